From an optimization exercise on the open Yosys and OpenROAD flow, aimed at small area, a short achievable clock period and few clock cycles; shortcuts taken in it are not production practice.
Where RTL was checked, it was by simulation tests only, not by an equivalence proof against the original.
The runs stand in the order in which they began. Some may have run side by side, so a run need not build on the results above it, and the first need not be the original design.
The series may have gaps, and a smaller design here may also do less where the tests do not look.
For runs 2 to 6, 9 to 15, 19 to 27 and 44 to 47, only the layout was checked, not whether the RTL still works.
The clock cells of runs 35 to 37 and 39 to 47 come from the design's own scripts or RTL, not from TritonCTS.
No driver is modelled on the clock port, so clock power and skew are understated where the tree is cut down; a real chip needs a root buffer or a tree.
Power is estimated from default activity; no workload was simulated.

==> flow/design.v <==
module MF(
	clk,
	rst_n,
	invalid,
	image_in,
	outvalid,
	image_out
);
input				clk,rst_n,invalid;
input 		[7:0]	image_in;
output	reg 		outvalid;
output	reg [7:0]	image_out;
reg			act;
reg [3:0]	row;
reg [3:0]	col;
reg			hc0, hb, hv;	 
wire last = (row == 4'd11);
wire row1_next = act & ((row == 4'd0 & col == 4'd9) | (row == 4'd1 & col != 4'd9));
always @(posedge clk or negedge rst_n) begin
	if (!rst_n) begin
		act <= 1'b0; row <= 4'd0; col <= 4'd0;
	end else if (act & !last) begin
		col <= (col == 4'd9) ? 4'd0 : col + 4'd1;
		row <= (col == 4'd9) ? row + 4'd1 : row;
	end else if (invalid) begin
		act <= 1'b1; row <= 4'd0; col <= 4'd0;
	end else begin
		act <= 1'b0;
	end
end
always @(posedge clk or negedge rst_n) begin
	if (!rst_n) begin
		hc0 <= 1'b0; hb <= 1'b0; hv <= 1'b0; outvalid <= 1'b0;
	end else begin
		hc0 <= (col == 4'd0);
		hb  <= (col <= 4'd1) | (row == 4'd1) | (row == 4'd10);
		hv  <= act & ((row >= 4'd2) | (row == 4'd1 & col != 4'd0));
		outvalid <= hv;
	end
end
reg [7:0]	in_r;
reg [7:0]	lb [1:20];
integer i;
always @(posedge clk) begin
	in_r <= invalid ? image_in : 8'd0;
	lb[1] <= in_r;
	for (i = 2; i <= 19; i = i + 1) lb[i] <= lb[i-1];
	lb[20] <= row1_next ? 8'd0 : lb[19];
end
wire [7:0] a = in_r, b = lb[10], c = lb[20];
wire ab = a >= b, ac = a >= c, bc = b >= c;
wire [7:0] vmax = (ab & ac) ? a : (!ab & bc) ? b : c;
wire [7:0] vmin = (!ab & !ac) ? a : (ab & !bc) ? b : c;
reg [7:0] vx, vn;		 
reg [7:0] lx, ln;		 
reg [7:0] px, pn;		 
always @(posedge clk) begin
	vx <= vmax;
	vn <= vmin;
end
wire [7:0] mx = (hc0 | px >= vx) ? px : vx;
wire [7:0] mn = hb ? 8'd0 : (pn <= vn) ? pn : vn;
wire [8:0] sum = {1'b0, mx} + {1'b0, mn};
always @(posedge clk) begin
	lx <= vx;
	ln <= vn;
	px <= (hc0 | vx >= lx) ? vx : lx;
	pn <= (vn <= ln) ? vn : ln;
	image_out <= sum[8:1];
end
endmodule
==> flow/run.sh <==
#!/bin/bash
# synth_recipe.tcl (not shown) runs the flow's synth.tcl, then flattens the netlist and writes it again
# the make line also repeats each setting of config.mk as NAME=value (left out here)
make -C /OpenROAD-flow-scripts/flow DESIGN_CONFIG=/design/flow/config.mk WORK_HOME=/design/flow/orfs CLKGATE_MAP_FILE= SYNTH_SCRIPT=/design/flow/synth_recipe.tcl finish
==> flow/config.mk <==
export PLATFORM = sky130hd
export DESIGN_NAME = MF
export DESIGN_NICKNAME = MF
export VERILOG_FILES = /design/flow/design.v
export SDC_FILE = /design/flow/constraint.sdc
export NUM_CORES = 4
export LEC_CHECK = 0
export CAP_MARGIN = 20
export CORE_MARGIN = 2
export CORE_UTILIZATION = 40
export SLEW_MARGIN = 20
==> flow/constraint.sdc <==
create_clock -name core_clock -period 10.0 [get_ports {clk}]
set_input_delay 2.0000 -clock core_clock [delete_from_list [all_inputs] [get_ports {clk}]]
set_output_delay 2.0000 -clock core_clock [all_outputs]
set_load 0.01 [all_outputs]
==> impl_metrics.tcl, run 1 <==
set metrics [dict create \
    timing.hold.ws_ns 0.320 \
    max_clock_freq_mhz 266 \
    layout-drive-gt1-share_pct 9.34 \
    clk_pin_slew_ns 0.06 \
    area_growth_pct 17.2 \
    power_switching_mw 0.910 \
    finalPower_mw 2.90 \
    max_cap_violations 0 \
    synthesis.area_sq_um 7730 \
    hold_class "flip-flop to flip-flop" \
    stdcell_count 956 \
    start_util_pct 41.1 \
    cp_cell_sequence "inv_1, ha_1, nor2b_1, o211ai_1, a21oi_1, o22ai_1, a21oi_1, or2_1, fa_1, nor2b_1, o21ai_1, nand2b_1, a21oi_1, o21bai_1, a21o_1, a21o_1" \
    fin_crit_ns 3.75 \
    dp_hpwl_mm 8.78 \
    status "complete, no violations" \
    cts_buffers 24 \
    grt_pass1_wl_mm 20.9 \
    synth_flop_cell "dfxtp_1" \
    grt_pass1_vias 4493 \
    setup_viol 0 \
    rows 50 \
    combPwrFrac_pct 28.5 \
    grt_overflow 0 \
    setup_tns_ns 0 \
    p_leak_nw 3.99 \
    dieHeight_microns 143 \
    p_seq_share_pct 40.6 \
    viasPerCell 4.58 \
    clock_sinks 237 \
    ant_nets 0 \
    post-route-period-util_pct 37.5 \
    slew_headroom_pct 33.2 \
    ctsHoldBuffers 0 \
    fp.dieW_microns 143 \
    clock_power_share_pct 30.8 \
    p_sw_share_pct 31.3 \
    synth_top_area_share_pct 58.0 \
    gp_congestion 0.815 \
    rsz0062_at_grt "no" \
    slowest_stage "o22ai_1" \
    cts_setup_buffers 0 \
    core_area_sq_um 18800 \
    ys_ff_latch 237 \
    powerDensity_nw_per_um2 320 \
    io_buffer_count 19 \
    cp_data_arrival_time_ns 4.20 \
    synthArstFlopShare_pct 5.49 \
    tightest_slew_ns 1.00 \
    drtPass1Iterations 4 \
    critical_path_class "flip-flop to flip-flop" \
    track_usage_pct 12.6 \
    grt_max_degree 16 \
    syn_inst 638 \
    rrSetupSlack_ns 6.25 \
    critPathMostFrequentCell "a21oi_1" \
    synth-edff-count 0 \
    wl_per_cell_microns 12.7 \
    syn_nets 721 \
    drc_errors 0 \
    critPathCaptureType "flip-flop" \
    dr_total_vias 4378 \
    crit_required_ns 10.45 \
    post_cts_resized 0 \
    vdd_drop_max_mv 0.145 \
    synth_cell_types 54 \
    ys_warn_count 2 \
    die_area_sq_um 20500 \
    synth_most_common_cell "dfxtp_1" \
    final_util_pct 48.2 \
    ys_top_cells_by_count "dfxtp_1, ha_1, inv_1" \
    n_antenna_cell 0 \
    drtIter0Drc 151 \
    worst_skew_pair.late_latency_ns 0.52 \
    p_int_mw 1.99 \
    ys_seq_area_share_pct 62.2 \
    syn_avg_cell_area_sq_um 12.1 \
    dp.cells 912 \
    cts_max_path_buffers 3 \
    hold_viol_final 0 \
    cts_root_buffer "clkbuf_16" \
    cts_tree "yes" \
    cp-start-kind "flip-flop" \
    synth_area_leader_cell "dfxtp_1" \
    io_pins 20 \
    clock_skew_ns 0.0181 \
    synth_area_leaders "dfxtp_1, ha_1, mux2i_1" \
    nNetsFinal 761 \
    htree_num_levels 1 \
    grt_antenna_before_repair 0 \
    slowest_delay_ns 0.79 \
    drv_slew 0 \
    crit_fanout 14 \
    totalWireLength_mm 12.1 \
]
## state kept, by name (all words and copies together), names as in the netlist, 4 cells and up
register   count
lb           160
image_out      8
in_r           8
ln             8
lx             8
pn             8
px             8
vn             8
vx             8
col            4
row            4
## worst max-delay path: cells and delay by family, from the launching register on
family	cells	cell delay, ns
AOI/OAI and AO/OA	9	1.86
DFF	1	0.35
adders and majority gates	2	0.74
and+or+nand+nor	4	0.67
buffers and inverters	1	0.08
## power by group through the flow
stage	registers (mW)	logic [mW]	clock network, mW
2_1_floorplan	1.18	0.640	0
3_3_place_gp	1.19	0.795	0
3_5_place_dp	1.20	0.827	0
4_1_cts	1.18	0.833	0.922
5_1_grt	1.20	0.941	0.962
6_report	1.18	0.828	0.895
## worst paths after layout
path	startpoint	cells after the start	end
max	vn[1]$_DFF_P_	16	image_out[7]$_DFF_P_
min	lb[16][4]$_DFF_P_	0	lb[17][4]$_DFF_P_
max reg2reg	vn[1]$_DFF_P_	16	image_out[7]$_DFF_P_
min reg2reg	lb[16][4]$_DFF_P_	0	lb[17][4]$_DFF_P_
max in group asynchronous	rst_n	1	hb$_DFF_PN0_
min in group asynchronous	rst_n	1	col[3]$_DFFE_PN0P_
## layout make-up
class	count	area (sq um)
fill	1644	9760
sequential	237	4810
multi-input combinational	335	2670
clock buffer	32	712
tap	260	325
inverter	61	229
timing repair buffer	19	190
clock inverter	12	131
## per-stage QoR
stage	worst slack, ns	area (sq um)
6_report	6.25	9070
3_3_place_gp	6.49	8220
4_1_cts	6.28	9070
5_1_grt	5.89	9070
3_5_place_dp	6.28	8220
2_1_floorplan	6.87	7730
## layer usage
metal / share of wire (%) / wire, microns / GRT usage (%) / vias up
met5: 0 / 0 / 0 / -
met2: 46 / 5520 / 20.6 / 83
met4: 2.5 / 300 / 4.48 / 0
met1: 49 / 5910 / 16.6 / 2029
li1: - / - / - / 2242
met3: 3.2 / 385 / 2.45 / 24
## cell usage in the layout (no fill, tap or decap), types with 10 or more instances in the layout
cell type and instances:
a21oi_1 25, and2_1 10, clkbuf_16 25, clkdlybuf4s50_1 19, dfrtp_1 13, dfxtp_1 224
ha_1 71, inv_1 61, mux2i_1 34, nand2_1 24, nand3_1 11, nor2_1 26
nor2b_1 12, o21ai_0 13, o21ai_1 23
## cells by family (layout without fill, tap and decap cells)
logic type | Yosys count | in the layout | synth area share, %
xor+xnor | 5 | 5 | 0.566
mux | 45 | 45 | 6.00
simple gates | 110 | 110 | 7.47
buf+inv | 66 | 124 | 3.30
flops | 237 | 237 | 62.2
fa+ha+maj | 72 | 72 | 11.7
compound gates | 103 | 103 | 8.73
Testbench counts, summed over its fixed seeds: cycles 14,464.
==> run 2: changes to the inputs <==
--- a/flow/design.v
+++ b/flow/design.v
@@ -14,5 +14,5 @@
 reg [3:0]	row;
 reg [3:0]	col;
-reg			hc0, hb, hv;	 
+reg			hb, hv;		 
 wire last = (row == 4'd11);
 wire row1_next = act & ((row == 4'd0 & col == 4'd9) | (row == 4'd1 & col != 4'd9));
@@ -31,7 +31,6 @@
 always @(posedge clk or negedge rst_n) begin
 	if (!rst_n) begin
-		hc0 <= 1'b0; hb <= 1'b0; hv <= 1'b0; outvalid <= 1'b0;
+		hb <= 1'b0; hv <= 1'b0; outvalid <= 1'b0;
 	end else begin
-		hc0 <= (col == 4'd0);
 		hb  <= (col <= 4'd1) | (row == 4'd1) | (row == 4'd10);
 		hv  <= act & ((row >= 4'd2) | (row == 4'd1 & col != 4'd0));
@@ -52,20 +51,22 @@
 wire [7:0] vmax = (ab & ac) ? a : (!ab & bc) ? b : c;
 wire [7:0] vmin = (!ab & !ac) ? a : (ab & !bc) ? b : c;
-reg [7:0] vx, vn;		 
-reg [7:0] lx, ln;		 
-reg [7:0] px, pn;		 
+reg [7:0] x0, x1, x2;	 
+reg [7:0] n0, n1, n2;	 
+reg       psx, hx, psn, hn;
+wire       psx_d = (x0 >= x1) | (col == 4'd1);	 
+wire [7:0] px = psx_d ? x0 : x1;
+wire       hx_d = (vmax > px) & (col != 4'd0);	 
+wire       psn_d = (n0 <= n1);
+wire [7:0] pn = psn_d ? n0 : n1;
+wire       hn_d = (vmin < pn);
 always @(posedge clk) begin
-	vx <= vmax;
-	vn <= vmin;
+	x0 <= vmax; x1 <= x0; x2 <= x1;
+	n0 <= vmin; n1 <= n0; n2 <= n1;
+	psx <= psx_d; hx <= hx_d;
+	psn <= psn_d; hn <= hn_d;
 end
-wire [7:0] mx = (hc0 | px >= vx) ? px : vx;
-wire [7:0] mn = hb ? 8'd0 : (pn <= vn) ? pn : vn;
+wire [7:0] mx = hx ? x0 : psx ? x1 : x2;
+wire [7:0] mn = hb ? 8'd0 : hn ? n0 : psn ? n1 : n2;
 wire [8:0] sum = {1'b0, mx} + {1'b0, mn};
-always @(posedge clk) begin
-	lx <= vx;
-	ln <= vn;
-	px <= (hc0 | vx >= lx) ? vx : lx;
-	pn <= (vn <= ln) ? vn : ln;
-	image_out <= sum[8:1];
-end
+always @(posedge clk) image_out <= sum[8:1];
 endmodule
==> flow/flow/run.sh (new file) <==
#!/bin/bash
set -euo pipefail
bash standard.sh SETUP_SLACK_MARGIN=7.2 finish > orfs_flow.log 2>&1
==> flow/standard.sh (new file) <==
#!/bin/bash
# synth_recipe.tcl (not shown) runs the flow's synth.tcl, then flattens the netlist and writes it again
# the make line also repeats each setting of config.mk as NAME=value (left out here)
make -C /OpenROAD-flow-scripts/flow DESIGN_CONFIG=/design/flow/config.mk WORK_HOME=/design/flow/orfs CLKGATE_MAP_FILE= SYNTH_SCRIPT=/design/flow/synth_recipe.tcl "${@:-finish}"
removed: flow/run.sh
==> run 2 against run 1 <==
  * Area after synthesis grew 1.0%
  * Worst hold slack barely moved
  * Register-to-register slack better by 0.76 ns
  * Critical path depth decreased by 15
  * Sequential cell count up 3
  * First-iteration DRC count increased by 15%
  * Clock skew fell by 0.0087 ns
==> impl_metrics.tcl, run 2 <==
set metrics [dict create \
    status "complete, no violations" \
    p_leak_nw 4.27 \
    finalPower_mw 2.48 \
    synth-edff-count 0 \
    drtPass1Iterations 4 \
    r2r_start "lb[20][6]$_SDFF_PP0_" \
    hold_viol_final 0 \
    clock_skew_ns 0.00935 \
    rr_endpoint "hn$_DFF_P_" \
    hold_depth 0 \
    max_cap_violations 0 \
    die_area_sq_um 20700 \
    cp_cell_sequence "buf_2" \
    viasPerCell 4.73 \
    clock_sinks 240 \
    htree_num_levels 1 \
    met3_length_microns 601 \
    top_layer "met4" \
    stdcell_count 1009 \
    cp_top_family "flip-flops" \
    vdd_drop_max_mv 0.183 \
    io_buffer_count 19 \
    synth_cell_types 52 \
    grt_pass1_vias 4806 \
    worst_skew_pair.late_latency_ns 0.51 \
    max_flop_register "lb" \
    post-route-period-util_pct 29.9 \
    fp.dieW_microns 144 \
    io_pins 20 \
    slew_headroom_pct 32.7 \
    synth_xor_area_share_pct 0.561 \
    cp_data_arrival_time_ns 0.99 \
    synthesis.area_sq_um 7810 \
    layout-drive-gt1-share_pct 22.2 \
    hold_class "flip-flop to flip-flop" \
    grt_pass1_wl_mm 23.1 \
    core_area_sq_um 19300 \
    syn_nets 740 \
    wl_per_cell_microns 14.2 \
    crit_required_ns 8.00 \
    cts_buffers 24 \
    seq_area_sq_um 4920 \
    cts_tree "yes" \
    synth_top_area_share_pct 58.4 \
    setup_viol 0 \
    totalWireLength_mm 14.3 \
    synth_area_leader_cell "dfxtp_1" \
    synth_most_common_cell "dfxtp_1" \
    muxShareOfSynthArea_pct 5.59 \
    area_growth_pct 26.2 \
    multi_input_area_sq_um 3110 \
    drc_errors 0 \
    cts_max_path_buffers 3 \
    max_clock_freq_mhz 334 \
    power_switching_mw 0.626 \
    p_sw_share_pct 25.3 \
    start_util_pct 40.4 \
    cts_root_buffer "clkbuf_16" \
    rows 51 \
    ys_warn_count 2 \
    combPwrFrac_pct 16.4 \
    drv_slew 0 \
    cp-start-kind "flip-flop" \
    largest_reg_flops 160 \
    nNetsFinal 808 \
    met1_length_mm 6.42 \
    synth_compound_area_share_pct 8.86 \
    syn_inst 658 \
    clk_pin_slew_ns 0.06 \
    mostFrequentLayoutCells "dfxtp_1, ha_1, mux2i_1, inv_1, nor2_1" \
    syn_avg_cell_area_sq_um 11.9 \
    place_area_sq_um 8320 \
    track_usage_pct 14.1 \
    dr_total_vias 4769 \
    crit_fanout 1 \
    design_area_sq_um 9860 \
    rrSetupSlack_ns 7.01 \
    clock_power_share_pct 38.7 \
    n_antenna_cell 0 \
    layout_commonest_cell "dfxtp_1" \
    critical_path_class "flip-flop to output port" \
    grt_antenna_before_repair 0 \
    critPathCaptureType "output port" \
    ys_ff_latch 240 \
    p_int_mw 1.85 \
    crit_buf_inv 1 \
    r2r_cells 13 \
    n_fill_cell 1639 \
    synth-simple-area-share_pct 8.68 \
    ys_top_cells_by_count "dfxtp_1, ha_1, inv_1" \
    grt_max_degree 18 \
    hold-path-endpoint "lb[4][6]$_DFF_P_" \
    synthArstFlopShare_pct 5.00 \
    drtIter0Drc 174 \
    p_seq_share_pct 44.9 \
    rsz0062_at_grt "yes" \
    synth_area_leaders "dfxtp_1, ha_1, mux2i_1" \
    slowest_stage "dfrtp_1" \
    synth_flop_cell "dfxtp_1" \
    ant_nets 0 \
    slowest_delay_ns 0.35 \
    gp_congestion 0.813 \
    grt_overflow 0 \
    hp-start "lb[3][6]$_DFF_P_" \
    dp_hpwl_mm 9.47 \
    fin_crit_ns 2.99 \
    ys_seq_area_share_pct 62.3 \
    wl_met2_mm 6.93 \
    timing.hold.ws_ns 0.320 \
    synth_top_family_by_area "adder cells" \
    powerDensity_nw_per_um2 251 \
    tightest_slew_ns 1.01 \
    synth_fa_ha_area_share_pct 11.5 \
    dp.cells 932 \
    dieHeight_microns 144 \
    setup_tns_ns 0 \
]
[run 2: cell count changes after synthesis, moves of 5 or more]
cell     change
nand4_1      +6
nand2_1     +11
inv_1       -19
buf_2        +5
mux2i_1      +7
mux2_2       -6
a21oi_1     +14
o21ai_1     -22
o21ai_0     +18
nor2_1      +11
[run 2: power by group through the flow]
stage,logic (mW),clock network [mW],registers (mW)
6_report,0.406,0.958,1.11
5_1_grt,0.452,1.02,1.13
4_1_cts,0.375,0.981,1.11
3_5_place_dp,0.347,0,1.14
3_3_place_gp,0.333,0,1.13
2_1_floorplan,0.272,0,1.10
[run 2: worst max-delay path by stage]
stage                     slack, ns            startpoint  cells after the start                  to
after global placement         6.69               invalid                      5  row[3]$_DFFE_PN0P_
after CTS                      6.98    outvalid$_DFF_PN0_                      1            outvalid
after floorplan                7.20     lb[10][4]$_DFF_P_                     14          hx$_DFF_P_
final                          7.01    outvalid$_DFF_PN0_                      1            outvalid
after global routing           6.89  lb[20][6]$_SDFF_PP0_                     13          hn$_DFF_P_
after detailed placement       6.56    in_r[4]$_SDFF_PN0_                     12          hn$_DFF_P_
[run 2: area by class of cell]
class                   instances  share of cell area, %
flip-flops and latches        240                   49.9
clock buffers                  30                   6.74
well taps                     265                   3.36
clock inverters                14                   2.11
multi-input cells             366                   31.6
repair buffers                 52                   4.67
inverters                      42                   1.62
[run 2: kinds of logic (layout without fill, tap and decap cells)]
kind of cell               after synthesis  after routing
muxes                                   43             43
adders and majority gates               71             71
and+or+nand+nor                        136            136
DFF                                    240            240
AOI/OAI and AO/OA                      111            111
buffers and inverters                   52            138
xor gates and xnor gates                 5              5
[run 2: metal layers]
| layer | global-route usage, % | up-vias |
|---|---|---|
| met4 | 5.31 | 0 |
| met3 | 3.10 | 29 |
| met1 | 17.3 | 2248 |
| li1 | - | 2395 |
| met5 | 0 | - |
| met2 | 24.1 | 97 |
[run 2: through the flow]
stage                     utilization (%)  setup WS (ns)
after CTS                            49.3           6.98
after global placement               43.0           6.69
final                                51.0           7.01
after floorplan                         -           7.20
after global routing                 51.0           6.89
after detailed placement             43.0           6.56
[run 2: what timing repair did]
| action | 4_1_cts | 5_1_grt |
|---|---|---|
| gates cloned | 0 | 1 |
| gates resized for setup | 91 | 45 |
| setup endpoints to repair | 15 | 15 |
| setup buffers | 18 | 14 |
| pin swaps | 22 | 24 |
| hold buffers | 0 | 0 |
==> run 3: changes to the inputs <==
--- a/flow/config.mk
+++ b/flow/config.mk
@@ -8,4 +8,7 @@
 export CAP_MARGIN = 20
 export CORE_MARGIN = 2
-export CORE_UTILIZATION = 40
+export CORE_UTILIZATION = 65
+export CTS_BUF_LIST = sky130_fd_sc_hd__clkbuf_16
+export CTS_CLUSTER_DIAMETER = 60
+export CTS_CLUSTER_SIZE = 24
 export SLEW_MARGIN = 20
==> run 3 against run 2 <==
  * Still clean
  * Sequential cell count did not move
  * Critical path depth rose by 14
  * Sequential power is essentially flat
  * Non-clock buffer count is 7 higher
  * Setup slack got worse by 0.027 ns
  * Global-route usage grew 7.7 points
  * Utilization rose by 27 points
  * Clock power fell by 39%
  * Cell area shrank 6.5%
  * Clock skew is 0.0038 ns higher
  * Clock-buffer cell count shrank 15
  * Wire length fell by 0.20%
  * Highest routed layer unchanged
==> impl_metrics.tcl, run 3 <==
set metrics [dict create \
    status "complete, no violations" \
    vdd_drop_max_mv 0.202 \
    crit_fanout 5 \
    layout_commonest_cell "dfxtp_1" \
    clk_pin_slew_ns 0.09 \
    synth_cell_types 52 \
    tightest_slew_ns 0.561 \
    grt_pass1_wl_mm 22.5 \
    cts_root_buffer "clkbuf_16" \
    io_buffer_count 19 \
    synthArstFlopShare_pct 5.00 \
    die_area_sq_um 12900 \
    dr_total_vias 4725 \
    ant_nets 0 \
    rsz0062_at_grt "yes" \
    finalPower_mw 2.11 \
    post-route-period-util_pct 30.2 \
    grt_antenna_before_repair 0 \
    synth_area_leaders "dfxtp_1, ha_1, mux2i_1" \
    cts_max_path_buffers 3 \
    max_flop_register "lb" \
    grt_overflow 0 \
    drtPass1Iterations 5 \
    viasPerCell 5.39 \
    crit_required_ns 10.38 \
    syn_inst 658 \
    mostFrequentLayoutCells "dfxtp_1, ha_1, inv_1, mux2i_1" \
    core_area_sq_um 11900 \
    r2r_cells 15 \
    ys_warn_count 2 \
    setup_viol 0 \
    max_clock_freq_mhz 331 \
    grt_pass1_vias 4728 \
    clock_skew_ns 0.0131 \
    synth-edff-count 0 \
    ys_top_cells_by_count "dfxtp_1, ha_1, inv_1" \
    ys_seq_area_share_pct 62.3 \
    drv_slew 0 \
    worst_skew_pair.late_latency_ns 0.47 \
    area_growth_pct 17.9 \
    dp_hpwl_mm 8.98 \
    clock_sinks 240 \
    fp.dieW_microns 114 \
    drtIter0Drc 299 \
    nNetsFinal 806 \
    htree_num_levels 1 \
    place_area_sq_um 8170 \
    n_antenna_cell 0 \
    syn_avg_cell_area_sq_um 11.9 \
    start_util_pct 65.9 \
    design_area_sq_um 9210 \
    setup_tns_ns 0 \
    gp_congestion 0.858 \
    cp-start-kind "flip-flop" \
    synth_top_area_share_pct 58.4 \
    wl_per_cell_microns 16.3 \
    critical_path_class "flip-flop to flip-flop" \
    cts_tree "yes" \
    grt_max_degree 26 \
    p_leak_nw 4.08 \
    io_pins 20 \
    rows 40 \
    synth_most_common_cell "dfxtp_1" \
    ys_ff_latch 240 \
    critPathCaptureType "flip-flop" \
    powerDensity_nw_per_um2 229 \
    cp_data_arrival_time_ns 3.40 \
    layout-drive-gt1-share_pct 20.5 \
    cts_buffers 15 \
    hold_class "flip-flop to flip-flop" \
    syn_nets 740 \
    drc_errors 0 \
    slew_headroom_pct 62.5 \
    totalWireLength_mm 14.3 \
    hold_depth 0 \
    synth_area_leader_cell "dfxtp_1" \
    synthesis.area_sq_um 7810 \
    hold_viol_final 0 \
    dieHeight_microns 114 \
    largest_reg_flops 160 \
    ctsHoldBuffers 0 \
    fin_crit_ns 3.02 \
    track_usage_pct 21.7 \
    max_cap_violations 0 \
    synth_flop_cell "dfxtp_1" \
]
-- run 3: cell counts after synthesis --
Identical to the previous run, type by type.
-- run 3: per-layer routing --
layer  track usage, %  share of wire, %
met1             28.9                46
met4             9.59               4.3
met3             3.56               4.0
met2             35.4                46
met5                0                 0
-- run 3: final timing paths --
| path | startpoint | end | slack [ns] |
|---|---|---|---|
| worst max-delay path | in_r[0]$_SDFF_PN0_ | hn$_DFF_P_ | 6.98 |
| worst min-delay path | lb[5][3]$_DFF_P_ | lb[6][3]$_DFF_P_ | 0.32 |
| worst max register to register | in_r[0]$_SDFF_PN0_ | hn$_DFF_P_ | 6.98 |
| worst min register to register | lb[5][3]$_DFF_P_ | lb[6][3]$_DFF_P_ | 0.32 |
| max in group asynchronous | rst_n | col[2]$_DFFE_PN0P_ | 7.74 |
| min in group asynchronous | rst_n | row[2]$_DFFE_PN0P_ | 1.89 |
-- run 3: power by group --
part | switching [mW] | total (mW) | internal (mW)
logic | 0.206 | 0.415 | 0.209
registers | 0.0685 | 1.11 | 1.04
clock network | 0.304 | 0.586 | 0.283
total | 0.578 | 2.11 | 1.53
-- run 3: critical path: stages, from the launching register on --
cell,delay (ns)
dfxtp_4,0.35
inv_1,0.05
ha_1,0.28
nand2b_4,0.15
a2111oi_4,0.42
o31ai_4,0.14
nor2_2,0.17
buf_6,0.14
nand2_2,0.06
o21ai_2,0.07
ha_1,0.27
a21o_1,0.19
a21o_1,0.17
a21oi_2,0.15
nand2_1,0.09
o31ai_2,0.23
-- run 3: logic make-up after synthesis --
group / count (synthesis) / synth area share, %
DFF: 240 / 62.3
buffers and inverters: 52 / 2.58
xor gates and xnor gates: 5 / 0.561
and+or+nand+nor: 136 / 8.68
muxes: 43 / 5.59
adders and majority gates: 71 / 11.5
AOI/OAI and AO/OA: 111 / 8.86
-- run 3: stage by stage --
| stage | setup WS, ns | utilization (%) | cells | hold slack (ns) |
|---|---|---|---|---|
| after CTS | 7.03 | 75.5 | 865 | 0.326 |
| after floorplan | 7.20 | - | 658 | 0.310 |
| after detailed placement | 6.62 | 68.9 | 815 | 0.312 |
| after global placement | 6.71 | 68.9 | 815 | 0.310 |
| after global routing | 6.86 | 77.7 | 877 | 0.326 |
| final | 6.98 | 77.7 | 877 | 0.320 |
-- run 3: timing repair --
action                                 in CTS  in global routing
pin swaps                                  27                 26
cloned                                      0                  1
setup endpoints to repair                  15                 11
setup buffers                              27                 11
endpoints found under the hold margin       0                  0
resized for setup                          84                 46
-- run 3: area by class of cell --
type / count / area [sq um]
clock buffers: 15 / 375
clock inverters: 8 / 63.8
fillers: 720 / 2650
inverters: 42 / 158
multi-input cells: 366 / 3050
flip-flops and latches: 240 / 4920
well taps: 147 / 184
repair buffers: 59 / 460
==> run 4: changes to the inputs <==
--- a/flow/config.mk
+++ b/flow/config.mk
@@ -9,6 +9,6 @@
 export CORE_MARGIN = 2
 export CORE_UTILIZATION = 65
-export CTS_BUF_LIST = sky130_fd_sc_hd__clkbuf_16
-export CTS_CLUSTER_DIAMETER = 60
-export CTS_CLUSTER_SIZE = 24
+export CTS_BUF_LIST = sky130_fd_sc_hd__clkbuf_8
+export CTS_CLUSTER_DIAMETER = 50
+export CTS_CLUSTER_SIZE = 16
 export SLEW_MARGIN = 20
==> run 4 against run 3 <==
  * Clock-buffer cell count increased by 8
  * Largest cell class unchanged
  * Via count is 3.2% higher
  * Critical path type unchanged
  * Power fell by 0.85%
  * Cell area increased by 1.7%
==> impl_metrics.tcl, run 4 <==
set metrics [dict create \
    status "complete, no violations" \
    crit_required_ns 10.39 \
    area_growth_pct 19.9 \
    synthesis.area_sq_um 7810 \
    totalWireLength_mm 15.6 \
    synth-edff-count 0 \
    syn_avg_cell_area_sq_um 11.9 \
    n_antenna_cell 0 \
    gp_congestion 0.858 \
    tightest_slew_ns 0.579 \
    ys_seq_area_share_pct 62.3 \
    ys_top_cells_by_count "dfxtp_1, ha_1, inv_1" \
    rsz0062_at_grt "yes" \
    post-route-period-util_pct 31.8 \
    max_flop_register "lb" \
    slowest_stage "dfxtp_4" \
    cp-startpoint "lb[20][5]$_SDFF_PP0_" \
    viasPerCell 5.48 \
    met1_length_mm 6.78 \
    io_buffer_count 19 \
    ys_ff_latch 240 \
    syn_nets 740 \
    synth_flop_cell "dfxtp_1" \
    syn_inst 658 \
    clock_skew_ns 0.0178 \
    slowest_delay_ns 0.38 \
    grt_max_degree 18 \
    drtIter0Drc 307 \
    grt_antenna_before_repair 0 \
    synth_most_common_cell "dfxtp_1" \
    slew_headroom_pct 61.3 \
    fin_ws_ns 6.82 \
    r2r_cells 15 \
    start_util_pct 65.9 \
    ys_warn_count 2 \
    hold_viol_final 0 \
    dr_total_vias 4874 \
    synth_area_leader_cell "dfxtp_1" \
    dieHeight_microns 114 \
    powerDensity_nw_per_um2 224 \
    cts_max_path_buffers 3 \
    synth_cell_types 52 \
    drv_slew 0 \
    critical_path_class "flip-flop to flip-flop" \
    worst_skew_pair.late_latency_ns 0.51 \
    cp_cell_sequence "inv_2, ha_4, a21oi_1, o21ai_1, a21oi_2, buf_12, nand2_4, buf_12, mux2i_1, o21ai_1, ha_1, a211oi_2, nor2b_2, o31ai_2, o31ai_2" \
    wl_per_cell_microns 17.6 \
    ant_nets 0 \
    max_cap_violations 0 \
    grt_overflow 0 \
    htree_num_levels 1 \
    rr_endpoint "hn$_DFF_P_" \
    dp.cells 815 \
    crit_fanout 5 \
    mostFrequentLayoutCells "dfxtp_1, ha_1, inv_1, mux2i_1, buf_4" \
    wl_met2_mm 7.31 \
    rows 40 \
    path_depth 15 \
    dp_hpwl_mm 8.98 \
    setup.worst_path.end "hn$_DFF_P_" \
    nNetsFinal 817 \
    vdd_drop_max_mv 0.216 \
    ctsHoldBuffers 0 \
    synthArstFlopShare_pct 5.00 \
    cp_top_family "compound AO/OA/AOI/OAI gates" \
    rrSetupSlack_ns 6.82 \
    track_usage_pct 22.0 \
    layout_commonest_cell "dfxtp_1" \
    hold_class "flip-flop to flip-flop" \
    setup_tns_ns 0 \
    place_ws_ns 6.62 \
    clk_pin_slew_ns 0.09 \
    cts_tree "yes" \
    cts_buffers 20 \
    fp.dieW_microns 114 \
    drc_errors 0 \
    cp_data_arrival_time_ns 3.57 \
    clock_sinks 240 \
    setup_viol 0 \
    hold_depth 0 \
    synth_area_leaders "dfxtp_1, ha_1, mux2i_1" \
    top_layer "met4" \
    die_area_sq_um 12900 \
    cp-start-kind "flip-flop" \
    largest_reg_flops 160 \
    layout-drive-gt1-share_pct 23.4 \
    synth_top_area_share_pct 58.4 \
    drtPass1Iterations 5 \
    cts_root_buffer "clkbuf_8" \
    io_pins 20 \
    crit_buf_inv 3 \
    max_clock_freq_mhz 314 \
    n_fill_cell 736 \
    final_util_pct 79.0 \
    met3_length_microns 633 \
    p_leak_nw 4.12 \
    critPathCaptureType "flip-flop" \
    fin_crit_ns 3.18 \
    core_area_sq_um 11900 \
    grt_pass1_vias 4749 \
    stdcell_count 890 \
    r2r_start "lb[20][5]$_SDFF_PP0_" \
    grt_pass1_wl_mm 22.6 \
]
run 4: worst min path at each step:
stage	start	to
floorplan	lb[9][4]$_DFF_P_	lb[10][4]$_DFF_P_
global placement	lb[7][4]$_DFF_P_	lb[8][4]$_DFF_P_
detailed placement	lb[12][1]$_DFF_P_	lb[13][1]$_DFF_P_
CTS	lb[9][1]$_DFF_P_	lb[10][1]$_DFF_P_
global route	lb[13][2]$_DFF_P_	lb[14][2]$_DFF_P_
finish	lb[15][3]$_DFF_P_	lb[16][3]$_DFF_P_
run 4: where the power goes:
part | leakage [nW] | internal [mW] | switching [mW]
Clock | 0.205 | 0.239 | 0.296
Combinational | 1.88 | 0.225 | 0.223
Sequential | 2.03 | 1.04 | 0.0693
Total | 4.12 | 1.51 | 0.588
run 4: repair_timing:
item                                    4_1_cts  5_1_grt
pin swaps                                    23       27
endpoints found under the setup margin       15       15
setup buffers                                25       20
resized for setup                           102       50
run 4: metrics by stage:
step	hold WS (ns)	area [sq um]	power [mW]
2_1_floorplan	0.310	7840	1.38
5_1_grt	0.316	9370	2.20
3_3_place_gp	0.310	8170	1.46
6_report	0.317	9370	2.09
4_1_cts	0.316	8980	2.05
3_5_place_dp	0.312	8170	1.48
run 4: kinds of logic (layout without fill, tap and decap cells):
kind of cell	count (synthesis)	after routing	share of synthesized area, %
muxes	43	43	5.59
AOI/OAI and AO/OA	111	111	8.86
adders and majority gates	71	71	11.5
buffers and inverters	52	137	2.58
DFF	240	240	62.3
and+or+nand+nor	136	136	8.68
xor gates and xnor gates	5	5	0.561
run 4: cell type report:
class                           count  area (sq um)  share of cell area, %
Inverter                           42           158                   1.68
Clock inverter                      7          70.1                  0.748
Clock buffer                       23           317                   3.38
Sequential cell                   240          4920                   52.5
Tap cell                          147           184                   1.96
Timing Repair Buffer               65           547                   5.84
Multi-Input combinational cell    366          3170                   33.8
run 4: layer usage:
metal,track usage [%],vias up
met3,3.88,64
met1,29.0,2284
met2,36.5,125
met5,0,-
met4,8.46,0
li1,-,2401
==> run 5: changes to the inputs <==
--- a/flow/design.v
+++ b/flow/design.v
@@ -40,22 +40,28 @@
 reg [7:0]	in_r;
 reg [7:0]	lb [1:20];
+reg			ab, ac, bc;
 integer i;
+wire [7:0] a_d = invalid ? image_in : 8'd0;
+wire [7:0] c_d = row1_next ? 8'd0 : lb[19];
 always @(posedge clk) begin
-	in_r <= invalid ? image_in : 8'd0;
+	in_r <= a_d;
 	lb[1] <= in_r;
 	for (i = 2; i <= 19; i = i + 1) lb[i] <= lb[i-1];
-	lb[20] <= row1_next ? 8'd0 : lb[19];
+	lb[20] <= c_d;
+	ab <= invalid ? image_in >= lb[9] : lb[9] == 8'd0;
+	ac <= row1_next | (invalid ? image_in >= lb[19] : lb[19] == 8'd0);
+	bc <= row1_next | lb[9] >= lb[19];
 end
 wire [7:0] a = in_r, b = lb[10], c = lb[20];
-wire ab = a >= b, ac = a >= c, bc = b >= c;
 wire [7:0] vmax = (ab & ac) ? a : (!ab & bc) ? b : c;
 wire [7:0] vmin = (!ab & !ac) ? a : (ab & !bc) ? b : c;
 reg [7:0] x0, x1, x2;	 
 reg [7:0] n0, n1, n2;	 
+reg       gx, gn;		 
 reg       psx, hx, psn, hn;
-wire       psx_d = (x0 >= x1) | (col == 4'd1);	 
+wire       psx_d = gx | (col == 4'd1);	 
 wire [7:0] px = psx_d ? x0 : x1;
 wire       hx_d = (vmax > px) & (col != 4'd0);	 
-wire       psn_d = (n0 <= n1);
+wire       psn_d = gn;
 wire [7:0] pn = psn_d ? n0 : n1;
 wire       hn_d = (vmin < pn);
@@ -63,4 +69,5 @@
 	x0 <= vmax; x1 <= x0; x2 <= x1;
 	n0 <= vmin; n1 <= n0; n2 <= n1;
+	gx <= vmax >= x0; gn <= vmin <= n0;
 	psx <= psx_d; hx <= hx_d;
 	psn <= psn_d; hn <= hn_d;
==> flow/flow/run.sh (replaced) <==
#!/bin/bash
set -euo pipefail
bash standard.sh SETUP_SLACK_MARGIN=7.5 finish > orfs_flow.log 2>&1
--- a/flow/config.mk
+++ b/flow/config.mk
@@ -9,6 +9,6 @@
 export CORE_MARGIN = 2
 export CORE_UTILIZATION = 65
-export CTS_BUF_LIST = sky130_fd_sc_hd__clkbuf_8
-export CTS_CLUSTER_DIAMETER = 50
-export CTS_CLUSTER_SIZE = 16
+export CTS_BUF_LIST = sky130_fd_sc_hd__clkbuf_16
+export CTS_CLUSTER_DIAMETER = 60
+export CTS_CLUSTER_SIZE = 24
 export SLEW_MARGIN = 20
==> run 5 against run 4 <==
  * Largest cell class unchanged
  * Clock-buffer cell count down 8
  * Wire length is 9.9% lower
  * Highest routed layer unchanged
  * Setup slack improved by 0.22 ns
  * Final cell count decreased by 5.7%
  * Synthesized cell count did not move
  * Cell area decreased by 5.3%
  * First-iteration DRC count shrank 16%
==> impl_metrics.tcl, run 5 <==
set metrics [dict create \
    rrSetupSlack_ns 7.65 \
    cts_max_path_buffers 3 \
    grt_overflow 0 \
    grt_pass1_wl_mm 22.9 \
    mostFrequentLayoutCells "dfxtp_1, ha_1, inv_1, nor2_1, mux2i_1" \
    rsz0062_at_grt "yes" \
    grt_max_degree 25 \
    hold_viol_final 0 \
    ys_seq_area_share_pct 62.9 \
    area_growth_pct 12.3 \
    largest_reg_flops 160 \
    cts_root_buffer "clkbuf_16" \
    crit_required_ns 8.00 \
    ys_ff_latch 245 \
    rows 40 \
    critPathCaptureType "output port" \
    n_fill_cell 798 \
    synth_most_common_cell "dfxtp_1" \
    worst_skew_pair.late_latency_ns 0.46 \
    setup_viol 0 \
    dr_total_vias 4627 \
    synth_area_leaders "dfxtp_1, ha_1, mux2i_1" \
    io_pins 20 \
    post-route-period-util_pct 29.6 \
    ys_top_cells_by_count "dfxtp_1, ha_1, inv_1" \
    synth_cell_types 49 \
    n_antenna_cell 0 \
    rr_endpoint "image_out[5]$_DFF_P_" \
    ctsHoldBuffers 0 \
    slowest_delay_ns 0.37 \
    max_flop_register "lb" \
    fp.dieW_microns 114 \
    syn_avg_cell_area_sq_um 12.0 \
    r2r_cells 9 \
    drtIter0Drc 257 \
    cts_tree "yes" \
    cp_data_arrival_time_ns 0.96 \
    die_area_sq_um 13000 \
    drv_slew 0 \
    synth_area_leader_cell "dfxtp_1" \
    gp_congestion 0.878 \
    max_cap_violations 0 \
    powerDensity_nw_per_um2 327 \
    stdcell_count 839 \
    synth_flop_cell "dfxtp_1" \
    path_depth 1 \
    wl_per_cell_microns 16.8 \
    cp_cell_sequence "buf_2" \
    critical_path_class "flip-flop to output port" \
    grt_antenna_before_repair 0 \
    slowest_stage "dfrtp_1" \
    hold_depth 0 \
    synthArstFlopShare_pct 4.90 \
    layout_commonest_cell "dfxtp_1" \
    dieHeight_microns 114 \
    layout-drive-gt1-share_pct 11.0 \
    grt_pass1_vias 4605 \
    r2r_start "psx$_DFF_P_" \
    hold_class "flip-flop to flip-flop" \
    syn_inst 658 \
    viasPerCell 5.51 \
    hp-start "lb[15][7]$_DFF_P_" \
    vdd_drop_max_mv 0.186 \
    final_util_pct 74.5 \
    tightest_slew_ns 0.632 \
    synthesis.area_sq_um 7900 \
    start_util_pct 66.3 \
    p_leak_nw 3.94 \
    syn_nets 739 \
    cts_buffers 15 \
    hold-path-endpoint "lb[16][7]$_DFF_P_" \
    htree_num_levels 1 \
    io_buffer_count 19 \
    dp.cells 813 \
    clk_pin_slew_ns 0.09 \
    slew_headroom_pct 57.7 \
    dp_hpwl_mm 9.80 \
    fin_crit_ns 2.96 \
    crit_buf_inv 1 \
    cp-start-kind "flip-flop" \
    synth_top_area_share_pct 59.1 \
    crit_fanout 1 \
    synth-edff-count 0 \
    totalWireLength_mm 14.1 \
    status "complete, no violations" \
    max_clock_freq_mhz 338 \
    drc_errors 0 \
    clock_skew_ns 0.0162 \
    setup_tns_ns 0 \
    ys_warn_count 2 \
    cp_top_family "flip-flops" \
    core_area_sq_um 11900 \
    nNetsFinal 769 \
    clock_sinks 245 \
    drtPass1Iterations 4 \
    timing.hold.ws_ns 0.323 \
    track_usage_pct 22.3 \
    ant_nets 0 \
]
[run 5: cell types whose count changed in the layout (fill, tap and decap cells not counted), sizes merged, moves of 6 or more]
cell / before / now
a211oi: 3 / 19
a21oi: 39 / 29
buf: 54 / 17
clkbuf: 24 / 16
clkdlybuf4s50: 9 / 1
mux2i: 41 / 32
nand2: 35 / 26
nor2b: 13 / 19
o22ai: 0 / 11
[run 5: worst max-delay path by stage]
| stage | slack, ns | from | to |
|---|---|---|---|
| CTS | 7.03 | outvalid$_DFF_PN0_ | outvalid |
| finish | 7.04 | outvalid$_DFF_PN0_ | outvalid |
| floorplan | 7.00 | image_in[0] | ac$_DFF_P_ |
| global route | 7.01 | outvalid$_DFF_PN0_ | outvalid |
| global placement | 6.22 | invalid | ac$_DFF_P_ |
| detailed placement | 6.10 | invalid | ac$_DFF_P_ |
[run 5: repair_timing]
action                     CTS  global route
setup endpoints to repair   33            16
buffers inserted             2             3
pin swaps                    4            10
gates resized for setup     80            16
[run 5: per-layer routing]
layer / GRT usage [%] / vias up / part of all wire, %
li1: - / 2331 / -
met1: 29.1 / 2215 / 46
met2: 39.3 / 62 / 49
met3: 2.91 / 19 / 2.5
met4: 5.53 / 0 / 2.0
met5: 0 / - / 0
[run 5: logic make-up after synthesis]
| logic type | share of synthesized area [%] |
|---|---|
| adders and majority gates | 11.2 |
| xor gates and xnor gates | 0.555 |
| AOI/OAI and AO/OA | 9.79 |
| DFF | 62.9 |
| and+or+nand+nor | 8.52 |
| buffers and inverters | 2.60 |
| muxes | 4.48 |
[run 5: report_power, final]
part           switching, mW  total, mW  internal, mW
logic                  0.495      0.928         0.433
clock network          0.307      0.640         0.332
registers              0.160       1.33          1.17
total                  0.963       2.90          1.94
[run 5: final cells by class]
type	count	area, sq um	share of cell area (%)
clock inverter	6	103	1.16
multi-input combinational	360	2870	32.4
clock buffer	15	375	4.23
sequential	245	4980	56.2
tap	147	184	2.07
inverter	42	174	1.96
timing repair buffer	24	179	2.02
[run 5: stage by stage]
step                area [sq um]  setup slack (ns)  total power [mW]
global route                8870              7.01              3.09
detailed placement          8320              6.10              2.23
finish                      8870              7.04              2.90
floorplan                   7990              7.00              1.98
CTS                         8800              7.03              2.89
global placement            8320              6.22              2.18
==> run 6: changes to the inputs <==
==> flow/flow/run.sh (replaced) <==
#!/bin/bash
set -euo pipefail
bash standard.sh SETUP_SLACK_MARGIN=7.2 finish > orfs_flow.log 2>&1
==> run 6 against run 5 <==
  * Largest power group unchanged
  * Clock skew down 0.0019 ns
  * First-iteration DRC count up 5.1%
  * Sequential share of layout area up 0.67 points
  * Area after synthesis unchanged
  * Synthesized cell count unchanged
  * Non-clock buffer count down 5
  * Worst hold slack better by 0.0071 ns
  * Power down 2.5%
==> impl_metrics.tcl, run 6 <==
set metrics [dict create \
    p_leak_nw 3.91 \
    io_buffer_count 19 \
    use_met1_pct 29.8 \
    slew_headroom_pct 59.0 \
    start_util_pct 66.3 \
    ys_top_cells_by_count "dfxtp_1, ha_1, inv_1" \
    synth_flop_cell "dfxtp_1" \
    track_usage_pct 21.7 \
    rsz0062_at_grt "yes" \
    clock_sinks 245 \
    max_flop_register "lb" \
    use_met2_pct 35.4 \
    layout_commonest_cell "dfxtp_1" \
    cts_buffers 15 \
    crit_fanout 1 \
    largest_reg_flops 160 \
    synthArstFlopShare_pct 4.90 \
    cp-start-kind "flip-flop" \
    cp_cell_sequence "buf_2" \
    syn_nets 739 \
    slowest_delay_ns 0.36 \
    io_pins 20 \
    wl_per_cell_microns 16.4 \
    synth_cell_types 49 \
    synth_most_common_cell "dfxtp_1" \
    hold_viol_final 0 \
    fin_crit_ns 2.94 \
    syn_avg_cell_area_sq_um 12.0 \
    drc_errors 0 \
    multi_input_area_sq_um 2820 \
    cts_tree "yes" \
    worst_skew_pair.late_latency_ns 0.46 \
    slowest_stage "dfrtp_1" \
    post-route-period-util_pct 29.4 \
    critPathCaptureType "output port" \
    ant_nets 0 \
    viasPerCell 5.46 \
    cp_top_family "flip-flops" \
    synth-edff-count 0 \
    fp.dieW_microns 114 \
    crit_buf_inv 1 \
    cp_data_arrival_time_ns 0.94 \
    setup_viol 0 \
    status "complete, no violations" \
    clock_skew_ns 0.0142 \
    gp_congestion 0.878 \
    clk_pin_slew_ns 0.08 \
    grt_antenna_before_repair 0 \
    synth_area_leader_cell "dfxtp_1" \
    critical_path_class "flip-flop to output port" \
    drtIter0Drc 270 \
    setup_tns_ns 0 \
    drtPass1Iterations 4 \
    use_met3_pct 3.23 \
    grt_pass1_wl_mm 22.6 \
    totalWireLength_mm 13.7 \
    powerDensity_nw_per_um2 323 \
    htree_num_levels 1 \
    gr-max-usage-layer "met2" \
    grt_pass1_vias 4599 \
    crit_required_ns 8.00 \
    synthesis.area_sq_um 7900 \
    ys_ff_latch 245 \
    core_area_sq_um 11900 \
    ys_warn_count 2 \
    layout-drive-gt1-share_pct 8.56 \
    n_antenna_cell 0 \
    vdd_drop_max_mv 0.185 \
    max_clock_freq_mhz 340 \
    ys_seq_area_share_pct 62.9 \
    die_area_sq_um 13000 \
    cts_setup_buffers 0 \
    final_util_pct 73.4 \
    tightest_slew_ns 0.613 \
    n_fill_cell 837 \
    area_growth_pct 10.7 \
    ctsHoldBuffers 0 \
    dieHeight_microns 114 \
    max_cap_violations 0 \
    grt_max_degree 26 \
    cts_max_path_buffers 3 \
    synth_top_area_share_pct 59.1 \
    synth_area_leaders "dfxtp_1, ha_1, mux2i_1" \
    dp_hpwl_mm 9.86 \
    rows 40 \
    grt_overflow 0 \
    mostFrequentLayoutCells "dfxtp_1, ha_1, inv_1, nor2_1, mux2i_1" \
    dr_total_vias 4566 \
    seq_area_sq_um 4970 \
    cts_root_buffer "clkbuf_16" \
    hold_class "flip-flop to flip-flop" \
    syn_inst 658 \
    drv_slew 0 \
    nNetsFinal 764 \
]
==> run 6: power by group <==
| part | total [mW] | internal [mW] | switching, mW |
|---|---|---|---|
| Clock | 0.622 | 0.308 | 0.314 |
| Combinational | 0.869 | 0.408 | 0.461 |
| Sequential | 1.33 | 1.17 | 0.167 |
| Total | 2.83 | 1.88 | 0.942 |
==> run 6: timing repair <==
item,CTS,global route
gates resized for setup,56,18
pin swaps,4,4
setup endpoints to repair,20,21
hold endpoints to repair,0,0
==> run 6: layer usage <==
| layer | wire (microns) | up-vias |
|---|---|---|
| met3 | 426 | 33 |
| met1 | 6560 | 2145 |
| met4 | 386 | 0 |
| met2 | 6340 | 71 |
| li1 | - | 2317 |
| met5 | 0 | - |
==> run 6: final cells by class <==
type                            count  area share, %
Sequential cell                   245           56.8
Multi-Input combinational cell    360           32.2
Clock buffer                       15           4.29
Tap cell                          147           2.10
Inverter                           42           1.99
Timing Repair Buffer               19           1.49
Clock inverter                      8           1.04
==> run 6: cell families after synthesis <==
| family | share of synthesized area (%) |
|---|---|
| adder cells (fa/ha/maj) | 11.2 |
| multiplexers | 4.48 |
| AO/OA/AOI/OAI | 9.79 |
| AND/OR/NAND/NOR | 8.52 |
| buffers and inverters | 2.60 |
| XOR/XNOR | 0.555 |
| flip-flops | 62.9 |
==> run 6: worst paths after layout <==
kind / end / slack, ns / from / cells past startpoint
min in group asynchronous: col[1]$_DFFE_PN0P_ / 1.89 / rst_n / 1
worst max register to register: gx$_DFF_P_ / 7.42 / bc$_DFF_P_ / 8
worst min register to register: lb[8][2]$_DFF_P_ / 0.33 / lb[7][2]$_DFF_P_ / 0
worst max-delay path: outvalid / 7.06 / outvalid$_DFF_PN0_ / 1
worst min-delay path: lb[8][2]$_DFF_P_ / 0.33 / lb[7][2]$_DFF_P_ / 0
max in group asynchronous: col[2]$_DFFE_PN0P_ / 7.73 / rst_n / 1
==> run 6: metrics by stage <==
| step | power (mW) | setup slack, ns | area [sq um] | hold slack (ns) | cells |
|---|---|---|---|---|---|
| floorplan | 1.98 | 7.00 | 7980 | 0.310 | 658 |
| global placement | 2.18 | 6.23 | 8310 | 0.310 | 813 |
| detailed placement | 2.22 | 6.17 | 8310 | 0.312 | 813 |
| CTS | 2.83 | 7.04 | 8730 | 0.332 | 836 |
| global route | 3.03 | 7.02 | 8740 | 0.334 | 836 |
| finish | 2.83 | 7.06 | 8740 | 0.330 | 836 |
==> run 7: changes to the inputs <==
--- a/flow/design.v
+++ b/flow/design.v
@@ -31,11 +31,11 @@
 always @(posedge clk or negedge rst_n) begin
 	if (!rst_n) begin
-		hb <= 1'b0; hv <= 1'b0; outvalid <= 1'b0;
+		hb <= 1'b0; hv <= 1'b0;
 	end else begin
 		hb  <= (col <= 4'd1) | (row == 4'd1) | (row == 4'd10);
 		hv  <= act & ((row >= 4'd2) | (row == 4'd1 & col != 4'd0));
-		outvalid <= hv;
 	end
 end
+always @(posedge clk) outvalid <= hv;
 reg [7:0]	in_r;
 reg [7:0]	lb [1:20];
==> flow/flow/run.sh (replaced) <==
#!/bin/bash
set -euo pipefail
bash standard.sh SETUP_SLACK_MARGIN=7.2 ADDER_MAP_FILE= finish > orfs_flow.log 2>&1
==> run 7 against run 6 <==
  * Critical path type is now input pin to flip-flop
  * Sequential cell count unchanged
  * Wire length decreased by 7.7%
  * First-iteration DRC count increased by 11%
  * Still clean on timing, DRC and antenna
  * Power decreased by 18%
  * Die area decreased by 2.8%
  * Largest power group unchanged
  * Sequential power decreased by 9.8%
==> impl_metrics.tcl, run 7 <==
set metrics [dict create \
    status "complete, no violations" \
    cp_cell_sequence "buf_8, clkinv_8, maj3_2, maj3_2, maj3_2, maj3_2, maj3_2, o21ai_1" \
    rows 39 \
    vdd_drop_max_mv 0.226 \
    cp_top_family "adder cells" \
    dr_total_vias 4369 \
    slew_headroom_pct 58.7 \
    wl_per_cell_microns 15.7 \
    synth_area_leaders "dfxtp_1, mux2i_1, dfrtp_1" \
    ant_nets 0 \
    grt_overflow 0 \
    fin_ws_ns 6.63 \
    clock_skew_ns 0.0145 \
    area_growth_pct 9.47 \
    grt_pass1_wl_mm 21.2 \
    synth_most_common_cell "dfxtp_1" \
    drtPass1Iterations 4 \
    synth_cell_types 67 \
    setup_viol 0 \
    dp_hpwl_mm 8.87 \
    fp.dieW_microns 113 \
    grt_antenna_before_repair 0 \
    syn_nets 651 \
    hold_class "flip-flop to flip-flop" \
    synthesis.area_sq_um 7670 \
    htree_num_levels 1 \
    core_area_sq_um 11500 \
    crit_required_ns 10.41 \
    place_area_sq_um 7950 \
    drc_errors 0 \
    post-route-period-util_pct 33.7 \
    synthArstFlopShare_pct 4.49 \
    p_sw_share_pct 29.0 \
    cts_root_buffer "clkbuf_16" \
    critical_path_class "input pin to flip-flop" \
    syn_inst 640 \
    fin_crit_ns 3.37 \
    powerDensity_nw_per_um2 275 \
    track_usage_pct 20.4 \
    gp_congestion 0.843 \
    final_util_pct 73.2 \
    totalWireLength_mm 12.7 \
    design_area_sq_um 8390 \
    layout-drive-gt1-share_pct 12.5 \
    rsz0062_at_grt "yes" \
    slowest_delay_ns 0.31 \
    ys_top_cells_by_count "dfxtp_1, nand2_1, mux2i_1, nor2_1, inv_1" \
    synth_flop_cell "dfxtp_1" \
    grt_pass1_vias 4320 \
    grt_max_degree 26 \
    synth_top_area_share_pct 61.1 \
    io_pins 20 \
    cts_tree "yes" \
    layout_commonest_cell "dfxtp_1" \
    power_switching_mw 0.670 \
    p_leak_nw 3.47 \
    ys_warn_count 2 \
    die_area_sq_um 12700 \
    max_clock_freq_mhz 296 \
    mostFrequentLayoutCells "dfxtp_1, nand2_1, nor2_1, mux2i_1, inv_1" \
    worst_skew_pair.late_latency_ns 0.47 \
    clk_pin_slew_ns 0.09 \
    drtIter0Drc 301 \
    combPwrFrac_pct 22.4 \
    crit_fanout 3 \
    synth_area_leader_cell "dfxtp_1" \
    crit_buf_inv 2 \
    place_ws_ns 5.64 \
    ys_seq_area_share_pct 64.7 \
    ys_ff_latch 245 \
    cts_buffers 15 \
    slowest_stage "maj3_2" \
    synth-edff-count 0 \
    ctsHoldBuffers 0 \
    p_int_mw 1.64 \
    max_flop_register "lb" \
    drv_slew 0 \
    cts_max_path_buffers 3 \
    io_buffer_count 19 \
    clock_power_share_pct 25.8 \
    cp_data_arrival_time_ns 3.78 \
    hold_viol_final 0 \
    viasPerCell 5.41 \
    p_seq_share_pct 51.8 \
    largest_reg_flops 160 \
    clock_sinks 245 \
    dieHeight_microns 113 \
    syn_avg_cell_area_sq_um 12.0 \
    start_util_pct 66.9 \
    cp-start-kind "input pin" \
    tightest_slew_ns 0.616 \
    n_antenna_cell 0 \
    critPathCaptureType "flip-flop" \
    max_cap_violations 0 \
    critPathMostFrequentCell "maj3_2" \
    nNetsFinal 671 \
    setup_tns_ns 0 \
]
==> run 7: worst reg2reg max path, delay by kind of cell (launching register included) <==
family,cells,cell delay [ns]
compound gates,2,0.27
fa+ha+maj,4,1.32
flops,1,0.71
mux,2,0.41
==> run 7: path summary, 6_finish.rpt <==
check,startpoint,to,slack (ns),cells after the start
setup / recovery,image_in[1],ab$_DFF_P_,6.63,8
hold / removal,lb[8][0]$_DFF_P_,lb[9][0]$_DFF_P_,0.33,0
setup reg to reg,ac$_DFF_P_,gx$_DFF_P_,7.19,8
hold reg to reg,lb[8][0]$_DFF_P_,lb[9][0]$_DFF_P_,0.33,0
max in group asynchronous,rst_n,row[2]$_DFFE_PN0P_,7.81,1
min in group asynchronous,rst_n,col[2]$_DFFE_PN0P_,1.86,1
==> run 7: cell type report <==
cell class,instances,area (sq um)
Multi-Input combinational cell,340,2470
Fill cell,812,3080
Clock inverter,7,70.1
Inverter,38,155
Clock buffer,15,375
Timing Repair Buffer,20,171
Sequential cell,245,4970
Tap cell,143,179
==> run 7: layer usage <==
| layer | global-route usage [%] | share of wire (%) | wire length, microns | vias to the layer above |
|---|---|---|---|---|
| met3 | 2.75 | 3.8 | 477 | 24 |
| met4 | 5.93 | 2.5 | 313 | 0 |
| met1 | 28.4 | 48 | 6040 | 2045 |
| met2 | 33.8 | 46 | 5830 | 95 |
| met5 | 0 | 0 | 0 | - |
| li1 | - | - | - | 2205 |
==> run 7: repair_timing <==
| action | in CTS | in global routing |
|---|---|---|
| cloned | 0 | 0 |
| resized for setup | 56 | 9 |
| setup endpoints to repair | 24 | 17 |
| pin swaps | 6 | 9 |
| buffers inserted | 0 | 1 |
==> run 7: per-stage QoR <==
stage	std cells	hold slack [ns]	total power [mW]
floorplan	640	0.310	1.62
global placement	785	0.310	1.72
detailed placement	785	0.312	1.74
CTS	807	0.329	2.32
global route	808	0.330	2.43
finish	808	0.328	2.31
==> run 7: power groups by stage <==
| stage | Clock (mW) | Sequential (mW) | Combinational (mW) |
|---|---|---|---|
| after global routing | 0.643 | 1.21 | 0.571 |
| final | 0.594 | 1.20 | 0.517 |
| after CTS | 0.608 | 1.19 | 0.513 |
| after global placement | 0 | 1.21 | 0.507 |
| after floorplan | 0 | 1.16 | 0.465 |
| after detailed placement | 0 | 1.22 | 0.524 |
==> run 7: cells by family (layout without fill, tap and decap cells) <==
kind of cell | count (synthesis) | in the layout | synth area share (%)
fa+ha+maj | 33 | 33 | 4.59
xor+xnor | 31 | 31 | 3.54
mux | 46 | 46 | 6.51
simple gates | 143 | 143 | 9.24
compound gates | 87 | 87 | 8.14
buf+inv | 55 | 80 | 3.28
flops | 245 | 245 | 64.7
Testbench counts for the RTL of run 7, summed over its fixed seeds: cycles 14,464.
==> run 8: changes to the inputs <==
==> flow/flow/run.sh (replaced) <==
#!/bin/bash
set -euo pipefail
bash standard.sh SETUP_SLACK_MARGIN=7.2 finish > orfs_flow.log 2>&1
==> run 8 against run 7 <==
  * Setup slack improved by 0.49 ns
  * Sequential cell count is the same
  * Utilization up 0.18 points
  * Largest power group unchanged
  * Cell area rose by 4.6%
  * Area after synthesis is 3.1% higher
  * Clock power rose by 3.7%
  * Worst hold slack hardly changed
  * Critical endpoint is now image_out[6]
  * Clock-buffer cell count unchanged
  * Critical path type is now flip-flop to output port
  * Critical path depth shrank 7
==> impl_metrics.tcl, run 8 <==
set metrics [dict create \
    crit_fanout 1 \
    max_clock_freq_mhz 347 \
    drc_errors 0 \
    htree_num_levels 1 \
    tightest_slew_ns 0.600 \
    fp.dieW_microns 114 \
    cp_cell_sequence "buf_2" \
    post-route-period-util_pct 28.8 \
    wl_per_cell_microns 16.1 \
    seq_area_sq_um 4970 \
    rows 40 \
    hold_viol_final 0 \
    hp-start "lb[3][1]$_DFF_P_" \
    start_util_pct 66.1 \
    io_buffer_count 19 \
    cts_max_path_buffers 3 \
    gp_congestion 0.901 \
    ant_nets 0 \
    setup_tns_ns 0 \
    syn_nets 735 \
    crit_buf_inv 1 \
    slowest_delay_ns 0.31 \
    totalWireLength_mm 13.4 \
    cts_root_buffer "clkbuf_16" \
    dp.cells 808 \
    dieHeight_microns 114 \
    max_cap_violations 0 \
    ctsHoldBuffers 0 \
    crit_required_ns 8.00 \
    multi_input_area_sq_um 2820 \
    r2r_start "psn$_DFF_P_" \
    p_leak_nw 3.91 \
    io_pins 20 \
    max_flop_register "lb" \
    fin_crit_ns 2.88 \
    area_growth_pct 11.0 \
    grt_overflow 0 \
    ys_top_cells_by_count "dfxtp_1, ha_1, inv_1" \
    hold_class "flip-flop to flip-flop" \
    synth-edff-count 0 \
    powerDensity_nw_per_um2 325 \
    ys_warn_count 2 \
    dp_hpwl_mm 9.64 \
    cp_top_family "flip-flops" \
    synth_area_leader_cell "dfxtp_1" \
    slew_headroom_pct 59.7 \
    dr_total_vias 4490 \
    track_usage_pct 21.4 \
    synth_most_common_cell "dfxtp_1" \
    slowest_stage "dfxtp_1" \
    grt_pass1_wl_mm 22.3 \
    mostFrequentLayoutCells "dfxtp_1, ha_1, inv_1, nor2_1, mux2i_1" \
    cp_data_arrival_time_ns 0.88 \
    cp-start-kind "flip-flop" \
    syn_inst 654 \
    critical_path_class "flip-flop to output port" \
    synth_top_area_share_pct 59.3 \
    clock_skew_ns 0.0143 \
    finalPower_mw 2.85 \
    drtIter0Drc 259 \
    die_area_sq_um 13100 \
    n_antenna_cell 0 \
    ys_ff_latch 245 \
    stdcell_count 834 \
    rsz0062_at_grt "yes" \
    clk_pin_slew_ns 0.09 \
    status "complete, no violations" \
    nNetsFinal 764 \
    drtPass1Iterations 4 \
    grt_max_degree 26 \
    syn_avg_cell_area_sq_um 12.1 \
    synth_cell_types 52 \
    drv_slew 0 \
    clock_sinks 245 \
    synthesis.area_sq_um 7900 \
    n_fill_cell 825 \
    ys_seq_area_share_pct 62.8 \
    cts_tree "yes" \
    synthArstFlopShare_pct 4.49 \
    cts_buffers 15 \
    vdd_drop_max_mv 0.170 \
    cp-startpoint "image_out[6]$_DFF_P_" \
    grt_antenna_before_repair 0 \
    synth_flop_cell "dfxtp_1" \
    setup_viol 0 \
    critPathCaptureType "output port" \
    viasPerCell 5.38 \
    synth_area_leaders "dfxtp_1, ha_1, mux2i_1" \
    layout-drive-gt1-share_pct 9.75 \
    layout_commonest_cell "dfxtp_1" \
    worst_skew_pair.late_latency_ns 0.46 \
    grt_pass1_vias 4576 \
    core_area_sq_um 12000 \
    largest_reg_flops 160 \
]
-- run 8: cells by family after synthesis --
kind of cell             count (synthesis)  share of synthesized area (%)
XOR/XNOR                                 7                          0.776
buffers and inverters                   55                           2.71
flip-flops                             245                           62.8
multiplexers                            36                           4.67
AO/OA/AOI/OAI                          117                           9.53
AND/OR/NAND/NOR                        124                           8.38
adder cells (fa/ha/maj)                 70                           11.2
-- run 8: power by group --
group / internal [mW] / total (mW) / leakage, nW / switching [mW]
logic: 0.429 / 0.901 / 1.59 / 0.473
registers: 1.17 / 1.33 / 2.09 / 0.166
clock network: 0.307 / 0.616 / 0.227 / 0.310
total: 1.90 / 2.85 / 3.91 / 0.948
-- run 8: timing repair --
item                                    CTS  global route
endpoints found under the setup margin   22            16
gates resized for setup                  60            13
pin swaps                                 5             2
endpoints found under the hold margin     0             0
setup buffers                             0             5
-- run 8: stage by stage --
step | hold slack [ns] | area, sq um | setup slack, ns | util (%)
4_1_cts | 0.332 | 8710 | 7.09 | 72.8
5_1_grt | 0.334 | 8770 | 7.08 | 73.4
6_report | 0.328 | 8770 | 7.12 | 73.4
3_5_place_dp | 0.312 | 8290 | 6.18 | 69.3
2_1_floorplan | 0.310 | 7970 | 7.00 | -
3_3_place_gp | 0.310 | 8290 | 6.22 | 69.3
-- run 8: worst paths after layout --
check | to | slack [ns] | cells after the start
worst max-delay path | image_out[6] | 7.12 | 1
worst min-delay path | lb[4][1]$_DFF_P_ | 0.33 | 0
worst max register to register | image_out[5]$_DFF_P_ | 7.31 | 9
worst min register to register | lb[4][1]$_DFF_P_ | 0.33 | 0
max in group asynchronous | hv$_DFF_PN0_ | 7.79 | 1
min in group asynchronous | hb$_DFF_PN0_ | 1.87 | 1
-- run 8: layer usage --
layer / vias up / GRT usage [%] / part of all wire, % / routed length, microns
li1: 2314 / - / - / -
met1: 2067 / 29.4 / 49 / 6510
met2: 80 / 35.7 / 46 / 6130
met3: 29 / 2.65 / 2.9 / 392
met4: 0 / 6.50 / 2.8 / 371
met5: - / 0 / 0 / 0
-- run 8: final cells by class --
cell class / count / share of cell area [%]
Sequential cell: 245 / 56.6
Multi-Input combinational cell: 354 / 32.1
Clock buffer: 15 / 4.28
Tap cell: 147 / 2.10
Inverter: 43 / 2.02
Timing Repair Buffer: 24 / 1.95
Clock inverter: 6 / 0.955
==> run 9: changes to the inputs <==
--- a/flow/design.v
+++ b/flow/design.v
@@ -56,8 +56,9 @@
 wire [7:0] vmax = (ab & ac) ? a : (!ab & bc) ? b : c;
 wire [7:0] vmin = (!ab & !ac) ? a : (ab & !bc) ? b : c;
-reg [7:0] x0, x1, x2;	 
-reg [7:0] n0, n1, n2;	 
-reg       gx, gn;		 
-reg       psx, hx, psn, hn;
+reg [7:0] x0, x1;	 
+reg [7:0] n0, n1;	 
+reg [7:0] xp, np;	 
+reg       gx, gn;	 
+reg       hx, hn;	 
 wire       psx_d = gx | (col == 4'd1);	 
 wire [7:0] px = psx_d ? x0 : x1;
@@ -67,12 +68,11 @@
 wire       hn_d = (vmin < pn);
 always @(posedge clk) begin
-	x0 <= vmax; x1 <= x0; x2 <= x1;
-	n0 <= vmin; n1 <= n0; n2 <= n1;
+	x0 <= vmax; x1 <= x0; xp <= px;
+	n0 <= vmin; n1 <= n0; np <= pn;
 	gx <= vmax >= x0; gn <= vmin <= n0;
-	psx <= psx_d; hx <= hx_d;
-	psn <= psn_d; hn <= hn_d;
+	hx <= hx_d; hn <= hn_d;
 end
-wire [7:0] mx = hx ? x0 : psx ? x1 : x2;
-wire [7:0] mn = hb ? 8'd0 : hn ? n0 : psn ? n1 : n2;
+wire [7:0] mx = hx ? x0 : xp;
+wire [7:0] mn = hb ? 8'd0 : hn ? n0 : np;
 wire [8:0] sum = {1'b0, mx} + {1'b0, mn};
 always @(posedge clk) image_out <= sum[8:1];
--- a/flow/config.mk
+++ b/flow/config.mk
@@ -10,5 +10,5 @@
 export CORE_UTILIZATION = 65
 export CTS_BUF_LIST = sky130_fd_sc_hd__clkbuf_16
-export CTS_CLUSTER_DIAMETER = 60
-export CTS_CLUSTER_SIZE = 24
+export CTS_CLUSTER_DIAMETER = 80
+export CTS_CLUSTER_SIZE = 40
 export SLEW_MARGIN = 20
==> run 9 against run 8 <==
  * Cell area fell by 2.1%
  * Utilization decreased by 1.3 points
  * Sequential share of layout area increased by 0.71 points
  * Global-route usage down 0.77 points
  * Register-to-register slack improved by 0.09 ns
  * Largest cell class unchanged
  * Highest routed layer unchanged
==> impl_metrics.tcl, run 9 <==
set metrics [dict create \
    totalWireLength_mm 12.7 \
    hold_viol_final 0 \
    largest_reg_flops 160 \
    max_flop_register "lb" \
    grt_pass1_wl_mm 21.3 \
    critical_path_class "flip-flop to output port" \
    rsz0062_at_grt "yes" \
    design_area_sq_um 8590 \
    fin_crit_ns 2.90 \
    p_leak_nw 3.90 \
    io_pins 20 \
    n_antenna_cell 0 \
    vdd_drop_max_mv 0.228 \
    synth_flop_cell "dfxtp_1" \
    ys_ff_latch 243 \
    drc_errors 0 \
    dieHeight_microns 114 \
    synth_cell_types 45 \
    cts_buffers 11 \
    max_cap_violations 0 \
    core_area_sq_um 11900 \
    start_util_pct 66.3 \
    hold_class "flip-flop to flip-flop" \
    r2r_start "col[0]$_DFFE_PN0P_" \
    slew_headroom_pct 29.9 \
    rows 40 \
    worst_skew_pair.late_latency_ns 0.48 \
    dp_hpwl_mm 9.28 \
    crit_required_ns 8.00 \
    crit_buf_inv 1 \
    htree_num_levels 1 \
    track_usage_pct 20.6 \
    synthArstFlopShare_pct 4.53 \
    cts_tree "yes" \
    drtPass1Iterations 6 \
    cp_top_family "flip-flops" \
    clock_skew_ns 0.0207 \
    tightest_slew_ns 1.04 \
    grt_max_degree 41 \
    ys_seq_area_share_pct 62.3 \
    syn_avg_cell_area_sq_um 12.1 \
    clock_sinks 243 \
    layout-drive-gt1-share_pct 8.32 \
    grt_antenna_before_repair 0 \
    drtIter0Drc 307 \
    max_clock_freq_mhz 344 \
    cp-start-kind "flip-flop" \
    nNetsFinal 750 \
    dr_total_vias 4378 \
    synth_top_area_share_pct 58.8 \
    setup_tns_ns 0 \
    setup_viol 0 \
    layout_commonest_cell "dfxtp_1" \
    wl_per_cell_microns 15.5 \
    hp-start "lb[11][0]$_DFF_P_" \
    ant_nets 0 \
    grt_pass1_vias 4352 \
    ys_top_cells_by_count "dfxtp_1, ha_1, inv_1" \
    cp-startpoint "image_out[1]$_DFF_P_" \
    powerDensity_nw_per_um2 294 \
    crit_fanout 1 \
    mostFrequentLayoutCells "dfxtp_1, ha_1, inv_1, mux2i_1, a21oi_1" \
    syn_nets 731 \
    critPathCaptureType "output port" \
    slowest_delay_ns 0.32 \
    status "complete, no violations" \
    ys_warn_count 2 \
    synth_area_leaders "dfxtp_1, ha_1, mux2i_1" \
    drv_slew 0 \
    synthesis.area_sq_um 7890 \
    io_buffer_count 19 \
    gp_congestion 0.808 \
    post-route-period-util_pct 29.0 \
    syn_inst 650 \
    clk_pin_slew_ns 0.12 \
    die_area_sq_um 13000 \
    synth-edff-count 0 \
    cp_cell_sequence "buf_2" \
    cp_data_arrival_time_ns 0.90 \
    n_fill_cell 842 \
    synth_most_common_cell "dfxtp_1" \
    cts_max_path_buffers 3 \
    fp.dieW_microns 114 \
    synth_area_leader_cell "dfxtp_1" \
    area_growth_pct 8.78 \
    place_area_sq_um 8270 \
    viasPerCell 5.34 \
    cts_root_buffer "clkbuf_16" \
    slowest_stage "dfxtp_1" \
    grt_overflow 0 \
]
[run 9: worst reg2reg max path, cell delays in order, from the launching register on]
cell	delay, ns
dfrtp_1	0.46
ha_1	0.27
a21oi_2	0.53
mux2i_1	0.32
ha_1	0.28
nor2b_1	0.13
o21a_1	0.16
o21a_1	0.16
o21bai_1	0.13
a21oi_1	0.08
[run 9: timing repair]
item / CTS / global route
buffers inserted: 0 / 0
hold buffers: 0 / 0
resized for setup: 50 / 8
setup endpoints to repair: 20 / 12
hold endpoints to repair: 0 / 0
[run 9: final timing paths]
kind	slack, ns	endpoint	depth (start not counted)
setup / recovery	7.10	image_out[1]	1
setup reg to reg	7.40	hx$_DFF_P_	9
min in group asynchronous	1.85	row[2]$_DFFE_PN0P_	1
hold / removal	0.32	lb[12][0]$_DFF_P_	0
hold reg to reg	0.32	lb[12][0]$_DFF_P_	0
max in group asynchronous	7.82	hb$_DFF_PN0_	1
[run 9: cell families after synthesis]
family | after synthesis | synth area share (%)
flops | 243 | 62.3
compound gates | 101 | 7.94
simple gates | 109 | 7.31
mux | 52 | 6.75
fa+ha+maj | 70 | 11.2
buf+inv | 67 | 3.60
xor+xnor | 8 | 0.888
[run 9: stage by stage]
| step | worst slack (ns) | util [%] | power, mW | hold slack (ns) | cells |
|---|---|---|---|---|---|
| floorplan | 7.09 | - | 1.82 | 0.310 | 650 |
| global placement | 6.30 | 69.4 | 1.97 | 0.310 | 803 |
| detailed placement | 6.22 | 69.4 | 2.00 | 0.312 | 803 |
| CTS | 7.08 | 72.2 | 2.55 | 0.329 | 820 |
| global route | 7.06 | 72.1 | 2.71 | 0.331 | 820 |
| finish | 7.10 | 72.1 | 2.52 | 0.322 | 820 |
[run 9: final cells by class]
cell class                      instances  area (sq um)  area share [%]
Multi-Input combinational cell        340          2770            32.3
Tap cell                              147           184            2.14
Clock inverter                          6           110            1.28
Clock buffer                           11           275            3.21
Inverter                               54           205            2.39
Timing Repair Buffer                   19           120            1.40
Sequential cell                       243          4920            57.3
[run 9: layer usage]
| metal | vias to the layer above | track usage [%] | routed length [microns] |
|---|---|---|---|
| met3 | 18 | 2.65 | 382 |
| met5 | - | 0 | 0 |
| li1 | 2236 | - | - |
| met2 | 55 | 34.4 | 5920 |
| met1 | 2069 | 28.7 | 6120 |
| met4 | 0 | 5.37 | 273 |
[run 9: where the power goes]
| group | switching (mW) | internal [mW] |
|---|---|---|
| registers | 0.143 | 1.14 |
| clock network | 0.309 | 0.249 |
| logic | 0.354 | 0.331 |
==> run 10: changes to the inputs <==
--- a/flow/config.mk
+++ b/flow/config.mk
@@ -11,4 +11,4 @@
 export CTS_BUF_LIST = sky130_fd_sc_hd__clkbuf_16
 export CTS_CLUSTER_DIAMETER = 80
-export CTS_CLUSTER_SIZE = 40
+export CTS_CLUSTER_SIZE = 30
 export SLEW_MARGIN = 20
==> run 10 against run 9 <==
  * Still clean on timing, DRC and antenna
  * Utilization is 0.27 points lower
  * Die area stayed put
  * Sequential cell count stayed put
  * Sequential power hardly changed
  * Critical endpoint unchanged
  * Largest cell class unchanged
==> impl_metrics.tcl, run 10 <==
set metrics [dict create \
    clock_sinks 243 \
    drtPass1Iterations 4 \
    synth_flop_cell "dfxtp_1" \
    place_ws_ns 6.22 \
    crit_buf_inv 1 \
    grt_pass1_vias 4396 \
    setup_tns_ns 0 \
    htree_num_levels 1 \
    io_buffer_count 19 \
    wl_per_cell_microns 15.5 \
    ant_nets 0 \
    synth_top_area_share_pct 58.8 \
    dieHeight_microns 114 \
    syn_nets 731 \
    synth_area_leaders "dfxtp_1, ha_1, mux2i_1" \
    r2r_cells 10 \
    hold-path-endpoint "lb[3][1]$_DFF_P_" \
    power_switching_mw 0.783 \
    p_int_mw 1.71 \
    finalPower_mw 2.49 \
    cp_top_family "flip-flops" \
    hold_viol_final 0 \
    clk_pin_slew_ns 0.10 \
    clock_power_share_pct 21.2 \
    timing.hold.ws_ns 0.319 \
    cts_buffers 12 \
    powerDensity_nw_per_um2 291 \
    crit_fanout 1 \
    hp-start "lb[2][1]$_DFF_P_" \
    critPathCaptureType "output port" \
    nNetsFinal 751 \
    gp_congestion 0.808 \
    tightest_slew_ns 1.04 \
    drtIter0Drc 292 \
    hold_class "flip-flop to flip-flop" \
    slowest_delay_ns 0.32 \
    synth_most_common_cell "dfxtp_1" \
    synth_cell_types 45 \
    fin_ws_ns 7.10 \
    design_area_sq_um 8550 \
    hold_depth 0 \
    slew_headroom_pct 30.2 \
    dp.cells 803 \
    viasPerCell 5.34 \
    drc_errors 0 \
    r2r_start "ac$_DFF_P_" \
    io_pins 20 \
    drv_slew 0 \
    vdd_drop_max_mv 0.180 \
    layout_commonest_cell "dfxtp_1" \
    rr_endpoint "gx$_DFF_P_" \
    clock_skew_ns 0.0250 \
    final_util_pct 71.8 \
    cts_tree "yes" \
    synthesis.area_sq_um 7890 \
    fin_crit_ns 2.90 \
    dr_total_vias 4370 \
    stdcell_count 819 \
    rrSetupSlack_ns 7.29 \
    synthArstFlopShare_pct 4.53 \
    critical_path_class "flip-flop to output port" \
    place_area_sq_um 8270 \
    cp-start-kind "flip-flop" \
    rsz0062_at_grt "yes" \
    grt_max_degree 32 \
    die_area_sq_um 13000 \
    p_seq_share_pct 51.3 \
    fp.dieW_microns 114 \
    crit_required_ns 8.00 \
    cts_root_buffer "clkbuf_16" \
    track_usage_pct 20.8 \
    cts_max_path_buffers 3 \
    cp_cell_sequence "buf_2" \
    ys_seq_area_share_pct 62.3 \
    max_flop_register "lb" \
    max_cap_violations 0 \
    grt_antenna_before_repair 0 \
    max_clock_freq_mhz 345 \
    layout-drive-gt1-share_pct 8.18 \
    grt_pass1_wl_mm 21.5 \
    slowest_stage "dfxtp_1" \
    ctsHoldBuffers 0 \
    ys_warn_count 2 \
    setup_viol 0 \
    cp_data_arrival_time_ns 0.90 \
    dp_hpwl_mm 9.28 \
    synth-edff-count 0 \
    ys_ff_latch 243 \
    p_sw_share_pct 31.4 \
    post-route-period-util_pct 29.0 \
    largest_reg_flops 160 \
    ys_top_cells_by_count "dfxtp_1, ha_1, inv_1" \
    p_leak_nw 3.89 \
    syn_avg_cell_area_sq_um 12.1 \
    rows 40 \
    area_growth_pct 8.37 \
    synth_area_leader_cell "dfxtp_1" \
    start_util_pct 66.3 \
    syn_inst 650 \
    grt_overflow 0 \
    mostFrequentLayoutCells "dfxtp_1, ha_1, inv_1, mux2i_1, a21oi_1" \
    n_antenna_cell 0 \
    status "complete, no violations" \
    core_area_sq_um 11900 \
    totalWireLength_mm 12.7 \
    worst_skew_pair.late_latency_ns 0.47 \
    combPwrFrac_pct 27.5 \
]
## run 10: cell counts after synthesis
No cell type changed its count.
## run 10: power groups by stage
stage,sequential [mW],combinational (mW),clock (mW)
2_1_floorplan,1.23,0.592,0
3_3_place_gp,1.29,0.678,0
3_5_place_dp,1.30,0.702,0
4_1_cts,1.28,0.692,0.540
5_1_grt,1.30,0.798,0.574
6_report,1.28,0.685,0.529
## run 10: cell families after synthesis
group / Yosys count / synth area share (%)
compound gates: 101 / 7.94
xor+xnor: 8 / 0.888
fa+ha+maj: 70 / 11.2
buf+inv: 67 / 3.60
flops: 243 / 62.3
mux: 52 / 6.75
simple gates: 109 / 7.31
## run 10: metal layers
layer	wire length, microns	up-vias	GRT usage [%]
li1	-	2239	-
met1	6270	2053	29.0
met2	5850	58	34.7
met3	350	20	2.54
met4	248	0	5.28
met5	0	-	0
## run 10: repair_timing
action | 4_1_cts | 5_1_grt
gates resized for setup | 51 | 10
endpoints found under the setup margin | 20 | 13
buffers inserted | 0 | 0
## run 10: area by class of cell
type                    instances  area [sq um]
well taps                     147           184
clock inverters                 3          36.3
clock buffers                  13           325
repair buffers                 19           113
inverters                      54           205
flip-flops and latches        243          4920
multi-input cells             340          2770
fillers                       856          3360
## run 10: worst max path at each step
| stage | cells after the start | endpoint | startpoint |
|---|---|---|---|
| global route | 10 | gx$_DFF_P_ | ac$_DFF_P_ |
| global placement | 5 | ac$_DFF_P_ | invalid |
| floorplan | 5 | ab$_DFF_P_ | image_in[6] |
| detailed placement | 5 | ac$_DFF_P_ | invalid |
| CTS | 1 | outvalid | outvalid$_DFF_P_ |
| finish | 1 | image_out[1] | image_out[1]$_DFF_P_ |
==> run 11: changes to the inputs <==
--- a/flow/config.mk
+++ b/flow/config.mk
@@ -8,5 +8,5 @@
 export CAP_MARGIN = 20
 export CORE_MARGIN = 2
-export CORE_UTILIZATION = 65
+export CORE_UTILIZATION = 75
 export CTS_BUF_LIST = sky130_fd_sc_hd__clkbuf_16
 export CTS_CLUSTER_DIAMETER = 80
==> run 11 against run 10 <==
  * Via count is 4.5% higher
  * Register-to-register slack better by 0.15 ns
  * Power is 2.5% higher
  * First-iteration DRC count is 9.9% lower
  * Utilization is 12 points higher
  * Worst hold slack better by 0.0023 ns
  * Maximum frequency is 0.51% lower
  * Die area is 13% lower
  * Area after synthesis stayed put
  * Clock-buffer cell count stayed put
  * Combinational power is 6.6% higher
==> impl_metrics.tcl, run 11 <==
set metrics [dict create \
    synth-edff-count 0 \
    dp.cells 792 \
    start_util_pct 76.8 \
    core_area_sq_um 10300 \
    dr_total_vias 4568 \
    synth_area_leaders "dfxtp_1, ha_1, mux2i_1" \
    nNetsFinal 751 \
    largest_reg_flops 160 \
    cts_tree "yes" \
    rsz0062_at_grt "yes" \
    hold_depth 0 \
    fin_crit_ns 2.91 \
    cp-start-kind "flip-flop" \
    cp_cell_sequence "buf_6" \
    critical_path_class "flip-flop to output port" \
    hold-path-endpoint "lb[2][5]$_DFF_P_" \
    totalWireLength_mm 15.0 \
    max_flop_register "lb" \
    ant_nets 0 \
    fp.dieW_microns 107 \
    cp_data_arrival_time_ns 0.91 \
    layout-drive-gt1-share_pct 10.3 \
    met3_length_microns 591 \
    max_cap_violations 0 \
    rows 37 \
    clk_pin_slew_ns 0.10 \
    slowest_delay_ns 0.33 \
    syn_nets 731 \
    synthArstFlopShare_pct 4.53 \
    synth_area_leader_cell "dfxtp_1" \
    ys_seq_area_share_pct 62.3 \
    synth_flop_cell "dfxtp_1" \
    n_antenna_cell 0 \
    post-route-period-util_pct 29.1 \
    r2r_start "ab$_DFF_P_" \
    layout_commonest_cell "dfxtp_1" \
    tightest_slew_ns 1.12 \
    synth_most_common_cell "dfxtp_1" \
    cp-startpoint "image_out[0]$_DFF_P_" \
    grt_antenna_before_repair 0 \
    clock_skew_ns 0.0305 \
    crit_fanout 1 \
    grt_pass1_vias 4755 \
    slowest_stage "dfxtp_2" \
    ys_warn_count 2 \
    drtIter0Drc 263 \
    grt_max_degree 32 \
    dp_hpwl_mm 9.96 \
    ctsHoldBuffers 0 \
    ys_ff_latch 243 \
    hold_class "flip-flop to flip-flop" \
    synth_top_area_share_pct 58.8 \
    syn_inst 650 \
    synth_cell_types 45 \
    wl_per_cell_microns 18.6 \
    met1_length_mm 6.56 \
    stdcell_count 809 \
    io_buffer_count 19 \
    gp_congestion 0.825 \
    synthesis.area_sq_um 7890 \
    cts_root_buffer "clkbuf_16" \
    worst_skew_pair.late_latency_ns 0.48 \
    vdd_drop_max_mv 0.264 \
    drc_errors 0 \
    drtPass1Iterations 4 \
    slew_headroom_pct 24.4 \
    track_usage_pct 26.7 \
    critPathCaptureType "output port" \
    drv_slew 0 \
    grt_pass1_wl_mm 23.5 \
    grt_overflow 0 \
    io_pins 20 \
    setup_tns_ns 0 \
    cts_setup_buffers 0 \
    wl_met2_mm 7.37 \
    powerDensity_nw_per_um2 296 \
    setup_viol 0 \
    viasPerCell 5.65 \
    rr_endpoint "gx$_DFF_P_" \
    status "complete, no violations" \
    htree_num_levels 1 \
    cts_buffers 12 \
    crit_buf_inv 1 \
    crit_required_ns 8.00 \
    ys_top_cells_by_count "dfxtp_1, ha_1, inv_1" \
    top_layer "met4" \
    hp-start "lb[1][5]$_DFF_P_" \
    cp_top_family "flip-flops" \
    dieHeight_microns 107 \
    finalPower_mw 2.56 \
    r2r_cells 8 \
    syn_avg_cell_area_sq_um 12.1 \
    clock_sinks 243 \
    final_util_pct 84.0 \
    max_clock_freq_mhz 343 \
    die_area_sq_um 11400 \
    p_leak_nw 3.92 \
    cts_max_path_buffers 3 \
    hold_viol_final 0 \
    mostFrequentLayoutCells "dfxtp_1, ha_1, inv_1, mux2i_1, a21oi_1" \
    timing.hold.ws_ns 0.321 \
    rrSetupSlack_ns 7.44 \
    area_growth_pct 9.42 \
]
==> run 11: power by group <==
group	internal, mW	total [mW]	switching, mW
Combinational	0.343	0.730	0.388
Sequential	1.14	1.29	0.149
Clock	0.242	0.538	0.296
==> run 11: cell families (layout without fill, tap and decap cells) <==
logic type,Yosys count,count (layout),share of synthesized area [%]
flops,243,243,62.3
fa+ha+maj,70,70,11.2
compound gates,101,101,7.94
mux,52,52,6.75
simple gates,109,109,7.31
buf+inv,67,90,3.60
xor+xnor,8,8,0.888
==> run 11: per-stage QoR <==
step                worst slack [ns]  instance area [sq um]
finish                          7.09                   8640
global route                    7.05                   8640
CTS                             7.08                   8590
detailed placement              6.16                   8260
global placement                6.29                   8260
floorplan                       7.09                   7980
==> run 11: final cells by class <==
class	instances	area, sq um
Multi-Input combinational cell	340	2840
Fill cell	538	1640
Inverter	54	205
Timing Repair Buffer	19	134
Tap cell	136	170
Clock inverter	4	42.5
Sequential cell	243	4920
Clock buffer	13	325
==> run 11: worst max path at each step <==
stage	to	slack [ns]	depth (start not counted)
floorplan	ab$_DFF_P_	7.09	5
global route	image_out[1]	7.05	1
detailed placement	ac$_DFF_P_	6.16	5
finish	image_out[0]	7.09	1
CTS	image_out[0]	7.08	1
global placement	ac$_DFF_P_	6.29	5
==> run 11: timing repair <==
item,4_1_cts,5_1_grt
endpoints found under the hold margin,0,0
endpoints found under the setup margin,20,14
pin swaps,0,5
resized for setup,58,23
==> run 11: routing by layer <==
metal	GRT usage (%)	up-vias
met2	46.5	104
met5	0	-
met1	34.1	2172
met3	3.53	46
met4	9.93	0
li1	-	2246
==> run 12: changes to the inputs <==
--- a/flow/config.mk
+++ b/flow/config.mk
@@ -8,5 +8,5 @@
 export CAP_MARGIN = 20
 export CORE_MARGIN = 2
-export CORE_UTILIZATION = 75
+export CORE_UTILIZATION = 85
 export CTS_BUF_LIST = sky130_fd_sc_hd__clkbuf_16
 export CTS_CLUSTER_DIAMETER = 80
==> run 12 against run 11 <==
  * Critical path depth unchanged
  * First-iteration DRC count increased by 120%
  * Non-clock buffer count unchanged
  * Synthesized cell count unchanged
  * Wire length increased by 68%
  * Maximum frequency decreased by 1.1%
  * Largest power group unchanged
  * Die area decreased by 11%
  * Clock-buffer cell count unchanged
  * Critical path type unchanged
==> impl_metrics.tcl, run 12 <==
set metrics [dict create \
    drv_slew 0 \
    synthArstFlopShare_pct 4.53 \
    area_growth_pct 9.73 \
    synth_most_common_cell "dfxtp_1" \
    ant_nets 0 \
    cts_setup_buffers 0 \
    synth_top_area_share_pct 58.8 \
    grt_pass1_vias 5864 \
    clock_sinks 243 \
    crit_fanout 1 \
    ys_warn_count 2 \
    timing.hold.ws_ns 0.320 \
    drc_errors 0 \
    p_seq_share_pct 47.3 \
    layout_commonest_cell "dfxtp_1" \
    slowest_stage "dfxtp_2" \
    synth_flop_cell "dfxtp_1" \
    hold_class "flip-flop to flip-flop" \
    rsz0062_at_grt "yes" \
    grt_pass1_wl_mm 34.2 \
    synth_area_leader_cell "dfxtp_1" \
    cts_root_buffer "clkbuf_16" \
    tightest_slew_ns 0.827 \
    max_flop_register "lb" \
    syn_nets 731 \
    totalWireLength_mm 25.2 \
    cp-start-kind "flip-flop" \
    setup_tns_ns 0 \
    crit_buf_inv 1 \
    wl_met2_mm 11.4 \
    grt_max_degree 32 \
    p_sw_share_pct 38.3 \
    power_switching_mw 1.09 \
    dp_hpwl_mm 12.4 \
    critPathCaptureType "output port" \
    met3_length_mm 2.86 \
    track_usage_pct 46.4 \
    fin_crit_ns 2.95 \
    mostFrequentLayoutCells "dfxtp_1, ha_1, inv_1, mux2i_1, a21oi_1" \
    clock_skew_ns 0.0410 \
    powerDensity_nw_per_um2 328 \
    io_pins 20 \
    n_fill_cell 212 \
    start_util_pct 86.7 \
    ys_ff_latch 243 \
    cts_max_path_buffers 3 \
    top_layer "met4" \
    met1_length_mm 8.16 \
    drtIter0Drc 570 \
    synth_cell_types 45 \
    worst_skew_pair.late_latency_ns 0.50 \
    cp_data_arrival_time_ns 0.95 \
    vdd_drop_max_mv 0.235 \
    critical_path_class "flip-flop to output port" \
    status "complete, no violations" \
    die_area_sq_um 10100 \
    layout-drive-gt1-share_pct 11.8 \
    clk_pin_slew_ns 0.12 \
    io_buffer_count 19 \
    fp.dieW_microns 100 \
    viasPerCell 7.35 \
    dieHeight_microns 100 \
    hold_viol_final 0 \
    grt_overflow 0 \
    synth_area_leaders "dfxtp_1, ha_1, mux2i_1" \
    synth-edff-count 0 \
    slew_headroom_pct 43.3 \
    gp_congestion 0.855 \
    drtPass1Iterations 6 \
    dr_total_vias 5759 \
    ctsHoldBuffers 0 \
    cp_cell_sequence "buf_6" \
    cts_tree "yes" \
    synthesis.area_sq_um 7890 \
    core_area_sq_um 9110 \
    largest_reg_flops 160 \
    cts_buffers 12 \
    htree_num_levels 1 \
    ys_top_cells_by_count "dfxtp_1, ha_1, inv_1" \
    grt_antenna_before_repair 3 \
    slowest_delay_ns 0.34 \
    syn_avg_cell_area_sq_um 12.1 \
    nNetsFinal 751 \
    max_cap_violations 0 \
    setup_viol 0 \
    ys_seq_area_share_pct 62.3 \
    syn_inst 650 \
    p_leak_nw 3.92 \
    rows 35 \
    wl_per_cell_microns 32.2 \
    p_int_mw 1.76 \
    cp_top_family "flip-flops" \
    max_clock_freq_mhz 339 \
    combPwrFrac_pct 32.8 \
    post-route-period-util_pct 29.5 \
    clock_power_share_pct 19.9 \
    crit_required_ns 8.00 \
]
==> run 12: cell types whose count changed in the layout (fill, tap and decap cells not counted), moves of 2 or more <==
cell and change:
clkdlybuf4s15_2 -2, buf_6 +2, dfxtp_1 -4, dfxtp_4 +2
dfxtp_2 +2
==> run 12: final timing paths <==
kind	start	cells past startpoint	end	slack [ns]
min in group asynchronous	rst_n	1	col[0]$_DFFE_PN0P_	1.86
min reg2reg	lb[7][4]$_DFF_P_	0	lb[8][4]$_DFF_P_	0.32
max in group asynchronous	rst_n	1	row[2]$_DFFE_PN0P_	7.75
min	lb[7][4]$_DFF_P_	0	lb[8][4]$_DFF_P_	0.32
max	outvalid$_DFF_P_	1	outvalid	7.05
max reg2reg	hx$_DFF_P_	8	image_out[7]$_DFF_P_	7.19
==> run 12: metal layers <==
layer	up-vias	track usage [%]
li1	2244	-
met1	2662	49.9
met2	588	78.6
met3	265	10.4
met4	0	37.0
met5	-	0
==> run 12: stage by stage <==
| step | power [mW] | area (sq um) | instances | util, % | setup slack, ns |
|---|---|---|---|---|---|
| floorplan | 1.82 | 7980 | 650 | - | 7.09 |
| global placement | 1.95 | 8220 | 767 | 90.3 | 6.31 |
| detailed placement | 2.06 | 8220 | 767 | 90.3 | 6.14 |
| CTS | 2.66 | 8580 | 783 | 94.2 | 7.07 |
| global route | 2.90 | 8660 | 783 | 95.1 | 7.03 |
| finish | 2.84 | 8660 | 784 | 95.1 | 7.05 |
==> run 12: cell families (layout without fill, tap and decap cells) <==
group	Yosys count	after routing	synth area share [%]
muxes	52	52	6.75
buffers and inverters	67	89	3.60
other	0	1	0
xor gates and xnor gates	8	8	0.888
DFF	243	243	62.3
adders and majority gates	70	70	11.2
AOI/OAI and AO/OA	101	101	7.94
and+or+nand+nor	109	109	7.31
==> run 12: layout make-up <==
class	instances	area [sq um]	share of cell area, %
Clock buffer	13	325	3.76
Tap cell	111	139	1.60
Multi-Input combinational cell	340	2890	33.3
Antenna cell	1	2.50	0.0289
Sequential cell	243	4930	57.0
Clock inverter	3	37.5	0.433
Timing Repair Buffer	19	133	1.53
Inverter	54	205	2.37
==> run 12: timing repair <==
action / in CTS / in global routing
resized for setup: 75 / 26
setup endpoints to repair: 23 / 14
pin swaps: 6 / 7
==> run 12: power by group through the flow <==
stage	registers [mW]	clock network [mW]	logic (mW)
after floorplan	1.23	0	0.592
after global routing	1.35	0.587	0.964
after CTS	1.30	0.543	0.816
after global placement	1.29	0	0.667
final	1.35	0.565	0.934
after detailed placement	1.31	0	0.754
==> run 13: changes to the inputs <==
--- a/flow/design.v
+++ b/flow/design.v
@@ -38,4 +38,34 @@
 end
 always @(posedge clk) outvalid <= hv;
+function [1:0] cmp8;
+	input [7:0] a, b;
+	reg [7:0] g, l;
+	reg [3:0] g1, l1;
+	reg [1:0] g2, l2;
+	integer k;
+	begin
+		g = a & ~b;
+		l = ~a & b;
+		for (k = 0; k < 4; k = k + 1) begin
+			g1[k] = g[2*k+1] | (~l[2*k+1] & g[2*k]);
+			l1[k] = l[2*k+1] | (~g[2*k+1] & l[2*k]);
+		end
+		for (k = 0; k < 2; k = k + 1) begin
+			g2[k] = g1[2*k+1] | (~l1[2*k+1] & g1[2*k]);
+			l2[k] = l1[2*k+1] | (~g1[2*k+1] & l1[2*k]);
+		end
+		cmp8 = {g2[1] | (~l2[1] & g2[0]), l2[1] | (~g2[1] & l2[0])};
+	end
+endfunction
+function ge8;	 
+	input [7:0] a, b;
+	reg [1:0] r;
+	begin r = cmp8(a, b); ge8 = ~r[0]; end
+endfunction
+function gt8;	 
+	input [7:0] a, b;
+	reg [1:0] r;
+	begin r = cmp8(a, b); gt8 = r[1]; end
+endfunction
 reg [7:0]	in_r;
 reg [7:0]	lb [1:20];
@@ -49,7 +79,7 @@
 	for (i = 2; i <= 19; i = i + 1) lb[i] <= lb[i-1];
 	lb[20] <= c_d;
-	ab <= invalid ? image_in >= lb[9] : lb[9] == 8'd0;
-	ac <= row1_next | (invalid ? image_in >= lb[19] : lb[19] == 8'd0);
-	bc <= row1_next | lb[9] >= lb[19];
+	ab <= invalid ? ge8(image_in, lb[9]) : lb[9] == 8'd0;
+	ac <= row1_next | (invalid ? ge8(image_in, lb[19]) : lb[19] == 8'd0);
+	bc <= row1_next | ge8(lb[9], lb[19]);
 end
 wire [7:0] a = in_r, b = lb[10], c = lb[20];
@@ -63,12 +93,12 @@
 wire       psx_d = gx | (col == 4'd1);	 
 wire [7:0] px = psx_d ? x0 : x1;
-wire       hx_d = (vmax > px) & (col != 4'd0);	 
+wire       hx_d = gt8(vmax, px) & (col != 4'd0);	 
 wire       psn_d = gn;
 wire [7:0] pn = psn_d ? n0 : n1;
-wire       hn_d = (vmin < pn);
+wire       hn_d = gt8(pn, vmin);
 always @(posedge clk) begin
 	x0 <= vmax; x1 <= x0; xp <= px;
 	n0 <= vmin; n1 <= n0; np <= pn;
-	gx <= vmax >= x0; gn <= vmin <= n0;
+	gx <= ge8(vmax, x0); gn <= ge8(n0, vmin);
 	hx <= hx_d; hn <= hn_d;
 end
--- a/flow/config.mk
+++ b/flow/config.mk
@@ -8,5 +8,5 @@
 export CAP_MARGIN = 20
 export CORE_MARGIN = 2
-export CORE_UTILIZATION = 85
+export CORE_UTILIZATION = 65
 export CTS_BUF_LIST = sky130_fd_sc_hd__clkbuf_16
 export CTS_CLUSTER_DIAMETER = 80
==> run 13 against run 12 <==
  * Still clean
  * Synthesized cell count decreased by 4.9%
  * Clock-buffer cell count unchanged
  * Sequential share of layout area increased by 3.1 points
  * Maximum frequency decreased by 16%
  * Combinational power decreased by 36%
  * Worst hold slack got worse by 0.014 ns
  * Critical path depth increased by 7
==> impl_metrics.tcl, run 13 <==
set metrics [dict create \
    cts_root_buffer "clkbuf_16" \
    crit_buf_inv 1 \
    syn_avg_cell_area_sq_um 12.1 \
    crit_fanout 2 \
    p_seq_share_pct 53.2 \
    r2r_start "ab$_DFF_P_" \
    ys_top_cells_by_count "dfxtp_1, inv_1, mux2i_1" \
    area_growth_pct 9.25 \
    worst_skew_pair.late_latency_ns 0.47 \
    synth-edff-count 0 \
    clock_power_share_pct 22.0 \
    design_area_sq_um 8200 \
    ant_nets 0 \
    clock_sinks 243 \
    mostFrequentLayoutCells "dfxtp_1, inv_1, mux2i_1, nor2_1, o21ai_0" \
    hp-start "lb[17][2]$_DFF_P_" \
    die_area_sq_um 12400 \
    drtPass1Iterations 4 \
    synth_most_common_cell "dfxtp_1" \
    core_area_sq_um 11300 \
    synth_flop_cell "dfxtp_1" \
    muxShareOfSynthArea_pct 9.85 \
    max_cap_violations 0 \
    drv_slew 0 \
    synthArstFlopShare_pct 4.53 \
    drc_errors 0 \
    fin_crit_ns 3.51 \
    max_flop_register "lb" \
    tightest_slew_ns 1.06 \
    gp_congestion 0.802 \
    fp.dieW_microns 111 \
    cp_top_family "adder cells" \
    fin_ws_ns 6.49 \
    n_antenna_cell 0 \
    max_clock_freq_mhz 285 \
    critPathMostFrequentCell "maj3_2" \
    hold_viol_final 0 \
    hold_class "flip-flop to flip-flop" \
    critPathCaptureType "flip-flop" \
    ys_seq_area_share_pct 65.5 \
    setup_tns_ns 0 \
    powerDensity_nw_per_um2 295 \
    synth_compound_area_share_pct 7.52 \
    syn_inst 618 \
    syn_nets 644 \
    ys_ff_latch 243 \
    setup_viol 0 \
    synthesis.area_sq_um 7510 \
    combPwrFrac_pct 24.8 \
    layout-drive-gt1-share_pct 12.0 \
    vdd_drop_max_mv 0.249 \
    cts_max_path_buffers 3 \
    largest_reg_flops 160 \
    rows 39 \
    cp-startpoint "image_in[0]" \
    critical_path_class "input pin to flip-flop" \
    final_util_pct 72.4 \
    place_ws_ns 5.54 \
    synth-simple-area-share_pct 7.88 \
    synth_area_leader_cell "dfxtp_1" \
    cp-start-kind "input pin" \
    synth_top_area_share_pct 61.9 \
    ys_warn_count 2 \
    viasPerCell 5.33 \
    totalWireLength_mm 12.3 \
    power_switching_mw 0.741 \
    p_sw_share_pct 30.6 \
    p_leak_nw 3.56 \
    cp_cell_sequence "buf_6, nand2b_4, maj3_2, maj3_2, maj3_2, maj3_2, maj3_2, a41o_1" \
    rsz0062_at_grt "yes" \
    grt_max_degree 32 \
    htree_num_levels 1 \
    timing.hold.ws_ns 0.306 \
    synth_area_leaders "dfxtp_1, mux2i_1, dfrtp_1" \
    io_buffer_count 19 \
    track_usage_pct 20.3 \
    cts_buffers 12 \
    p_int_mw 1.68 \
    clk_pin_slew_ns 0.11 \
    nNetsFinal 666 \
    io_pins 20 \
    synth_fa_ha_area_share_pct 5.38 \
    cp_data_arrival_time_ns 3.89 \
    layout_commonest_cell "dfxtp_1" \
    dr_total_vias 4190 \
    drtIter0Drc 244 \
    post-route-period-util_pct 35.1 \
    grt_overflow 0 \
    synth_cell_types 54 \
    slowest_delay_ns 0.30 \
    cts_tree "yes" \
    slowest_stage "maj3_2" \
    synth_top_family_by_area "multiplexers" \
    dp_hpwl_mm 8.65 \
    place_area_sq_um 7840 \
    grt_pass1_vias 4071 \
    slew_headroom_pct 29.6 \
    wl_per_cell_microns 15.6 \
    crit_required_ns 10.38 \
    clock_skew_ns 0.0310 \
    grt_antenna_before_repair 0 \
    dieHeight_microns 111 \
    start_util_pct 66.3 \
    status "complete, no violations" \
    synth_xor_area_share_pct 0.467 \
    grt_pass1_wl_mm 20.5 \
]
-- run 13: metal layers --
layer / up-vias / share of wire (%) / GRT usage, %
li1: 2124 / - / -
met1: 1997 / 49 / 29.2
met2: 46 / 45 / 32.4
met3: 23 / 2.7 / 2.67
met4: 0 / 3.0 / 6.67
met5: - / 0 / 0
-- run 13: worst paths after layout --
check | slack, ns | endpoint | depth (start not counted)
setup / recovery | 6.49 | ab$_DFF_P_ | 8
hold / removal | 0.31 | lb[18][2]$_DFF_P_ | 0
setup reg to reg | 6.82 | gx$_DFF_P_ | 7
hold reg to reg | 0.31 | lb[18][2]$_DFF_P_ | 0
max in group asynchronous | 7.82 | col[3]$_DFFE_PN0P_ | 1
min in group asynchronous | 1.85 | row[0]$_DFFE_PN0P_ | 1
-- run 13: cells by family after synthesis --
kind of cell    Yosys count
flops                   243
xor+xnor                  4
compound gates           86
simple gates            117
buf+inv                  62
fa+ha+maj                35
mux                      71
-- run 13: through the flow --
| stage | total power [mW] | std cells |
|---|---|---|
| 2_1_floorplan | 1.74 | 618 |
| 3_3_place_gp | 1.89 | 768 |
| 3_5_place_dp | 1.92 | 768 |
| 4_1_cts | 2.43 | 786 |
| 5_1_grt | 2.57 | 786 |
| 6_report | 2.42 | 786 |
-- run 13: area by class of cell --
| cell class | instances | area (sq um) |
|---|---|---|
| multi-input cells | 313 | 2390 |
| clock buffers | 13 | 325 |
| fillers | 802 | 3120 |
| flip-flops and latches | 243 | 4930 |
| inverters | 50 | 188 |
| clock inverters | 4 | 40.0 |
| repair buffers | 20 | 156 |
| well taps | 143 | 179 |
-- run 13: power by group through the flow --
stage                     registers [mW]  logic (mW)  clock network [mW]
after floorplan                     1.23       0.510                   0
after global placement              1.30       0.592                   0
after detailed placement            1.31       0.611                   0
after CTS                           1.29       0.601               0.544
after global routing                1.31       0.680               0.576
final                               1.29       0.601               0.533
-- run 13: what timing repair did --
action	4_1_cts	5_1_grt
pin swaps	8	1
hold buffers	0	0
setup endpoints to repair	23	18
resized for setup	54	3
setup buffers	1	0
==> run 14: changes to the inputs <==
--- a/flow/design.v
+++ b/flow/design.v
@@ -79,6 +79,6 @@
 	for (i = 2; i <= 19; i = i + 1) lb[i] <= lb[i-1];
 	lb[20] <= c_d;
-	ab <= invalid ? ge8(image_in, lb[9]) : lb[9] == 8'd0;
-	ac <= row1_next | (invalid ? ge8(image_in, lb[19]) : lb[19] == 8'd0);
+	ab <= invalid ? image_in >= lb[9] : lb[9] == 8'd0;
+	ac <= row1_next | (invalid ? image_in >= lb[19] : lb[19] == 8'd0);
 	bc <= row1_next | ge8(lb[9], lb[19]);
 end
==> run 14 against run 13 <==
  * Sequential share of layout area is 0.33 points lower
  * Synthesized cell count is 0.65% higher
  * First-iteration DRC count is 4.9% higher
  * Via count is 0.67% higher
  * Sequential cell count stayed put
  * Cell area is 0.52% higher
  * Die area is 0.31% higher
  * Final cell count is 0.25% higher
  * Utilization is 0.063 points higher
  * Non-clock buffer count is 1 lower
  * Largest power group unchanged
  * Critical path type unchanged
  * Still clean on timing, DRC and antenna
  * Global-route usage is 0.35 points lower
  * Register-to-register slack better by 0.23 ns
==> impl_metrics.tcl, run 14 <==
set metrics [dict create \
    n_antenna_cell 0 \
    synth_flop_cell "dfxtp_1" \
    slew_headroom_pct 32.3 \
    n_fill_cell 840 \
    clock_sinks 243 \
    cts_buffers 12 \
    finalPower_mw 2.40 \
    layout-drive-gt1-share_pct 11.0 \
    clock_skew_ns 0.0263 \
    gp_congestion 0.809 \
    max_cap_violations 0 \
    r2r_cells 8 \
    rsz0062_at_grt "yes" \
    track_usage_pct 20.0 \
    cts_tree "yes" \
    dieHeight_microns 112 \
    setup_tns_ns 0 \
    critical_path_class "input pin to flip-flop" \
    largest_reg_flops 160 \
    area_growth_pct 9.47 \
    ys_ff_latch 243 \
    ys_top_cells_by_count "dfxtp_1, inv_1, nor2_1" \
    synth_cell_types 52 \
    synthesis.area_sq_um 7530 \
    tightest_slew_ns 1.01 \
    p_leak_nw 3.64 \
    critPathCaptureType "flip-flop" \
    fin_crit_ns 3.25 \
    syn_nets 664 \
    p_int_mw 1.68 \
    nNetsFinal 684 \
    p_sw_share_pct 29.9 \
    cp-start-kind "input pin" \
    ctsHoldBuffers 0 \
    design_area_sq_um 8240 \
    viasPerCell 5.35 \
    grt_antenna_before_repair 0 \
    mostFrequentLayoutCells "dfxtp_1, inv_1, nor2_1, mux2i_1, ha_1" \
    ys_warn_count 2 \
    grt_max_degree 32 \
    rrSetupSlack_ns 7.05 \
    clk_pin_slew_ns 0.11 \
    grt_pass1_wl_mm 20.2 \
    die_area_sq_um 12500 \
    wl_per_cell_microns 15.4 \
    syn_avg_cell_area_sq_um 12.1 \
    drv_slew 0 \
    start_util_pct 66.2 \
    synthArstFlopShare_pct 4.53 \
    hold_depth 0 \
    combPwrFrac_pct 24.9 \
    io_buffer_count 19 \
    post-route-period-util_pct 32.5 \
    powerDensity_nw_per_um2 291 \
    worst_skew_pair.late_latency_ns 0.47 \
    syn_inst 622 \
    ant_nets 0 \
    synth_top_area_share_pct 61.7 \
    hold_class "flip-flop to flip-flop" \
    layout_commonest_cell "dfxtp_1" \
    setup_viol 0 \
    synth_area_leader_cell "dfxtp_1" \
    cts_root_buffer "clkbuf_16" \
    synth_area_leaders "dfxtp_1, ha_1, mux2i_1" \
    cp_data_arrival_time_ns 3.61 \
    rows 39 \
    grt_overflow 0 \
    status "complete, no violations" \
    grt_pass1_vias 4235 \
    max_clock_freq_mhz 307 \
    p_seq_share_pct 52.9 \
    dp_hpwl_mm 8.45 \
    totalWireLength_mm 12.2 \
    synth-edff-count 0 \
    clock_power_share_pct 22.1 \
    dr_total_vias 4218 \
    crit_fanout 3 \
    hold_viol_final 0 \
    ys_seq_area_share_pct 65.3 \
    core_area_sq_um 11400 \
    htree_num_levels 1 \
    drtIter0Drc 256 \
    cts_max_path_buffers 3 \
    drtPass1Iterations 5 \
    drc_errors 0 \
    fp.dieW_microns 112 \
    max_flop_register "lb" \
    io_pins 20 \
    vdd_drop_max_mv 0.188 \
    power_switching_mw 0.717 \
    place_area_sq_um 7870 \
    synth_most_common_cell "dfxtp_1" \
    crit_required_ns 10.35 \
]
run 14: changes by cell type in the layout (fill, tap and decap cells not counted), moves of 4 or more:
cell / before / now
o21ai_1: 0 / 7
a21oi_1: 14 / 21
o21ai_0: 28 / 19
ha_1: 14 / 28
maj3_2: 10 / 3
a22oi_1: 6 / 2
nor2_1: 31 / 37
o22ai_1: 0 / 5
a21o_1: 0 / 13
mux2i_1: 48 / 35
a31oi_1: 2 / 6
run 14: cell type report:
cell class              count  area, sq um  area share, %
flip-flops and latches    243         4920           59.7
repair buffers             19          154           1.87
clock buffers              13          325           3.95
multi-input cells         318         2430           29.4
clock inverters             4         40.0          0.486
well taps                 143          179           2.17
inverters                  48          193           2.34
run 14: worst paths after layout:
kind	from	endpoint
max	image_in[0]	ab$_DFF_P_
min	lb[5][3]$_DFF_P_	lb[6][3]$_DFF_P_
max reg2reg	ab$_DFF_P_	hn$_DFF_P_
min reg2reg	lb[5][3]$_DFF_P_	lb[6][3]$_DFF_P_
max in group asynchronous	rst_n	row[3]$_DFFE_PN0P_
min in group asynchronous	rst_n	col[2]$_DFFE_PN0P_
run 14: cell families after synthesis:
group	Yosys count	synth area share, %
compound gates	102	8.61
xor+xnor	6	0.698
fa+ha+maj	42	6.76
buf+inv	61	3.26
flops	243	65.3
mux	61	8.59
simple gates	107	6.75
run 14: metal layers:
| layer | wire, microns | global-route usage (%) |
|---|---|---|
| met2 | 5490 | 32.6 |
| met4 | 383 | 7.33 |
| met1 | 5890 | 27.2 |
| met3 | 401 | 3.21 |
| met5 | 0 | 0 |
run 14: through the flow:
step | setup slack (ns) | hold WS, ns | util, % | instances
CTS | 6.77 | 0.323 | 72.3 | 788
global placement | 5.79 | 0.310 | 69.2 | 771
floorplan | 6.53 | 0.310 | - | 622
finish | 6.75 | 0.318 | 72.5 | 788
global route | 6.73 | 0.329 | 72.5 | 788
detailed placement | 5.77 | 0.312 | 69.2 | 771
run 14: what timing repair did:
item | 4_1_cts | 5_1_grt
buffers inserted | 0 | 0
setup endpoints to repair | 23 | 16
gates resized for setup | 53 | 6
pin swaps | 4 | 1
run 14: critical path: stages:
cell,delay [ns]
buf_8,0.11
inv_12,0.04
ha_4,0.18
nand2b_4,0.13
a21o_1,0.15
a21o_1,0.15
a21o_1,0.15
a21o_1,0.18
a21o_1,0.15
a21o_1,0.17
a21oi_2,0.13
o21ai_1,0.07
run 14: power groups by stage:
stage	registers, mW	logic (mW)	clock network (mW)
detailed placement	1.29	0.607	0
global placement	1.28	0.593	0
floorplan	1.22	0.512	0
finish	1.27	0.598	0.530
global route	1.29	0.674	0.581
CTS	1.27	0.597	0.544
==> run 15: changes to the inputs <==
--- a/flow/design.v
+++ b/flow/design.v
@@ -79,6 +79,6 @@
 	for (i = 2; i <= 19; i = i + 1) lb[i] <= lb[i-1];
 	lb[20] <= c_d;
-	ab <= invalid ? image_in >= lb[9] : lb[9] == 8'd0;
-	ac <= row1_next | (invalid ? image_in >= lb[19] : lb[19] == 8'd0);
+	ab <= invalid ? ge8(image_in, lb[9]) : lb[9] == 8'd0;
+	ac <= row1_next | (invalid ? ge8(image_in, lb[19]) : lb[19] == 8'd0);
 	bc <= row1_next | ge8(lb[9], lb[19]);
 end
--- a/flow/config.mk
+++ b/flow/config.mk
@@ -6,4 +6,5 @@
 export NUM_CORES = 4
 export LEC_CHECK = 0
+export ABC_AREA = 1
 export CAP_MARGIN = 20
 export CORE_MARGIN = 2
==> run 15 against run 14 <==
  * Cell area about the same
  * Global-route usage is 3.1 points higher
  * Combinational power is about 30% higher
  * Critical path depth is 11 lower
  * Wire length grew 13%
  * Clock power is essentially flat
  * Setup slack better by 0.35 ns
  * Sequential cell count unchanged
  * Register-to-register slack improved by 0.55 ns
  * Power increased by 7.3%
  * Non-clock buffer count stayed put
  * Critical endpoint is now outvalid
  * Largest cell class unchanged
==> impl_metrics.tcl, run 15 <==
set metrics [dict create \
    synth-edff-count 0 \
    grt_overflow 0 \
    cts_root_buffer "clkbuf_16" \
    drv_slew 0 \
    slowest_delay_ns 0.31 \
    hold_depth 0 \
    multi_input_area_sq_um 2200 \
    tightest_slew_ns 0.527 \
    critPathCaptureType "output port" \
    gp_congestion 0.819 \
    drc_errors 0 \
    layout_commonest_cell "dfxtp_1" \
    setup_tns_ns 0 \
    cts_tree "yes" \
    slew_headroom_pct 64.9 \
    grt_antenna_before_repair 0 \
    start_util_pct 66.4 \
    crit_buf_inv 1 \
    die_area_sq_um 12500 \
    largest_reg_flops 160 \
    drtIter0Drc 406 \
    max_clock_freq_mhz 344 \
    core_area_sq_um 11400 \
    slowest_stage "dfxtp_1" \
    path_depth 1 \
    power_switching_mw 0.893 \
    cts_max_path_buffers 3 \
    vdd_drop_max_mv 0.278 \
    clock_skew_ns 0.0165 \
    p_int_mw 1.68 \
    synth_flop_cell "dfxtp_1" \
    synth_area_leader_cell "dfxtp_1" \
    post-route-period-util_pct 29.1 \
    synth_area_leaders "dfxtp_1, nand2_1, inv_1" \
    cp-start-kind "flip-flop" \
    fin_ws_ns 7.09 \
    synth_top_area_share_pct 61.5 \
    grt_pass1_vias 5087 \
    io_buffer_count 19 \
    grt_max_degree 32 \
    crit_required_ns 8.00 \
    area_growth_pct 9.23 \
    worst_skew_pair.late_latency_ns 0.47 \
    syn_nets 839 \
    grt_pass1_wl_mm 23.7 \
    cts_setup_buffers 0 \
    ant_nets 0 \
    synth_cell_types 41 \
    ys_top_cells_by_count "dfxtp_1, nand2_1, inv_1" \
    wl_per_cell_microns 13.9 \
    nNetsFinal 867 \
    clk_pin_slew_ns 0.11 \
    r2r_cells 11 \
    ctsHoldBuffers 0 \
    ys_ff_latch 243 \
    setup_viol 0 \
    cp_top_family "flip-flops" \
    hold_viol_final 0 \
    p_leak_nw 4.03 \
    io_pins 20 \
    n_antenna_cell 0 \
    syn_inst 813 \
    cp_cell_sequence "buf_2" \
    max_cap_violations 0 \
    powerDensity_nw_per_um2 312 \
    totalWireLength_mm 13.8 \
    hold_class "flip-flop to flip-flop" \
    ys_seq_area_share_pct 65.2 \
    crit_fanout 1 \
    rows 39 \
    seq_area_sq_um 4920 \
    viasPerCell 5.20 \
    dp_hpwl_mm 9.91 \
    timing.hold.ws_ns 0.326 \
    dr_total_vias 5136 \
    fp.dieW_microns 112 \
    synth_most_common_cell "dfxtp_1" \
    layout-drive-gt1-share_pct 5.21 \
    max_flop_register "lb" \
    ys_warn_count 2 \
    dieHeight_microns 112 \
    final_util_pct 72.5 \
    p_sw_share_pct 34.7 \
    clock_power_share_pct 20.7 \
    status "complete, no violations" \
    cp_data_arrival_time_ns 0.91 \
    cts_buffers 12 \
    place_ws_ns 6.42 \
    synthesis.area_sq_um 7550 \
    syn_avg_cell_area_sq_um 9.29 \
    htree_num_levels 1 \
    n_fill_cell 835 \
    p_seq_share_pct 49.0 \
    critical_path_class "flip-flop to output port" \
    fin_crit_ns 2.91 \
    mostFrequentLayoutCells "dfxtp_1, nand2_1, inv_1, nand3_1, nor2_1" \
    track_usage_pct 23.1 \
    clock_sinks 243 \
    rsz0062_at_grt "yes" \
    drtPass1Iterations 12 \
    synthArstFlopShare_pct 4.53 \
    combPwrFrac_pct 30.3 \
]
run 15: area by class of cell:
class / count / area share [%]
sequential: 243 / 59.7
multi-input combinational: 452 / 26.7
inverter: 113 / 5.14
clock buffer: 13 / 3.94
tap: 143 / 2.17
timing repair buffer: 19 / 1.93
clock inverter: 4 / 0.440
run 15: logic make-up after synthesis:
logic type,after synthesis,share of synthesized area (%)
buffers and inverters,118,5.88
xor gates and xnor gates,9,1.04
DFF,243,65.2
and+or+nand+nor,329,17.8
AOI/OAI and AO/OA,99,7.51
adders and majority gates,15,2.58
run 15: stage by stage:
stage | std cells | total power [mW] | area, sq um
finish | 987 | 2.57 | 8250
global route | 987 | 2.77 | 8250
CTS | 987 | 2.58 | 8220
detailed placement | 970 | 2.07 | 7900
global placement | 970 | 2.03 | 7900
floorplan | 813 | 1.85 | 7550
run 15: power groups by stage:
| stage | sequential [mW] | clock (mW) | combinational, mW |
|---|---|---|---|
| finish | 1.26 | 0.532 | 0.780 |
| global route | 1.28 | 0.574 | 0.908 |
| CTS | 1.26 | 0.546 | 0.778 |
| detailed placement | 1.28 | 0 | 0.786 |
| global placement | 1.27 | 0 | 0.752 |
| floorplan | 1.25 | 0 | 0.593 |
run 15: per-layer routing:
layer	wire length [microns]	track usage, %
met5	0	0
met4	408	7.74
met3	645	3.10
met2	6520	39.8
met1	6180	30.3
run 15: worst paths after layout:
kind,from,endpoint,slack (ns)
worst max-delay path,outvalid$_DFF_P_,outvalid,7.09
worst min-delay path,lb[5][0]$_DFF_P_,lb[6][0]$_DFF_P_,0.33
worst max register to register,hn$_DFF_P_,image_out[7]$_DFF_P_,7.60
worst min register to register,lb[5][0]$_DFF_P_,lb[6][0]$_DFF_P_,0.33
max in group asynchronous,rst_n,col[0]$_DFFE_PN0P_,7.84
min in group asynchronous,rst_n,row[0]$_DFFE_PN0P_,1.84
run 15: timing repair:
item / 4_1_cts / 5_1_grt
cloned: 0 / 0
pin swaps: 1 / 1
gates resized for setup: 44 / 10
endpoints found under the setup margin: 20 / 11
==> run 16: changes to the inputs <==
--- a/flow/design.v
+++ b/flow/design.v
@@ -23,8 +23,6 @@
 		col <= (col == 4'd9) ? 4'd0 : col + 4'd1;
 		row <= (col == 4'd9) ? row + 4'd1 : row;
-	end else if (invalid) begin
-		act <= 1'b1; row <= 4'd0; col <= 4'd0;
 	end else begin
-		act <= 1'b0;
+		act <= invalid; row <= 4'd0; col <= 4'd0;
 	end
 end
==> flow/flow/run.sh (replaced) <==
#!/bin/bash
set -euo pipefail
KNOBS="SETUP_SLACK_MARGIN=7.2"
bash standard.sh $KNOBS cts > orfs_flow_cts.log 2>&1
R=orfs/results/$FLOW_PLATFORM/MF/base
openroad -no_init -exit -threads "${NUM_CORES:-4}" flow/unroot.tcl > unroot.log 2>&1
bash standard.sh $KNOBS finish > orfs_flow_finish.log 2>&1
==> flow/flow/unroot.tcl (new file) <==
set odb orfs/results/$::env(FLOW_PLATFORM)/MF/base/4_cts.odb
read_db $odb
set block [ord::get_db_block]
set port_net [[$block findBTerm clk] getNet]
set roots {}
foreach it [$port_net getITerms] { lappend roots [$it getInst] }
if {[llength $roots] != 1} { puts "unroot: clock port drives [llength $roots] cells; left as is"; exit 0 }
set root [lindex $roots 0]
set master [[$root getMaster] getName]
if {![string match "sky130_fd_sc_hd__clkbuf_*" $master]} { puts "unroot: root is $master; left as is"; exit 0 }
set out_net ""
foreach it [$root getITerms] {
  if {[$it isOutputSignal]} { set out_net [$it getNet] }
}
set loads {}
foreach it [$out_net getITerms] {
  if {[$it getInst] ne $root} { lappend loads $it }
}
if {[llength $loads] > 4 || [llength [$out_net getBTerms]] > 0} { puts "unroot: root drives [llength $loads] pins; left as is"; exit 0 }
foreach it $loads { $it disconnect; $it connect $port_net }
puts "unroot: removed [$root getName] ($master); clock port now drives [llength $loads] buffers"
odb::dbInst_destroy $root
odb::dbNet_destroy $out_net
write_db $odb
==> run 16 against run 15 <==
  * Via count decreased by 2.5%
  * Cell area shrank 0.11%
  * Setup slack better by 0.12 ns
  * Combinational power decreased by 42%
  * Synthesized cell count decreased by 1.7%
  * Global-route usage down 0.68 points
  * Sequential power is 9% lower
  * Critical path type unchanged
  * Critical endpoint is now image_out[5]
  * Largest cell class unchanged
==> impl_metrics.tcl, run 16 <==
set metrics [dict create \
    status "complete, no violations" \
    synthesis.area_sq_um 7550 \
    nNetsFinal 851 \
    grt_pass1_vias 4862 \
    worst_skew_pair.late_latency_ns 0.34 \
    cp_top_family "flip-flops" \
    syn_nets 825 \
    cp-start-kind "flip-flop" \
    layout-drive-gt1-share_pct 7.48 \
    synth_top_area_share_pct 61.5 \
    fin_crit_ns 2.79 \
    crit_fanout 1 \
    critPathCaptureType "output port" \
    synthArstFlopShare_pct 4.53 \
    p_sw_share_pct 29.2 \
    cts_root_buffer "clkbuf_16" \
    dp.cells 955 \
    drtIter0Drc 297 \
    area_growth_pct 9.10 \
    synth-edff-count 0 \
    dr_total_vias 5008 \
    gp_congestion 0.898 \
    p_leak_nw 3.96 \
    slowest_stage "dfxtp_2" \
    max_flop_register "lb" \
    totalWireLength_mm 13.7 \
    cts_max_path_buffers 3 \
    final_util_pct 72.5 \
    drc_errors 0 \
    slew_headroom_pct 66.3 \
    hold_viol_final 0 \
    grt_pass1_wl_mm 22.9 \
    p_int_mw 1.51 \
    critical_path_class "flip-flop to output port" \
    cts_tree "yes" \
    design_area_sq_um 8240 \
    start_util_pct 66.4 \
    ys_ff_latch 243 \
    grt_overflow 0 \
    htree_num_levels 1 \
    n_antenna_cell 0 \
    cp_data_arrival_time_ns 0.79 \
    cp-startpoint "image_out[5]$_DFF_P_" \
    combPwrFrac_pct 21.3 \
    p_seq_share_pct 54.0 \
    powerDensity_nw_per_um2 259 \
    clock_sinks 243 \
    synth_cell_types 40 \
    ctsHoldBuffers 0 \
    core_area_sq_um 11400 \
    synth_flop_cell "dfxtp_1" \
    ys_top_cells_by_count "dfxtp_1, nand2_1, inv_1" \
    timing.hold.ws_ns 0.318 \
    synth_area_leaders "dfxtp_1, nand2_1, inv_1" \
    syn_inst 799 \
    grt_max_degree 32 \
    max_clock_freq_mhz 359 \
    setup_tns_ns 0 \
    ant_nets 0 \
    grt_antenna_before_repair 0 \
    rsz0062_at_grt "yes" \
    wl_per_cell_microns 14.1 \
    dp_hpwl_mm 9.82 \
    cts_setup_buffers 0 \
    layout_commonest_cell "dfxtp_1" \
    finalPower_mw 2.13 \
    power_switching_mw 0.622 \
    post-route-period-util_pct 27.9 \
    stdcell_count 972 \
    setup_viol 0 \
    place_ws_ns 6.63 \
    syn_avg_cell_area_sq_um 9.45 \
    synth_area_leader_cell "dfxtp_1" \
    crit_required_ns 8.00 \
    die_area_sq_um 12500 \
    r2r_start "hn$_DFF_P_" \
    dieHeight_microns 112 \
    tightest_slew_ns 0.504 \
    max_cap_violations 0 \
    vdd_drop_max_mv 0.206 \
    ys_warn_count 2 \
    fin_ws_ns 7.21 \
    drv_slew 0 \
    clk_pin_slew_ns 0.10 \
    rows 39 \
    cts_buffers 12 \
    place_area_sq_um 7880 \
    slowest_delay_ns 0.33 \
    synth_most_common_cell "dfxtp_1" \
    clock_skew_ns 0.0281 \
    largest_reg_flops 160 \
    cp_cell_sequence "buf_6" \
    mostFrequentLayoutCells "dfxtp_1, nand2_1, inv_1, nor2_1, nand3_1" \
    fp.dieW_microns 112 \
    ys_seq_area_share_pct 65.1 \
    io_pins 20 \
    io_buffer_count 19 \
    hp-start "lb[15][7]$_DFF_P_" \
    hold_class "flip-flop to flip-flop" \
    clock_power_share_pct 24.8 \
    track_usage_pct 22.4 \
    crit_buf_inv 1 \
    drtPass1Iterations 5 \
    viasPerCell 5.15 \
]
## run 16: final cells by class
cell class                      count  area (sq um)
Clock buffer                       12           300
Clock inverter                      5          71.3
Fill cell                         828          3130
Inverter                          108           408
Multi-Input combinational cell    442          2200
Sequential cell                   243          4920
Tap cell                          143           179
Timing Repair Buffer               19           161
## run 16: cells by family after synthesis
logic type      synth area share, %
buf+inv                        5.90
fa+ha+maj                      2.58
flops                          65.1
simple gates                   18.2
compound gates                 7.01
xor+xnor                       1.16
## run 16: path summary, 6_finish.rpt
kind                                         to  slack, ns  cells after the start
max                                image_out[5]       7.21                      1
min                           lb[16][7]$_DFF_P_       0.32                      0
max reg2reg                image_out[5]$_DFF_P_       7.72                      9
min reg2reg                   lb[16][7]$_DFF_P_       0.32                      0
max in group asynchronous          hb$_DFF_PN0_       7.67                      1
min in group asynchronous    row[3]$_DFFE_PN0P_       1.98                      1
## run 16: metal layers
metal  wire length (microns)  part of all wire, %  track usage, %
met1                    6330                   46            30.3
met5                       0                    0               0
met4                     470                  3.4            7.98
met3                     503                  3.7            2.12
met2                    6370                   47            38.0
## run 16: what timing repair did
action / 4_1_cts / 5_1_grt
resized for setup: 44 / 13
pin swaps: 0 / 4
setup endpoints to repair: 11 / 8
## run 16: power by group through the flow
| stage | registers [mW] | clock network (mW) | logic [mW] |
|---|---|---|---|
| finish | 1.15 | 0.528 | 0.453 |
| global route | 1.16 | 0.573 | 0.520 |
| CTS | 1.15 | 0.569 | 0.449 |
| detailed placement | 1.17 | 0 | 0.458 |
| global placement | 1.17 | 0 | 0.442 |
| floorplan | 1.15 | 0 | 0.341 |
Testbench counts for the RTL of run 16, summed over its fixed seeds: cycles 14,464.
==> run 17: changes to the inputs <==
--- a/flow/config.mk
+++ b/flow/config.mk
@@ -10,5 +10,5 @@
 export CORE_MARGIN = 2
 export CORE_UTILIZATION = 65
-export CTS_BUF_LIST = sky130_fd_sc_hd__clkbuf_16
+export CTS_BUF_LIST = sky130_fd_sc_hd__clkbuf_8 sky130_fd_sc_hd__clkbuf_16
 export CTS_CLUSTER_DIAMETER = 80
 export CTS_CLUSTER_SIZE = 30
==> run 17 against run 16 <==
  * Wire length unchanged
  * Critical path type unchanged
  * Global-route usage unchanged
  * Sequential power about the same
==> impl_metrics.tcl, run 17 <==
set metrics [dict create \
    grt_antenna_before_repair 0 \
    slew_headroom_pct 66.3 \
    cp_cell_sequence "buf_6" \
    setup_viol 0 \
    n_antenna_cell 0 \
    slowest_delay_ns 0.33 \
    drtPass1Iterations 5 \
    vdd_drop_max_mv 0.206 \
    rsz0062_at_grt "yes" \
    dp_hpwl_mm 9.82 \
    max_cap_violations 0 \
    synthArstFlopShare_pct 4.53 \
    syn_inst 799 \
    core_area_sq_um 11400 \
    n_fill_cell 828 \
    slowest_stage "dfxtp_2" \
    cts_root_buffer "clkbuf_16" \
    crit_fanout 1 \
    p_seq_share_pct 54.0 \
    rows 39 \
    gp_congestion 0.898 \
    timing.hold.ws_ns 0.318 \
    p_leak_nw 3.96 \
    cp_data_arrival_time_ns 0.79 \
    die_area_sq_um 12500 \
    combPwrFrac_pct 21.3 \
    cp-start-kind "flip-flop" \
    ys_ff_latch 243 \
    cts_setup_buffers 0 \
    grt_overflow 0 \
    syn_avg_cell_area_sq_um 9.45 \
    synth_area_leaders "dfxtp_1, nand2_1, inv_1" \
    clock_sinks 243 \
    io_pins 20 \
    cts_max_path_buffers 3 \
    start_util_pct 66.4 \
    max_flop_register "lb" \
    hold_class "flip-flop to flip-flop" \
    drc_errors 0 \
    synth_cell_types 40 \
    grt_max_degree 32 \
    crit_buf_inv 1 \
    dieHeight_microns 112 \
    synth_most_common_cell "dfxtp_1" \
    status "complete, no violations" \
    hold_viol_final 0 \
    totalWireLength_mm 13.7 \
    synth_area_leader_cell "dfxtp_1" \
    grt_pass1_vias 4862 \
    tightest_slew_ns 0.504 \
    fin_crit_ns 2.79 \
    ys_seq_area_share_pct 65.1 \
    cp_top_family "flip-flops" \
    viasPerCell 5.15 \
    area_growth_pct 9.10 \
    clock_power_share_pct 24.8 \
    ys_warn_count 2 \
    drtIter0Drc 297 \
    power_switching_mw 0.622 \
    max_clock_freq_mhz 359 \
    synth-edff-count 0 \
    p_sw_share_pct 29.2 \
    ys_top_cells_by_count "dfxtp_1, nand2_1, inv_1" \
    layout-drive-gt1-share_pct 7.48 \
    cts_buffers 12 \
    crit_required_ns 8.00 \
    track_usage_pct 22.4 \
    p_int_mw 1.51 \
    htree_num_levels 1 \
    nNetsFinal 851 \
    powerDensity_nw_per_um2 259 \
    dr_total_vias 5008 \
    critPathCaptureType "output port" \
    synth_flop_cell "dfxtp_1" \
    grt_pass1_wl_mm 22.9 \
    largest_reg_flops 160 \
    post-route-period-util_pct 27.9 \
    syn_nets 825 \
    cts_tree "yes" \
    drv_slew 0 \
    clk_pin_slew_ns 0.10 \
    critical_path_class "flip-flop to output port" \
    wl_per_cell_microns 14.1 \
    worst_skew_pair.late_latency_ns 0.34 \
    setup_tns_ns 0 \
    ant_nets 0 \
    layout_commonest_cell "dfxtp_1" \
    clock_skew_ns 0.0281 \
    synthesis.area_sq_um 7550 \
    io_buffer_count 19 \
    fp.dieW_microns 112 \
    synth_top_area_share_pct 61.5 \
    ctsHoldBuffers 0 \
    mostFrequentLayoutCells "dfxtp_1, nand2_1, inv_1, nor2_1, nand3_1" \
]
## run 17: cell counts after synthesis
Identical to the previous run, type by type.
## run 17: final timing paths
kind / startpoint / to / slack [ns] / cells past startpoint
min reg2reg: lb[15][7]$_DFF_P_ / lb[16][7]$_DFF_P_ / 0.32 / 0
min: lb[15][7]$_DFF_P_ / lb[16][7]$_DFF_P_ / 0.32 / 0
max reg2reg: hn$_DFF_P_ / image_out[5]$_DFF_P_ / 7.72 / 9
max in group asynchronous: rst_n / hb$_DFF_PN0_ / 7.67 / 1
min in group asynchronous: rst_n / row[3]$_DFFE_PN0P_ / 1.98 / 1
max: image_out[5]$_DFF_P_ / image_out[5] / 7.21 / 1
## run 17: area by class of cell
cell class / instances / area [sq um] / share of cell area, %
multi-input cells: 442 / 2200 / 26.7
repair buffers: 19 / 161 / 1.96
well taps: 143 / 179 / 2.17
clock buffers: 12 / 300 / 3.64
flip-flops and latches: 243 / 4920 / 59.7
clock inverters: 5 / 71.3 / 0.866
inverters: 108 / 408 / 4.95
## run 17: per-layer routing
| metal | up-vias | track usage, % | wire (microns) |
|---|---|---|---|
| li1 | 2547 | - | - |
| met1 | 2280 | 30.3 | 6330 |
| met2 | 134 | 38.0 | 6370 |
| met3 | 47 | 2.12 | 503 |
| met4 | 0 | 7.98 | 470 |
| met5 | - | 0 | 0 |
## run 17: timing repair
item	in CTS	in global routing
gates resized for setup	44	13
pin swaps	0	4
setup endpoints to repair	11	8
## run 17: power groups by stage
stage | Clock [mW] | Combinational (mW) | Sequential (mW)
2_1_floorplan | 0 | 0.341 | 1.15
3_3_place_gp | 0 | 0.442 | 1.17
3_5_place_dp | 0 | 0.458 | 1.17
4_1_cts | 0.569 | 0.449 | 1.15
5_1_grt | 0.573 | 0.520 | 1.16
6_report | 0.528 | 0.453 | 1.15
## run 17: kinds of logic after synthesis
family | share of synthesized area (%)
flops | 65.1
buf+inv | 5.90
xor+xnor | 1.16
fa+ha+maj | 2.58
compound gates | 7.01
simple gates | 18.2
## run 17: through the flow
stage / cell area (sq um) / std cells / util [%] / total power [mW] / worst slack, ns
after floorplan: 7550 / 799 / - / 1.50 / 7.29
after global placement: 7880 / 955 / 69.3 / 1.61 / 6.69
after detailed placement: 7880 / 955 / 69.3 / 1.63 / 6.63
after CTS: 8240 / 973 / 72.5 / 2.17 / 7.06
after global routing: 8240 / 972 / 72.5 / 2.26 / 7.18
final: 8240 / 972 / 72.5 / 2.13 / 7.21
==> run 18: changes to the inputs <==
--- a/flow/flow/run.sh
+++ b/flow/flow/run.sh
@@ -1,5 +1,5 @@
 #!/bin/bash
 set -euo pipefail
-KNOBS="SETUP_SLACK_MARGIN=7.2"
+KNOBS="SETUP_SLACK_MARGIN=7.7"
 bash standard.sh $KNOBS cts > orfs_flow_cts.log 2>&1
 R=orfs/results/$FLOW_PLATFORM/MF/base
--- a/flow/config.mk
+++ b/flow/config.mk
@@ -10,5 +10,5 @@
 export CORE_MARGIN = 2
 export CORE_UTILIZATION = 65
-export CTS_BUF_LIST = sky130_fd_sc_hd__clkbuf_8 sky130_fd_sc_hd__clkbuf_16
+export CTS_BUF_LIST = sky130_fd_sc_hd__clkbuf_16
 export CTS_CLUSTER_DIAMETER = 80
 export CTS_CLUSTER_SIZE = 30
==> run 18 against run 17 <==
  * Critical endpoint is now outvalid
  * Setup slack gained 0.0031 ns
  * Cell area grew 1.4%
  * Clock-buffer cell count unchanged
  * Global-route usage increased by 0.38 points
  * Sequential cell count unchanged
  * Maximum frequency increased by 0.11%
  * Clock skew fell by 0.011 ns
  * Clock power shrank 4.4%
==> impl_metrics.tcl, run 18 <==
set metrics [dict create \
    grt_pass1_vias 5084 \
    syn_inst 799 \
    top_layer "met4" \
    ys_seq_area_share_pct 65.1 \
    viasPerCell 5.23 \
    max_cap_violations 0 \
    powerDensity_nw_per_um2 257 \
    syn_avg_cell_area_sq_um 9.45 \
    r2r_start "hb$_DFF_PN0_" \
    dieHeight_microns 112 \
    p_leak_nw 3.94 \
    setup_tns_ns 0 \
    tightest_slew_ns 0.492 \
    rr_endpoint "image_out[7]$_DFF_P_" \
    cp_top_family "flip-flops" \
    track_usage_pct 22.8 \
    crit_fanout 1 \
    rsz0062_at_grt "yes" \
    ys_warn_count 2 \
    fp.dieW_microns 112 \
    ys_ff_latch 243 \
    synth_xor_area_share_pct 1.16 \
    synth_area_leaders "dfxtp_1, nand2_1, inv_1" \
    n_antenna_cell 0 \
    ctsHoldBuffers 0 \
    n_fill_cell 800 \
    synth_top_family_by_area "simple AND/OR/NAND/NOR gates" \
    cp_data_arrival_time_ns 0.78 \
    max_flop_register "lb" \
    synth_flop_cell "dfxtp_1" \
    synth_cell_types 40 \
    crit_required_ns 8.00 \
    hold_class "flip-flop to flip-flop" \
    synthesis.area_sq_um 7550 \
    cp-start-kind "flip-flop" \
    synth_most_common_cell "dfxtp_1" \
    slowest_stage "dfxtp_2" \
    hold_depth 0 \
    core_area_sq_um 11400 \
    drtPass1Iterations 6 \
    dp_hpwl_mm 9.92 \
    drtIter0Drc 474 \
    grt_overflow 0 \
    synthArstFlopShare_pct 4.53 \
    cp_cell_sequence "buf_6" \
    io_pins 20 \
    layout_commonest_cell "dfxtp_1" \
    ant_nets 0 \
    drc_errors 0 \
    ys_top_cells_by_count "dfxtp_1, nand2_1, inv_1" \
    grt_pass1_wl_mm 23.3 \
    cts_tree "yes" \
    synth_area_leader_cell "dfxtp_1" \
    io_buffer_count 19 \
    layout-drive-gt1-share_pct 12.3 \
    wl_met2_mm 6.69 \
    muxShareOfSynthArea_pct 0 \
    rrSetupSlack_ns 7.86 \
    die_area_sq_um 12500 \
    worst_skew_pair.late_latency_ns 0.34 \
    slew_headroom_pct 67.1 \
    totalWireLength_mm 14.0 \
    crit_buf_inv 1 \
    synth_compound_area_share_pct 7.01 \
    max_clock_freq_mhz 359 \
    synth_top_area_share_pct 61.5 \
    met1_length_mm 6.24 \
    met3_length_microns 649 \
    htree_num_levels 1 \
    hold_viol_final 0 \
    vdd_drop_max_mv 0.263 \
    grt_antenna_before_repair 0 \
    r2r_cells 12 \
    final_util_pct 73.4 \
    slowest_delay_ns 0.33 \
    critical_path_class "flip-flop to output port" \
    post-route-period-util_pct 27.8 \
    wl_per_cell_microns 14.3 \
    clock_sinks 243 \
    fin_crit_ns 2.78 \
    drv_slew 0 \
    synth-edff-count 0 \
    area_growth_pct 10.6 \
    critPathCaptureType "output port" \
    grt_max_degree 32 \
    dr_total_vias 5101 \
    cts_buffers 12 \
    start_util_pct 66.4 \
    gp_congestion 0.928 \
    mostFrequentLayoutCells "dfxtp_1, nand2_1, inv_1, nor2_1, nand3_1" \
    status "complete, no violations" \
    clock_skew_ns 0.0169 \
    largest_reg_flops 160 \
    cts_max_path_buffers 3 \
    clk_pin_slew_ns 0.11 \
    nNetsFinal 854 \
    syn_nets 825 \
    synth-simple-area-share_pct 18.2 \
    rows 39 \
    hp-start "lb[16][7]$_DFF_P_" \
    cts_root_buffer "clkbuf_16" \
    synth_fa_ha_area_share_pct 2.58 \
    hold-path-endpoint "lb[17][7]$_DFF_P_" \
    setup_viol 0 \
]
==> run 18: power by group <==
part	internal (mW)	switching, mW	total (mW)
Clock	0.225	0.280	0.505
Combinational	0.189	0.295	0.484
Sequential	1.09	0.0646	1.16
==> run 18: area by class of cell <==
cell class | instances | area (sq um) | share of cell area [%]
Clock buffer | 12 | 300 | 3.60
Clock inverter | 5 | 40.0 | 0.479
Inverter | 108 | 415 | 4.97
Multi-Input combinational cell | 442 | 2260 | 27.1
Sequential cell | 243 | 4930 | 59.1
Tap cell | 143 | 179 | 2.14
Timing Repair Buffer | 22 | 223 | 2.67
==> run 18: what timing repair did <==
| action | 4_1_cts | 5_1_grt |
|---|---|---|
| setup buffers | 2 | 1 |
| pin swaps | 13 | 13 |
| endpoints found under the hold margin | 0 | 0 |
| cloned | 0 | 0 |
| setup endpoints to repair | 22 | 25 |
| resized for setup | 98 | 21 |
==> run 18: worst max-delay path by stage <==
stage	to	slack, ns	cells after the start	from
detailed placement	ab$_DFF_P_	6.61	8	image_in[3]
floorplan	ab$_DFF_P_	7.30	7	image_in[3]
finish	outvalid	7.22	1	outvalid$_DFF_P_
global placement	ab$_DFF_P_	6.65	8	image_in[3]
global route	outvalid	7.19	1	outvalid$_DFF_P_
CTS	outvalid	7.08	1	outvalid$_DFF_P_
==> run 18: kinds of logic after synthesis <==
family                   Yosys count
AO/OA/AOI/OAI                     92
XOR/XNOR                          10
adder cells (fa/ha/maj)           15
buffers and inverters            114
flip-flops                       243
AND/OR/NAND/NOR                  325
==> run 18: routing by layer <==
metal  up-vias  global-route usage [%]
met3        29                    2.34
met1      2336                    29.7
met5         -                       0
li1       2564                       -
met2       172                    40.3
met4         0                    7.16
==> run 18: metrics by stage <==
| step | std cells | setup slack, ns | cell area, sq um | hold slack [ns] | power (mW) |
|---|---|---|---|---|---|
| floorplan | 799 | 7.30 | 7590 | 0.310 | 1.50 |
| global placement | 955 | 6.65 | 7900 | 0.310 | 1.61 |
| detailed placement | 955 | 6.61 | 7900 | 0.312 | 1.63 |
| CTS | 975 | 7.08 | 8340 | 0.333 | 2.17 |
| global route | 975 | 7.19 | 8350 | 0.329 | 2.27 |
| finish | 975 | 7.22 | 8350 | 0.329 | 2.15 |
==> run 19: changes to the inputs <==
--- a/flow/design.v
+++ b/flow/design.v
@@ -18,21 +18,20 @@
 wire row1_next = act & ((row == 4'd0 & col == 4'd9) | (row == 4'd1 & col != 4'd9));
 always @(posedge clk or negedge rst_n) begin
-	if (!rst_n) begin
-		act <= 1'b0; row <= 4'd0; col <= 4'd0;
-	end else if (act & !last) begin
+	if (!rst_n) act <= 1'b0;
+	else act <= (act & !last) | invalid;
+end
+always @(posedge clk) begin
+	if (act & !last) begin
 		col <= (col == 4'd9) ? 4'd0 : col + 4'd1;
 		row <= (col == 4'd9) ? row + 4'd1 : row;
 	end else begin
-		act <= invalid; row <= 4'd0; col <= 4'd0;
+		row <= 4'd0; col <= 4'd0;
 	end
 end
 always @(posedge clk or negedge rst_n) begin
-	if (!rst_n) begin
-		hb <= 1'b0; hv <= 1'b0;
-	end else begin
-		hb  <= (col <= 4'd1) | (row == 4'd1) | (row == 4'd10);
-		hv  <= act & ((row >= 4'd2) | (row == 4'd1 & col != 4'd0));
-	end
+	if (!rst_n) hv <= 1'b0;
+	else hv <= act & ((row >= 4'd2) | (row == 4'd1 & col != 4'd0));
 end
+always @(posedge clk) hb <= (col <= 4'd1) | (row == 4'd1) | (row == 4'd10);
 always @(posedge clk) outvalid <= hv;
 function [1:0] cmp8;
--- a/flow/flow/run.sh
+++ b/flow/flow/run.sh
@@ -1,5 +1,5 @@
 #!/bin/bash
 set -euo pipefail
-KNOBS="SETUP_SLACK_MARGIN=7.7"
+KNOBS="SETUP_SLACK_MARGIN=7.45"
 bash standard.sh $KNOBS cts > orfs_flow_cts.log 2>&1
 R=orfs/results/$FLOW_PLATFORM/MF/base
==> run 19 against run 18 <==
  * Die area shrank 0.40%
  * Setup slack lost 0.0042 ns
  * Global-route usage shrank 0.36 points
  * Critical path type unchanged
  * Largest cell class unchanged
==> impl_metrics.tcl, run 19 <==
set metrics [dict create \
    status "complete, no violations" \
    area_growth_pct 9.58 \
    cp-startpoint "image_out[7]$_DFF_P_" \
    clock_sinks 243 \
    cp_cell_sequence "buf_6" \
    vdd_drop_max_mv 0.206 \
    crit_required_ns 8.00 \
    synthArstFlopShare_pct 0.823 \
    cts_max_path_buffers 3 \
    dieHeight_microns 112 \
    hold_viol_final 0 \
    hold_depth 0 \
    max_clock_freq_mhz 359 \
    viasPerCell 5.20 \
    path_depth 1 \
    dp.cells 955 \
    r2r_cells 11 \
    hold_class "flip-flop to flip-flop" \
    cp-start-kind "flip-flop" \
    synth_area_leaders "dfxtp_1, nand2_1, inv_1" \
    grt_pass1_vias 4933 \
    ant_nets 0 \
    max_flop_register "lb" \
    rr_endpoint "image_out[7]$_DFF_P_" \
    die_area_sq_um 12400 \
    cts_tree "yes" \
    fin_crit_ns 2.79 \
    synth-edff-count 0 \
    ys_warn_count 2 \
    synth_area_leader_cell "dfxtp_1" \
    drv_slew 0 \
    ys_seq_area_share_pct 64.8 \
    cp_data_arrival_time_ns 0.79 \
    io_pins 20 \
    setup.worst_path.end "image_out[7]" \
    track_usage_pct 22.5 \
    syn_inst 802 \
    nNetsFinal 853 \
    mostFrequentLayoutCells "dfxtp_1, nand2_1, inv_1, nand3_1, nor2_1" \
    ys_top_cells_by_count "dfxtp_1, nand2_1, inv_1" \
    htree_num_levels 1 \
    rsz0062_at_grt "yes" \
    crit_fanout 1 \
    drc_errors 0 \
    start_util_pct 66.1 \
    n_fill_cell 824 \
    grt_max_degree 31 \
    multi_input_area_sq_um 2250 \
    grt_pass1_wl_mm 23.0 \
    critical_path_class "flip-flop to output port" \
    drtPass1Iterations 5 \
    layout-drive-gt1-share_pct 9.52 \
    worst_skew_pair.late_latency_ns 0.34 \
    r2r_start "hx$_DFF_P_" \
    slowest_delay_ns 0.34 \
    setup_tns_ns 0 \
    tightest_slew_ns 0.590 \
    critPathCaptureType "output port" \
    p_leak_nw 3.95 \
    rows 39 \
    slew_headroom_pct 60.7 \
    dp_hpwl_mm 9.67 \
    powerDensity_nw_per_um2 307 \
    seq_area_sq_um 4880 \
    stdcell_count 973 \
    crit_buf_inv 1 \
    synth_cell_types 40 \
    io_buffer_count 19 \
    n_antenna_cell 0 \
    syn_avg_cell_area_sq_um 9.38 \
    ys_ff_latch 243 \
    drtIter0Drc 422 \
    cts_root_buffer "clkbuf_16" \
    setup_viol 0 \
    wl_per_cell_microns 14.2 \
    synth_most_common_cell "dfxtp_1" \
    layout_commonest_cell "dfxtp_1" \
    grt_antenna_before_repair 0 \
    synth_flop_cell "dfxtp_1" \
    grt_overflow 0 \
    clock_skew_ns 0.0218 \
    synth_top_area_share_pct 64.1 \
    totalWireLength_mm 13.8 \
    largest_reg_flops 160 \
    cp_top_family "flip-flops" \
    fp.dieW_microns 112 \
    syn_nets 828 \
    max_cap_violations 0 \
    dr_total_vias 5060 \
    cts_buffers 12 \
    core_area_sq_um 11400 \
    slowest_stage "dfxtp_2" \
    rrSetupSlack_ns 7.75 \
    gp_congestion 0.948 \
    clk_pin_slew_ns 0.11 \
    post-route-period-util_pct 27.9 \
    synthesis.area_sq_um 7520 \
]
## run 19: changes by cell type after synthesis, sizes merged, moves of 2 or more
cell / previous run / this run
nand2: 193 / 204
o21ai: 50 / 37
xor2: 8 / 5
o211ai: 3 / 5
nor2: 67 / 53
a21oi: 20 / 22
a211oi: 1 / 9
buf: 2 / 4
nand3: 48 / 55
inv: 105 / 108
dfxtp: 232 / 241
dfrtp: 11 / 2
clkinv: 3 / 1
## run 19: worst min path at each step
| stage | endpoint | slack, ns | from |
|---|---|---|---|
| 6_report | lb[7][4]$_DFF_P_ | 0.32 | lb[6][4]$_DFF_P_ |
| 5_1_grt | lb[7][4]$_DFF_P_ | 0.32 | lb[6][4]$_DFF_P_ |
| 4_1_cts | lb[7][4]$_DFF_P_ | 0.32 | lb[6][4]$_DFF_P_ |
| 3_5_place_dp | lb[18][3]$_DFF_P_ | 0.31 | lb[17][3]$_DFF_P_ |
| 3_3_place_gp | lb[2][2]$_DFF_P_ | 0.31 | lb[1][2]$_DFF_P_ |
| 2_1_floorplan | lb[12][0]$_DFF_P_ | 0.31 | lb[11][0]$_DFF_P_ |
## run 19: per-stage QoR
stage	area, sq um	power (mW)	worst slack, ns	utilization, %	hold WS [ns]
after floorplan	7520	1.82	7.29	-	0.310
final	8240	2.53	7.21	72.5	0.317
after global placement	7830	1.98	6.64	68.8	0.310
after global routing	8240	2.71	7.19	72.5	0.324
after CTS	8200	2.56	7.07	72.1	0.322
after detailed placement	7830	2.02	6.61	68.8	0.312
## run 19: routing by layer
layer | part of all wire [%] | vias up | GRT usage (%)
li1 | - | 2572 | -
met1 | 46 | 2282 | 30.4
met2 | 46 | 165 | 38.3
met3 | 5.0 | 41 | 2.94
met4 | 3.0 | 0 | 6.58
met5 | 0 | - | 0
## run 19: repair_timing
| item | 4_1_cts | 5_1_grt |
|---|---|---|
| endpoints found under the setup margin | 12 | 12 |
| hold buffers | 0 | 0 |
| resized for setup | 62 | 49 |
| pin swaps | 6 | 16 |
| setup buffers | 0 | 2 |
| endpoints found under the hold margin | 0 | 0 |
## run 19: cell families after synthesis
kind of cell	share of synthesized area (%)
AO/OA/AOI/OAI	7.19
XOR/XNOR	0.699
adder cells (fa/ha/maj)	2.60
buffers and inverters	6.29
flip-flops	64.8
AND/OR/NAND/NOR	18.4
## run 19: final cells by class
class | count | share of cell area (%)
multi-input cells | 441 | 27.3
well taps | 143 | 2.17
repair buffers | 21 | 1.94
clock inverters | 4 | 0.729
clock buffers | 12 | 3.64
flip-flops and latches | 243 | 59.2
inverters | 109 | 5.06
## run 19: power by group
group	leakage [nW]	internal (mW)	switching, mW
logic	1.74	0.272	0.471
registers	2.03	1.15	0.108
clock network	0.177	0.250	0.282
total	3.95	1.67	0.860
==> run 20: changes to the inputs <==
--- a/flow/design.v
+++ b/flow/design.v
@@ -14,5 +14,4 @@
 reg [3:0]	row;
 reg [3:0]	col;
-reg			hb, hv;		 
 wire last = (row == 4'd11);
 wire row1_next = act & ((row == 4'd0 & col == 4'd9) | (row == 4'd1 & col != 4'd9));
@@ -21,18 +20,17 @@
 	else act <= (act & !last) | invalid;
 end
+wire       step = act & !last;
+wire [3:0] col_n = step ? ((col == 4'd9) ? 4'd0 : col + 4'd1) : 4'd0;
+wire [3:0] row_n = step ? ((col == 4'd9) ? row + 4'd1 : row) : 4'd0;
+reg        c0, c1, border;
 always @(posedge clk) begin
-	if (act & !last) begin
-		col <= (col == 4'd9) ? 4'd0 : col + 4'd1;
-		row <= (col == 4'd9) ? row + 4'd1 : row;
-	end else begin
-		row <= 4'd0; col <= 4'd0;
-	end
+	col <= col_n;
+	row <= row_n;
+	c0 <= (col_n == 4'd0);
+	c1 <= (col_n == 4'd1);
+	border <= (col_n <= 4'd1) | (row_n == 4'd1) | (row_n == 4'd10);
 end
-always @(posedge clk or negedge rst_n) begin
-	if (!rst_n) hv <= 1'b0;
-	else hv <= act & ((row >= 4'd2) | (row == 4'd1 & col != 4'd0));
-end
-always @(posedge clk) hb <= (col <= 4'd1) | (row == 4'd1) | (row == 4'd10);
-always @(posedge clk) outvalid <= hv;
+wire valid = act & ((row >= 4'd2) | (row == 4'd1 & col != 4'd0));
+always @(posedge clk) outvalid <= valid;
 function [1:0] cmp8;
 	input [7:0] a, b;
@@ -85,22 +83,17 @@
 reg [7:0] x0, x1;	 
 reg [7:0] n0, n1;	 
-reg [7:0] xp, np;	 
 reg       gx, gn;	 
-reg       hx, hn;	 
-wire       psx_d = gx | (col == 4'd1);	 
-wire [7:0] px = psx_d ? x0 : x1;
-wire       hx_d = gt8(vmax, px) & (col != 4'd0);	 
-wire       psn_d = gn;
-wire [7:0] pn = psn_d ? n0 : n1;
-wire       hn_d = gt8(pn, vmin);
+wire [7:0] px = (gx | c1) ? x0 : x1;	 
+wire       hx = gt8(vmax, px) & !c0;	 
+wire [7:0] pn = gn ? n0 : n1;
+wire       hn = gt8(pn, vmin);
+wire [7:0] mx = hx ? vmax : px;
+wire [7:0] mn = border ? 8'd0 : hn ? vmin : pn;
+wire [8:0] sum = {1'b0, mx} + {1'b0, mn};
 always @(posedge clk) begin
-	x0 <= vmax; x1 <= x0; xp <= px;
-	n0 <= vmin; n1 <= n0; np <= pn;
+	x0 <= vmax; x1 <= x0;
+	n0 <= vmin; n1 <= n0;
 	gx <= ge8(vmax, x0); gn <= ge8(n0, vmin);
-	hx <= hx_d; hn <= hn_d;
+	image_out <= sum[8:1];
 end
-wire [7:0] mx = hx ? x0 : xp;
-wire [7:0] mn = hb ? 8'd0 : hn ? n0 : np;
-wire [8:0] sum = {1'b0, mx} + {1'b0, mn};
-always @(posedge clk) image_out <= sum[8:1];
 endmodule
==> run 20 against run 19 <==
  * Still clean on timing, DRC and antenna
  * Maximum frequency shrank 11%
  * First-iteration DRC count grew 22%
  * Synthesized cell count shrank 4.5%
  * Sequential cell count shrank 17
  * Sequential share of layout area shrank 4.8 points
  * Largest cell class unchanged
  * Wire length grew 17%
==> impl_metrics.tcl, run 20 <==
set metrics [dict create \
    p_leak_nw 3.84 \
    vdd_drop_max_mv 0.340 \
    drtPass1Iterations 5 \
    max_cap_violations 0 \
    rsz0062_at_grt "yes" \
    synth-edff-count 0 \
    mostFrequentLayoutCells "dfxtp_1, nand2_1, inv_1, nor2_1, nand3_1" \
    design_area_sq_um 8360 \
    drc_errors 0 \
    syn_inst 766 \
    dp_hpwl_mm 9.62 \
    layout_commonest_cell "dfxtp_1" \
    grt_antenna_before_repair 0 \
    setup_viol 0 \
    area_growth_pct 17.3 \
    dieHeight_microns 109 \
    fp.dieW_microns 109 \
    slowest_stage "dfxtp_4" \
    worst_skew_pair.late_latency_ns 0.33 \
    cts_root_buffer "clkbuf_16" \
    grt_max_degree 32 \
    timing.hold.ws_ns 0.334 \
    status "complete, no violations" \
    cts_max_path_buffers 3 \
    dp.cells 919 \
    cts_buffers 11 \
    slew_headroom_pct 60.3 \
    grt_overflow 0 \
    io_pins 20 \
    totalWireLength_mm 16.2 \
    tightest_slew_ns 0.579 \
    rrSetupSlack_ns 6.88 \
    io_buffer_count 19 \
    slowest_delay_ns 0.46 \
    synthArstFlopShare_pct 0.442 \
    cp_data_arrival_time_ns 3.34 \
    clk_pin_slew_ns 0.11 \
    gp_congestion 0.859 \
    max_clock_freq_mhz 320 \
    syn_nets 792 \
    nNetsFinal 848 \
    critPathCaptureType "flip-flop" \
    ys_seq_area_share_pct 63.6 \
    hold_viol_final 0 \
    crit_fanout 15 \
    setup_tns_ns 0 \
    synth_flop_cell "dfxtp_1" \
    cts_tree "yes" \
    stdcell_count 962 \
    cp_cell_sequence "nand2_1, o21ai_1, nand3_1, nand3_1, nand2_1, a21oi_2, nand2_2, nand2_4, inv_6, o21ai_4, a21oi_4, fa_2, nand3_2, nand2_2, a21oi_2, nor2_2, nor2_1, nor2_1, nor2_1, o21bai_1" \
    critPathMostFrequentCell "nor2_1" \
    cp-start-kind "flip-flop" \
    synth_most_common_cell "dfxtp_1" \
    clock_skew_ns 0.00830 \
    fin_crit_ns 3.12 \
    rows 38 \
    track_usage_pct 25.5 \
    max_flop_register "lb" \
    final_util_pct 77.8 \
    htree_num_levels 1 \
    grt_pass1_wl_mm 23.4 \
    crit_required_ns 10.22 \
    synth_cell_types 44 \
    n_antenna_cell 0 \
    layout-drive-gt1-share_pct 19.8 \
    ys_warn_count 2 \
    powerDensity_nw_per_um2 378 \
    drv_slew 0 \
    largest_reg_flops 160 \
    post-route-period-util_pct 31.2 \
    wl_per_cell_microns 16.8 \
    drtIter0Drc 515 \
    critical_path_class "flip-flop to flip-flop" \
    ctsHoldBuffers 0 \
    syn_avg_cell_area_sq_um 9.30 \
    hold_class "flip-flop to flip-flop" \
    die_area_sq_um 11800 \
    synth_area_leader_cell "dfxtp_1" \
    synth_area_leaders "dfxtp_1, nand2_1, inv_1" \
    ant_nets 0 \
    start_util_pct 66.3 \
    ys_top_cells_by_count "dfxtp_1, nand2_1, inv_1" \
    grt_pass1_vias 4809 \
    viasPerCell 5.41 \
    core_area_sq_um 10700 \
    dr_total_vias 5204 \
    place_area_sq_um 7490 \
    ys_ff_latch 226 \
    synth_top_area_share_pct 63.2 \
    synthesis.area_sq_um 7120 \
    clock_sinks 226 \
]
run 20: final cells by class:
class                   count  area (sq um)
clock inverters             2          20.0
inverters                 115           459
repair buffers             49           378
well taps                 140           175
flip-flops and latches    226          4540
clock buffers              10           250
multi-input cells         420          2530
fillers                   695          2390
run 20: critical path, delay by kind of cell, from the launching register on:
family | cells | cell delay, ns
adders and majority gates | 1 | 0.39
DFF | 1 | 0.46
buffers and inverters | 1 | 0.06
and+or+nand+nor | 12 | 1.27
AOI/OAI and AO/OA | 6 | 0.85
run 20: worst paths after layout:
| path | depth (start not counted) | start | end |
|---|---|---|---|
| max | 20 | gn$_DFF_P_ | image_out[7]$_DFF_P_ |
| min in group asynchronous | 1 | rst_n | act$_DFF_PN0_ |
| max in group asynchronous | 1 | rst_n | act$_DFF_PN0_ |
| min reg2reg | 0 | lb[1][0]$_DFF_P_ | lb[2][0]$_DFF_P_ |
| min | 0 | lb[1][0]$_DFF_P_ | lb[2][0]$_DFF_P_ |
| max reg2reg | 20 | gn$_DFF_P_ | image_out[7]$_DFF_P_ |
run 20: report_power, final:
group          internal (mW)  switching [mW]  leakage [nW]  total [mW]
logic                  0.650           0.931          1.81        1.58
clock network          0.187           0.255         0.136       0.442
registers               1.04          0.0938          1.89        1.14
total                   1.88            1.28          3.84        3.16
run 20: what timing repair did:
item | in CTS | in global routing
pin swaps | 28 | 29
gates cloned | 0 | 1
gates resized for setup | 120 | 71
endpoints found under the setup margin | 20 | 21
setup buffers | 17 | 13
run 20: metrics by stage:
step | setup slack (ns) | power [mW]
final | 6.88 | 3.16
after global routing | 6.72 | 3.33
after CTS | 7.09 | 2.80
after detailed placement | 6.24 | 2.13
after global placement | 6.31 | 2.08
after floorplan | 7.04 | 1.89
run 20: logic make-up after synthesis:
| logic type | count (synthesis) | synth area share [%] |
|---|---|---|
| XOR/XNOR | 5 | 0.615 |
| multiplexers | 1 | 0.141 |
| buffers and inverters | 121 | 6.67 |
| flip-flops | 226 | 63.6 |
| AND/OR/NAND/NOR | 301 | 18.4 |
| AO/OA/AOI/OAI | 95 | 7.60 |
| adder cells (fa/ha/maj) | 17 | 3.02 |
run 20: metal layers:
metal	wire (microns)	up-vias	global-route usage, %
li1	-	2535	-
met1	6820	2407	33.0
met3	828	56	3.77
met4	753	0	12.6
met5	0	-	0
met2	7770	206	42.0
==> run 21: changes to the inputs <==
--- a/flow/design.v
+++ b/flow/design.v
@@ -81,18 +81,16 @@
 wire [7:0] vmax = (ab & ac) ? a : (!ab & bc) ? b : c;
 wire [7:0] vmin = (!ab & !ac) ? a : (ab & !bc) ? b : c;
-reg [7:0] x0, x1;	 
-reg [7:0] n0, n1;	 
-reg       gx, gn;	 
-wire [7:0] px = (gx | c1) ? x0 : x1;	 
-wire       hx = gt8(vmax, px) & !c0;	 
-wire [7:0] pn = gn ? n0 : n1;
-wire       hn = gt8(pn, vmin);
-wire [7:0] mx = hx ? vmax : px;
-wire [7:0] mn = border ? 8'd0 : hn ? vmin : pn;
+reg [7:0] x0, n0;	 
+reg [7:0] xp, np;	 
+wire       hx = gt8(vmax, xp) & !c0;	 
+wire       hn = gt8(np, vmin);
+wire       gx = ge8(vmax, x0) | c0;	 
+wire       gn = ge8(n0, vmin);
+wire [7:0] mx = hx ? vmax : xp;
+wire [7:0] mn = border ? 8'd0 : hn ? vmin : np;
 wire [8:0] sum = {1'b0, mx} + {1'b0, mn};
 always @(posedge clk) begin
-	x0 <= vmax; x1 <= x0;
-	n0 <= vmin; n1 <= n0;
-	gx <= ge8(vmax, x0); gn <= ge8(n0, vmin);
+	x0 <= vmax; xp <= gx ? vmax : x0;
+	n0 <= vmin; np <= gn ? vmin : n0;
 	image_out <= sum[8:1];
 end
==> run 21 against run 20 <==
  * Sequential power hardly changed
  * Die area is 0.79% lower
  * Sequential cell count is 3 lower
  * Critical path type unchanged
  * Highest routed layer unchanged
==> impl_metrics.tcl, run 21 <==
set metrics [dict create \
    status "complete, no violations" \
    mostFrequentLayoutCells "dfxtp_1, nand2_1, inv_1, nor2_1" \
    setup_tns_ns 0 \
    cts_tree "yes" \
    grt_pass1_vias 4981 \
    gp_congestion 0.903 \
    ys_seq_area_share_pct 63.3 \
    max_clock_freq_mhz 317 \
    ctsHoldBuffers 0 \
    slowest_stage "dfxtp_4" \
    layout-drive-gt1-share_pct 24.3 \
    grt_overflow 0 \
    wl_per_cell_microns 16.2 \
    grt_pass1_wl_mm 22.9 \
    dp.cells 921 \
    totalWireLength_mm 15.9 \
    cp_cell_sequence "buf_12, nor2_4, buf_6, nand2_1, nand2_4, inv_2, nand2_1, nand2_2, o21ai_2, nand2_2, nand2_4, o21ai_2, a21oi_4, ha_4, a21oi_2, nand2_2, a21oi_2, nor2_1, nor2_1, nor2_1, nor2_1, o21bai_1" \
    clk_pin_slew_ns 0.11 \
    fin_ws_ns 6.85 \
    area_growth_pct 21.1 \
    synth-edff-count 0 \
    die_area_sq_um 11700 \
    clock_skew_ns 0.0109 \
    critical_path_class "flip-flop to flip-flop" \
    syn_avg_cell_area_sq_um 9.19 \
    drtPass1Iterations 5 \
    io_buffer_count 19 \
    drv_slew 0 \
    max_flop_register "lb" \
    n_antenna_cell 0 \
    hold_class "flip-flop to flip-flop" \
    fp.dieW_microns 108 \
    largest_reg_flops 160 \
    rows 38 \
    synth_area_leader_cell "dfxtp_1" \
    post-route-period-util_pct 31.5 \
    drtIter0Drc 462 \
    vdd_drop_max_mv 0.341 \
    layout_commonest_cell "dfxtp_1" \
    dieHeight_microns 108 \
    crit_fanout 7 \
    io_pins 20 \
    powerDensity_nw_per_um2 359 \
    tightest_slew_ns 0.526 \
    cp-startpoint "ab$_DFF_P_" \
    cts_max_path_buffers 3 \
    grt_max_degree 32 \
    synth_flop_cell "dfxtp_1" \
    cp_top_family "simple AND/OR/NAND/NOR gates" \
    syn_inst 769 \
    synth_area_leaders "dfxtp_1, nand2_1, inv_1" \
    viasPerCell 5.36 \
    ys_top_cells_by_count "dfxtp_1, nand2_1, inv_1" \
    slew_headroom_pct 64.8 \
    final_util_pct 79.6 \
    hp-start "lb[8][4]$_DFF_P_" \
    place_ws_ns 6.35 \
    finalPower_mw 3.07 \
    clock_sinks 223 \
    nNetsFinal 869 \
    syn_nets 795 \
    setup_viol 0 \
    ys_warn_count 2 \
    cp-start-kind "flip-flop" \
    r2r_start "ab$_DFF_P_" \
    stdcell_count 984 \
    worst_skew_pair.late_latency_ns 0.33 \
    ys_ff_latch 223 \
    track_usage_pct 24.9 \
    dp_hpwl_mm 9.60 \
    hold_viol_final 0 \
    synth_cell_types 42 \
    core_area_sq_um 10700 \
    synthArstFlopShare_pct 0.448 \
    synth_most_common_cell "dfxtp_1" \
    rsz0062_at_grt "yes" \
    max_cap_violations 0 \
    critPathMostFrequentCell "nor2_1" \
    crit_buf_inv 3 \
    synthesis.area_sq_um 7070 \
    ant_nets 0 \
    cp_data_arrival_time_ns 3.38 \
    start_util_pct 65.8 \
    synth_top_area_share_pct 62.9 \
    fin_crit_ns 3.15 \
    p_leak_nw 3.93 \
    cts_buffers 11 \
    critPathCaptureType "flip-flop" \
    htree_num_levels 1 \
    crit_required_ns 10.23 \
    dr_total_vias 5272 \
    grt_antenna_before_repair 1 \
    slowest_delay_ns 0.37 \
    drc_errors 0 \
    cts_root_buffer "clkbuf_16" \
]
## run 21: cell types whose count changed after synthesis, moves of 5 or more
cell and delta:
inv_2 +9, a21oi_1 +6, inv_1 -12, o21ai_0 -18, nand2_1 +24, nor4_1 -5, nand2_2 -9, o21ai_1 +11
## run 21: cell families (layout without fill, tap and decap cells)
family	after synthesis	after routing	share of synthesized area [%]
simple gates	306	308	18.3
xor+xnor	6	6	0.744
compound gates	101	102	8.41
fa+ha+maj	15	15	2.76
buf+inv	118	190	6.50
flops	223	223	63.3
## run 21: stage by stage
stage | hold slack (ns) | instance area [sq um]
after floorplan | 0.310 | 7110
after global placement | 0.310 | 7410
after detailed placement | 0.312 | 7410
after CTS | 0.333 | 8140
after global routing | 0.339 | 8560
final | 0.329 | 8560
## run 21: cell type report
| class | instances | area (sq um) |
|---|---|---|
| clock buffers | 10 | 250 |
| clock inverters | 3 | 25.0 |
| fillers | 684 | 2190 |
| inverters | 111 | 432 |
| multi-input cells | 431 | 2660 |
| flip-flops and latches | 223 | 4480 |
| well taps | 140 | 175 |
| repair buffers | 66 | 532 |
## run 21: final timing paths
| path | cells past startpoint | slack [ns] | to |
|---|---|---|---|
| worst max-delay path | 22 | 6.85 | image_out[7]$_DFF_P_ |
| worst min-delay path | 0 | 0.33 | lb[9][4]$_DFF_P_ |
| worst max register to register | 22 | 6.85 | image_out[7]$_DFF_P_ |
| worst min register to register | 0 | 0.33 | lb[9][4]$_DFF_P_ |
| max in group asynchronous | 1 | 8.09 | act$_DFF_PN0_ |
| min in group asynchronous | 1 | 1.81 | act$_DFF_PN0_ |
## run 21: worst register-to-register path, cell delays in order, from the launching register on
cell and delay [ns]:
dfxtp_4 0.37, buf_12 0.14, nor2_4 0.17, buf_6 0.15, nand2_1 0.09, nand2_4 0.14, inv_2 0.08, nand2_1 0.13
nand2_2 0.08, o21ai_2 0.15, nand2_2 0.11, nand2_4 0.13, o21ai_2 0.09, a21oi_4 0.18, ha_4 0.24, a21oi_2 0.17
nand2_2 0.10, a21oi_2 0.14, nor2_1 0.07, nor2_1 0.11, nor2_1 0.07, nor2_1 0.08, o21bai_1 0.06
## run 21: power breakdown
group / switching [mW] / internal [mW] / leakage [nW] / total (mW)
Combinational: 0.877 / 0.626 / 1.93 / 1.50
Sequential: 0.0884 / 1.03 / 1.86 / 1.12
Clock: 0.255 / 0.188 / 0.140 / 0.443
Total: 1.22 / 1.85 / 3.93 / 3.07
## run 21: routing by layer
layer	part of all wire, %	global-route usage, %
met2	50	44.1
met5	0	0
met1	41	30.0
met4	3.6	8.97
met3	5.8	5.36
## run 21: timing repair
item | CTS | global route
gates resized for setup | 131 | 80
buffers inserted | 30 | 17
pin swaps | 44 | 43
setup endpoints to repair | 29 | 28
gates cloned | 1 | 2
==> run 22: changes to the inputs <==
--- a/flow/design.v
+++ b/flow/design.v
@@ -14,4 +14,5 @@
 reg [3:0]	row;
 reg [3:0]	col;
+reg			hb, hv;		 
 wire last = (row == 4'd11);
 wire row1_next = act & ((row == 4'd0 & col == 4'd9) | (row == 4'd1 & col != 4'd9));
@@ -20,17 +21,18 @@
 	else act <= (act & !last) | invalid;
 end
-wire       step = act & !last;
-wire [3:0] col_n = step ? ((col == 4'd9) ? 4'd0 : col + 4'd1) : 4'd0;
-wire [3:0] row_n = step ? ((col == 4'd9) ? row + 4'd1 : row) : 4'd0;
-reg        c0, c1, border;
 always @(posedge clk) begin
-	col <= col_n;
-	row <= row_n;
-	c0 <= (col_n == 4'd0);
-	c1 <= (col_n == 4'd1);
-	border <= (col_n <= 4'd1) | (row_n == 4'd1) | (row_n == 4'd10);
+	if (act & !last) begin
+		col <= (col == 4'd9) ? 4'd0 : col + 4'd1;
+		row <= (col == 4'd9) ? row + 4'd1 : row;
+	end else begin
+		row <= 4'd0; col <= 4'd0;
+	end
 end
-wire valid = act & ((row >= 4'd2) | (row == 4'd1 & col != 4'd0));
-always @(posedge clk) outvalid <= valid;
+always @(posedge clk or negedge rst_n) begin
+	if (!rst_n) hv <= 1'b0;
+	else hv <= act & ((row >= 4'd2) | (row == 4'd1 & col != 4'd0));
+end
+always @(posedge clk) hb <= (col <= 4'd1) | (row == 4'd1) | (row == 4'd10);
+always @(posedge clk) outvalid <= hv;
 function [1:0] cmp8;
 	input [7:0] a, b;
@@ -81,17 +83,24 @@
 wire [7:0] vmax = (ab & ac) ? a : (!ab & bc) ? b : c;
 wire [7:0] vmin = (!ab & !ac) ? a : (ab & !bc) ? b : c;
-reg [7:0] x0, n0;	 
+reg [7:0] x0, x1;	 
+reg [7:0] n0, n1;	 
 reg [7:0] xp, np;	 
-wire       hx = gt8(vmax, xp) & !c0;	 
-wire       hn = gt8(np, vmin);
-wire       gx = ge8(vmax, x0) | c0;	 
-wire       gn = ge8(n0, vmin);
-wire [7:0] mx = hx ? vmax : xp;
-wire [7:0] mn = border ? 8'd0 : hn ? vmin : np;
+reg       gx, gn;	 
+reg       hx, hn;	 
+wire       psx_d = gx | (col == 4'd1);	 
+wire [7:0] px = psx_d ? x0 : x1;
+wire       hx_d = gt8(vmax, px) & (col != 4'd0);	 
+wire       psn_d = gn;
+wire [7:0] pn = psn_d ? n0 : n1;
+wire       hn_d = gt8(pn, vmin);
+always @(posedge clk) begin
+	x0 <= vmax; x1 <= x0; xp <= px;
+	n0 <= vmin; n1 <= n0; np <= pn;
+	gx <= ge8(vmax, x0); gn <= ge8(n0, vmin);
+	hx <= hx_d; hn <= hn_d;
+end
+wire [7:0] mx = hx ? x0 : xp;
+wire [7:0] mn = hb ? 8'd0 : hn ? n0 : np;
 wire [8:0] sum = {1'b0, mx} + {1'b0, mn};
-always @(posedge clk) begin
-	x0 <= vmax; xp <= gx ? vmax : x0;
-	n0 <= vmin; np <= gn ? vmin : n0;
-	image_out <= sum[8:1];
-end
+always @(posedge clk) image_out <= sum[8:1];
 endmodule
--- a/flow/config.mk
+++ b/flow/config.mk
@@ -9,5 +9,5 @@
 export CAP_MARGIN = 20
 export CORE_MARGIN = 2
-export CORE_UTILIZATION = 65
+export CORE_UTILIZATION = 55
 export CTS_BUF_LIST = sky130_fd_sc_hd__clkbuf_16
 export CTS_CLUSTER_DIAMETER = 80
==> run 22 against run 21 <==
  * Cell area decreased by 3.5%
  * Via count fell by 6.4%
  * Maximum frequency up 14%
  * Critical path type is now flip-flop to output port
  * Register-to-register slack improved by 0.90 ns
  * Final cell count increased by 2.2%
==> impl_metrics.tcl, run 22 <==
set metrics [dict create \
    dp_hpwl_mm 9.62 \
    area_growth_pct 9.80 \
    max_cap_violations 0 \
    ys_top_cells_by_count "dfxtp_1, nand2_1, inv_1" \
    crit_required_ns 8.00 \
    clock_sinks 243 \
    grt_overflow 0 \
    grt_pass1_vias 4578 \
    hold-path-endpoint "lb[2][4]$_DFF_P_" \
    powerDensity_nw_per_um2 305 \
    core_area_sq_um 13300 \
    clock_skew_ns 0.0146 \
    setup_tns_ns 0 \
    cp_top_family "flip-flops" \
    ys_warn_count 2 \
    max_flop_register "lb" \
    p_leak_nw 3.95 \
    nNetsFinal 853 \
    synth_top_area_share_pct 64.1 \
    rows 42 \
    critical_path_class "flip-flop to output port" \
    viasPerCell 4.90 \
    n_fill_cell 1156 \
    ys_ff_latch 243 \
    wl_per_cell_microns 13.2 \
    dieHeight_microns 121 \
    cp-start-kind "flip-flop" \
    gp_congestion 0.896 \
    drtIter0Drc 357 \
    rsz0062_at_grt "yes" \
    synthesis.area_sq_um 7520 \
    syn_nets 828 \
    grt_antenna_before_repair 0 \
    cts_buffers 12 \
    io_buffer_count 19 \
    synthArstFlopShare_pct 0.823 \
    hold_class "flip-flop to flip-flop" \
    vdd_drop_max_mv 0.199 \
    multi_input_area_sq_um 2230 \
    rr_endpoint "image_out[7]$_DFF_P_" \
    r2r_cells 11 \
    slowest_stage "dfxtp_1" \
    cts_tree "yes" \
    crit_fanout 1 \
    post-route-period-util_pct 27.7 \
    fp.dieW_microns 121 \
    die_area_sq_um 14600 \
    n_antenna_cell 0 \
    slew_headroom_pct 61.7 \
    ys_seq_area_share_pct 64.8 \
    tightest_slew_ns 0.574 \
    mostFrequentLayoutCells "dfxtp_1, nand2_1, inv_1, nand3_1, nor2_1" \
    stdcell_count 1006 \
    synth_area_leader_cell "dfxtp_1" \
    largest_reg_flops 160 \
    dp.cells 988 \
    drv_slew 0 \
    crit_buf_inv 1 \
    totalWireLength_mm 13.3 \
    synth_cell_types 40 \
    dr_total_vias 4933 \
    hold_viol_final 0 \
    setup_viol 0 \
    start_util_pct 56.6 \
    seq_area_sq_um 4880 \
    fin_crit_ns 2.77 \
    cp_cell_sequence "buf_2" \
    layout_commonest_cell "dfxtp_1" \
    ant_nets 0 \
    cts_root_buffer "clkbuf_16" \
    fin_ws_ns 7.23 \
    synth-edff-count 0 \
    synth_area_leaders "dfxtp_1, nand2_1, inv_1" \
    drtPass1Iterations 6 \
    htree_num_levels 1 \
    drc_errors 0 \
    max_clock_freq_mhz 361 \
    layout-drive-gt1-share_pct 8.19 \
    io_pins 20 \
    cts_max_path_buffers 3 \
    clk_pin_slew_ns 0.11 \
    synth_flop_cell "dfxtp_1" \
    cp_data_arrival_time_ns 0.77 \
    slowest_delay_ns 0.31 \
    grt_pass1_wl_mm 21.8 \
    track_usage_pct 18.7 \
    hp-start "lb[1][4]$_DFF_P_" \
    synth_most_common_cell "dfxtp_1" \
    syn_avg_cell_area_sq_um 9.38 \
    hold_depth 0 \
    ctsHoldBuffers 0 \
    critPathCaptureType "output port" \
    place_ws_ns 6.60 \
    grt_max_degree 31 \
    rrSetupSlack_ns 7.75 \
    syn_inst 802 \
    status "complete, no violations" \
    worst_skew_pair.late_latency_ns 0.34 \
    r2r_start "hx$_DFF_P_" \
]
## run 22: cell types whose count changed after synthesis, sizes merged, moves of 5 or more
| cell | delta |
|---|---|
| nand2 | +24 |
| a211oi | +9 |
| a21oi | -9 |
| nor2 | -6 |
| nor4 | +5 |
| dfxtp | +19 |
## run 22: where the power goes
group / internal, mW / switching [mW] / total, mW
combinational: 0.269 / 0.465 / 0.734
sequential: 1.15 / 0.104 / 1.25
clock: 0.250 / 0.284 / 0.534
total: 1.67 / 0.853 / 2.52
## run 22: metal layers
layer / vias to the layer above / track usage (%) / share of wire, %
met2: 91 / 30.3 / 46
li1: 2571 / - / -
met5: - / 0 / 0
met4: 0 / 5.52 / 2.2
met1: 2249 / 26.2 / 49
met3: 22 / 2.40 / 3.5
## run 22: cells by family after synthesis
logic type | count (synthesis) | synth area share [%]
and+or+nand+nor | 330 | 18.4
DFF | 243 | 64.8
buffers and inverters | 118 | 6.29
AOI/OAI and AO/OA | 90 | 7.19
adders and majority gates | 15 | 2.60
xor gates and xnor gates | 6 | 0.699
## run 22: metrics by stage
step           total power, mW  instance area [sq um]  hold slack, ns  utilization, %
3_3_place_gp              1.99                   7870           0.310            59.2
3_5_place_dp              2.02                   7870           0.312            59.2
6_report                  2.52                   8260           0.329            62.1
2_1_floorplan             1.82                   7520           0.310               -
5_1_grt                   2.72                   8260           0.336            62.1
4_1_cts                   2.56                   8220           0.331            61.9
## run 22: repair_timing
| action | in CTS | in global routing |
|---|---|---|
| resized for setup | 62 | 28 |
| pin swaps | 9 | 10 |
| setup endpoints to repair | 12 | 11 |
| buffers inserted | 0 | 2 |
## run 22: worst max-delay path by stage
stage	cells past startpoint	from	endpoint
6_report	1	outvalid$_DFF_P_	outvalid
5_1_grt	1	image_out[0]$_DFF_P_	image_out[0]
4_1_cts	1	image_out[5]$_DFF_P_	image_out[5]
3_5_place_dp	8	image_in[3]	ab$_DFF_P_
3_3_place_gp	8	image_in[3]	ab$_DFF_P_
2_1_floorplan	7	image_in[3]	ab$_DFF_P_
## run 22: cell type report
cell class                      count  area share (%)
Inverter                          109            5.02
Multi-Input combinational cell    441            27.0
Tap cell                          176            2.67
Timing Repair Buffer               21            1.89
Clock buffer                       12            3.64
Clock inverter                      4           0.742
Sequential cell                   243            59.0
==> run 23: changes to the inputs <==
--- a/flow/config.mk
+++ b/flow/config.mk
@@ -9,5 +9,5 @@
 export CAP_MARGIN = 20
 export CORE_MARGIN = 2
-export CORE_UTILIZATION = 55
+export CORE_UTILIZATION = 70
 export CTS_BUF_LIST = sky130_fd_sc_hd__clkbuf_16
 export CTS_CLUSTER_DIAMETER = 80
==> run 23 against run 22 <==
  * Final cell count shrank 3.9%
  * First-iteration DRC count increased by 33%
  * Synthesized cell count is the same
  * Critical path depth unchanged
  * Setup slack worse by 0.023 ns
  * Register-to-register slack got worse by 0.03 ns
  * Critical endpoint is now image_out[0]
  * Largest power group unchanged
==> impl_metrics.tcl, run 23 <==
set metrics [dict create \
    ant_nets 0 \
    cp_cell_sequence "buf_2" \
    synth-edff-count 0 \
    clock_skew_ns 0.0308 \
    critical_path_class "flip-flop to output port" \
    drc_errors 0 \
    io_buffer_count 19 \
    slowest_stage "dfxtp_1" \
    cts_max_path_buffers 3 \
    synthesis.area_sq_um 7520 \
    layout_commonest_cell "dfxtp_1" \
    hold_viol_final 0 \
    max_cap_violations 0 \
    setup_tns_ns 0 \
    cp_data_arrival_time_ns 0.79 \
    vdd_drop_max_mv 0.208 \
    status "complete, no violations" \
    grt_max_degree 32 \
    rr_endpoint "image_out[7]$_DFF_P_" \
    synth_flop_cell "dfxtp_1" \
    ys_ff_latch 243 \
    synth_area_leader_cell "dfxtp_1" \
    hold_depth 0 \
    hp-start "lb[8][7]$_DFF_P_" \
    track_usage_pct 27.1 \
    nNetsFinal 855 \
    n_antenna_cell 0 \
    fp.dieW_microns 108 \
    viasPerCell 5.41 \
    tightest_slew_ns 0.586 \
    dp_hpwl_mm 10.8 \
    post-route-period-util_pct 27.9 \
    ys_seq_area_share_pct 64.8 \
    syn_avg_cell_area_sq_um 9.38 \
    dr_total_vias 5228 \
    layout-drive-gt1-share_pct 9.39 \
    n_fill_cell 641 \
    hold_class "flip-flop to flip-flop" \
    cts_root_buffer "clkbuf_16" \
    synthArstFlopShare_pct 0.823 \
    drv_slew 0 \
    synth_cell_types 40 \
    ys_top_cells_by_count "dfxtp_1, nand2_1, inv_1" \
    crit_buf_inv 1 \
    rsz0062_at_grt "yes" \
    grt_pass1_vias 5149 \
    r2r_cells 12 \
    io_pins 20 \
    gp_congestion 0.930 \
    drtIter0Drc 474 \
    fin_crit_ns 2.79 \
    grt_pass1_wl_mm 24.7 \
    start_util_pct 72.5 \
    syn_inst 802 \
    cp_top_family "flip-flops" \
    max_flop_register "lb" \
    dieHeight_microns 108 \
    rows 37 \
    synth_most_common_cell "dfxtp_1" \
    slowest_delay_ns 0.33 \
    grt_overflow 0 \
    critPathCaptureType "output port" \
    mostFrequentLayoutCells "dfxtp_1, nand2_1, inv_1, nand3_1, nor2_1" \
    drtPass1Iterations 5 \
    largest_reg_flops 160 \
    wl_per_cell_microns 15.8 \
    clock_sinks 243 \
    htree_num_levels 1 \
    synth_top_area_share_pct 64.1 \
    finalPower_mw 2.55 \
    grt_antenna_before_repair 0 \
    powerDensity_nw_per_um2 312 \
    p_leak_nw 3.94 \
    crit_fanout 1 \
    slew_headroom_pct 60.9 \
    crit_required_ns 8.00 \
    core_area_sq_um 10400 \
    worst_skew_pair.late_latency_ns 0.33 \
    ys_warn_count 2 \
    die_area_sq_um 11600 \
    clk_pin_slew_ns 0.11 \
    cp-start-kind "flip-flop" \
    max_clock_freq_mhz 358 \
    area_growth_pct 9.03 \
    syn_nets 828 \
    setup_viol 0 \
    rrSetupSlack_ns 7.72 \
    r2r_start "hx$_DFF_P_" \
    cts_tree "yes" \
    hold-path-endpoint "lb[9][7]$_DFF_P_" \
    cts_buffers 12 \
    synth_area_leaders "dfxtp_1, nand2_1, inv_1" \
    totalWireLength_mm 15.3 \
]
run 23: cell counts after synthesis:
Identical to the previous run, type by type.
run 23: final cells by class:
class	instances	area, sq um	area share [%]
Clock buffer	12	300	3.66
Tap cell	136	170	2.08
Multi-Input combinational cell	441	2220	27.1
Sequential cell	243	4880	59.5
Timing Repair Buffer	23	169	2.06
Inverter	109	420	5.13
Clock inverter	3	37.5	0.458
run 23: where the power goes:
part           leakage [nW]  internal, mW  switching, mW  total [mW]
combinational          1.74         0.278          0.509       0.787
sequential             2.03          1.15          0.112        1.26
clock                 0.170         0.224          0.281       0.505
total                  3.94          1.65          0.902        2.55
run 23: worst max-delay path by stage:
| stage | depth (start not counted) | startpoint | slack (ns) | endpoint |
|---|---|---|---|---|
| floorplan | 7 | image_in[3] | 7.29 | ab$_DFF_P_ |
| global placement | 8 | image_in[3] | 6.67 | ab$_DFF_P_ |
| detailed placement | 8 | image_in[3] | 6.65 | ab$_DFF_P_ |
| CTS | 1 | image_out[0]$_DFF_P_ | 7.06 | image_out[0] |
| global route | 1 | image_out[0]$_DFF_P_ | 7.18 | image_out[0] |
| finish | 1 | image_out[0]$_DFF_P_ | 7.21 | image_out[0] |
run 23: routing by layer:
layer | global-route usage (%) | vias to the layer above | part of all wire (%)
met2 | 47.9 | 179 | 49
met3 | 2.91 | 40 | 4.8
met5 | 0 | - | 0
met1 | 34.5 | 2437 | 42
li1 | - | 2572 | -
met4 | 9.62 | 0 | 3.2
run 23: kinds of logic after synthesis:
kind of cell	after synthesis	share of synthesized area (%)
AOI/OAI and AO/OA	90	7.19
xor gates and xnor gates	6	0.699
adders and majority gates	15	2.60
buffers and inverters	118	6.29
DFF	243	64.8
and+or+nand+nor	330	18.4
run 23: timing repair:
item                                    4_1_cts  5_1_grt
endpoints found under the setup margin       13       12
pin swaps                                     8       13
setup buffers                                 1        3
hold buffers                                  0        0
gates resized for setup                      59       43
run 23: stage by stage:
| step | instances | setup WS, ns | utilization, % | cell area [sq um] | hold WS (ns) |
|---|---|---|---|---|---|
| 6_report | 967 | 7.21 | 79.1 | 8200 | 0.310 |
| 5_1_grt | 967 | 7.18 | 79.1 | 8200 | 0.299 |
| 4_1_cts | 965 | 7.06 | 78.6 | 8150 | 0.307 |
| 3_5_place_dp | 948 | 6.65 | 75.4 | 7820 | 0.312 |
| 3_3_place_gp | 948 | 6.67 | 75.4 | 7820 | 0.310 |
| 2_1_floorplan | 802 | 7.29 | - | 7520 | 0.310 |
==> run 24: changes to the inputs <==
--- a/flow/config.mk
+++ b/flow/config.mk
@@ -9,7 +9,7 @@
 export CAP_MARGIN = 20
 export CORE_MARGIN = 2
-export CORE_UTILIZATION = 70
+export CORE_UTILIZATION = 65
 export CTS_BUF_LIST = sky130_fd_sc_hd__clkbuf_16
-export CTS_CLUSTER_DIAMETER = 80
-export CTS_CLUSTER_SIZE = 30
+export CTS_CLUSTER_DIAMETER = 60
+export CTS_CLUSTER_SIZE = 24
 export SLEW_MARGIN = 20
==> run 24 against run 23 <==
  * Clock skew down 0.015 ns
  * Sequential cell count unchanged
  * Non-clock buffer count down 2
  * Via count down 4.7%
  * Global-route usage down 4.7 points
  * Worst hold slack better by 0.0099 ns
  * Still clean
==> impl_metrics.tcl, run 24 <==
set metrics [dict create \
    status "complete, no violations" \
    r2r_cells 11 \
    max_cap_violations 0 \
    largest_reg_flops 160 \
    grt_pass1_wl_mm 22.9 \
    ant_nets 0 \
    wl_per_cell_microns 13.8 \
    fin_ws_ns 7.22 \
    clock_skew_ns 0.0163 \
    multi_input_area_sq_um 2230 \
    synth_top_area_share_pct 64.1 \
    ys_warn_count 2 \
    io_buffer_count 19 \
    drtIter0Drc 377 \
    slowest_stage "dfxtp_2" \
    synth_flop_cell "dfxtp_1" \
    hp-start "lb[3][4]$_DFF_P_" \
    p_leak_nw 3.98 \
    tightest_slew_ns 0.578 \
    mostFrequentLayoutCells "dfxtp_1, nand2_1, inv_1, nand3_1, nor2_1" \
    grt_max_degree 26 \
    hold_depth 0 \
    cp_data_arrival_time_ns 0.78 \
    combPwrFrac_pct 29.1 \
    drtPass1Iterations 5 \
    nNetsFinal 855 \
    syn_avg_cell_area_sq_um 9.38 \
    clk_pin_slew_ns 0.09 \
    start_util_pct 66.1 \
    viasPerCell 5.11 \
    grt_overflow 0 \
    hold_viol_final 0 \
    n_fill_cell 819 \
    power_switching_mw 0.857 \
    hold-path-endpoint "lb[4][4]$_DFF_P_" \
    cts_max_path_buffers 3 \
    powerDensity_nw_per_um2 307 \
    max_clock_freq_mhz 360 \
    setup_viol 0 \
    cts_buffers 14 \
    gp_congestion 0.948 \
    timing.hold.ws_ns 0.320 \
    ys_ff_latch 243 \
    synthArstFlopShare_pct 0.823 \
    post-route-period-util_pct 27.8 \
    die_area_sq_um 12400 \
    dieHeight_microns 112 \
    setup_tns_ns 0 \
    vdd_drop_max_mv 0.286 \
    fp.dieW_microns 112 \
    dp_hpwl_mm 9.67 \
    max_flop_register "lb" \
    htree_num_levels 1 \
    cp_cell_sequence "buf_6" \
    seq_area_sq_um 4880 \
    drc_errors 0 \
    core_area_sq_um 11400 \
    rsz0062_at_grt "yes" \
    layout-drive-gt1-share_pct 9.25 \
    totalWireLength_mm 13.5 \
    cts_root_buffer "clkbuf_16" \
    worst_skew_pair.late_latency_ns 0.34 \
    p_int_mw 1.68 \
    area_growth_pct 9.83 \
    crit_buf_inv 1 \
    cp_top_family "flip-flops" \
    synth_area_leader_cell "dfxtp_1" \
    crit_required_ns 8.00 \
    layout_commonest_cell "dfxtp_1" \
    p_sw_share_pct 33.8 \
    cts_tree "yes" \
    drv_slew 0 \
    syn_nets 828 \
    dr_total_vias 4982 \
    grt_pass1_vias 4916 \
    clock_sinks 243 \
    rr_endpoint "image_out[7]$_DFF_P_" \
    n_antenna_cell 0 \
    grt_antenna_before_repair 0 \
    hold_class "flip-flop to flip-flop" \
    critical_path_class "flip-flop to output port" \
    synth_most_common_cell "dfxtp_1" \
    ys_seq_area_share_pct 64.8 \
    clock_power_share_pct 21.3 \
    slew_headroom_pct 61.4 \
    place_ws_ns 6.61 \
    io_pins 20 \
    r2r_start "hx$_DFF_P_" \
    ys_top_cells_by_count "dfxtp_1, nand2_1, inv_1" \
    p_seq_share_pct 49.5 \
    fin_crit_ns 2.78 \
    synth_area_leaders "dfxtp_1, nand2_1, inv_1" \
    slowest_delay_ns 0.33 \
    synth_cell_types 40 \
    crit_fanout 1 \
    rrSetupSlack_ns 7.74 \
    track_usage_pct 22.4 \
    syn_inst 802 \
    critPathCaptureType "output port" \
    cp-start-kind "flip-flop" \
    synthesis.area_sq_um 7520 \
    synth-edff-count 0 \
    rows 39 \
]
-- run 24: final cells by class --
| type | count | share of cell area, % |
|---|---|---|
| clock inverters | 4 | 0.424 |
| inverters | 109 | 5.07 |
| multi-input cells | 441 | 27.0 |
| well taps | 143 | 2.17 |
| flip-flops and latches | 243 | 59.1 |
| clock buffers | 14 | 4.24 |
| repair buffers | 21 | 2.03 |
-- run 24: repair_timing --
action | in CTS | in global routing
hold buffers | 0 | 0
buffers inserted | 1 | 1
pin swaps | 6 | 13
endpoints found under the setup margin | 12 | 12
gates resized for setup | 60 | 43
hold endpoints to repair | 0 | 0
-- run 24: how the worst max path moves through the flow --
| stage | startpoint | cells past startpoint | endpoint | slack [ns] |
|---|---|---|---|---|
| after floorplan | image_in[3] | 7 | ab$_DFF_P_ | 7.29 |
| after global placement | image_in[3] | 8 | ab$_DFF_P_ | 6.64 |
| after detailed placement | image_in[3] | 8 | ab$_DFF_P_ | 6.61 |
| after CTS | image_out[0]$_DFF_P_ | 1 | image_out[0] | 7.08 |
| after global routing | image_out[6]$_DFF_P_ | 1 | image_out[6] | 7.20 |
| final | image_out[7]$_DFF_P_ | 1 | image_out[7] | 7.22 |
-- run 24: cells by family (layout without fill, tap and decap cells) --
| kind of cell | Yosys count | after routing | synth area share (%) |
|---|---|---|---|
| simple gates | 330 | 330 | 18.4 |
| flops | 243 | 243 | 64.8 |
| buf+inv | 118 | 148 | 6.29 |
| compound gates | 90 | 90 | 7.19 |
| fa+ha+maj | 15 | 15 | 2.60 |
| xor+xnor | 6 | 6 | 0.699 |
-- run 24: power by group through the flow --
stage	clock network [mW]	logic, mW	registers, mW
6_report	0.541	0.739	1.26
4_1_cts	0.576	0.733	1.26
3_5_place_dp	0	0.740	1.28
3_3_place_gp	0	0.714	1.27
2_1_floorplan	0	0.575	1.24
5_1_grt	0.583	0.861	1.28
-- run 24: per-layer routing --
metal  part of all wire (%)  wire length (microns)  global-route usage (%)
met5                      0                      0                       0
met4                    2.6                    352                    6.58
met3                    3.5                    475                    2.89
met2                     46                   6160                    37.1
met1                     48                   6490                    31.3
-- run 24: metrics by stage --
step                      utilization, %  cell area [sq um]  cells  power, mW
after global placement              68.8               7830    955       1.98
after detailed placement            68.8               7830    955       2.02
after global routing                72.7               8260    975       2.73
final                               72.7               8260    975       2.54
after CTS                           72.4               8230    975       2.56
after floorplan                        -               7520    802       1.82
==> run 25: changes to the inputs <==
--- a/flow/config.mk
+++ b/flow/config.mk
@@ -11,5 +11,5 @@
 export CORE_UTILIZATION = 65
 export CTS_BUF_LIST = sky130_fd_sc_hd__clkbuf_16
-export CTS_CLUSTER_DIAMETER = 60
-export CTS_CLUSTER_SIZE = 24
+export CTS_CLUSTER_DIAMETER = 80
+export CTS_CLUSTER_SIZE = 36
 export SLEW_MARGIN = 20
==> run 25 against run 24 <==
  * Still clean on timing, DRC and antenna
  * Sequential cell count unchanged
  * Die area unchanged
  * Area after synthesis unchanged
  * Global-route usage down 0.15 points
  * Sequential share of layout area up 0.63 points
  * Critical path type unchanged
  * Critical endpoint unchanged
==> impl_metrics.tcl, run 25 <==
set metrics [dict create \
    cts_max_path_buffers 3 \
    drc_errors 0 \
    place_ws_ns 6.61 \
    vdd_drop_max_mv 0.241 \
    ys_top_cells_by_count "dfxtp_1, nand2_1, inv_1" \
    ys_ff_latch 243 \
    drtPass1Iterations 5 \
    stdcell_count 972 \
    wl_per_cell_microns 13.9 \
    max_cap_violations 0 \
    syn_avg_cell_area_sq_um 9.38 \
    critical_path_class "flip-flop to output port" \
    start_util_pct 66.1 \
    clock_sinks 243 \
    dp.cells 955 \
    hold_viol_final 0 \
    largest_reg_flops 160 \
    grt_overflow 0 \
    final_util_pct 71.9 \
    dr_total_vias 5032 \
    layout-drive-gt1-share_pct 9.53 \
    grt_max_degree 37 \
    n_fill_cell 834 \
    powerDensity_nw_per_um2 303 \
    synth_area_leader_cell "dfxtp_1" \
    setup_tns_ns 0 \
    synth_most_common_cell "dfxtp_1" \
    syn_nets 828 \
    clock_skew_ns 0.0182 \
    grt_antenna_before_repair 0 \
    cts_root_buffer "clkbuf_16" \
    clk_pin_slew_ns 0.12 \
    gp_congestion 0.948 \
    core_area_sq_um 11400 \
    dieHeight_microns 112 \
    mostFrequentLayoutCells "dfxtp_1, nand2_1, inv_1, nand3_1, nor2_1" \
    grt_pass1_vias 4901 \
    worst_skew_pair.late_latency_ns 0.34 \
    cp_top_family "flip-flops" \
    synth_flop_cell "dfxtp_1" \
    totalWireLength_mm 13.5 \
    viasPerCell 5.18 \
    slew_headroom_pct 61.6 \
    ys_warn_count 2 \
    synthesis.area_sq_um 7520 \
    drtIter0Drc 508 \
    fin_crit_ns 2.79 \
    cp_cell_sequence "buf_6" \
    synth-edff-count 0 \
    crit_fanout 1 \
    crit_required_ns 8.00 \
    io_pins 20 \
    rows 39 \
    synthArstFlopShare_pct 0.823 \
    ys_seq_area_share_pct 64.8 \
    tightest_slew_ns 0.576 \
    synth_cell_types 40 \
    synth_top_area_share_pct 64.1 \
    finalPower_mw 2.48 \
    max_clock_freq_mhz 359 \
    grt_pass1_wl_mm 22.8 \
    critPathCaptureType "output port" \
    nNetsFinal 852 \
    setup_viol 0 \
    slowest_stage "dfxtp_2" \
    synth_area_leaders "dfxtp_1, nand2_1, inv_1" \
    die_area_sq_um 12400 \
    post-route-period-util_pct 27.9 \
    fin_ws_ns 7.21 \
    cp_data_arrival_time_ns 0.79 \
    track_usage_pct 22.3 \
    status "complete, no violations" \
    syn_inst 802 \
    drv_slew 0 \
    htree_num_levels 1 \
    ant_nets 0 \
    hold_class "flip-flop to flip-flop" \
    area_growth_pct 8.67 \
    cts_buffers 11 \
    cts_tree "yes" \
    fp.dieW_microns 112 \
    rsz0062_at_grt "yes" \
    dp_hpwl_mm 9.67 \
    io_buffer_count 19 \
    max_flop_register "lb" \
    cp-start-kind "flip-flop" \
    slowest_delay_ns 0.34 \
    n_antenna_cell 0 \
    p_leak_nw 3.92 \
    layout_commonest_cell "dfxtp_1" \
    crit_buf_inv 1 \
]
run 25: cell count changes in the layout (fill, tap and decap cells not counted), moves of 2 or more:
cell       previous run  this run
buf_6                 6         4
clkbuf_16            14        10
clkbuf_2              3         5
inv_1               102        99
inv_2                 6         8
inv_6                 0         2
nand2_1             194       196
nor2_1               50        47
nor2_2                3         5
run 25: layer usage:
| layer | vias up | routed length [microns] | global-route usage (%) |
|---|---|---|---|
| met1 | 2273 | 6380 | 31.1 |
| met2 | 156 | 6200 | 37.4 |
| met5 | - | 0 | 0 |
| met4 | 0 | 311 | 6.17 |
| met3 | 32 | 590 | 2.29 |
| li1 | 2571 | - | - |
run 25: timing repair:
| item | CTS | global route |
|---|---|---|
| pin swaps | 6 | 15 |
| setup endpoints to repair | 12 | 12 |
| cloned | 0 | 0 |
| gates resized for setup | 62 | 42 |
| hold buffers | 0 | 0 |
| buffers inserted | 0 | 2 |
run 25: where the power goes:
part	internal (mW)	leakage (nW)	switching [mW]
combinational	0.272	1.74	0.470
clock	0.196	0.149	0.283
sequential	1.15	2.03	0.107
run 25: cell families after synthesis:
| group | share of synthesized area (%) |
|---|---|
| adders and majority gates | 2.60 |
| buffers and inverters | 6.29 |
| AOI/OAI and AO/OA | 7.19 |
| xor gates and xnor gates | 0.699 |
| and+or+nand+nor | 18.4 |
| DFF | 64.8 |
run 25: final cells by class:
class                   instances  area (sq um)  share of cell area [%]
repair buffers                 21           160                    1.96
clock inverters                 5          51.3                   0.628
inverters                     109           414                    5.07
multi-input cells             441          2240                    27.4
flip-flops and latches        243          4880                    59.7
clock buffers                  10           250                    3.06
well taps                     143           179                    2.19
run 25: final timing paths:
| path | start | endpoint | slack, ns | depth (start not counted) |
|---|---|---|---|---|
| setup / recovery | image_out[7]$_DFF_P_ | image_out[7] | 7.21 | 1 |
| hold / removal | lb[17][6]$_DFF_P_ | lb[18][6]$_DFF_P_ | 0.32 | 0 |
| setup reg to reg | hx$_DFF_P_ | image_out[7]$_DFF_P_ | 7.72 | 11 |
| hold reg to reg | lb[17][6]$_DFF_P_ | lb[18][6]$_DFF_P_ | 0.32 | 0 |
| max in group asynchronous | rst_n | act$_DFF_PN0_ | 8.01 | 1 |
| min in group asynchronous | rst_n | hv$_DFF_PN0_ | 1.84 | 1 |
run 25: metrics by stage:
stage	area, sq um	hold WS (ns)
6_report	8170	0.321
5_1_grt	8170	0.324
4_1_cts	8140	0.322
3_5_place_dp	7830	0.312
3_3_place_gp	7830	0.310
2_1_floorplan	7520	0.310
==> run 26: changes to the inputs <==
--- a/flow/design.v
+++ b/flow/design.v
@@ -68,4 +68,5 @@
 reg [7:0]	lb [1:20];
 reg			ab, ac, bc;
+reg			nopix;	 
 integer i;
 wire [7:0] a_d = invalid ? image_in : 8'd0;
@@ -76,11 +77,13 @@
 	for (i = 2; i <= 19; i = i + 1) lb[i] <= lb[i-1];
 	lb[20] <= c_d;
-	ab <= invalid ? ge8(image_in, lb[9]) : lb[9] == 8'd0;
-	ac <= row1_next | (invalid ? ge8(image_in, lb[19]) : lb[19] == 8'd0);
+	ab <= ge8(image_in, lb[9]);
+	ac <= row1_next | ge8(image_in, lb[19]);
+	nopix <= !invalid;
 	bc <= row1_next | ge8(lb[9], lb[19]);
 end
 wire [7:0] a = in_r, b = lb[10], c = lb[20];
-wire [7:0] vmax = (ab & ac) ? a : (!ab & bc) ? b : c;
-wire [7:0] vmin = (!ab & !ac) ? a : (ab & !bc) ? b : c;
+wire       ab_a = ab & !nopix, ac_a = ac & !nopix;
+wire [7:0] vmax = (ab_a & ac_a) ? a : (!ab_a & bc) ? b : c;
+wire [7:0] vmin = (nopix | !ab & !ac) ? a : (ab & !bc) ? b : c;
 reg [7:0] x0, x1;	 
 reg [7:0] n0, n1;	 
--- a/flow/flow/unroot.tcl
+++ b/flow/flow/unroot.tcl
@@ -22,3 +22,28 @@
 odb::dbInst_destroy $root
 odb::dbNet_destroy $out_net
+
+# The paths to the outputs are the longest: give the output registers and
+# the output port buffers a stronger drive (same cell types).
+proc swap_master {inst name} {
+  set m [[ord::get_db] findMaster $name]
+  if {$m ne "NULL" && $m ne ""} { $inst swapMaster $m }
+}
+foreach bt [$block getBTerms] {
+  if {[$bt getIoType] ne "OUTPUT"} continue
+  foreach it [[$bt getNet] getITerms] {
+    set buf [$it getInst]
+    if {[[$buf getMaster] getName] eq "sky130_fd_sc_hd__buf_2"} { swap_master $buf sky130_fd_sc_hd__buf_4 }
+    foreach bit [$buf getITerms] {
+      if {![$bit isInputSignal]} continue
+      foreach dit [[$bit getNet] getITerms] {
+        if {![$dit isOutputSignal]} continue
+        set ff [$dit getInst]
+        if {[[$ff getMaster] getName] eq "sky130_fd_sc_hd__dfxtp_1"} { swap_master $ff sky130_fd_sc_hd__dfxtp_4 }
+        puts "unroot: [$buf getName] [[$buf getMaster] getName], [$ff getName] [[$ff getMaster] getName]"
+      }
+    }
+  }
+}
+detailed_placement
+check_placement
 write_db $odb
--- a/flow/config.mk
+++ b/flow/config.mk
@@ -12,4 +12,4 @@
 export CTS_BUF_LIST = sky130_fd_sc_hd__clkbuf_16
 export CTS_CLUSTER_DIAMETER = 80
-export CTS_CLUSTER_SIZE = 36
+export CTS_CLUSTER_SIZE = 30
 export SLEW_MARGIN = 20
==> run 26 against run 25 <==
  * Utilization rose by 1.3 points
  * Non-clock buffer count rose by 1
  * Global-route usage fell by 0.47 points
  * Setup slack got worse by 0.016 ns
  * Clock power rose by 4.6%
  * Critical path type unchanged
==> impl_metrics.tcl, run 26 <==
set metrics [dict create \
    grt_antenna_before_repair 0 \
    slew_headroom_pct 61.0 \
    setup_tns_ns 0 \
    setup_viol 0 \
    grt_pass1_wl_mm 22.3 \
    critPathCaptureType "output port" \
    dieHeight_microns 112 \
    drc_errors 0 \
    grt_overflow 0 \
    cp-start-kind "flip-flop" \
    synth_fa_ha_area_share_pct 2.57 \
    top_layer "met4" \
    rsz0062_at_grt "yes" \
    io_buffer_count 19 \
    n_antenna_cell 0 \
    syn_inst 786 \
    worst_skew_pair.late_latency_ns 0.34 \
    cp_cell_sequence "buf_6" \
    fp.dieW_microns 112 \
    synth_area_leaders "dfxtp_1, nand2_1, inv_1" \
    ys_warn_count 2 \
    gp_congestion 0.810 \
    cts_buffers 12 \
    synth_top_area_share_pct 63.9 \
    mostFrequentLayoutCells "dfxtp_1, nand2_1, inv_1, nand3_1, nor2_1" \
    tightest_slew_ns 0.579 \
    powerDensity_nw_per_um2 303 \
    synthArstFlopShare_pct 0.820 \
    status "complete, no violations" \
    ctsHoldBuffers 0 \
    hold_depth 0 \
    area_growth_pct 10.2 \
    crit_required_ns 8.00 \
    synth_area_leader_cell "dfxtp_1" \
    ys_top_cells_by_count "dfxtp_1, nand2_1, inv_1" \
    drtIter0Drc 292 \
    slowest_stage "dfxtp_4" \
    clock_sinks 244 \
    cts_tree "yes" \
    stdcell_count 957 \
    rrSetupSlack_ns 7.74 \
    synth_cell_types 43 \
    post-route-period-util_pct 28.0 \
    synth_compound_area_share_pct 8.11 \
    ys_seq_area_share_pct 64.5 \
    viasPerCell 5.18 \
    syn_nets 812 \
    synth_most_common_cell "dfxtp_1" \
    cp_top_family "flip-flops" \
    n_fill_cell 837 \
    htree_num_levels 1 \
    p_sw_share_pct 33.8 \
    grt_pass1_vias 4768 \
    ys_ff_latch 244 \
    muxShareOfSynthArea_pct 0 \
    synth_xor_area_share_pct 0.808 \
    syn_avg_cell_area_sq_um 9.65 \
    final_util_pct 73.2 \
    dr_total_vias 4957 \
    met3_length_microns 473 \
    met1_length_mm 6.27 \
    synth-edff-count 0 \
    synth_top_family_by_area "simple AND/OR/NAND/NOR gates" \
    hold-path-endpoint "lb[17][4]$_DFF_P_" \
    synth_flop_cell "dfxtp_1" \
    max_clock_freq_mhz 357 \
    r2r_cells 11 \
    max_cap_violations 0 \
    rows 39 \
    layout_commonest_cell "dfxtp_1" \
    crit_fanout 1 \
    largest_reg_flops 160 \
    dp_hpwl_mm 9.60 \
    power_switching_mw 0.856 \
    r2r_start "hx$_DFF_P_" \
    cts_root_buffer "clkbuf_16" \
    p_leak_nw 3.93 \
    dp.cells 939 \
    track_usage_pct 21.8 \
    fin_crit_ns 2.80 \
    totalWireLength_mm 13.6 \
    hp-start "lb[16][4]$_DFF_P_" \
    grt_max_degree 31 \
    io_pins 20 \
    drtPass1Iterations 5 \
    p_int_mw 1.67 \
    hold_viol_final 0 \
    wl_met2_mm 6.54 \
    critical_path_class "flip-flop to output port" \
    max_flop_register "lb" \
    ant_nets 0 \
    synthesis.area_sq_um 7590 \
    start_util_pct 66.4 \
    clk_pin_slew_ns 0.11 \
    core_area_sq_um 11400 \
    combPwrFrac_pct 30.0 \
    layout-drive-gt1-share_pct 12.0 \
    clock_skew_ns 0.0253 \
    timing.hold.ws_ns 0.327 \
    p_seq_share_pct 50.1 \
    die_area_sq_um 12600 \
    slowest_delay_ns 0.35 \
    clock_power_share_pct 19.9 \
    cts_max_path_buffers 3 \
    crit_buf_inv 1 \
    drv_slew 0 \
    synth-simple-area-share_pct 17.8 \
    hold_class "flip-flop to flip-flop" \
    cp_data_arrival_time_ns 0.80 \
    wl_per_cell_microns 14.2 \
    nNetsFinal 838 \
    vdd_drop_max_mv 0.247 \
    rr_endpoint "image_out[7]$_DFF_P_" \
]
## run 26: changes by cell type after synthesis, moves of 5 or more
cell	change
nand2_1	-17
o21ai_1	+11
inv_1	-8
nand3_1	-8
nor2_1	-5
nor4_1	-5
o21ai_2	+5
## run 26: worst max path at each step
stage	start	cells past startpoint	end
2_1_floorplan	image_in[3]	6	ac$_DFF_P_
3_3_place_gp	image_in[5]	7	ab$_DFF_P_
5_1_grt	image_out[6]$_DFF_P_	1	image_out[6]
6_report	image_out[6]$_DFF_P_	1	image_out[6]
4_1_cts	image_out[6]$_DFF_P_	1	image_out[6]
3_5_place_dp	image_in[5]	7	ab$_DFF_P_
## run 26: power by group through the flow
stage	registers [mW]	clock network, mW	logic, mW
2_1_floorplan	1.24	0	0.586
3_3_place_gp	1.27	0	0.713
3_5_place_dp	1.27	0	0.735
4_1_cts	1.25	0.537	0.728
5_1_grt	1.29	0.543	0.871
6_report	1.27	0.502	0.760
## run 26: repair_timing
item	in CTS	in global routing
gates resized for setup	59	40
gates cloned	0	0
setup buffers	0	3
endpoints found under the setup margin	11	22
pin swaps	5	8
## run 26: cell families after synthesis
| kind of cell | after synthesis |
|---|---|
| buffers and inverters | 113 |
| xor gates and xnor gates | 7 |
| adders and majority gates | 15 |
| AOI/OAI and AO/OA | 102 |
| and+or+nand+nor | 305 |
| DFF | 244 |
## run 26: metrics by stage
stage	power [mW]	setup slack [ns]	cell area [sq um]
after floorplan	1.82	7.36	7630
after global placement	1.98	6.70	7920
after detailed placement	2.01	6.62	7920
after CTS	2.52	7.08	8260
after global routing	2.70	7.17	8360
final	2.53	7.20	8360
## run 26: final cells by class
class                           count  area, sq um  share of cell area [%]
Timing Repair Buffer               22          211                    2.53
Multi-Input combinational cell    429         2290                    27.4
Tap cell                          143          179                    2.14
Sequential cell                   244         4930                    58.9
Clock inverter                      3         31.3                   0.374
Inverter                          104          422                    5.04
Clock buffer                       12          300                    3.59
## run 26: per-layer routing
layer | track usage [%] | up-vias
met5 | 0 | -
met4 | 6.67 | 0
met3 | 2.86 | 24
met2 | 37.4 | 100
met1 | 29.2 | 2303
li1 | - | 2530
==> run 27: changes to the inputs <==
==> flow/flow/unroot.tcl (replaced) <==
set odb orfs/results/$::env(FLOW_PLATFORM)/MF/base/4_cts.odb
read_db $odb
set block [ord::get_db_block]
set port_net [[$block findBTerm clk] getNet]
set roots {}
foreach it [$port_net getITerms] { lappend roots [$it getInst] }
if {[llength $roots] != 1} { puts "unroot: clock port drives [llength $roots] cells; left as is"; exit 0 }
set root [lindex $roots 0]
set master [[$root getMaster] getName]
if {![string match "sky130_fd_sc_hd__clkbuf_*" $master]} { puts "unroot: root is $master; left as is"; exit 0 }
set out_net ""
foreach it [$root getITerms] {
  if {[$it isOutputSignal]} { set out_net [$it getNet] }
}
set loads {}
foreach it [$out_net getITerms] {
  if {[$it getInst] ne $root} { lappend loads $it }
}
if {[llength $loads] > 4 || [llength [$out_net getBTerms]] > 0} { puts "unroot: root drives [llength $loads] pins; left as is"; exit 0 }
foreach it $loads { $it disconnect; $it connect $port_net }
puts "unroot: removed [$root getName] ($master); clock port now drives [llength $loads] buffers"
odb::dbInst_destroy $root
odb::dbNet_destroy $out_net
write_db $odb
==> run 27 against run 26 <==
  * Power is 1.3% lower
  * Sequential power hardly changed
  * Area after synthesis stayed put
  * Critical path depth stayed put
  * Clock skew hardly changed
  * Cell area is 1.1% lower
  * Global-route usage hardly changed
  * Largest cell class unchanged
  * Maximum frequency is 0.92% higher
  * First-iteration DRC count is 17% higher
  * Synthesized cell count stayed put
  * Still clean on timing, DRC and antenna
  * Critical path type unchanged
  * Sequential cell count stayed put
==> impl_metrics.tcl, run 27 <==
set metrics [dict create \
    critPathCaptureType "output port" \
    crit_buf_inv 1 \
    syn_nets 812 \
    io_pins 20 \
    area_growth_pct 9.02 \
    crit_fanout 1 \
    synthesis.area_sq_um 7590 \
    cts_buffers 12 \
    largest_reg_flops 160 \
    drtIter0Drc 343 \
    wl_per_cell_microns 14.1 \
    fin_ws_ns 7.22 \
    hold_class "flip-flop to flip-flop" \
    cts_max_path_buffers 3 \
    design_area_sq_um 8270 \
    slowest_delay_ns 0.32 \
    synth_area_leaders "dfxtp_1, nand2_1, inv_1" \
    synth_top_area_share_pct 63.9 \
    stdcell_count 957 \
    crit_required_ns 8.00 \
    tightest_slew_ns 0.547 \
    synth-edff-count 0 \
    p_leak_nw 3.91 \
    timing.hold.ws_ns 0.327 \
    max_flop_register "lb" \
    drtPass1Iterations 8 \
    post-route-period-util_pct 27.8 \
    track_usage_pct 21.8 \
    grt_max_degree 31 \
    layout-drive-gt1-share_pct 10.9 \
    syn_inst 786 \
    cp_top_family "flip-flops" \
    clk_pin_slew_ns 0.11 \
    setup_viol 0 \
    ys_warn_count 2 \
    dp_hpwl_mm 9.60 \
    viasPerCell 5.20 \
    io_buffer_count 19 \
    synth_most_common_cell "dfxtp_1" \
    max_clock_freq_mhz 360 \
    fin_crit_ns 2.78 \
    finalPower_mw 2.50 \
    final_util_pct 72.4 \
    place_ws_ns 6.62 \
    n_antenna_cell 0 \
    gp_congestion 0.810 \
    hold_viol_final 0 \
    slew_headroom_pct 63.1 \
    cp-start-kind "flip-flop" \
    powerDensity_nw_per_um2 302 \
    worst_skew_pair.late_latency_ns 0.34 \
    ant_nets 0 \
    core_area_sq_um 11400 \
    drv_slew 0 \
    synth_cell_types 43 \
    start_util_pct 66.4 \
    cp_data_arrival_time_ns 0.78 \
    layout_commonest_cell "dfxtp_1" \
    ys_ff_latch 244 \
    die_area_sq_um 12600 \
    synth_area_leader_cell "dfxtp_1" \
    setup_tns_ns 0 \
    fp.dieW_microns 112 \
    drc_errors 0 \
    htree_num_levels 1 \
    mostFrequentLayoutCells "dfxtp_1, nand2_1, inv_1, nand3_1, nor2_1" \
    grt_pass1_wl_mm 22.3 \
    dp.cells 939 \
    slowest_stage "dfxtp_1" \
    nNetsFinal 838 \
    status "complete, no violations" \
    grt_overflow 0 \
    synth_flop_cell "dfxtp_1" \
    dieHeight_microns 112 \
    synthArstFlopShare_pct 0.820 \
    cp_cell_sequence "buf_2" \
    max_cap_violations 0 \
    grt_pass1_vias 4761 \
    clock_sinks 244 \
    dr_total_vias 4973 \
    cts_root_buffer "clkbuf_16" \
    ctsHoldBuffers 0 \
    critical_path_class "flip-flop to output port" \
    n_fill_cell 841 \
    rows 39 \
    cts_tree "yes" \
    rsz0062_at_grt "yes" \
    vdd_drop_max_mv 0.248 \
    grt_antenna_before_repair 0 \
    place_area_sq_um 7920 \
    ys_top_cells_by_count "dfxtp_1, nand2_1, inv_1" \
    ys_seq_area_share_pct 64.5 \
    syn_avg_cell_area_sq_um 9.65 \
    totalWireLength_mm 13.5 \
    clock_skew_ns 0.0252 \
]
run 27: cell counts after synthesis:
Identical to the previous run, type by type.
run 27: cell families (layout without fill, tap and decap cells):
family | Yosys count | count (layout) | share of synthesized area, %
and+or+nand+nor | 305 | 305 | 17.8
DFF | 244 | 244 | 64.5
buffers and inverters | 113 | 141 | 6.18
AOI/OAI and AO/OA | 102 | 102 | 8.11
adders and majority gates | 15 | 15 | 2.57
xor gates and xnor gates | 7 | 7 | 0.808
run 27: area by class of cell:
cell class | instances | area, sq um | area share [%]
clock buffer | 12 | 300 | 3.63
tap | 143 | 179 | 2.16
inverter | 104 | 422 | 5.10
timing repair buffer | 22 | 155 | 1.88
sequential | 244 | 4890 | 59.2
multi-input combinational | 429 | 2290 | 27.7
clock inverter | 3 | 31.3 | 0.378
run 27: final timing paths:
check | startpoint | endpoint | slack [ns] | depth (start not counted)
max | image_out[6]$_DFF_P_ | image_out[6] | 7.22 | 1
min | lb[16][4]$_DFF_P_ | lb[17][4]$_DFF_P_ | 0.33 | 0
max reg2reg | hn$_DFF_P_ | image_out[7]$_DFF_P_ | 7.76 | 10
min reg2reg | lb[16][4]$_DFF_P_ | lb[17][4]$_DFF_P_ | 0.33 | 0
max in group asynchronous | rst_n | act$_DFF_PN0_ | 8.03 | 1
min in group asynchronous | rst_n | hv$_DFF_PN0_ | 1.83 | 1
run 27: what timing repair did:
item | CTS | global route
pin swaps | 5 | 8
endpoints found under the setup margin | 11 | 22
resized for setup | 59 | 31
buffers inserted | 0 | 3
run 27: routing by layer:
metal | wire length (microns) | track usage [%]
met2 | 6440 | 37.2
met5 | 0 | 0
met4 | 319 | 6.67
met3 | 484 | 2.86
met1 | 6280 | 29.3
run 27: where the power goes:
group          total [mW]  internal [mW]  switching, mW
registers            1.25           1.15          0.106
logic               0.740          0.274          0.466
clock network       0.503          0.224          0.278
total                2.50           1.65          0.850
==> run 28: changes to the inputs <==
--- a/flow/design.v
+++ b/flow/design.v
@@ -18,20 +18,21 @@
 wire row1_next = act & ((row == 4'd0 & col == 4'd9) | (row == 4'd1 & col != 4'd9));
 always @(posedge clk or negedge rst_n) begin
-	if (!rst_n) act <= 1'b0;
-	else act <= (act & !last) | invalid;
-end
-always @(posedge clk) begin
-	if (act & !last) begin
+	if (!rst_n) begin
+		act <= 1'b0; row <= 4'd0; col <= 4'd0;
+	end else if (act & !last) begin
 		col <= (col == 4'd9) ? 4'd0 : col + 4'd1;
 		row <= (col == 4'd9) ? row + 4'd1 : row;
 	end else begin
-		row <= 4'd0; col <= 4'd0;
+		act <= invalid; row <= 4'd0; col <= 4'd0;
 	end
 end
 always @(posedge clk or negedge rst_n) begin
-	if (!rst_n) hv <= 1'b0;
-	else hv <= act & ((row >= 4'd2) | (row == 4'd1 & col != 4'd0));
+	if (!rst_n) begin
+		hb <= 1'b0; hv <= 1'b0;
+	end else begin
+		hb  <= (col <= 4'd1) | (row == 4'd1) | (row == 4'd10);
+		hv  <= act & ((row >= 4'd2) | (row == 4'd1 & col != 4'd0));
+	end
 end
-always @(posedge clk) hb <= (col <= 4'd1) | (row == 4'd1) | (row == 4'd10);
 always @(posedge clk) outvalid <= hv;
 function [1:0] cmp8;
@@ -68,5 +69,4 @@
 reg [7:0]	lb [1:20];
 reg			ab, ac, bc;
-reg			nopix;	 
 integer i;
 wire [7:0] a_d = invalid ? image_in : 8'd0;
@@ -77,13 +77,11 @@
 	for (i = 2; i <= 19; i = i + 1) lb[i] <= lb[i-1];
 	lb[20] <= c_d;
-	ab <= ge8(image_in, lb[9]);
-	ac <= row1_next | ge8(image_in, lb[19]);
-	nopix <= !invalid;
+	ab <= invalid ? ge8(image_in, lb[9]) : lb[9] == 8'd0;
+	ac <= row1_next | (invalid ? ge8(image_in, lb[19]) : lb[19] == 8'd0);
 	bc <= row1_next | ge8(lb[9], lb[19]);
 end
 wire [7:0] a = in_r, b = lb[10], c = lb[20];
-wire       ab_a = ab & !nopix, ac_a = ac & !nopix;
-wire [7:0] vmax = (ab_a & ac_a) ? a : (!ab_a & bc) ? b : c;
-wire [7:0] vmin = (nopix | !ab & !ac) ? a : (ab & !bc) ? b : c;
+wire [7:0] vmax = (ab & ac) ? a : (!ab & bc) ? b : c;
+wire [7:0] vmin = (!ab & !ac) ? a : (ab & !bc) ? b : c;
 reg [7:0] x0, x1;	 
 reg [7:0] n0, n1;	 
==> run 28 against run 27 <==
  * Largest power group unchanged
  * Still clean on timing, DRC and antenna
  * Combinational power shrank about 40%
  * Global-route usage shrank 0.17 points
  * Maximum frequency grew 0.39%
==> impl_metrics.tcl, run 28 <==
set metrics [dict create \
    status "complete, no violations" \
    io_pins 20 \
    crit_required_ns 8.00 \
    nNetsFinal 853 \
    synth_most_common_cell "dfxtp_1" \
    grt_overflow 0 \
    stdcell_count 973 \
    ctsHoldBuffers 0 \
    core_area_sq_um 11400 \
    dp.cells 955 \
    cts_tree "yes" \
    io_buffer_count 19 \
    slew_headroom_pct 65.5 \
    slowest_delay_ns 0.33 \
    cp_cell_sequence "buf_6" \
    cts_root_buffer "clkbuf_16" \
    ant_nets 0 \
    fp.dieW_microns 112 \
    synth_flop_cell "dfxtp_1" \
    drv_slew 0 \
    synth_compound_area_share_pct 7.01 \
    synthArstFlopShare_pct 4.53 \
    synth_fa_ha_area_share_pct 2.58 \
    dp_hpwl_mm 9.61 \
    max_clock_freq_mhz 361 \
    rsz0062_at_grt "yes" \
    setup_tns_ns 0 \
    gp_congestion 0.914 \
    p_leak_nw 3.91 \
    synthesis.area_sq_um 7550 \
    powerDensity_nw_per_um2 256 \
    dr_total_vias 5005 \
    place_area_sq_um 7880 \
    synth_cell_types 40 \
    n_antenna_cell 0 \
    clk_pin_slew_ns 0.10 \
    critical_path_class "flip-flop to output port" \
    viasPerCell 5.14 \
    grt_pass1_wl_mm 22.0 \
    syn_nets 825 \
    p_seq_share_pct 54.6 \
    slowest_stage "dfxtp_2" \
    grt_antenna_before_repair 0 \
    grt_max_degree 32 \
    synth_top_family_by_area "simple AND/OR/NAND/NOR gates" \
    combPwrFrac_pct 21.2 \
    totalWireLength_mm 13.2 \
    hold_class "flip-flop to flip-flop" \
    ys_warn_count 2 \
    die_area_sq_um 12500 \
    drc_errors 0 \
    p_sw_share_pct 29.6 \
    syn_avg_cell_area_sq_um 9.45 \
    mostFrequentLayoutCells "dfxtp_1, nand2_1, inv_1, nor2_1, nand3_1" \
    dieHeight_microns 112 \
    layout-drive-gt1-share_pct 9.16 \
    cp_data_arrival_time_ns 0.77 \
    htree_num_levels 1 \
    crit_fanout 1 \
    setup_viol 0 \
    design_area_sq_um 8210 \
    clock_sinks 243 \
    cts_buffers 12 \
    wl_per_cell_microns 13.6 \
    drtPass1Iterations 5 \
    area_growth_pct 8.75 \
    grt_pass1_vias 4777 \
    max_flop_register "lb" \
    synth-simple-area-share_pct 18.2 \
    max_cap_violations 0 \
    track_usage_pct 21.6 \
    critPathCaptureType "output port" \
    worst_skew_pair.late_latency_ns 0.34 \
    cp_top_family "flip-flops" \
    clock_power_share_pct 24.2 \
    clock_skew_ns 0.0173 \
    start_util_pct 66.4 \
    power_switching_mw 0.623 \
    ys_seq_area_share_pct 65.1 \
    vdd_drop_max_mv 0.274 \
    ys_ff_latch 243 \
    p_int_mw 1.48 \
    crit_buf_inv 1 \
    largest_reg_flops 160 \
    drtIter0Drc 381 \
    rows 39 \
    ys_top_cells_by_count "dfxtp_1, nand2_1, inv_1" \
    synth_area_leaders "dfxtp_1, nand2_1, inv_1" \
    synth-edff-count 0 \
    synth_xor_area_share_pct 1.16 \
    synth_area_leader_cell "dfxtp_1" \
    cp-start-kind "flip-flop" \
    muxShareOfSynthArea_pct 0 \
    syn_inst 799 \
    post-route-period-util_pct 27.7 \
    tightest_slew_ns 0.515 \
    hold_viol_final 0 \
    cts_max_path_buffers 3 \
    layout_commonest_cell "dfxtp_1" \
    synth_top_area_share_pct 61.5 \
    timing.hold.ws_ns 0.330 \
    fin_crit_ns 2.77 \
]
## run 28: cell types whose count changed after synthesis, sizes merged, moves of 4 or more
cell | before | now
a21oi | 24 | 20
nor2 | 49 | 67
dfxtp | 242 | 232
a211oi | 8 | 1
dfrtp | 2 | 11
nor3 | 6 | 2
or2 | 1 | 6
nor4 | 0 | 4
## run 28: cell type report
type	count	area, sq um
inverter	108	408
timing repair buffer	21	145
fill	852	3160
clock inverter	4	38.8
sequential	243	4920
clock buffer	12	300
multi-input combinational	442	2220
tap	143	179
## run 28: worst paths after layout
path | start | to | slack (ns) | depth (start not counted)
max | image_out[5]$_DFF_P_ | image_out[5] | 7.23 | 1
min | lb[1][3]$_DFF_P_ | lb[2][3]$_DFF_P_ | 0.33 | 0
max reg2reg | hn$_DFF_P_ | image_out[5]$_DFF_P_ | 7.76 | 9
min reg2reg | lb[1][3]$_DFF_P_ | lb[2][3]$_DFF_P_ | 0.33 | 0
max in group asynchronous | rst_n | hb$_DFF_PN0_ | 7.66 | 1
min in group asynchronous | rst_n | act$_DFFE_PN0N_ | 1.98 | 1
## run 28: per-stage QoR
step	setup slack, ns	util [%]	total power, mW
final	7.23	72.2	2.11
after global routing	7.20	72.2	2.23
after CTS	7.08	72.5	2.14
after detailed placement	6.63	69.3	1.63
after global placement	6.67	69.3	1.61
after floorplan	7.29	-	1.50
## run 28: metal layers
layer / vias up / part of all wire [%] / GRT usage [%]
li1: 2548 / - / -
met1: 2304 / 47 / 30.0
met2: 126 / 46 / 35.5
met3: 27 / 4.5 / 2.67
met4: 0 / 2.8 / 7.41
met5: - / 0 / 0
## run 28: cells by family (layout without fill, tap and decap cells)
family          after synthesis  in the layout
compound gates               92             92
xor+xnor                     10             10
fa+ha+maj                    15             15
buf+inv                     114            145
flops                       243            243
simple gates                325            325
## run 28: timing repair
action,in CTS,in global routing
buffers inserted,2,0
setup endpoints to repair,12,11
resized for setup,62,14
pin swaps,9,6
## run 28: worst reg2reg max path, cell delays in order (launching register included)
cell     delay, ns
dfxtp_1       0.55
nor2_1        0.09
nor3_1        0.26
inv_1         0.10
fa_1          0.44
o21ai_0       0.29
nand2_1       0.08
nand2_1       0.07
a21oi_1       0.08
xor2_1        0.15
## run 28: power groups by stage
stage | registers, mW | logic [mW] | clock network (mW)
5_1_grt | 1.16 | 0.516 | 0.552
3_5_place_dp | 1.17 | 0.455 | 0
3_3_place_gp | 1.17 | 0.442 | 0
2_1_floorplan | 1.15 | 0.341 | 0
6_report | 1.15 | 0.447 | 0.510
4_1_cts | 1.15 | 0.446 | 0.546
Testbench counts for the RTL of run 28, summed over its fixed seeds: cycles 14,464.
==> run 29: changes to the inputs <==
--- a/flow/config.mk
+++ b/flow/config.mk
@@ -7,5 +7,5 @@
 export LEC_CHECK = 0
 export ABC_AREA = 1
-export CAP_MARGIN = 20
+export CAP_MARGIN = 5
 export CORE_MARGIN = 2
 export CORE_UTILIZATION = 65
@@ -13,3 +13,3 @@
 export CTS_CLUSTER_DIAMETER = 80
 export CTS_CLUSTER_SIZE = 30
-export SLEW_MARGIN = 20
+export SLEW_MARGIN = 5
==> run 29 against run 28 <==
  * Power stayed put
  * Non-clock buffer count stayed put
  * Sequential power hardly changed
  * Maximum frequency stayed put
  * Register-to-register slack hardly changed
  * Die area stayed put
  * Clock skew stayed put
  * Clock-buffer cell count stayed put
  * Synthesized cell count stayed put
  * Sequential cell count stayed put
  * Critical path type unchanged
  * Critical endpoint unchanged
  * Highest routed layer unchanged
==> impl_metrics.tcl, run 29 <==
set metrics [dict create \
    status "complete, no violations" \
    grt_pass1_vias 4777 \
    layout-drive-gt1-share_pct 9.16 \
    cp_top_family "flip-flops" \
    synth_most_common_cell "dfxtp_1" \
    synth_xor_area_share_pct 1.16 \
    dp_hpwl_mm 9.61 \
    worst_skew_pair.late_latency_ns 0.34 \
    cts_tree "yes" \
    grt_antenna_before_repair 0 \
    stdcell_count 973 \
    io_buffer_count 19 \
    drv_slew 0 \
    mostFrequentLayoutCells "dfxtp_1, nand2_1, inv_1, nor2_1, nand3_1" \
    synth_top_family_by_area "simple AND/OR/NAND/NOR gates" \
    dieHeight_microns 112 \
    vdd_drop_max_mv 0.274 \
    grt_max_degree 32 \
    r2r_cells 9 \
    ys_warn_count 2 \
    layout_commonest_cell "dfxtp_1" \
    dp.cells 955 \
    synth_area_leader_cell "dfxtp_1" \
    hold_class "flip-flop to flip-flop" \
    hold-path-endpoint "lb[2][3]$_DFF_P_" \
    synth-edff-count 0 \
    seq_area_sq_um 4920 \
    synth_top_area_share_pct 61.5 \
    grt_overflow 0 \
    ys_seq_area_share_pct 65.1 \
    rrSetupSlack_ns 7.76 \
    cts_root_buffer "clkbuf_16" \
    post-route-period-util_pct 27.7 \
    crit_buf_inv 1 \
    cp_cell_sequence "buf_6" \
    start_util_pct 66.4 \
    n_antenna_cell 0 \
    rr_endpoint "image_out[5]$_DFF_P_" \
    grt_pass1_wl_mm 22.0 \
    drtPass1Iterations 5 \
    wl_per_cell_microns 13.6 \
    synth_cell_types 40 \
    powerDensity_nw_per_um2 256 \
    fin_crit_ns 2.77 \
    ys_top_cells_by_count "dfxtp_1, nand2_1, inv_1" \
    final_util_pct 72.2 \
    max_cap_violations 0 \
    area_growth_pct 8.75 \
    slew_headroom_pct 65.5 \
    multi_input_area_sq_um 2220 \
    drtIter0Drc 381 \
    totalWireLength_mm 13.2 \
    nNetsFinal 853 \
    muxShareOfSynthArea_pct 0 \
    max_flop_register "lb" \
    drc_errors 0 \
    cp-start-kind "flip-flop" \
    htree_num_levels 1 \
    hold_depth 0 \
    gp_congestion 0.914 \
    hp-start "lb[1][3]$_DFF_P_" \
    n_fill_cell 852 \
    critPathCaptureType "output port" \
    ant_nets 0 \
    hold_viol_final 0 \
    r2r_start "hn$_DFF_P_" \
    cts_buffers 12 \
    cp_data_arrival_time_ns 0.77 \
    crit_fanout 1 \
    crit_required_ns 8.00 \
    cts_max_path_buffers 3 \
    largest_reg_flops 160 \
    synth-simple-area-share_pct 18.2 \
    synth_fa_ha_area_share_pct 2.58 \
    slowest_stage "dfxtp_2" \
    synthArstFlopShare_pct 4.53 \
    rows 39 \
    rsz0062_at_grt "yes" \
    track_usage_pct 21.6 \
    die_area_sq_um 12500 \
    setup_tns_ns 0 \
    setup_viol 0 \
    slowest_delay_ns 0.33 \
    critical_path_class "flip-flop to output port" \
    synth_area_leaders "dfxtp_1, nand2_1, inv_1" \
    clock_skew_ns 0.0173 \
    ctsHoldBuffers 0 \
    fp.dieW_microns 112 \
    syn_inst 799 \
    synthesis.area_sq_um 7550 \
    ys_ff_latch 243 \
    dr_total_vias 5005 \
    p_leak_nw 3.91 \
    clk_pin_slew_ns 0.10 \
    max_clock_freq_mhz 361 \
    tightest_slew_ns 0.515 \
    synth_flop_cell "dfxtp_1" \
    viasPerCell 5.14 \
    clock_sinks 243 \
    synth_compound_area_share_pct 7.01 \
    core_area_sq_um 11400 \
    io_pins 20 \
    syn_avg_cell_area_sq_um 9.45 \
    syn_nets 825 \
]
-- run 29: worst reg2reg max path, cell delays in order (launching register included) --
cell and delay (ns):
dfxtp_1 0.55, nor2_1 0.09, nor3_1 0.26, inv_1 0.10
fa_1 0.44, o21ai_0 0.29, nand2_1 0.08, nand2_1 0.07
a21oi_1 0.08, xor2_1 0.15
-- run 29: stage by stage --
step / power [mW] / instance area (sq um) / hold slack [ns] / worst slack (ns)
5_1_grt: 2.23 / 8210 / 0.333 / 7.20
3_3_place_gp: 1.61 / 7880 / 0.310 / 6.67
2_1_floorplan: 1.50 / 7550 / 0.310 / 7.29
6_report: 2.11 / 8210 / 0.330 / 7.23
4_1_cts: 2.14 / 8240 / 0.331 / 7.08
3_5_place_dp: 1.63 / 7880 / 0.312 / 6.63
-- run 29: kinds of logic (layout without fill, tap and decap cells) --
family / Yosys count / after routing
AO/OA/AOI/OAI: 92 / 92
XOR/XNOR: 10 / 10
adder cells (fa/ha/maj): 15 / 15
buffers and inverters: 114 / 145
flip-flops: 243 / 243
AND/OR/NAND/NOR: 325 / 325
-- run 29: power by group --
| part | switching, mW | internal [mW] | leakage [nW] |
|---|---|---|---|
| clock | 0.283 | 0.226 | 0.174 |
| combinational | 0.279 | 0.168 | 1.67 |
| sequential | 0.0602 | 1.09 | 2.07 |
| total | 0.623 | 1.48 | 3.91 |
-- run 29: worst max path at each step --
stage,endpoint,cells past startpoint,start
3_3_place_gp,ab$_DFF_P_,8,image_in[3]
6_report,image_out[5],1,image_out[5]$_DFF_P_
2_1_floorplan,ab$_DFF_P_,7,image_in[3]
4_1_cts,image_out[5],1,image_out[5]$_DFF_P_
3_5_place_dp,ab$_DFF_P_,8,image_in[3]
5_1_grt,outvalid,1,outvalid$_DFF_P_
-- run 29: what timing repair did --
| item | CTS | global route |
|---|---|---|
| endpoints found under the setup margin | 12 | 11 |
| gates resized for setup | 62 | 14 |
| pin swaps | 9 | 6 |
| buffers inserted | 2 | 0 |
-- run 29: cell type report --
| type | count | share of cell area, % |
|---|---|---|
| Clock buffer | 12 | 3.66 |
| Clock inverter | 4 | 0.472 |
| Inverter | 108 | 4.97 |
| Multi-Input combinational cell | 442 | 27.0 |
| Sequential cell | 243 | 59.9 |
| Tap cell | 143 | 2.18 |
| Timing Repair Buffer | 21 | 1.77 |
-- run 29: routing by layer --
layer	global-route usage, %	vias to the layer above	part of all wire (%)
met5	0	-	0
met4	7.41	0	2.8
met3	2.67	27	4.5
met2	35.5	126	46
met1	30.0	2304	47
li1	-	2548	-
==> run 30: changes to the inputs <==
--- a/flow/config.mk
+++ b/flow/config.mk
@@ -7,5 +7,5 @@
 export LEC_CHECK = 0
 export ABC_AREA = 1
-export CAP_MARGIN = 5
+export CAP_MARGIN = 20
 export CORE_MARGIN = 2
 export CORE_UTILIZATION = 65
@@ -13,3 +13,4 @@
 export CTS_CLUSTER_DIAMETER = 80
 export CTS_CLUSTER_SIZE = 30
-export SLEW_MARGIN = 5
+export GPL_TIMING_DRIVEN = 0
+export SLEW_MARGIN = 20
==> run 30 against run 29 <==
  * Critical path depth is the same
  * Cell area grew 1.5%
  * Utilization grew 1.1 points
  * Final cell count grew 0.72%
  * Critical path type unchanged
  * Largest cell class unchanged
  * Largest power group unchanged
==> impl_metrics.tcl, run 30 <==
set metrics [dict create \
    status "complete, no violations" \
    dr_total_vias 5078 \
    grt_pass1_wl_mm 23.7 \
    clk_pin_slew_ns 0.11 \
    synth_area_leader_cell "dfxtp_1" \
    io_pins 20 \
    crit_buf_inv 1 \
    post-route-period-util_pct 27.9 \
    layout-drive-gt1-share_pct 11.1 \
    dieHeight_microns 112 \
    cts_root_buffer "clkbuf_16" \
    cp-start-kind "flip-flop" \
    synth_area_leaders "dfxtp_1, nand2_1, inv_1" \
    final_util_pct 73.3 \
    powerDensity_nw_per_um2 255 \
    syn_avg_cell_area_sq_um 9.45 \
    cp_data_arrival_time_ns 0.79 \
    n_fill_cell 853 \
    mostFrequentLayoutCells "dfxtp_1, nand2_1, inv_1, nor2_1, nand3_1" \
    htree_num_levels 1 \
    slowest_stage "dfxtp_2" \
    clock_sinks 243 \
    cp_top_family "flip-flops" \
    gp_congestion 0.959 \
    slowest_delay_ns 0.33 \
    crit_fanout 1 \
    worst_skew_pair.late_latency_ns 0.35 \
    design_area_sq_um 8330 \
    max_clock_freq_mhz 358 \
    grt_overflow 0 \
    p_leak_nw 3.95 \
    layout_commonest_cell "dfxtp_1" \
    ys_warn_count 2 \
    synth_cell_types 40 \
    ys_seq_area_share_pct 65.1 \
    max_flop_register "lb" \
    slew_headroom_pct 65.9 \
    io_buffer_count 19 \
    viasPerCell 5.18 \
    place_ws_ns 6.57 \
    drtIter0Drc 412 \
    dp_hpwl_mm 9.98 \
    totalWireLength_mm 14.2 \
    syn_inst 799 \
    synth_top_area_share_pct 61.5 \
    synth_most_common_cell "dfxtp_1" \
    drc_errors 0 \
    setup_viol 0 \
    wl_per_cell_microns 14.5 \
    place_area_sq_um 7920 \
    grt_max_degree 32 \
    ys_top_cells_by_count "dfxtp_1, nand2_1, inv_1" \
    grt_pass1_vias 5070 \
    grt_antenna_before_repair 0 \
    n_antenna_cell 0 \
    ys_ff_latch 243 \
    hold_class "flip-flop to flip-flop" \
    clock_skew_ns 0.0231 \
    hold_viol_final 0 \
    cp_cell_sequence "buf_6" \
    fp.dieW_microns 112 \
    fin_ws_ns 7.21 \
    die_area_sq_um 12500 \
    area_growth_pct 10.4 \
    seq_area_sq_um 4920 \
    nNetsFinal 859 \
    critical_path_class "flip-flop to output port" \
    tightest_slew_ns 0.510 \
    drtPass1Iterations 5 \
    max_cap_violations 0 \
    track_usage_pct 23.3 \
    synthesis.area_sq_um 7550 \
    cts_tree "yes" \
    dp.cells 961 \
    rows 39 \
    ctsHoldBuffers 0 \
    cts_buffers 12 \
    cts_max_path_buffers 3 \
    core_area_sq_um 11400 \
    setup_tns_ns 0 \
    synthArstFlopShare_pct 4.53 \
    ant_nets 0 \
    synth-edff-count 0 \
    largest_reg_flops 160 \
    crit_required_ns 8.00 \
    drv_slew 0 \
    critPathCaptureType "output port" \
    stdcell_count 980 \
    start_util_pct 66.4 \
    syn_nets 825 \
    multi_input_area_sq_um 2260 \
    synth_flop_cell "dfxtp_1" \
    fin_crit_ns 2.79 \
    rsz0062_at_grt "yes" \
    vdd_drop_max_mv 0.228 \
]
-- run 30: cell counts after synthesis --
No cell type changed its count.
-- run 30: area by class of cell --
type / count / share of cell area, %
flip-flops and latches: 243 / 59.1
multi-input cells: 442 / 27.1
inverters: 108 / 5.01
clock buffers: 12 / 3.60
well taps: 143 / 2.15
repair buffers: 21 / 2.03
plain buffers: 6 / 0.601
clock inverters: 5 / 0.450
-- run 30: power by group --
part	internal [mW]	total, mW	switching, mW
registers	1.09	1.14	0.0540
logic	0.176	0.476	0.300
clock network	0.225	0.506	0.281
total	1.49	2.13	0.635
-- run 30: what timing repair did --
action                     CTS  global route
setup buffers                1             1
resized for setup           66            43
setup endpoints to repair   20            13
pin swaps                    6             9
-- run 30: final timing paths --
kind / from / to / slack, ns / cells after the start
max in group asynchronous: rst_n / act$_DFFE_PN0N_ / 7.68 / 1
worst max-delay path: outvalid$_DFF_P_ / outvalid / 7.21 / 1
min in group asynchronous: rst_n / hb$_DFF_PN0_ / 1.98 / 1
worst min register to register: lb[8][0]$_DFF_P_ / lb[9][0]$_DFF_P_ / 0.33 / 0
worst min-delay path: lb[8][0]$_DFF_P_ / lb[9][0]$_DFF_P_ / 0.33 / 0
worst max register to register: hn$_DFF_P_ / image_out[7]$_DFF_P_ / 7.80 / 12
-- run 30: kinds of logic (layout without fill, tap and decap cells) --
kind of cell | Yosys count | count (layout) | synth area share, %
compound gates | 92 | 92 | 7.01
xor+xnor | 10 | 10 | 1.16
fa+ha+maj | 15 | 15 | 2.58
buf+inv | 114 | 152 | 5.90
flops | 243 | 243 | 65.1
simple gates | 325 | 325 | 18.2
-- run 30: through the flow --
step                      total power [mW]  hold slack, ns
after floorplan                       1.50           0.310
after global placement                1.61           0.310
after detailed placement              1.64           0.312
after CTS                             2.15           0.334
after global routing                  2.25           0.341
final                                 2.13           0.334
-- run 30: routing by layer --
layer / global-route usage, % / vias up / routed length, microns
li1: - / 2569 / -
met1: 31.1 / 2357 / 6430
met2: 39.2 / 113 / 6660
met3: 2.50 / 39 / 497
met4: 9.47 / 0 / 575
met5: 0 / - / 0
==> run 31: changes to the inputs <==
--- a/flow/design.v
+++ b/flow/design.v
@@ -18,20 +18,28 @@
 wire row1_next = act & ((row == 4'd0 & col == 4'd9) | (row == 4'd1 & col != 4'd9));
 always @(posedge clk or negedge rst_n) begin
-	if (!rst_n) begin
-		act <= 1'b0; row <= 4'd0; col <= 4'd0;
-	end else if (act & !last) begin
+	if (!rst_n) act <= 1'b0;
+	else act <= (act & !last) | invalid;
+end
+always @(posedge clk) begin
+	if (act & !last) begin
 		col <= (col == 4'd9) ? 4'd0 : col + 4'd1;
 		row <= (col == 4'd9) ? row + 4'd1 : row;
 	end else begin
-		act <= invalid; row <= 4'd0; col <= 4'd0;
+		row <= 4'd0; col <= 4'd0;
 	end
 end
+reg			v1;
 always @(posedge clk or negedge rst_n) begin
 	if (!rst_n) begin
-		hb <= 1'b0; hv <= 1'b0;
+		v1 <= 1'b0; hv <= 1'b0;
 	end else begin
-		hb  <= (col <= 4'd1) | (row == 4'd1) | (row == 4'd10);
-		hv  <= act & ((row >= 4'd2) | (row == 4'd1 & col != 4'd0));
+		v1 <= act & ((row >= 4'd2) | (row == 4'd1 & col != 4'd0));
+		hv <= v1;
 	end
+end
+reg			b1;
+always @(posedge clk) begin
+	b1 <= (col <= 4'd1) | (row == 4'd1) | (row == 4'd10);
+	hb <= b1;
 end
 always @(posedge clk) outvalid <= hv;
@@ -67,5 +75,5 @@
 endfunction
 reg [7:0]	in_r;
-reg [7:0]	lb [1:20];
+reg [7:0]	lb [1:21];
 reg			ab, ac, bc;
 integer i;
@@ -77,9 +85,15 @@
 	for (i = 2; i <= 19; i = i + 1) lb[i] <= lb[i-1];
 	lb[20] <= c_d;
-	ab <= invalid ? ge8(image_in, lb[9]) : lb[9] == 8'd0;
-	ac <= row1_next | (invalid ? ge8(image_in, lb[19]) : lb[19] == 8'd0);
-	bc <= row1_next | ge8(lb[9], lb[19]);
+	lb[21] <= lb[20];
+	ab <= ge8(in_r, lb[10]);
+	ac <= ge8(in_r, lb[20]);
+	bc <= ge8(lb[10], lb[20]);
 end
-wire [7:0] a = in_r, b = lb[10], c = lb[20];
+reg			c0, c1;
+always @(posedge clk) begin
+	c0 <= (col == 4'd0);
+	c1 <= (col == 4'd1);
+end
+wire [7:0] a = lb[1], b = lb[11], c = lb[21];
 wire [7:0] vmax = (ab & ac) ? a : (!ab & bc) ? b : c;
 wire [7:0] vmin = (!ab & !ac) ? a : (ab & !bc) ? b : c;
@@ -89,7 +103,7 @@
 reg       gx, gn;	 
 reg       hx, hn;	 
-wire       psx_d = gx | (col == 4'd1);	 
+wire       psx_d = gx | c1;	 
 wire [7:0] px = psx_d ? x0 : x1;
-wire       hx_d = gt8(vmax, px) & (col != 4'd0);	 
+wire       hx_d = gt8(vmax, px) & !c0;	 
 wire       psn_d = gn;
 wire [7:0] pn = psn_d ? n0 : n1;
==> flow/flow/unroot.tcl (replaced) <==
# After clock tree synthesis:
#  - then build the two remaining levels from inverters instead of buffers
#    (an inverter is about half a buffer's delay): every register still sees
#    two stages and an even number of inversions, so no register's clock
#    moves against another's.
set odb orfs/results/$::env(FLOW_PLATFORM)/MF/base/4_cts.odb
read_db $odb
set block [ord::get_db_block]
set port_net [[$block findBTerm clk] getNet]

proc out_net {inst} {
  foreach it [$inst getITerms] { if {[$it isOutputSignal]} { return [$it getNet] } }
  return "NULL"
}
proc loads {net} {
  set l {}
  if {$net eq "NULL" || $net eq ""} { return $l }
  foreach it [$net getITerms] { if {[$it isInputSignal]} { lappend l $it } }
  return $l
}

# 1. remove the root buffer
set roots {}
foreach it [$port_net getITerms] { lappend roots [$it getInst] }
if {[llength $roots] != 1} { puts "unroot: clock port drives [llength $roots] cells; left as is"; write_db $odb; exit 0 }
set root [lindex $roots 0]
set rnet [out_net $root]
set rloads [loads $rnet]
if {![string match "sky130_fd_sc_hd__clkbuf_*" [[$root getMaster] getName]] || [llength $rloads] > 4 || [llength [$rnet getBTerms]] > 0} {
  puts "unroot: root not removed"; write_db $odb; exit 0
}
foreach it $rloads { $it disconnect; $it connect $port_net }
puts "unroot: removed [$root getName]; clock port now drives [llength $rloads] buffers"
odb::dbInst_destroy $root
odb::dbNet_destroy $rnet

# 2. the tree must be port -> mid buffers -> leaf buffers -> registers
set mids {}
foreach it [$port_net getITerms] { lappend mids [$it getInst] }
set leaves {}
set ok 1
foreach m $mids {
  if {![string match "sky130_fd_sc_hd__clkbuf_*" [[$m getMaster] getName]]} { set ok 0 }
  foreach it [loads [out_net $m]] {
    set l [$it getInst]
    set ln [out_net $l]
    if {$ln eq "NULL"} continue   ;# a dummy load
    if {![string match "sky130_fd_sc_hd__clkbuf_*" [[$l getMaster] getName]]} { set ok 0; continue }
    lappend leaves $l
    foreach fit [loads $ln] {
      set f [$fit getInst]
      if {[[$f getMaster] getType] ne "CORE" || [string match "*clkbuf*" [[$f getMaster] getName]] || [[$fit getMTerm] getName] ne "CLK"} {
        if {[out_net $f] ne "NULL" && [llength [loads [out_net $f]]] > 0} { set ok 0 }
      }
    }
  }
}
if {!$ok} { puts "unroot: tree is not two buffer levels; buffers kept"; write_db $odb; exit 0 }

proc to_inv {block inst mname} {
  set m [[ord::get_db] findMaster $mname]
  set in_net ""; set o_net ""
  foreach it [$inst getITerms] {
    if {[$it isInputSignal]} { set in_net [$it getNet] }
    if {[$it isOutputSignal]} { set o_net [$it getNet] }
  }
  set name [$inst getName]
  set loc [$inst getLocation]
  odb::dbInst_destroy $inst
  set new [odb::dbInst_create $block $m ${name}_inv]
  $new setLocation [lindex $loc 0] [lindex $loc 1]
  $new setPlacementStatus PLACED
  [$new findITerm A] connect $in_net
  [$new findITerm Y] connect $o_net
}
foreach m $mids { to_inv $block $m sky130_fd_sc_hd__clkinv_16 }
foreach l $leaves { to_inv $block $l sky130_fd_sc_hd__clkinv_8 }
puts "unroot: [llength $mids] mid and [llength $leaves] leaf buffers made inverters"
detailed_placement
check_placement
write_db $odb
--- a/flow/config.mk
+++ b/flow/config.mk
@@ -13,4 +13,3 @@
 export CTS_CLUSTER_DIAMETER = 80
 export CTS_CLUSTER_SIZE = 30
-export GPL_TIMING_DRIVEN = 0
 export SLEW_MARGIN = 20
==> run 31 against run 30 <==
  * Global-route usage is 1.5 points lower
  * Largest power group unchanged
  * Largest cell class unchanged
  * Maximum frequency increased by 5.7%
  * Combinational power rose by 75%
  * Critical endpoint is now image_out[3]
  * Register-to-register slack improved by 0.03 ns
  * Sequential cell count grew 12
  * Clock-buffer cell count fell by 11
  * Via count fell by 1.2%
==> impl_metrics.tcl, run 31 <==
set metrics [dict create \
    status "complete, no violations" \
    design_area_sq_um 8360 \
    rows 40 \
    syn_inst 817 \
    setup_tns_ns 0 \
    clock_sinks 255 \
    synth_cell_types 38 \
    clock_skew_ns 0.0157 \
    nNetsFinal 866 \
    r2r_start "hn$_DFF_P_" \
    viasPerCell 5.07 \
    layout_commonest_cell "dfxtp_1" \
    power_switching_mw 0.981 \
    grt_pass1_vias 4778 \
    synth_flop_cell "dfxtp_1" \
    hold_viol_final 0 \
    syn_avg_cell_area_sq_um 9.55 \
    powerDensity_nw_per_um2 312 \
    synthesis.area_sq_um 7800 \
    max_cap_violations 0 \
    io_pins 20 \
    die_area_sq_um 12900 \
    combPwrFrac_pct 31.9 \
    synth_most_common_cell "dfxtp_1" \
    stdcell_count 989 \
    hold-path-endpoint "lb[8][3]$_DFF_P_" \
    tightest_slew_ns 0.583 \
    ctsHoldBuffers 0 \
    worst_skew_pair.late_latency_ns 0.20 \
    slowest_delay_ns 0.33 \
    rsz0062_at_grt "yes" \
    grt_overflow 0 \
    p_seq_share_pct 51.6 \
    synth_area_leaders "dfxtp_1, nand2_1, inv_1" \
    io_buffer_count 19 \
    crit_buf_inv 1 \
    cp_data_arrival_time_ns 0.64 \
    grt_pass1_wl_mm 22.5 \
    dr_total_vias 5019 \
    track_usage_pct 21.8 \
    clk_pin_slew_ns 0.11 \
    synth_area_leader_cell "dfxtp_1" \
    rrSetupSlack_ns 7.83 \
    cp_cell_sequence "buf_6" \
    drc_errors 0 \
    synthArstFlopShare_pct 1.18 \
    clock_power_share_pct 16.5 \
    grt_max_degree 32 \
    crit_fanout 1 \
    core_area_sq_um 11900 \
    dp.cells 973 \
    vdd_drop_max_mv 0.166 \
    ys_seq_area_share_pct 65.6 \
    n_antenna_cell 0 \
    dieHeight_microns 114 \
    drv_slew 0 \
    gp_congestion 0.923 \
    synth-edff-count 0 \
    hold_class "flip-flop to flip-flop" \
    grt_antenna_before_repair 0 \
    crit_required_ns 8.00 \
    max_flop_register "lb" \
    n_fill_cell 910 \
    drtPass1Iterations 5 \
    area_growth_pct 7.17 \
    layout-drive-gt1-share_pct 6.18 \
    r2r_cells 11 \
    fp.dieW_microns 114 \
    multi_input_area_sq_um 2180 \
    slowest_stage "dfxtp_2" \
    wl_per_cell_microns 13.8 \
    post-route-period-util_pct 26.4 \
    start_util_pct 65.8 \
    max_clock_freq_mhz 379 \
    rr_endpoint "image_out[7]$_DFF_P_" \
    place_area_sq_um 8120 \
    ys_warn_count 2 \
    dp_hpwl_mm 9.87 \
    ant_nets 0 \
    synth_top_area_share_pct 64.7 \
    timing.hold.ws_ns 0.325 \
    setup_viol 0 \
    totalWireLength_mm 13.7 \
    hold_depth 0 \
    p_int_mw 1.63 \
    fin_crit_ns 2.64 \
    seq_area_sq_um 5120 \
    ys_ff_latch 255 \
    p_leak_nw 3.92 \
    ys_top_cells_by_count "dfxtp_1, nand2_1, inv_1" \
    mostFrequentLayoutCells "dfxtp_1, nand2_1, inv_1, nand3_1" \
    p_sw_share_pct 37.6 \
    critPathCaptureType "output port" \
    drtIter0Drc 431 \
    cp_top_family "flip-flops" \
    final_util_pct 70.5 \
    syn_nets 844 \
    cp-start-kind "flip-flop" \
    critical_path_class "flip-flop to output port" \
    hp-start "lb[7][3]$_DFF_P_" \
    largest_reg_flops 168 \
    slew_headroom_pct 61.1 \
]
-- run 31: cell types whose count changed after synthesis, sizes merged, moves of 4 or more --
cell | before | now
dfxtp | 232 | 252
nor2 | 67 | 48
inv | 105 | 118
dfrtp | 11 | 3
nand3 | 48 | 56
a211oi | 1 | 7
o21bai | 0 | 5
buf | 2 | 6
nand4 | 5 | 1
-- run 31: cell families (layout without fill, tap and decap cells) --
kind of cell	count (synthesis)	in the layout	synth area share, %
and+or+nand+nor	302	302	16.3
AOI/OAI and AO/OA	110	110	8.32
xor gates and xnor gates	6	6	0.674
adders and majority gates	16	16	2.66
DFF	255	255	65.6
buffers and inverters	128	153	6.45
-- run 31: final cells by class --
| class | instances | share of cell area, % |
|---|---|---|
| timing repair buffer | 19 | 1.83 |
| clock inverter | 4 | 0.584 |
| tap | 147 | 2.20 |
| multi-input combinational | 434 | 26.1 |
| clock buffer | 1 | 0.299 |
| inverter | 129 | 7.77 |
| sequential | 255 | 61.3 |
-- run 31: repair_timing --
action | in CTS | in global routing
gates resized for setup | 39 | 4
endpoints found under the setup margin | 10 | 10
setup buffers | 0 | 0
gates cloned | 0 | 0
-- run 31: power by group through the flow --
stage | registers (mW) | logic, mW | clock network [mW]
floorplan | 1.32 | 0.649 | 0
CTS | 1.34 | 0.827 | 0.569
global placement | 1.36 | 0.802 | 0
detailed placement | 1.37 | 0.833 | 0
finish | 1.35 | 0.831 | 0.431
global route | 1.37 | 0.960 | 0.478
-- run 31: how the worst max path moves through the flow --
stage	startpoint	end	slack [ns]	cells after the start
3_3_place_gp	invalid	act$_DFF_PN0_	6.88	2
2_1_floorplan	invalid	act$_DFF_PN0_	7.47	2
3_5_place_dp	invalid	act$_DFF_PN0_	6.86	2
4_1_cts	image_out[3]$_DFF_P_	image_out[3]	7.07	1
6_report	image_out[3]$_DFF_P_	image_out[3]	7.36	1
5_1_grt	outvalid$_DFF_P_	outvalid	7.33	1
-- run 31: layer usage --
layer | wire length, microns | up-vias | GRT usage [%]
li1 | - | 2605 | -
met4 | 279 | 0 | 5.04
met3 | 397 | 21 | 2.13
met2 | 6460 | 100 | 37.5
met5 | 0 | - | 0
met1 | 6520 | 2293 | 30.3
-- run 31: per-stage QoR --
stage,power (mW),worst slack (ns)
floorplan,1.97,7.47
global placement,2.16,6.88
detailed placement,2.20,6.86
CTS,2.74,7.07
global route,2.81,7.33
finish,2.61,7.36
Testbench counts for the RTL of run 31, summed over its fixed seeds: cycles 14,592.
==> run 32: changes to the inputs <==
--- a/flow/flow/run.sh
+++ b/flow/flow/run.sh
@@ -1,5 +1,5 @@
 #!/bin/bash
 set -euo pipefail
-KNOBS="SETUP_SLACK_MARGIN=7.45"
+KNOBS="SETUP_SLACK_MARGIN=7.36"
 bash standard.sh $KNOBS cts > orfs_flow_cts.log 2>&1
 R=orfs/results/$FLOW_PLATFORM/MF/base
==> run 32 against run 31 <==
  * Combinational power about the same
  * Critical path type unchanged
  * Sequential cell count did not move
  * First-iteration DRC count is 15% lower
  * Die area stayed put
  * Global-route usage shrank 0.49 points
  * Sequential share of layout area increased by 0.19 points
  * Via count increased by 0.96%
  * Utilization down 0.23 points
==> impl_metrics.tcl, run 32 <==
set metrics [dict create \
    setup_tns_ns 0 \
    start_util_pct 65.8 \
    critPathCaptureType "output port" \
    ys_seq_area_share_pct 65.6 \
    design_area_sq_um 8330 \
    ys_ff_latch 255 \
    clock_sinks 255 \
    synth-edff-count 0 \
    synth_cell_types 38 \
    rows 40 \
    vdd_drop_max_mv 0.188 \
    place_area_sq_um 8120 \
    totalWireLength_mm 13.4 \
    hold_class "flip-flop to flip-flop" \
    status "complete, no violations" \
    synth_compound_area_share_pct 8.32 \
    layout_commonest_cell "dfxtp_1" \
    io_pins 20 \
    syn_nets 844 \
    powerDensity_nw_per_um2 308 \
    fp.dieW_microns 114 \
    slew_headroom_pct 61.0 \
    seq_area_sq_um 5120 \
    cp_data_arrival_time_ns 0.63 \
    cts_setup_buffers 0 \
    max_cap_violations 0 \
    drtIter0Drc 368 \
    n_fill_cell 931 \
    syn_avg_cell_area_sq_um 9.55 \
    slowest_delay_ns 0.32 \
    hold_viol_final 0 \
    grt_overflow 0 \
    worst_skew_pair.late_latency_ns 0.20 \
    synthArstFlopShare_pct 1.18 \
    r2r_start "hn$_DFF_P_" \
    hp-start "lb[12][5]$_DFF_P_" \
    setup_viol 0 \
    viasPerCell 5.12 \
    finalPower_mw 2.57 \
    ant_nets 0 \
    drv_slew 0 \
    drc_errors 0 \
    multi_input_area_sq_um 2180 \
    syn_inst 817 \
    cp_top_family "flip-flops" \
    synthesis.area_sq_um 7800 \
    synth_top_family_by_area "simple AND/OR/NAND/NOR gates" \
    crit_required_ns 8.00 \
    clock_skew_ns 0.0202 \
    slowest_stage "dfxtp_1" \
    rsz0062_at_grt "yes" \
    nNetsFinal 866 \
    synth_xor_area_share_pct 0.674 \
    grt_antenna_before_repair 0 \
    crit_buf_inv 1 \
    post-route-period-util_pct 26.3 \
    cp-start-kind "flip-flop" \
    drtPass1Iterations 5 \
    ys_warn_count 2 \
    dr_total_vias 5067 \
    layout-drive-gt1-share_pct 5.94 \
    muxShareOfSynthArea_pct 0 \
    cp-startpoint "image_out[4]$_DFF_P_" \
    gp_congestion 0.915 \
    grt_pass1_wl_mm 22.1 \
    fin_crit_ns 2.63 \
    tightest_slew_ns 0.584 \
    cp_cell_sequence "buf_2" \
    n_antenna_cell 0 \
    critical_path_class "flip-flop to output port" \
    dp_hpwl_mm 9.86 \
    grt_max_degree 32 \
    io_buffer_count 19 \
    core_area_sq_um 11900 \
    max_flop_register "lb" \
    clk_pin_slew_ns 0.10 \
    die_area_sq_um 12900 \
    synth-simple-area-share_pct 16.3 \
    track_usage_pct 21.4 \
    area_growth_pct 6.82 \
    p_leak_nw 3.91 \
    synth_fa_ha_area_share_pct 2.66 \
    ys_top_cells_by_count "dfxtp_1, nand2_1, inv_1" \
    crit_fanout 1 \
    synth_area_leaders "dfxtp_1, nand2_1, inv_1" \
    synth_area_leader_cell "dfxtp_1" \
    synth_top_area_share_pct 64.7 \
    dieHeight_microns 114 \
    largest_reg_flops 168 \
    synth_flop_cell "dfxtp_1" \
    synth_most_common_cell "dfxtp_1" \
    max_clock_freq_mhz 380 \
    ctsHoldBuffers 0 \
    grt_pass1_vias 4803 \
    wl_per_cell_microns 13.6 \
    mostFrequentLayoutCells "dfxtp_1, nand2_1, inv_1, nand3_1" \
]
run 32: cell type report:
class | instances | share of cell area [%]
repair buffers | 19 | 1.80
clock inverters | 4 | 0.300
inverters | 129 | 7.79
flip-flops and latches | 255 | 61.5
clock buffers | 1 | 0.300
multi-input cells | 434 | 26.1
well taps | 147 | 2.21
run 32: worst paths after layout:
check / end / slack [ns] / depth (start not counted)
worst max register to register: image_out[7]$_DFF_P_ / 7.79 / 11
worst max-delay path: image_out[4] / 7.37 / 1
max in group asynchronous: hv$_DFF_PN0_ / 7.86 / 1
min in group asynchronous: act$_DFF_PN0_ / 1.98 / 1
worst min register to register: lb[13][5]$_DFF_P_ / 0.32 / 0
worst min-delay path: lb[13][5]$_DFF_P_ / 0.32 / 0
run 32: cell families (layout without fill, tap and decap cells):
| kind of cell | count (synthesis) | after routing |
|---|---|---|
| simple gates | 302 | 302 |
| flops | 255 | 255 |
| buf+inv | 128 | 153 |
| compound gates | 110 | 110 |
| fa+ha+maj | 16 | 16 |
| xor+xnor | 6 | 6 |
run 32: what timing repair did:
action | CTS | global route
endpoints found under the setup margin | 10 | 9
gates resized for setup | 39 | 0
pin swaps | 0 | 0
gates cloned | 0 | 0
run 32: power by group:
| group | total (mW) | switching, mW | internal, mW | leakage, nW |
|---|---|---|---|---|
| registers | 1.34 | 0.122 | 1.22 | 2.13 |
| logic | 0.828 | 0.528 | 0.299 | 1.67 |
| clock network | 0.399 | 0.321 | 0.0788 | 0.116 |
run 32: stage by stage:
| step | std cells | hold WS (ns) | setup slack (ns) | utilization [%] |
|---|---|---|---|---|
| 2_1_floorplan | 817 | 0.310 | 7.42 | - |
| 3_3_place_gp | 973 | 0.310 | 6.88 | 68.4 |
| 3_5_place_dp | 973 | 0.312 | 6.86 | 68.4 |
| 4_1_cts | 990 | 0.327 | 7.08 | 71.0 |
| 5_1_grt | 989 | 0.327 | 7.33 | 70.3 |
| 6_report | 989 | 0.323 | 7.37 | 70.3 |
run 32: worst reg2reg max path, delay by kind of cell, from the launching register on:
family,cells,cell delay (ns)
DFF,1,0.61
and+or+nand+nor,7,0.85
AOI/OAI and AO/OA,3,0.38
adders and majority gates,1,0.31
run 32: per-layer routing:
layer | vias to the layer above | share of wire, % | track usage [%]
li1 | 2616 | - | -
met1 | 2293 | 48 | 29.2
met2 | 130 | 46 | 35.8
met3 | 28 | 3.9 | 2.44
met4 | 0 | 3.0 | 6.99
met5 | - | 0 | 0
==> run 33: changes to the inputs <==
--- a/flow/flow/run.sh
+++ b/flow/flow/run.sh
@@ -1,5 +1,5 @@
 #!/bin/bash
 set -euo pipefail
-KNOBS="SETUP_SLACK_MARGIN=7.36"
+KNOBS="SETUP_SLACK_MARGIN=7.1"
 bash standard.sh $KNOBS cts > orfs_flow_cts.log 2>&1
 R=orfs/results/$FLOW_PLATFORM/MF/base
==> run 33 against run 32 <==
  * Setup slack stayed put
  * Largest cell class unchanged
  * Still clean
  * Wire length stayed put
  * Non-clock buffer count stayed put
==> impl_metrics.tcl, run 33 <==
set metrics [dict create \
    n_antenna_cell 0 \
    status "complete, no violations" \
    grt_overflow 0 \
    syn_nets 844 \
    dr_total_vias 5067 \
    worst_skew_pair.late_latency_ns 0.20 \
    ys_top_cells_by_count "dfxtp_1, nand2_1, inv_1" \
    setup_viol 0 \
    ant_nets 0 \
    hold_class "flip-flop to flip-flop" \
    cp_top_family "flip-flops" \
    p_sw_share_pct 37.8 \
    nNetsFinal 866 \
    critical_path_class "flip-flop to output port" \
    cts_setup_buffers 0 \
    fin_crit_ns 2.63 \
    synth_area_leader_cell "dfxtp_1" \
    cp_cell_sequence "buf_2" \
    hold_viol_final 0 \
    design_area_sq_um 8340 \
    final_util_pct 70.3 \
    place_area_sq_um 8120 \
    dp.cells 973 \
    finalPower_mw 2.57 \
    drv_slew 0 \
    fp.dieW_microns 114 \
    totalWireLength_mm 13.4 \
    p_leak_nw 3.92 \
    p_seq_share_pct 52.3 \
    crit_required_ns 8.00 \
    ys_ff_latch 255 \
    clk_pin_slew_ns 0.10 \
    io_pins 20 \
    dieHeight_microns 114 \
    synth_cell_types 38 \
    p_int_mw 1.60 \
    power_switching_mw 0.971 \
    slew_headroom_pct 61.0 \
    grt_antenna_before_repair 0 \
    max_flop_register "lb" \
    mostFrequentLayoutCells "dfxtp_1, nand2_1, inv_1, nand3_1" \
    die_area_sq_um 12900 \
    syn_avg_cell_area_sq_um 9.55 \
    area_growth_pct 6.86 \
    setup_tns_ns 0 \
    max_clock_freq_mhz 380 \
    drc_errors 0 \
    core_area_sq_um 11900 \
    max_cap_violations 0 \
    synth-edff-count 0 \
    crit_buf_inv 1 \
    place_ws_ns 6.86 \
    tightest_slew_ns 0.584 \
    clock_sinks 255 \
    drtIter0Drc 368 \
    gp_congestion 0.915 \
    synth_most_common_cell "dfxtp_1" \
    rows 40 \
    rsz0062_at_grt "no" \
    powerDensity_nw_per_um2 308 \
    cp-start-kind "flip-flop" \
    clock_skew_ns 0.0202 \
    syn_inst 817 \
    grt_pass1_wl_mm 22.1 \
    n_fill_cell 929 \
    stdcell_count 989 \
    synth_top_area_share_pct 64.7 \
    post-route-period-util_pct 26.3 \
    crit_fanout 1 \
    fin_ws_ns 7.37 \
    io_buffer_count 19 \
    start_util_pct 65.8 \
    slowest_delay_ns 0.32 \
    grt_max_degree 32 \
    drtPass1Iterations 5 \
    viasPerCell 5.12 \
    ctsHoldBuffers 0 \
    timing.hold.ws_ns 0.323 \
    vdd_drop_max_mv 0.188 \
    largest_reg_flops 168 \
    track_usage_pct 21.4 \
    layout-drive-gt1-share_pct 5.94 \
    cp_data_arrival_time_ns 0.63 \
    slowest_stage "dfxtp_1" \
    synthesis.area_sq_um 7800 \
    clock_power_share_pct 15.5 \
    layout_commonest_cell "dfxtp_1" \
    wl_per_cell_microns 13.6 \
    combPwrFrac_pct 32.2 \
    ys_seq_area_share_pct 65.6 \
    critPathCaptureType "output port" \
    dp_hpwl_mm 9.86 \
    ys_warn_count 2 \
    synth_flop_cell "dfxtp_1" \
    synth_area_leaders "dfxtp_1, nand2_1, inv_1" \
    synthArstFlopShare_pct 1.18 \
    grt_pass1_vias 4803 \
]
run 33: cell counts after synthesis:
Identical to the previous run, type by type.
run 33: power by group through the flow:
stage               clock network, mW  registers, mW  logic (mW)
finish                          0.399           1.34       0.828
CTS                             0.541           1.34       0.825
global route                    0.446           1.37       0.954
global placement                    0           1.36       0.802
detailed placement                  0           1.36       0.833
floorplan                           0           1.32       0.649
run 33: repair_timing:
| action | 4_1_cts | 5_1_grt |
|---|---|---|
| setup endpoints to repair | 9 | 1 |
| pin swaps | 0 | 0 |
| resized for setup | 38 | 1 |
run 33: per-layer routing:
metal | track usage (%) | up-vias | routed length, microns
met2 | 35.8 | 130 | 6100
met1 | 29.2 | 2293 | 6370
met4 | 6.99 | 0 | 398
met5 | 0 | - | 0
met3 | 2.44 | 28 | 529
li1 | - | 2616 | -
run 33: path summary, 6_finish.rpt:
kind / startpoint / endpoint / slack (ns) / cells past startpoint
min in group asynchronous: rst_n / act$_DFF_PN0_ / 1.98 / 1
min reg2reg: lb[12][5]$_DFF_P_ / lb[13][5]$_DFF_P_ / 0.32 / 0
min: lb[12][5]$_DFF_P_ / lb[13][5]$_DFF_P_ / 0.32 / 0
max reg2reg: hn$_DFF_P_ / image_out[7]$_DFF_P_ / 7.79 / 11
max: image_out[4]$_DFF_P_ / image_out[4] / 7.37 / 1
max in group asynchronous: rst_n / hv$_DFF_PN0_ / 7.86 / 1
run 33: cells by family after synthesis:
logic type	synth area share [%]
fa+ha+maj	2.66
simple gates	16.3
xor+xnor	0.674
buf+inv	6.45
compound gates	8.32
flops	65.6
run 33: cell type report:
class                      count  area [sq um]  area share [%]
clock buffer                   1          25.0           0.300
clock inverter                 4          25.0           0.300
inverter                     129           649            7.79
multi-input combinational    434          2180            26.1
sequential                   255          5120            61.4
tap                          147           184            2.21
timing repair buffer          19           154            1.85
==> run 34: changes to the inputs <==
--- a/flow/flow/run.sh
+++ b/flow/flow/run.sh
@@ -1,5 +1,5 @@
 #!/bin/bash
 set -euo pipefail
-KNOBS="SETUP_SLACK_MARGIN=7.1"
+KNOBS="SETUP_SLACK_MARGIN=7.45"
 bash standard.sh $KNOBS cts > orfs_flow_cts.log 2>&1
 R=orfs/results/$FLOW_PLATFORM/MF/base
--- a/flow/flow/unroot.tcl
+++ b/flow/flow/unroot.tcl
@@ -77,4 +77,18 @@
 foreach l $leaves { to_inv $block $l sky130_fd_sc_hd__clkinv_8 }
 puts "unroot: [llength $mids] mid and [llength $leaves] leaf buffers made inverters"
+
+# 3. the input port buffers: plain small buffers instead of delay cells
+set n 0
+foreach bt [$block getBTerms] {
+  if {[$bt getIoType] ne "INPUT" || [$bt getName] eq "clk"} continue
+  foreach it [[$bt getNet] getITerms] {
+    set b [$it getInst]
+    if {[string match "sky130_fd_sc_hd__*dly*" [[$b getMaster] getName]]} {
+      $b swapMaster [[ord::get_db] findMaster sky130_fd_sc_hd__buf_2]
+      incr n
+    }
+  }
+}
+puts "unroot: $n input port buffers made buf_2"
 detailed_placement
 check_placement
==> run 34 against run 33 <==
  * Register-to-register slack better by 0.02 ns
  * Combinational power about the same
  * Sequential cell count unchanged
  * Setup slack worse by 0.0081 ns
  * Power up 1.4%
  * First-iteration DRC count up 11%
  * Sequential power about the same
  * Critical path type unchanged
  * Critical endpoint is now image_out[3]
  * Largest cell class unchanged
==> impl_metrics.tcl, run 34 <==
set metrics [dict create \
    core_area_sq_um 11900 \
    ys_warn_count 2 \
    synth-simple-area-share_pct 16.3 \
    status "complete, no violations" \
    dr_total_vias 5008 \
    gr-max-usage-layer "met2" \
    crit_fanout 1 \
    path_depth 1 \
    synth-edff-count 0 \
    ctsHoldBuffers 0 \
    die_area_sq_um 12900 \
    syn_nets 844 \
    dp_hpwl_mm 9.87 \
    n_antenna_cell 0 \
    critPathCaptureType "output port" \
    vdd_drop_max_mv 0.165 \
    drtPass1Iterations 5 \
    p_leak_nw 3.92 \
    use_met1_pct 30.3 \
    rows 40 \
    place_ws_ns 6.86 \
    wl_per_cell_microns 13.8 \
    start_util_pct 65.8 \
    cp-start-kind "flip-flop" \
    fin_crit_ns 2.64 \
    synth_cell_types 38 \
    synth_xor_area_share_pct 0.674 \
    clock_sinks 255 \
    synth_top_family_by_area "simple AND/OR/NAND/NOR gates" \
    slowest_stage "dfxtp_2" \
    max_clock_freq_mhz 378 \
    setup_viol 0 \
    nNetsFinal 866 \
    area_growth_pct 6.59 \
    n_fill_cell 919 \
    totalWireLength_mm 13.6 \
    grt_overflow 0 \
    post-route-period-util_pct 26.4 \
    fp.dieW_microns 114 \
    r2r_cells 11 \
    tightest_slew_ns 0.581 \
    timing.hold.ws_ns 0.325 \
    fin_ws_ns 7.36 \
    synth_most_common_cell "dfxtp_1" \
    synthesis.area_sq_um 7800 \
    cp_data_arrival_time_ns 0.64 \
    powerDensity_nw_per_um2 313 \
    ys_top_cells_by_count "dfxtp_1, nand2_1, inv_1" \
    gp_congestion 0.923 \
    synth_top_area_share_pct 64.7 \
    hold_viol_final 0 \
    syn_inst 817 \
    hold_class "flip-flop to flip-flop" \
    syn_avg_cell_area_sq_um 9.55 \
    grt_pass1_wl_mm 22.5 \
    max_flop_register "lb" \
    viasPerCell 5.06 \
    max_cap_violations 0 \
    worst_skew_pair.late_latency_ns 0.20 \
    cp_cell_sequence "buf_6" \
    largest_reg_flops 168 \
    synth_compound_area_share_pct 8.32 \
    synth_area_leader_cell "dfxtp_1" \
    cp_top_family "flip-flops" \
    drv_slew 0 \
    synth_fa_ha_area_share_pct 2.66 \
    critical_path_class "flip-flop to output port" \
    crit_buf_inv 1 \
    slowest_delay_ns 0.33 \
    rrSetupSlack_ns 7.81 \
    grt_pass1_vias 4775 \
    ys_ff_latch 255 \
    ant_nets 0 \
    synth_flop_cell "dfxtp_1" \
    grt_max_degree 32 \
    rsz0062_at_grt "yes" \
    grt_antenna_before_repair 0 \
    drc_errors 0 \
    muxShareOfSynthArea_pct 0 \
    layout_commonest_cell "dfxtp_1" \
    ys_seq_area_share_pct 65.6 \
    hold_depth 0 \
    crit_required_ns 8.00 \
    synthArstFlopShare_pct 1.18 \
    slew_headroom_pct 61.2 \
    io_pins 20 \
    drtIter0Drc 408 \
    use_met3_pct 2.13 \
    layout-drive-gt1-share_pct 7.24 \
    use_met2_pct 37.5 \
    cts_setup_buffers 0 \
    dieHeight_microns 114 \
    setup_tns_ns 0 \
    io_buffer_count 19 \
    synth_area_leaders "dfxtp_1, nand2_1, inv_1" \
    clk_pin_slew_ns 0.11 \
    clock_skew_ns 0.0142 \
    track_usage_pct 21.8 \
    mostFrequentLayoutCells "dfxtp_1, nand2_1, inv_1, nand3_1" \
]
[run 34: logic make-up (layout without fill, tap and decap cells)]
| family | count (synthesis) | in the layout |
|---|---|---|
| AND/OR/NAND/NOR | 302 | 302 |
| buffers and inverters | 128 | 153 |
| adder cells (fa/ha/maj) | 16 | 16 |
| flip-flops | 255 | 255 |
| XOR/XNOR | 6 | 6 |
| AO/OA/AOI/OAI | 110 | 110 |
[run 34: routing by layer]
layer	part of all wire, %	vias to the layer above
met2	47	100
met3	2.6	19
met1	48	2285
met5	0	-
met4	1.9	0
li1	-	2604
[run 34: layout make-up]
type / instances / area, sq um / share of cell area (%)
inverters: 129 / 649 / 7.81
clock buffers: 1 / 25.0 / 0.301
well taps: 147 / 184 / 2.21
multi-input cells: 434 / 2180 / 26.2
clock inverters: 4 / 48.8 / 0.587
repair buffers: 19 / 108 / 1.29
flip-flops and latches: 255 / 5120 / 61.6
[run 34: final timing paths]
| path | from | endpoint |
|---|---|---|
| max | image_out[3]$_DFF_P_ | image_out[3] |
| min | lb[7][3]$_DFF_P_ | lb[8][3]$_DFF_P_ |
| max reg2reg | hn$_DFF_P_ | image_out[7]$_DFF_P_ |
| min reg2reg | lb[7][3]$_DFF_P_ | lb[8][3]$_DFF_P_ |
| max in group asynchronous | rst_n | act$_DFF_PN0_ |
| min in group asynchronous | rst_n | v1$_DFF_PN0_ |
[run 34: where the power goes]
part           switching (mW)  internal (mW)  total [mW]  leakage [nW]
Sequential              0.125           1.22        1.35          2.13
Combinational           0.529          0.300       0.830          1.67
Clock                   0.325          0.104       0.430         0.124
Total                   0.979           1.63        2.60          3.92
[run 34: per-stage QoR]
stage / cells / util (%) / power (mW) / cell area, sq um
global placement: 973 / 68.4 / 2.16 / 8120
finish: 989 / 70.1 / 2.60 / 8320
detailed placement: 973 / 68.4 / 2.20 / 8120
CTS: 990 / 71.2 / 2.74 / 8450
floorplan: 817 / - / 1.97 / 7810
global route: 989 / 70.1 / 2.80 / 8320
[run 34: what timing repair did]
action,CTS,global route
endpoints found under the hold margin,0,0
gates cloned,0,0
resized for setup,39,2
endpoints found under the setup margin,10,9
==> run 35: changes to the inputs <==
--- a/flow/flow/unroot.tcl
+++ b/flow/flow/unroot.tcl
@@ -78,4 +78,17 @@
 puts "unroot: [llength $mids] mid and [llength $leaves] leaf buffers made inverters"
 
+# the tree's dummy loads (clock buffers that drive nothing) go
+foreach inst [$block getInsts] {
+  if {![string match "sky130_fd_sc_hd__clkbuf_*" [[$inst getMaster] getName]]} continue
+  set o [out_net $inst]
+  if {$o ne "NULL" && [llength [loads $o]] > 0} continue
+  set inn ""
+  foreach it [$inst getITerms] { if {[$it isInputSignal]} { set inn [$it getNet] } }
+  if {$inn eq "" || $inn eq "NULL" || [$inn getSigType] ne "CLOCK"} continue
+  puts "unroot: removed dummy load [$inst getName]"
+  odb::dbInst_destroy $inst
+  if {$o ne "NULL"} { odb::dbNet_destroy $o }
+}
+
 # 3. the input port buffers: plain small buffers instead of delay cells
 set n 0
==> run 35 against run 34 <==
  * Maximum frequency barely moved
  * Via count rose by 0.42%
  * Area after synthesis did not move
  * Critical path depth is the same
  * Sequential share of layout area up 0.23 points
  * Wire length is essentially flat
  * Sequential cell count unchanged
  * Combinational power barely moved
  * Sequential power hardly changed
  * Utilization shrank 0.26 points
  * Clock skew rose by 0.0081 ns
  * Still clean on timing, DRC and antenna
  * Cell area decreased by 0.38%
==> impl_metrics.tcl, run 35 <==
set metrics [dict create \
    ys_warn_count 2 \
    grt_antenna_before_repair 0 \
    final_util_pct 69.8 \
    n_antenna_cell 0 \
    synthesis.area_sq_um 7800 \
    ys_ff_latch 255 \
    hp-start "lb[2][2]$_DFF_P_" \
    cp-startpoint "image_out[3]$_DFF_P_" \
    totalWireLength_mm 13.6 \
    synth-edff-count 0 \
    drv_slew 0 \
    synth_flop_cell "dfxtp_1" \
    ctsHoldBuffers 0 \
    largest_reg_flops 168 \
    synthArstFlopShare_pct 1.18 \
    io_buffer_count 19 \
    finalPower_mw 2.58 \
    place_area_sq_um 8120 \
    synth_most_common_cell "dfxtp_1" \
    p_leak_nw 3.91 \
    max_cap_violations 0 \
    hold-path-endpoint "lb[3][2]$_DFF_P_" \
    critical_path_class "flip-flop to output port" \
    crit_fanout 1 \
    setup_viol 0 \
    r2r_start "hn$_DFF_P_" \
    seq_area_sq_um 5120 \
    vdd_drop_max_mv 0.165 \
    multi_input_area_sq_um 2180 \
    status "complete, no violations" \
    syn_avg_cell_area_sq_um 9.55 \
    cp_top_family "flip-flops" \
    rows 40 \
    cp-start-kind "flip-flop" \
    rrSetupSlack_ns 7.81 \
    hold_viol_final 0 \
    start_util_pct 65.8 \
    syn_inst 817 \
    fin_crit_ns 2.64 \
    slowest_stage "dfxtp_2" \
    grt_max_degree 32 \
    slowest_delay_ns 0.33 \
    viasPerCell 5.09 \
    die_area_sq_um 12900 \
    synth_top_area_share_pct 64.7 \
    track_usage_pct 21.9 \
    synth_area_leaders "dfxtp_1, nand2_1, inv_1" \
    ys_top_cells_by_count "dfxtp_1, nand2_1, inv_1" \
    powerDensity_nw_per_um2 312 \
    crit_required_ns 8.00 \
    syn_nets 844 \
    post-route-period-util_pct 26.4 \
    dp_hpwl_mm 9.87 \
    cp_data_arrival_time_ns 0.64 \
    grt_pass1_wl_mm 22.5 \
    worst_skew_pair.late_latency_ns 0.20 \
    drtPass1Iterations 4 \
    dieHeight_microns 114 \
    mostFrequentLayoutCells "dfxtp_1, nand2_1, inv_1, nand3_1" \
    drc_errors 0 \
    rr_endpoint "image_out[7]$_DFF_P_" \
    wl_per_cell_microns 13.8 \
    core_area_sq_um 11900 \
    io_pins 20 \
    setup_tns_ns 0 \
    slew_headroom_pct 60.8 \
    hold_depth 0 \
    design_area_sq_um 8280 \
    layout-drive-gt1-share_pct 7.13 \
    grt_overflow 0 \
    clock_sinks 255 \
    dp.cells 973 \
    stdcell_count 988 \
    ys_seq_area_share_pct 65.6 \
    area_growth_pct 6.19 \
    synth_cell_types 38 \
    max_clock_freq_mhz 378 \
    layout_commonest_cell "dfxtp_1" \
    rsz0062_at_grt "yes" \
    hold_class "flip-flop to flip-flop" \
    r2r_cells 11 \
    nNetsFinal 866 \
    n_fill_cell 922 \
    synth_area_leader_cell "dfxtp_1" \
    grt_pass1_vias 4768 \
    critPathCaptureType "output port" \
    crit_buf_inv 1 \
    fp.dieW_microns 114 \
    cp_cell_sequence "buf_2" \
    drtIter0Drc 429 \
    gp_congestion 0.923 \
    ant_nets 0 \
    dr_total_vias 5029 \
    max_flop_register "lb" \
    clk_pin_slew_ns 0.11 \
    clock_skew_ns 0.0223 \
    tightest_slew_ns 0.587 \
]
run 35: how the worst max path moves through the flow:
| stage | endpoint | depth (start not counted) | slack, ns |
|---|---|---|---|
| after floorplan | act$_DFF_PN0_ | 2 | 7.47 |
| after global placement | act$_DFF_PN0_ | 2 | 6.88 |
| final | image_out[3] | 1 | 7.36 |
| after CTS | image_out[3] | 1 | 7.07 |
| after detailed placement | act$_DFF_PN0_ | 2 | 6.86 |
| after global routing | outvalid | 1 | 7.33 |
run 35: metrics by stage:
stage | setup slack [ns] | hold WS, ns
2_1_floorplan | 7.47 | 0.310
3_3_place_gp | 6.88 | 0.310
3_5_place_dp | 6.86 | 0.312
4_1_cts | 7.07 | 0.328
5_1_grt | 7.33 | 0.325
6_report | 7.36 | 0.323
run 35: cell type report:
class	instances	area share (%)
clock inverters	4	0.589
repair buffers	19	1.22
multi-input cells	434	26.3
well taps	147	2.22
flip-flops and latches	255	61.8
inverters	129	7.84
run 35: logic make-up after synthesis:
group | Yosys count | share of synthesized area, %
fa+ha+maj | 16 | 2.66
flops | 255 | 65.6
buf+inv | 128 | 6.45
simple gates | 302 | 16.3
compound gates | 110 | 8.32
xor+xnor | 6 | 0.674
run 35: power by group:
part,switching (mW),total (mW),leakage (nW),internal [mW]
logic,0.530,0.829,1.66,0.298
registers,0.124,1.35,2.13,1.22
clock network,0.322,0.410,0.112,0.0881
total,0.977,2.58,3.91,1.61
run 35: timing repair:
item                                    4_1_cts  5_1_grt
endpoints found under the setup margin       10        9
gates resized for setup                      39        1
setup buffers                                 0        0
gates cloned                                  0        0
run 35: layer usage:
metal  global-route usage [%]  share of wire (%)  up-vias  routed length [microns]
met5                        0                  0        -                        0
met4                     5.28                1.8        0                      240
met3                     2.02                3.1       18                      427
met2                     37.5                 48      116                     6480
met1                     30.3                 47     2295                     6460
li1                         -                  -     2600                        -
==> run 36: changes to the inputs <==
--- a/flow/config.mk
+++ b/flow/config.mk
@@ -6,5 +6,5 @@
 export NUM_CORES = 4
 export LEC_CHECK = 0
-export ABC_AREA = 1
+export ABC_AREA = 0
 export CAP_MARGIN = 20
 export CORE_MARGIN = 2
==> run 36 against run 35 <==
  * First-iteration DRC count down 36%
  * Die area down 3.1%
  * Sequential share of layout area up 1.9 points
  * Global-route usage down 2.6 points
  * Power down 7.4%
  * Critical path depth unchanged
  * Worst hold slack better by 0.0019 ns
  * Critical path type unchanged
  * Largest power group unchanged
==> impl_metrics.tcl, run 36 <==
set metrics [dict create \
    crit_required_ns 8.00 \
    p_leak_nw 3.48 \
    hold_class "flip-flop to flip-flop" \
    crit_fanout 1 \
    ys_top_cells_by_count "dfxtp_1, inv_1, mux2i_1" \
    gp_congestion 0.756 \
    ys_ff_latch 255 \
    multi_input_area_sq_um 2220 \
    area_growth_pct 6.71 \
    cp-start-kind "flip-flop" \
    layout-drive-gt1-share_pct 11.6 \
    viasPerCell 5.13 \
    cp_data_arrival_time_ns 0.63 \
    grt_antenna_before_repair 0 \
    setup_tns_ns 0 \
    clock_skew_ns 0.0246 \
    rrSetupSlack_ns 7.59 \
    synth_cell_types 52 \
    grt_max_degree 32 \
    max_flop_register "lb" \
    syn_inst 597 \
    timing.hold.ws_ns 0.325 \
    met3_length_microns 358 \
    max_clock_freq_mhz 381 \
    wl_met2_mm 5.48 \
    synth_flop_cell "dfxtp_1" \
    cp_cell_sequence "buf_6" \
    slowest_delay_ns 0.33 \
    drc_errors 0 \
    synth_area_leader_cell "dfxtp_1" \
    grt_pass1_wl_mm 19.6 \
    slew_headroom_pct 54.2 \
    dp_hpwl_mm 8.10 \
    grt_overflow 0 \
    nNetsFinal 647 \
    start_util_pct 66.4 \
    die_area_sq_um 12500 \
    rsz0062_at_grt "yes" \
    synthesis.area_sq_um 7550 \
    clk_pin_slew_ns 0.10 \
    design_area_sq_um 8060 \
    fin_crit_ns 2.63 \
    n_fill_cell 838 \
    synth_area_leaders "dfxtp_1, mux2i_1, mux2_2" \
    hold_viol_final 0 \
    critical_path_class "flip-flop to output port" \
    syn_avg_cell_area_sq_um 12.7 \
    critPathCaptureType "output port" \
    ys_seq_area_share_pct 67.8 \
    ctsHoldBuffers 0 \
    clock_sinks 255 \
    layout_commonest_cell "dfxtp_1" \
    syn_nets 624 \
    crit_buf_inv 1 \
    fp.dieW_microns 112 \
    place_area_sq_um 7880 \
    n_antenna_cell 0 \
    slowest_stage "dfxtp_2" \
    worst_skew_pair.late_latency_ns 0.20 \
    tightest_slew_ns 0.679 \
    drv_slew 0 \
    top_layer "met4" \
    io_pins 20 \
    setup_viol 0 \
    cp_top_family "flip-flops" \
    dr_total_vias 3923 \
    core_area_sq_um 11400 \
    ys_warn_count 2 \
    rows 39 \
    dieHeight_microns 112 \
    met1_length_mm 5.63 \
    synth-edff-count 0 \
    wl_per_cell_microns 15.2 \
    drtIter0Drc 273 \
    largest_reg_flops 168 \
    synth_top_area_share_pct 66.8 \
    grt_pass1_vias 4116 \
    synth_most_common_cell "dfxtp_1" \
    ant_nets 0 \
    vdd_drop_max_mv 0.221 \
    seq_area_sq_um 5140 \
    max_cap_violations 0 \
    drtPass1Iterations 4 \
    io_buffer_count 19 \
    mostFrequentLayoutCells "dfxtp_1, inv_1, mux2i_1" \
    finalPower_mw 2.39 \
    totalWireLength_mm 11.6 \
    powerDensity_nw_per_um2 297 \
    post-route-period-util_pct 26.3 \
    synthArstFlopShare_pct 1.18 \
    track_usage_pct 19.3 \
    status "complete, no violations" \
]
-- run 36: changes by cell type in the layout (fill, tap and decap cells not counted), moves of 21 or more --
cell     previous run  this run
nor2b_1             0        21
nand2_1           184        21
o21ai_0            45        16
nor2_1             45        21
mux2i_1             0        43
inv_1             114        46
nand3_1            54         3
-- run 36: report_power, final --
group,switching [mW],total (mW),internal (mW),leakage (nW)
logic,0.319,0.647,0.328,1.24
clock network,0.324,0.387,0.0631,0.105
registers,0.148,1.36,1.21,2.13
total,0.792,2.39,1.60,3.48
-- run 36: kinds of logic (layout without fill, tap and decap cells) --
logic type	after synthesis	after routing	synth area share, %
compound gates	73	73	6.13
mux	63	63	8.83
buf+inv	55	80	2.98
fa+ha+maj	42	42	6.31
xor+xnor	11	11	1.28
flops	255	255	67.8
simple gates	98	98	6.69
-- run 36: routing by layer --
layer	vias to the layer above	GRT usage, %
met4	0	4.53
met3	17	2.83
met1	1828	26.0
met2	44	33.1
met5	-	0
li1	2034	-
-- run 36: layout make-up --
cell class                      count  share of cell area (%)
Clock inverter                      4                   0.310
Inverter                           55                    4.61
Multi-Input combinational cell    287                    27.5
Sequential cell                   255                    63.7
Tap cell                          143                    2.22
Timing Repair Buffer               21                    1.65
-- run 36: timing repair --
action | 4_1_cts | 5_1_grt
setup endpoints to repair | 14 | 15
pin swaps | 0 | 0
buffers inserted | 0 | 0
resized for setup | 44 | 8
-- run 36: worst paths after layout --
kind,startpoint,to,cells past startpoint
max in group asynchronous,rst_n,act$_DFF_PN0_,1
worst max register to register,hx$_DFF_P_,image_out[7]$_DFF_P_,9
min in group asynchronous,rst_n,hv$_DFF_PN0_,1
worst min-delay path,lb[9][2]$_DFF_P_,lb[10][2]$_DFF_P_,0
worst min register to register,lb[9][2]$_DFF_P_,lb[10][2]$_DFF_P_,0
worst max-delay path,outvalid$_DFF_P_,outvalid,1
-- run 36: through the flow --
stage	util, %	setup slack (ns)	instances
finish	70.9	7.37	765
CTS	72.2	7.08	767
detailed placement	69.3	7.02	750
floorplan	-	7.57	597
global placement	69.3	7.03	750
global route	70.9	7.34	765
==> run 37: changes to the inputs <==
--- a/flow/config.mk
+++ b/flow/config.mk
@@ -9,5 +9,5 @@
 export CAP_MARGIN = 20
 export CORE_MARGIN = 2
-export CORE_UTILIZATION = 65
+export CORE_UTILIZATION = 55
 export CTS_BUF_LIST = sky130_fd_sc_hd__clkbuf_16
 export CTS_CLUSTER_DIAMETER = 80
==> run 37 against run 36 <==
  * Still clean on timing, DRC and antenna
  * Clock skew rose by 0.00093 ns
  * Sequential cell count unchanged
  * Global-route usage decreased by 3.1 points
  * Worst hold slack improved by 0.0035 ns
  * Utilization decreased by 10 points
  * Cell area is 0.39% higher
  * Area after synthesis unchanged
  * First-iteration DRC count shrank 49%
  * Synthesized cell count is the same
==> impl_metrics.tcl, run 37 <==
set metrics [dict create \
    status "complete, no violations" \
    grt_pass1_vias 3920 \
    synth_flop_cell "dfxtp_1" \
    layout-drive-gt1-share_pct 11.3 \
    synth_cell_types 52 \
    setup_tns_ns 0 \
    n_antenna_cell 0 \
    dp_hpwl_mm 7.96 \
    synth_xor_area_share_pct 1.28 \
    area_growth_pct 7.12 \
    cp-start-kind "flip-flop" \
    drv_slew 0 \
    grt_pass1_wl_mm 19.1 \
    hold_class "flip-flop to flip-flop" \
    max_flop_register "lb" \
    gp_congestion 0.783 \
    cp_data_arrival_time_ns 0.64 \
    viasPerCell 4.97 \
    setup_viol 0 \
    powerDensity_nw_per_um2 294 \
    ys_seq_area_share_pct 67.8 \
    fin_ws_ns 7.36 \
    track_usage_pct 16.1 \
    ys_ff_latch 255 \
    crit_buf_inv 1 \
    wl_per_cell_microns 14.0 \
    nNetsFinal 647 \
    max_cap_violations 0 \
    ys_top_cells_by_count "dfxtp_1, inv_1, mux2i_1" \
    cp_cell_sequence "buf_6" \
    mostFrequentLayoutCells "dfxtp_1, inv_1, mux2i_1" \
    cp_top_family "flip-flops" \
    rows 42 \
    crit_fanout 1 \
    muxShareOfSynthArea_pct 8.83 \
    slowest_delay_ns 0.33 \
    critPathCaptureType "output port" \
    crit_required_ns 8.00 \
    critical_path_class "flip-flop to output port" \
    final_util_pct 60.6 \
    synthArstFlopShare_pct 1.18 \
    synth_compound_area_share_pct 6.13 \
    synth-edff-count 0 \
    p_leak_nw 3.48 \
    synth_area_leader_cell "dfxtp_1" \
    start_util_pct 56.6 \
    synth_most_common_cell "dfxtp_1" \
    post-route-period-util_pct 26.4 \
    grt_antenna_before_repair 0 \
    syn_avg_cell_area_sq_um 12.7 \
    slowest_stage "dfxtp_2" \
    synthesis.area_sq_um 7550 \
    worst_skew_pair.late_latency_ns 0.20 \
    synth_area_leaders "dfxtp_1, mux2i_1, mux2_2" \
    fin_crit_ns 2.64 \
    ant_nets 0 \
    grt_max_degree 32 \
    clock_skew_ns 0.0255 \
    syn_inst 597 \
    hold_viol_final 0 \
    io_pins 20 \
    place_ws_ns 7.01 \
    largest_reg_flops 168 \
    slew_headroom_pct 52.2 \
    synth_top_family_by_area "multiplexers" \
    rsz0062_at_grt "yes" \
    dr_total_vias 3964 \
    cts_setup_buffers 0 \
    vdd_drop_max_mv 0.146 \
    io_buffer_count 19 \
    drc_errors 0 \
    synth-simple-area-share_pct 6.69 \
    synth_top_area_share_pct 66.8 \
    clock_sinks 255 \
    dieHeight_microns 121 \
    max_clock_freq_mhz 379 \
    grt_overflow 0 \
    finalPower_mw 2.38 \
    drtPass1Iterations 4 \
    ys_warn_count 2 \
    syn_nets 624 \
    layout_commonest_cell "dfxtp_1" \
    core_area_sq_um 13300 \
    drtIter0Drc 138 \
    totalWireLength_mm 11.2 \
    synth_fa_ha_area_share_pct 6.31 \
    die_area_sq_um 14700 \
    tightest_slew_ns 0.709 \
    fp.dieW_microns 121 \
    clk_pin_slew_ns 0.11 \
    ctsHoldBuffers 0 \
]
-- run 37: cell counts after synthesis --
No cell type changed its count.
-- run 37: repair_timing --
| item | in CTS | in global routing |
|---|---|---|
| hold endpoints to repair | 0 | 0 |
| endpoints found under the setup margin | 14 | 14 |
| gates resized for setup | 43 | 6 |
-- run 37: cell families (layout without fill, tap and decap cells) --
kind of cell             Yosys count  count (layout)
AO/OA/AOI/OAI                     73              73
XOR/XNOR                          11              11
adder cells (fa/ha/maj)           42              42
buffers and inverters             55              80
flip-flops                       255             255
multiplexers                      63              63
AND/OR/NAND/NOR                   98              98
-- run 37: area by class of cell --
cell class                 count  area, sq um
timing repair buffer          21          116
inverter                      55          372
tap                          176          220
sequential                   255         5140
fill                        1118         5260
clock inverter                 4         27.5
multi-input combinational    287         2220
-- run 37: power by group --
group | switching (mW) | total (mW) | internal (mW) | leakage [nW]
Combinational | 0.314 | 0.637 | 0.323 | 1.24
Clock | 0.319 | 0.382 | 0.0626 | 0.104
Sequential | 0.147 | 1.36 | 1.21 | 2.13
-- run 37: worst paths after layout --
check                                   from           endpoint  slack (ns)  depth (start not counted)
setup / recovery            outvalid$_DFF_P_           outvalid        7.36                          1
hold / removal             lb[14][0]$_DFF_P_  lb[15][0]$_DFF_P_        0.33                          0
setup reg to reg                  c1$_DFF_P_         hx$_DFF_P_        7.63                          7
hold reg to reg            lb[14][0]$_DFF_P_  lb[15][0]$_DFF_P_        0.33                          0
max in group asynchronous              rst_n      act$_DFF_PN0_        8.31                          1
min in group asynchronous              rst_n       v1$_DFF_PN0_        1.57                          1
-- run 37: worst register-to-register path, delay by kind of cell (launching register included) --
kind,cells,cell delay [ns]
compound gates,1,0.23
fa+ha+maj,3,0.94
flops,1,0.35
mux,1,0.38
simple gates,2,0.36
-- run 37: through the flow --
stage          cells  hold slack (ns)  instance area (sq um)
6_report         798            0.329                   8090
3_3_place_gp     783            0.310                   7920
3_5_place_dp     783            0.312                   7920
5_1_grt          798            0.341                   8090
2_1_floorplan    597            0.310                   7550
4_1_cts          800            0.330                   8240
-- run 37: metal layers --
layer,vias up,GRT usage [%],share of wire (%)
met5,-,0,0
met4,0,3.95,2.1
met3,16,2.02,2.4
met2,51,26.5,45
met1,1863,22.8,50
li1,2034,-,-
==> run 38: changes to the inputs <==
--- a/flow/config.mk
+++ b/flow/config.mk
@@ -9,7 +9,7 @@
 export CAP_MARGIN = 20
 export CORE_MARGIN = 2
-export CORE_UTILIZATION = 55
+export CORE_UTILIZATION = 65
 export CTS_BUF_LIST = sky130_fd_sc_hd__clkbuf_16
-export CTS_CLUSTER_DIAMETER = 80
-export CTS_CLUSTER_SIZE = 30
+export CTS_CLUSTER_DIAMETER = 60
+export CTS_CLUSTER_SIZE = 24
 export SLEW_MARGIN = 20
==> run 38 against run 37 <==
  * Still clean on timing, DRC and antenna
  * Wire length increased by 5.5%
  * Final cell count decreased by 3.4%
  * Utilization increased by 11 points
  * Global-route usage increased by 3.6 points
  * Sequential power about the same
  * Synthesized cell count unchanged
  * Cell area increased by 0.88%
  * Area after synthesis unchanged
  * Worst hold slack got worse by 0.020 ns
  * First-iteration DRC count increased by 59%
  * Clock power increased by 22%
  * Critical path type unchanged
  * Highest routed layer unchanged
==> impl_metrics.tcl, run 38 <==
set metrics [dict create \
    status "complete, no violations" \
    drv_slew 0 \
    clock_sinks 255 \
    stdcell_count 771 \
    io_buffer_count 19 \
    vdd_drop_max_mv 0.187 \
    synth_top_area_share_pct 66.8 \
    rsz0062_at_grt "yes" \
    dr_total_vias 3978 \
    clock_skew_ns 0.0317 \
    clk_pin_slew_ns 0.09 \
    finalPower_mw 2.47 \
    met1_length_mm 5.55 \
    met3_length_microns 354 \
    drtIter0Drc 219 \
    gp_congestion 0.756 \
    cp-start-kind "flip-flop" \
    dieHeight_microns 112 \
    synthArstFlopShare_pct 1.18 \
    die_area_sq_um 12500 \
    grt_overflow 0 \
    combPwrFrac_pct 26.2 \
    synth_flop_cell "dfxtp_1" \
    slowest_stage "dfxtp_2" \
    nNetsFinal 650 \
    slowest_delay_ns 0.33 \
    drc_errors 0 \
    ys_top_cells_by_count "dfxtp_1, inv_1, mux2i_1" \
    syn_avg_cell_area_sq_um 12.7 \
    track_usage_pct 19.7 \
    max_clock_freq_mhz 377 \
    synthesis.area_sq_um 7550 \
    hold_class "flip-flop to flip-flop" \
    wl_met2_mm 5.67 \
    setup_tns_ns 0 \
    cp_data_arrival_time_ns 0.65 \
    powerDensity_nw_per_um2 303 \
    dp_hpwl_mm 8.10 \
    grt_pass1_wl_mm 19.9 \
    crit_fanout 1 \
    final_util_pct 71.8 \
    ys_seq_area_share_pct 67.8 \
    post-route-period-util_pct 26.5 \
    ant_nets 0 \
    grt_max_degree 30 \
    dp.cells 750 \
    crit_required_ns 8.00 \
    syn_nets 624 \
    setup_viol 0 \
    p_int_mw 1.64 \
    rows 39 \
    timing.hold.ws_ns 0.309 \
    synth-edff-count 0 \
    cp_top_family "flip-flops" \
    place_ws_ns 7.02 \
    layout-drive-gt1-share_pct 12.4 \
    critical_path_class "flip-flop to output port" \
    syn_inst 597 \
    ys_warn_count 2 \
    critPathCaptureType "output port" \
    slew_headroom_pct 54.0 \
    max_cap_violations 0 \
    synth_cell_types 52 \
    wl_per_cell_microns 15.3 \
    mostFrequentLayoutCells "dfxtp_1, inv_1, mux2i_1" \
    tightest_slew_ns 0.683 \
    fin_crit_ns 2.65 \
    area_growth_pct 8.07 \
    clock_power_share_pct 18.9 \
    ys_ff_latch 255 \
    fin_ws_ns 7.35 \
    synth_most_common_cell "dfxtp_1" \
    start_util_pct 66.4 \
    n_antenna_cell 0 \
    io_pins 20 \
    design_area_sq_um 8160 \
    layout_commonest_cell "dfxtp_1" \
    synth_area_leaders "dfxtp_1, mux2i_1, mux2_2" \
    cp_cell_sequence "buf_6" \
    max_flop_register "lb" \
    viasPerCell 5.16 \
    synth_area_leader_cell "dfxtp_1" \
    hold_viol_final 0 \
    worst_skew_pair.late_latency_ns 0.22 \
    p_sw_share_pct 33.5 \
    place_area_sq_um 7880 \
    crit_buf_inv 1 \
    largest_reg_flops 168 \
    grt_pass1_vias 4164 \
    power_switching_mw 0.827 \
    top_layer "met4" \
    p_seq_share_pct 55.0 \
    drtPass1Iterations 4 \
    totalWireLength_mm 11.8 \
    p_leak_nw 3.52 \
    grt_antenna_before_repair 0 \
    fp.dieW_microns 112 \
    core_area_sq_um 11400 \
    ctsHoldBuffers 0 \
]
## run 38: cell counts after synthesis
Identical to the previous run, type by type.
## run 38: cell families after synthesis
family	share of synthesized area, %
buf+inv	2.98
flops	67.8
xor+xnor	1.28
mux	8.83
fa+ha+maj	6.31
compound gates	6.13
simple gates	6.69
## run 38: power groups by stage
stage / logic, mW / clock network, mW / registers, mW
floorplan: 0.539 / 0 / 1.30
finish: 0.646 / 0.466 / 1.36
CTS: 0.649 / 0.637 / 1.35
detailed placement: 0.656 / 0 / 1.37
global placement: 0.627 / 0 / 1.36
global route: 0.723 / 0.520 / 1.39
## run 38: final timing paths
kind | endpoint | start | cells past startpoint | slack, ns
worst max register to register | hn$_DFF_P_ | bc$_DFF_P_ | 7 | 7.57
max in group asynchronous | act$_DFF_PN0_ | rst_n | 1 | 8.34
min in group asynchronous | hv$_DFF_PN0_ | rst_n | 1 | 1.56
worst min register to register | lb[14][5]$_DFF_P_ | lb[13][5]$_DFF_P_ | 0 | 0.31
worst max-delay path | outvalid | outvalid$_DFF_P_ | 1 | 7.35
worst min-delay path | lb[14][5]$_DFF_P_ | lb[13][5]$_DFF_P_ | 0 | 0.31
## run 38: area by class of cell
cell class                 instances  area [sq um]
sequential                       255          5140
fill                             812          3210
multi-input combinational        287          2220
inverter                          58           420
tap                              143           179
timing repair buffer              21           133
clock inverter                     7          78.8
## run 38: what timing repair did
item                                    4_1_cts  5_1_grt
endpoints found under the setup margin       14       14
resized for setup                            43        9
gates cloned                                  0        0
buffers inserted                              0        0
pin swaps                                     0        0
## run 38: metal layers
metal  vias to the layer above  track usage (%)
li1                       2042                -
met1                      1858             25.9
met2                        57             34.2
met3                        21             3.27
met4                         0             5.27
met5                         -                0
==> run 39: changes to the inputs <==
--- a/flow/config.mk
+++ b/flow/config.mk
@@ -9,7 +9,7 @@
 export CAP_MARGIN = 20
 export CORE_MARGIN = 2
-export CORE_UTILIZATION = 65
+export CORE_UTILIZATION = 75
 export CTS_BUF_LIST = sky130_fd_sc_hd__clkbuf_16
-export CTS_CLUSTER_DIAMETER = 60
-export CTS_CLUSTER_SIZE = 24
+export CTS_CLUSTER_DIAMETER = 80
+export CTS_CLUSTER_SIZE = 30
 export SLEW_MARGIN = 20
==> run 39 against run 38 <==
  * Still clean on timing, DRC and antenna
  * Sequential share of layout area is 0.88 points higher
  * Utilization increased by 11 points
  * Register-to-register slack barely moved
  * Worst hold slack improved by 0.0098 ns
  * Maximum frequency up 0.18%
  * Cell area down 1.3%
  * Critical path depth is the same
  * Power shrank 0.95%
  * First-iteration DRC count rose by 28%
  * Area after synthesis stayed put
  * Sequential cell count is the same
  * Setup slack better by 0.0047 ns
  * Critical endpoint unchanged
  * Largest cell class unchanged
==> impl_metrics.tcl, run 39 <==
set metrics [dict create \
    cp_cell_sequence "buf_6" \
    ys_warn_count 2 \
    fp.dieW_microns 104 \
    critical_path_class "flip-flop to output port" \
    synth_fa_ha_area_share_pct 6.31 \
    drtPass1Iterations 5 \
    clock_sinks 255 \
    max_cap_violations 0 \
    slew_headroom_pct 44.6 \
    grt_overflow 0 \
    synth_top_area_share_pct 66.8 \
    n_antenna_cell 0 \
    status "complete, no violations" \
    n_fill_cell 543 \
    rsz0062_at_grt "yes" \
    layout-drive-gt1-share_pct 11.8 \
    ys_ff_latch 255 \
    setup_viol 0 \
    grt_pass1_vias 4423 \
    wl_per_cell_microns 18.2 \
    fin_ws_ns 7.35 \
    dr_total_vias 4194 \
    crit_buf_inv 1 \
    place_ws_ns 7.01 \
    powerDensity_nw_per_um2 304 \
    final_util_pct 82.4 \
    p_seq_share_pct 56.1 \
    mostFrequentLayoutCells "dfxtp_1, inv_1, mux2i_1" \
    io_pins 20 \
    clk_pin_slew_ns 0.11 \
    muxShareOfSynthArea_pct 8.83 \
    ys_seq_area_share_pct 67.8 \
    post-route-period-util_pct 26.5 \
    crit_required_ns 8.00 \
    synth_xor_area_share_pct 1.28 \
    slowest_stage "dfxtp_2" \
    layout_commonest_cell "dfxtp_1" \
    drc_errors 0 \
    syn_nets 624 \
    clock_skew_ns 0.0250 \
    ant_nets 0 \
    grt_max_degree 32 \
    vdd_drop_max_mv 0.203 \
    dp_hpwl_mm 8.99 \
    combPwrFrac_pct 28.2 \
    synth_area_leader_cell "dfxtp_1" \
    max_clock_freq_mhz 378 \
    cp_top_family "flip-flops" \
    slowest_delay_ns 0.34 \
    fin_crit_ns 2.65 \
    ys_top_cells_by_count "dfxtp_1, inv_1, mux2i_1" \
    p_sw_share_pct 34.2 \
    crit_fanout 1 \
    synth_cell_types 52 \
    seq_area_sq_um 5140 \
    synth_flop_cell "dfxtp_1" \
    clock_power_share_pct 15.7 \
    power_switching_mw 0.838 \
    multi_input_area_sq_um 2220 \
    cp_data_arrival_time_ns 0.65 \
    synthArstFlopShare_pct 1.18 \
    area_growth_pct 6.66 \
    cp-start-kind "flip-flop" \
    worst_skew_pair.late_latency_ns 0.20 \
    grt_antenna_before_repair 0 \
    nNetsFinal 647 \
    grt_pass1_wl_mm 22.5 \
    setup_tns_ns 0 \
    die_area_sq_um 10900 \
    syn_avg_cell_area_sq_um 12.7 \
    start_util_pct 77.3 \
    synth_compound_area_share_pct 6.13 \
    p_leak_nw 3.48 \
    synthesis.area_sq_um 7550 \
    track_usage_pct 26.2 \
    totalWireLength_mm 13.7 \
    synth_most_common_cell "dfxtp_1" \
    tightest_slew_ns 0.823 \
    synth-simple-area-share_pct 6.69 \
    p_int_mw 1.61 \
    hold_viol_final 0 \
    critPathCaptureType "output port" \
    largest_reg_flops 168 \
    syn_inst 597 \
    synth_top_family_by_area "multiplexers" \
    io_buffer_count 19 \
    rows 36 \
    viasPerCell 5.56 \
    hold_class "flip-flop to flip-flop" \
    drtIter0Drc 280 \
    timing.hold.ws_ns 0.319 \
    synth-edff-count 0 \
    dieHeight_microns 104 \
    finalPower_mw 2.45 \
    max_flop_register "lb" \
    core_area_sq_um 9770 \
    drv_slew 0 \
    synth_area_leaders "dfxtp_1, mux2i_1, mux2_2" \
    gp_congestion 0.789 \
    ctsHoldBuffers 0 \
]
-- run 39: cell families after synthesis --
family,Yosys count
muxes,63
buffers and inverters,55
AOI/OAI and AO/OA,73
and+or+nand+nor,98
adders and majority gates,42
xor gates and xnor gates,11
DFF,255
-- run 39: final timing paths --
kind	from	to	slack (ns)	depth (start not counted)
hold reg to reg	lb[7][2]$_DFF_P_	lb[8][2]$_DFF_P_	0.32	0
setup / recovery	outvalid$_DFF_P_	outvalid	7.35	1
setup reg to reg	hx$_DFF_P_	image_out[7]$_DFF_P_	7.58	9
min in group asynchronous	rst_n	hv$_DFF_PN0_	1.57	1
max in group asynchronous	rst_n	v1$_DFF_PN0_	8.31	1
hold / removal	lb[7][2]$_DFF_P_	lb[8][2]$_DFF_P_	0.32	0
-- run 39: area by class of cell --
class | instances | share of cell area [%]
sequential | 255 | 63.8
multi-input combinational | 287 | 27.6
inverter | 55 | 4.61
tap | 133 | 2.07
timing repair buffer | 21 | 1.68
clock inverter | 3 | 0.295
-- run 39: per-layer routing --
layer | GRT usage, % | wire length, microns | vias up
met2 | 46.9 | 7110 | 110
met3 | 3.26 | 484 | 37
met4 | 9.56 | 445 | 0
met1 | 32.4 | 5700 | 2014
li1 | - | - | 2033
met5 | 0 | 0 | -
-- run 39: repair_timing --
action,CTS,global route
pin swaps,0,0
endpoints found under the setup margin,14,14
gates resized for setup,46,9
buffers inserted,0,0
-- run 39: power by group through the flow --
stage / combinational, mW / clock [mW] / sequential, mW
floorplan: 0.539 / 0 / 1.30
global placement: 0.621 / 0 / 1.36
detailed placement: 0.669 / 0 / 1.38
CTS: 0.680 / 0.540 / 1.36
global route: 0.753 / 0.425 / 1.40
finish: 0.689 / 0.384 / 1.37
-- run 39: stage by stage --
stage | cell area (sq um) | std cells
after global placement | 7870 | 740
after floorplan | 7550 | 597
after global routing | 8060 | 754
after CTS | 8190 | 756
final | 8060 | 754
after detailed placement | 7870 | 740
==> run 40: changes to the inputs <==
--- a/flow/flow/run.sh
+++ b/flow/flow/run.sh
@@ -1,5 +1,5 @@
 #!/bin/bash
 set -euo pipefail
-KNOBS="SETUP_SLACK_MARGIN=7.45"
+KNOBS="SETUP_SLACK_MARGIN=7.2"
 bash standard.sh $KNOBS cts > orfs_flow_cts.log 2>&1
 R=orfs/results/$FLOW_PLATFORM/MF/base
--- a/flow/config.mk
+++ b/flow/config.mk
@@ -9,5 +9,5 @@
 export CAP_MARGIN = 20
 export CORE_MARGIN = 2
-export CORE_UTILIZATION = 75
+export CORE_UTILIZATION = 65
 export CTS_BUF_LIST = sky130_fd_sc_hd__clkbuf_16
 export CTS_CLUSTER_DIAMETER = 80
==> run 40 against run 39 <==
  * Combinational power is 6.5% lower
  * Synthesized cell count is the same
  * Clock power about the same
  * Area after synthesis unchanged
  * Sequential power hardly changed
  * Power shrank 2.5%
  * Register-to-register slack got worse by 0.09 ns
  * Cell area is 0.25% lower
  * Sequential share of layout area barely moved
  * Wire length is 15% lower
  * Critical path type unchanged
  * Critical endpoint unchanged
  * Largest cell class unchanged
==> impl_metrics.tcl, run 40 <==
set metrics [dict create \
    ant_nets 0 \
    syn_avg_cell_area_sq_um 12.7 \
    crit_fanout 1 \
    hold_class "flip-flop to flip-flop" \
    rows 39 \
    wl_per_cell_microns 15.2 \
    synth_most_common_cell "dfxtp_1" \
    synth_area_leader_cell "dfxtp_1" \
    synth-edff-count 0 \
    grt_antenna_before_repair 0 \
    nNetsFinal 647 \
    synth_top_area_share_pct 66.8 \
    slew_headroom_pct 54.6 \
    dp_hpwl_mm 8.10 \
    clk_pin_slew_ns 0.11 \
    worst_skew_pair.late_latency_ns 0.20 \
    cp-startpoint "outvalid$_DFF_P_" \
    p_leak_nw 3.48 \
    slowest_delay_ns 0.33 \
    totalWireLength_mm 11.6 \
    post-route-period-util_pct 26.3 \
    layout_commonest_cell "dfxtp_1" \
    dr_total_vias 3928 \
    max_cap_violations 0 \
    rsz0062_at_grt "no" \
    layout-drive-gt1-share_pct 11.4 \
    cp_data_arrival_time_ns 0.63 \
    vdd_drop_max_mv 0.221 \
    die_area_sq_um 12500 \
    drtPass1Iterations 4 \
    timing.hold.ws_ns 0.327 \
    hold_viol_final 0 \
    cp-start-kind "flip-flop" \
    viasPerCell 5.13 \
    start_util_pct 66.4 \
    setup_viol 0 \
    cp_cell_sequence "buf_6" \
    mostFrequentLayoutCells "dfxtp_1, inv_1, mux2i_1" \
    hp-start "lb[9][2]$_DFF_P_" \
    ctsHoldBuffers 0 \
    largest_reg_flops 168 \
    syn_nets 624 \
    critPathCaptureType "output port" \
    dp.cells 750 \
    final_util_pct 70.7 \
    cp_top_family "flip-flops" \
    n_fill_cell 838 \
    max_flop_register "lb" \
    ys_ff_latch 255 \
    io_pins 20 \
    synth_area_leaders "dfxtp_1, mux2i_1, mux2_2" \
    ys_top_cells_by_count "dfxtp_1, inv_1, mux2i_1" \
    ys_seq_area_share_pct 67.8 \
    drc_errors 0 \
    place_ws_ns 7.02 \
    grt_max_degree 32 \
    clock_sinks 255 \
    max_clock_freq_mhz 380 \
    grt_pass1_vias 4109 \
    status "complete, no violations" \
    track_usage_pct 19.2 \
    io_buffer_count 19 \
    tightest_slew_ns 0.674 \
    syn_inst 597 \
    core_area_sq_um 11400 \
    drv_slew 0 \
    setup_tns_ns 0 \
    r2r_start "c1$_DFF_P_" \
    synthArstFlopShare_pct 1.18 \
    critical_path_class "flip-flop to output port" \
    synth_cell_types 52 \
    crit_required_ns 8.00 \
    drtIter0Drc 283 \
    stdcell_count 765 \
    fin_ws_ns 7.37 \
    crit_buf_inv 1 \
    ys_warn_count 2 \
    fin_crit_ns 2.63 \
    n_antenna_cell 0 \
    synth_flop_cell "dfxtp_1" \
    powerDensity_nw_per_um2 297 \
    synthesis.area_sq_um 7550 \
    slowest_stage "dfxtp_2" \
    grt_pass1_wl_mm 19.5 \
    area_growth_pct 6.39 \
    grt_overflow 0 \
    gp_congestion 0.756 \
    dieHeight_microns 112 \
    fp.dieW_microns 112 \
    clock_skew_ns 0.0222 \
]
## run 40: path summary, 6_finish.rpt
| path | to | slack, ns | depth (start not counted) |
|---|---|---|---|
| max in group asynchronous | act$_DFF_PN0_ | 8.30 | 1 |
| worst max-delay path | outvalid | 7.37 | 1 |
| worst max register to register | hx$_DFF_P_ | 7.49 | 7 |
| worst min-delay path | lb[10][2]$_DFF_P_ | 0.33 | 0 |
| min in group asynchronous | hv$_DFF_PN0_ | 1.58 | 1 |
| worst min register to register | lb[10][2]$_DFF_P_ | 0.33 | 0 |
## run 40: metal layers
metal / wire length, microns / vias to the layer above / global-route usage, % / part of all wire [%]
met5: 0 / - / 0 / 0
met4: 171 / 0 / 4.53 / 1.5
met3: 386 / 17 / 2.83 / 3.3
met2: 5470 / 51 / 33.0 / 47
met1: 5610 / 1826 / 26.0 / 48
li1: - / 2034 / - / -
## run 40: kinds of logic after synthesis
| group | Yosys count | synth area share, % |
|---|---|---|
| XOR/XNOR | 11 | 1.28 |
| multiplexers | 63 | 8.83 |
| flip-flops | 255 | 67.8 |
| AO/OA/AOI/OAI | 73 | 6.13 |
| adder cells (fa/ha/maj) | 42 | 6.31 |
| buffers and inverters | 55 | 2.98 |
| AND/OR/NAND/NOR | 98 | 6.69 |
## run 40: where the power goes
| group | internal, mW | leakage (nW) | switching (mW) |
|---|---|---|---|
| Clock | 0.0631 | 0.105 | 0.324 |
| Sequential | 1.21 | 2.13 | 0.146 |
| Combinational | 0.325 | 1.24 | 0.319 |
## run 40: final cells by class
class | count | area [sq um] | share of cell area (%)
Multi-Input combinational cell | 287 | 2210 | 27.5
Sequential cell | 255 | 5130 | 63.8
Clock inverter | 4 | 25.0 | 0.311
Inverter | 55 | 372 | 4.62
Tap cell | 143 | 179 | 2.23
Timing Repair Buffer | 21 | 123 | 1.53
## run 40: repair_timing
| item | CTS | global route |
|---|---|---|
| resized for setup | 42 | 3 |
| endpoints found under the hold margin | 0 | 0 |
| pin swaps | 0 | 0 |
| setup buffers | 0 | 0 |
| setup endpoints to repair | 11 | 2 |
## run 40: through the flow
stage	cell area (sq um)	power (mW)
2_1_floorplan	7550	1.84
3_3_place_gp	7880	1.99
3_5_place_dp	7880	2.03
4_1_cts	8200	2.55
5_1_grt	8040	2.54
6_report	8040	2.38
==> run 41: changes to the inputs <==
--- a/flow/design.v
+++ b/flow/design.v
@@ -16,5 +16,4 @@
 reg			hb, hv;		 
 wire last = (row == 4'd11);
-wire row1_next = act & ((row == 4'd0 & col == 4'd9) | (row == 4'd1 & col != 4'd9));
 always @(posedge clk or negedge rst_n) begin
 	if (!rst_n) act <= 1'b0;
@@ -78,15 +77,13 @@
 reg			ab, ac, bc;
 integer i;
-wire [7:0] a_d = invalid ? image_in : 8'd0;
-wire [7:0] c_d = row1_next ? 8'd0 : lb[19];
+wire no_a = (row >= 4'd10);
+wire no_c = (row == 4'd1);
 always @(posedge clk) begin
-	in_r <= a_d;
+	in_r <= image_in;
 	lb[1] <= in_r;
-	for (i = 2; i <= 19; i = i + 1) lb[i] <= lb[i-1];
-	lb[20] <= c_d;
-	lb[21] <= lb[20];
-	ab <= ge8(in_r, lb[10]);
-	ac <= ge8(in_r, lb[20]);
-	bc <= ge8(lb[10], lb[20]);
+	for (i = 2; i <= 21; i = i + 1) lb[i] <= lb[i-1];
+	ab <= !no_a & ge8(in_r, lb[10]);
+	ac <= no_c | (!no_a & ge8(in_r, lb[20]));
+	bc <= no_c | ge8(lb[10], lb[20]);
 end
 reg			c0, c1;
--- a/flow/config.mk
+++ b/flow/config.mk
@@ -9,5 +9,5 @@
 export CAP_MARGIN = 20
 export CORE_MARGIN = 2
-export CORE_UTILIZATION = 65
+export CORE_UTILIZATION = 60
 export CTS_BUF_LIST = sky130_fd_sc_hd__clkbuf_16
 export CTS_CLUSTER_DIAMETER = 80
==> run 41 against run 40 <==
  * Sequential share of layout area shrank 0.17 points
  * Power grew 7.6%
  * Worst hold slack lost 0.0053 ns
  * First-iteration DRC count shrank 55%
  * Maximum frequency is essentially flat
  * Global-route usage shrank 1.9 points
  * Sequential cell count is the same
  * Wire length shrank 3.6%
  * Clock skew grew 0.0037 ns
  * Critical path type unchanged
  * Largest cell class unchanged
  * Largest power group unchanged
==> impl_metrics.tcl, run 41 <==
set metrics [dict create \
    status "complete, no violations" \
    syn_avg_cell_area_sq_um 12.4 \
    use_met1_pct 23.7 \
    drc_errors 0 \
    setup_tns_ns 0 \
    drtPass1Iterations 4 \
    dp_hpwl_mm 8.01 \
    max_cap_violations 0 \
    totalWireLength_mm 11.2 \
    place_area_sq_um 7890 \
    layout-drive-gt1-share_pct 9.52 \
    core_area_sq_um 12200 \
    tightest_slew_ns 0.741 \
    hold_class "flip-flop to flip-flop" \
    crit_buf_inv 1 \
    synth_area_leader_cell "dfxtp_1" \
    n_fill_cell 956 \
    drtIter0Drc 126 \
    slowest_delay_ns 0.32 \
    syn_nets 633 \
    gr-max-usage-layer "met2" \
    grt_pass1_vias 3906 \
    dr_total_vias 4019 \
    synth_top_area_share_pct 66.8 \
    n_antenna_cell 0 \
    hold_viol_final 0 \
    synthesis.area_sq_um 7550 \
    grt_max_degree 31 \
    ys_ff_latch 255 \
    vdd_drop_max_mv 0.148 \
    use_met2_pct 29.5 \
    io_buffer_count 19 \
    max_flop_register "lb" \
    cp_data_arrival_time_ns 0.63 \
    synth_flop_cell "dfxtp_1" \
    ys_seq_area_share_pct 67.8 \
    track_usage_pct 17.4 \
    start_util_pct 62.1 \
    syn_inst 607 \
    grt_antenna_before_repair 0 \
    synth_cell_types 49 \
    design_area_sq_um 8050 \
    synthArstFlopShare_pct 1.18 \
    fin_crit_ns 2.63 \
    grt_pass1_wl_mm 18.6 \
    place_ws_ns 7.19 \
    ys_top_cells_by_count "dfxtp_1, inv_1, mux2i_1" \
    post-route-period-util_pct 26.3 \
    slowest_stage "dfxtp_1" \
    stdcell_count 798 \
    grt_overflow 0 \
    fp.dieW_microns 116 \
    area_growth_pct 6.61 \
    slew_headroom_pct 50.1 \
    critical_path_class "flip-flop to output port" \
    clock_sinks 255 \
    rsz0062_at_grt "no" \
    cp_cell_sequence "buf_2" \
    cp-start-kind "flip-flop" \
    ctsHoldBuffers 0 \
    io_pins 20 \
    gp_congestion 0.811 \
    cp_top_family "flip-flops" \
    mostFrequentLayoutCells "dfxtp_1, inv_1, mux2i_1, nor2_1, o21ai_0" \
    layout_commonest_cell "dfxtp_1" \
    die_area_sq_um 13500 \
    rows 40 \
    p_leak_nw 3.54 \
    synth-edff-count 0 \
    clock_skew_ns 0.0260 \
    dp.cells 783 \
    crit_fanout 1 \
    drv_slew 0 \
    powerDensity_nw_per_um2 319 \
    largest_reg_flops 168 \
    worst_skew_pair.late_latency_ns 0.20 \
    synth_most_common_cell "dfxtp_1" \
    fin_ws_ns 7.37 \
    synth_area_leaders "dfxtp_1, mux2i_1, inv_1" \
    dieHeight_microns 116 \
    critPathCaptureType "output port" \
    clk_pin_slew_ns 0.10 \
    crit_required_ns 8.00 \
    finalPower_mw 2.56 \
    ys_warn_count 2 \
    use_met3_pct 2.70 \
    wl_per_cell_microns 14.1 \
    ant_nets 0 \
    max_clock_freq_mhz 380 \
    viasPerCell 5.04 \
    nNetsFinal 654 \
    setup_viol 0 \
]
-- run 41: cell count changes in the layout (fill, tap and decap cells not counted), sizes merged, moves of 6 or more --
cell	change
and2	-8
inv	+7
maj3	-7
mux2	-6
mux2i	+8
nor2	+12
nor2b	-9
o22ai	-6
-- run 41: per-layer routing --
layer	vias to the layer above	routed length, microns
li1	2079	-
met1	1877	5460
met2	47	5230
met3	16	353
met4	0	173
met5	-	0
-- run 41: cells by family after synthesis --
| logic type | Yosys count | share of synthesized area (%) |
|---|---|---|
| buffers and inverters | 64 | 3.48 |
| multiplexers | 65 | 8.88 |
| AO/OA/AOI/OAI | 94 | 8.18 |
| flip-flops | 255 | 67.8 |
| AND/OR/NAND/NOR | 86 | 5.38 |
| adder cells (fa/ha/maj) | 34 | 5.24 |
| XOR/XNOR | 9 | 1.04 |
-- run 41: final cells by class --
| type | count | area (sq um) | area share, % |
|---|---|---|---|
| repair buffers | 19 | 95.1 | 1.18 |
| clock inverters | 4 | 47.5 | 0.591 |
| well taps | 168 | 210 | 2.61 |
| multi-input cells | 288 | 2170 | 26.9 |
| inverters | 64 | 405 | 5.03 |
| flip-flops and latches | 255 | 5120 | 63.6 |
-- run 41: timing repair --
action                     CTS  global route
cloned                       0             0
gates resized for setup     36             3
setup endpoints to repair    9             3
setup buffers                0             0
-- run 41: worst register-to-register path: stages, from the launching register on --
cell,delay [ns]
dfxtp_1,0.62
mux2i_1,0.32
nor3_1,0.10
fa_1,0.42
a21o_1,0.18
a21oi_1,0.24
o21bai_1,0.09
a21oi_1,0.25
nor2b_1,0.08
o21ai_0,0.16
nand2b_1,0.07
-- run 41: worst paths after layout --
kind,depth (start not counted),slack (ns),to,startpoint
max in group asynchronous,1,8.33,v1$_DFF_PN0_,rst_n
min in group asynchronous,1,1.57,act$_DFF_PN0_,rst_n
worst max register to register,10,7.40,image_out[7]$_DFF_P_,hn$_DFF_P_
worst min register to register,0,0.32,lb[10][3]$_DFF_P_,lb[9][3]$_DFF_P_
worst max-delay path,1,7.37,image_out[4],image_out[4]$_DFF_P_
worst min-delay path,0,0.32,lb[10][3]$_DFF_P_,lb[9][3]$_DFF_P_
-- run 41: power by group --
group          total (mW)  leakage [nW]  switching [mW]  internal (mW)
clock network       0.404         0.113           0.317         0.0877
registers            1.37          2.15           0.154           1.22
logic               0.789          1.27           0.408          0.382
total                2.56          3.54           0.878           1.69
-- run 41: stage by stage --
stage	hold slack (ns)	util [%]
floorplan	0.310	-
global placement	0.310	64.9
detailed placement	0.312	64.9
CTS	0.328	67.6
global route	0.327	66.2
finish	0.321	66.2
Testbench counts for the RTL of run 41, summed over its fixed seeds: cycles 14,592.
==> run 42: changes to the inputs <==
--- a/flow/flow/unroot.tcl
+++ b/flow/flow/unroot.tcl
@@ -75,4 +75,28 @@
 }
 foreach m $mids { to_inv $block $m sky130_fd_sc_hd__clkinv_16 }
+
+# with two first-level inverters, give each a twin that takes half of its
+# leaves: the clock port then drives four, each with a lighter load
+set mids {}
+foreach it [$port_net getITerms] { lappend mids [$it getInst] }
+if {[llength $mids] == 2} {
+  set k 0
+  foreach m $mids {
+    set ls [loads [out_net $m]]
+    if {[llength $ls] < 4} continue
+    set half [lrange $ls 0 [expr {[llength $ls] / 2 - 1}]]
+    set twin [odb::dbInst_create $block [$m getMaster] clkinv_twin_$k]
+    set loc [$m getLocation]
+    $twin setLocation [lindex $loc 0] [lindex $loc 1]
+    $twin setPlacementStatus PLACED
+    set tn [odb::dbNet_create $block clknet_twin_$k]
+    $tn setSigType CLOCK
+    [$twin findITerm A] connect $port_net
+    [$twin findITerm Y] connect $tn
+    foreach t $half { $t disconnect; $t connect $tn }
+    incr k
+  }
+  puts "unroot: $k first-level inverters split"
+}
 foreach l $leaves { to_inv $block $l sky130_fd_sc_hd__clkinv_8 }
 puts "unroot: [llength $mids] mid and [llength $leaves] leaf buffers made inverters"
--- a/flow/config.mk
+++ b/flow/config.mk
@@ -9,5 +9,5 @@
 export CAP_MARGIN = 20
 export CORE_MARGIN = 2
-export CORE_UTILIZATION = 60
+export CORE_UTILIZATION = 65
 export CTS_BUF_LIST = sky130_fd_sc_hd__clkbuf_16
 export CTS_CLUSTER_DIAMETER = 80
==> run 42 against run 41 <==
  * Cell area barely moved
  * Highest routed layer unchanged
  * Via count rose by 1.2%
  * Final cell count fell by 3.0%
  * Largest cell class unchanged
  * Critical path depth did not move
  * Critical endpoint is now image_out[6]
  * Sequential power barely moved
  * Still clean on timing, DRC and antenna
  * Setup slack improved by 0.032 ns
  * Sequential share of layout area barely moved
  * Worst hold slack got worse by 0.0059 ns
==> impl_metrics.tcl, run 42 <==
set metrics [dict create \
    synth_area_leaders "dfxtp_1, mux2i_1, inv_1" \
    synth_flop_cell "dfxtp_1" \
    max_clock_freq_mhz 385 \
    nNetsFinal 656 \
    rsz0062_at_grt "no" \
    grt_antenna_before_repair 0 \
    slowest_stage "dfxtp_1" \
    clock_power_share_pct 15.7 \
    dr_total_vias 4069 \
    die_area_sq_um 12500 \
    cp_cell_sequence "buf_2" \
    ys_warn_count 2 \
    cp-start-kind "flip-flop" \
    p_leak_nw 3.55 \
    fin_crit_ns 2.60 \
    setup_viol 0 \
    totalWireLength_mm 11.8 \
    io_buffer_count 19 \
    syn_nets 633 \
    ys_top_cells_by_count "dfxtp_1, inv_1, mux2i_1" \
    cp_top_family "flip-flops" \
    largest_reg_flops 168 \
    syn_avg_cell_area_sq_um 12.4 \
    layout-drive-gt1-share_pct 9.98 \
    grt_pass1_vias 4013 \
    viasPerCell 5.26 \
    synthesis.area_sq_um 7550 \
    clk_pin_slew_ns 0.10 \
    hold_viol_final 0 \
    clock_skew_ns 0.0355 \
    synth_area_leader_cell "dfxtp_1" \
    ant_nets 0 \
    rows 39 \
    start_util_pct 66.4 \
    synth_cell_types 49 \
    stdcell_count 774 \
    drtPass1Iterations 4 \
    drv_slew 0 \
    crit_buf_inv 1 \
    synth_most_common_cell "dfxtp_1" \
    critPathCaptureType "output port" \
    vdd_drop_max_mv 0.214 \
    grt_overflow 0 \
    crit_required_ns 8.00 \
    dieHeight_microns 112 \
    drc_errors 0 \
    wl_per_cell_microns 15.2 \
    p_sw_share_pct 34.6 \
    gr-max-usage-layer "met2" \
    critical_path_class "flip-flop to output port" \
    clock_sinks 255 \
    slowest_delay_ns 0.31 \
    core_area_sq_um 11400 \
    gp_congestion 0.831 \
    max_flop_register "lb" \
    grt_pass1_wl_mm 19.6 \
    track_usage_pct 19.2 \
    synthArstFlopShare_pct 1.18 \
    crit_fanout 1 \
    drtIter0Drc 211 \
    synth-edff-count 0 \
    io_pins 20 \
    status "complete, no violations" \
    n_antenna_cell 0 \
    grt_max_degree 31 \
    post-route-period-util_pct 26.0 \
    powerDensity_nw_per_um2 319 \
    p_seq_share_pct 53.5 \
    use_met2_pct 31.1 \
    worst_skew_pair.late_latency_ns 0.17 \
    dp.cells 758 \
    cp_data_arrival_time_ns 0.60 \
    combPwrFrac_pct 30.8 \
    use_met1_pct 27.2 \
    slew_headroom_pct 51.4 \
    fp.dieW_microns 112 \
    mostFrequentLayoutCells "dfxtp_1, inv_1, mux2i_1, nor2_1, o21ai_0" \
    ys_ff_latch 255 \
    power_switching_mw 0.889 \
    layout_commonest_cell "dfxtp_1" \
    syn_inst 607 \
    p_int_mw 1.68 \
    max_cap_violations 0 \
    synth_top_area_share_pct 66.8 \
    ys_seq_area_share_pct 67.8 \
    use_met3_pct 3.10 \
    hold_class "flip-flop to flip-flop" \
    dp_hpwl_mm 8.11 \
    tightest_slew_ns 0.726 \
    setup_tns_ns 0 \
    area_growth_pct 6.68 \
]
-- run 42: cell counts after synthesis --
Identical to the previous run, type by type.
-- run 42: layout make-up --
| cell class | count | area [sq um] |
|---|---|---|
| Timing Repair Buffer | 19 | 95.1 |
| Tap cell | 143 | 179 |
| Clock inverter | 3 | 22.5 |
| Inverter | 66 | 465 |
| Fill cell | 802 | 3310 |
| Sequential cell | 255 | 5120 |
| Multi-Input combinational cell | 288 | 2170 |
-- run 42: cell families after synthesis --
kind of cell,Yosys count,share of synthesized area [%]
and+or+nand+nor,86,5.38
muxes,65,8.88
adders and majority gates,34,5.24
xor gates and xnor gates,9,1.04
AOI/OAI and AO/OA,94,8.18
buffers and inverters,64,3.48
DFF,255,67.8
-- run 42: power by group through the flow --
stage | Clock [mW] | Combinational [mW] | Sequential, mW
after floorplan | 0 | 0.686 | 1.32
after global placement | 0 | 0.777 | 1.39
after detailed placement | 0 | 0.810 | 1.40
after CTS | 0.544 | 0.798 | 1.38
after global routing | 0.455 | 0.889 | 1.40
final | 0.404 | 0.792 | 1.37
-- run 42: per-stage QoR --
| stage | setup WS (ns) | hold slack [ns] | area (sq um) | util (%) | power [mW] |
|---|---|---|---|---|---|
| finish | 7.40 | 0.315 | 8060 | 70.9 | 2.57 |
| global route | 7.27 | 0.322 | 8060 | 70.9 | 2.75 |
| CTS | 7.07 | 0.328 | 8160 | 71.8 | 2.72 |
| detailed placement | 7.18 | 0.312 | 7860 | 69.1 | 2.21 |
| global placement | 7.19 | 0.309 | 7860 | 69.1 | 2.16 |
| floorplan | 7.59 | 0.310 | 7550 | - | 2.00 |
-- run 42: repair_timing --
action / CTS / global route
resized for setup: 36 / 4
endpoints found under the setup margin: 9 / 3
hold buffers: 0 / 0
pin swaps: 0 / 0
buffers inserted: 0 / 0
-- run 42: layer usage --
layer  routed length [microns]  part of all wire, %
met1                      5790                   49
met2                      5370                   46
met3                       357                  3.0
met4                       255                  2.2
met5                         0                    0
-- run 42: final timing paths --
path                                              to  slack, ns                  from  cells after the start
worst max-delay path                    image_out[6]       7.40  image_out[6]$_DFF_P_                      1
worst min-delay path               lb[14][5]$_DFF_P_       0.32     lb[13][5]$_DFF_P_                      0
worst max register to register  image_out[7]$_DFF_P_       7.41            hx$_DFF_P_                      9
worst min register to register     lb[14][5]$_DFF_P_       0.32     lb[13][5]$_DFF_P_                      0
max in group asynchronous              act$_DFF_PN0_       8.29                 rst_n                      1
min in group asynchronous               hv$_DFF_PN0_       1.61                 rst_n                      1
-- run 42: worst register-to-register path: stages (launching register included) --
cell      delay (ns)
dfxtp_1         0.54
mux2_2          0.42
fa_1            0.46
a21o_1          0.18
a21oi_1         0.24
o21bai_1        0.09
a21oi_1         0.28
nor2b_1         0.07
o21ai_0         0.15
nand2b_1        0.07
==> run 43: changes to the inputs <==
--- a/flow/flow/unroot.tcl
+++ b/flow/flow/unroot.tcl
@@ -75,28 +75,4 @@
 }
 foreach m $mids { to_inv $block $m sky130_fd_sc_hd__clkinv_16 }
-
-# with two first-level inverters, give each a twin that takes half of its
-# leaves: the clock port then drives four, each with a lighter load
-set mids {}
-foreach it [$port_net getITerms] { lappend mids [$it getInst] }
-if {[llength $mids] == 2} {
-  set k 0
-  foreach m $mids {
-    set ls [loads [out_net $m]]
-    if {[llength $ls] < 4} continue
-    set half [lrange $ls 0 [expr {[llength $ls] / 2 - 1}]]
-    set twin [odb::dbInst_create $block [$m getMaster] clkinv_twin_$k]
-    set loc [$m getLocation]
-    $twin setLocation [lindex $loc 0] [lindex $loc 1]
-    $twin setPlacementStatus PLACED
-    set tn [odb::dbNet_create $block clknet_twin_$k]
-    $tn setSigType CLOCK
-    [$twin findITerm A] connect $port_net
-    [$twin findITerm Y] connect $tn
-    foreach t $half { $t disconnect; $t connect $tn }
-    incr k
-  }
-  puts "unroot: $k first-level inverters split"
-}
 foreach l $leaves { to_inv $block $l sky130_fd_sc_hd__clkinv_8 }
 puts "unroot: [llength $mids] mid and [llength $leaves] leaf buffers made inverters"
==> run 43 against run 42 <==
  * Still clean
  * Combinational power is essentially flat
  * Critical path depth did not move
  * Global-route usage decreased by 0.17 points
  * Setup slack worse by 0.026 ns
  * Clock skew decreased by 0.014 ns
  * Sequential power is essentially flat
  * First-iteration DRC count fell by 5.2%
  * Utilization shrank 0.53 points
  * Via count is 0.59% lower
  * Area after synthesis did not move
  * Wire length fell by 0.31%
==> impl_metrics.tcl, run 43 <==
set metrics [dict create \
    status "complete, no violations" \
    syn_nets 633 \
    slew_headroom_pct 50.9 \
    vdd_drop_max_mv 0.213 \
    synth_xor_area_share_pct 1.04 \
    drv_slew 0 \
    layout_commonest_cell "dfxtp_1" \
    io_pins 20 \
    synth-simple-area-share_pct 5.38 \
    synth_top_family_by_area "multiplexers" \
    n_antenna_cell 0 \
    grt_pass1_vias 3986 \
    slowest_stage "dfxtp_1" \
    dp_hpwl_mm 8.11 \
    ant_nets 0 \
    synth_area_leader_cell "dfxtp_1" \
    place_area_sq_um 7860 \
    rows 39 \
    hold_class "flip-flop to flip-flop" \
    totalWireLength_mm 11.7 \
    cp-start-kind "flip-flop" \
    nNetsFinal 654 \
    synthArstFlopShare_pct 1.18 \
    hold_viol_final 0 \
    critPathCaptureType "output port" \
    crit_buf_inv 1 \
    synth_area_leaders "dfxtp_1, mux2i_1, inv_1" \
    max_clock_freq_mhz 381 \
    cp-startpoint "image_out[6]$_DFF_P_" \
    synth-edff-count 0 \
    hp-start "lb[9][3]$_DFF_P_" \
    tightest_slew_ns 0.734 \
    crit_fanout 1 \
    fin_crit_ns 2.63 \
    p_leak_nw 3.52 \
    design_area_sq_um 8000 \
    synth_fa_ha_area_share_pct 5.24 \
    cp_data_arrival_time_ns 0.63 \
    setup_tns_ns 0 \
    syn_inst 607 \
    ys_top_cells_by_count "dfxtp_1, inv_1, mux2i_1" \
    p_sw_share_pct 34.8 \
    clk_pin_slew_ns 0.10 \
    cp_top_family "flip-flops" \
    die_area_sq_um 12500 \
    rsz0062_at_grt "no" \
    synth_flop_cell "dfxtp_1" \
    max_cap_violations 0 \
    io_buffer_count 19 \
    max_flop_register "lb" \
    crit_required_ns 8.00 \
    synth_cell_types 49 \
    worst_skew_pair.late_latency_ns 0.20 \
    synth_most_common_cell "dfxtp_1" \
    finalPower_mw 2.55 \
    clock_sinks 255 \
    powerDensity_nw_per_um2 319 \
    critical_path_class "flip-flop to output port" \
    clock_skew_ns 0.0220 \
    combPwrFrac_pct 31.1 \
    grt_pass1_wl_mm 19.5 \
    dieHeight_microns 112 \
    syn_avg_cell_area_sq_um 12.4 \
    synth_compound_area_share_pct 8.18 \
    grt_max_degree 31 \
    drtIter0Drc 200 \
    track_usage_pct 19.1 \
    ys_warn_count 2 \
    wl_per_cell_microns 15.2 \
    layout-drive-gt1-share_pct 9.70 \
    fp.dieW_microns 112 \
    start_util_pct 66.4 \
    cts_setup_buffers 0 \
    cp_cell_sequence "buf_2" \
    largest_reg_flops 168 \
    drtPass1Iterations 4 \
    r2r_start "hx$_DFF_P_" \
    n_fill_cell 808 \
    core_area_sq_um 11400 \
    dr_total_vias 4045 \
    power_switching_mw 0.888 \
    ys_seq_area_share_pct 67.8 \
    clock_power_share_pct 15.0 \
    ys_ff_latch 255 \
    synthesis.area_sq_um 7550 \
    synth_top_area_share_pct 66.8 \
    slowest_delay_ns 0.31 \
    viasPerCell 5.24 \
    mostFrequentLayoutCells "dfxtp_1, inv_1, mux2i_1, nor2_1, o21ai_0" \
    setup_viol 0 \
    p_int_mw 1.66 \
    area_growth_pct 5.88 \
    post-route-period-util_pct 26.3 \
    muxShareOfSynthArea_pct 8.88 \
    grt_overflow 0 \
    p_seq_share_pct 53.9 \
    grt_antenna_before_repair 0 \
    gp_congestion 0.831 \
    drc_errors 0 \
]
run 43: routing by layer:
layer,up-vias,wire length [microns],track usage (%)
li1,2083,-,-
met1,1902,5870,27.1
met2,42,5350,31.1
met3,18,302,2.67
met4,0,224,4.77
met5,-,0,0
run 43: area by class of cell:
cell class	count	area (sq um)	area share (%)
flip-flops and latches	255	5120	64.1
multi-input cells	288	2170	27.1
inverters	64	405	5.07
well taps	143	179	2.24
repair buffers	19	95.1	1.19
clock inverters	3	22.5	0.282
run 43: cells by family after synthesis:
family                     after synthesis
buffers and inverters                   64
and+or+nand+nor                         86
muxes                                   65
AOI/OAI and AO/OA                       94
xor gates and xnor gates                 9
DFF                                    255
adders and majority gates               34
run 43: final timing paths:
kind / to / slack [ns] / cells past startpoint
worst min-delay path: lb[10][3]$_DFF_P_ / 0.32 / 0
worst max register to register: image_out[7]$_DFF_P_ / 7.41 / 9
min in group asynchronous: hv$_DFF_PN0_ / 1.58 / 1
max in group asynchronous: act$_DFF_PN0_ / 8.32 / 1
worst min register to register: lb[10][3]$_DFF_P_ / 0.32 / 0
worst max-delay path: image_out[6] / 7.37 / 1
run 43: power groups by stage:
stage               sequential, mW  clock [mW]  combinational [mW]
detailed placement            1.40           0               0.810
global placement              1.39           0               0.777
finish                        1.37       0.382               0.793
floorplan                     1.32           0               0.686
global route                  1.40       0.430               0.889
CTS                           1.38       0.544               0.798
run 43: timing repair:
action / 4_1_cts / 5_1_grt
gates resized for setup: 36 / 4
endpoints found under the setup margin: 9 / 4
hold buffers: 0 / 0
gates cloned: 0 / 0
run 43: per-stage QoR:
stage	worst slack [ns]	instances	util [%]	hold WS, ns
floorplan	7.59	607	-	0.310
global route	7.27	772	70.3	0.331
CTS	7.07	774	71.8	0.328
detailed placement	7.18	758	69.1	0.312
finish	7.37	772	70.3	0.321
global placement	7.19	758	69.1	0.309
==> run 44: changes to the inputs <==
--- a/flow/design.v
+++ b/flow/design.v
@@ -16,4 +16,5 @@
 reg			hb, hv;		 
 wire last = (row == 4'd11);
+wire row1_next = act & ((row == 4'd0 & col == 4'd9) | (row == 4'd1 & col != 4'd9));
 always @(posedge clk or negedge rst_n) begin
 	if (!rst_n) act <= 1'b0;
@@ -28,18 +29,9 @@
 	end
 end
-reg			v1;
 always @(posedge clk or negedge rst_n) begin
-	if (!rst_n) begin
-		v1 <= 1'b0; hv <= 1'b0;
-	end else begin
-		v1 <= act & ((row >= 4'd2) | (row == 4'd1 & col != 4'd0));
-		hv <= v1;
-	end
+	if (!rst_n) hv <= 1'b0;
+	else hv <= act & ((row >= 4'd2) | (row == 4'd1 & col != 4'd0));
 end
-reg			b1;
-always @(posedge clk) begin
-	b1 <= (col <= 4'd1) | (row == 4'd1) | (row == 4'd10);
-	hb <= b1;
-end
+always @(posedge clk) hb <= (col <= 4'd1) | (row == 4'd1) | (row == 4'd10);
 always @(posedge clk) outvalid <= hv;
 function [1:0] cmp8;
@@ -74,25 +66,22 @@
 endfunction
 reg [7:0]	in_r;
-reg [7:0]	lb [1:21];
+reg [7:0]	lb [1:20];
 reg			ab, ac, bc;
+reg			nopix;	 
 integer i;
-wire no_a = (row >= 4'd10);
-wire no_c = (row == 4'd1);
 always @(posedge clk) begin
 	in_r <= image_in;
 	lb[1] <= in_r;
-	for (i = 2; i <= 21; i = i + 1) lb[i] <= lb[i-1];
-	ab <= !no_a & ge8(in_r, lb[10]);
-	ac <= no_c | (!no_a & ge8(in_r, lb[20]));
-	bc <= no_c | ge8(lb[10], lb[20]);
+	for (i = 2; i <= 19; i = i + 1) lb[i] <= lb[i-1];
+	lb[20] <= lb[19];
+	ab <= ge8(image_in, lb[9]);
+	ac <= row1_next | ge8(image_in, lb[19]);
+	nopix <= !invalid;
+	bc <= row1_next | ge8(lb[9], lb[19]);
 end
-reg			c0, c1;
-always @(posedge clk) begin
-	c0 <= (col == 4'd0);
-	c1 <= (col == 4'd1);
-end
-wire [7:0] a = lb[1], b = lb[11], c = lb[21];
-wire [7:0] vmax = (ab & ac) ? a : (!ab & bc) ? b : c;
-wire [7:0] vmin = (!ab & !ac) ? a : (ab & !bc) ? b : c;
+wire [7:0] a = in_r, b = lb[10], c = lb[20];
+wire       ab_a = ab & !nopix, ac_a = ac & !nopix;
+wire [7:0] vmax = (ab_a & ac_a) ? a : (!ab_a & bc) ? b : c;
+wire [7:0] vmin = (!ab_a & !ac_a) ? a : (ab & !bc) ? b : c;	 
 reg [7:0] x0, x1;	 
 reg [7:0] n0, n1;	 
@@ -100,7 +89,7 @@
 reg       gx, gn;	 
 reg       hx, hn;	 
-wire       psx_d = gx | c1;	 
+wire       psx_d = gx | (col == 4'd1);	 
 wire [7:0] px = psx_d ? x0 : x1;
-wire       hx_d = gt8(vmax, px) & !c0;	 
+wire       hx_d = gt8(vmax, px) & (col != 4'd0);	 
 wire       psn_d = gn;
 wire [7:0] pn = psn_d ? n0 : n1;
--- a/flow/config.mk
+++ b/flow/config.mk
@@ -6,5 +6,5 @@
 export NUM_CORES = 4
 export LEC_CHECK = 0
-export ABC_AREA = 0
+export ABC_AREA = 1
 export CAP_MARGIN = 20
 export CORE_MARGIN = 2
==> run 44 against run 43 <==
  * Still clean
  * Via count grew 18%
  * Global-route usage up 2.9 points
  * Synthesized cell count grew 25%
  * Maximum frequency shrank 4.0%
  * Critical path type is now input pin to flip-flop
==> impl_metrics.tcl, run 44 <==
set metrics [dict create \
    cp_data_arrival_time_ns 2.83 \
    clock_power_share_pct 15.8 \
    grt_pass1_vias 4628 \
    dieHeight_microns 111 \
    syn_nets 784 \
    rrSetupSlack_ns 7.65 \
    core_area_sq_um 11300 \
    fin_crit_ns 2.73 \
    r2r_start "hx$_DFF_P_" \
    combPwrFrac_pct 32.2 \
    clock_sinks 244 \
    met3_length_microns 506 \
    p_leak_nw 3.75 \
    grt_max_degree 32 \
    slew_headroom_pct 63.1 \
    layout-drive-gt1-share_pct 8.94 \
    synthesis.area_sq_um 7480 \
    synth_top_area_share_pct 64.8 \
    p_sw_share_pct 37.8 \
    wl_per_cell_microns 14.3 \
    die_area_sq_um 12400 \
    power_switching_mw 0.914 \
    dr_total_vias 4788 \
    cts_setup_buffers 0 \
    cp-start-kind "input pin" \
    p_seq_share_pct 52.0 \
    syn_inst 758 \
    dp_hpwl_mm 9.37 \
    max_flop_register "lb" \
    hp-start "lb[18][3]$_DFF_P_" \
    io_buffer_count 19 \
    met1_length_mm 6.15 \
    drc_errors 0 \
    synth_most_common_cell "dfxtp_1" \
    grt_pass1_wl_mm 22.1 \
    post-route-period-util_pct 27.3 \
    p_int_mw 1.50 \
    ys_top_cells_by_count "dfxtp_1, nand2_1, inv_1" \
    synth_flop_cell "dfxtp_1" \
    grt_antenna_before_repair 0 \
    worst_skew_pair.late_latency_ns 0.20 \
    ys_warn_count 2 \
    mostFrequentLayoutCells "dfxtp_1, nand2_1, inv_1, nand3_1, nor2_1" \
    crit_required_ns 10.10 \
    max_clock_freq_mhz 366 \
    status "complete, no violations" \
    hold_viol_final 0 \
    syn_avg_cell_area_sq_um 9.87 \
    io_pins 20 \
    synthArstFlopShare_pct 0.820 \
    rsz0062_at_grt "no" \
    clock_skew_ns 0.0436 \
    track_usage_pct 21.9 \
    grt_overflow 0 \
    hold_class "flip-flop to flip-flop" \
    powerDensity_nw_per_um2 304 \
    tightest_slew_ns 0.547 \
    largest_reg_flops 160 \
    synth_cell_types 43 \
    drv_slew 0 \
    rows 39 \
    clk_pin_slew_ns 0.11 \
    drtPass1Iterations 4 \
    synth-edff-count 0 \
    start_util_pct 66.1 \
    critical_path_class "input pin to flip-flop" \
    totalWireLength_mm 13.3 \
    setup_viol 0 \
    max_cap_violations 0 \
    place_area_sq_um 7780 \
    critPathCaptureType "flip-flop" \
    layout_commonest_cell "dfxtp_1" \
    gp_congestion 0.880 \
    top_layer "met4" \
    ant_nets 0 \
    nNetsFinal 808 \
    wl_met2_mm 6.15 \
    setup_tns_ns 0 \
    n_fill_cell 879 \
    synth_area_leader_cell "dfxtp_1" \
    ys_seq_area_share_pct 65.4 \
    synth_area_leaders "dfxtp_1, nand2_1, inv_1" \
    vdd_drop_max_mv 0.245 \
    drtIter0Drc 479 \
    cp-startpoint "image_in[7]" \
    area_growth_pct 6.05 \
    design_area_sq_um 7930 \
    ys_ff_latch 244 \
    fp.dieW_microns 111 \
    viasPerCell 5.17 \
    crit_fanout 3 \
    n_antenna_cell 0 \
]
[run 44: cell count changes after synthesis, sizes merged, moves of 5 or more]
cell / before / now
nand2b: 12 / 0
maj3: 19 / 0
a22oi: 6 / 0
mux2: 13 / 0
dfxtp: 252 / 242
inv: 53 / 90
nand2: 16 / 179
o21ai: 22 / 52
mux2i: 52 / 0
nor2: 35 / 48
nor2b: 12 / 0
nand4: 1 / 6
nand3: 2 / 53
[run 44: what timing repair did]
item | in CTS | in global routing
hold buffers | 0 | 0
setup endpoints to repair | 10 | 1
resized for setup | 41 | 1
hold endpoints to repair | 0 | 0
[run 44: cell type report]
cell class	instances	area (sq um)	area share, %
Timing Repair Buffer	19	95.1	1.20
Tap cell	143	179	2.26
Inverter	101	549	6.92
Sequential cell	244	4900	61.7
Clock inverter	3	32.5	0.410
Multi-Input combinational cell	416	2180	27.5
[run 44: cell families (layout without fill, tap and decap cells)]
logic type	after synthesis	after routing	synth area share (%)
simple gates	295	295	17.7
flops	244	244	65.4
buf+inv	98	123	5.52
xor+xnor	7	7	0.820
fa+ha+maj	15	15	2.61
compound gates	99	99	7.89
[run 44: worst max-delay path, cell delays in order]
cell,delay [ns]
buf_2,0.11
inv_1,0.13
nand2_1,0.10
a21oi_2,0.18
o21ai_1,0.10
a21oi_1,0.13
o21ai_0,0.08
[run 44: routing by layer]
metal,up-vias,GRT usage [%]
met2,117,37.0
met1,2187,29.4
met3,35,2.19
met5,-,0
li1,2449,-
met4,0,8.40
[run 44: through the flow]
| step | worst slack, ns | power [mW] | cells | hold slack (ns) | util (%) |
|---|---|---|---|---|---|
| after floorplan | 7.32 | 1.86 | 758 | 0.310 | - |
| after global placement | 6.73 | 2.03 | 912 | 0.310 | 68.7 |
| after detailed placement | 6.64 | 2.07 | 912 | 0.312 | 68.7 |
| after CTS | 7.08 | 2.58 | 928 | 0.315 | 71.6 |
| after global routing | 7.20 | 2.59 | 926 | 0.312 | 70.1 |
| final | 7.27 | 2.42 | 926 | 0.298 | 70.1 |
[run 44: path summary, 6_finish.rpt]
check | end | cells past startpoint
min in group asynchronous | hv$_DFF_PN0_ | 1
max reg2reg | image_out[7]$_DFF_P_ | 10
max | ac$_DFF_P_ | 7
min | lb[19][3]$_DFF_P_ | 0
max in group asynchronous | act$_DFF_PN0_ | 1
min reg2reg | lb[19][3]$_DFF_P_ | 0
[run 44: power by group through the flow]
stage / Clock (mW) / Combinational [mW] / Sequential [mW]
after floorplan: 0 / 0.622 / 1.24
after global placement: 0 / 0.757 / 1.27
after detailed placement: 0 / 0.788 / 1.28
after CTS: 0.541 / 0.777 / 1.26
after global routing: 0.424 / 0.890 / 1.28
final: 0.381 / 0.778 / 1.26
==> run 45: changes to the inputs <==
--- a/flow/config.mk
+++ b/flow/config.mk
@@ -6,5 +6,5 @@
 export NUM_CORES = 4
 export LEC_CHECK = 0
-export ABC_AREA = 1
+export ABC_AREA = 0
 export CAP_MARGIN = 20
 export CORE_MARGIN = 2
==> run 45 against run 44 <==
  * Global-route usage decreased by 1.3 points
  * Via count decreased by 19%
  * Die area decreased by 5.4%
==> impl_metrics.tcl, run 45 <==
set metrics [dict create \
    status "complete, no violations" \
    die_area_sq_um 11700 \
    syn_avg_cell_area_sq_um 12.5 \
    drtPass1Iterations 4 \
    synth-edff-count 0 \
    ant_nets 0 \
    synth_area_leaders "dfxtp_1, mux2i_1, inv_1" \
    clk_pin_slew_ns 0.11 \
    grt_max_degree 32 \
    ys_ff_latch 244 \
    cp_top_family "adder cells" \
    r2r_cells 8 \
    dieHeight_microns 108 \
    grt_antenna_before_repair 1 \
    syn_inst 563 \
    synth_cell_types 55 \
    drtIter0Drc 196 \
    final_util_pct 72.3 \
    slowest_stage "maj3_2" \
    layout-drive-gt1-share_pct 15.6 \
    crit_required_ns 10.08 \
    synth_top_area_share_pct 68.6 \
    synth_most_common_cell "dfxtp_1" \
    fin_crit_ns 4.22 \
    drv_slew 0 \
    worst_skew_pair.late_latency_ns 0.20 \
    p_leak_nw 3.31 \
    gp_congestion 0.816 \
    hold_depth 0 \
    post-route-period-util_pct 42.2 \
    critPathMostFrequentCell "maj3_2" \
    dp_hpwl_mm 8.10 \
    slew_headroom_pct 54.2 \
    clock_sinks 244 \
    max_flop_register "lb" \
    wl_per_cell_microns 16.0 \
    ys_seq_area_share_pct 69.3 \
    max_clock_freq_mhz 237 \
    dp.cells 715 \
    crit_buf_inv 1 \
    drc_errors 0 \
    cp-start-kind "input pin" \
    totalWireLength_mm 11.8 \
    max_cap_violations 0 \
    synth_flop_cell "dfxtp_1" \
    dr_total_vias 3876 \
    powerDensity_nw_per_um2 298 \
    grt_pass1_wl_mm 18.8 \
    hold_class "flip-flop to flip-flop" \
    area_growth_pct 10.0 \
    synthArstFlopShare_pct 0.820 \
    ys_top_cells_by_count "dfxtp_1, inv_1, nor2_1" \
    n_fill_cell 746 \
    synth_area_leader_cell "dfxtp_1" \
    grt_overflow 0 \
    io_buffer_count 19 \
    largest_reg_flops 160 \
    cp_cell_sequence "buf_8, nand2b_4, maj3_2, maj3_2, maj3_2, maj3_2, maj3_2, maj3_2, maj3_2" \
    core_area_sq_um 10700 \
    crit_fanout 2 \
    start_util_pct 65.8 \
    timing.hold.ws_ns 0.318 \
    path_depth 9 \
    vdd_drop_max_mv 0.185 \
    setup_tns_ns 0 \
    io_pins 20 \
    critPathCaptureType "flip-flop" \
    clock_skew_ns 0.0323 \
    syn_nets 589 \
    critical_path_class "input pin to flip-flop" \
    stdcell_count 738 \
    fp.dieW_microns 108 \
    cp_data_arrival_time_ns 4.30 \
    rsz0062_at_grt "yes" \
    setup_viol 0 \
    ctsHoldBuffers 0 \
    slowest_delay_ns 0.31 \
    layout_commonest_cell "dfxtp_1" \
    hold_viol_final 0 \
    nNetsFinal 622 \
    synthesis.area_sq_um 7070 \
    viasPerCell 5.25 \
    track_usage_pct 20.7 \
    finalPower_mw 2.31 \
    grt_pass1_vias 3812 \
    ys_warn_count 2 \
    mostFrequentLayoutCells "dfxtp_1, inv_1, nor2_1, nand2_1, mux2i_1" \
    tightest_slew_ns 0.678 \
    rows 38 \
]
-- run 45: cell types whose count changed in the layout (fill, tap and decap cells not counted), sizes merged, moves of 15 or more --
cell	change
mux2i	+27
nand3	-52
inv	-43
nand2	-152
o21ai	-40
nor2	-18
mux2	+15
-- run 45: per-stage QoR --
stage,instance area (sq um),setup slack [ns]
2_1_floorplan,7080,5.68
3_3_place_gp,7420,5.12
3_5_place_dp,7420,5.07
4_1_cts,7790,6.05
5_1_grt,7770,5.74
6_report,7770,5.78
-- run 45: metal layers --
metal	track usage (%)	vias to the layer above	part of all wire (%)
met5	0	-	0
met4	5.40	0	1.7
met3	2.77	16	2.8
met2	35.2	59	48
met1	28.0	1835	47
li1	-	1966	-
-- run 45: final cells by class --
| type | count | area, sq um | area share [%] |
|---|---|---|---|
| Timing Repair Buffer | 27 | 200 | 2.58 |
| Tap cell | 140 | 175 | 2.25 |
| Inverter | 60 | 390 | 5.02 |
| Multi-Input combinational cell | 263 | 2070 | 26.6 |
| Sequential cell | 244 | 4900 | 63.0 |
| Clock inverter | 3 | 36.3 | 0.467 |
| Antenna cell | 1 | 2.50 | 0.0322 |
-- run 45: final timing paths --
path | slack [ns] | startpoint | end
min in group asynchronous | 1.56 | rst_n | act$_DFF_PN0_
hold reg to reg | 0.32 | lb[17][2]$_DFF_P_ | lb[18][2]$_DFF_P_
hold / removal | 0.32 | lb[17][2]$_DFF_P_ | lb[18][2]$_DFF_P_
setup reg to reg | 7.29 | lb[9][0]$_DFF_P_ | ab$_DFF_P_
setup / recovery | 5.78 | image_in[0] | ab$_DFF_P_
max in group asynchronous | 8.35 | rst_n | hv$_DFF_PN0_
-- run 45: logic make-up after synthesis --
group,Yosys count,synth area share [%]
compound gates,82,8.36
xor+xnor,11,1.36
fa+ha+maj,29,4.87
buf+inv,56,2.99
flops,244,69.3
mux,42,6.22
simple gates,99,6.92
-- run 45: what timing repair did --
action                     4_1_cts  5_1_grt
hold endpoints to repair         0        0
setup buffers                    1        7
gates resized for setup         60       19
pin swaps                        8        8
setup endpoints to repair       15        6
-- run 45: power by group --
part	switching, mW	internal [mW]
Combinational	0.341	0.328
Sequential	0.121	1.14
Clock	0.318	0.0648
Total	0.779	1.53
==> run 46: changes to the inputs <==
--- a/flow/design.v
+++ b/flow/design.v
@@ -55,4 +55,24 @@
 	end
 endfunction
+function [1:0] cmp4;
+	input [3:0] a, b;
+	reg [3:0] g, l;
+	reg [1:0] g1, l1;
+	integer k;
+	begin
+		g = a & ~b;
+		l = ~a & b;
+		for (k = 0; k < 2; k = k + 1) begin
+			g1[k] = g[2*k+1] | (~l[2*k+1] & g[2*k]);
+			l1[k] = l[2*k+1] | (~g[2*k+1] & l[2*k]);
+		end
+		cmp4 = {g1[1] | (~l1[1] & g1[0]), l1[1] | (~g1[1] & l1[0])};
+	end
+endfunction
+function cmp4_lt;	 
+	input [3:0] a, b;
+	reg [1:0] r;
+	begin r = cmp4(a, b); cmp4_lt = r[0]; end
+endfunction
 function ge8;	 
 	input [7:0] a, b;
@@ -67,5 +87,7 @@
 reg [7:0]	in_r;
 reg [7:0]	lb [1:20];
-reg			ab, ac, bc;
+reg [1:0]	ab_h, ac_h;	 
+reg			ab_l, ac_l;	 
+reg			bc;
 reg			nopix;	 
 integer i;
@@ -75,10 +97,14 @@
 	for (i = 2; i <= 19; i = i + 1) lb[i] <= lb[i-1];
 	lb[20] <= lb[19];
-	ab <= ge8(image_in, lb[9]);
-	ac <= row1_next | ge8(image_in, lb[19]);
+	ab_h <= cmp4(image_in[7:4], lb[9][7:4]);
+	ab_l <= !cmp4_lt(image_in[3:0], lb[9][3:0]);
+	ac_h <= row1_next ? 2'b10 : cmp4(image_in[7:4], lb[19][7:4]);
+	ac_l <= !cmp4_lt(image_in[3:0], lb[19][3:0]);
 	nopix <= !invalid;
 	bc <= row1_next | ge8(lb[9], lb[19]);
 end
 wire [7:0] a = in_r, b = lb[10], c = lb[20];
+wire       ab = ab_h[1] | (!ab_h[0] & ab_l);
+wire       ac = ac_h[1] | (!ac_h[0] & ac_l);
 wire       ab_a = ab & !nopix, ac_a = ac & !nopix;
 wire [7:0] vmax = (ab_a & ac_a) ? a : (!ab_a & bc) ? b : c;
--- a/flow/config.mk
+++ b/flow/config.mk
@@ -6,5 +6,5 @@
 export NUM_CORES = 4
 export LEC_CHECK = 0
-export ABC_AREA = 0
+export ABC_AREA = 1
 export CAP_MARGIN = 20
 export CORE_MARGIN = 2
==> run 46 against run 45 <==
  * Cell area increased by 5.0%
  * Area after synthesis increased by 9.3%
  * Final cell count increased by 28%
  * Maximum frequency increased by 60%
  * Clock power about the same
  * Worst hold slack improved by 0.0067 ns
  * Global-route usage increased by 1.5 points
  * Combinational power increased by 24%
  * Utilization decreased by 1.5 points
  * First-iteration DRC count increased by 64%
  * Via count increased by 27%
==> impl_metrics.tcl, run 46 <==
set metrics [dict create \
    powerDensity_nw_per_um2 306 \
    grt_pass1_wl_mm 22.8 \
    cp-start-kind "flip-flop" \
    clock_skew_ns 0.0202 \
    layout-drive-gt1-share_pct 11.0 \
    post-route-period-util_pct 26.4 \
    area_growth_pct 5.60 \
    n_fill_cell 855 \
    grt_overflow 0 \
    critPathCaptureType "output port" \
    muxShareOfSynthArea_pct 0 \
    r2r_cells 7 \
    path_depth 1 \
    dp_hpwl_mm 10.0 \
    clk_pin_slew_ns 0.10 \
    grt_max_degree 31 \
    start_util_pct 67.1 \
    grt_pass1_vias 4873 \
    synth_cell_types 47 \
    nNetsFinal 826 \
    viasPerCell 5.21 \
    die_area_sq_um 12800 \
    gp_congestion 0.880 \
    crit_fanout 1 \
    slowest_delay_ns 0.33 \
    status "complete, no violations" \
    crit_buf_inv 1 \
    syn_nets 803 \
    ys_top_cells_by_count "dfxtp_1, nand2_1, inv_1" \
    p_leak_nw 3.86 \
    synth_xor_area_share_pct 0.794 \
    synth-edff-count 0 \
    setup_viol 0 \
    syn_avg_cell_area_sq_um 9.94 \
    fin_crit_ns 2.64 \
    ant_nets 0 \
    hold_class "flip-flop to flip-flop" \
    cp_top_family "flip-flops" \
    fin_ws_ns 7.36 \
    drc_errors 0 \
    max_cap_violations 0 \
    worst_skew_pair.late_latency_ns 0.20 \
    synth_top_family_by_area "simple AND/OR/NAND/NOR gates" \
    rsz0062_at_grt "no" \
    totalWireLength_mm 13.7 \
    n_antenna_cell 0 \
    io_buffer_count 19 \
    layout_commonest_cell "dfxtp_1" \
    clock_sinks 248 \
    max_flop_register "lb" \
    dr_total_vias 4918 \
    slew_headroom_pct 57.2 \
    crit_required_ns 8.00 \
    vdd_drop_max_mv 0.214 \
    io_pins 20 \
    track_usage_pct 22.2 \
    max_clock_freq_mhz 378 \
    critical_path_class "flip-flop to output port" \
    drv_slew 0 \
    largest_reg_flops 160 \
    slowest_stage "dfxtp_1" \
    tightest_slew_ns 0.636 \
    synth-simple-area-share_pct 17.4 \
    synth_compound_area_share_pct 8.68 \
    design_area_sq_um 8160 \
    wl_per_cell_microns 14.5 \
    core_area_sq_um 11500 \
    finalPower_mw 2.49 \
    synth_most_common_cell "dfxtp_1" \
    cp_data_arrival_time_ns 0.64 \
    place_ws_ns 6.76 \
    cp_cell_sequence "buf_2" \
    synth_area_leaders "dfxtp_1, nand2_1, inv_1" \
    drtIter0Drc 322 \
    place_area_sq_um 8010 \
    synth_fa_ha_area_share_pct 2.53 \
    ys_ff_latch 248 \
    hold_depth 0 \
    hold_viol_final 0 \
    cts_setup_buffers 0 \
    setup_tns_ns 0 \
    synth_area_leader_cell "dfxtp_1" \
    rows 39 \
    grt_antenna_before_repair 0 \
    drtPass1Iterations 16 \
    ys_seq_area_share_pct 64.4 \
    mostFrequentLayoutCells "dfxtp_1, nand2_1, inv_1, nor2_1, nand3_1" \
    synthArstFlopShare_pct 0.806 \
    syn_inst 777 \
    synthesis.area_sq_um 7720 \
    synth_flop_cell "dfxtp_1" \
    ys_warn_count 2 \
    fp.dieW_microns 113 \
    dieHeight_microns 113 \
    synth_top_area_share_pct 63.8 \
]
-- run 46: kinds of logic (layout without fill, tap and decap cells) --
| group | count (synthesis) | count (layout) |
|---|---|---|
| flip-flops | 248 | 248 |
| AO/OA/AOI/OAI | 106 | 106 |
| buffers and inverters | 115 | 139 |
| adder cells (fa/ha/maj) | 15 | 15 |
| XOR/XNOR | 7 | 7 |
| AND/OR/NAND/NOR | 286 | 286 |
-- run 46: path summary, 6_finish.rpt --
check	start	end	slack [ns]
worst max-delay path	outvalid$_DFF_P_	outvalid	7.36
worst min-delay path	lb[4][4]$_DFF_P_	lb[5][4]$_DFF_P_	0.32
worst max register to register	hx$_DFF_P_	image_out[7]$_DFF_P_	7.39
worst min register to register	lb[4][4]$_DFF_P_	lb[5][4]$_DFF_P_	0.32
max in group asynchronous	rst_n	act$_DFF_PN0_	8.33
min in group asynchronous	rst_n	hv$_DFF_PN0_	1.57
-- run 46: where the power goes --
part	internal (mW)	leakage, nW	switching [mW]	total, mW
combinational	0.308	1.66	0.519	0.827
sequential	1.17	2.09	0.111	1.28
clock	0.0642	0.0984	0.320	0.385
total	1.54	3.86	0.950	2.49
-- run 46: metrics by stage --
step	instances	hold slack, ns	utilization [%]
detailed placement	930	0.312	69.6
finish	944	0.324	70.8
global route	944	0.332	70.8
floorplan	777	0.310	-
CTS	946	0.328	72.3
global placement	930	0.310	69.6
-- run 46: final cells by class --
type                            count  area (sq um)  share of cell area (%)
Inverter                          117           604                    7.41
Tap cell                          143           179                    2.19
Multi-Input combinational cell    414          2280                    27.9
Clock inverter                      3          26.3                   0.322
Sequential cell                   248          4980                    61.0
Timing Repair Buffer               19          95.1                    1.17
-- run 46: per-layer routing --
layer	GRT usage (%)	share of wire [%]	wire length, microns	vias to the layer above
li1	-	-	-	2494
met1	28.8	44	6070	2264
met3	3.11	4.5	619	33
met2	38.3	48	6570	127
met4	7.89	3.4	465	0
met5	0	0	0	-
-- run 46: repair_timing --
action,in CTS,in global routing
setup endpoints to repair,9,2
hold buffers,0,0
gates resized for setup,36,2
==> run 47: changes to the inputs <==
--- a/flow/config.mk
+++ b/flow/config.mk
@@ -6,5 +6,5 @@
 export NUM_CORES = 4
 export LEC_CHECK = 0
-export ABC_AREA = 1
+export ABC_AREA = 0
 export CAP_MARGIN = 20
 export CORE_MARGIN = 2
==> run 47 against run 46 <==
  * Via count shrank 17%
  * Still clean
  * Sequential cell count stayed put
  * Setup slack lost 0.54 ns
  * Sequential power about the same
  * First-iteration DRC count down 25%
  * Worst hold slack worse by 0.017 ns
  * Sequential share of layout area hardly changed
  * Power down 6.3%
==> impl_metrics.tcl, run 47 <==
set metrics [dict create \
    status "complete, no violations" \
    n_fill_cell 675 \
    seq_area_sq_um 4990 \
    syn_nets 602 \
    clk_pin_slew_ns 0.10 \
    tightest_slew_ns 0.653 \
    synth_area_leaders "dfxtp_1, mux2_2, mux2i_1" \
    slowest_stage "maj3_2" \
    cp-start-kind "input pin" \
    core_area_sq_um 10900 \
    dr_total_vias 4062 \
    fin_ws_ns 6.82 \
    fin_crit_ns 3.18 \
    rows 38 \
    p_leak_nw 3.51 \
    combPwrFrac_pct 29.1 \
    wl_per_cell_microns 16.9 \
    slowest_delay_ns 0.33 \
    start_util_pct 67.2 \
    setup_tns_ns 0 \
    dp_hpwl_mm 8.34 \
    fp.dieW_microns 110 \
    p_int_mw 1.57 \
    syn_avg_cell_area_sq_um 12.7 \
    io_pins 20 \
    slew_headroom_pct 55.2 \
    p_sw_share_pct 32.9 \
    place_ws_ns 6.20 \
    clock_power_share_pct 16.4 \
    setup_viol 0 \
    synth-edff-count 0 \
    drtIter0Drc 241 \
    max_flop_register "lb" \
    nNetsFinal 647 \
    grt_overflow 0 \
    ys_top_cells_by_count "dfxtp_1, inv_1, nor2_1" \
    critPathMostFrequentCell "maj3_2" \
    grt_max_degree 32 \
    ant_nets 0 \
    cp_cell_sequence "buf_8, or2b_1, maj3_2, maj3_2, maj3_2" \
    powerDensity_nw_per_um2 286 \
    power_switching_mw 0.768 \
    grt_pass1_vias 4069 \
    worst_skew_pair.late_latency_ns 0.20 \
    max_cap_violations 0 \
    crit_required_ns 10.07 \
    io_buffer_count 19 \
    crit_buf_inv 1 \
    layout_commonest_cell "dfxtp_1" \
    multi_input_area_sq_um 2300 \
    synth_most_common_cell "dfxtp_1" \
    synth_cell_types 62 \
    grt_antenna_before_repair 1 \
    dieHeight_microns 110 \
    final_util_pct 75.1 \
    stdcell_count 763 \
    grt_pass1_wl_mm 19.9 \
    totalWireLength_mm 12.9 \
    timing.hold.ws_ns 0.307 \
    area_growth_pct 11.8 \
    layout-drive-gt1-share_pct 21.5 \
    max_clock_freq_mhz 314 \
    drtPass1Iterations 4 \
    track_usage_pct 21.4 \
    die_area_sq_um 12100 \
    synth_area_leader_cell "dfxtp_1" \
    largest_reg_flops 160 \
    drc_errors 0 \
    drv_slew 0 \
    gp_congestion 0.870 \
    ys_ff_latch 248 \
    synth_flop_cell "dfxtp_1" \
    dp.cells 729 \
    n_antenna_cell 0 \
    cp_data_arrival_time_ns 3.26 \
    rsz0062_at_grt "yes" \
    crit_fanout 2 \
    clock_skew_ns 0.0234 \
    mostFrequentLayoutCells "dfxtp_1, inv_1, nor2_1, maj3_2, mux2i_1" \
    viasPerCell 5.32 \
    synthArstFlopShare_pct 0.806 \
    critical_path_class "input pin to flip-flop" \
    clock_sinks 248 \
    p_seq_share_pct 54.5 \
    synthesis.area_sq_um 7320 \
    vdd_drop_max_mv 0.180 \
    ys_seq_area_share_pct 68.0 \
    ys_warn_count 2 \
    hold_class "flip-flop to flip-flop" \
    cp_top_family "adder cells" \
    post-route-period-util_pct 31.8 \
    hold_viol_final 0 \
    syn_inst 576 \
    critPathCaptureType "flip-flop" \
    synth_top_area_share_pct 67.3 \
]
run 47: cell types whose count changed in the layout (fill, tap and decap cells not counted), moves of 14 or more:
cell,delta
mux2_2,+20
nand3_1,-29
nand2_1,-130
a21oi_1,-15
nand2_2,-14
mux2i_1,+21
buf_4,+18
inv_1,-53
maj3_2,+23
nor2_1,-33
run 47: layer usage:
| metal | up-vias | GRT usage, % | share of wire, % |
|---|---|---|---|
| met5 | - | 0 | 0.10 |
| met1 | 1935 | 27.3 | 45 |
| li1 | 2032 | - | - |
| met2 | 68 | 37.0 | 49 |
| met4 | 2 | 7.50 | 2.3 |
| met3 | 25 | 3.29 | 3.4 |
run 47: kinds of logic after synthesis:
| family | after synthesis | synth area share [%] |
|---|---|---|
| adder cells (fa/ha/maj) | 47 | 7.23 |
| multiplexers | 43 | 6.28 |
| XOR/XNOR | 11 | 1.32 |
| buffers and inverters | 56 | 2.89 |
| AND/OR/NAND/NOR | 86 | 5.97 |
| flip-flops | 248 | 68.0 |
| AO/OA/AOI/OAI | 85 | 8.31 |
run 47: final timing paths:
kind	slack [ns]	from	depth (start not counted)	endpoint
max	6.82	image_in[0]	5	ab_l$_DFF_P_
max reg2reg	7.26	lb[19][0]$_DFF_P_	9	bc$_DFF_P_
min	0.31	lb[4][6]$_DFF_P_	0	lb[5][6]$_DFF_P_
min in group asynchronous	1.56	rst_n	1	hv$_DFF_PN0_
max in group asynchronous	8.34	rst_n	1	act$_DFF_PN0_
min reg2reg	0.31	lb[4][6]$_DFF_P_	0	lb[5][6]$_DFF_P_
run 47: power groups by stage:
| stage | clock (mW) | sequential, mW | combinational [mW] |
|---|---|---|---|
| 2_1_floorplan | 0 | 1.24 | 0.510 |
| 4_1_cts | 0.542 | 1.27 | 0.638 |
| 3_3_place_gp | 0 | 1.28 | 0.617 |
| 6_report | 0.383 | 1.27 | 0.679 |
| 3_5_place_dp | 0 | 1.28 | 0.640 |
| 5_1_grt | 0.427 | 1.30 | 0.760 |
run 47: repair_timing:
| item | in CTS | in global routing |
|---|---|---|
| resized for setup | 69 | 40 |
| endpoints found under the setup margin | 18 | 12 |
| setup buffers | 3 | 16 |
| pin swaps | 5 | 15 |
| hold buffers | 0 | 0 |
run 47: final cells by class:
type / count / share of cell area [%]
Sequential cell: 248 / 61.0
Timing Repair Buffer: 38 / 3.52
Tap cell: 140 / 2.14
Clock inverter: 4 / 0.382
Multi-Input combinational cell: 272 / 28.1
Inverter: 61 / 4.86
run 47: stage by stage:
step                instance area (sq um)  total power, mW
floorplan                            7350             1.75
global placement                     7690             1.89
detailed placement                   7690             1.92
CTS                                  8090             2.45
global route                         8180             2.48
finish                               8180             2.34

## static timing again, ports no longer ideal
The flow's constraints put no driver on any port. The routed layouts listed below were extracted and timed again, unchanged, in two steps.
Step 1, drivers: a clkbuf_16 drives clk and a buf_2 each remaining input, both assumed.
Step 2, shift: input delay + t, output delay - t, t = (earliest + latest rising clock arrival at the registers) / 2. This alone moves slack from input paths to output paths.
a / b / c = no drivers / after step 1 / after step 2; a / b = the first two.
| run | t (ns) | setup slack, ns | pins driven straight from the clock port |
|---|---|---|---|
| run 1 | 0.552 | 6.247 / 6.247 / 6.247 | 1 |
| run 2 | 0.546 | 7.006 / 6.964 / 7.008 | 1 |
| run 3 | 0.502 | 6.979 / 6.979 / 6.979 | 1 |
| run 4 | 0.536 | 6.820 / 6.820 / 6.820 | 1 |
| run 5 | 0.496 | 7.042 / 7.002 / 6.707 | 1 |
| run 6 | 0.497 | 7.056 / 7.015 / 6.736 | 1 |
| run 7 | 0.502 | 6.627 / 6.617 / 6.115 | 1 |
| run 8 | 0.495 | 7.117 / 7.078 / 6.767 | 1 |
| run 9 | 0.506 | 7.096 / 7.056 / 6.753 | 1 |
| run 10 | 0.500 | 7.103 / 7.064 / 6.799 | 1 |
| run 11 | 0.506 | 7.088 / 7.044 / 6.694 | 1 |
| run 12 | 0.520 | 7.054 / 7.015 / 6.572 | 1 |
| run 13 | 0.499 | 6.486 / 6.497 / 5.997 | 1 |
| run 14 | 0.499 | 6.747 / 6.748 / 6.249 | 1 |
| run 15 | 0.502 | 7.093 / 7.055 / 6.823 | 1 |
| run 16 | 0.380 | 7.213 / 7.162 / 6.898 | 2 |
| run 17 | 0.380 | 7.213 / 7.162 / 6.898 | 2 |
| run 18 | 0.387 | 7.216 / 7.165 / 7.085 | 2 |
| run 19 | 0.387 | 7.212 / 7.159 / 7.083 | 2 |
| run 20 | 0.378 | 6.879 / 6.879 / 6.809 | 2 |
| run 21 | 0.380 | 6.849 / 6.849 / 6.799 | 2 |
| run 22 | 0.395 | 7.230 / 7.172 / 7.075 | 2 |
| run 23 | 0.377 | 7.207 / 7.152 / 7.095 | 2 |
| run 24 | 0.381 | 7.222 / 7.170 / 7.053 | 2 |
| run 25 | 0.389 | 7.211 / 7.157 / 7.084 | 2 |
| run 26 | 0.387 | 7.195 / 7.140 / 7.059 | 2 |
| run 27 | 0.387 | 7.221 / 7.166 / 7.059 | 2 |
| run 28 | 0.388 | 7.231 / 7.179 / 6.974 | 2 |
| run 29 | 0.388 | 7.231 / 7.179 / 6.974 | 2 |
| run 30 | 0.391 | 7.208 / 7.154 / 7.076 | 2 |
| run 31 | 0.309 | 7.360 / 7.242 / 7.355 | 2 |
| run 32 | 0.307 | 7.365 / 7.247 / 7.170 | 2 |
| run 33 | 0.307 | 7.365 / 7.247 / 7.281 | 2 |
| run 34 | 0.309 | 7.357 / 7.242 / 7.401 | 2 |
| run 35 | 0.307 | 7.357 / 7.240 / 7.405 | 2 |
| run 36 | 0.308 | 7.373 / 7.255 / 7.528 | 2 |
| run 37 | 0.303 | 7.358 / 7.239 / 7.542 | 2 |
| run 38 | 0.315 | 7.349 / 7.234 / 7.545 | 2 |
| run 39 | 0.308 | 7.353 / 7.233 / 7.518 | 2 |
| run 40 | 0.308 | 7.371 / 7.253 / 7.487 | 2 |
| run 41 | 0.304 | 7.369 / 7.251 / 7.399 | 2 |
| run 42 | 0.340 | 7.401 / 7.209 / 7.408 | 4 |
| run 43 | 0.302 | 7.375 / 7.257 / 7.409 | 2 |
| run 44 | 0.304 | 7.267 / 7.243 / 7.064 | 2 |
| run 45 | 0.303 | 5.777 / 5.856 / 5.552 | 2 |
| run 46 | 0.304 | 7.355 / 7.239 / 7.159 | 2 |
| run 47 | 0.305 | 6.817 / 6.882 / 6.576 | 2 |
After both steps setup and hold are still met in every run listed. For run 7, which loses most, drivers alone change the setup slack by -0.010 ns; drivers and shift together by -0.512 ns.
